From an optimization exercise on the open Yosys and OpenROAD flow, aimed at small area and a short achievable clock period; shortcuts taken in it are not production practice.
Where RTL was checked, it was by simulation tests only, not by an equivalence proof against the original.
Runs are listed by start time; runs that overlapped did not see each other's results, and the first one shown may already differ from the original design.
Some runs may be left out. An edit can pass the tests and still lose a function that they never use.
For runs 2, 6, 13 to 18, 23 to 25, 27 and 41, only the layout was checked, not whether the RTL still works.
Power figures rest on the tool's default switching activity, not on a simulated workload.

==> design.v <==
module abs_difference
#(parameter WIDTH = 8)
(ori, can, abs);
	input [WIDTH-1:0] ori, can;
	wire signed[WIDTH:0] neg1, neg2;
	output  [WIDTH-1:0] abs;
	assign neg1 = ori - can;
	assign neg2 = can - ori;
	assign abs = (neg1 < 0)? neg2[7:0] : neg1[7:0];
endmodule	
module SAD_4x8
#(parameter WIDTH = 8)
(
	input clk, rst, en,
	input [WIDTH-1:0]
		ori_0,
		ori_1,
		ori_2,
		ori_3,
		ori_4,
		ori_5,
		ori_6,
		ori_7,
		ori_8,
		ori_9,
		ori_10,
		ori_11,
		ori_12,
		ori_13,
		ori_14,
		ori_15,
		ori_16,
		ori_17,
		ori_18,
		ori_19,
		ori_20,
		ori_21,
		ori_22,
		ori_23,
		ori_24,
		ori_25,
		ori_26,
		ori_27,
		ori_28,
		ori_29,
		ori_30,
		ori_31,
		can_0,
		can_1,
		can_2,
		can_3,
		can_4,
		can_5,
		can_6,
		can_7,
		can_8,
		can_9,
		can_10,
		can_11,
		can_12,
		can_13,
		can_14,
		can_15,
		can_16,
		can_17,
		can_18,
		can_19,
		can_20,
		can_21,
		can_22,
		can_23,
		can_24,
		can_25,
		can_26,
		can_27,
		can_28,
		can_29,
		can_30,
		can_31,
	output [WIDTH+4:0] out_sad
 );
	reg [WIDTH-1:0] reg_ori_0,
					reg_ori_1,
					reg_ori_2,
					reg_ori_3,
					reg_ori_4,
					reg_ori_5,
					reg_ori_6,
					reg_ori_7,
					reg_ori_8,
					reg_ori_9,
					reg_ori_10,
					reg_ori_11,
					reg_ori_12,
					reg_ori_13,
					reg_ori_14,
					reg_ori_15,
					reg_ori_16,
					reg_ori_17,
					reg_ori_18,
					reg_ori_19,
					reg_ori_20,
					reg_ori_21,
					reg_ori_22,
					reg_ori_23,
					reg_ori_24,
					reg_ori_25,
					reg_ori_26,
					reg_ori_27,
					reg_ori_28,
					reg_ori_29,
					reg_ori_30,
					reg_ori_31,
					reg_can_0,
					reg_can_1,
					reg_can_2,
					reg_can_3,
					reg_can_4,
					reg_can_5,
					reg_can_6,
					reg_can_7,
					reg_can_8,
					reg_can_9,
					reg_can_10,
					reg_can_11,
					reg_can_12,
					reg_can_13,
					reg_can_14,
					reg_can_15,
					reg_can_16,
					reg_can_17,
					reg_can_18,
					reg_can_19,
					reg_can_20,
					reg_can_21,
					reg_can_22,
					reg_can_23,
					reg_can_24,
					reg_can_25,
					reg_can_26,
					reg_can_27,
					reg_can_28,
					reg_can_29,
					reg_can_30,
					reg_can_31;
	reg [WIDTH+1:0] reg_sum_0,
					reg_sum_1,
					reg_sum_2,
					reg_sum_3,
					reg_sum_4,
					reg_sum_5,
					reg_sum_6,
					reg_sum_7;
	reg [WIDTH+4:0] reg_total_sum;
	reg reg_en;
	wire [WIDTH+1:0] sum_0,
					 sum_1,
					 sum_2,
					 sum_3,
					 sum_4,
					 sum_5,
					 sum_6,
					 sum_7;
	wire [WIDTH-1:0] abs_diff_0,
					 abs_diff_1,
					 abs_diff_2,
					 abs_diff_3,
					 abs_diff_4,
					 abs_diff_5,
					 abs_diff_6,
					 abs_diff_7,
					 abs_diff_8,
					 abs_diff_9,
		 			 abs_diff_10,
		 			 abs_diff_11,
		 			 abs_diff_12,
		 			 abs_diff_13,
					 abs_diff_14,
					 abs_diff_15,
					 abs_diff_16,
					 abs_diff_17,
					 abs_diff_18,
					 abs_diff_19,
					 abs_diff_20,
					 abs_diff_21,
					 abs_diff_22,
					 abs_diff_23,
					 abs_diff_24,
					 abs_diff_25,
					 abs_diff_26,
					 abs_diff_27,
					 abs_diff_28,
					 abs_diff_29,
					 abs_diff_30,
					 abs_diff_31;
	always @(posedge clk)
	begin
		if(rst)
		begin
			reg_ori_0 <= 0;
			reg_ori_1 <= 0;
			reg_ori_2 <= 0;
			reg_ori_3 <= 0;
			reg_ori_4 <= 0;
			reg_ori_5 <= 0;
			reg_ori_6 <= 0;
			reg_ori_7 <= 0;
			reg_ori_8 <= 0;
			reg_ori_9 <= 0;
			reg_ori_10 <= 0;
			reg_ori_11 <= 0;
			reg_ori_12 <= 0;
			reg_ori_13 <= 0;
			reg_ori_14 <= 0;
			reg_ori_15 <= 0;
			reg_ori_16 <= 0;
			reg_ori_17 <= 0;
			reg_ori_18 <= 0;
			reg_ori_19 <= 0;
			reg_ori_20 <= 0;
			reg_ori_21 <= 0;
			reg_ori_22 <= 0;
			reg_ori_23 <= 0;
			reg_ori_24 <= 0;
			reg_ori_25 <= 0;
			reg_ori_26 <= 0;
			reg_ori_27 <= 0;
			reg_ori_28 <= 0;
			reg_ori_29 <= 0;
			reg_ori_30 <= 0;
			reg_ori_31 <= 0;
			reg_can_0 <= 0;
			reg_can_1 <= 0;
			reg_can_2 <= 0;
			reg_can_3 <= 0;
			reg_can_4 <= 0;
			reg_can_5 <= 0;
			reg_can_6 <= 0;
			reg_can_7 <= 0;
			reg_can_8 <= 0;
			reg_can_9 <= 0;
			reg_can_10 <= 0;
			reg_can_11 <= 0;
			reg_can_12 <= 0;
			reg_can_13 <= 0;
			reg_can_14 <= 0;
			reg_can_15 <= 0;
			reg_can_16 <= 0;
			reg_can_17 <= 0;
			reg_can_18 <= 0;
			reg_can_19 <= 0;
			reg_can_20 <= 0;
			reg_can_21 <= 0;
			reg_can_22 <= 0;
			reg_can_23 <= 0;
			reg_can_24 <= 0;
			reg_can_25 <= 0;
			reg_can_26 <= 0;
			reg_can_27 <= 0;
			reg_can_28 <= 0;
			reg_can_29 <= 0;
			reg_can_30 <= 0;
			reg_can_31 <= 0;
			reg_en <= 0;			
		end
		else
		begin
			if(en)
			begin
				reg_ori_0 <= ori_0;
				reg_ori_1 <= ori_1;
				reg_ori_2 <= ori_2;
				reg_ori_3 <= ori_3;
				reg_ori_4 <= ori_4;
				reg_ori_5 <= ori_5;
				reg_ori_6 <= ori_6;
				reg_ori_7 <= ori_7;
				reg_ori_8 <= ori_8;
				reg_ori_9 <= ori_9;
				reg_ori_10 <= ori_10;
				reg_ori_11 <= ori_11;
				reg_ori_12 <= ori_12;
				reg_ori_13 <= ori_13;
				reg_ori_14 <= ori_14;
				reg_ori_15 <= ori_15;
				reg_ori_16 <= ori_16;
				reg_ori_17 <= ori_17;
				reg_ori_18 <= ori_18;
				reg_ori_19 <= ori_19;
				reg_ori_20 <= ori_20;
				reg_ori_21 <= ori_21;
				reg_ori_22 <= ori_22;
				reg_ori_23 <= ori_23;
				reg_ori_24 <= ori_24;
				reg_ori_25 <= ori_25;
				reg_ori_26 <= ori_26;
				reg_ori_27 <= ori_27;
				reg_ori_28 <= ori_28;
				reg_ori_29 <= ori_29;
				reg_ori_30 <= ori_30;
				reg_ori_31 <= ori_31;
				reg_can_0 <= can_0;
				reg_can_1 <= can_1;
				reg_can_2 <= can_2;
				reg_can_3 <= can_3;
				reg_can_4 <= can_4;
				reg_can_5 <= can_5;
				reg_can_6 <= can_6;
				reg_can_7 <= can_7;
				reg_can_8 <= can_8;
				reg_can_9 <= can_9;
				reg_can_10 <= can_10;
				reg_can_11 <= can_11;
				reg_can_12 <= can_12;
				reg_can_13 <= can_13;
				reg_can_14 <= can_14;
				reg_can_15 <= can_15;
				reg_can_16 <= can_16;
				reg_can_17 <= can_17;
				reg_can_18 <= can_18;
				reg_can_19 <= can_19;
				reg_can_20 <= can_20;
				reg_can_21 <= can_21;
				reg_can_22 <= can_22;
				reg_can_23 <= can_23;
				reg_can_24 <= can_24;
				reg_can_25 <= can_25;
				reg_can_26 <= can_26;
				reg_can_27 <= can_27;
				reg_can_28 <= can_28;
				reg_can_29 <= can_29;
				reg_can_30 <= can_30;
				reg_can_31 <= can_31;
			end
			reg_en <= en;
		end
	end
	abs_difference #(WIDTH) b_abs_diff_0 (reg_ori_0, reg_can_0, abs_diff_0);
	abs_difference #(WIDTH) b_abs_diff_1 (reg_ori_1, reg_can_1, abs_diff_1);
	abs_difference #(WIDTH) b_abs_diff_2 (reg_ori_2, reg_can_2, abs_diff_2);
	abs_difference #(WIDTH) b_abs_diff_3 (reg_ori_3, reg_can_3, abs_diff_3);
	abs_difference #(WIDTH) b_abs_diff_4 (reg_ori_4, reg_can_4, abs_diff_4);
	abs_difference #(WIDTH) b_abs_diff_5 (reg_ori_5, reg_can_5, abs_diff_5);
	abs_difference #(WIDTH) b_abs_diff_6 (reg_ori_6, reg_can_6, abs_diff_6);
	abs_difference #(WIDTH) b_abs_diff_7 (reg_ori_7, reg_can_7, abs_diff_7);
	abs_difference #(WIDTH) b_abs_diff_8 (reg_ori_8, reg_can_8, abs_diff_8);
	abs_difference #(WIDTH) b_abs_diff_9 (reg_ori_9, reg_can_9, abs_diff_9);
	abs_difference #(WIDTH) b_abs_diff_10 (reg_ori_10, reg_can_10, abs_diff_10);
	abs_difference #(WIDTH) b_abs_diff_11 (reg_ori_11, reg_can_11, abs_diff_11);
	abs_difference #(WIDTH) b_abs_diff_12 (reg_ori_12, reg_can_12, abs_diff_12);
	abs_difference #(WIDTH) b_abs_diff_13 (reg_ori_13, reg_can_13, abs_diff_13);
	abs_difference #(WIDTH) b_abs_diff_14 (reg_ori_14, reg_can_14, abs_diff_14);
	abs_difference #(WIDTH) b_abs_diff_15 (reg_ori_15, reg_can_15, abs_diff_15);
	abs_difference #(WIDTH) b_abs_diff_16 (reg_ori_16, reg_can_16, abs_diff_16);
	abs_difference #(WIDTH) b_abs_diff_17 (reg_ori_17, reg_can_17, abs_diff_17);
	abs_difference #(WIDTH) b_abs_diff_18 (reg_ori_18, reg_can_18, abs_diff_18);
	abs_difference #(WIDTH) b_abs_diff_19 (reg_ori_19, reg_can_19, abs_diff_19);
	abs_difference #(WIDTH) b_abs_diff_20 (reg_ori_20, reg_can_20, abs_diff_20);
	abs_difference #(WIDTH) b_abs_diff_21 (reg_ori_21, reg_can_21, abs_diff_21);
	abs_difference #(WIDTH) b_abs_diff_22 (reg_ori_22, reg_can_22, abs_diff_22);
	abs_difference #(WIDTH) b_abs_diff_23 (reg_ori_23, reg_can_23, abs_diff_23);
	abs_difference #(WIDTH) b_abs_diff_24 (reg_ori_24, reg_can_24, abs_diff_24);
	abs_difference #(WIDTH) b_abs_diff_25 (reg_ori_25, reg_can_25, abs_diff_25);
	abs_difference #(WIDTH) b_abs_diff_26 (reg_ori_26, reg_can_26, abs_diff_26);
	abs_difference #(WIDTH) b_abs_diff_27 (reg_ori_27, reg_can_27, abs_diff_27);
	abs_difference #(WIDTH) b_abs_diff_28 (reg_ori_28, reg_can_28, abs_diff_28);
	abs_difference #(WIDTH) b_abs_diff_29 (reg_ori_29, reg_can_29, abs_diff_29);
	abs_difference #(WIDTH) b_abs_diff_30 (reg_ori_30, reg_can_30, abs_diff_30);
	abs_difference #(WIDTH) b_abs_diff_31 (reg_ori_31, reg_can_31, abs_diff_31);
	assign sum_0 = abs_diff_0 +
				   abs_diff_1 +
				   abs_diff_2 +
				   abs_diff_3;
	assign sum_1 = abs_diff_4 +
				   abs_diff_5 +
				   abs_diff_6 +
				   abs_diff_7;
	assign sum_2 = abs_diff_8 +
				   abs_diff_9 +
				   abs_diff_10 +
				   abs_diff_11;
    assign sum_3 = abs_diff_12 +
				   abs_diff_13 +
				   abs_diff_14 +
				   abs_diff_15;
	assign sum_4 = abs_diff_16 +
				   abs_diff_17 +
				   abs_diff_18 +
				   abs_diff_19;
	assign sum_5 = abs_diff_20 +
				   abs_diff_21 +
				   abs_diff_22 +
				   abs_diff_23;
	assign sum_6 = abs_diff_24 +
				   abs_diff_25 +
				   abs_diff_26 +
				   abs_diff_27;
	assign sum_7 = abs_diff_28 +
				   abs_diff_29 +
				   abs_diff_30 +
				   abs_diff_31;
	always @(posedge clk)
	begin
		if(rst)
		begin
			reg_sum_0 <= 0;
			reg_sum_1 <= 0;
			reg_sum_2 <= 0;
			reg_sum_3 <= 0;
			reg_sum_4 <= 0;
			reg_sum_5 <= 0;
			reg_sum_6 <= 0;
			reg_sum_7 <= 0;
		end
		else
		begin
			reg_sum_0 <= sum_0;
			reg_sum_1 <= sum_1;
			reg_sum_2 <= sum_2;
			reg_sum_3 <= sum_3;
			reg_sum_4 <= sum_4;
			reg_sum_5 <= sum_5;
			reg_sum_6 <= sum_6;
			reg_sum_7 <= sum_7;
		end
	end
	always @(posedge clk)
	begin
		if(rst)
		begin
			reg_total_sum <= 0;
		end
		else
		begin
			if(reg_en)
				reg_total_sum <= reg_sum_0 +
								 reg_sum_1 +
								 reg_sum_2 +
								 reg_sum_3 +
								 reg_sum_4 +
								 reg_sum_5 +
								 reg_sum_6 +
								 reg_sum_7;
		end
	end
	assign out_sad = reg_total_sum;
endmodule
module control
(
	input  clk, rst, init, finish, ack,
 	output en, done, rst_sad
);
	reg [3:0] state;
	reg reg_en, reg_done, reg_rst_sad;
	parameter INIT = 0, CALC = 1, WAIT = 2, DONE = 3;
	always @(state)
	begin
		case(state)
			INIT:
			begin
				reg_rst_sad = 1;
				reg_done = 0;
				reg_en = 0;
			end
			CALC:
			begin
				reg_rst_sad = 0;
				reg_done = 0;
				reg_en = 1;
			end
			WAIT:
			begin
				reg_rst_sad = 0;
				reg_done = 0;
				reg_en = 1;
			end
			DONE:
			begin
				reg_rst_sad = 0;
				reg_done = 1;
				reg_en = 0;
			end
			default:
			begin
				reg_rst_sad = 1;
				reg_done = 0;
				reg_en = 0;
			end
		endcase
	end
	always @(posedge clk or posedge rst)
	begin
		if(rst)
			state <= INIT;
		else
		begin
			case(state)
				INIT:
				begin
					if(init)
						state <= CALC;
					else
						state <= INIT;
				end
				CALC:
				begin
					if(init)
						state <= CALC;
					else
						state <= WAIT;
				end
				WAIT:
				begin
					if(finish)
						state <= DONE;
					else
						state <= WAIT;
				end
				DONE:
				begin
					if(ack)
						state <= INIT;
					else
						state <= DONE;
				end
			endcase
		end
	end
	assign rst_sad = reg_rst_sad;
	assign en = reg_en;
	assign done = reg_done;
endmodule
module top_level
#(parameter WIDTH = 8)
(
	input clk, rst, init, finish, ack,
	input [WIDTH-1:0]
		ori_0,
		ori_1,
		ori_2,
		ori_3,
		ori_4,
		ori_5,
		ori_6,
		ori_7,
		ori_8,
		ori_9,
		ori_10,
		ori_11,
		ori_12,
		ori_13,
		ori_14,
		ori_15,
		ori_16,
		ori_17,
		ori_18,
		ori_19,
		ori_20,
		ori_21,
		ori_22,
		ori_23,
		ori_24,
		ori_25,
		ori_26,
		ori_27,
		ori_28,
		ori_29,
		ori_30,
		ori_31,
		can_0,
		can_1,
		can_2,
		can_3,
		can_4,
		can_5,
		can_6,
		can_7,
		can_8,
		can_9,
		can_10,
		can_11,
		can_12,
		can_13,
		can_14,
		can_15,
		can_16,
		can_17,
		can_18,
		can_19,
		can_20,
		can_21,
		can_22,
		can_23,
		can_24,
		can_25,
		can_26,
		can_27,
		can_28,
		can_29,
		can_30,
		can_31,
	output done,
	output [WIDTH+4:0] out_sad
	);
	reg [WIDTH-1:0] reg_ori_0,
					reg_ori_1,
					reg_ori_2,
					reg_ori_3,
					reg_ori_4,
					reg_ori_5,
					reg_ori_6,
					reg_ori_7,
					reg_ori_8,
					reg_ori_9,
					reg_ori_10,
					reg_ori_11,
					reg_ori_12,
					reg_ori_13,
					reg_ori_14,
					reg_ori_15,
					reg_ori_16,
					reg_ori_17,
					reg_ori_18,
					reg_ori_19,
					reg_ori_20,
					reg_ori_21,
					reg_ori_22,
					reg_ori_23,
					reg_ori_24,
					reg_ori_25,
					reg_ori_26,
					reg_ori_27,
					reg_ori_28,
					reg_ori_29,
					reg_ori_30,
					reg_ori_31,
					reg_can_0,
					reg_can_1,
					reg_can_2,
					reg_can_3,
					reg_can_4,
					reg_can_5,
					reg_can_6,
					reg_can_7,
					reg_can_8,
					reg_can_9,
					reg_can_10,
					reg_can_11,
					reg_can_12,
					reg_can_13,
					reg_can_14,
					reg_can_15,
					reg_can_16,
					reg_can_17,
					reg_can_18,
					reg_can_19,
					reg_can_20,
					reg_can_21,
					reg_can_22,
					reg_can_23,
					reg_can_24,
					reg_can_25,
					reg_can_26,
					reg_can_27,
					reg_can_28,
					reg_can_29,
					reg_can_30,
					reg_can_31;
	wire rst_regs, en;
	control b_control(
		.clk(clk),
		.rst(rst),
		.init(init),
		.finish(finish),
		.ack(ack),
		.en(en),
		.done(done),
		.rst_sad(rst_regs)
		);
	SAD_4x8 b_SAD_4x8(
		.clk(clk),
		.rst(rst_regs),
		.en(en),
		.ori_0(ori_0),
		.ori_1(ori_1),
		.ori_2(ori_2),
		.ori_3(ori_3),
		.ori_4(ori_4),
		.ori_5(ori_5),
		.ori_6(ori_6),
		.ori_7(ori_7),
		.ori_8(ori_8),
		.ori_9(ori_9),
		.ori_10(ori_10),
		.ori_11(ori_11),
		.ori_12(ori_12),
		.ori_13(ori_13),
		.ori_14(ori_14),
		.ori_15(ori_15),
		.ori_16(ori_16),
		.ori_17(ori_17),
		.ori_18(ori_18),
		.ori_19(ori_19),
		.ori_20(ori_20),
		.ori_21(ori_21),
		.ori_22(ori_22),
		.ori_23(ori_23),
		.ori_24(ori_24),
		.ori_25(ori_25),
		.ori_26(ori_26),
		.ori_27(ori_27),
		.ori_28(ori_28),
		.ori_29(ori_29),
		.ori_30(ori_30),
		.ori_31(ori_31),
		.can_0(can_0),
		.can_1(can_1),
		.can_2(can_2),
		.can_3(can_3),
		.can_4(can_4),
		.can_5(can_5),
		.can_6(can_6),
		.can_7(can_7),
		.can_8(can_8),
		.can_9(can_9),
		.can_10(can_10),
		.can_11(can_11),
		.can_12(can_12),
		.can_13(can_13),
		.can_14(can_14),
		.can_15(can_15),
		.can_16(can_16),
		.can_17(can_17),
		.can_18(can_18),
		.can_19(can_19),
		.can_20(can_20),
		.can_21(can_21),
		.can_22(can_22),
		.can_23(can_23),
		.can_24(can_24),
		.can_25(can_25),
		.can_26(can_26),
		.can_27(can_27),
		.can_28(can_28),
		.can_29(can_29),
		.can_30(can_30),
		.can_31(can_31),
		.out_sad(out_sad)
		);
endmodule
==> run.sh <==
#!/bin/bash
# synth_recipe.tcl (not shown) runs the flow's synth.tcl, then flattens the netlist and writes it again
# the make line also repeats each setting of config.mk as NAME=value (left out here)
make -C /OpenROAD-flow-scripts/flow DESIGN_CONFIG=/design/flow/config.mk WORK_HOME=/design/flow/orfs CLKGATE_MAP_FILE= SYNTH_SCRIPT=/design/flow/synth_recipe.tcl finish
==> config.mk <==
export PLATFORM = sky130hd
export DESIGN_NAME = top_level
export DESIGN_NICKNAME = top_level
export VERILOG_FILES = /design/flow/design.v
export SDC_FILE = /design/flow/constraint.sdc
export NUM_CORES = 4
export LEC_CHECK = 0
export CAP_MARGIN = 20
export CORE_MARGIN = 2
export CORE_UTILIZATION = 40
export SLEW_MARGIN = 20
==> constraint.sdc <==
create_clock -name core_clock -period 5.8 [get_ports {clk}]
set_input_delay 1.1600 -clock core_clock [delete_from_list [all_inputs] [get_ports {clk}]]
set_output_delay 1.1600 -clock core_clock [all_outputs]
set_load 0.01 [all_outputs]
==> results_dict.tcl, run 1 <==
set metrics [dict create \
    status "timing/DRC/antenna clean" \
    syn_area_per_cell_um2 8.71 \
    setup_violations 0 \
    cts.sinks 608 \
    clkTransAtPathRegs_ns 0.05 \
    cts_tree "done" \
    fp.dieW_um 354 \
    fill_cells 11800 \
    die_h_um 354 \
    cp_max_fo 6 \
    vias_per_cell 4.99 \
    crit_required_ns 6.36 \
    max_clock_freq_mhz 182 \
    hold_class "register to register" \
    skew_ns 0.0310 \
    min_period_ns 5.48 \
    async_reset_ff_share_pct 0.329 \
    drive_gt1_share_pct 3.69 \
    crit_type "register to register" \
    seqCellArea_um2 12200 \
    synth-seq-cells 608 \
    grt_use_met3_pct 3.62 \
    grt_overflow 0 \
    grt_pass1_vias 38300 \
    drt_iter0_drc 1888 \
    design.core.area_um2 122000 \
    synth_edf_count 0 \
    start_util_pct 40.3 \
    arrival_ns 6.05 \
    grt_use_met2_pct 34.8 \
    area_delta_synth_final_pct 19.5 \
    cts_max_level 3 \
    synth-seq-area-share_pct 24.8 \
    grt_max_degree 133 \
    num-nets-final 7442 \
    end_kind "register" \
    gp_congestion 0.869 \
    final_cell_mix "844 x inv_1, 725 x nor2_1, 637 x ha_1" \
    start_kind "register" \
    wl_um 131000 \
    drt_pass1_iterations 5 \
    synth_ff_type "dfxtp_1" \
    final_common_cell "inv_1" \
    maxCapViolCount 0 \
    post_synth_num_cell_types 63 \
    dieArea_um2 125000 \
    ioPinCount 531 \
    grt_pass1_wl_um 206000 \
    hold_viol 0 \
    fin_tns_setup_ns 0 \
    clkLatencyLatePin_ns 0.69 \
    antenna_found_initial 15 \
    drv_slew 0 \
    clock_path_buffers 3 \
    slew_headroom_pct 40.0 \
    port_buffers 530 \
    cts_buffers 78 \
    grt_setup_unrepaired "false" \
    use_met1_pct 26.7 \
    synth_nets 6981 \
    post-dp-hpwl_um 105000 \
    synth_cells 5631 \
    grt_usage_pct 20.4 \
    via_count 38800 \
    finalCritPeriodShare_pct 94.5 \
    drc 0 \
    syn_area_um2 49000 \
    yosysWarnings 2 \
    multi_input_area_um2 32900 \
    cts_root_buf "clkbuf_16" \
    top_usage_layer "met2" \
    rows 128 \
    post_drt_wl_per_cell_um 16.8 \
    worstMarginPinSlew_ns 0.899 \
    antenna_left 0 \
]
## cell type report
class / instances / share of cell area (%)
antenna: 5 / 0.0214
clock buffer: 109 / 3.88
clock inverter: 29 / 0.717
inverter: 844 / 5.41
multi-input combinational: 4009 / 56.2
sequential: 608 / 20.8
tap: 1625 / 3.47
timing repair buffer: 551 / 9.51
## critical path, stage by stage (launching register included)
cell      delay, ns
dfxtp_1        0.32
ha_1           0.29
a21o_1         0.19
a21oi_1        0.21
o21a_1         0.18
o21ai_0        0.09
a21oi_1        0.18
xor2_1         0.20
fa_1           0.47
fa_1           0.52
fa_1           0.55
inv_1          0.05
fa_1           0.51
ha_2           0.31
and3_1         0.23
a221o_1        0.31
a21oi_1        0.14
o21ai_1        0.09
nor4bb_1       0.15
or3_1          0.37
## state kept, by name, indices dropped and copies added, names as in the netlist, 10 cells and up
signal,flops
b_SAD_4x8.reg_sum_0,10
b_SAD_4x8.reg_sum_1,10
b_SAD_4x8.reg_sum_2,10
b_SAD_4x8.reg_sum_3,10
b_SAD_4x8.reg_sum_4,10
b_SAD_4x8.reg_sum_5,10
b_SAD_4x8.reg_sum_6,10
b_SAD_4x8.reg_sum_7,10
b_SAD_4x8.reg_total_sum,13
## layer usage
metal	share of wire (%)	vias up	wire (µm)
li1	-	19800	-
met1	47	18200	61000
met2	47	665	61700
met3	4.0	156	5270
met4	2.1	18	2720
met5	0.079	-	103
## final timing paths
kind	startpoint	endpoint	slack, ns	cells after the start
setup / recovery	b_SAD_4x8.reg_sum_1[1]$_SDFF_PN0_	b_SAD_4x8.reg_total_sum[12]$_SDFFE_PN0P_	0.32	19
hold / removal	b_SAD_4x8.reg_total_sum[7]$_SDFFE_PN0P_	b_SAD_4x8.reg_total_sum[7]$_SDFFE_PN0P_	0.48	2
setup reg to reg	b_SAD_4x8.reg_sum_1[1]$_SDFF_PN0_	b_SAD_4x8.reg_total_sum[12]$_SDFFE_PN0P_	0.32	19
hold reg to reg	b_SAD_4x8.reg_total_sum[7]$_SDFFE_PN0P_	b_SAD_4x8.reg_total_sum[7]$_SDFFE_PN0P_	0.48	2
max in group asynchronous	rst	b_control.state[0]$_DFFE_PP0P_	5.03	2
min in group asynchronous	rst	b_control.state[1]$_DFFE_PP0P_	0.66	2
## repair_timing
action	in CTS	in global routing
setup endpoints to repair	0	1
buffers inserted	0	2
hold buffers	0	0
resized for setup	0	4
## Yosys cell counts, drive strengths merged (41+ instances only)
master / number / area (µm²)
xnor2: 128 / 1120
inv: 844 / 3170
mux2i: 613 / 6140
buf: 102 / 510
a31oi: 50 / 313
ha: 640 / 8010
o21a: 42 / 323
o21ai: 159 / 796
nand2: 179 / 672
a311oi: 46 / 403
dfxtp: 606 / 12100
o21bai: 124 / 1250
a21oi: 426 / 2230
nand3: 41 / 205
fa: 193 / 3860
a211oi: 58 / 435
clkbuf: 68 / 258
nor2: 725 / 2720
nor2b: 68 / 425
xor2: 117 / 1020
a21o: 140 / 1050
## metrics by stage
step | std cells | hold slack, ns | setup WS [ns] | instance area [µm²] | utilization (%)
2_1_floorplan | 5631 | 0.460 | 0.508 | 49000 | -
5_1_grt | 7780 | 0.512 | 0.0225 | 58600 | 48.1
6_report | 7780 | 0.484 | 0.320 | 58600 | 48.1
4_1_cts | 7773 | 0.486 | 0.212 | 58600 | 48.1
3_3_place_gp | 7635 | 0.465 | 0.313 | 55900 | 45.9
3_5_place_dp | 7635 | 0.477 | 0.263 | 55900 | 45.9
## logic make-up (layout without fill, tap and decap cells)
family | count (synthesis) | after routing | synth area share (%)
AO/OA/AOI/OAI | 1147 | 1147 | 15.6
AND/OR/NAND/NOR | 1147 | 1147 | 9.86
buffers and inverters | 1014 | 1533 | 8.03
adder cells (fa/ha/maj) | 833 | 833 | 24.2
multiplexers | 637 | 637 | 13.1
flip-flops | 608 | 608 | 24.8
XOR/XNOR | 245 | 245 | 4.38
other | 0 | 5 | 0
Power of run 1 is not shown: default switching activity piles up to over one toggle a cycle in this logic, so the estimate is an artifact.
--- run 2: outline of the changes from run 1 ---
design.v: 750 -> 1562 lines; modules unchanged: 0
  abs_difference: edited, 10 -> 8 lines
  SAD_4x8: edited, 437 -> 1364 lines, shown in part
  control: edited, 85 -> 25 lines
  top_level: edited, 218 -> 165 lines, not shown
==> module abs_difference as of run 2 <==
module abs_difference
#(parameter WIDTH = 8)
(ori, can, abs);
	input  [WIDTH-1:0] ori, can;
	output [WIDTH-1:0] abs;
	wire [WIDTH:0] t = {1'b0, ori} + {1'b0, ~can};
	assign abs = t[WIDTH] ? t[WIDTH-1:0] + 1'b1 : ~t[WIDTH-1:0];
endmodule
==> module SAD_4x8 as of run 2, first 100 of 1364 lines <==
module SAD_4x8
(
	input clk,
	input [7:0]
		ori_0,
		ori_1,
		ori_2,
		ori_3,
		ori_4,
		ori_5,
		ori_6,
		ori_7,
		ori_8,
		ori_9,
		ori_10,
		ori_11,
		ori_12,
		ori_13,
		ori_14,
		ori_15,
		ori_16,
		ori_17,
		ori_18,
		ori_19,
		ori_20,
		ori_21,
		ori_22,
		ori_23,
		ori_24,
		ori_25,
		ori_26,
		ori_27,
		ori_28,
		ori_29,
		ori_30,
		ori_31,
		can_0,
		can_1,
		can_2,
		can_3,
		can_4,
		can_5,
		can_6,
		can_7,
		can_8,
		can_9,
		can_10,
		can_11,
		can_12,
		can_13,
		can_14,
		can_15,
		can_16,
		can_17,
		can_18,
		can_19,
		can_20,
		can_21,
		can_22,
		can_23,
		can_24,
		can_25,
		can_26,
		can_27,
		can_28,
		can_29,
		can_30,
		can_31,
	output [12:0] sum_out
);
	wire [8:0] t_0 = {1'b0, ori_0} + {1'b0, ~can_0};
	wire c_0 = t_0[8];
	wire [7:0] y_0 = t_0[7:0] ^ {8{~c_0}};
	wire [8:0] t_1 = {1'b0, ori_1} + {1'b0, ~can_1};
	wire c_1 = t_1[8];
	wire [7:0] y_1 = t_1[7:0] ^ {8{~c_1}};
	wire [8:0] t_2 = {1'b0, ori_2} + {1'b0, ~can_2};
	wire c_2 = t_2[8];
	wire [7:0] y_2 = t_2[7:0] ^ {8{~c_2}};
	wire [8:0] t_3 = {1'b0, ori_3} + {1'b0, ~can_3};
	wire c_3 = t_3[8];
	wire [7:0] y_3 = t_3[7:0] ^ {8{~c_3}};
	wire [8:0] t_4 = {1'b0, ori_4} + {1'b0, ~can_4};
	wire c_4 = t_4[8];
	wire [7:0] y_4 = t_4[7:0] ^ {8{~c_4}};
	wire [8:0] t_5 = {1'b0, ori_5} + {1'b0, ~can_5};
	wire c_5 = t_5[8];
	wire [7:0] y_5 = t_5[7:0] ^ {8{~c_5}};
	wire [8:0] t_6 = {1'b0, ori_6} + {1'b0, ~can_6};
	wire c_6 = t_6[8];
	wire [7:0] y_6 = t_6[7:0] ^ {8{~c_6}};
	wire [8:0] t_7 = {1'b0, ori_7} + {1'b0, ~can_7};
	wire c_7 = t_7[8];
	wire [7:0] y_7 = t_7[7:0] ^ {8{~c_7}};
	wire [8:0] t_8 = {1'b0, ori_8} + {1'b0, ~can_8};
	wire c_8 = t_8[8];
	wire [7:0] y_8 = t_8[7:0] ^ {8{~c_8}};
	wire d0_8 = ori_8[0] ^ can_8[0];
	wire p1_8 = c_8 & t_8[0];
	wire [8:0] t_9 = {1'b0, ori_9} + {1'b0, ~can_9};
==> module control as of run 2 <==
module control
(
	input  clk, rst, init, finish, ack,
	output done,   
	output idle,   
	output en      
);
	localparam IDLE = 2'd0, CALC = 2'd1, WAIT = 2'd2, DONE = 2'd3;
	reg [1:0] state;
	always @(posedge clk or posedge rst)
	begin
		if (rst)
			state <= IDLE;
		else
			case (state)
				IDLE: state <= init ? CALC : IDLE;
				CALC: state <= init ? CALC : WAIT;
				WAIT: state <= finish ? DONE : WAIT;
				DONE: state <= ack ? IDLE : DONE;
			endcase
	end
	assign done = (state == DONE);
	assign idle = (state == IDLE);
	assign en   = (state == CALC) || (state == WAIT);
endmodule
==> run 2 against run 1 <==
Against the previous run: wire length fell by 38%; register-to-register slack improved by 1.7 ns; count of clock-buffer cells in the layout fell by 91; cell count fell by 45%; worst hold slack improved by 0.0090 ns; global-route usage rose by 4.0 points; die area fell by 47%; clock skew fell by 0.014 ns; setup slack improved by 0.80 ns; sequential cell count fell by 411; synthesized area fell by 48%; critical endpoint is now b_SAD_4x8.ra[36]$_DFF_P_; highest routed layer unchanged.
==> results_dict.tcl, run 2 <==
set metrics [dict create \
    status "timing/DRC/antenna clean" \
    async_reset_ff_share_pct 1.02 \
    drive_gt1_share_pct 2.52 \
    synth-seq-area-share_pct 15.4 \
    max_clock_freq_mhz 214 \
    largest_reg_flops 133 \
    syn_area_per_cell_um2 8.92 \
    finalCritPeriodShare_pct 80.7 \
    hold_class "register to register" \
    drv_slew 0 \
    cts_buffers 17 \
    regMostFlops "b_SAD_4x8.ra" \
    final_common_cell "inv_1" \
    hold_viol 0 \
    ir_drop_mv 0.763 \
    synth-seq-cells 197 \
    min_period_ns 4.68 \
    area_delta_synth_final_pct 26.9 \
    critPathSlowestCell "a211oi_1" \
    die_h_um 257 \
    fill_cells 5904 \
    p_int_mw 7.77 \
    synth_commonest_cells "675 x inv_1, 291 x fa_1, 282 x ha_1" \
    yosysWarnings 3 \
    dieArea_um2 66300 \
    synth_cells 2879 \
    synth_edf_count 0 \
    antenna_left 0 \
    yosys-top-cells-area "fa_1 23%, dfxtp_1 15%, ha_1 14%, inv_1 9.9%, xnor2_1 8.9%" \
    skew_ns 0.0172 \
    vias_per_cell 4.96 \
    grt_pass1_vias 22700 \
    cp_common_cell "fa_1" \
    synth_nets 3969 \
    cts.sinks 197 \
    clkTransAtPathRegs_ns 0.08 \
    clkLatencyLatePin_ns 0.44 \
    drt_pass1_iterations 5 \
    ctsHoldBuffers 0 \
    finalInstanceArea_um2 32600 \
    gp_congestion 0.883 \
    critical-path-max-stage-delay_ns 0.75 \
    start_util_pct 40.6 \
    rows 92 \
    port_buffers 530 \
    start_kind "input pin" \
    cts_root_buf "clkbuf_16" \
    antenna_found_initial 7 \
    design.core.area_um2 63300 \
    p_sw_share_pct 49.7 \
    syn_area_um2 25700 \
    reg_top3 "b_SAD_4x8.ra: 133 flops, b_SAD_4x8.rb: 47 flops, total: 13 flops" \
    clock_path_buffers 2 \
    powerDensity_nw_per_um2 473 \
    leakagePower_nw 15.3 \
    synth.top_cell.area_share_pct 22.7 \
    crit_chain "clkdlybuf4s50_1, ha_1, inv_1, fa_1, and2b_1, o31a_2, o21ai_0, a211oi_1, o21ai_0, xnor2_1, fa_1, inv_1, fa_1" \
    grt_overflow 0 \
    seqCellArea_um2 3950 \
    wl_um 81400 \
    cts_max_level 4 \
    num-nets-final 4492 \
    drc 0 \
    post_cts_buffers 0 \
    grt_usage_pct 24.4 \
    post_cts_resized 0 \
    drt_iter0_drc 1090 \
    post_drt_wl_per_cell_um 19.1 \
    p_clk_share_pct 8.2 \
    via_count 21200 \
    fin_tns_setup_ns 0 \
    grt_setup_unrepaired "false" \
    synth_ff_type "dfxtp_1" \
    grt_max_degree 21 \
    post-dp-hpwl_um 74600 \
    grt_pass1_wl_um 126000 \
    ioPinCount 531 \
    yosysTopAreaCell "fa_1" \
    arrival_ns 5.01 \
    cp_max_fo 6 \
    yosys.cell_count.top_type "inv_1" \
    switchingPower_mw 7.66 \
    final_cell_mix "675 x inv_1, 530 x clkdlybuf4s50_1, 291 x fa_1" \
    crit_type "input pin to register" \
    seqPwrFrac_pct 17.1 \
    maxCapViolCount 0 \
    crit_required_ns 6.13 \
    cts_tree "done" \
    slew_headroom_pct 39.6 \
    combPwrFrac_pct 74.8 \
    setup_violations 0 \
    fp.dieW_um 257 \
    end_kind "register" \
    dpl_cell_area_um2 31900 \
    post_synth_num_cell_types 79 \
    worstMarginPinSlew_ns 0.900 \
    multi_input_area_um2 19100 \
]
[run 2: cell count changes in the layout (fill, tap and decap cells not counted), sizes merged, moves of 98 or more]
cell / previous run / this run
xnor2: 128 / 261
a21oi: 426 / 131
fa: 193 / 291
inv: 848 / 679
dfxtp: 606 / 195
ha: 640 / 282
nor2: 725 / 103
mux2i: 613 / 13
[run 2: cells by family (layout without fill, tap and decap cells)]
kind of cell,count (synthesis),in the layout,synth area share (%)
AO/OA/AOI/OAI,585,585,15.8
XOR/XNOR,347,347,12.0
adder cells (fa/ha/maj),573,573,36.4
buffers and inverters,703,1239,10.3
flip-flops,197,197,15.4
multiplexers,22,22,0.901
other,0,4,0
AND/OR/NAND/NOR,452,452,9.17
[run 2: critical path, delay by kind of cell]
kind                       cells  cell delay, ns
adders and majority gates      4            1.57
buffers and inverters          3            0.58
and+or+nand+nor                1            0.23
xor gates and xnor gates       1            0.21
AOI/OAI and AO/OA              4            1.26
[run 2: metal layers]
metal	vias up	global-route usage [%]	routed length, µm
met5	-	0	41
met4	6	3.48	813
met3	54	2.64	3280
met2	506	45.1	42100
met1	10200	31.1	35200
li1	10400	-	-
[run 2: path summary, 6_finish.rpt]
kind,startpoint,to,slack (ns),cells after the start
setup / recovery,ori_24[0],b_SAD_4x8.ra[36]$_DFF_P_,1.12,13
hold / removal,en_1$_DFF_P_,en_2$_DFF_P_,0.49,0
setup reg to reg,b_SAD_4x8.rb[11]$_DFF_P_,total[9]$_SDFFE_PN0P_,2.00,12
hold reg to reg,en_1$_DFF_P_,en_2$_DFF_P_,0.49,0
max in group asynchronous,rst,b_control.state[1]$_DFF_PP0_,4.84,2
min in group asynchronous,rst,b_control.state[0]$_DFF_PP0_,0.85,2
[run 2: through the flow]
step | utilization [%] | power (mW) | hold WS, ns | cells | worst slack [ns]
after floorplan | - | 10.1 | 0.432 | 2879 | 1.48
after global placement | 50.5 | 14.1 | 0.476 | 4229 | 0.737
final | 51.5 | 15.4 | 0.493 | 4265 | 1.12
after detailed placement | 50.5 | 14.4 | 0.487 | 4229 | 0.667
after global routing | 51.5 | 17.1 | 0.509 | 4265 | 0.863
after CTS | 51.5 | 15.7 | 0.498 | 4261 | 1.13
[run 2: power by group through the flow]
stage          Combinational (mW)  Clock (mW)  Sequential (mW)
6_report                     11.5        1.26             2.64
5_1_grt                      13.1        1.33             2.70
4_1_cts                      11.8        1.28             2.65
3_5_place_dp                 11.7           0             2.68
3_3_place_gp                 11.4           0             2.68
2_1_floorplan                7.65           0             2.49
[run 2: layout make-up]
cell class                 count  share of cell area, %
timing repair buffer         532                   16.3
clock buffer                  18                   1.32
clock inverter                14                  0.649
multi-input combinational   1979                   58.5
sequential                   197                   12.1
antenna                        4                 0.0307
tap                          846                   3.25
inverter                     675                   7.77
==> run 3: too many edits to list; what changed since run 2 <==
design.v: 1562 -> 1562 lines; modules unchanged: 3
  SAD_4x8: edited, 1364 -> 1364 lines, shown in part
==> module SAD_4x8, changes in run 3, first 14 of 475 lines <==
@@ -260,7 +260,7 @@
 	wire p2_31 = p1_31 & t_31[1];
 	wire d2_31 = y_31[2] ^ p2_31;
 	wire p3_31 = p2_31 & t_31[2];
-	reg [132:0] ra;
+	reg [195:0] ra;
 	reg [46:0] rb;
 	wire s1;
 	wire c2;
@@ -809,7 +809,7 @@
 	wire s545;
 	wire c546;
 	always @(posedge clk)
-		ra <= {c310, c308, c306, s309, s307, s305, c304, c302, c300, c298, c296, c294, c292, c184, s303, s301, s299, s297, s295, s293, s291, c290, c288, c286, c284, c282, c280, c278, s183, s289, s287, s285, s283, s281, s279, s277, c276, c274, c272, c270, c268, c266, c264, s163, s275, s273, s271, s269, s267, s265, s263, c262, c260, c258, c256, c254, c252, c250, c248, s143, s261, s259, s257, s255, s253, s251, s249, s247, c246, c244, c242, c240, c238, c236, c234, c232, c230, s123, s245, s243, s241, s239, s237, s235, s233, s231, s229, c228, c226, c224, c222, c220, c218, c216, c214, c212, s227, s225, s223, s221, s219, s217, s215, s213, s211, c210, c208, c206, c204, c202, c200, c198, c196, c194, s209, s207, s205, s203, s201, s199, s197, s195, s193, c192, c190, c188, c186, s191, s189, s187, s185, s25, s23};
--- a/config.mk
+++ b/config.mk
@@ -8,4 +8,5 @@
 export CAP_MARGIN = 20
 export CORE_MARGIN = 2
 export CORE_UTILIZATION = 40
+export SETUP_SLACK_MARGIN = 2.5
 export SLEW_MARGIN = 20
==> run 3 against run 2 <==
Against the previous run: critical path depth is 1 higher; non-clock buffer count is 101 higher; still clean on timing, DRC and antenna; synthesized area grew 4.6%; largest cell class unchanged; synthesized cell count rose by 1.3%; global-route usage fell by 1.3 points.
==> results_dict.tcl, run 3 <==
set metrics [dict create \
    status "timing/DRC/antenna clean" \
    grt_pass1_wl_um 127000 \
    reg_top3 "b_SAD_4x8.ra: 196 flops, b_SAD_4x8.rb: 47 flops, total: 13 flops" \
    crit_chain "inv_2, fa_1, inv_1, fa_1, inv_2, fa_1, inv_2, ha_4, a21o_1, a21oi_2, or4b_4, a31oi_4, xor2_1, o21ai_1" \
    clkTransAtPathRegs_ns 0.07 \
    synth_nets 4007 \
    min_period_ns 3.55 \
    fin_util_pct 55.6 \
    num-nets-final 4637 \
    gp_congestion 0.893 \
    clkLatencyLatePin_ns 0.56 \
    clock_path_buffers 3 \
    maxCapViolCount 0 \
    finalCritPeriodShare_pct 61.2 \
    slew_headroom_pct 62.0 \
    drc 0 \
    regMostFlops "b_SAD_4x8.ra" \
    grt_usage_pct 23.2 \
    die_h_um 263 \
    setup_violations 0 \
    via_count 22000 \
    critical-path-max-stage-delay_ns 0.53 \
    multi_input_area_um2 21300 \
    yosysWarnings 3 \
    yosys-top-cells-area "fa_1 22%, dfxtp_1 19%, ha_1 13%, inv_1 8.4%, xnor2_1 8.1%" \
    crit_type "register to register" \
    synth_edf_count 0 \
    critPathSlowestCell "fa_1" \
    rows 95 \
    leakagePower_nw 17.1 \
    grt_overflow 0 \
    cp_max_fo 2 \
    worstMarginPinSlew_ns 0.561 \
    drt_pass1_iterations 7 \
    fill_cells 5944 \
    synth-seq-area-share_pct 19.4 \
    fp.dieW_um 263 \
    yosys.cell_count.top_type "inv_1" \
    ioPinCount 531 \
    arrival_ns 4.00 \
    antenna_left 0 \
    grt_setup_unrepaired "true" \
    final_cell_mix "562 x inv_1, 472 x clkdlybuf4s50_1, 261 x fa_1" \
    grt_pass1_vias 23500 \
    post-dp-hpwl_um 70100 \
    synth_cells 2917 \
    start_util_pct 40.2 \
    synth-seq-cells 260 \
    post_drt_wl_per_cell_um 18.6 \
    powerDensity_nw_per_um2 557 \
    area_delta_synth_final_pct 38.2 \
    yosysTopAreaCell "fa_1" \
    wl_um 82600 \
    skew_ns 0.0197 \
    cts.sinks 260 \
    end_kind "register" \
    hold_viol 0 \
    cts_buffers 30 \
    grt_max_degree 15 \
    hold_class "register to register" \
    synth_xor_xnor_area_share_pct 12.1 \
    synth_top_family_by_area "adder cells" \
    antenna_found_initial 2 \
    power_mw 20.7 \
    dieArea_um2 69300 \
    vias_per_cell 4.95 \
    drt_iter0_drc 761 \
    post_synth_num_cell_types 81 \
    crit_required_ns 6.25 \
    ir_drop_mv 1.48 \
    synth.top_cell.area_share_pct 21.7 \
    design.core.area_um2 66800 \
    cts_root_buf "clkbuf_16" \
    final_common_cell "inv_1" \
    drive_gt1_share_pct 15.0 \
    port_buffers 530 \
    synth_commonest_cells "598 x inv_1, 291 x fa_1, 282 x ha_1" \
    synth-simple-area-share_pct 10.3 \
    muxShareOfSynthArea_pct 0.647 \
    synth_ff_type "dfxtp_1" \
    cts_tree "done" \
    synthAdderAreaFrac_pct 34.8 \
    fin_tns_setup_ns 0 \
    max_clock_freq_mhz 282 \
    synth-compound-area-share_pct 13.8 \
    seqCellArea_um2 5220 \
    syn_area_um2 26900 \
    start_kind "register" \
    cts_max_level 1 \
    syn_area_per_cell_um2 9.21 \
    largest_reg_flops 196 \
    drv_slew 0 \
    async_reset_ff_share_pct 0.769 \
]
run 3: what timing repair did:
item                                    in CTS  in global routing
hold buffers                                 0                  0
endpoints found under the setup margin     117                130
buffers inserted                            52                 51
gates resized for setup                    161                307
gates cloned                                 0                  0
pin swaps                                  101                171
run 3: cell families (layout without fill, tap and decap cells):
| family | after synthesis | count (layout) |
|---|---|---|
| multiplexers | 17 | 17 |
| XOR/XNOR | 368 | 368 |
| flip-flops | 260 | 260 |
| AO/OA/AOI/OAI | 535 | 535 |
| adder cells (fa/ha/maj) | 573 | 573 |
| AND/OR/NAND/NOR | 531 | 531 |
| buffers and inverters | 633 | 1286 |
| other | 0 | 2 |
run 3: worst paths after layout:
check	slack, ns	from	to	depth (start not counted)
setup / recovery	2.25	b_SAD_4x8.rb[39]$_DFF_P_	total[12]$_SDFFE_PN0P_	14
hold / removal	0.45	total[9]$_SDFFE_PN0P_	total[9]$_SDFFE_PN0P_	2
setup reg to reg	2.25	b_SAD_4x8.rb[39]$_DFF_P_	total[12]$_SDFFE_PN0P_	14
hold reg to reg	0.45	total[9]$_SDFFE_PN0P_	total[9]$_SDFFE_PN0P_	2
max in group asynchronous	4.90	rst	b_control.state[1]$_DFF_PP0_	2
min in group asynchronous	0.78	rst	b_control.state[0]$_DFF_PP0_	2
run 3: critical path: cells and delay by family, from the launching register on:
kind	cells	cell delay (ns)
adders and majority gates	4	1.77
DFF	1	0.32
xor gates and xnor gates	1	0.17
buffers and inverters	4	0.18
and+or+nand+nor	1	0.49
AOI/OAI and AO/OA	4	0.51
run 3: layer usage:
metal	track usage, %	up-vias	share of wire [%]
met5	0	-	0
met4	3.98	0	1.6
met3	1.86	76	2.9
met2	43.7	447	52
met1	29.0	10700	43
li1	-	10700	-
run 3: metrics by stage:
step                std cells  hold WS [ns]  area (µm²)  worst slack, ns
floorplan                2917         0.428       27100             2.27
global placement         4285         0.445       33300             1.35
detailed placement       4285         0.442       33300             1.34
CTS                      4392         0.458       35400             2.22
global route             4445         0.477       37200             2.13
finish                   4445         0.452       37200             2.25
run 3: power by group:
| group | switching, mW | total, mW | internal, mW |
|---|---|---|---|
| clock network | 0.780 | 1.87 | 1.09 |
| logic | 8.33 | 15.4 | 7.12 |
| registers | 0.525 | 3.39 | 2.86 |
| total | 9.63 | 20.7 | 11.1 |
run 3: layout make-up:
| class | count | area share (%) |
|---|---|---|
| Antenna cell | 2 | 0.0135 |
| Tap cell | 873 | 2.94 |
| Clock buffer | 38 | 2.29 |
| Inverter | 598 | 6.14 |
| Timing Repair Buffer | 633 | 16.8 |
| Multi-Input combinational cell | 2024 | 57.4 |
| Sequential cell | 260 | 14.0 |
| Clock inverter | 17 | 0.384 |
==> run 4, diff against run 3 <==
--- a/config.mk
+++ b/config.mk
@@ -8,5 +8,5 @@
 export CAP_MARGIN = 20
 export CORE_MARGIN = 2
 export CORE_UTILIZATION = 40
-export SETUP_SLACK_MARGIN = 2.5
+export SETUP_SLACK_MARGIN = 3.5
 export SLEW_MARGIN = 20
==> run 4 against run 3 <==
Against the previous run: total power rose by 13%; register-to-register slack got worse by 0.06 ns; sequential power rose by 1%; core utilization rose by 13 points; sequential cell count did not move; maximum frequency fell by 1.7%; die area did not move; count of clock-buffer cells in the layout fell by 5; global-route usage rose by 2.8 points.
==> results_dict.tcl, run 4 <==
set metrics [dict create \
    ff2ff_setup_slack_ns 2.19 \
    yosys-top-cells-area "fa_1 22%, dfxtp_1 19%, ha_1 13%, inv_1 8.4%, xnor2_1 8.1%" \
    cp_common_cell "fa_1" \
    synth_top_family_by_area "adder cells" \
    yosysWarnings 3 \
    grt_usage_pct 25.9 \
    post-dp-hpwl_um 71600 \
    muxShareOfSynthArea_pct 0.647 \
    arrival_ns 4.06 \
    ir_drop_mv 0.878 \
    post_drt_wl_per_cell_um 19.6 \
    die_h_um 263 \
    cts_tree "done" \
    critPathSlowestCell "fa_1" \
    maxCapViolCount 0 \
    gp_congestion 0.886 \
    skew_ns 0.0224 \
    hold-path-endpoint "total[10]$_SDFFE_PN0P_" \
    yosys.cell_count.top_type "inv_1" \
    area_delta_synth_final_pct 71.5 \
    drt_pass1_iterations 5 \
    drive_gt1_share_pct 50.9 \
    largest_reg_flops 196 \
    synth-seq-cells 260 \
    synth.top_cell.area_share_pct 21.7 \
    cts_root_buf "clkbuf_16" \
    start_util_pct 40.2 \
    r2r_end "total[12]$_SDFFE_PN0P_" \
    hold_path_depth 2 \
    syn_area_um2 26900 \
    synth-seq-area-share_pct 19.4 \
    hold_class "register to register" \
    cts_buffers 29 \
    port_buffers 530 \
    fill_cells 4912 \
    grt_pass1_vias 26000 \
    dieArea_um2 69300 \
    reg_top3 "b_SAD_4x8.ra: 196 flops, b_SAD_4x8.rb: 47 flops, total: 13 flops" \
    synth_nets 4007 \
    grt_max_degree 16 \
    dp_slack_ns 1.40 \
    via_count 23700 \
    synth_cells 2917 \
    leakagePower_nw 20.0 \
    fin_tns_setup_ns 0 \
    antenna_left 0 \
    grt_overflow 0 \
    post_synth_num_cell_types 81 \
    wl_um 92800 \
    min_period_ns 3.61 \
    worstRegToRegCells 14 \
    syn_area_per_cell_um2 9.21 \
    async_reset_ff_share_pct 0.769 \
    start_kind "register" \
    vias_per_cell 5.01 \
    num-nets-final 4923 \
    setup_ws_ns 2.19 \
    clkLatencyLatePin_ns 0.56 \
    rows 95 \
    grt_pass1_wl_um 143000 \
    regMostFlops "b_SAD_4x8.ra" \
    drv_slew 0 \
    whs_ns 0.452 \
    cts.sinks 260 \
    worstMarginPinSlew_ns 0.589 \
    crit_chain "inv_1, fa_1, inv_2, fa_1, inv_1, fa_1, inv_2, ha_4, a21o_1, a21oi_2, or4b_4, a31oi_4, xor2_1, o21ai_1" \
    synth-simple-area-share_pct 10.3 \
    design.core.area_um2 66800 \
    finalCritPeriodShare_pct 62.3 \
    crit_type "register to register" \
    crit_required_ns 6.25 \
    synth-compound-area-share_pct 13.8 \
    final_cell_mix "302 x buf_4, 300 x inv_1, 253 x inv_2" \
    grt_setup_unrepaired "true" \
    cts_max_level 1 \
    synth_xor_xnor_area_share_pct 12.1 \
    hold_viol 0 \
    synth_commonest_cells "598 x inv_1, 291 x fa_1, 282 x ha_1" \
    hp-start "total[10]$_SDFFE_PN0P_" \
    clkTransAtPathRegs_ns 0.06 \
    setup_violations 0 \
    antenna_found_initial 3 \
    max_clock_freq_mhz 277 \
    drt_iter0_drc 994 \
    yosysTopAreaCell "fa_1" \
    drc 0 \
    ioPinCount 531 \
    synth_ff_type "dfxtp_1" \
    clock_path_buffers 3 \
    fp.dieW_um 263 \
    critical-path-max-stage-delay_ns 0.55 \
    r2r-start "b_SAD_4x8.rb[41]$_DFF_P_" \
    slew_headroom_pct 60.4 \
    status "timing/DRC/antenna clean" \
    powerDensity_nw_per_um2 509 \
    final_common_cell "buf_4" \
    cp_max_fo 3 \
    synth_edf_count 0 \
    synthAdderAreaFrac_pct 34.8 \
    end_kind "register" \
]
==> run 4: cell counts after synthesis <==
No cell type changed its count.
==> run 4: power breakdown <==
part           total [mW]  internal [mW]  switching (mW)
sequential           3.43           2.90           0.536
combinational        18.0           8.72            9.30
clock                1.99           1.20           0.795
==> run 4: worst max-delay path by stage <==
| stage | start | endpoint | slack, ns | cells after the start |
|---|---|---|---|---|
| 6_report | b_SAD_4x8.rb[41]$_DFF_P_ | total[12]$_SDFFE_PN0P_ | 2.19 | 14 |
| 5_1_grt | b_SAD_4x8.rb[41]$_DFF_P_ | total[12]$_SDFFE_PN0P_ | 2.13 | 14 |
| 4_1_cts | b_SAD_4x8.rb[39]$_DFF_P_ | total[12]$_SDFFE_PN0P_ | 2.18 | 14 |
| 3_5_place_dp | can_3[0] | b_SAD_4x8.ra[177]$_DFF_P_ | 1.40 | 11 |
| 3_3_place_gp | can_3[0] | b_SAD_4x8.ra[177]$_DFF_P_ | 1.44 | 11 |
| 2_1_floorplan | can_3[0] | b_SAD_4x8.ra[177]$_DFF_P_ | 2.27 | 11 |
==> run 4: critical path: cells and delay by family, from the launching register on <==
family                   cells  cell delay (ns)
AO/OA/AOI/OAI                4             0.58
XOR/XNOR                     1             0.19
adder cells (fa/ha/maj)      4             1.75
buffers and inverters        4             0.19
flip-flops                   1             0.31
AND/OR/NAND/NOR              1             0.50
==> run 4: area by class of cell <==
type | count | area, µm² | area share, %
clock buffers | 33 | 781 | 1.69
repair buffers | 920 | 8390 | 18.2
flip-flops and latches | 260 | 5280 | 11.5
diodes | 1 | 2.50 | 0.00543
multi-input cells | 2024 | 27600 | 60.0
inverters | 598 | 2660 | 5.76
well taps | 873 | 1090 | 2.37
clock inverters | 21 | 263 | 0.570
==> run 4: repair_timing <==
item                                    in CTS  in global routing
hold buffers                                 0                  0
endpoints found under the setup margin     232                217
pin swaps                                  630                444
gates resized for setup                   1884                483
setup buffers                              300                 90
==> run 4: logic make-up after synthesis <==
family,after synthesis
buf+inv,633
fa+ha+maj,573
compound gates,535
simple gates,531
xor+xnor,368
flops,260
mux,17
==> run 4: layer usage <==
metal | up-vias | GRT usage [%] | share of wire (%)
li1 | 11300 | - | -
met1 | 11900 | 32.4 | 42
met2 | 436 | 49.5 | 55
met3 | 89 | 1.93 | 2.6
met4 | 2 | 3.74 | 1.4
met5 | - | 0 | 0.014
==> run 4: metrics by stage <==
step | utilization [%] | std cells | power [mW] | instance area [µm²]
after floorplan | - | 2917 | 13.7 | 29300
after global placement | 53.2 | 4285 | 17.5 | 35500
after detailed placement | 53.2 | 4285 | 17.8 | 35500
after CTS | 65.5 | 4639 | 22.1 | 43800
after global routing | 69.0 | 4730 | 25.5 | 46100
final | 69.0 | 4730 | 23.4 | 46100
==> run 5, diff against run 4 <==
--- a/config.mk
+++ b/config.mk
@@ -8,5 +8,4 @@
 export CAP_MARGIN = 20
 export CORE_MARGIN = 2
 export CORE_UTILIZATION = 40
-export SETUP_SLACK_MARGIN = 3.5
 export SLEW_MARGIN = 20
==> run 5 against run 4 <==
Against the previous run: still clean on timing, DRC and antenna; via count fell by 13%; maximum frequency fell by 4.6%; core utilization fell by 18 points; register-to-register slack got worse by 0.17 ns; synthesized area did not move; clock power rose by 9.5%; global-route usage fell by 4.3 points; sequential share of layout area rose by 3.8 points; critical path depth fell by 3; setup slack got worse by 0.17 ns; largest cell class unchanged; largest power group unchanged.
==> results_dict.tcl, run 5 <==
set metrics [dict create \
    yosysWarnings 3 \
    worstMarginPinSlew_ns 0.784 \
    grt_pass1_vias 21400 \
    finalCritPeriodShare_pct 65.3 \
    synth_cells 2917 \
    largest_reg_flops 196 \
    maxCapViolCount 0 \
    start_util_pct 40.2 \
    leakagePower_nw 15.8 \
    cts_max_level 1 \
    crit_type "input pin to register" \
    syn_area_um2 26900 \
    synth-seq-area-share_pct 19.4 \
    synth_ff_type "dfxtp_1" \
    yosysTopAreaCell "fa_1" \
    cts.sinks 260 \
    hold_viol 0 \
    fill_cells 6341 \
    fp.dieW_um 263 \
    start_kind "input pin" \
    slew_headroom_pct 47.1 \
    post_cts_resized 0 \
    whs_ns 0.451 \
    crit_required_ns 6.24 \
    area_delta_synth_final_pct 27.5 \
    grt_setup_unrepaired "false" \
    arrival_ns 4.23 \
    post_synth_num_cell_types 81 \
    end_kind "register" \
    drt_iter0_drc 810 \
    grt_overflow 0 \
    yosys.cell_count.top_type "inv_1" \
    cp_max_fo 8 \
    antenna_left 0 \
    ir_drop_mv 0.829 \
    clkLatencyLatePin_ns 0.56 \
    cts_buffers 30 \
    wl_um 74900 \
    clkTransAtPathRegs_ns 0.06 \
    hold_class "register to register" \
    synth_edf_count 0 \
    synth_commonest_cells "598 x inv_1, 291 x fa_1, 282 x ha_1" \
    post-dp-hpwl_um 66800 \
    setup_violations 0 \
    ioPinCount 531 \
    skew_ns 0.0155 \
    status "timing/DRC/antenna clean" \
    drive_gt1_share_pct 2.91 \
    async_reset_ff_share_pct 0.769 \
    post_cts_buffers 0 \
    grt_usage_pct 21.6 \
    cts_root_buf "clkbuf_16" \
    cts_tree "done" \
    fin_tns_setup_ns 0 \
    final_cell_mix "598 x inv_1, 530 x clkdlybuf4s50_1, 291 x fa_1" \
    gp_congestion 0.848 \
    synth-seq-cells 260 \
    vias_per_cell 4.76 \
    min_period_ns 3.79 \
    syn_area_per_cell_um2 9.21 \
    die_h_um 263 \
    grt_max_degree 15 \
    reg_top3 "b_SAD_4x8.ra: 196 flops, b_SAD_4x8.rb: 47 flops, total: 13 flops" \
    ctsHoldBuffers 0 \
    design.core.area_um2 66800 \
    rows 95 \
    max_clock_freq_mhz 264 \
    post_drt_wl_per_cell_um 17.2 \
    antenna_found_initial 4 \
    regMostFlops "b_SAD_4x8.ra" \
    yosys-top-cells-area "fa_1 22%, dfxtp_1 19%, ha_1 13%, inv_1 8.4%, xnor2_1 8.1%" \
    synth_nets 4007 \
    drv_slew 0 \
    dieArea_um2 69300 \
    via_count 20700 \
    final_common_cell "inv_1" \
    clock_path_buffers 3 \
    port_buffers 530 \
    synth.top_cell.area_share_pct 21.7 \
    grt_pass1_wl_um 117000 \
    drc 0 \
    drt_pass1_iterations 5 \
    num-nets-final 4534 \
    powerDensity_nw_per_um2 530 \
]
-- run 5: cell counts after synthesis --
Identical to the previous run, type by type.
-- run 5: kinds of logic after synthesis --
logic type | count (synthesis) | share of synthesized area (%)
fa+ha+maj | 573 | 34.8
simple gates | 531 | 10.3
mux | 17 | 0.647
compound gates | 535 | 13.8
flops | 260 | 19.4
xor+xnor | 368 | 12.1
buf+inv | 633 | 8.94
-- run 5: layout make-up --
class / count / area (µm²) / share of cell area [%]
diodes: 3 / 7.51 / 0.0219
well taps: 873 / 1090 / 3.19
repair buffers: 530 / 5310 / 15.5
clock buffers: 36 / 835 / 2.44
multi-input cells: 2024 / 19300 / 56.2
flip-flops and latches: 260 / 5220 / 15.2
inverters: 598 / 2240 / 6.55
clock inverters: 19 / 312 / 0.909
-- run 5: stage by stage --
step                worst slack, ns  instance area (µm²)  util, %  std cells  power, mW
CTS                            1.98                34300     51.3       4340       18.5
global route                   1.78                34300     51.3       4343       20.5
global placement               1.48                33100     49.6       4285       16.0
finish                         2.01                34300     51.3       4343       18.2
detailed placement             1.44                33100     49.6       4285       16.2
floorplan                      2.15                26900        -       2917       12.2
-- run 5: worst paths after layout --
kind,from,endpoint,slack [ns],depth (start not counted)
worst min-delay path,total[8]$_SDFFE_PN0P_,total[8]$_SDFFE_PN0P_,0.45,2
worst min register to register,total[8]$_SDFFE_PN0P_,total[8]$_SDFFE_PN0P_,0.45,2
worst max register to register,b_SAD_4x8.rb[39]$_DFF_P_,total[12]$_SDFFE_PN0P_,2.02,14
max in group asynchronous,rst,b_control.state[0]$_DFF_PP0_,4.94,2
min in group asynchronous,rst,b_control.state[1]$_DFF_PP0_,0.75,2
worst max-delay path,can_0[0],b_SAD_4x8.ra[176]$_DFF_P_,2.01,11
-- run 5: worst max-delay path, cell delays in order --
cell and delay, ns:
clkdlybuf4s50_1 0.45, inv_1 0.04, ha_1 0.21, fa_1 0.41
a21o_1 0.21, a2111oi_4 0.37, o21bai_1 0.12, a21o_1 0.36
xor2_1 0.24, xnor2_1 0.22, fa_1 0.41
-- run 5: power breakdown --
group          total (mW)  internal (mW)  switching (mW)
clock network        2.18           1.38           0.803
registers            3.41           2.86           0.554
logic                12.6           5.48            7.07
-- run 5: layer usage --
metal	track usage [%]	share of wire, %	vias to the layer above
li1	-	-	10500
met1	27.5	44	9629
met5	0	0	-
met2	39.1	50	410
met4	4.73	2.2	0
met3	2.54	3.7	82
--- run 6: outline of the changes from run 5 ---
design.v: 1562 -> 1593 lines; modules unchanged: 2
  SAD_4x8: edited, 1364 -> 1392 lines, shown in part
  control: edited, 25 -> 28 lines
==> module SAD_4x8, changes in run 6, first 31 of 1147 lines <==
@@ -260,8 +260,8 @@
 	wire p2_31 = p1_31 & t_31[1];
 	wire d2_31 = y_31[2] ^ p2_31;
 	wire p3_31 = p2_31 & t_31[2];
-	reg [195:0] ra;
-	reg [46:0] rb;
+	reg [287:0] ra;
+	reg [44:0] rb;
 	wire s1;
 	wire c2;
 	wire s3;
@@ -808,557 +808,585 @@
 	wire c544;
 	wire s545;
 	wire c546;
+	wire s547;
+	wire c548;
+	wire s549;
+	wire c550;
+	wire s551;
+	wire c552;
+	wire s553;
+	wire c554;
+	wire s555;
+	wire c556;
+	wire s557;
+	wire c558;
+	wire s559;
+	wire c560;
 	always @(posedge clk)
-		ra <= {c184, c182, c180, c178, c176, c174, c172, c170, c168, c166, s183, s181, s179, s177, s175, s173, s171, s169, s167, s165, c164, c162, c160, c158, c156, c154, c152, c150, c148, c146, y_31[7], y_30[7], s163, s161, s159, s157, s155, s153, s151, s149, s147, s145, c144, c142, c140, c138, c136, c134, c132, c130, c128, c126, y_31[6], y_30[6], s143, s141, s139, s137, s135, s133, s131, s129, s127, s125, c124, c122, c120, c118, c116, c114, c112, c110, c108, c106, y_31[5], y_30[5], s123, s121, s119, s117, s115, s113, s111, s109, s107, s105, c104, c102, c100, c98, c96, c94, c92, c90, c88, c86, c84, c82, c80, y_31[4], y_30[4], s103, s101, s99, s97, s95, s93, s91, s89, s87, s85, s83, s81, s79, c78, c76, c74, c72, c70, c68, c66, c64, c62, c60, c58, c56, c54, p3_31, s77, s75, s73, s71, s69, s67, s65, s63, s61, s59, s57, s55, s53, c52, c50, c48, c46, c44, c42, c40, c38, c36, c34, c32, c30, c28, d2_31, s51, s49, s47, s45, s43, s41, s39, s37, s35, s33, s31, s29, s27, c26, c24, c22, c20, c18, c16, c14, c12, c10, c8, c6, c4, c2, d1_31, s25, s23, s21, s19, s17, s15, s13, s11, s9, s7, s5, s3, s1, d0_31};
==> module control as of run 6 <==
module control
(
	input  clk, rst, init, finish, ack,
	output done,   
	output idle,   
	output en      
);
	reg busy, wait_st, done_st;
	wire calc = busy & ~wait_st;
	always @(posedge clk or posedge rst)
	begin
		if (rst)
		begin
			busy    <= 1'b0;
			wait_st <= 1'b0;
			done_st <= 1'b0;
		end
		else
		begin
			busy    <= (idle & init) | calc | (wait_st & ~finish);
			wait_st <= (calc & ~init) | (wait_st & ~finish);
			done_st <= (wait_st & finish) | (done_st & ~ack);
		end
	end
	assign done = done_st;
	assign idle = ~busy & ~done_st;
	assign en   = busy;
endmodule
removed: run.sh
==> flow/run.sh (new file) <==
#!/bin/bash
# The standard layout, except that the port buffers are buf_1 cells
# (buffer_ports otherwise picks the slow, large clkdlybuf4s50_1). repair_design
# and repair_timing still resize them as they do any buffer.
set -euo pipefail
export BUFFER_PORTS_ARGS="-buffer_cell sky130_fd_sc_hd__buf_1"
bash standard.sh finish > standard.log 2>&1
==> standard.sh (new file) <==
#!/bin/bash
# synth_recipe.tcl (not shown) runs the flow's synth.tcl, then flattens the netlist and writes it again
# the make line also repeats each setting of config.mk as NAME=value (left out here)
make -C /OpenROAD-flow-scripts/flow DESIGN_CONFIG=/design/flow/config.mk WORK_HOME=/design/flow/orfs CLKGATE_MAP_FILE= SYNTH_SCRIPT=/design/flow/synth_recipe.tcl "${@:-finish}"
==> run 6 against run 5 <==
Against the previous run: register-to-register slack gained 0.21 ns; setup slack gained 0.21 ns; worst hold slack lost 0.044 ns; core utilization shrank 5.1 points; synthesized cell count grew 9.0%; cell count grew 8.0%; design area shrank 1.6%; wire length grew 5.9%; count of clock-buffer cells in the layout grew 19; die area grew 9.4%; clock skew shrank 0.0015 ns; synthesized area grew 9.5%.
==> results_dict.tcl, run 6 <==
set metrics [dict create \
    async_reset_ff_share_pct 0.855 \
    syn_area_per_cell_um2 9.26 \
    crit_family "adder cells" \
    largest_reg_flops 288 \
    synthAdderAreaFrac_pct 32.2 \
    dieArea_um2 75800 \
    vias_per_cell 4.75 \
    start_kind "register" \
    fill_cells 7195 \
    synth_top_family_by_area "adder cells" \
    post_synth_num_cell_types 69 \
    synth-simple-area-share_pct 7.77 \
    synth.top_cell.area_share_pct 23.7 \
    setup_violations 0 \
    grt_pass1_vias 22500 \
    post_drt_wl_per_cell_um 16.9 \
    dpl_cell_area_um2 32400 \
    cp-startpoint "b_SAD_4x8.ra[123]$_DFF_P_" \
    maxCapViolCount 0 \
    hold_viol 0 \
    clkTransAtPathRegs_ns 0.06 \
    status "timing/DRC/antenna clean" \
    regMostFlops "b_SAD_4x8.ra" \
    yosysWarnings 3 \
    final_common_cell "inv_1" \
    cts_tree "done" \
    min_period_ns 3.57 \
    design.core.area_um2 73000 \
    yosys-top-cells-area "dfxtp_1 24%, fa_1 20%, ha_1 12%, inv_1 9.4%, xnor2_1 8.1%" \
    synth_nets 4277 \
    antenna_left 0 \
    skew_ns 0.0139 \
    arrival_ns 4.01 \
    post_cts_buffers 0 \
    cts_max_level 2 \
    finalInstanceArea_um2 33700 \
    num-nets-final 4798 \
    clock_path_buffers 3 \
    via_count 22300 \
    start_util_pct 40.3 \
    crit_type "register to register" \
    antenna_found_initial 1 \
    cp_num_buf_inv 4 \
    worstRegToRegCells 10 \
    r2r_end "b_SAD_4x8.rb[19]$_DFF_P_" \
    wl_um 79300 \
    end_kind "register" \
    syn_area_um2 29400 \
    post_cts_resized 0 \
    r2r-start "b_SAD_4x8.ra[123]$_DFF_P_" \
    synth-compound-area-share_pct 15.3 \
    reg_top3 "b_SAD_4x8.ra: 288 flops, b_SAD_4x8.rb: 45 flops, total: 13 flops" \
    grt_max_degree 14 \
    ctsHoldBuffers 0 \
    slew_headroom_pct 60.2 \
    synth_ff_type "dfxtp_1" \
    cts.sinks 351 \
    finalCritPeriodShare_pct 61.6 \
    grt_setup_unrepaired "false" \
    port_buffers 530 \
    grt_overflow 0 \
    crit_required_ns 6.24 \
    drive_gt1_share_pct 3.43 \
    fp.dieW_um 275 \
    area_delta_synth_final_pct 14.5 \
    muxShareOfSynthArea_pct 0.914 \
    max_clock_freq_mhz 280 \
    drt_pass1_iterations 7 \
    clkLatencyLatePin_ns 0.56 \
    cts_buffers 39 \
    hold_class "register to register" \
    synth_xor_xnor_area_share_pct 9.73 \
    synth-seq-area-share_pct 23.9 \
    rows 99 \
    cp_max_fo 1 \
    worstMarginPinSlew_ns 0.596 \
    drc 0 \
    post-dp-hpwl_um 70000 \
    cts_root_buf "clkbuf_16" \
    fin_tns_setup_ns 0 \
    final_cell_mix "738 x inv_1, 530 x buf_1, 348 x dfxtp_1" \
    synth_edf_count 0 \
    grt_pass1_wl_um 120000 \
    critPathSlowestCell "fa_1" \
    critical-path-max-stage-delay_ns 0.55 \
    drv_slew 0 \
    synth_commonest_cells "738 x inv_1, 348 x dfxtp_1, 296 x fa_1" \
    crit_path_end "b_SAD_4x8.rb[19]$_DFF_P_" \
    ff2ff_setup_slack_ns 2.23 \
    cp_common_cell "fa_1" \
    yosys.cell_count.top_type "inv_1" \
    crit_chain "inv_1, fa_1, inv_1, fa_1, fa_1, inv_1, fa_1, fa_1, inv_1, fa_1" \
    ioPinCount 531 \
    synth-seq-cells 351 \
    die_h_um 275 \
    gp_congestion 0.884 \
    grt_usage_pct 20.9 \
    drt_iter0_drc 902 \
    synth_cells 3179 \
    yosysTopAreaCell "dfxtp_1" \
    worst-path-stages 10 \
]
==> run 6: changes by cell type after synthesis, moves of 20 or more <==
cell | before | now
inv_1 | 598 | 738
dfxtp_1 | 258 | 348
xor2_1 | 116 | 56
o21ai_0 | 102 | 150
a31oi_1 | 7 | 44
nand2b_1 | 21 | 56
nand3_1 | 39 | 6
a211oi_1 | 31 | 57
nor2_1 | 147 | 122
xnor2_1 | 249 | 271
nand2_1 | 80 | 59
clkbuf_1 | 17 | 37
==> run 6: worst min-delay path by stage <==
stage | from | endpoint | slack, ns | cells past startpoint
CTS | rst | b_control.done_st$_DFF_PP0_ | 0.40 | 2
global placement | en_1$_DFF_P_ | en_2$_DFF_P_ | 0.41 | 0
global route | en_1$_DFF_P_ | en_2$_DFF_P_ | 0.43 | 0
floorplan | b_control.busy$_DFF_PP0_ | en_1$_DFF_P_ | 0.37 | 0
detailed placement | en_1$_DFF_P_ | en_2$_DFF_P_ | 0.40 | 0
finish | en_1$_DFF_P_ | en_2$_DFF_P_ | 0.41 | 0
==> run 6: kinds of logic after synthesis <==
kind of cell,Yosys count
buf+inv,788
compound gates,683
fa+ha+maj,581
simple gates,423
flops,351
xor+xnor,327
mux,26
==> run 6: through the flow <==
step / std cells / hold WS [ns] / utilization [%] / setup slack (ns)
floorplan: 3179 / 0.369 / - / 2.32
global placement: 4618 / 0.409 / 44.4 / 2.22
detailed placement: 4618 / 0.402 / 44.4 / 2.21
CTS: 4689 / 0.403 / 46.2 / 2.20
global route: 4690 / 0.427 / 46.2 / 2.04
finish: 4690 / 0.407 / 46.2 / 2.23
==> run 6: cell type report <==
type	instances	area (µm²)	area share, %
Tap cell	959	1200	3.56
Clock buffer	55	1140	3.37
Clock inverter	16	154	0.457
Multi-Input combinational cell	2040	19400	57.6
Antenna cell	1	2.50	0.00742
Sequential cell	351	7040	20.9
Timing Repair Buffer	530	1990	5.90
Inverter	738	2770	8.22
==> run 6: routing by layer <==
metal | part of all wire (%) | track usage, %
met5 | 0 | 0
met4 | 2.5 | 5.69
met3 | 3.8 | 2.48
met2 | 50 | 37.7
met1 | 43 | 26.1
Power of run 6 is not shown: the default activity estimate is doubtful for this run.
## Run 7: large edit since run 6, in outline
design.v: 1593 -> 1585 lines; modules unchanged: 3
  SAD_4x8: edited, 1392 -> 1384 lines, shown in part
==> module SAD_4x8 as of run 7, first 100 of 1384 lines <==
module SAD_4x8
(
	input clk,
	input [7:0]
		ori_0,
		ori_1,
		ori_2,
		ori_3,
		ori_4,
		ori_5,
		ori_6,
		ori_7,
		ori_8,
		ori_9,
		ori_10,
		ori_11,
		ori_12,
		ori_13,
		ori_14,
		ori_15,
		ori_16,
		ori_17,
		ori_18,
		ori_19,
		ori_20,
		ori_21,
		ori_22,
		ori_23,
		ori_24,
		ori_25,
		ori_26,
		ori_27,
		ori_28,
		ori_29,
		ori_30,
		ori_31,
		can_0,
		can_1,
		can_2,
		can_3,
		can_4,
		can_5,
		can_6,
		can_7,
		can_8,
		can_9,
		can_10,
		can_11,
		can_12,
		can_13,
		can_14,
		can_15,
		can_16,
		can_17,
		can_18,
		can_19,
		can_20,
		can_21,
		can_22,
		can_23,
		can_24,
		can_25,
		can_26,
		can_27,
		can_28,
		can_29,
		can_30,
		can_31,
	output [12:0] sum_out
);
	wire [8:0] t_0 = {1'b0, ori_0} + {1'b0, ~can_0};
	wire c_0 = t_0[8];
	wire [7:0] y_0 = t_0[7:0] ^ {8{~c_0}};
	wire [8:0] t_1 = {1'b0, ori_1} + {1'b0, ~can_1};
	wire c_1 = t_1[8];
	wire [7:0] y_1 = t_1[7:0] ^ {8{~c_1}};
	wire [8:0] t_2 = {1'b0, ori_2} + {1'b0, ~can_2};
	wire c_2 = t_2[8];
	wire [7:0] y_2 = t_2[7:0] ^ {8{~c_2}};
	wire [8:0] t_3 = {1'b0, ori_3} + {1'b0, ~can_3};
	wire c_3 = t_3[8];
	wire [7:0] y_3 = t_3[7:0] ^ {8{~c_3}};
	wire [8:0] t_4 = {1'b0, ori_4} + {1'b0, ~can_4};
	wire c_4 = t_4[8];
	wire [7:0] y_4 = t_4[7:0] ^ {8{~c_4}};
	wire [8:0] t_5 = {1'b0, ori_5} + {1'b0, ~can_5};
	wire c_5 = t_5[8];
	wire [7:0] y_5 = t_5[7:0] ^ {8{~c_5}};
	wire [8:0] t_6 = {1'b0, ori_6} + {1'b0, ~can_6};
	wire c_6 = t_6[8];
	wire [7:0] y_6 = t_6[7:0] ^ {8{~c_6}};
	wire [8:0] t_7 = {1'b0, ori_7} + {1'b0, ~can_7};
	wire c_7 = t_7[8];
	wire [7:0] y_7 = t_7[7:0] ^ {8{~c_7}};
	wire [8:0] t_8 = {1'b0, ori_8} + {1'b0, ~can_8};
	wire c_8 = t_8[8];
	wire [7:0] y_8 = t_8[7:0] ^ {8{~c_8}};
	wire d0_8 = ori_8[0] ^ can_8[0];
	wire p1_8 = c_8 & t_8[0];
	wire [8:0] t_9 = {1'b0, ori_9} + {1'b0, ~can_9};
==> run 7 against run 6 <==
Against the previous run: global-route usage rose by 0.54 points; synthesized area down 8.8%; sequential cell count shrank 92; maximum frequency increased by 6.8%; worst hold slack better by 0.034 ns; critical path type unchanged; synthesized cell count fell by 7.2%; count of clock-buffer cells in the layout down 18; clock skew rose by 0.014 ns; sequential share of layout area fell by 4.0 points; first-iteration DRC count fell by 2.7%; critical path depth up 1.
==> results_dict.tcl, run 7 <==
set metrics [dict create \
    vias_per_cell 4.80 \
    skew_ns 0.0282 \
    drt_iter0_drc 878 \
    cts_buffers 29 \
    drive_gt1_share_pct 3.22 \
    start_util_pct 40.6 \
    setup_violations 0 \
    antennaDiodeCount 0 \
    final_common_cell "inv_1" \
    reg_top3 "b_SAD_4x8.ra: 196 flops, b_SAD_4x8.rb: 45 flops, total: 13 flops" \
    post-dp-hpwl_um 67200 \
    synth_commonest_cells "653 x inv_1, 291 x fa_1, 283 x ha_1" \
    async_reset_ff_share_pct 1.16 \
    ioPinCount 531 \
    cts.sinks 259 \
    clkTransAtPathRegs_ns 0.06 \
    clkLatencyLatePin_ns 0.58 \
    maxCapViolCount 0 \
    final_cell_mix "653 x inv_1, 530 x buf_1, 291 x fa_1" \
    antenna_found_initial 3 \
    powerDensity_nw_per_um2 618 \
    post_cts_resized 0 \
    via_count 21000 \
    area_delta_synth_final_pct 14.8 \
    slew_headroom_pct 55.1 \
    synth_ff_type "dfxtp_1" \
    syn_area_um2 26900 \
    ctsHoldBuffers 0 \
    yosys-top-cells-area "fa_1 22%, dfxtp_1 19%, ha_1 13%, inv_1 9.1%, xnor2_1 8.6%" \
    port_buffers 530 \
    yosysTopAreaCell "fa_1" \
    yosysWarnings 3 \
    rows 94 \
    regMostFlops "b_SAD_4x8.ra" \
    cp_num_buf_inv 2 \
    post_synth_num_cell_types 85 \
    num-nets-final 4581 \
    drc 0 \
    max_clock_freq_mhz 299 \
    hold_class "input pin to async pin" \
    start_kind "register" \
    fin_tns_setup_ns 0 \
    wl_um 75200 \
    fp.dieW_um 263 \
    arrival_ns 3.78 \
    synth_edf_count 0 \
    clock_path_buffers 3 \
    synth_nets 4041 \
    grt_setup_unrepaired "false" \
    cts_tree "done" \
    cp_max_fo 3 \
    cts_root_buf "clkbuf_16" \
    synth.top_cell.area_share_pct 21.7 \
    worstMarginPinSlew_ns 0.670 \
    finalCritPeriodShare_pct 57.7 \
    cts_max_level 1 \
    syn_area_per_cell_um2 9.10 \
    largest_reg_flops 196 \
    crit_type "register to register" \
    drt_pass1_iterations 5 \
    grt_pass1_vias 20900 \
    gp_congestion 0.929 \
    grt_overflow 0 \
    ir_drop_mv 0.720 \
    crit_chain "inv_1, fa_1, inv_1, fa_1, fa_1, a211oi_1, o21bai_1, o2111a_1, o41ai_2, xor2_1, o21ai_1" \
    post_drt_wl_per_cell_um 17.2 \
    dp_slack_ns 1.84 \
    drv_slew 0 \
    leakagePower_nw 14.4 \
    yosys.cell_count.top_type "inv_1" \
    crit_family "adder cells" \
    end_kind "register" \
    die_h_um 263 \
    antenna_left 0 \
    grt_pass1_wl_um 115000 \
    min_period_ns 3.35 \
    synth-seq-area-share_pct 19.4 \
    design.core.area_um2 66100 \
    dieArea_um2 69200 \
    synth-seq-cells 259 \
    status "timing/DRC/antenna clean" \
    critical-path-max-stage-delay_ns 0.50 \
    setup_ws_ns 2.45 \
    hold_viol 0 \
    grt_usage_pct 21.4 \
    crit_required_ns 6.23 \
    grt_max_degree 16 \
    post_cts_buffers 0 \
    cp_common_cell "fa_1" \
    synth_cells 2950 \
    critPathSlowestCell "fa_1" \
]
run 7: changes by cell type in the layout (fill, tap and decap cells not counted), moves of 15 or more:
| cell | delta |
|---|---|
| dfxtp_1 | -92 |
| inv_1 | -85 |
| o21ai_0 | -55 |
| nand2_1 | +51 |
| nand3_1 | +44 |
| a31oi_1 | -37 |
| nand2b_1 | -37 |
| xor2_1 | +36 |
| a211oi_1 | -33 |
| nor3_1 | +26 |
| o21ai_1 | +22 |
| a21oi_1 | -18 |
| o211ai_1 | +17 |
| a21boi_0 | -15 |
run 7: cell families after synthesis:
logic type | after synthesis | share of synthesized area, %
xor+xnor | 357 | 11.7
mux | 22 | 0.853
buf+inv | 674 | 9.49
fa+ha+maj | 574 | 34.9
simple gates | 525 | 9.88
compound gates | 539 | 13.8
flops | 259 | 19.4
run 7: final cells by class:
cell class | instances | area (µm²)
tap | 864 | 1080
fill | 6531 | 35300
multi-input combinational | 2017 | 19100
sequential | 259 | 5200
clock buffer | 37 | 806
clock inverter | 15 | 201
inverter | 653 | 2450
timing repair buffer | 530 | 1990
run 7: power by group:
| part | internal, mW | switching, mW | total [mW] |
|---|---|---|---|
| clock network | 1.16 | 0.785 | 1.95 |
| logic | 5.80 | 7.81 | 13.6 |
| registers | 2.93 | 0.549 | 3.48 |
run 7: per-layer routing:
layer | part of all wire (%) | global-route usage, % | routed length (µm) | vias up
li1 | - | - | - | 10600
met1 | 45 | 28.0 | 33600 | 9803
met2 | 49 | 37.9 | 36900 | 479
met3 | 4.3 | 2.85 | 3250 | 78
met4 | 1.9 | 3.94 | 1440 | 8
met5 | 0.072 | 0 | 54 | -
run 7: path summary, 6_finish.rpt:
| path | startpoint | endpoint | slack (ns) | cells past startpoint |
|---|---|---|---|---|
| min reg2reg | total[12]$_SDFFE_PP0P_ | total[12]$_SDFFE_PP0P_ | 0.45 | 2 |
| min | rst | b_control.wait_st$_DFF_PP0_ | 0.44 | 2 |
| max | b_SAD_4x8.rb[5]$_DFF_P_ | total[12]$_SDFFE_PP0P_ | 2.45 | 11 |
| min in group core_clock | total[12]$_SDFFE_PP0P_ | total[12]$_SDFFE_PP0P_ | 0.45 | 2 |
| max reg2reg | b_SAD_4x8.rb[5]$_DFF_P_ | total[12]$_SDFFE_PP0P_ | 2.45 | 11 |
| max in group asynchronous | rst | b_control.busy$_DFF_PP0_ | 5.22 | 2 |
run 7: stage by stage:
| stage | power, mW | cells | hold slack (ns) | utilization, % | area [µm²] |
|---|---|---|---|---|---|
| finish | 19.0 | 4375 | 0.441 | 46.6 | 30800 |
| detailed placement | 17.3 | 4323 | 0.444 | 45.1 | 29800 |
| floorplan | 12.9 | 2950 | 0.387 | - | 26900 |
| CTS | 19.3 | 4375 | 0.412 | 46.6 | 30800 |
| global placement | 16.9 | 4323 | 0.436 | 45.1 | 29800 |
| global route | 21.4 | 4375 | 0.429 | 46.6 | 30800 |
run 7: worst register-to-register path, delay by kind of cell, from the launching register on:
kind	cells	cell delay (ns)
flops	1	0.31
compound gates	5	1.13
fa+ha+maj	3	1.45
xor+xnor	1	0.21
buf+inv	2	0.11
--- run 8: outline of the changes from run 7 ---
design.v: 1585 -> 1315 lines; modules unchanged: 3
  SAD_4x8: edited, 1384 -> 1106 lines, shown in part
  sad_fa: new, 4 lines
  sad_ha: new, 4 lines
==> module SAD_4x8 as of run 8, first 100 of 1106 lines <==
module SAD_4x8
(
	input clk,
	input [7:0]
		ori_0,
		ori_1,
		ori_2,
		ori_3,
		ori_4,
		ori_5,
		ori_6,
		ori_7,
		ori_8,
		ori_9,
		ori_10,
		ori_11,
		ori_12,
		ori_13,
		ori_14,
		ori_15,
		ori_16,
		ori_17,
		ori_18,
		ori_19,
		ori_20,
		ori_21,
		ori_22,
		ori_23,
		ori_24,
		ori_25,
		ori_26,
		ori_27,
		ori_28,
		ori_29,
		ori_30,
		ori_31,
		can_0,
		can_1,
		can_2,
		can_3,
		can_4,
		can_5,
		can_6,
		can_7,
		can_8,
		can_9,
		can_10,
		can_11,
		can_12,
		can_13,
		can_14,
		can_15,
		can_16,
		can_17,
		can_18,
		can_19,
		can_20,
		can_21,
		can_22,
		can_23,
		can_24,
		can_25,
		can_26,
		can_27,
		can_28,
		can_29,
		can_30,
		can_31,
	output [12:0] sum_out
);
	wire [8:0] t_0 = {1'b0, ori_0} + {1'b0, ~can_0};
	wire c_0 = t_0[8];
	wire [7:0] y_0 = t_0[7:0] ^ {8{~c_0}};
	wire [8:0] t_1 = {1'b0, ori_1} + {1'b0, ~can_1};
	wire c_1 = t_1[8];
	wire [7:0] y_1 = t_1[7:0] ^ {8{~c_1}};
	wire [8:0] t_2 = {1'b0, ori_2} + {1'b0, ~can_2};
	wire c_2 = t_2[8];
	wire [7:0] y_2 = t_2[7:0] ^ {8{~c_2}};
	wire [8:0] t_3 = {1'b0, ori_3} + {1'b0, ~can_3};
	wire c_3 = t_3[8];
	wire [7:0] y_3 = t_3[7:0] ^ {8{~c_3}};
	wire [8:0] t_4 = {1'b0, ori_4} + {1'b0, ~can_4};
	wire c_4 = t_4[8];
	wire [7:0] y_4 = t_4[7:0] ^ {8{~c_4}};
	wire [8:0] t_5 = {1'b0, ori_5} + {1'b0, ~can_5};
	wire c_5 = t_5[8];
	wire [7:0] y_5 = t_5[7:0] ^ {8{~c_5}};
	wire [8:0] t_6 = {1'b0, ori_6} + {1'b0, ~can_6};
	wire c_6 = t_6[8];
	wire [7:0] y_6 = t_6[7:0] ^ {8{~c_6}};
	wire [8:0] t_7 = {1'b0, ori_7} + {1'b0, ~can_7};
	wire c_7 = t_7[8];
	wire [7:0] y_7 = t_7[7:0] ^ {8{~c_7}};
	wire [8:0] t_8 = {1'b0, ori_8} + {1'b0, ~can_8};
	wire c_8 = t_8[8];
	wire [7:0] y_8 = t_8[7:0] ^ {8{~c_8}};
	wire d0_8 = ori_8[0] ^ can_8[0];
	wire p1_8 = c_8 & t_8[0];
	wire [8:0] t_9 = {1'b0, ori_9} + {1'b0, ~can_9};
==> module sad_fa as of run 8 <==
module sad_fa(input a, b, c, output s, co);
	assign s = a ^ b ^ c;
	assign co = (a & b) | (a & c) | (b & c);
endmodule
==> module sad_ha as of run 8 <==
module sad_ha(input a, b, output s, co);
	assign s = a ^ b;
	assign co = a & b;
endmodule
--- a/config.mk
+++ b/config.mk
@@ -9,3 +9,5 @@
 export CORE_MARGIN = 2
 export CORE_UTILIZATION = 40
 export SLEW_MARGIN = 20
+export SYNTH_HIERARCHICAL = 1
+export SYNTH_MINIMUM_KEEP_SIZE = 0
==> run 8 against run 7 <==
Against the previous run: core utilization down 0.075 points; critical path type unchanged; sequential power up 3%; first-iteration DRC count down 6.0%; total power down 1.5%; still clean; maximum frequency down 2.5%; clock skew down 0.015 ns.
==> results_dict.tcl, run 8 <==
set metrics [dict create \
    status "timing/DRC/antenna clean" \
    via_count 20400 \
    cp-startpoint "b_SAD_4x8.rb[5]$_DFF_P_" \
    yosys-top-cells-area "fa_1 22%, dfxtp_1 19%, ha_1 13%, xnor2_1 9.0%, inv_1 6.1%" \
    start_util_pct 40.4 \
    maxCapViolCount 0 \
    powerDensity_nw_per_um2 613 \
    design.core.area_um2 65700 \
    yosysWarnings 9 \
    synth_ff_type "dfxtp_1" \
    critical-path-max-stage-delay_ns 0.47 \
    antenna_found_initial 0 \
    cp_max_fo 4 \
    worstMarginPinSlew_ns 0.947 \
    gp_congestion 0.879 \
    cts_max_level 1 \
    fin_util_pct 46.6 \
    grt_usage_pct 20.9 \
    dieArea_um2 68500 \
    reg_top3 "b_SAD_4x8.ra: 196 flops, b_SAD_4x8.rb: 45 flops, total: 13 flops" \
    seqCellArea_um2 5200 \
    slew_headroom_pct 36.7 \
    power_mw 18.8 \
    skew_ns 0.0129 \
    async_reset_ff_share_pct 1.16 \
    synth-seq-cells 259 \
    post_cts_resized 0 \
    wl_um 72900 \
    crit_type "register to register" \
    synth_cells 2747 \
    area_delta_synth_final_pct 15.2 \
    clock_path_buffers 3 \
    drive_gt1_share_pct 4.26 \
    cts_root_buf "clkbuf_16" \
    ioPinCount 531 \
    grt_pass1_vias 20200 \
    post_cts_buffers 0 \
    arrival_ns 3.92 \
    post-dp-hpwl_um 64800 \
    crit_required_ns 6.29 \
    cts_buffers 30 \
    yosys.cell_count.top_type "inv_1" \
    start_kind "register" \
    syn_area_per_cell_um2 9.67 \
    fill_cells 6356 \
    critPathSlowestCell "fa_1" \
    ctsHoldBuffers 0 \
    antenna_left 0 \
    port_buffers 530 \
    finalCritPeriodShare_pct 59.2 \
    cts_tree "done" \
    final_common_cell "buf_1" \
    die_h_um 262 \
    synth_nets 3843 \
    ir_drop_mv 0.647 \
    clkLatencyLatePin_ns 0.56 \
    synth_edf_count 0 \
    multi_input_area_um2 19600 \
    post_drt_wl_per_cell_um 17.5 \
    synth.top_cell.area_share_pct 22.3 \
    setup_violations 0 \
    ff2ff_setup_slack_ns 2.37 \
    post_synth_num_cell_types 66 \
    regMostFlops "b_SAD_4x8.ra" \
    largest_reg_flops 196 \
    leakagePower_nw 13.5 \
    grt_overflow 0 \
    synth_commonest_cells "430 x inv_1, 296 x fa_1, 283 x ha_1" \
    fin_tns_setup_ns 0 \
    worstRegToRegCells 11 \
    drv_slew 0 \
    antennaDiodeCount 0 \
    fp.dieW_um 262 \
    synth-seq-area-share_pct 19.6 \
    setup_ws_ns 2.37 \
    r2r-start "b_SAD_4x8.rb[5]$_DFF_P_" \
    dp_slack_ns 1.91 \
    min_period_ns 3.43 \
    grt_pass1_wl_um 110000 \
    crit_chain "fa_1, fa_1, ha_1, nor2b_1, o31a_1, o31ai_4, a21oi_1, or4_1, nand4_1, nand3_1, a21oi_1" \
    max_clock_freq_mhz 291 \
    hold_class "input pin to async pin" \
    end_kind "register" \
    num-nets-final 4380 \
    cts.sinks 259 \
    drc 0 \
    clkTransAtPathRegs_ns 0.06 \
    rows 94 \
    drt_iter0_drc 825 \
    syn_area_um2 26600 \
    drt_pass1_iterations 4 \
    yosysTopAreaCell "fa_1" \
    final_cell_mix "530 x buf_1, 430 x inv_1, 296 x fa_1" \
    hold_viol 0 \
    whs_ns 0.438 \
    grt_setup_unrepaired "false" \
    grt_max_degree 28 \
    vias_per_cell 4.90 \
]
## run 8: power by group
group	total [mW]	internal [mW]	switching (mW)
clock network	2.08	1.30	0.781
logic	13.1	5.97	7.14
registers	3.57	2.94	0.638
total	18.8	10.2	8.56
## run 8: worst paths after layout
check | to
max | total[12]$_SDFFE_PP0P_
min | b_control.busy$_DFF_PP0_
max reg2reg | total[12]$_SDFFE_PP0P_
min reg2reg | en_1$_DFF_P_
max in group asynchronous | b_control.wait_st$_DFF_PP0_
min in group core_clock | en_1$_DFF_P_
## run 8: metal layers
layer | GRT usage [%] | up-vias | wire length, µm
met5 | 0 | - | 0
met4 | 2.35 | 0 | 697
met3 | 1.91 | 42 | 2500
met2 | 36.8 | 377 | 35600
met1 | 28.7 | 9675 | 34100
li1 | - | 10300 | -
## run 8: final cells by class
class / count / share of cell area, %
clock buffer: 41 / 2.92
clock inverter: 15 / 0.695
inverter: 430 / 5.27
multi-input combinational: 2033 / 64.1
sequential: 259 / 17.0
tap: 864 / 3.53
timing repair buffer: 530 / 6.50
## run 8: modules after synthesis (local to each module, per instance)
module     times used  area (µm²)  flops+latches  cells
control             1         136              3     13
top_level           1         551             15     58
sad_fa            263        20.0              0      1
SAD_4x8             1       20400            241   2398
sad_ha             15        12.5              0      1
## run 8: worst max-delay path: cells and delay by family (launching register included)
kind / cells / cell delay, ns
AOI/OAI and AO/OA: 4 / 0.88
adders and majority gates: 3 / 1.20
DFF: 1 / 0.43
and+or+nand+nor: 4 / 0.84
## run 8: kinds of logic after synthesis
group,count (synthesis),share of synthesized area [%]
flip-flops,259,19.6
multiplexers,27,1.07
buffers and inverters,455,6.56
XOR/XNOR,344,11.4
AND/OR/NAND/NOR,522,10.3
adder cells (fa/ha/maj),579,35.6
AO/OA/AOI/OAI,561,15.5
## run 8: through the flow
step                      area (µm²)  std cells
after global placement         29500       4116
after global routing           30600       4172
after floorplan                26600       2747
after CTS                      30600       4172
final                          30600       4172
after detailed placement       29500       4116
==> run 9, diff against run 8 <==
==> design.v: back to that of run 7 <==
--- a/config.mk
+++ b/config.mk
@@ -5,9 +5,8 @@
 export SDC_FILE = /design/flow/constraint.sdc
 export NUM_CORES = 4
 export LEC_CHECK = 0
+export ABC_AREA = 1
 export CAP_MARGIN = 20
 export CORE_MARGIN = 2
 export CORE_UTILIZATION = 40
 export SLEW_MARGIN = 20
-export SYNTH_HIERARCHICAL = 1
-export SYNTH_MINIMUM_KEEP_SIZE = 0
==> run 9 against run 8 <==
Against the previous run: register-to-register slack better by 0.20 ns; count of clock-buffer cells in the layout fell by 1; critical endpoint is now b_SAD_4x8.rb[35]$_DFF_P_; combinational power up 3%; die area up 2.6%; highest routed layer unchanged; via count up 9.7%; first-iteration DRC count grew 29%.
==> results_dict.tcl, run 9 <==
set metrics [dict create \
    synth_commonest_cells "900 x inv_1, 646 x nand2_1, 291 x fa_1" \
    synth_nets 4515 \
    cp_max_fo 1 \
    drive_gt1_share_pct 4.19 \
    reg_top3 "b_SAD_4x8.ra: 196 flops, b_SAD_4x8.rb: 45 flops, total: 13 flops" \
    clkLatencyLatePin_ns 0.59 \
    post_cts_resized 0 \
    setup_violations 0 \
    cp_num_buf_inv 2 \
    syn_area_per_cell_um2 7.97 \
    grt_max_degree 16 \
    fill_cells 6744 \
    post_drt_wl_per_cell_um 15.5 \
    antenna_found_initial 1 \
    powerDensity_nw_per_um2 605 \
    vias_per_cell 4.60 \
    synth_cells 3424 \
    num-nets-final 5073 \
    switchingPower_mw 9.42 \
    via_count 22400 \
    p_sw_share_pct 49.6 \
    combPwrFrac_pct 71.3 \
    antennaDiodeCount 0 \
    final_common_cell "inv_1" \
    drt_pass1_iterations 6 \
    hold-path-endpoint "en_2$_DFF_P_" \
    cp_common_cell "fa_1" \
    maxCapViolCount 0 \
    worstRegToRegCells 7 \
    yosys-top-cells-area "fa_1 21%, dfxtp_1 19%, ha_1 13%, inv_1 12%, nand2_1 8.9%" \
    synth_ff_type "dfxtp_1" \
    final_cell_mix "900 x inv_1, 646 x nand2_1, 530 x buf_1" \
    grt_overflow 0 \
    antenna_left 0 \
    synth-seq-cells 259 \
    min_period_ns 3.23 \
    cts.sinks 259 \
    cts_tree "done" \
    async_reset_ff_share_pct 1.16 \
    leakagePower_nw 16.9 \
    top_usage_layer "met2" \
    crit_required_ns 6.24 \
    grt_pass1_vias 22400 \
    post-dp-hpwl_um 68500 \
    r2r_end "b_SAD_4x8.rb[35]$_DFF_P_" \
    ioPinCount 531 \
    p_int_mw 9.57 \
    yosys.cell_count.top_type "inv_1" \
    synth_edf_count 0 \
    port_buffers 530 \
    hold_class "register to register" \
    rows 95 \
    critical-path-max-stage-delay_ns 0.64 \
    grt_use_met2_pct 38.9 \
    grt_use_met3_pct 1.93 \
    grt_pass1_wl_um 118000 \
    synth-seq-area-share_pct 19.1 \
    cts_root_buf "clkbuf_16" \
    worstMarginPinSlew_ns 1.01 \
    clkTransAtPathRegs_ns 0.07 \
    hold_path_depth 0 \
    crit_chain "fa_1, inv_1, fa_1, fa_1, fa_1, inv_1, fa_1" \
    end_kind "register" \
    synth.top_cell.area_share_pct 21.4 \
    p_clk_share_pct 10.5 \
    status "timing/DRC/antenna clean" \
    grt_setup_unrepaired "false" \
    area_delta_synth_final_pct 15.1 \
    gp_congestion 0.917 \
    skew_ns 0.0330 \
    cts_max_level 1 \
    hp-start "en_1$_DFF_P_" \
    start_kind "register" \
    yosysWarnings 3 \
    ir_drop_mv 0.627 \
    drv_slew 0 \
    dp_cells 4824 \
    crit_type "register to register" \
    critPathSlowestCell "fa_1" \
    finalCritPeriodShare_pct 55.7 \
    instances_no_fill 4878 \
    start_util_pct 40.5 \
    max_clock_freq_mhz 310 \
    yosysTopAreaCell "fa_1" \
    grt_usage_pct 21.4 \
    ff2ff_setup_slack_ns 2.57 \
    wl_um 75600 \
    clock_path_buffers 3 \
    whs_ns 0.379 \
    fp.dieW_um 265 \
    arrival_ns 3.67 \
    use_met1_pct 28.0 \
    r2r-start "b_SAD_4x8.ra[170]$_DFF_P_" \
    crit_family "adder cells" \
    drt_iter0_drc 1065 \
    cts_buffers 29 \
    post_synth_num_cell_types 40 \
    post_cts_buffers 0 \
    dieArea_um2 70300 \
    hold_viol 0 \
    slew_headroom_pct 32.6 \
    seqPwrFrac_pct 18.2 \
    die_h_um 265 \
    ctsHoldBuffers 0 \
    syn_area_um2 27300 \
    largest_reg_flops 196 \
    regMostFlops "b_SAD_4x8.ra" \
    fin_tns_setup_ns 0 \
    drc 0 \
    design.core.area_um2 67400 \
]
## run 9: cell types whose count changed after synthesis, moves of 30 or more
cell	change
nand2_1	+567
inv_1	+470
xnor2_1	-168
nand3_1	+145
xor2_1	+104
nand4_1	+81
nand2b_1	-57
nor2_1	-57
a211oi_1	-40
and3_1	-36
nor4_1	-35
nor2b_1	-31
o211ai_1	-31
a21o_1	-30
## run 9: kinds of logic (layout without fill, tap and decap cells)
group	after synthesis	after routing	share of synthesized area [%]
and+or+nand+nor	1100	1100	18.1
xor gates and xnor gates	280	280	9.02
buffers and inverters	913	1494	12.6
AOI/OAI and AO/OA	298	298	6.94
adders and majority gates	574	574	34.3
DFF	259	259	19.1
## run 9: cell type report
class                   instances  area, µm²  area share, %
inverters                     910       3420           10.9
clock inverters                14        204          0.650
well taps                     873       1090           3.48
flip-flops and latches        259       5200           16.6
multi-input cells            2252      18600           59.4
clock buffers                  40        847           2.70
repair buffers                530       1990           6.34
## run 9: power groups by stage
stage | sequential, mW | combinational [mW] | clock, mW
6_report | 3.45 | 13.5 | 2.00
5_1_grt | 3.54 | 15.8 | 2.13
4_1_cts | 3.48 | 13.8 | 2.04
3_5_place_dp | 3.50 | 13.7 | 0
3_3_place_gp | 3.52 | 13.6 | 0
2_1_floorplan | 3.24 | 9.66 | 0
## run 9: worst register-to-register path, cell delays in order (launching register included)
cell and delay (ns):
dfxtp_1 0.33, fa_1 0.64, inv_1 0.11, fa_1 0.45
fa_1 0.52, fa_1 0.52, inv_1 0.05, fa_1 0.47
## run 9: how the worst max path moves through the flow
stage	startpoint	end	slack [ns]	depth (start not counted)
after CTS	b_SAD_4x8.ra[170]$_DFF_P_	b_SAD_4x8.rb[35]$_DFF_P_	2.57	7
after floorplan	can_27[0]	b_SAD_4x8.ra[141]$_DFF_P_	2.67	12
after global routing	b_SAD_4x8.ra[170]$_DFF_P_	b_SAD_4x8.rb[35]$_DFF_P_	2.50	7
after global placement	can_12[0]	b_SAD_4x8.ra[33]$_DFF_P_	2.22	11
after detailed placement	can_12[0]	b_SAD_4x8.ra[33]$_DFF_P_	2.18	11
final	b_SAD_4x8.ra[170]$_DFF_P_	b_SAD_4x8.rb[35]$_DFF_P_	2.57	7
## run 9: metrics by stage
step	util (%)	setup slack, ns	cell area (µm²)	power (mW)
3_3_place_gp	45.0	2.22	30300	17.1
3_5_place_dp	45.0	2.18	30300	17.2
4_1_cts	46.6	2.57	31400	19.3
2_1_floorplan	-	2.67	27300	12.9
6_report	46.6	2.57	31400	19.0
5_1_grt	46.6	2.50	31400	21.5
## run 9: metal layers
metal | vias to the layer above | share of wire, % | wire (µm)
met1 | 10300 | 45 | 33800
met5 | - | 0 | 0
li1 | 11600 | - | -
met4 | 0 | 1.2 | 921
met2 | 454 | 50 | 38000
met3 | 52 | 3.8 | 2910
==> run 10, diff against run 9 <==
--- a/config.mk
+++ b/config.mk
@@ -8,5 +8,6 @@
 export ABC_AREA = 1
 export CAP_MARGIN = 20
 export CORE_MARGIN = 2
-export CORE_UTILIZATION = 40
+export CORE_UTILIZATION = 60
+export PLACE_DENSITY = 0.75
 export SLEW_MARGIN = 20
==> run 10 against run 9 <==
Against the previous run: synthesized cell count did not move; critical path depth unchanged; critical path type unchanged; cell count decreased by 5.7%; core utilization rose by 22 points; die area decreased by 33%; sequential cell count is the same; setup slack worse by 0.057 ns; global-route usage up 9.0 points; non-clock buffer count unchanged; count of clock-buffer cells in the layout is 5 lower.
==> results_dict.tcl, run 10 <==
set metrics [dict create \
    post_cts_buffers 0 \
    drv_slew 0 \
    vias_per_cell 4.96 \
    arrival_ns 3.69 \
    clkLatencyLatePin_ns 0.54 \
    regMostFlops "b_SAD_4x8.ra" \
    worstMarginPinSlew_ns 0.812 \
    grt_max_degree 15 \
    cts_buffers 28 \
    grt_pass1_wl_um 113000 \
    async_reset_ff_share_pct 1.16 \
    synth-seq-cells 259 \
    syn_area_per_cell_um2 7.97 \
    skew_ns 0.00978 \
    r2r_end "b_SAD_4x8.rb[19]$_DFF_P_" \
    cp-startpoint "b_SAD_4x8.ra[101]$_DFF_P_" \
    final_cell_mix "900 x inv_1, 646 x nand2_1, 530 x buf_1" \
    synth_nets 4515 \
    hold_viol 0 \
    synth_xor_xnor_area_share_pct 9.02 \
    crit_path_end "b_SAD_4x8.rb[19]$_DFF_P_" \
    synth_commonest_cells "900 x inv_1, 646 x nand2_1, 291 x fa_1" \
    post_cts_resized 0 \
    dieArea_um2 47200 \
    port_buffers 530 \
    rows 78 \
    clkTransAtPathRegs_ns 0.06 \
    cts.sinks 259 \
    fin_tns_setup_ns 0 \
    yosysTopAreaCell "fa_1" \
    slew_headroom_pct 45.6 \
    syn_area_um2 27300 \
    gp_congestion 0.940 \
    ff2ff_setup_slack_ns 2.51 \
    synthAdderAreaFrac_pct 34.3 \
    yosys-top-cells-area "fa_1 21%, dfxtp_1 19%, ha_1 13%, inv_1 12%, nand2_1 8.9%" \
    drt_iter0_drc 1201 \
    drt_pass1_iterations 5 \
    synth_top_family_by_area "adder cells" \
    end_kind "register" \
    post-dp-hpwl_um 62900 \
    design.core.area_um2 45100 \
    critical-path-max-stage-delay_ns 0.59 \
    yosys.cell_count.top_type "inv_1" \
    final_common_cell "inv_1" \
    grt_overflow 0 \
    largest_reg_flops 196 \
    fp.dieW_um 217 \
    antenna_left 0 \
    grt_usage_pct 30.4 \
    synth-seq-area-share_pct 19.1 \
    cts_max_level 1 \
    cts_tree "done" \
    r2r-start "b_SAD_4x8.ra[101]$_DFF_P_" \
    synth_ff_type "dfxtp_1" \
    drc 0 \
    ioPinCount 531 \
    cp_max_fo 1 \
    max_clock_freq_mhz 304 \
    setup_violations 0 \
    worstRegToRegCells 7 \
    synth_edf_count 0 \
    crit_required_ns 6.21 \
    synth_cells 3424 \
    synth-simple-area-share_pct 18.1 \
    reg_top3 "b_SAD_4x8.ra: 196 flops, b_SAD_4x8.rb: 45 flops, total: 13 flops" \
    maxCapViolCount 0 \
    status "timing/DRC/antenna clean" \
    via_count 22800 \
    post_synth_num_cell_types 40 \
    start_kind "register" \
    num-nets-final 5072 \
    post_drt_wl_per_cell_um 15.4 \
    finalCritPeriodShare_pct 56.7 \
    crit_type "register to register" \
    ctsHoldBuffers 0 \
    cp_common_cell "fa_1" \
    synth.top_cell.area_share_pct 21.4 \
    hold_class "register to register" \
    clock_path_buffers 3 \
    cts_root_buf "clkbuf_16" \
    drive_gt1_share_pct 4.05 \
    die_h_um 217 \
    yosysWarnings 3 \
    grt_setup_unrepaired "false" \
    antenna_found_initial 2 \
    grt_pass1_vias 22600 \
    area_delta_synth_final_pct 13.5 \
    critPathSlowestCell "fa_1" \
    synth-compound-area-share_pct 6.94 \
    wl_um 71000 \
    min_period_ns 3.29 \
    crit_chain "inv_1, fa_1, fa_1, fa_1, fa_1, inv_1, fa_1" \
    start_util_pct 60.5 \
    muxShareOfSynthArea_pct 0 \
]
## run 10: layer usage
| metal | GRT usage [%] | routed length, µm | vias up |
|---|---|---|---|
| met2 | 55.2 | 35500 | 604 |
| met5 | 0 | 13 | - |
| met4 | 6.94 | 1790 | 2 |
| met1 | 38.6 | 30100 | 10600 |
| li1 | - | - | 11600 |
| met3 | 3.52 | 3590 | 93 |
## run 10: critical path: cells and delay by family, from the launching register on
family	cells	cell delay, ns
buf+inv	2	0.12
fa+ha+maj	5	2.73
flops	1	0.31
## run 10: kinds of logic after synthesis
group	count (synthesis)
xor+xnor	280
fa+ha+maj	574
flops	259
buf+inv	913
compound gates	298
simple gates	1100
## run 10: stage by stage
step	std cells	worst slack, ns	cell area [µm²]	hold WS [ns]	utilization, %
floorplan	3424	2.67	27300	0.351	-
global placement	4551	2.25	30000	0.366	66.5
detailed placement	4551	2.22	30000	0.364	66.5
CTS	4601	2.52	31000	0.373	68.7
global route	4602	2.43	31000	0.393	68.7
finish	4602	2.51	31000	0.369	68.7
## run 10: layout make-up
cell class              count  area (µm²)
diodes                      1        2.50
clock buffers              35         758
clock inverters            15         213
fillers                  3961       14100
inverters                 910        3420
multi-input cells        2252       18600
flip-flops and latches    259        5200
well taps                 600         751
repair buffers            530        1990
## run 10: worst min path at each step
stage	from	endpoint	slack, ns	cells after the start
after global routing	en_1$_DFF_P_	en_2$_DFF_P_	0.39	0
after CTS	en_1$_DFF_P_	en_2$_DFF_P_	0.37	0
final	en_1$_DFF_P_	en_2$_DFF_P_	0.37	0
after detailed placement	en_1$_DFF_P_	en_2$_DFF_P_	0.36	0
after global placement	en_1$_DFF_P_	en_2$_DFF_P_	0.37	0
after floorplan	en_1$_DFF_P_	en_2$_DFF_P_	0.35	0
Power of run 10 is not shown: the default activity estimate is doubtful for this run.
==> run 11, diff against run 10 <==
--- a/config.mk
+++ b/config.mk
@@ -8,6 +8,6 @@
 export ABC_AREA = 1
 export CAP_MARGIN = 20
 export CORE_MARGIN = 2
-export CORE_UTILIZATION = 60
-export PLACE_DENSITY = 0.75
+export CORE_UTILIZATION = 45
+export PLACE_DENSITY = 0.9
 export SLEW_MARGIN = 20
==> run 11 against run 10 <==
Against the previous run: still clean; maximum frequency increased by 2.0%; wire length increased by 8.5%; sequential share of layout area decreased by 0.083 points; setup slack improved by 0.065 ns; synthesized area did not move; sequential cell count unchanged; non-clock buffer count unchanged.
==> results_dict.tcl, run 11 <==
set metrics [dict create \
    syn_area_um2 27300 \
    fill_cells 5527 \
    synth_nets 4515 \
    clkLatencyLatePin_ns 0.55 \
    post_drt_wl_per_cell_um 16.1 \
    grt_overflow 0 \
    cts_max_level 1 \
    finalCritPeriodShare_pct 55.6 \
    clock_path_buffers 3 \
    status "timing/DRC/antenna clean" \
    skew_ns 0.0161 \
    start_kind "register" \
    grt_pass1_vias 23500 \
    synth-seq-area-share_pct 19.1 \
    finalInstanceArea_um2 31100 \
    die_h_um 250 \
    area_delta_synth_final_pct 14.1 \
    post_cts_buffers 0 \
    max_clock_freq_mhz 310 \
    grt_max_degree 15 \
    rows 90 \
    whs_ns 0.405 \
    min_period_ns 3.22 \
    dieArea_um2 62600 \
    cts_root_buf "clkbuf_16" \
    antenna_found_initial 7 \
    crit_type "register to register" \
    yosysTopAreaCell "fa_1" \
    port_buffers 530 \
    gp_congestion 0.961 \
    reg_top3 "b_SAD_4x8.ra: 196 flops, b_SAD_4x8.rb: 45 flops, total: 13 flops" \
    ioPinCount 531 \
    dpl_cell_area_um2 30200 \
    worstMarginPinSlew_ns 0.897 \
    post-dp-hpwl_um 68500 \
    wl_um 77000 \
    synth-seq-cells 259 \
    drv_slew 0 \
    cts_buffers 27 \
    cts.sinks 259 \
    cp_common_cell "fa_1" \
    synth_cells 3424 \
    drt_iter0_drc 1320 \
    drc 0 \
    async_reset_ff_share_pct 1.16 \
    hold_viol 0 \
    final_common_cell "inv_1" \
    drt_pass1_iterations 6 \
    yosys.cell_count.top_type "inv_1" \
    end_kind "register" \
    synth.top_cell.area_share_pct 21.4 \
    arrival_ns 3.63 \
    slew_headroom_pct 40.0 \
    post_cts_resized 0 \
    grt_pass1_wl_um 120000 \
    num-nets-final 5071 \
    post_synth_num_cell_types 40 \
    clkTransAtPathRegs_ns 0.07 \
    cts_tree "done" \
    syn_area_per_cell_um2 7.97 \
    start_util_pct 45.4 \
    fin_tns_setup_ns 0 \
    synth_commonest_cells "900 x inv_1, 646 x nand2_1, 291 x fa_1" \
    crit_chain "inv_1, fa_1, inv_1, fa_1, inv_1, fa_1, fa_1, inv_1, fa_1" \
    hold_class "register to register" \
    maxCapViolCount 0 \
    synth_ff_type "dfxtp_1" \
    design.core.area_um2 60100 \
    grt_usage_pct 24.5 \
    antenna_left 0 \
    crit_required_ns 6.21 \
    yosysWarnings 3 \
    via_count 23300 \
    yosys-top-cells-area "fa_1 21%, dfxtp_1 19%, ha_1 13%, inv_1 12%, nand2_1 8.9%" \
    largest_reg_flops 196 \
    ctsHoldBuffers 0 \
    cp_max_fo 1 \
    setup_violations 0 \
    final_cell_mix "900 x inv_1, 646 x nand2_1, 530 x buf_1" \
    fp.dieW_um 250 \
    grt_setup_unrepaired "false" \
    critical-path-max-stage-delay_ns 0.53 \
    critPathSlowestCell "fa_1" \
    regMostFlops "b_SAD_4x8.ra" \
    synth_edf_count 0 \
    vias_per_cell 4.86 \
    drive_gt1_share_pct 4.05 \
]
[run 11: cell counts after synthesis]
No cell type changed its count.
[run 11: worst max-delay path: cells and delay by family (launching register included)]
family	cells	cell delay (ns)
adder cells (fa/ha/maj)	5	2.44
flip-flops	1	0.35
buffers and inverters	4	0.30
[run 11: worst paths after layout]
check                      cells past startpoint                      start  slack (ns)                          end
max in group asynchronous                      2                        rst        5.21     b_control.busy$_DFF_PP0_
min reg2reg                                    0               en_1$_DFF_P_        0.41                 en_2$_DFF_P_
min                                            0               en_1$_DFF_P_        0.41                 en_2$_DFF_P_
max reg2reg                                    9  b_SAD_4x8.ra[110]$_DFF_P_        2.58     b_SAD_4x8.rb[23]$_DFF_P_
min in group asynchronous                      2                        rst        0.45  b_control.wait_st$_DFF_PP0_
max                                            9  b_SAD_4x8.ra[110]$_DFF_P_        2.58     b_SAD_4x8.rb[23]$_DFF_P_
[run 11: logic make-up after synthesis]
| kind of cell | synth area share (%) |
|---|---|
| AND/OR/NAND/NOR | 18.1 |
| buffers and inverters | 12.6 |
| adder cells (fa/ha/maj) | 34.3 |
| AO/OA/AOI/OAI | 6.94 |
| XOR/XNOR | 9.02 |
| flip-flops | 19.1 |
[run 11: per-stage QoR]
stage / instances / util (%) / setup WS, ns
after floorplan: 3424 / - / 2.67
after global placement: 4733 / 50.3 / 2.29
after detailed placement: 4733 / 50.3 / 2.27
after CTS: 4781 / 51.8 / 2.54
after global routing: 4784 / 51.8 / 2.47
final: 4784 / 51.8 / 2.58
[run 11: metal layers]
metal  routed length, µm  vias to the layer above  global-route usage, %  part of all wire [%]
li1                    -                    11600                      -                     -
met4                3090                        8                   8.78                   4.0
met1               32200                    10700                   30.4                    42
met3                3850                      186                   3.08                   5.0
met2               37800                      746                   43.5                    49
met5                  55                        -                      0                 0.071
[run 11: area by class of cell]
cell class / instances / area (µm²) / area share, %
Clock buffer: 36 / 769 / 2.47
Timing Repair Buffer: 530 / 1990 / 6.39
Inverter: 910 / 3420 / 11.0
Clock inverter: 12 / 123 / 0.394
Sequential cell: 259 / 5200 / 16.7
Tap cell: 782 / 978 / 3.14
Antenna cell: 3 / 7.51 / 0.0241
Multi-Input combinational cell: 2252 / 18600 / 59.9
Power of run 11 is not shown: the default activity estimate is doubtful for this run.
==> run 12, diff against run 11 <==
==> design.v: back to that of run 8 <==
--- a/config.mk
+++ b/config.mk
@@ -8,6 +8,7 @@
 export ABC_AREA = 1
 export CAP_MARGIN = 20
 export CORE_MARGIN = 2
-export CORE_UTILIZATION = 45
-export PLACE_DENSITY = 0.9
+export CORE_UTILIZATION = 40
 export SLEW_MARGIN = 20
+export SYNTH_HIERARCHICAL = 1
+export SYNTH_MINIMUM_KEEP_SIZE = 0
==> run 12 against run 11 <==
Against the previous run: largest cell class unchanged; via count rose by 6.7%; count of clock-buffer cells in the layout rose by 5; core utilization fell by 5.8 points; wire length rose by 3.9%; die area rose by 18%; highest routed layer is now met4; worst hold slack improved by 0.037 ns; critical path type unchanged; setup slack improved by 0.17 ns; maximum frequency rose by 5.7%; still clean.
==> results_dict.tcl, run 12 <==
set metrics [dict create \
    antenna_left 0 \
    skew_ns 0.0331 \
    port_buffers 530 \
    yosysWarnings 9 \
    min_period_ns 3.05 \
    setup_violations 0 \
    grt_pass1_wl_um 126000 \
    synth_commonest_cells "1365 x nand2_1, 834 x inv_1, 296 x fa_1" \
    slew_headroom_pct 60.1 \
    vias_per_cell 4.50 \
    die_h_um 272 \
    synth-seq-area-share_pct 18.1 \
    rows 98 \
    num-nets-final 5642 \
    via_count 24800 \
    leakagePower_nw 18.0 \
    dp_cells 5465 \
    ioPinCount 531 \
    fill_cells 7353 \
    grt_setup_unrepaired "false" \
    design.core.area_um2 71200 \
    setup_ws_ns 2.75 \
    clkLatencyLatePin_ns 0.58 \
    finalInstanceArea_um2 32700 \
    max_clock_freq_mhz 328 \
    synth-seq-cells 259 \
    dp_slack_ns 2.42 \
    largest_reg_flops 196 \
    post_cts_resized 0 \
    cts_root_buf "clkbuf_16" \
    start_util_pct 40.2 \
    critical-path-max-stage-delay_ns 0.54 \
    grt_max_degree 16 \
    crit_type "register to register" \
    grt_usage_pct 21.6 \
    gp_congestion 0.917 \
    synth_cells 3989 \
    finalCritPeriodShare_pct 52.6 \
    dpl_cell_area_um2 31800 \
    synth_ff_type "dfxtp_1" \
    seqCellArea_um2 5200 \
    maxCapViolCount 0 \
    fp.dieW_um 272 \
    drv_slew 0 \
    cp_common_cell "fa_1" \
    status "timing/DRC/antenna clean" \
    regMostFlops "b_SAD_4x8.ra" \
    dieArea_um2 73800 \
    crit_chain "fa_1, fa_1, fa_1, fa_1, fa_1" \
    cts.sinks 259 \
    clock_path_buffers 3 \
    wl_um 80000 \
    cts_tree "done" \
    worstMarginPinSlew_ns 0.597 \
    start_kind "register" \
    post_cts_buffers 0 \
    post_synth_num_cell_types 29 \
    cts_max_level 1 \
    area_delta_synth_final_pct 14.2 \
    yosys-top-cells-area "fa_1 21%, dfxtp_1 18%, nand2_1 18%, ha_1 12%, inv_1 11%" \
    post-dp-hpwl_um 71800 \
    end_kind "register" \
    ctsHoldBuffers 0 \
    grt_overflow 0 \
    final_cell_mix "1365 x nand2_1, 834 x inv_1, 530 x buf_1" \
    final_common_cell "nand2_1" \
    fin_tns_setup_ns 0 \
    yosys.cell_count.top_type "nand2_1" \
    multi_input_area_um2 20200 \
    post_drt_wl_per_cell_um 14.5 \
    hold_class "register to register" \
    synth_nets 5085 \
    instances_no_fill 5517 \
    syn_area_per_cell_um2 7.19 \
    synth_edf_count 0 \
    power_mw 18.5 \
    drc 0 \
    cp_max_fo 1 \
    fin_util_pct 45.9 \
    powerDensity_nw_per_um2 565 \
    async_reset_ff_share_pct 1.16 \
    reg_top3 "b_SAD_4x8.ra: 196 flops, b_SAD_4x8.rb: 45 flops, total: 13 flops" \
    drive_gt1_share_pct 3.70 \
    synth.top_cell.area_share_pct 20.7 \
    crit_required_ns 6.24 \
    antenna_found_initial 0 \
    cts_buffers 29 \
    ir_drop_mv 0.655 \
    antennaDiodeCount 0 \
    drt_pass1_iterations 5 \
    hold_viol 0 \
    grt_pass1_vias 24300 \
    critPathSlowestCell "fa_1" \
    whs_ns 0.442 \
    arrival_ns 3.49 \
    yosysTopAreaCell "fa_1" \
    syn_area_um2 28700 \
    drt_iter0_drc 1016 \
    clkTransAtPathRegs_ns 0.06 \
]
==> run 12: path summary, 6_finish.rpt <==
| check | endpoint | startpoint | slack, ns | cells after the start |
|---|---|---|---|---|
| max reg2reg | b_SAD_4x8.rb[27]$_DFF_P_ | b_SAD_4x8.ra[125]$_DFF_P_ | 2.75 | 5 |
| min | en_1$_DFF_P_ | b_control.busy$_DFF_PP0_ | 0.44 | 0 |
| max in group asynchronous | b_control.wait_st$_DFF_PP0_ | rst | 5.22 | 2 |
| min in group asynchronous | b_control.busy$_DFF_PP0_ | rst | 0.45 | 2 |
| min reg2reg | en_1$_DFF_P_ | b_control.busy$_DFF_PP0_ | 0.44 | 0 |
| max | b_SAD_4x8.rb[27]$_DFF_P_ | b_SAD_4x8.ra[125]$_DFF_P_ | 2.75 | 5 |
==> run 12: per-module statistics from Yosys, one instance, submodules excluded <==
module / area [µm²] / copies in the design
SAD_4x8: 22600 / 1
top_level: 524 / 1
control: 133 / 1
sad_fa: 20.0 / 263
sad_ha: 12.5 / 15
==> run 12: report_power, final <==
| group | internal [mW] | switching, mW |
|---|---|---|
| combinational | 5.67 | 7.44 |
| sequential | 2.91 | 0.655 |
| clock | 1.06 | 0.756 |
==> run 12: logic make-up (layout without fill, tap and decap cells) <==
| group | Yosys count | count (layout) | share of synthesized area, % |
|---|---|---|---|
| fa+ha+maj | 579 | 579 | 33.0 |
| simple gates | 1997 | 1997 | 29.6 |
| buf+inv | 862 | 1440 | 11.4 |
| xor+xnor | 175 | 175 | 5.35 |
| flops | 259 | 259 | 18.1 |
| compound gates | 117 | 117 | 2.49 |
==> run 12: layout make-up <==
| type | count | share of cell area [%] |
|---|---|---|
| multi-input combinational | 2868 | 61.7 |
| clock inverter | 11 | 0.352 |
| timing repair buffer | 530 | 6.08 |
| clock buffer | 41 | 2.48 |
| tap | 950 | 3.63 |
| inverter | 858 | 9.84 |
| sequential | 259 | 15.9 |
==> run 12: critical path: cells and delay by family, from the launching register on <==
| family | cells | cell delay, ns |
|---|---|---|
| adder cells (fa/ha/maj) | 5 | 2.52 |
| flip-flops | 1 | 0.43 |
==> run 12: per-layer routing <==
metal  GRT usage [%]  vias up  share of wire, %
met5               0        -                 0
li1                -    13100                 -
met2            38.5      406                49
met1            29.3    11200                47
met4            2.37        0               1.1
met3            1.70       44               3.0
## Run 13: large edit since run 12, in outline
design.v: 1315 -> 1603 lines; modules unchanged: 2
  SAD_4x8: edited, 1106 -> 1406 lines, shown in part
  top_level: edited, 165 -> 161 lines
  removed: sad_fa, sad_ha
==> module SAD_4x8, changes in run 13, first 18 of 874 lines <==
@@ -66,7 +66,10 @@
 		can_29,
 		can_30,
 		can_31,
-	output [12:0] sum_out
+	input clr,    
+	input upd,    
+	input take,   
+	output [12:0] out_sad
 );
 	wire [8:0] t_0 = {1'b0, ori_0} + {1'b0, ~can_0};
 	wire c_0 = t_0[8];
@@ -822,285 +825,582 @@
 		ra <= {c184, c182, c180, c178, c176, c174, c172, c170, c168, c166, s183, s181, s179, s177, s175, s173, s171, s169, s167, s165, c164, c162, c160, c158, c156, c154, c152, c150, c148, c146, y_31[7], y_30[7], s163, s161, s159, s157, s155, s153, s151, s149, s147, s145, c144, c142, c140, c138, c136, c134, c132, c130, c128, c126, y_31[6], y_30[6], s143, s141, s139, s137, s135, s133, s131, s129, s127, s125, c124, c122, c120, c118, c116, c114, c112, c110, c108, c106, y_31[5], y_30[5], s123, s121, s119, s117, s115, s113, s111, s109, s107, s105, c104, c102, c100, c98, c96, c94, c92, c90, c88, c86, c84, c82, c80, y_31[4], y_30[4], s103, s101, s99, s97, s95, s93, s91, s89, s87, s85, s83, s81, s79, c78, c76, c74, c72, c70, c68, c66, c64, c62, c60, c58, c56, c54, p3_31, s77, s75, s73, s71, s69, s67, s65, s63, s61, s59, s57, s55, s53, c52, c50, c48, c46, c44, c42, c40, c38, c36, c34, c32, c30, c28, d2_31, s51, s49, s47, s45, s43, s41, s39, s37, s35, s33, s31, s29, s27, c26, c24, c22, c20, c18, c16, c14, c12, c10, c8, c6, c4, c2, d1_31, s25, s23, s21, s19, s17, s15, s13, s11, s9, s7, s5, s3, s1, d0_31};
 	always @(posedge clk)
 		rb <= {c510, s509, c508, c506, c470, s507, s505, c504, c502, s503, s501, c500, c498, s499, s497, c496, c494, s495, s493, c492, c490, s491, s489, c488, c486, s487, s485, c484, c482, s483, s481, c480, c478, s479, s477, c476, c474, s475, s473, c472, s421, s471, s415, s413, s349};
-	sad_fa u_s1 (.a(y_0[0]), .b(c_0), .c(y_1[0]), .s(s1), .co(c2));
-	sad_fa u_s3 (.a(c_1), .b(y_2[0]), .c(c_2), .s(s3), .co(c4));
==> module top_level, changes in run 13 <==
@@ -71,7 +71,6 @@
 	output [WIDTH+4:0] out_sad
 	);
 	wire idle, en;
-	wire [12:0] sum;
 	control b_control(
 		.clk(clk),
 		.rst(rst),
@@ -82,6 +81,12 @@
 		.idle(idle),
 		.en(en)
 		);
+	reg en_1, en_2;
+	always @(posedge clk)
+	begin
+		en_1 <= en;
+		en_2 <= en_1;
+	end
 	SAD_4x8 b_SAD_4x8(
 		.clk(clk),
 		.ori_0(ori_0),
@@ -148,18 +153,9 @@
 		.can_29(can_29),
 		.can_30(can_30),
 		.can_31(can_31),
-		.sum_out(sum)
+		.clr(idle),
+		.upd(en_1),
+		.take(en_2),
+		.out_sad(out_sad)
 		);
-	reg en_1, en_2;
-	reg [12:0] total;
-	always @(posedge clk)
-	begin
-		en_1 <= en;
-		en_2 <= en_1;
-		if (idle)
-			total <= 0;
-		else if (en_1)
-			total <= en_2 ? sum : 13'd0;
-	end
-	assign out_sad = total;
 endmodule
--- a/config.mk
+++ b/config.mk
@@ -10,5 +10,3 @@
 export CORE_MARGIN = 2
 export CORE_UTILIZATION = 40
 export SLEW_MARGIN = 20
-export SYNTH_HIERARCHICAL = 1
-export SYNTH_MINIMUM_KEEP_SIZE = 0
==> run 13 against run 12 <==
Against the previous run: die area increased by 0.66%; maximum frequency decreased by 12%; critical path depth increased by 3; critical endpoint is now out_sad[12]; synthesized cell count decreased by 1.8%; still clean.
==> results_dict.tcl, run 13 <==
set metrics [dict create \
    cts_root_buf "clkbuf_16" \
    final_common_cell "nand2_1" \
    yosys.cell_count.top_type "nand2_1" \
    finalCritPeriodShare_pct 59.4 \
    ioPinCount 531 \
    min_period_ns 3.45 \
    syn_area_per_cell_um2 7.36 \
    hold_viol 0 \
    cp_max_fo 3 \
    ff2ff_setup_slack_ns 2.57 \
    synth_commonest_cells "1080 x nand2_1, 1039 x inv_1, 314 x nand3_1" \
    arrival_ns 2.29 \
    grt_usage_pct 20.6 \
    p_int_mw 9.09 \
    clkTransAtPathRegs_ns 0.06 \
    fp.dieW_um 273 \
    antenna_found_initial 1 \
    drt_iter0_drc 995 \
    cts.sinks 266 \
    synth-seq-area-share_pct 18.5 \
    ir_drop_mv 0.553 \
    area_delta_synth_final_pct 14.3 \
    rows 98 \
    crit_type "register to output pin" \
    synth_cells 3919 \
    whs_ns 0.467 \
    die_h_um 273 \
    cts_buffers 28 \
    hold_class "input pin to async pin" \
    skew_ns 0.00968 \
    cts_max_level 1 \
    syn_area_um2 28900 \
    instances_no_fill 5445 \
    fill_cells 7335 \
    gp_congestion 0.878 \
    vias_per_cell 4.45 \
    p_clk_share_pct 10.7 \
    r2r-start "b_SAD_4x8.ra[103]$_DFF_P_" \
    grt_pass1_wl_um 121000 \
    regMostFlops "b_SAD_4x8.ra" \
    powerDensity_nw_per_um2 532 \
    status "timing/DRC/antenna clean" \
    async_reset_ff_share_pct 1.13 \
    via_count 24200 \
    clock_path_buffers 3 \
    clkLatencyLatePin_ns 0.55 \
    worstRegToRegCells 7 \
    p_sw_share_pct 48.1 \
    worstMarginPinSlew_ns 0.891 \
    seqPwrFrac_pct 20.2 \
    grt_setup_unrepaired "false" \
    wl_um 77000 \
    grt_overflow 0 \
    yosys-top-cells-area "fa_1 20%, dfxtp_1 18%, nand2_1 14%, inv_1 14%, ha_1 12%" \
    dp_cells 5393 \
    post_cts_buffers 0 \
    max_clock_freq_mhz 290 \
    post_synth_num_cell_types 39 \
    drv_slew 0 \
    setup_violations 0 \
    cts_tree "done" \
    post_cts_resized 0 \
    combPwrFrac_pct 69.0 \
    dpl_cell_area_um2 32000 \
    synth-seq-cells 266 \
    num-nets-final 5565 \
    r2r_end "b_SAD_4x8.rb[19]$_DFF_P_" \
    drt_pass1_iterations 5 \
    post-dp-hpwl_um 69400 \
    synth.top_cell.area_share_pct 20.3 \
    synth_edf_count 0 \
    post_drt_wl_per_cell_um 14.1 \
    synth_ff_type "dfxtp_1" \
    grt_max_degree 26 \
    fin_tns_setup_ns 0 \
    slew_headroom_pct 40.5 \
    switchingPower_mw 8.43 \
    maxCapViolCount 0 \
    largest_reg_flops 196 \
    finalInstanceArea_um2 33000 \
    reg_top3 "b_SAD_4x8.ra: 196 flops, b_SAD_4x8.rb: 45 flops, b_SAD_4x8.t_a: 7 flops" \
    drc 0 \
    dieArea_um2 74300 \
    end_kind "output pin" \
    crit_required_ns 4.64 \
    yosysTopAreaCell "fa_1" \
    antenna_left 0 \
    synth_nets 5011 \
    drive_gt1_share_pct 4.05 \
    port_buffers 530 \
    design.core.area_um2 71500 \
    start_kind "register" \
    yosysWarnings 3 \
    ctsHoldBuffers 0 \
    leakagePower_nw 18.6 \
    grt_pass1_vias 23500 \
    final_cell_mix "1080 x nand2_1, 1039 x inv_1, 530 x buf_1" \
    start_util_pct 40.4 \
]
## run 13: changes by cell type in the layout (fill, tap and decap cells not counted), moves of 12 or more
cell,before,now
a21oi_1,81,118
a21oi_2,5,17
inv_1,834,1039
nand2_1,1365,1080
nand2_4,0,15
nand3_1,284,314
nand3_2,0,16
nand3b_1,70,19
nor2_1,163,69
nor3_2,16,0
or2_2,32,15
xnor2_1,52,84
## run 13: logic make-up after synthesis
| kind of cell | share of synthesized area [%] |
|---|---|
| buf+inv | 13.9 |
| simple gates | 24.3 |
| compound gates | 4.20 |
| fa+ha+maj | 32.6 |
| xor+xnor | 6.56 |
| flops | 18.5 |
## run 13: power by group through the flow
| stage | combinational (mW) | clock (mW) | sequential, mW |
|---|---|---|---|
| after floorplan | 8.32 | 0 | 3.30 |
| after global placement | 11.9 | 0 | 3.62 |
| after detailed placement | 12.3 | 0 | 3.61 |
| after CTS | 12.3 | 1.94 | 3.58 |
| after global routing | 14.3 | 2.01 | 3.63 |
| final | 12.1 | 1.88 | 3.55 |
## run 13: worst max path at each step
stage | startpoint | end | slack (ns) | cells past startpoint
floorplan | can_30[0] | b_SAD_4x8.ra[94]$_DFF_P_ | 2.76 | 11
global route | b_SAD_4x8.t_a[0]$_SDFFE_PP0P_ | out_sad[12] | 2.22 | 8
global placement | can_10[0] | b_SAD_4x8.ra[58]$_DFF_P_ | 2.48 | 9
detailed placement | can_11[0] | b_SAD_4x8.ra[58]$_DFF_P_ | 2.47 | 9
finish | b_SAD_4x8.t_b[0]$_SDFFE_PP0P_ | out_sad[12] | 2.35 | 8
CTS | b_SAD_4x8.t_b[0]$_SDFFE_PP0P_ | out_sad[12] | 2.30 | 8
## run 13: worst max-delay path, cell delays in order, from the launching register on
cell	delay [ns]
dfxtp_1	0.31
inv_1	0.06
fa_1	0.42
inv_1	0.12
fa_1	0.25
nand4_1	0.11
nand3_1	0.09
xor2_1	0.15
buf_1	0.24
## run 13: routing by layer
metal,up-vias,wire length [µm],global-route usage [%],share of wire [%]
met5,-,0,0,0
met4,0,917,2.89,1.2
met3,57,2470,1.42,3.2
met2,435,36900,36.0,48
met1,11000,36700,28.5,48
li1,12800,-,-,-
## run 13: through the flow
| stage | util (%) | worst slack, ns | total power, mW |
|---|---|---|---|
| final | 46.1 | 2.35 | 17.5 |
| after global routing | 46.1 | 2.22 | 19.9 |
| after CTS | 46.1 | 2.30 | 17.9 |
| after global placement | 44.8 | 2.48 | 15.5 |
| after detailed placement | 44.8 | 2.47 | 15.9 |
| after floorplan | - | 2.76 | 11.6 |
## run 13: cell type report
cell class	count	area (µm²)	share of cell area [%]
Inverter	1057	3970	12.0
Multi-Input combinational cell	2590	19500	59.2
Clock buffer	44	862	2.61
Antenna cell	1	2.50	0.00759
Timing Repair Buffer	530	1990	6.03
Sequential cell	266	5340	16.2
Clock inverter	7	110	0.334
Tap cell	950	1190	3.60
==> run 14, diff against run 13 <==
--- a/design.v
+++ b/design.v
@@ -272,7 +272,7 @@
 	wire d2_31 = y_31[2] ^ p2_31;
 	wire p3_31 = p2_31 & t_31[2];
 	reg [195:0] ra;
-	reg [44:0] rb;
+	reg [62:0] rb;
 	wire s1;
 	wire c2;
 	wire s3;
@@ -832,7 +832,7 @@
 	always @(posedge clk)
 		ra <= {c184, c182, c180, c178, c176, c174, c172, c170, c168, c166, s183, s181, s179, s177, s175, s173, s171, s169, s167, s165, c164, c162, c160, c158, c156, c154, c152, c150, c148, c146, y_31[7], y_30[7], s163, s161, s159, s157, s155, s153, s151, s149, s147, s145, c144, c142, c140, c138, c136, c134, c132, c130, c128, c126, y_31[6], y_30[6], s143, s141, s139, s137, s135, s133, s131, s129, s127, s125, c124, c122, c120, c118, c116, c114, c112, c110, c108, c106, y_31[5], y_30[5], s123, s121, s119, s117, s115, s113, s111, s109, s107, s105, c104, c102, c100, c98, c96, c94, c92, c90, c88, c86, c84, c82, c80, y_31[4], y_30[4], s103, s101, s99, s97, s95, s93, s91, s89, s87, s85, s83, s81, s79, c78, c76, c74, c72, c70, c68, c66, c64, c62, c60, c58, c56, c54, p3_31, s77, s75, s73, s71, s69, s67, s65, s63, s61, s59, s57, s55, s53, c52, c50, c48, c46, c44, c42, c40, c38, c36, c34, c32, c30, c28, d2_31, s51, s49, s47, s45, s43, s41, s39, s37, s35, s33, s31, s29, s27, c26, c24, c22, c20, c18, c16, c14, c12, c10, c8, c6, c4, c2, d1_31, s25, s23, s21, s19, s17, s15, s13, s11, s9, s7, s5, s3, s1, d0_31};
 	always @(posedge clk)
-		rb <= {c510, s509, c508, c506, c470, s507, s505, c504, c502, s503, s501, c500, c498, s499, s497, c496, c494, s495, s493, c492, c490, s491, s489, c488, c486, s487, s485, c484, c482, s483, s481, c480, c478, s479, s477, c476, c474, s475, s473, c472, s421, s471, s415, s413, s349};
+		rb <= {c470, c468, c466, s469, s467, s465, c464, c462, c460, s463, s461, s459, c458, c456, c454, s457, s455, s453, c452, c450, c448, s451, s449, s447, c446, c444, c442, s445, s443, s441, c440, c438, c436, s439, s437, s435, c434, c432, c430, s433, s431, s429, c428, c426, c424, s427, s425, s423, c422, c420, c418, s421, s419, s417, c416, c414, s355, s415, s413, s349, s347, s259, ra[13]};
 	assign s1 = y_0[0] ^ c_0 ^ y_1[0];
 	assign c2 = (y_0[0] & c_0) | (y_0[0] & y_1[0]) | (c_0 & y_1[0]);
 	assign s3 = c_1 ^ y_2[0] ^ c_2;
@@ -1303,92 +1303,92 @@
 	assign c468 = (c346 & c406) | (c346 & c408) | (c406 & c408);
 	assign s469 = c410 ^ c412;
 	assign c470 = c410 & c412;
-	assign s471 = ra[13] ^ s259 ^ s347;
-	assign c472 = (ra[13] & s259) | (ra[13] & s347) | (s259 & s347);
-	assign s473 = s355 ^ c414 ^ c416;
-	assign c474 = (s355 & c414) | (s355 & c416) | (c414 & c416);
-	assign s475 = s417 ^ s419;
-	assign c476 = s417 & s419;
-	assign s477 = c418 ^ c420 ^ c422;
-	assign c478 = (c418 & c420) | (c418 & c422) | (c420 & c422);
-	assign s479 = s423 ^ s425 ^ s427;
-	assign c480 = (s423 & s425) | (s423 & s427) | (s425 & s427);
-	assign s481 = c424 ^ c426 ^ c428;
-	assign c482 = (c424 & c426) | (c424 & c428) | (c426 & c428);
-	assign s483 = s429 ^ s431 ^ s433;
-	assign c484 = (s429 & s431) | (s429 & s433) | (s431 & s433);
-	assign s485 = c430 ^ c432 ^ c434;
-	assign c486 = (c430 & c432) | (c430 & c434) | (c432 & c434);
-	assign s487 = s435 ^ s437 ^ s439;
-	assign c488 = (s435 & s437) | (s435 & s439) | (s437 & s439);
-	assign s489 = c436 ^ c438 ^ c440;
-	assign c490 = (c436 & c438) | (c436 & c440) | (c438 & c440);
-	assign s491 = s441 ^ s443 ^ s445;
-	assign c492 = (s441 & s443) | (s441 & s445) | (s443 & s445);
-	assign s493 = c442 ^ c444 ^ c446;
-	assign c494 = (c442 & c444) | (c442 & c446) | (c444 & c446);
-	assign s495 = s447 ^ s449 ^ s451;
-	assign c496 = (s447 & s449) | (s447 & s451) | (s449 & s451);
-	assign s497 = c448 ^ c450 ^ c452;
-	assign c498 = (c448 & c450) | (c448 & c452) | (c450 & c452);
-	assign s499 = s453 ^ s455 ^ s457;
-	assign c500 = (s453 & s455) | (s453 & s457) | (s455 & s457);
-	assign s501 = c454 ^ c456 ^ c458;
-	assign c502 = (c454 & c456) | (c454 & c458) | (c456 & c458);
-	assign s503 = s459 ^ s461 ^ s463;
-	assign c504 = (s459 & s461) | (s459 & s463) | (s461 & s463);
-	assign s505 = c460 ^ c462 ^ c464;
-	assign c506 = (c460 & c462) | (c460 & c464) | (c462 & c464);
-	assign s507 = s465 ^ s467 ^ s469;
-	assign c508 = (s465 & s467) | (s465 & s469) | (s467 & s469);
-	assign s509 = c466 ^ c468;
-	assign c510 = c466 & c468;
-	assign s511 = rb[0] ^ rb[1];
-	assign c512 = rb[0] & rb[1];
-	assign s513 = rb[4] ^ rb[5] ^ rb[6];
-	assign c514 = (rb[4] & rb[5]) | (rb[4] & rb[6]) | (rb[5] & rb[6]);
-	assign s515 = rb[8] ^ rb[9] ^ rb[10];
-	assign c516 = (rb[8] & rb[9]) | (rb[8] & rb[10]) | (rb[9] & rb[10]);
-	assign s517 = rb[12] ^ rb[13] ^ rb[14];
-	assign c518 = (rb[12] & rb[13]) | (rb[12] & rb[14]) | (rb[13] & rb[14]);
-	assign s519 = rb[16] ^ rb[17] ^ rb[18];
-	assign c520 = (rb[16] & rb[17]) | (rb[16] & rb[18]) | (rb[17] & rb[18]);
-	assign s521 = rb[20] ^ rb[21] ^ rb[22];
-	assign c522 = (rb[20] & rb[21]) | (rb[20] & rb[22]) | (rb[21] & rb[22]);
-	assign s523 = rb[24] ^ rb[25] ^ rb[26];
-	assign c524 = (rb[24] & rb[25]) | (rb[24] & rb[26]) | (rb[25] & rb[26]);
-	assign s525 = rb[28] ^ rb[29] ^ rb[30];
-	assign c526 = (rb[28] & rb[29]) | (rb[28] & rb[30]) | (rb[29] & rb[30]);
-	assign s527 = rb[32] ^ rb[33] ^ rb[34];
-	assign c528 = (rb[32] & rb[33]) | (rb[32] & rb[34]) | (rb[33] & rb[34]);
-	assign s529 = rb[36] ^ rb[37] ^ rb[38];
-	assign c530 = (rb[36] & rb[37]) | (rb[36] & rb[38]) | (rb[37] & rb[38]);
-	assign s531 = rb[40] ^ rb[41] ^ rb[42];
-	assign c532 = (rb[40] & rb[41]) | (rb[40] & rb[42]) | (rb[41] & rb[42]);
-	assign s533 = rb[2] ^ rb[3];
-	assign c534 = rb[2] & rb[3];
-	assign s535 = rb[7] ^ c512 ^ s513;
-	assign c536 = (rb[7] & c512) | (rb[7] & s513) | (c512 & s513);
-	assign s537 = rb[11] ^ c514 ^ s515;
-	assign c538 = (rb[11] & c514) | (rb[11] & s515) | (c514 & s515);
-	assign s539 = rb[15] ^ c516 ^ s517;
-	assign c540 = (rb[15] & c516) | (rb[15] & s517) | (c516 & s517);
-	assign s541 = rb[19] ^ c518 ^ s519;
-	assign c542 = (rb[19] & c518) | (rb[19] & s519) | (c518 & s519);
-	assign s543 = rb[23] ^ c520 ^ s521;
-	assign c544 = (rb[23] & c520) | (rb[23] & s521) | (c520 & s521);
-	assign s545 = rb[27] ^ c522 ^ s523;
-	assign c546 = (rb[27] & c522) | (rb[27] & s523) | (c522 & s523);
-	assign s547 = rb[31] ^ c524 ^ s525;
-	assign c548 = (rb[31] & c524) | (rb[31] & s525) | (c524 & s525);
-	assign s549 = rb[35] ^ c526 ^ s527;
-	assign c550 = (rb[35] & c526) | (rb[35] & s527) | (c526 & s527);
-	assign s551 = rb[39] ^ c528 ^ s529;
-	assign c552 = (rb[39] & c528) | (rb[39] & s529) | (c528 & s529);
-	assign s553 = rb[43] ^ c530 ^ s531;
-	assign c554 = (rb[43] & c530) | (rb[43] & s531) | (c530 & s531);
-	assign s555 = rb[44] ^ c532;
-	assign c556 = rb[44] & c532;
+	assign s471 = rb[0] ^ rb[1] ^ rb[2];
+	assign c472 = (rb[0] & rb[1]) | (rb[0] & rb[2]) | (rb[1] & rb[2]);
+	assign s473 = rb[6] ^ rb[7] ^ rb[8];
+	assign c474 = (rb[6] & rb[7]) | (rb[6] & rb[8]) | (rb[7] & rb[8]);
+	assign s475 = rb[9] ^ rb[10];
+	assign c476 = rb[9] & rb[10];
+	assign s477 = rb[12] ^ rb[13] ^ rb[14];
+	assign c478 = (rb[12] & rb[13]) | (rb[12] & rb[14]) | (rb[13] & rb[14]);
+	assign s479 = rb[15] ^ rb[16] ^ rb[17];
+	assign c480 = (rb[15] & rb[16]) | (rb[15] & rb[17]) | (rb[16] & rb[17]);
+	assign s481 = rb[18] ^ rb[19] ^ rb[20];
+	assign c482 = (rb[18] & rb[19]) | (rb[18] & rb[20]) | (rb[19] & rb[20]);
+	assign s483 = rb[21] ^ rb[22] ^ rb[23];
+	assign c484 = (rb[21] & rb[22]) | (rb[21] & rb[23]) | (rb[22] & rb[23]);
+	assign s485 = rb[24] ^ rb[25] ^ rb[26];
+	assign c486 = (rb[24] & rb[25]) | (rb[24] & rb[26]) | (rb[25] & rb[26]);
+	assign s487 = rb[27] ^ rb[28] ^ rb[29];
+	assign c488 = (rb[27] & rb[28]) | (rb[27] & rb[29]) | (rb[28] & rb[29]);
+	assign s489 = rb[30] ^ rb[31] ^ rb[32];
+	assign c490 = (rb[30] & rb[31]) | (rb[30] & rb[32]) | (rb[31] & rb[32]);
+	assign s491 = rb[33] ^ rb[34] ^ rb[35];
+	assign c492 = (rb[33] & rb[34]) | (rb[33] & rb[35]) | (rb[34] & rb[35]);
+	assign s493 = rb[36] ^ rb[37] ^ rb[38];
+	assign c494 = (rb[36] & rb[37]) | (rb[36] & rb[38]) | (rb[37] & rb[38]);
+	assign s495 = rb[39] ^ rb[40] ^ rb[41];
+	assign c496 = (rb[39] & rb[40]) | (rb[39] & rb[41]) | (rb[40] & rb[41]);
+	assign s497 = rb[42] ^ rb[43] ^ rb[44];
+	assign c498 = (rb[42] & rb[43]) | (rb[42] & rb[44]) | (rb[43] & rb[44]);
+	assign s499 = rb[45] ^ rb[46] ^ rb[47];
+	assign c500 = (rb[45] & rb[46]) | (rb[45] & rb[47]) | (rb[46] & rb[47]);
+	assign s501 = rb[48] ^ rb[49] ^ rb[50];
+	assign c502 = (rb[48] & rb[49]) | (rb[48] & rb[50]) | (rb[49] & rb[50]);
+	assign s503 = rb[51] ^ rb[52] ^ rb[53];
+	assign c504 = (rb[51] & rb[52]) | (rb[51] & rb[53]) | (rb[52] & rb[53]);
+	assign s505 = rb[54] ^ rb[55] ^ rb[56];
+	assign c506 = (rb[54] & rb[55]) | (rb[54] & rb[56]) | (rb[55] & rb[56]);
+	assign s507 = rb[57] ^ rb[58] ^ rb[59];
+	assign c508 = (rb[57] & rb[58]) | (rb[57] & rb[59]) | (rb[58] & rb[59]);
+	assign s509 = rb[60] ^ rb[61];
+	assign c510 = rb[60] & rb[61];
+	assign s511 = rb[3] ^ rb[4];
+	assign c512 = rb[3] & rb[4];
+	assign s513 = rb[11] ^ c472 ^ s473;
+	assign c514 = (rb[11] & c472) | (rb[11] & s473) | (c472 & s473);
+	assign s515 = c474 ^ c476 ^ s477;
+	assign c516 = (c474 & c476) | (c474 & s477) | (c476 & s477);
+	assign s517 = c478 ^ c480 ^ s481;
+	assign c518 = (c478 & c480) | (c478 & s481) | (c480 & s481);
+	assign s519 = c482 ^ c484 ^ s485;
+	assign c520 = (c482 & c484) | (c482 & s485) | (c484 & s485);
+	assign s521 = c486 ^ c488 ^ s489;
+	assign c522 = (c486 & c488) | (c486 & s489) | (c488 & s489);
+	assign s523 = c490 ^ c492 ^ s493;
+	assign c524 = (c490 & c492) | (c490 & s493) | (c492 & s493);
+	assign s525 = c494 ^ c496 ^ s497;
+	assign c526 = (c494 & c496) | (c494 & s497) | (c496 & s497);
+	assign s527 = c498 ^ c500 ^ s501;
+	assign c528 = (c498 & c500) | (c498 & s501) | (c500 & s501);
+	assign s529 = c502 ^ c504 ^ s505;
+	assign c530 = (c502 & c504) | (c502 & s505) | (c504 & s505);
+	assign s531 = rb[62] ^ c506 ^ c508;
+	assign c532 = (rb[62] & c506) | (rb[62] & c508) | (c506 & c508);
+	assign s533 = rb[5] ^ s471;
+	assign c534 = rb[5] & s471;
+	assign s535 = s475 ^ c512 ^ s513;
+	assign c536 = (s475 & c512) | (s475 & s513) | (c512 & s513);
+	assign s537 = s479 ^ c514 ^ s515;
+	assign c538 = (s479 & c514) | (s479 & s515) | (c514 & s515);
+	assign s539 = s483 ^ c516 ^ s517;
+	assign c540 = (s483 & c516) | (s483 & s517) | (c516 & s517);
+	assign s541 = s487 ^ c518 ^ s519;
+	assign c542 = (s487 & c518) | (s487 & s519) | (c518 & s519);
+	assign s543 = s491 ^ c520 ^ s521;
+	assign c544 = (s491 & c520) | (s491 & s521) | (c520 & s521);
+	assign s545 = s495 ^ c522 ^ s523;
+	assign c546 = (s495 & c522) | (s495 & s523) | (c522 & s523);
+	assign s547 = s499 ^ c524 ^ s525;
+	assign c548 = (s499 & c524) | (s499 & s525) | (c524 & s525);
+	assign s549 = s503 ^ c526 ^ s527;
+	assign c550 = (s503 & c526) | (s503 & s527) | (c526 & s527);
+	assign s551 = s507 ^ c528 ^ s529;
+	assign c552 = (s507 & c528) | (s507 & s529) | (c528 & s529);
+	assign s553 = s509 ^ c530 ^ s531;
+	assign c554 = (s509 & c530) | (s509 & s531) | (c530 & s531);
+	assign s555 = c510 ^ c532;
+	assign c556 = c510 & c532;
 	wire [12:0] op_a = {c556, c554, c552, c550, c548, c546, c544, c542, c540, c538, c536, c534, s511};
 	wire [12:0] op_b = {1'b0, s555, s553, s551, s549, s547, s545, s543, s541, s539, s537, s535, s533};
 	wire [6:0] lo = op_a[5:0] + op_b[5:0];
==> run 14 against run 13 <==
Against the previous run: still clean on timing, DRC and antenna; via count fell by 0.14%; worst hold slack got worse by 0.14 ns; synthesized area is 0.69% higher; wire length grew 2.2%; register-to-register slack barely moved; global-route usage grew 0.33 points; sequential share of layout area increased by 1.0 points; clock skew is 0.0017 ns higher; setup slack got worse by 0.015 ns; die area increased by 0.67%; maximum frequency down 0.42%; largest cell class unchanged.
==> results_dict.tcl, run 14 <==
set metrics [dict create \
    p_int_mw 8.51 \
    grt_pass1_vias 23900 \
    cp-startpoint "b_SAD_4x8.t_b[0]$_SDFFE_PP0P_" \
    grt_max_degree 27 \
    rows 98 \
    cp_max_fo 3 \
    post_synth_num_cell_types 38 \
    clock_path_buffers 3 \
    cts_buffers 30 \
    start_kind "register" \
    regMostFlops "b_SAD_4x8.ra" \
    drt_iter0_drc 1040 \
    p_clk_share_pct 11.7 \
    syn_area_um2 29100 \
    crit_required_ns 4.64 \
    final_cell_mix "1058 x nand2_1, 1058 x inv_1, 530 x buf_1" \
    arrival_ns 2.30 \
    dieArea_um2 74800 \
    grt_overflow 0 \
    die_h_um 273 \
    end_kind "output pin" \
    port_buffers 530 \
    drc 0 \
    grt_usage_pct 20.9 \
    synth.top_cell.area_share_pct 20.2 \
    synth_commonest_cells "1058 x inv_1, 1058 x nand2_1, 298 x nand3_1" \
    whs_ns 0.332 \
    drt_pass1_iterations 5 \
    yosysWarnings 3 \
    synth_cells 3919 \
    powerDensity_nw_per_um2 492 \
    post-dp-hpwl_um 70800 \
    async_reset_ff_share_pct 1.06 \
    ir_drop_mv 0.513 \
    antennaDiodeCount 0 \
    max_clock_freq_mhz 289 \
    worstRegToRegCells 12 \
    cts.sinks 284 \
    grt_pass1_wl_um 123000 \
    post_cts_resized 0 \
    p_sw_share_pct 47.9 \
    syn_area_per_cell_um2 7.41 \
    hold_class "register to register" \
    via_count 24200 \
    skew_ns 0.0113 \
    fin_tns_setup_ns 0 \
    post_drt_wl_per_cell_um 14.5 \
    wl_um 78700 \
    clkTransAtPathRegs_ns 0.06 \
    crit_path_end "out_sad[12]" \
    leakagePower_nw 18.7 \
    cts_root_buf "clkbuf_16" \
    ff2ff_setup_slack_ns 2.56 \
    crit_chain "inv_1, fa_1, inv_1, fa_1, nand4_1, nand3_1, xor2_1, buf_1" \
    grt_setup_unrepaired "false" \
    drive_gt1_share_pct 3.65 \
    crit_type "register to output pin" \
    hp-start "b_SAD_4x8.ra[13]$_DFF_P_" \
    ioPinCount 531 \
    cts_tree "done" \
    post_cts_buffers 0 \
    setup_violations 0 \
    cp_num_buf_inv 3 \
    fp.dieW_um 273 \
    synth-seq-cells 284 \
    status "timing/DRC/antenna clean" \
    synth-seq-area-share_pct 19.6 \
    yosysTopAreaCell "fa_1" \
    vias_per_cell 4.45 \
    gp_congestion 0.902 \
    synth_ff_type "dfxtp_1" \
    synth_nets 5011 \
    maxCapViolCount 0 \
    start_util_pct 40.5 \
    antenna_found_initial 0 \
    design.core.area_um2 71700 \
    r2r-start "b_SAD_4x8.rb[0]$_DFF_P_" \
    seqPwrFrac_pct 22.2 \
    crit_family "adder cells" \
    combPwrFrac_pct 66.0 \
    cts_max_level 1 \
    critical-path-max-stage-delay_ns 0.40 \
    hold_viol 0 \
    reg_top3 "b_SAD_4x8.ra: 196 flops, b_SAD_4x8.rb: 63 flops, b_SAD_4x8.t_a: 7 flops" \
    synth_edf_count 0 \
    yosys-top-cells-area "fa_1 20%, dfxtp_1 19%, inv_1 14%, nand2_1 14%, ha_1 12%" \
    min_period_ns 3.46 \
    num-nets-final 5567 \
    fill_cells 7377 \
    area_delta_synth_final_pct 14.1 \
    finalCritPeriodShare_pct 59.7 \
    worst-path-stages 8 \
    worstMarginPinSlew_ns 0.892 \
    slew_headroom_pct 40.5 \
    r2r_end "b_SAD_4x8.t_lo[4]$_SDFFE_PP0P_" \
    antenna_left 0 \
    ctsHoldBuffers 0 \
    largest_reg_flops 196 \
    critPathSlowestCell "fa_1" \
    clkLatencyLatePin_ns 0.57 \
    switchingPower_mw 7.82 \
    drv_slew 0 \
]
-- run 14: cell count changes after synthesis, sizes merged, moves of 13 or more --
cell / before / now
nand3: 330 / 313
nand2: 1119 / 1096
dfxtp: 263 / 281
inv: 1057 / 1070
-- run 14: how the worst min path moves through the flow --
stage / slack [ns] / to / cells after the start
CTS: 0.33 / b_SAD_4x8.rb[0]$_DFF_P_ / 0
floorplan: 0.31 / b_SAD_4x8.rb[0]$_DFF_P_ / 0
global placement: 0.32 / b_SAD_4x8.rb[0]$_DFF_P_ / 0
detailed placement: 0.32 / b_SAD_4x8.rb[0]$_DFF_P_ / 0
global route: 0.35 / b_SAD_4x8.rb[0]$_DFF_P_ / 0
finish: 0.33 / b_SAD_4x8.rb[0]$_DFF_P_ / 0
-- run 14: logic make-up after synthesis --
kind of cell	count (synthesis)	synth area share, %
AO/OA/AOI/OAI	186	4.01
XOR/XNOR	227	6.84
adder cells (fa/ha/maj)	575	32.3
buffers and inverters	1076	14.0
flip-flops	284	19.6
AND/OR/NAND/NOR	1571	23.2
-- run 14: layout make-up --
class                           count  area, µm²  share of cell area [%]
Multi-Input combinational cell   2559      19300                    58.2
Sequential cell                   284       5700                    17.2
Inverter                         1070       4020                    12.1
Timing Repair Buffer              530       1990                    6.00
Tap cell                          950       1190                    3.58
Clock buffer                       42        868                    2.62
Clock inverter                     10        105                   0.317
-- run 14: through the flow --
step | std cells | worst slack, ns | total power, mW | utilization (%) | cell area [µm²]
2_1_floorplan | 3919 | 2.78 | 10.9 | - | 29100
3_3_place_gp | 5393 | 2.39 | 14.3 | 44.9 | 32200
3_5_place_dp | 5393 | 2.33 | 14.6 | 44.9 | 32200
4_1_cts | 5445 | 2.29 | 16.6 | 46.2 | 33200
5_1_grt | 5445 | 2.15 | 18.4 | 46.2 | 33200
6_report | 5445 | 2.34 | 16.3 | 46.2 | 33200
-- run 14: power groups by stage --
stage          clock network (mW)  registers, mW  logic [mW]
2_1_floorplan                   0           3.40        7.49
5_1_grt                      2.05           3.73        12.6
4_1_cts                      1.97           3.66        11.0
3_3_place_gp                    0           3.71        10.6
6_report                     1.92           3.63        10.8
3_5_place_dp                    0           3.69        10.9
-- run 14: worst reg2reg max path, stage by stage (launching register included) --
cell	delay [ns]
dfxtp_1	0.30
inv_1	0.05
fa_1	0.42
inv_1	0.20
fa_1	0.49
fa_1	0.57
inv_1	0.05
fa_1	0.40
o21ai_0	0.30
xnor2_1	0.17
nand2_1	0.07
nand2_1	0.08
inv_1	0.03
-- run 14: per-layer routing --
metal | vias to the layer above | routed length [µm] | global-route usage, %
met1 | 11000 | 36300 | 27.8
met3 | 62 | 2460 | 1.84
li1 | 12700 | - | -
met5 | - | 0 | 0
met2 | 398 | 38700 | 37.6
met4 | 0 | 1220 | 3.18
==> run 15: too many edits to list; what changed since run 14 <==
design.v: 1603 -> 1333 lines; modules unchanged: 3
  SAD_4x8: edited, 1406 -> 1128 lines, shown in part
  sad_fa: new, 4 lines
  sad_ha: new, 4 lines
==> module SAD_4x8 as of run 15, first 102 of 1128 lines <==
module SAD_4x8
(
	input clk,
	input [7:0]
		ori_0,
		ori_1,
		ori_2,
		ori_3,
		ori_4,
		ori_5,
		ori_6,
		ori_7,
		ori_8,
		ori_9,
		ori_10,
		ori_11,
		ori_12,
		ori_13,
		ori_14,
		ori_15,
		ori_16,
		ori_17,
		ori_18,
		ori_19,
		ori_20,
		ori_21,
		ori_22,
		ori_23,
		ori_24,
		ori_25,
		ori_26,
		ori_27,
		ori_28,
		ori_29,
		ori_30,
		ori_31,
		can_0,
		can_1,
		can_2,
		can_3,
		can_4,
		can_5,
		can_6,
		can_7,
		can_8,
		can_9,
		can_10,
		can_11,
		can_12,
		can_13,
		can_14,
		can_15,
		can_16,
		can_17,
		can_18,
		can_19,
		can_20,
		can_21,
		can_22,
		can_23,
		can_24,
		can_25,
		can_26,
		can_27,
		can_28,
		can_29,
		can_30,
		can_31,
	input clr,    
	input upd,    
	input take,   
	output [12:0] out_sad
);
	wire [8:0] t_0 = {1'b0, ori_0} + {1'b0, ~can_0};
	wire c_0 = t_0[8];
	wire [7:0] y_0 = t_0[7:0] ^ {8{~c_0}};
	wire [8:0] t_1 = {1'b0, ori_1} + {1'b0, ~can_1};
	wire c_1 = t_1[8];
	wire [7:0] y_1 = t_1[7:0] ^ {8{~c_1}};
	wire [8:0] t_2 = {1'b0, ori_2} + {1'b0, ~can_2};
	wire c_2 = t_2[8];
	wire [7:0] y_2 = t_2[7:0] ^ {8{~c_2}};
	wire [8:0] t_3 = {1'b0, ori_3} + {1'b0, ~can_3};
	wire c_3 = t_3[8];
	wire [7:0] y_3 = t_3[7:0] ^ {8{~c_3}};
	wire [8:0] t_4 = {1'b0, ori_4} + {1'b0, ~can_4};
	wire c_4 = t_4[8];
	wire [7:0] y_4 = t_4[7:0] ^ {8{~c_4}};
	wire [8:0] t_5 = {1'b0, ori_5} + {1'b0, ~can_5};
	wire c_5 = t_5[8];
	wire [7:0] y_5 = t_5[7:0] ^ {8{~c_5}};
	wire [8:0] t_6 = {1'b0, ori_6} + {1'b0, ~can_6};
	wire c_6 = t_6[8];
	wire [7:0] y_6 = t_6[7:0] ^ {8{~c_6}};
	wire [8:0] t_7 = {1'b0, ori_7} + {1'b0, ~can_7};
	wire c_7 = t_7[8];
	wire [7:0] y_7 = t_7[7:0] ^ {8{~c_7}};
	wire [8:0] t_8 = {1'b0, ori_8} + {1'b0, ~can_8};
	wire c_8 = t_8[8];
	wire [7:0] y_8 = t_8[7:0] ^ {8{~c_8}};
	wire d0_8 = ori_8[0] ^ can_8[0];
	wire p1_8 = c_8 & t_8[0];
==> module sad_fa as of run 15 <==
module sad_fa(input a, b, c, output s, co);
	assign s = a ^ b ^ c;
	assign co = (a & b) | (a & c) | (b & c);
endmodule
==> module sad_ha as of run 15 <==
module sad_ha(input a, b, output s, co);
	assign s = a ^ b;
	assign co = a & b;
endmodule
--- a/config.mk
+++ b/config.mk
@@ -5,8 +5,10 @@
 export SDC_FILE = /design/flow/constraint.sdc
 export NUM_CORES = 4
 export LEC_CHECK = 0
-export ABC_AREA = 1
+export ABC_AREA = 0
 export CAP_MARGIN = 20
 export CORE_MARGIN = 2
 export CORE_UTILIZATION = 40
 export SLEW_MARGIN = 20
+export SYNTH_HIERARCHICAL = 1
+export SYNTH_MINIMUM_KEEP_SIZE = 0
==> run 15 against run 14 <==
Against the previous run: clock skew rose by 0.0047 ns; combinational power barely moved; non-clock buffer count rose by 2; synthesized area fell by 5.8%; die area fell by 5.8%; count of clock-buffer cells in the layout rose by 1; register-to-register slack got worse by 0.06 ns; setup slack got worse by 0.35 ns.
==> results_dict.tcl, run 15 <==
set metrics [dict create \
    powerDensity_nw_per_um2 519 \
    grt_max_degree 29 \
    start_kind "register" \
    wl_um 76100 \
    crit_type "register to output pin" \
    drc 0 \
    post_cts_resized 0 \
    skew_ns 0.0161 \
    grt_usage_pct 21.6 \
    drv_slew 0 \
    crit_required_ns 4.64 \
    post_cts_buffers 0 \
    yosysTopAreaCell "fa_1" \
    post-dp-hpwl_um 67500 \
    drt_iter0_drc 1019 \
    post_drt_wl_per_cell_um 18.0 \
    num-nets-final 4418 \
    ioPinCount 531 \
    hold_viol 0 \
    min_period_ns 3.81 \
    cts_tree "done" \
    yosys.cell_count.top_type "inv_1" \
    gp_congestion 0.907 \
    cts.sinks 284 \
    drt_pass1_iterations 6 \
    synth.top_cell.area_share_pct 21.8 \
    cp_max_fo 2 \
    antennaDiodeCount 0 \
    synth_nets 3871 \
    syn_area_per_cell_um2 9.86 \
    start_util_pct 40.6 \
    antenna_left 0 \
    arrival_ns 2.65 \
    maxCapViolCount 0 \
    finalInstanceArea_um2 31500 \
    async_reset_ff_share_pct 1.06 \
    clkTransAtPathRegs_ns 0.06 \
    r2r-start "b_SAD_4x8.rb[0]$_DFF_P_" \
    instances_no_fill 4220 \
    leakagePower_nw 14.0 \
    vias_per_cell 5.00 \
    dpl_cell_area_um2 30400 \
    grt_pass1_vias 21700 \
    ctsHoldBuffers 0 \
    die_h_um 266 \
    post_synth_num_cell_types 74 \
    antenna_found_initial 1 \
    p_int_mw 9.18 \
    fill_cells 6609 \
    power_mw 16.3 \
    critical-path-max-stage-delay_ns 0.40 \
    syn_area_um2 27400 \
    crit_chain "inv_1, fa_1, inv_1, fa_1, a21o_1, a21oi_1, o21bai_1, a21oi_1, xnor2_1, buf_1" \
    grt_pass1_wl_um 118000 \
    synth-seq-area-share_pct 20.8 \
    hold_class "register to register" \
    dp_slack_ns 2.04 \
    cts_root_buf "clkbuf_16" \
    cp-startpoint "b_SAD_4x8.t_a[0]$_SDFFE_PP0P_" \
    grt_setup_unrepaired "false" \
    synth_cells 2774 \
    setup_violations 0 \
    clkLatencyLatePin_ns 0.53 \
    final_cell_mix "530 x buf_1, 379 x inv_1, 298 x fa_1" \
    setup_ws_ns 1.99 \
    fp.dieW_um 266 \
    ir_drop_mv 0.501 \
    hp-start "b_SAD_4x8.ra[13]$_DFF_P_" \
    via_count 21100 \
    cts_buffers 34 \
    end_kind "output pin" \
    area_delta_synth_final_pct 15.0 \
    synth-seq-cells 284 \
    seqPwrFrac_pct 23.1 \
    grt_overflow 0 \
    design.core.area_um2 67400 \
    combPwrFrac_pct 64.2 \
    critPathSlowestCell "fa_1" \
    cp_num_buf_inv 3 \
    switchingPower_mw 7.16 \
    dp_cells 4158 \
    status "timing/DRC/antenna clean" \
    yosys-top-cells-area "fa_1 22%, dfxtp_1 21%, ha_1 13%, xnor2_1 6.9%, inv_1 5.2%" \
    finalCritPeriodShare_pct 65.7 \
    dieArea_um2 70500 \
    yosysWarnings 9 \
    fin_tns_setup_ns 0 \
    regMostFlops "b_SAD_4x8.ra" \
    reg_top3 "b_SAD_4x8.ra: 196 flops, b_SAD_4x8.rb: 63 flops, b_SAD_4x8.t_a: 7 flops" \
    crit_family "compound AO/OA/AOI/OAI gates" \
    synth_commonest_cells "379 x inv_1, 298 x fa_1, 282 x ha_1" \
    synth_edf_count 0 \
    p_clk_share_pct 12.7 \
    port_buffers 530 \
    final_common_cell "buf_1" \
    cts_max_level 2 \
    clock_path_buffers 3 \
    worstMarginPinSlew_ns 0.560 \
    p_sw_share_pct 43.8 \
    synth_ff_type "dfxtp_1" \
    largest_reg_flops 196 \
    max_clock_freq_mhz 262 \
    drive_gt1_share_pct 3.56 \
    slew_headroom_pct 62.5 \
    rows 95 \
]
run 15: changes by cell type in the layout (fill, tap and decap cells not counted), sizes merged, moves of 46 or more:
cell	delta
o21ai	+67
mux2i	+50
a211oi	+59
nand2	-1012
xor2	-49
inv	-687
xnor2	+124
nor2	+73
nand2b	+46
nand3	-278
run 15: cells by family (layout without fill, tap and decap cells):
logic type / count (synthesis) / count (layout) / synth area share [%]
AO/OA/AOI/OAI: 596 / 596 / 15.0
XOR/XNOR: 322 / 322 / 11.4
adder cells (fa/ha/maj): 580 / 580 / 34.7
buffers and inverters: 400 / 973 / 5.51
flip-flops: 284 / 284 / 20.8
multiplexers: 50 / 50 / 1.83
AND/OR/NAND/NOR: 542 / 542 / 10.8
run 15: final cells by class:
type,instances,area [µm²],area share (%)
well taps,873,1090,3.47
multi-input cells,2090,20100,64.0
inverters,379,1420,4.52
repair buffers,532,2000,6.37
flip-flops and latches,284,5700,18.1
clock buffers,43,935,2.97
clock inverters,19,166,0.529
run 15: layer usage:
| layer | wire, µm | track usage [%] |
|---|---|---|
| met5 | 14 | 0 |
| met1 | 34300 | 28.4 |
| met4 | 949 | 3.47 |
| met3 | 3300 | 2.83 |
| met2 | 37500 | 38.3 |
run 15: worst paths after layout:
| path | endpoint | slack, ns | cells after the start |
|---|---|---|---|
| worst max-delay path | out_sad[12] | 1.99 | 10 |
| worst min-delay path | b_SAD_4x8.rb[0]$_DFF_P_ | 0.33 | 0 |
| worst max register to register | b_SAD_4x8.t_c$_SDFFE_PP0P_ | 2.50 | 9 |
| worst min register to register | b_SAD_4x8.rb[0]$_DFF_P_ | 0.33 | 0 |
| max in group asynchronous | b_control.wait_st$_DFF_PP0_ | 5.20 | 2 |
| min in group asynchronous | b_control.busy$_DFF_PP0_ | 0.47 | 2 |
run 15: worst reg2reg max path: stages, from the launching register on:
cell,delay (ns)
dfxtp_1,0.34
fa_1,0.55
fa_1,0.57
fa_1,0.46
fa_1,0.45
a21o_1,0.19
a21oi_1,0.22
nor2b_1,0.08
nor4b_1,0.22
a2111oi_0,0.08
run 15: metrics by stage:
stage / utilization [%] / hold WS, ns
after global routing: 46.7 / 0.340
after CTS: 46.7 / 0.334
final: 46.7 / 0.331
after floorplan: - / 0.310
after global placement: 45.1 / 0.319
after detailed placement: 45.1 / 0.319
run 15: power by group through the flow:
stage	registers (mW)	clock network (mW)	logic, mW
after floorplan	3.52	0	7.17
after global placement	3.85	0	10.4
after detailed placement	3.83	0	10.6
after CTS	3.81	2.14	10.6
after global routing	3.88	2.22	12.0
final	3.77	2.08	10.5
run 15: Yosys stat by module (local to each module, per instance):
| module | flops+latches | cell area (µm²) |
|---|---|---|
| SAD_4x8 | 279 | 21700 |
| control | 3 | 136 |
| top_level | 2 | 40.0 |
| sad_fa | 0 | 20.0 |
| sad_ha | 0 | 12.5 |
==> run 16, diff against run 15 <==
--- a/config.mk
+++ b/config.mk
@@ -5,7 +5,7 @@
 export SDC_FILE = /design/flow/constraint.sdc
 export NUM_CORES = 4
 export LEC_CHECK = 0
-export ABC_AREA = 0
+export ABC_AREA = 1
 export CAP_MARGIN = 20
 export CORE_MARGIN = 2
 export CORE_UTILIZATION = 40
==> run 16 against run 15 <==
Against the previous run: count of clock-buffer cells in the layout is the same; total power grew 0.36%; clock skew grew 0.0041 ns; global-route usage shrank 0.64 points; synthesized area grew 6.7%; register-to-register slack gained 0.26 ns; combinational power is essentially flat; first-iteration DRC count shrank 5.0%; synthesized cell count grew 42%; critical path depth shrank 2; sequential cell count is the same; die area grew 6.6%.
==> results_dict.tcl, run 16 <==
set metrics [dict create \
    switchingPower_mw 7.51 \
    synth-seq-area-share_pct 19.5 \
    fill_cells 7404 \
    crit_chain "inv_1, fa_1, inv_1, fa_1, nand4_1, nand3_1, xor2_1, buf_1" \
    drv_slew 0 \
    post-dp-hpwl_um 69900 \
    crit_type "register to output pin" \
    cts.sinks 284 \
    area_delta_synth_final_pct 14.8 \
    grt_pass1_wl_um 123000 \
    setup_violations 0 \
    min_period_ns 3.44 \
    yosys-top-cells-area "fa_1 20%, dfxtp_1 19%, nand2_1 16%, ha_1 12%, inv_1 11%" \
    vias_per_cell 4.51 \
    grt_overflow 0 \
    dp_cells 5424 \
    finalCritPeriodShare_pct 59.4 \
    synth.top_cell.area_share_pct 20.4 \
    drc 0 \
    yosys.cell_count.top_type "nand2_1" \
    powerDensity_nw_per_um2 489 \
    slew_headroom_pct 33.6 \
    skew_ns 0.0202 \
    gp_congestion 0.874 \
    ir_drop_mv 0.628 \
    post_synth_num_cell_types 28 \
    yosysTopAreaCell "fa_1" \
    end_kind "output pin" \
    wl_um 78200 \
    antenna_found_initial 0 \
    arrival_ns 2.28 \
    start_util_pct 40.2 \
    dieArea_um2 75200 \
    hold_viol 0 \
    dp_slack_ns 2.44 \
    cts_root_buf "clkbuf_16" \
    async_reset_ff_share_pct 1.06 \
    grt_usage_pct 20.9 \
    final_cell_mix "1277 x nand2_1, 845 x inv_1, 530 x buf_1" \
    maxCapViolCount 0 \
    fp.dieW_um 274 \
    num-nets-final 5598 \
    clock_path_buffers 3 \
    port_buffers 530 \
    worstMarginPinSlew_ns 0.995 \
    ctsHoldBuffers 0 \
    cts_tree "done" \
    seqCellArea_um2 5700 \
    hold_class "register to register" \
    post_cts_resized 0 \
    fin_util_pct 46.2 \
    synth_commonest_cells "1277 x nand2_1, 845 x inv_1, 298 x fa_1" \
    critical-path-max-stage-delay_ns 0.41 \
    drt_iter0_drc 968 \
    cts_buffers 34 \
    post_cts_buffers 0 \
    whs_ns 0.327 \
    grt_setup_unrepaired "false" \
    p_int_mw 8.88 \
    cts_max_level 2 \
    instances_no_fill 5483 \
    synth_nets 5037 \
    syn_area_um2 29200 \
    via_count 24700 \
    clkLatencyLatePin_ns 0.54 \
    synth-seq-cells 284 \
    leakagePower_nw 18.4 \
    start_kind "register" \
    fin_tns_setup_ns 0 \
    grt_max_degree 29 \
    p_sw_share_pct 45.8 \
    syn_area_per_cell_um2 7.41 \
    reg_top3 "b_SAD_4x8.ra: 196 flops, b_SAD_4x8.rb: 63 flops, b_SAD_4x8.t_a: 7 flops" \
    synth_edf_count 0 \
    setup_ws_ns 2.36 \
    post_drt_wl_per_cell_um 14.3 \
    crit_family "adder cells" \
    largest_reg_flops 196 \
    combPwrFrac_pct 63.6 \
    rows 99 \
    final_common_cell "nand2_1" \
    antenna_left 0 \
    crit_required_ns 4.64 \
    seqPwrFrac_pct 23.1 \
    design.core.area_um2 72600 \
    synth_ff_type "dfxtp_1" \
    grt_pass1_vias 24300 \
    die_h_um 274 \
    critPathSlowestCell "fa_1" \
    cp_num_buf_inv 3 \
    p_clk_share_pct 13.3 \
    cp_max_fo 3 \
    ioPinCount 531 \
    status "timing/DRC/antenna clean" \
    clkTransAtPathRegs_ns 0.06 \
    antennaDiodeCount 0 \
    drive_gt1_share_pct 5.19 \
    yosysWarnings 9 \
    max_clock_freq_mhz 290 \
    synth_cells 3940 \
    regMostFlops "b_SAD_4x8.ra" \
    multi_input_area_um2 20200 \
    drt_pass1_iterations 7 \
]
==> run 16: cell count changes after synthesis, moves of 54 or more <==
cell	change
nand2_2	+54
nand2_1	+1193
a21oi_1	-73
xnor2_1	-171
a211oi_1	-59
o21ai_0	-79
nand3_1	+261
inv_1	+466
nand3b_1	+66
==> run 16: modules after synthesis, one instance, submodules excluded <==
| module | flops+latches | times used | cells |
|---|---|---|---|
| top_level | 2 | 1 | 2 |
| sad_fa | 0 | 263 | 1 |
| control | 3 | 1 | 16 |
| SAD_4x8 | 279 | 1 | 3644 |
| sad_ha | 0 | 15 | 1 |
==> run 16: power by group through the flow <==
| stage | clock, mW | combinational [mW] | sequential [mW] |
|---|---|---|---|
| 6_report | 2.18 | 10.4 | 3.79 |
| 5_1_grt | 2.33 | 12.0 | 3.90 |
| 4_1_cts | 2.24 | 10.6 | 3.83 |
| 3_5_place_dp | 0 | 10.5 | 3.86 |
| 3_3_place_gp | 0 | 10.3 | 3.86 |
| 2_1_floorplan | 0 | 7.28 | 3.49 |
==> run 16: kinds of logic after synthesis <==
logic type / count (synthesis) / share of synthesized area [%]
and+or+nand+nor: 1891 / 28.0
AOI/OAI and AO/OA: 127 / 3.21
xor gates and xnor gates: 182 / 5.46
buffers and inverters: 876 / 11.3
DFF: 284 / 19.5
adders and majority gates: 580 / 32.5
==> run 16: worst paths after layout <==
| path | cells past startpoint | end | from | slack [ns] |
|---|---|---|---|---|
| max | 8 | out_sad[12] | b_SAD_4x8.t_c$_SDFFE_PP0P_ | 2.36 |
| min | 0 | b_SAD_4x8.rb[0]$_DFF_P_ | b_SAD_4x8.ra[13]$_DFF_P_ | 0.33 |
| max reg2reg | 9 | b_SAD_4x8.t_lo[4]$_SDFFE_PP0P_ | b_SAD_4x8.rb[0]$_DFF_P_ | 2.76 |
| min reg2reg | 0 | b_SAD_4x8.rb[0]$_DFF_P_ | b_SAD_4x8.ra[13]$_DFF_P_ | 0.33 |
| max in group asynchronous | 2 | b_control.busy$_DFF_PP0_ | rst | 5.22 |
| min in group asynchronous | 2 | b_control.done_st$_DFF_PP0_ | rst | 0.45 |
==> run 16: layout make-up <==
type	count	area share (%)
multi-input cells	2780	60.3
flip-flops and latches	284	17.0
inverters	871	9.76
repair buffers	530	5.94
well taps	959	3.58
clock buffers	43	2.85
clock inverters	16	0.594
==> run 16: stage by stage <==
step	power [mW]	area, µm²
after floorplan	10.8	29200
after global placement	14.2	32400
after detailed placement	14.4	32400
after CTS	16.7	33500
after global routing	18.2	33500
final	16.4	33500
==> run 16: metal layers <==
metal  share of wire (%)  GRT usage, %
met1                  45          27.0
met2                  49          37.7
met3                 4.2          2.63
met4                 1.7          3.66
met5                   0             0
==> run 17, diff against run 16 <==
--- a/design.v
+++ b/design.v
@@ -272,7 +272,7 @@
 	wire d2_31 = y_31[2] ^ p2_31;
 	wire p3_31 = p2_31 & t_31[2];
 	reg [195:0] ra;
-	reg [62:0] rb;
+	reg [44:0] rb;
 	wire s1;
 	wire c2;
 	wire s3;
@@ -832,7 +832,7 @@
 	always @(posedge clk)
 		ra <= {c184, c182, c180, c178, c176, c174, c172, c170, c168, c166, s183, s181, s179, s177, s175, s173, s171, s169, s167, s165, c164, c162, c160, c158, c156, c154, c152, c150, c148, c146, y_31[7], y_30[7], s163, s161, s159, s157, s155, s153, s151, s149, s147, s145, c144, c142, c140, c138, c136, c134, c132, c130, c128, c126, y_31[6], y_30[6], s143, s141, s139, s137, s135, s133, s131, s129, s127, s125, c124, c122, c120, c118, c116, c114, c112, c110, c108, c106, y_31[5], y_30[5], s123, s121, s119, s117, s115, s113, s111, s109, s107, s105, c104, c102, c100, c98, c96, c94, c92, c90, c88, c86, c84, c82, c80, y_31[4], y_30[4], s103, s101, s99, s97, s95, s93, s91, s89, s87, s85, s83, s81, s79, c78, c76, c74, c72, c70, c68, c66, c64, c62, c60, c58, c56, c54, p3_31, s77, s75, s73, s71, s69, s67, s65, s63, s61, s59, s57, s55, s53, c52, c50, c48, c46, c44, c42, c40, c38, c36, c34, c32, c30, c28, d2_31, s51, s49, s47, s45, s43, s41, s39, s37, s35, s33, s31, s29, s27, c26, c24, c22, c20, c18, c16, c14, c12, c10, c8, c6, c4, c2, d1_31, s25, s23, s21, s19, s17, s15, s13, s11, s9, s7, s5, s3, s1, d0_31};
 	always @(posedge clk)
-		rb <= {c470, c468, c466, s469, s467, s465, c464, c462, c460, s463, s461, s459, c458, c456, c454, s457, s455, s453, c452, c450, c448, s451, s449, s447, c446, c444, c442, s445, s443, s441, c440, c438, c436, s439, s437, s435, c434, c432, c430, s433, s431, s429, c428, c426, c424, s427, s425, s423, c422, c420, c418, s421, s419, s417, c416, c414, s355, s415, s413, s349, s347, s259, ra[13]};
+		rb <= {c510, s509, c508, c506, c470, s507, s505, c504, c502, s503, s501, c500, c498, s499, s497, c496, c494, s495, s493, c492, c490, s491, s489, c488, c486, s487, s485, c484, c482, s483, s481, c480, c478, s479, s477, c476, c474, s475, s473, c472, s421, s471, s415, s413, s349};
 	sad_fa u_s1 (.a(y_0[0]), .b(c_0), .c(y_1[0]), .s(s1), .co(c2));
 	sad_fa u_s3 (.a(c_1), .b(y_2[0]), .c(c_2), .s(s3), .co(c4));
 	sad_fa u_s5 (.a(y_3[0]), .b(c_3), .c(y_4[0]), .s(s5), .co(c6));
@@ -1068,49 +1068,49 @@
 	sad_fa u_s465 (.a(c340), .b(c342), .c(c344), .s(s465), .co(c466));
 	sad_fa u_s467 (.a(c346), .b(c406), .c(c408), .s(s467), .co(c468));
 	sad_ha u_s469 (.a(c410), .b(c412), .s(s469), .co(c470));
-	sad_fa u_s471 (.a(rb[0]), .b(rb[1]), .c(rb[2]), .s(s471), .co(c472));
-	sad_fa u_s473 (.a(rb[6]), .b(rb[7]), .c(rb[8]), .s(s473), .co(c474));
-	sad_ha u_s475 (.a(rb[9]), .b(rb[10]), .s(s475), .co(c476));
-	sad_fa u_s477 (.a(rb[12]), .b(rb[13]), .c(rb[14]), .s(s477), .co(c478));
-	sad_fa u_s479 (.a(rb[15]), .b(rb[16]), .c(rb[17]), .s(s479), .co(c480));
-	sad_fa u_s481 (.a(rb[18]), .b(rb[19]), .c(rb[20]), .s(s481), .co(c482));
-	sad_fa u_s483 (.a(rb[21]), .b(rb[22]), .c(rb[23]), .s(s483), .co(c484));
-	sad_fa u_s485 (.a(rb[24]), .b(rb[25]), .c(rb[26]), .s(s485), .co(c486));
-	sad_fa u_s487 (.a(rb[27]), .b(rb[28]), .c(rb[29]), .s(s487), .co(c488));
-	sad_fa u_s489 (.a(rb[30]), .b(rb[31]), .c(rb[32]), .s(s489), .co(c490));
-	sad_fa u_s491 (.a(rb[33]), .b(rb[34]), .c(rb[35]), .s(s491), .co(c492));
-	sad_fa u_s493 (.a(rb[36]), .b(rb[37]), .c(rb[38]), .s(s493), .co(c494));
-	sad_fa u_s495 (.a(rb[39]), .b(rb[40]), .c(rb[41]), .s(s495), .co(c496));
-	sad_fa u_s497 (.a(rb[42]), .b(rb[43]), .c(rb[44]), .s(s497), .co(c498));
-	sad_fa u_s499 (.a(rb[45]), .b(rb[46]), .c(rb[47]), .s(s499), .co(c500));
-	sad_fa u_s501 (.a(rb[48]), .b(rb[49]), .c(rb[50]), .s(s501), .co(c502));
-	sad_fa u_s503 (.a(rb[51]), .b(rb[52]), .c(rb[53]), .s(s503), .co(c504));
-	sad_fa u_s505 (.a(rb[54]), .b(rb[55]), .c(rb[56]), .s(s505), .co(c506));
-	sad_fa u_s507 (.a(rb[57]), .b(rb[58]), .c(rb[59]), .s(s507), .co(c508));
-	sad_ha u_s509 (.a(rb[60]), .b(rb[61]), .s(s509), .co(c510));
-	sad_ha u_s511 (.a(rb[3]), .b(rb[4]), .s(s511), .co(c512));
-	sad_fa u_s513 (.a(rb[11]), .b(c472), .c(s473), .s(s513), .co(c514));
-	sad_fa u_s515 (.a(c474), .b(c476), .c(s477), .s(s515), .co(c516));
-	sad_fa u_s517 (.a(c478), .b(c480), .c(s481), .s(s517), .co(c518));
-	sad_fa u_s519 (.a(c482), .b(c484), .c(s485), .s(s519), .co(c520));
-	sad_fa u_s521 (.a(c486), .b(c488), .c(s489), .s(s521), .co(c522));
-	sad_fa u_s523 (.a(c490), .b(c492), .c(s493), .s(s523), .co(c524));
-	sad_fa u_s525 (.a(c494), .b(c496), .c(s497), .s(s525), .co(c526));
-	sad_fa u_s527 (.a(c498), .b(c500), .c(s501), .s(s527), .co(c528));
-	sad_fa u_s529 (.a(c502), .b(c504), .c(s505), .s(s529), .co(c530));
-	sad_fa u_s531 (.a(rb[62]), .b(c506), .c(c508), .s(s531), .co(c532));
-	sad_ha u_s533 (.a(rb[5]), .b(s471), .s(s533), .co(c534));
-	sad_fa u_s535 (.a(s475), .b(c512), .c(s513), .s(s535), .co(c536));
-	sad_fa u_s537 (.a(s479), .b(c514), .c(s515), .s(s537), .co(c538));
-	sad_fa u_s539 (.a(s483), .b(c516), .c(s517), .s(s539), .co(c540));
-	sad_fa u_s541 (.a(s487), .b(c518), .c(s519), .s(s541), .co(c542));
-	sad_fa u_s543 (.a(s491), .b(c520), .c(s521), .s(s543), .co(c544));
-	sad_fa u_s545 (.a(s495), .b(c522), .c(s523), .s(s545), .co(c546));
-	sad_fa u_s547 (.a(s499), .b(c524), .c(s525), .s(s547), .co(c548));
-	sad_fa u_s549 (.a(s503), .b(c526), .c(s527), .s(s549), .co(c550));
-	sad_fa u_s551 (.a(s507), .b(c528), .c(s529), .s(s551), .co(c552));
-	sad_fa u_s553 (.a(s509), .b(c530), .c(s531), .s(s553), .co(c554));
-	sad_ha u_s555 (.a(c510), .b(c532), .s(s555), .co(c556));
+	sad_fa u_s471 (.a(ra[13]), .b(s259), .c(s347), .s(s471), .co(c472));
+	sad_fa u_s473 (.a(s355), .b(c414), .c(c416), .s(s473), .co(c474));
+	sad_ha u_s475 (.a(s417), .b(s419), .s(s475), .co(c476));
+	sad_fa u_s477 (.a(c418), .b(c420), .c(c422), .s(s477), .co(c478));
+	sad_fa u_s479 (.a(s423), .b(s425), .c(s427), .s(s479), .co(c480));
+	sad_fa u_s481 (.a(c424), .b(c426), .c(c428), .s(s481), .co(c482));
+	sad_fa u_s483 (.a(s429), .b(s431), .c(s433), .s(s483), .co(c484));
+	sad_fa u_s485 (.a(c430), .b(c432), .c(c434), .s(s485), .co(c486));
+	sad_fa u_s487 (.a(s435), .b(s437), .c(s439), .s(s487), .co(c488));
+	sad_fa u_s489 (.a(c436), .b(c438), .c(c440), .s(s489), .co(c490));
+	sad_fa u_s491 (.a(s441), .b(s443), .c(s445), .s(s491), .co(c492));
+	sad_fa u_s493 (.a(c442), .b(c444), .c(c446), .s(s493), .co(c494));
+	sad_fa u_s495 (.a(s447), .b(s449), .c(s451), .s(s495), .co(c496));
+	sad_fa u_s497 (.a(c448), .b(c450), .c(c452), .s(s497), .co(c498));
+	sad_fa u_s499 (.a(s453), .b(s455), .c(s457), .s(s499), .co(c500));
+	sad_fa u_s501 (.a(c454), .b(c456), .c(c458), .s(s501), .co(c502));
+	sad_fa u_s503 (.a(s459), .b(s461), .c(s463), .s(s503), .co(c504));
+	sad_fa u_s505 (.a(c460), .b(c462), .c(c464), .s(s505), .co(c506));
+	sad_fa u_s507 (.a(s465), .b(s467), .c(s469), .s(s507), .co(c508));
+	sad_ha u_s509 (.a(c466), .b(c468), .s(s509), .co(c510));
+	sad_ha u_s511 (.a(rb[0]), .b(rb[1]), .s(s511), .co(c512));
+	sad_fa u_s513 (.a(rb[4]), .b(rb[5]), .c(rb[6]), .s(s513), .co(c514));
+	sad_fa u_s515 (.a(rb[8]), .b(rb[9]), .c(rb[10]), .s(s515), .co(c516));
+	sad_fa u_s517 (.a(rb[12]), .b(rb[13]), .c(rb[14]), .s(s517), .co(c518));
+	sad_fa u_s519 (.a(rb[16]), .b(rb[17]), .c(rb[18]), .s(s519), .co(c520));
+	sad_fa u_s521 (.a(rb[20]), .b(rb[21]), .c(rb[22]), .s(s521), .co(c522));
+	sad_fa u_s523 (.a(rb[24]), .b(rb[25]), .c(rb[26]), .s(s523), .co(c524));
+	sad_fa u_s525 (.a(rb[28]), .b(rb[29]), .c(rb[30]), .s(s525), .co(c526));
+	sad_fa u_s527 (.a(rb[32]), .b(rb[33]), .c(rb[34]), .s(s527), .co(c528));
+	sad_fa u_s529 (.a(rb[36]), .b(rb[37]), .c(rb[38]), .s(s529), .co(c530));
+	sad_fa u_s531 (.a(rb[40]), .b(rb[41]), .c(rb[42]), .s(s531), .co(c532));
+	sad_ha u_s533 (.a(rb[2]), .b(rb[3]), .s(s533), .co(c534));
+	sad_fa u_s535 (.a(rb[7]), .b(c512), .c(s513), .s(s535), .co(c536));
+	sad_fa u_s537 (.a(rb[11]), .b(c514), .c(s515), .s(s537), .co(c538));
+	sad_fa u_s539 (.a(rb[15]), .b(c516), .c(s517), .s(s539), .co(c540));
+	sad_fa u_s541 (.a(rb[19]), .b(c518), .c(s519), .s(s541), .co(c542));
+	sad_fa u_s543 (.a(rb[23]), .b(c520), .c(s521), .s(s543), .co(c544));
+	sad_fa u_s545 (.a(rb[27]), .b(c522), .c(s523), .s(s545), .co(c546));
+	sad_fa u_s547 (.a(rb[31]), .b(c524), .c(s525), .s(s547), .co(c548));
+	sad_fa u_s549 (.a(rb[35]), .b(c526), .c(s527), .s(s549), .co(c550));
+	sad_fa u_s551 (.a(rb[39]), .b(c528), .c(s529), .s(s551), .co(c552));
+	sad_fa u_s553 (.a(rb[43]), .b(c530), .c(s531), .s(s553), .co(c554));
+	sad_ha u_s555 (.a(rb[44]), .b(c532), .s(s555), .co(c556));
 	wire [12:0] op_a = {c556, c554, c552, c550, c548, c546, c544, c542, c540, c538, c536, c534, s511};
 	wire [12:0] op_b = {1'b0, s555, s553, s551, s549, s547, s545, s543, s541, s539, s537, s535, s533};
 	wire [6:0] lo = op_a[5:0] + op_b[5:0];
--- a/config.mk
+++ b/config.mk
@@ -5,7 +5,7 @@
 export SDC_FILE = /design/flow/constraint.sdc
 export NUM_CORES = 4
 export LEC_CHECK = 0
-export ABC_AREA = 1
+export ABC_AREA = 0
 export CAP_MARGIN = 20
 export CORE_MARGIN = 2
 export CORE_UTILIZATION = 40
==> run 17 against run 16 <==
Against the previous run: clock power is 17% lower; global-route usage grew 0.26 points; maximum frequency decreased by 11%; synthesized cell count is 30% lower; critical endpoint unchanged; via count decreased by 15%; highest routed layer unchanged; sequential share of layout area is 0.26 points higher; clock skew is 0.0041 ns higher; critical path depth is 2 higher; sequential power is 3% lower.
==> results_dict.tcl, run 17 <==
set metrics [dict create \
    r2r_end "b_SAD_4x8.rb[31]$_DFF_P_" \
    antenna_left 0 \
    rows 95 \
    clock_path_buffers 3 \
    design.core.area_um2 67000 \
    ir_drop_mv 0.641 \
    synth-seq-cells 266 \
    largest_reg_flops 196 \
    grt_pass1_wl_um 115000 \
    skew_ns 0.0242 \
    critical-path-max-stage-delay_ns 0.39 \
    powerDensity_nw_per_um2 560 \
    synth_edf_count 0 \
    fill_cells 6562 \
    area_delta_synth_final_pct 14.5 \
    post_drt_wl_per_cell_um 17.8 \
    drt_pass1_iterations 5 \
    instances_no_fill 4187 \
    cp-startpoint "b_SAD_4x8.t_a[0]$_SDFFE_PP0P_" \
    setup_violations 0 \
    ff2ff_setup_slack_ns 2.77 \
    r2r-start "b_SAD_4x8.ra[149]$_DFF_P_" \
    cts.sinks 266 \
    gp_congestion 0.875 \
    vias_per_cell 5.00 \
    crit_path_end "out_sad[12]" \
    post_cts_buffers 0 \
    async_reset_ff_share_pct 1.13 \
    grt_overflow 0 \
    synth-seq-area-share_pct 19.8 \
    antennaDiodeCount 0 \
    cts_root_buf "clkbuf_16" \
    crit_type "register to output pin" \
    critPathSlowestCell "fa_1" \
    fin_tns_setup_ns 0 \
    antenna_found_initial 0 \
    fin_util_pct 46.1 \
    port_buffers 530 \
    dpl_cell_area_um2 30000 \
    whs_ns 0.446 \
    synth_commonest_cells "379 x inv_1, 298 x fa_1, 282 x ha_1" \
    clkLatencyLatePin_ns 0.56 \
    reg_top3 "b_SAD_4x8.ra: 196 flops, b_SAD_4x8.rb: 45 flops, b_SAD_4x8.t_a: 7 flops" \
    cts_max_level 1 \
    syn_area_um2 27000 \
    drive_gt1_share_pct 3.11 \
    cts_tree "done" \
    grt_setup_unrepaired "false" \
    worstRegToRegCells 5 \
    grt_max_degree 29 \
    grt_usage_pct 21.2 \
    hold_viol 0 \
    leakagePower_nw 13.8 \
    slew_headroom_pct 46.9 \
    finalInstanceArea_um2 30900 \
    yosysWarnings 9 \
    synth_ff_type "dfxtp_1" \
    via_count 20900 \
    fp.dieW_um 264 \
    dp_cells 4139 \
    max_clock_freq_mhz 259 \
    yosys-top-cells-area "fa_1 22%, dfxtp_1 20%, ha_1 13%, xnor2_1 6.9%, inv_1 5.3%" \
    crit_required_ns 4.64 \
    syn_area_per_cell_um2 9.80 \
    drv_slew 0 \
    ioPinCount 531 \
    cp_num_buf_inv 3 \
    worstMarginPinSlew_ns 0.797 \
    die_h_um 264 \
    yosysTopAreaCell "fa_1" \
    post_synth_num_cell_types 74 \
    min_period_ns 3.86 \
    synth.top_cell.area_share_pct 22.1 \
    start_kind "register" \
    finalCritPeriodShare_pct 66.5 \
    crit_chain "inv_1, fa_1, inv_1, fa_1, a21o_1, a21oi_1, o21bai_1, a21oi_1, xnor2_1, buf_1" \
    hold_class "input pin to async pin" \
    end_kind "output pin" \
    arrival_ns 2.70 \
    ctsHoldBuffers 0 \
    grt_pass1_vias 21400 \
    final_common_cell "buf_1" \
    yosys.cell_count.top_type "inv_1" \
    post_cts_resized 0 \
    wl_um 74700 \
    synth_cells 2756 \
    cp_max_fo 2 \
    clkTransAtPathRegs_ns 0.06 \
    regMostFlops "b_SAD_4x8.ra" \
    start_util_pct 40.3 \
    dieArea_um2 69600 \
    worst-path-stages 10 \
    synth_nets 3853 \
    cts_buffers 29 \
    num-nets-final 4394 \
    final_cell_mix "530 x buf_1, 379 x inv_1, 298 x fa_1" \
    maxCapViolCount 0 \
    drt_iter0_drc 953 \
    crit_family "compound AO/OA/AOI/OAI gates" \
    drc 0 \
    post-dp-hpwl_um 66300 \
    status "timing/DRC/antenna clean" \
]
[run 17: cell families (layout without fill, tap and decap cells)]
logic type	count (synthesis)	count (layout)	share of synthesized area (%)
adder cells (fa/ha/maj)	580	580	35.2
AO/OA/AOI/OAI	596	596	15.2
buffers and inverters	400	958	5.58
flip-flops	266	266	19.8
AND/OR/NAND/NOR	542	542	10.9
multiplexers	50	50	1.85
XOR/XNOR	322	322	11.5
[run 17: per-module statistics from Yosys, one instance, submodules excluded]
module / flip-flops and latches / cell area, µm²
SAD_4x8: 261 / 21400
control: 3 / 136
top_level: 2 / 40.0
sad_fa: 0 / 20.0
sad_ha: 0 / 12.5
[run 17: per-layer routing]
| layer | up-vias | wire (µm) | track usage (%) |
|---|---|---|---|
| li1 | 10500 | - | - |
| met5 | - | 0 | 0 |
| met1 | 9947 | 34400 | 28.3 |
| met4 | 0 | 1140 | 3.15 |
| met2 | 412 | 36700 | 37.7 |
| met3 | 65 | 2430 | 2.23 |
[run 17: cell type report]
cell class / count / area (µm²) / area share (%)
multi-input cells: 2090 / 20100 / 65.2
flip-flops and latches: 266 / 5340 / 17.3
repair buffers: 531 / 2000 / 6.46
inverters: 379 / 1420 / 4.60
well taps: 873 / 1090 / 3.53
clock buffers: 39 / 813 / 2.63
clock inverters: 9 / 105 / 0.340
[run 17: worst min-delay path by stage]
| stage | start | to | slack (ns) |
|---|---|---|---|
| finish | rst | b_control.busy$_DFF_PP0_ | 0.45 |
| floorplan | en_1$_DFF_P_ | en_2$_DFF_P_ | 0.33 |
| global placement | b_SAD_4x8.ra[12]$_DFF_P_ | b_SAD_4x8.rb[2]$_DFF_P_ | 0.44 |
| detailed placement | b_SAD_4x8.ra[12]$_DFF_P_ | b_SAD_4x8.rb[2]$_DFF_P_ | 0.45 |
| global route | rst | b_control.busy$_DFF_PP0_ | 0.44 |
| CTS | rst | b_control.busy$_DFF_PP0_ | 0.42 |
[run 17: where the power goes]
| part | switching (mW) | internal (mW) | leakage [nW] |
|---|---|---|---|
| Clock | 0.741 | 1.06 | 0.452 |
| Combinational | 6.32 | 5.53 | 11.1 |
| Sequential | 0.644 | 3.02 | 2.25 |
[run 17: per-stage QoR]
step | worst slack (ns) | total power, mW
2_1_floorplan | 2.30 | 11.4
4_1_cts | 1.89 | 17.6
6_report | 1.94 | 17.3
3_5_place_dp | 2.02 | 15.7
3_3_place_gp | 2.01 | 15.6
5_1_grt | 1.75 | 19.2
==> run 18, diff against run 17 <==
--- a/config.mk
+++ b/config.mk
@@ -5,7 +5,7 @@
 export SDC_FILE = /design/flow/constraint.sdc
 export NUM_CORES = 4
 export LEC_CHECK = 0
-export ABC_AREA = 0
+export ABC_AREA = 1
 export CAP_MARGIN = 20
 export CORE_MARGIN = 2
 export CORE_UTILIZATION = 40
==> run 18 against run 17 <==
Against the previous run: still clean; total power is 1.1% lower; setup slack better by 0.35 ns; worst hold slack lost 0.012 ns; via count grew 16%; design area is 6.8% higher; register-to-register slack got worse by 0.04 ns; sequential power hardly changed; combinational power decreased by 3%; wire length grew 3.2%; sequential cell count stayed put; largest cell class unchanged.
==> results_dict.tcl, run 18 <==
set metrics [dict create \
    synth_edf_count 0 \
    grt_overflow 0 \
    start_util_pct 40.4 \
    post_cts_resized 0 \
    via_count 24300 \
    crit_required_ns 4.64 \
    syn_area_um2 28800 \
    grt_setup_unrepaired "false" \
    p_clk_share_pct 11.4 \
    clkTransAtPathRegs_ns 0.06 \
    switchingPower_mw 7.86 \
    async_reset_ff_share_pct 1.13 \
    reg_top3 "b_SAD_4x8.ra: 196 flops, b_SAD_4x8.rb: 45 flops, b_SAD_4x8.t_a: 7 flops" \
    crit_type "register to output pin" \
    cts_buffers 30 \
    synth_cells 3922 \
    status "timing/DRC/antenna clean" \
    yosysTopAreaCell "fa_1" \
    combPwrFrac_pct 67.3 \
    antenna_left 0 \
    antenna_found_initial 1 \
    powerDensity_nw_per_um2 519 \
    ctsHoldBuffers 0 \
    setup_violations 0 \
    drc 0 \
    clkLatencyLatePin_ns 0.59 \
    area_delta_synth_final_pct 14.5 \
    synth-seq-cells 266 \
    syn_area_per_cell_um2 7.35 \
    yosys-top-cells-area "fa_1 21%, dfxtp_1 18%, nand2_1 17%, ha_1 12%, inv_1 11%" \
    gp_congestion 0.888 \
    cts_tree "done" \
    worstRegToRegCells 5 \
    seqPwrFrac_pct 21.3 \
    worstMarginPinSlew_ns 0.979 \
    die_h_um 272 \
    port_buffers 530 \
    r2r-start "b_SAD_4x8.ra[126]$_DFF_P_" \
    post-dp-hpwl_um 69100 \
    p_sw_share_pct 45.9 \
    final_common_cell "nand2_1" \
    design.core.area_um2 71400 \
    final_cell_mix "1277 x nand2_1, 845 x inv_1, 530 x buf_1" \
    rows 98 \
    synth.top_cell.area_share_pct 20.7 \
    leakagePower_nw 18.2 \
    min_period_ns 3.51 \
    post_synth_num_cell_types 28 \
    post_drt_wl_per_cell_um 14.1 \
    synth-seq-area-share_pct 18.5 \
    cts.sinks 266 \
    wl_um 77000 \
    antennaDiodeCount 0 \
    max_clock_freq_mhz 285 \
    regMostFlops "b_SAD_4x8.ra" \
    start_kind "register" \
    fp.dieW_um 272 \
    p_int_mw 9.26 \
    drive_gt1_share_pct 5.07 \
    cts_root_buf "clkbuf_16" \
    synth_commonest_cells "1277 x nand2_1, 845 x inv_1, 298 x fa_1" \
    hold_class "input pin to async pin" \
    yosys.cell_count.top_type "nand2_1" \
    num-nets-final 5576 \
    ff2ff_setup_slack_ns 2.73 \
    end_kind "output pin" \
    synth_nets 5019 \
    yosysWarnings 9 \
    ir_drop_mv 0.873 \
    slew_headroom_pct 34.6 \
    grt_pass1_wl_um 122000 \
    synth_ff_type "dfxtp_1" \
    fin_util_pct 46.3 \
    vias_per_cell 4.46 \
    arrival_ns 2.35 \
    post_cts_buffers 0 \
    grt_usage_pct 20.7 \
    ioPinCount 531 \
    hold_viol 0 \
    drv_slew 0 \
    maxCapViolCount 0 \
    skew_ns 0.0360 \
    dieArea_um2 74200 \
    largest_reg_flops 196 \
    fill_cells 7357 \
    cts_max_level 1 \
    cp_max_fo 3 \
    grt_max_degree 29 \
    clock_path_buffers 3 \
    finalCritPeriodShare_pct 60.4 \
    grt_pass1_vias 23900 \
    drt_iter0_drc 1015 \
    fin_tns_setup_ns 0 \
    r2r_end "b_SAD_4x8.rb[27]$_DFF_P_" \
    drt_pass1_iterations 5 \
]
-- run 18: cell types whose count changed in the layout (fill, tap and decap cells not counted), sizes merged, moves of 40 or more --
cell / previous run / this run
inv: 380 / 874
a21oi: 162 / 120
nand3: 35 / 305
mux2i: 50 / 0
xor2: 88 / 139
nor2: 159 / 119
xnor2: 214 / 43
a21o: 47 / 2
o21ai: 88 / 4
nand2: 84 / 1331
nor2b: 44 / 0
nand2b: 46 / 0
a211oi: 59 / 0
nand3b: 1 / 67
-- run 18: per-module statistics from Yosys (local to each module, per instance) --
module / cells / flip-flops and latches / times used
sad_ha: 1 / 0 / 15
top_level: 2 / 2 / 1
control: 16 / 3 / 1
sad_fa: 1 / 0 / 263
SAD_4x8: 3626 / 261 / 1
-- run 18: worst max path at each step --
stage                                from                       end  slack [ns]  cells past startpoint
3_3_place_gp                     can_4[0]  b_SAD_4x8.ra[29]$_DFF_P_        2.50                      9
6_report       b_SAD_4x8.t_c$_SDFFE_PP0P_               out_sad[12]        2.29                      8
3_5_place_dp                     can_2[0]  b_SAD_4x8.ra[28]$_DFF_P_        2.46                      9
5_1_grt        b_SAD_4x8.t_c$_SDFFE_PP0P_               out_sad[12]        2.14                      8
4_1_cts        b_SAD_4x8.t_c$_SDFFE_PP0P_               out_sad[12]        2.23                      8
2_1_floorplan                    can_2[0]   b_SAD_4x8.ra[2]$_DFF_P_        2.79                      8
-- run 18: layout make-up --
cell class / instances / area (µm²) / area share, %
Multi-Input combinational cell: 2780 / 20200 / 61.2
Clock inverter: 11 / 153 / 0.462
Inverter: 871 / 3270 / 9.90
Sequential cell: 266 / 5340 / 16.2
Timing Repair Buffer: 530 / 1990 / 6.02
Tap cell: 950 / 1190 / 3.60
Clock buffer: 42 / 886 / 2.68
-- run 18: worst max-delay path, stage by stage (launching register included) --
cell	delay [ns]
dfxtp_1	0.33
inv_1	0.06
fa_1	0.43
inv_1	0.13
fa_1	0.25
nand4_1	0.11
nand3_1	0.09
xor2_1	0.14
buf_1	0.24
-- run 18: logic make-up after synthesis --
family / share of synthesized area (%)
AND/OR/NAND/NOR: 28.3
XOR/XNOR: 5.53
adder cells (fa/ha/maj): 32.9
AO/OA/AOI/OAI: 3.25
buffers and inverters: 11.4
flip-flops: 18.5
-- run 18: power by group through the flow --
| stage | clock network (mW) | registers, mW | logic (mW) |
|---|---|---|---|
| detailed placement | 0 | 3.71 | 11.8 |
| global placement | 0 | 3.72 | 11.7 |
| CTS | 2.02 | 3.68 | 11.9 |
| finish | 1.96 | 3.64 | 11.5 |
| floorplan | 0 | 3.38 | 7.87 |
| global route | 2.09 | 3.75 | 13.4 |
-- run 18: metal layers --
layer / part of all wire (%) / track usage, % / vias to the layer above
met4: 1.2 / 2.85 / 0
li1: - / - / 12900
met1: 46 / 27.5 / 10900
met3: 3.4 / 1.89 / 51
met2: 49 / 37.1 / 393
met5: 0 / 0 / -
-- run 18: per-stage QoR --
stage | total power, mW | area [µm²] | worst slack (ns) | cells | hold slack [ns]
global route | 19.2 | 33000 | 2.14 | 5450 | 0.424
detailed placement | 15.5 | 32000 | 2.46 | 5397 | 0.460
floorplan | 11.2 | 28800 | 2.79 | 3922 | 0.326
finish | 17.1 | 33000 | 2.29 | 5450 | 0.434
CTS | 17.6 | 33000 | 2.23 | 5450 | 0.410
global placement | 15.4 | 32000 | 2.50 | 5397 | 0.451
==> run 19, diff against run 18 <==
--- a/design.v
+++ b/design.v
@@ -74,10 +74,7 @@
 		can_29,
 		can_30,
 		can_31,
-	input clr,    
-	input upd,    
-	input take,   
-	output [12:0] out_sad
+	output [12:0] sum_out
 );
 	wire [8:0] t_0 = {1'b0, ori_0} + {1'b0, ~can_0};
 	wire c_0 = t_0[8];
@@ -1113,26 +1110,7 @@
 	sad_ha u_s555 (.a(rb[44]), .b(c532), .s(s555), .co(c556));
 	wire [12:0] op_a = {c556, c554, c552, c550, c548, c546, c544, c542, c540, c538, c536, c534, s511};
 	wire [12:0] op_b = {1'b0, s555, s553, s551, s549, s547, s545, s543, s541, s539, s537, s535, s533};
-	wire [6:0] lo = op_a[5:0] + op_b[5:0];
-	wire [6:0] nxt_a = op_a[12:6];
-	wire [5:0] nxt_b = {op_b[11], op_b[10], op_b[9], op_b[8], op_b[7], op_b[6]};
-	reg [5:0] t_lo;
-	reg t_c;
-	reg [6:0] t_a;
-	reg [5:0] t_b;
-	always @(posedge clk)
-	begin
-		if (clr | (upd & ~take))
-		begin
-			t_lo <= 0; t_c <= 0; t_a <= 0; t_b <= 0;
-		end
-		else if (upd)
-		begin
-			t_lo <= lo[5:0]; t_c <= lo[6]; t_a <= nxt_a; t_b <= nxt_b;
-		end
-	end
-	wire [6:0] hi_b = {1'b0, t_b[5], t_b[4], t_b[3], t_b[2], t_b[1], t_b[0]};
-	assign out_sad = {t_a + hi_b + t_c, t_lo};
+	assign sum_out = op_a + op_b;
 endmodule
 module sad_fa(input a, b, c, output s, co);
 	assign s = a ^ b ^ c;
@@ -1243,6 +1221,7 @@
 	output [WIDTH+4:0] out_sad
 	);
 	wire idle, en;
+	wire [12:0] sum;
 	control b_control(
 		.clk(clk),
 		.rst(rst),
@@ -1253,12 +1232,6 @@
 		.idle(idle),
 		.en(en)
 		);
-	reg en_1, en_2;
-	always @(posedge clk)
-	begin
-		en_1 <= en;
-		en_2 <= en_1;
-	end
 	SAD_4x8 b_SAD_4x8(
 		.clk(clk),
 		.ori_0(ori_0),
@@ -1325,9 +1298,18 @@
 		.can_29(can_29),
 		.can_30(can_30),
 		.can_31(can_31),
-		.clr(idle),
-		.upd(en_1),
-		.take(en_2),
-		.out_sad(out_sad)
+		.sum_out(sum)
 		);
+	reg en_1, en_2;
+	reg [12:0] total;
+	always @(posedge clk)
+	begin
+		en_1 <= en;
+		en_2 <= en_1;
+		if (idle)
+			total <= 0;
+		else if (en_1)
+			total <= en_2 ? sum : 13'd0;
+	end
+	assign out_sad = total;
 endmodule
--- a/config.mk
+++ b/config.mk
@@ -9,6 +9,7 @@
 export CAP_MARGIN = 20
 export CORE_MARGIN = 2
 export CORE_UTILIZATION = 40
+export SETUP_SLACK_MARGIN = 2.6
 export SLEW_MARGIN = 20
 export SYNTH_HIERARCHICAL = 1
 export SYNTH_MINIMUM_KEEP_SIZE = 0
==> run 19 against run 18 <==
Against the previous run: design area fell by 0.88%; critical path depth fell by 3; count of clock-buffer cells in the layout is 1 lower; critical endpoint is now b_SAD_4x8.rb[27]$_DFF_P_; critical path type is now register to register; largest cell class unchanged.
==> results_dict.tcl, run 19 <==
set metrics [dict create \
    fp.dieW_um 272 \
    grt_max_degree 16 \
    grt_pass1_wl_um 126000 \
    dieArea_um2 73800 \
    start_kind "register" \
    hold_class "register to register" \
    drt_pass1_iterations 5 \
    port_buffers 530 \
    grt_setup_unrepaired "false" \
    grt_overflow 0 \
    leakagePower_nw 18.0 \
    cp_max_fo 1 \
    regMostFlops "b_SAD_4x8.ra" \
    vias_per_cell 4.50 \
    die_h_um 272 \
    synth_edf_count 0 \
    final_cell_mix "1365 x nand2_1, 834 x inv_1, 530 x buf_1" \
    fin_tns_setup_ns 0 \
    cts_max_level 1 \
    antenna_left 0 \
    drc 0 \
    post-dp-hpwl_um 71800 \
    synth_commonest_cells "1365 x nand2_1, 834 x inv_1, 296 x fa_1" \
    slew_headroom_pct 60.1 \
    crit_chain "fa_1, fa_1, fa_1, fa_1, fa_1" \
    drv_slew 0 \
    dp_slack_ns 2.42 \
    num-nets-final 5642 \
    cts_root_buf "clkbuf_16" \
    ioPinCount 531 \
    power_mw 18.5 \
    yosys.cell_count.top_type "nand2_1" \
    worstMarginPinSlew_ns 0.597 \
    synth-seq-cells 259 \
    arrival_ns 3.49 \
    ctsHoldBuffers 0 \
    cts_tree "done" \
    final_common_cell "nand2_1" \
    gp_congestion 0.917 \
    clock_path_buffers 3 \
    design.core.area_um2 71200 \
    setup_ws_ns 2.75 \
    async_reset_ff_share_pct 1.16 \
    start_util_pct 40.2 \
    grt_pass1_vias 24300 \
    synth-seq-area-share_pct 18.1 \
    post_synth_num_cell_types 29 \
    wl_um 80000 \
    status "timing/DRC/antenna clean" \
    area_delta_synth_final_pct 14.2 \
    clkTransAtPathRegs_ns 0.06 \
    post_cts_buffers 0 \
    reg_top3 "b_SAD_4x8.ra: 196 flops, b_SAD_4x8.rb: 45 flops, total: 13 flops" \
    skew_ns 0.0331 \
    clkLatencyLatePin_ns 0.58 \
    largest_reg_flops 196 \
    synth.top_cell.area_share_pct 20.7 \
    antennaDiodeCount 0 \
    yosys-top-cells-area "fa_1 21%, dfxtp_1 18%, nand2_1 18%, ha_1 12%, inv_1 11%" \
    syn_area_um2 28700 \
    yosysTopAreaCell "fa_1" \
    cp_num_buf_inv 0 \
    setup_violations 0 \
    grt_usage_pct 21.6 \
    antenna_found_initial 0 \
    via_count 24800 \
    whs_ns 0.442 \
    cp_common_cell "fa_1" \
    powerDensity_nw_per_um2 565 \
    crit_required_ns 6.24 \
    rows 98 \
    post_drt_wl_per_cell_um 14.5 \
    post_cts_resized 0 \
    crit_family "adder cells" \
    critPathSlowestCell "fa_1" \
    critical-path-max-stage-delay_ns 0.54 \
    synth_nets 5085 \
    finalCritPeriodShare_pct 52.6 \
    synth_ff_type "dfxtp_1" \
    hold_viol 0 \
    maxCapViolCount 0 \
    drt_iter0_drc 1016 \
    end_kind "register" \
    fill_cells 7353 \
    yosysWarnings 9 \
    cts.sinks 259 \
    ir_drop_mv 0.655 \
    drive_gt1_share_pct 3.70 \
    max_clock_freq_mhz 328 \
    synth_cells 3989 \
    crit_type "register to register" \
    syn_area_per_cell_um2 7.19 \
    cts_buffers 29 \
    min_period_ns 3.05 \
]
-- run 19: cell types whose count changed after synthesis, sizes merged, moves of 10 or more --
cell,delta
nand2,+61
xor2,-16
nor2,+51
nand3,-21
a21oi,-31
inv,-13
o21ai,+10
-- run 19: per-layer routing --
layer,global-route usage [%],vias up,wire [µm]
met5,0,-,0
met4,2.37,0,863
met3,1.70,44,2410
met2,38.5,406,39100
met1,29.3,11200,37700
li1,-,13100,-
-- run 19: path summary, 6_finish.rpt --
path,from,end,slack [ns],cells past startpoint
setup / recovery,b_SAD_4x8.ra[125]$_DFF_P_,b_SAD_4x8.rb[27]$_DFF_P_,2.75,5
hold / removal,b_control.busy$_DFF_PP0_,en_1$_DFF_P_,0.44,0
setup reg to reg,b_SAD_4x8.ra[125]$_DFF_P_,b_SAD_4x8.rb[27]$_DFF_P_,2.75,5
hold reg to reg,b_control.busy$_DFF_PP0_,en_1$_DFF_P_,0.44,0
max in group asynchronous,rst,b_control.wait_st$_DFF_PP0_,5.22,2
min in group asynchronous,rst,b_control.busy$_DFF_PP0_,0.45,2
-- run 19: power by group --
part	internal [mW]	switching (mW)	total, mW	leakage, nW
Sequential	2.91	0.655	3.56	2.19
Clock	1.06	0.756	1.81	0.456
Combinational	5.67	7.44	13.1	15.4
-- run 19: worst reg2reg max path: cells and delay by family, from the launching register on --
family	cells	cell delay, ns
adders and majority gates	5	2.53
DFF	1	0.43
-- run 19: area by class of cell --
class	count	area (µm²)	share of cell area, %
Sequential cell	259	5200	15.9
Timing Repair Buffer	530	1990	6.08
Tap cell	950	1190	3.63
Clock inverter	11	115	0.352
Inverter	858	3220	9.84
Clock buffer	41	811	2.48
Multi-Input combinational cell	2868	20200	61.7
-- run 19: per-module statistics from Yosys, one instance, submodules excluded --
module / flip-flops and latches / copies in the design
control: 3 / 1
top_level: 15 / 1
SAD_4x8: 241 / 1
sad_ha: 0 / 15
sad_fa: 0 / 263
-- run 19: through the flow --
stage               area, µm²  util [%]  instances
detailed placement      31800      44.6       5465
global route            32700      45.9       5517
global placement        31800      44.6       5465
CTS                     32700      45.9       5517
finish                  32700      45.9       5517
floorplan               28700         -       3989
-- run 19: kinds of logic (layout without fill, tap and decap cells) --
logic type      after synthesis  in the layout  synth area share (%)
xor+xnor                    175            175                  5.35
buf+inv                     862           1440                  11.4
flops                       259            259                  18.1
fa+ha+maj                   579            579                  33.0
compound gates              117            117                  2.49
simple gates               1997           1997                  29.6
==> run 20, diff against run 19 <==
==> design.v: back to that of run 7 <==
--- a/config.mk
+++ b/config.mk
@@ -8,8 +8,7 @@
 export ABC_AREA = 1
 export CAP_MARGIN = 20
 export CORE_MARGIN = 2
-export CORE_UTILIZATION = 40
-export SETUP_SLACK_MARGIN = 2.6
+export CORE_UTILIZATION = 45
+export PLACE_DENSITY = 0.9
+export SETUP_SLACK_MARGIN = 2.8
 export SLEW_MARGIN = 20
-export SYNTH_HIERARCHICAL = 1
-export SYNTH_MINIMUM_KEEP_SIZE = 0
==> run 20 against run 19 <==
Against the previous run: sequential share of layout area increased by 0.53 points; global-route usage increased by 1.9 points; synthesized cell count decreased by 14%; synthesized area decreased by 4.8%; wire length decreased by 8.0%; highest routed layer unchanged; design area decreased by 2.9%; count of clock-buffer cells in the layout decreased by 4; sequential cell count unchanged.
==> results_dict.tcl, run 20 <==
set metrics [dict create \
    synth_ff_type "dfxtp_1" \
    drv_slew 0 \
    num-nets-final 5073 \
    port_buffers 530 \
    via_count 23100 \
    antenna_found_initial 2 \
    yosys.cell_count.top_type "inv_1" \
    arrival_ns 3.54 \
    ctsHoldBuffers 0 \
    synth_cells 3424 \
    post-dp-hpwl_um 65100 \
    ff2ff_setup_slack_ns 2.69 \
    clkTransAtPathRegs_ns 0.06 \
    cts_buffers 29 \
    synth_commonest_cells "900 x inv_1, 646 x nand2_1, 291 x fa_1" \
    final_common_cell "inv_1" \
    syn_area_per_cell_um2 7.97 \
    start_util_pct 45.4 \
    synth_edf_count 0 \
    hold_viol 0 \
    grt_pass1_wl_um 117000 \
    yosysTopAreaCell "fa_1" \
    antenna_left 0 \
    cts_max_level 1 \
    cp_num_buf_inv 2 \
    async_reset_ff_share_pct 1.16 \
    synth-seq-cells 259 \
    crit_type "register to register" \
    yosysWarnings 3 \
    maxCapViolCount 0 \
    cts_tree "done" \
    crit_family "adder cells" \
    fin_tns_setup_ns 0 \
    grt_max_degree 15 \
    grt_overflow 0 \
    grt_pass1_vias 23700 \
    crit_chain "fa_2, inv_2, fa_1, fa_1, fa_1, inv_2, fa_1" \
    worstMarginPinSlew_ns 1.00 \
    fill_cells 5481 \
    synth.top_cell.area_share_pct 21.4 \
    end_kind "register" \
    hold_class "register to register" \
    drc 0 \
    largest_reg_flops 196 \
    post_drt_wl_per_cell_um 15.4 \
    reg_top3 "b_SAD_4x8.ra: 196 flops, b_SAD_4x8.rb: 45 flops, total: 13 flops" \
    rows 90 \
    die_h_um 250 \
    setup_ws_ns 2.69 \
    gp_congestion 0.948 \
    fp.dieW_um 250 \
    post_synth_num_cell_types 40 \
    wl_um 73600 \
    synth_nets 4515 \
    cp_common_cell "fa_1" \
    slew_headroom_pct 33.1 \
    status "timing/DRC/antenna clean" \
    critical-path-max-stage-delay_ns 0.63 \
    drt_pass1_iterations 6 \
    min_period_ns 3.11 \
    cts.sinks 259 \
    setup_violations 0 \
    synth-seq-area-share_pct 19.1 \
    clock_path_buffers 3 \
    crit_required_ns 6.22 \
    post_cts_buffers 0 \
    start_kind "register" \
    finalCritPeriodShare_pct 53.6 \
    dp_slack_ns 2.31 \
    critPathSlowestCell "fa_2" \
    max_clock_freq_mhz 322 \
    grt_setup_unrepaired "true" \
    regMostFlops "b_SAD_4x8.ra" \
    skew_ns 0.0140 \
    cts_root_buf "clkbuf_16" \
    dieArea_um2 62600 \
    syn_area_um2 27300 \
    vias_per_cell 4.83 \
    drt_iter0_drc 1077 \
    grt_usage_pct 23.5 \
    whs_ns 0.402 \
    final_cell_mix "856 x inv_1, 631 x nand2_1, 528 x buf_1" \
    drive_gt1_share_pct 8.34 \
    clkLatencyLatePin_ns 0.56 \
    design.core.area_um2 60100 \
    cp_max_fo 1 \
    yosys-top-cells-area "fa_1 21%, dfxtp_1 19%, ha_1 13%, inv_1 12%, nand2_1 8.9%" \
    area_delta_synth_final_pct 16.5 \
    ioPinCount 531 \
]
## run 20: cell types whose count changed in the layout (fill, tap and decap cells not counted), moves of 22 or more
| cell | previous run | this run |
|---|---|---|
| nand3b_1 | 70 | 20 |
| fa_2 | 0 | 58 |
| nand3_1 | 284 | 183 |
| nor2_1 | 163 | 52 |
| inv_1 | 834 | 856 |
| a21oi_1 | 81 | 157 |
| inv_2 | 24 | 49 |
| xor2_1 | 123 | 173 |
| fa_1 | 296 | 233 |
| xnor2_1 | 52 | 105 |
| nand2_1 | 1365 | 631 |
| nand4_1 | 25 | 90 |
| o21ai_0 | 2 | 29 |
## run 20: layout make-up
class | instances | area [µm²] | area share (%)
clock inverter | 15 | 241 | 0.760
clock buffer | 37 | 807 | 2.54
tap | 782 | 978 | 3.08
antenna | 2 | 5.00 | 0.0157
sequential | 259 | 5220 | 16.4
multi-input combinational | 2252 | 19100 | 60.1
inverter | 910 | 3450 | 10.8
timing repair buffer | 530 | 1990 | 6.27
## run 20: worst paths after layout
check | start | to | depth (start not counted)
setup / recovery | b_SAD_4x8.ra[100]$_DFF_P_ | b_SAD_4x8.rb[19]$_DFF_P_ | 7
hold / removal | en_1$_DFF_P_ | en_2$_DFF_P_ | 0
setup reg to reg | b_SAD_4x8.ra[100]$_DFF_P_ | b_SAD_4x8.rb[19]$_DFF_P_ | 7
hold reg to reg | en_1$_DFF_P_ | en_2$_DFF_P_ | 0
max in group asynchronous | rst | b_control.done_st$_DFF_PP0_ | 2
min in group asynchronous | rst | b_control.wait_st$_DFF_PP0_ | 2
## run 20: metal layers
| layer | vias up | track usage, % | share of wire (%) |
|---|---|---|---|
| met4 | 0 | 7.63 | 3.7 |
| met3 | 145 | 2.51 | 4.7 |
| met5 | - | 0 | 0 |
| li1 | 11600 | - | - |
| met1 | 10700 | 29.1 | 42 |
| met2 | 655 | 42.5 | 50 |
## run 20: kinds of logic (layout without fill, tap and decap cells)
group,count (synthesis),in the layout,synth area share (%)
AO/OA/AOI/OAI,298,298,6.94
XOR/XNOR,280,280,9.02
adder cells (fa/ha/maj),574,574,34.3
buffers and inverters,913,1492,12.6
flip-flops,259,259,19.1
other,0,2,0
AND/OR/NAND/NOR,1100,1100,18.1
## run 20: stage by stage
stage / std cells / util (%) / instance area [µm²]
final: 4787 / 52.9 / 31800
after global routing: 4787 / 52.9 / 31800
after CTS: 4785 / 52.8 / 31700
after detailed placement: 4733 / 50.9 / 30600
after global placement: 4733 / 50.9 / 30600
after floorplan: 3424 / - / 27700
## run 20: timing repair
item	CTS	global route
gates resized for setup	41	33
setup endpoints to repair	16	17
pin swaps	32	31
gates cloned	0	0
Power of run 20 is not shown: the default activity estimate is doubtful for this run.
==> run 21, diff against run 20 <==
==> design.v: back to that of run 8 <==
--- a/config.mk
+++ b/config.mk
@@ -10,5 +10,7 @@
 export CORE_MARGIN = 2
 export CORE_UTILIZATION = 45
 export PLACE_DENSITY = 0.9
-export SETUP_SLACK_MARGIN = 2.8
+export SETUP_SLACK_MARGIN = 2.9
 export SLEW_MARGIN = 20
+export SYNTH_HIERARCHICAL = 1
+export SYNTH_MINIMUM_KEEP_SIZE = 0
==> run 21 against run 20 <==
Against the previous run: synthesized cell count up 17%; sequential cell count unchanged; synthesized area rose by 5.1%; worst hold slack gained 0.030 ns; core utilization down 0.074 points; cell count increased by 13%; critical path depth fell by 2; sequential share of layout area is 0.68 points lower; maximum frequency is 4.3% higher; design area is 4.8% higher; register-to-register slack better by 0.13 ns; largest cell class unchanged.
==> results_dict.tcl, run 21 <==
set metrics [dict create \
    synth_nets 5085 \
    cts_max_level 1 \
    grt_pass1_wl_um 133000 \
    cts_buffers 28 \
    combPwrFrac_pct 71.3 \
    synth-simple-area-share_pct 29.6 \
    synth-seq-area-share_pct 18.1 \
    drc 0 \
    fill_cells 5936 \
    arrival_ns 3.41 \
    min_period_ns 2.98 \
    clock_path_buffers 3 \
    drv_slew 0 \
    yosys.cell_count.top_type "nand2_1" \
    hold_viol 0 \
    post-dp-hpwl_um 74900 \
    max_clock_freq_mhz 335 \
    rows 92 \
    num-nets-final 5641 \
    end_kind "register" \
    critPathSlowestCell "fa_2" \
    antenna_found_initial 7 \
    synth_cells 3989 \
    synth_xor_xnor_area_share_pct 5.35 \
    crit_chain "fa_2, fa_1, fa_2, fa_1, fa_1" \
    crit_family "adder cells" \
    syn_area_um2 28700 \
    synth-compound-area-share_pct 2.49 \
    gp_congestion 0.965 \
    p_int_mw 10.0 \
    whs_ns 0.432 \
    crit_type "register to register" \
    skew_ns 0.0378 \
    synth_ff_type "dfxtp_1" \
    largest_reg_flops 196 \
    worstMarginPinSlew_ns 0.655 \
    synth_top_family_by_area "adder cells" \
    yosysTopAreaCell "fa_1" \
    dieArea_um2 65700 \
    vias_per_cell 4.85 \
    reg_top3 "b_SAD_4x8.ra: 196 flops, b_SAD_4x8.rb: 45 flops, total: 13 flops" \
    drt_iter0_drc 1570 \
    cts_tree "done" \
    fin_util_pct 52.8 \
    setup_violations 0 \
    status "timing/DRC/antenna clean" \
    switchingPower_mw 9.30 \
    leakagePower_nw 18.1 \
    post_drt_wl_per_cell_um 15.6 \
    ff2ff_setup_slack_ns 2.82 \
    finalInstanceArea_um2 33300 \
    drt_pass1_iterations 8 \
    crit_required_ns 6.23 \
    setup_ws_ns 2.82 \
    clkTransAtPathRegs_ns 0.06 \
    post_synth_num_cell_types 29 \
    fin_tns_setup_ns 0 \
    yosys-top-cells-area "fa_1 21%, dfxtp_1 18%, nand2_1 18%, ha_1 12%, inv_1 11%" \
    cts.sinks 259 \
    seqPwrFrac_pct 18.9 \
    p_sw_share_pct 48.1 \
    async_reset_ff_share_pct 1.16 \
    powerDensity_nw_per_um2 581 \
    grt_usage_pct 25.4 \
    start_util_pct 45.4 \
    drive_gt1_share_pct 6.88 \
    syn_area_per_cell_um2 7.19 \
    dp_slack_ns 2.34 \
    design.core.area_um2 63100 \
    wl_um 84500 \
    clkLatencyLatePin_ns 0.59 \
    maxCapViolCount 0 \
    start_kind "register" \
    synth_commonest_cells "1365 x nand2_1, 834 x inv_1, 296 x fa_1" \
    yosysWarnings 9 \
    fp.dieW_um 256 \
    slew_headroom_pct 56.3 \
    cp_common_cell "fa_1" \
    cts_root_buf "clkbuf_16" \
    muxShareOfSynthArea_pct 0 \
    grt_setup_unrepaired "true" \
    power_mw 19.3 \
    dpl_cell_area_um2 32100 \
    instances_no_fill 5416 \
    synth.top_cell.area_share_pct 20.7 \
    ir_drop_mv 0.683 \
    via_count 26300 \
    synth_edf_count 0 \
    dp_cells 5361 \
    grt_max_degree 16 \
    cp_max_fo 1 \
    area_delta_synth_final_pct 16.2 \
    regMostFlops "b_SAD_4x8.ra" \
    final_cell_mix "1352 x nand2_1, 819 x inv_1, 527 x buf_1" \
    antenna_left 0 \
    grt_overflow 0 \
    die_h_um 256 \
    synth-seq-cells 259 \
    cp_num_buf_inv 0 \
    grt_pass1_vias 26100 \
    ctsHoldBuffers 0 \
    critical-path-max-stage-delay_ns 0.63 \
    port_buffers 530 \
    synthAdderAreaFrac_pct 33.0 \
    p_clk_share_pct 9.9 \
    ioPinCount 531 \
    hold_class "input pin to async pin" \
    final_common_cell "nand2_1" \
    finalCritPeriodShare_pct 51.4 \
]
[run 21: cell count changes after synthesis, sizes merged, moves of 21 or more]
| cell | previous run | this run |
|---|---|---|
| nand4 | 90 | 25 |
| inv | 909 | 858 |
| xnor2 | 105 | 52 |
| nand3b | 20 | 70 |
| a31oi | 21 | 0 |
| o21ai | 44 | 14 |
| nor2 | 53 | 170 |
| xor2 | 175 | 123 |
| nand2 | 678 | 1392 |
| nand3 | 204 | 284 |
| a21oi | 179 | 89 |
[run 21: worst paths after layout]
check | start | endpoint | cells after the start
worst max-delay path | b_SAD_4x8.ra[99]$_DFF_P_ | b_SAD_4x8.rb[19]$_DFF_P_ | 5
worst min-delay path | rst | b_control.wait_st$_DFF_PP0_ | 2
worst max register to register | b_SAD_4x8.ra[99]$_DFF_P_ | b_SAD_4x8.rb[19]$_DFF_P_ | 5
worst min register to register | b_SAD_4x8.ra[12]$_DFF_P_ | b_SAD_4x8.rb[2]$_DFF_P_ | 1
max in group asynchronous | rst | b_control.done_st$_DFF_PP0_ | 2
min in group core_clock | b_SAD_4x8.ra[12]$_DFF_P_ | b_SAD_4x8.rb[2]$_DFF_P_ | 1
[run 21: repair_timing]
item	CTS	global route
endpoints found under the setup margin	18	18
setup buffers	0	0
pin swaps	20	13
gates resized for setup	41	27
[run 21: power by group through the flow]
stage                     Clock, mW  Combinational, mW  Sequential [mW]
after floorplan                   0               9.09             3.30
after global placement            0               12.6             3.68
after detailed placement          0               13.3             3.67
after CTS                      1.94               13.6             3.67
after global routing           2.00               15.5             3.73
final                          1.91               13.8             3.65
[run 21: final cells by class]
type / instances / area [µm²] / share of cell area, %
Clock inverter: 9 / 151 / 0.455
Multi-Input combinational cell: 2868 / 20700 / 62.2
Inverter: 858 / 3280 / 9.84
Clock buffer: 42 / 843 / 2.53
Sequential cell: 259 / 5240 / 15.7
Timing Repair Buffer: 530 / 1990 / 5.99
Antenna cell: 4 / 10.0 / 0.0301
Tap cell: 846 / 1060 / 3.18
[run 21: kinds of logic after synthesis]
group                    after synthesis
buffers and inverters                862
adder cells (fa/ha/maj)              579
XOR/XNOR                             175
AO/OA/AOI/OAI                        117
flip-flops                           259
AND/OR/NAND/NOR                     1997
[run 21: modules after synthesis, one instance, submodules excluded]
| module | area, µm² | flops+latches | times used |
|---|---|---|---|
| SAD_4x8 | 22600 | 241 | 1 |
| sad_ha | 12.5 | 0 | 15 |
| sad_fa | 20.0 | 0 | 263 |
| top_level | 524 | 15 | 1 |
| control | 133 | 3 | 1 |
[run 21: metal layers]
metal | share of wire, % | global-route usage (%)
met2 | 49 | 45.7
met1 | 42 | 31.2
met5 | 0.044 | 0
met3 | 5.3 | 3.19
met4 | 4.1 | 8.62
==> run 22, diff against run 21 <==
--- a/config.mk
+++ b/config.mk
@@ -8,9 +8,8 @@
 export ABC_AREA = 1
 export CAP_MARGIN = 20
 export CORE_MARGIN = 2
-export CORE_UTILIZATION = 45
-export PLACE_DENSITY = 0.9
-export SETUP_SLACK_MARGIN = 2.9
+export CORE_UTILIZATION = 40
+export SETUP_SLACK_MARGIN = 3.1
 export SLEW_MARGIN = 20
 export SYNTH_HIERARCHICAL = 1
 export SYNTH_MINIMUM_KEEP_SIZE = 0
==> run 22 against run 21 <==
Against the previous run: maximum frequency decreased by 1.2%; via count decreased by 3.5%; count of clock-buffer cells in the layout increased by 1; still clean.
==> results_dict.tcl, run 22 <==
set metrics [dict create \
    regMostFlops "b_SAD_4x8.ra" \
    drive_gt1_share_pct 16.5 \
    grt_overflow 0 \
    setup_ws_ns 2.78 \
    async_reset_ff_share_pct 1.16 \
    yosysWarnings 9 \
    yosys-top-cells-area "fa_1 21%, dfxtp_1 18%, nand2_1 18%, ha_1 12%, inv_1 11%" \
    via_count 25300 \
    skew_ns 0.0234 \
    cts_buffers 29 \
    maxCapViolCount 0 \
    synth-seq-cells 259 \
    post_drt_wl_per_cell_um 14.8 \
    synth_ff_type "dfxtp_1" \
    powerDensity_nw_per_um2 587 \
    end_kind "register" \
    cts_root_buf "clkbuf_16" \
    grt_usage_pct 21.9 \
    syn_area_per_cell_um2 7.19 \
    r2r-start "b_SAD_4x8.ra[75]$_DFF_P_" \
    ff2ff_setup_slack_ns 2.78 \
    crit_required_ns 6.30 \
    syn_area_um2 28700 \
    num-nets-final 5676 \
    drv_slew 0 \
    cp_max_fo 1 \
    slew_headroom_pct 50.7 \
    synthAdderAreaFrac_pct 33.0 \
    wl_um 82300 \
    min_period_ns 3.02 \
    synth_commonest_cells "1365 x nand2_1, 834 x inv_1, 296 x fa_1" \
    design.core.area_um2 71200 \
    synth-simple-area-share_pct 29.6 \
    finalCritPeriodShare_pct 52.0 \
    reg_top3 "b_SAD_4x8.ra: 196 flops, b_SAD_4x8.rb: 45 flops, total: 13 flops" \
    worstMarginPinSlew_ns 0.739 \
    cp-startpoint "b_SAD_4x8.ra[75]$_DFF_P_" \
    port_buffers 530 \
    dp_slack_ns 2.37 \
    fp.dieW_um 272 \
    muxShareOfSynthArea_pct 0 \
    yosys.cell_count.top_type "nand2_1" \
    grt_pass1_vias 24600 \
    dieArea_um2 73800 \
    drc 0 \
    vias_per_cell 4.56 \
    clkTransAtPathRegs_ns 0.06 \
    switchingPower_mw 9.87 \
    area_delta_synth_final_pct 25.4 \
    hold_viol 0 \
    yosysTopAreaCell "fa_1" \
    antennaDiodeCount 0 \
    r2r_end "b_SAD_4x8.rb[15]$_DFF_P_" \
    combPwrFrac_pct 74.0 \
    cts_max_level 1 \
    synth.top_cell.area_share_pct 20.7 \
    crit_type "register to register" \
    ir_drop_mv 0.741 \
    leakagePower_nw 18.5 \
    antenna_found_initial 1 \
    start_kind "register" \
    worstRegToRegCells 5 \
    synth-compound-area-share_pct 2.49 \
    antenna_left 0 \
    grt_pass1_wl_um 127000 \
    synth_xor_xnor_area_share_pct 5.35 \
    p_sw_share_pct 46.8 \
    synth_nets 5085 \
    synth_cells 3989 \
    largest_reg_flops 196 \
    dpl_cell_area_um2 33800 \
    post-dp-hpwl_um 73100 \
    dp_cells 5465 \
    ctsHoldBuffers 0 \
    clkLatencyLatePin_ns 0.57 \
    rows 98 \
    cts_tree "done" \
    drt_pass1_iterations 5 \
    final_common_cell "nand2_1" \
    instances_no_fill 5552 \
    gp_congestion 0.909 \
    fin_tns_setup_ns 0 \
    finalInstanceArea_um2 35900 \
    clock_path_buffers 3 \
    ioPinCount 531 \
    start_util_pct 40.2 \
    cts.sinks 259 \
    status "timing/DRC/antenna clean" \
    fill_cells 7039 \
    synth-seq-area-share_pct 18.1 \
    arrival_ns 3.51 \
    synth_edf_count 0 \
    post_synth_num_cell_types 29 \
    grt_max_degree 16 \
    die_h_um 272 \
    max_clock_freq_mhz 332 \
    final_cell_mix "1297 x nand2_1, 754 x inv_1, 507 x buf_1" \
    synth_top_family_by_area "adder cells" \
    hold_class "input pin to async pin" \
    p_clk_share_pct 9.1 \
    p_int_mw 11.2 \
    seqPwrFrac_pct 17.0 \
    grt_setup_unrepaired "true" \
    drt_iter0_drc 1180 \
    setup_violations 0 \
]
-- run 22: cell types whose count changed in the layout (fill, tap and decap cells not counted), sizes merged --
cell,previous run,this run
clkinvlp,1,3
bufinv,3,2
buf,527,540
clkbuf,45,60
nand2,1392,1399
diode,4,0
-- run 22: worst max-delay path by stage --
| stage | endpoint | cells past startpoint |
|---|---|---|
| 2_1_floorplan | b_SAD_4x8.ra[30]$_DFF_P_ | 10 |
| 3_3_place_gp | b_SAD_4x8.ra[29]$_DFF_P_ | 11 |
| 3_5_place_dp | b_SAD_4x8.ra[58]$_DFF_P_ | 11 |
| 4_1_cts | b_SAD_4x8.rb[19]$_DFF_P_ | 5 |
| 5_1_grt | b_SAD_4x8.rb[15]$_DFF_P_ | 5 |
| 6_report | b_SAD_4x8.rb[15]$_DFF_P_ | 5 |
-- run 22: layout make-up --
| type | count | area [µm²] | share of cell area, % |
|---|---|---|---|
| flip-flops and latches | 259 | 5230 | 14.6 |
| clock inverters | 10 | 119 | 0.331 |
| repair buffers | 557 | 2280 | 6.36 |
| multi-input cells | 2875 | 22700 | 63.1 |
| inverters | 858 | 3570 | 9.93 |
| clock buffers | 43 | 878 | 2.44 |
| well taps | 950 | 1190 | 3.31 |
-- run 22: Yosys stat by module (local to each module, per instance) --
module / flip-flops and latches / cell area (µm²) / copies in the design / cells
top_level: 15 / 524 / 1 / 59
control: 3 / 133 / 1 / 16
SAD_4x8: 241 / 22600 / 1 / 3636
sad_ha: 0 / 12.5 / 15 / 1
sad_fa: 0 / 20.0 / 263 / 1
-- run 22: cells by family after synthesis --
group / count (synthesis)
simple gates: 1997
flops: 259
compound gates: 117
fa+ha+maj: 579
xor+xnor: 175
buf+inv: 862
-- run 22: worst max-delay path, stage by stage (launching register included) --
cell and delay (ns):
dfxtp_2 0.32, fa_2 0.63, fa_1 0.46, fa_2 0.56, fa_2 0.44, fa_2 0.54
-- run 22: per-layer routing --
layer	global-route usage, %	wire [µm]	up-vias	part of all wire, %
li1	-	-	13200	-
met1	29.0	37300	11600	45
met2	38.8	40600	475	49
met3	2.46	3110	70	3.8
met4	3.64	1350	0	1.6
met5	0	0	-	0
-- run 22: power groups by stage --
stage,sequential (mW),combinational [mW],clock [mW]
after detailed placement,3.60,13.7,0
after global routing,3.68,17.6,2.02
after floorplan,3.30,9.36,0
after CTS,3.60,14.3,1.94
final,3.58,15.6,1.91
after global placement,3.62,13.3,0
-- run 22: repair_timing --
item | 4_1_cts | 5_1_grt
endpoints found under the setup margin | 55 | 110
pin swaps | 21 | 89
gates cloned | 0 | 7
buffers inserted | 2 | 25
gates resized for setup | 68 | 150
-- run 22: through the flow --
stage / util, % / hold slack [ns] / total power, mW
after floorplan: - / 0.402 / 12.7
after global placement: 47.5 / 0.448 / 16.9
after detailed placement: 47.5 / 0.450 / 17.3
after CTS: 49.2 / 0.415 / 19.8
after global routing: 50.5 / 0.421 / 23.3
final: 50.5 / 0.437 / 21.1
## Run 23: large edit since run 22, in outline
design.v: 1315 -> 1492 lines; modules unchanged: 5
  SAD_4x8: edited, 1106 -> 1277 lines, shown in part
  sad_x3: new, 3 lines
  sad_mj: new, 3 lines
==> module SAD_4x8 as of run 23, first 100 of 1277 lines <==
module SAD_4x8
(
	input clk,
	input [7:0]
		ori_0,
		ori_1,
		ori_2,
		ori_3,
		ori_4,
		ori_5,
		ori_6,
		ori_7,
		ori_8,
		ori_9,
		ori_10,
		ori_11,
		ori_12,
		ori_13,
		ori_14,
		ori_15,
		ori_16,
		ori_17,
		ori_18,
		ori_19,
		ori_20,
		ori_21,
		ori_22,
		ori_23,
		ori_24,
		ori_25,
		ori_26,
		ori_27,
		ori_28,
		ori_29,
		ori_30,
		ori_31,
		can_0,
		can_1,
		can_2,
		can_3,
		can_4,
		can_5,
		can_6,
		can_7,
		can_8,
		can_9,
		can_10,
		can_11,
		can_12,
		can_13,
		can_14,
		can_15,
		can_16,
		can_17,
		can_18,
		can_19,
		can_20,
		can_21,
		can_22,
		can_23,
		can_24,
		can_25,
		can_26,
		can_27,
		can_28,
		can_29,
		can_30,
		can_31,
	output [12:0] sum_out
);
	wire [8:0] t_0 = {1'b0, ori_0} + {1'b0, ~can_0};
	wire c_0 = t_0[8];
	wire [7:0] y_0 = t_0[7:0] ^ {8{~c_0}};
	wire [8:0] t_1 = {1'b0, ori_1} + {1'b0, ~can_1};
	wire c_1 = t_1[8];
	wire [7:0] y_1 = t_1[7:0] ^ {8{~c_1}};
	wire [8:0] t_2 = {1'b0, ori_2} + {1'b0, ~can_2};
	wire c_2 = t_2[8];
	wire [7:0] y_2 = t_2[7:0] ^ {8{~c_2}};
	wire [8:0] t_3 = {1'b0, ori_3} + {1'b0, ~can_3};
	wire c_3 = t_3[8];
	wire [7:0] y_3 = t_3[7:0] ^ {8{~c_3}};
	wire [8:0] t_4 = {1'b0, ori_4} + {1'b0, ~can_4};
	wire c_4 = t_4[8];
	wire [7:0] y_4 = t_4[7:0] ^ {8{~c_4}};
	wire [8:0] t_5 = {1'b0, ori_5} + {1'b0, ~can_5};
	wire c_5 = t_5[8];
	wire [7:0] y_5 = t_5[7:0] ^ {8{~c_5}};
	wire [8:0] t_6 = {1'b0, ori_6} + {1'b0, ~can_6};
	wire c_6 = t_6[8];
	wire [7:0] y_6 = t_6[7:0] ^ {8{~c_6}};
	wire [8:0] t_7 = {1'b0, ori_7} + {1'b0, ~can_7};
	wire c_7 = t_7[8];
	wire [7:0] y_7 = t_7[7:0] ^ {8{~c_7}};
	wire [8:0] t_8 = {1'b0, ori_8} + {1'b0, ~can_8};
	wire c_8 = t_8[8];
	wire [7:0] y_8 = t_8[7:0] ^ {8{~c_8}};
	wire d0_8 = ori_8[0] ^ can_8[0];
	wire p1_8 = c_8 & t_8[0];
	wire [8:0] t_9 = {1'b0, ori_9} + {1'b0, ~can_9};
==> module sad_x3 as of run 23 <==
module sad_x3(input a, b, c, output s);
	assign s = a ^ b ^ c;
endmodule
==> module sad_mj as of run 23 <==
module sad_mj(input a, b, c, output co);
	assign co = (a & b) | (a & c) | (b & c);
endmodule
--- a/config.mk
+++ b/config.mk
@@ -9,7 +9,6 @@
 export CAP_MARGIN = 20
 export CORE_MARGIN = 2
 export CORE_UTILIZATION = 40
-export SETUP_SLACK_MARGIN = 3.1
 export SLEW_MARGIN = 20
 export SYNTH_HIERARCHICAL = 1
 export SYNTH_MINIMUM_KEEP_SIZE = 0
==> run 23 against run 22 <==
Against the previous run: still clean on timing, DRC and antenna; worst hold slack improved by 0.0092 ns; via count increased by 39%; sequential share of layout area fell by 1.4 points; die area rose by 21%; synthesized area up 22%; cell count up 40%; sequential power grew 5%; first-iteration DRC count increased by 37%; clock skew up 0.0019 ns; maximum frequency increased by 4.8%; register-to-register slack better by 0.64 ns; largest cell class unchanged.
==> results_dict.tcl, run 23 <==
set metrics [dict create \
    cts_max_level 2 \
    maxCapViolCount 0 \
    ctsHoldBuffers 0 \
    cp_max_fo 9 \
    critPathSlowestCell "fa_1" \
    finalCritPeriodShare_pct 49.6 \
    syn_area_um2 34900 \
    combPwrFrac_pct 73.0 \
    hold_viol 0 \
    yosysTopAreaCell "nand2_1" \
    synth.top_cell.area_share_pct 29.2 \
    start_kind "input pin" \
    slew_headroom_pct 60.7 \
    syn_area_per_cell_um2 5.78 \
    drive_gt1_share_pct 5.25 \
    fin_tns_setup_ns 0 \
    ff2ff_setup_slack_ns 3.42 \
    cp-startpoint "can_21[0]" \
    final_common_cell "nand2_1" \
    status "timing/DRC/antenna clean" \
    area_delta_synth_final_pct 13.2 \
    synth_nets 6952 \
    port_buffers 530 \
    dp_slack_ns 2.36 \
    synth_cells 6027 \
    start_util_pct 40.3 \
    dpl_cell_area_um2 38300 \
    synth_commonest_cells "2715 x nand2_1, 1344 x inv_1, 462 x nand3_1" \
    ioPinCount 531 \
    powerDensity_nw_per_um2 568 \
    vias_per_cell 4.52 \
    whs_ns 0.446 \
    grt_max_degree 16 \
    synth-seq-area-share_pct 14.9 \
    synth-seq-cells 259 \
    crit_chain "buf_1, inv_1, ha_1, inv_1, fa_1, inv_1, nand3_1, nand2_2, nand2_1, nand2_2, xor2_1, fa_1" \
    end_kind "register" \
    grt_overflow 0 \
    arrival_ns 3.29 \
    reg_top3 "b_SAD_4x8.ra: 196 flops, b_SAD_4x8.rb: 45 flops, total: 13 flops" \
    drt_iter0_drc 1622 \
    wl_um 99600 \
    post_cts_buffers 0 \
    grt_setup_unrepaired "false" \
    design.core.area_um2 86600 \
    synth_edf_count 0 \
    setup_violations 0 \
    rows 108 \
    seqPwrFrac_pct 16.8 \
    power_mw 22.4 \
    drt_pass1_iterations 5 \
    instances_no_fill 7769 \
    skew_ns 0.0253 \
    cts_buffers 34 \
    clkTransAtPathRegs_ns 0.06 \
    drv_slew 0 \
    ir_drop_mv 0.362 \
    max_clock_freq_mhz 347 \
    cts.sinks 259 \
    cp_num_buf_inv 4 \
    fin_util_pct 45.6 \
    cp_common_cell "inv_1" \
    crit_required_ns 6.21 \
    post_drt_wl_per_cell_um 12.8 \
    post_cts_resized 0 \
    p_int_mw 9.82 \
    post-dp-hpwl_um 88800 \
    synth_ff_type "dfxtp_1" \
    antenna_left 0 \
    dieArea_um2 89500 \
    antenna_found_initial 3 \
    fp.dieW_um 299 \
    grt_pass1_wl_um 158000 \
    regMostFlops "b_SAD_4x8.ra" \
    post_synth_num_cell_types 32 \
    crit_type "input pin to register" \
    hold_class "input pin to async pin" \
    setup_ws_ns 2.92 \
    yosys.cell_count.top_type "nand2_1" \
    final_cell_mix "2715 x nand2_1, 1344 x inv_1, 530 x buf_1" \
    clock_path_buffers 3 \
    grt_usage_pct 22.0 \
    yosys-top-cells-area "nand2_1 29%, dfxtp_1 15%, inv_1 14%, ha_1 10%, fa_1 7.2%" \
    gp_congestion 0.881 \
    num-nets-final 7514 \
    finalInstanceArea_um2 39500 \
    critical-path-max-stage-delay_ns 0.49 \
    min_period_ns 2.88 \
    r2r-start "b_SAD_4x8.rb[12]$_DFF_P_" \
    leakagePower_nw 24.5 \
    largest_reg_flops 196 \
    yosysWarnings 9 \
    p_sw_share_pct 56.2 \
    die_h_um 299 \
    drc 0 \
    clkLatencyLatePin_ns 0.55 \
    cts_root_buf "clkbuf_16" \
    cts_tree "done" \
    p_clk_share_pct 10.2 \
    grt_pass1_vias 31800 \
    async_reset_ff_share_pct 1.16 \
    via_count 35100 \
    dp_cells 7708 \
    switchingPower_mw 12.6 \
    worstMarginPinSlew_ns 0.589 \
    crit_family "adder cells" \
]
## run 23: path summary, 6_finish.rpt
check	endpoint	cells after the start
setup / recovery	b_SAD_4x8.ra[63]$_DFF_P_	12
hold / removal	b_control.wait_st$_DFF_PP0_	2
setup reg to reg	total[12]$_SDFFE_PP0P_	18
hold reg to reg	en_1$_DFF_P_	0
max in group asynchronous	b_control.busy$_DFF_PP0_	2
min in group core_clock	en_1$_DFF_P_	0
## run 23: cells by family (layout without fill, tap and decap cells)
| group | Yosys count | after routing | synth area share (%) |
|---|---|---|---|
| AND/OR/NAND/NOR | 3700 | 3700 | 46.4 |
| buffers and inverters | 1371 | 1957 | 14.8 |
| adder cells (fa/ha/maj) | 408 | 408 | 17.3 |
| flip-flops | 259 | 259 | 14.9 |
| XOR/XNOR | 175 | 175 | 4.40 |
| AO/OA/AOI/OAI | 114 | 114 | 2.08 |
| other | 0 | 1 | 0 |
## run 23: power by group through the flow
stage	Sequential [mW]	Combinational (mW)	Clock (mW)
2_1_floorplan	3.31	12.7	0
3_3_place_gp	3.79	15.9	0
3_5_place_dp	3.80	16.4	0
4_1_cts	3.77	16.4	2.33
5_1_grt	3.89	19.0	2.41
6_report	3.77	16.4	2.28
## run 23: cell type report
| type | instances | area, µm² |
|---|---|---|
| repair buffers | 530 | 1990 |
| inverters | 1367 | 5130 |
| well taps | 1155 | 1450 |
| fillers | 9303 | 47200 |
| multi-input cells | 4397 | 24500 |
| clock inverters | 21 | 283 |
| clock buffers | 39 | 911 |
| flip-flops and latches | 259 | 5200 |
| diodes | 1 | 2.50 |
## run 23: modules after synthesis (local to each module, per instance)
module,copies in the design,area [µm²],flip-flops and latches,cells inside
sad_ha,15,12.5,0,1
sad_mj,171,21.3,0,4
sad_fa,92,20.0,0,1
top_level,1,524,15,59
control,1,133,3,16
sad_x3,171,35.0,0,9
SAD_4x8,1,22600,241,3622
## run 23: worst register-to-register path, delay by kind of cell (launching register included)
kind	cells	cell delay [ns]
DFF	1	0.41
adders and majority gates	1	0.34
buffers and inverters	2	0.13
AOI/OAI and AO/OA	1	0.07
and+or+nand+nor	14	1.27
## run 23: metal layers
layer,wire [µm],global-route usage (%)
met3,3020,1.81
met4,1420,3.80
met2,48100,39.8
met1,47100,28.7
met5,0,0
==> run 24, diff against run 23 <==
--- a/design.v
+++ b/design.v
@@ -830,98 +830,190 @@
 		ra <= {c184, c182, c180, c178, c176, c174, c172, c170, c168, c166, s183, s181, s179, s177, s175, s173, s171, s169, s167, s165, c164, c162, c160, c158, c156, c154, c152, c150, c148, c146, y_31[7], y_30[7], s163, s161, s159, s157, s155, s153, s151, s149, s147, s145, c144, c142, c140, c138, c136, c134, c132, c130, c128, c126, y_31[6], y_30[6], s143, s141, s139, s137, s135, s133, s131, s129, s127, s125, c124, c122, c120, c118, c116, c114, c112, c110, c108, c106, y_31[5], y_30[5], s123, s121, s119, s117, s115, s113, s111, s109, s107, s105, c104, c102, c100, c98, c96, c94, c92, c90, c88, c86, c84, c82, c80, y_31[4], y_30[4], s103, s101, s99, s97, s95, s93, s91, s89, s87, s85, s83, s81, s79, c78, c76, c74, c72, c70, c68, c66, c64, c62, c60, c58, c56, c54, p3_31, s77, s75, s73, s71, s69, s67, s65, s63, s61, s59, s57, s55, s53, c52, c50, c48, c46, c44, c42, c40, c38, c36, c34, c32, c30, c28, d2_31, s51, s49, s47, s45, s43, s41, s39, s37, s35, s33, s31, s29, s27, c26, c24, c22, c20, c18, c16, c14, c12, c10, c8, c6, c4, c2, d1_31, s25, s23, s21, s19, s17, s15, s13, s11, s9, s7, s5, s3, s1, d0_31};
 	always @(posedge clk)
 		rb <= {c510, s509, c508, c506, c470, s507, s505, c504, c502, s503, s501, c500, c498, s499, s497, c496, c494, s495, s493, c492, c490, s491, s489, c488, c486, s487, s485, c484, c482, s483, s481, c480, c478, s479, s477, c476, c474, s475, s473, c472, s421, s471, s415, s413, s349};
-	sad_fa u_s1 (.a(y_0[0]), .b(c_0), .c(y_1[0]), .s(s1), .co(c2));
-	sad_fa u_s3 (.a(c_1), .b(y_2[0]), .c(c_2), .s(s3), .co(c4));
-	sad_fa u_s5 (.a(y_3[0]), .b(c_3), .c(y_4[0]), .s(s5), .co(c6));
-	sad_fa u_s7 (.a(c_4), .b(y_5[0]), .c(c_5), .s(s7), .co(c8));
-	sad_fa u_s9 (.a(y_6[0]), .b(c_6), .c(y_7[0]), .s(s9), .co(c10));
-	sad_fa u_s11 (.a(c_7), .b(d0_8), .c(d0_9), .s(s11), .co(c12));
-	sad_fa u_s13 (.a(d0_10), .b(d0_11), .c(d0_12), .s(s13), .co(c14));
-	sad_fa u_s15 (.a(d0_13), .b(d0_14), .c(d0_15), .s(s15), .co(c16));
-	sad_fa u_s17 (.a(d0_16), .b(d0_17), .c(d0_18), .s(s17), .co(c18));
-	sad_fa u_s19 (.a(d0_19), .b(d0_20), .c(d0_21), .s(s19), .co(c20));
-	sad_fa u_s21 (.a(d0_22), .b(d0_23), .c(d0_24), .s(s21), .co(c22));
-	sad_fa u_s23 (.a(d0_25), .b(d0_26), .c(d0_27), .s(s23), .co(c24));
-	sad_fa u_s25 (.a(d0_28), .b(d0_29), .c(d0_30), .s(s25), .co(c26));
-	sad_fa u_s27 (.a(y_0[1]), .b(y_1[1]), .c(y_2[1]), .s(s27), .co(c28));
-	sad_fa u_s29 (.a(y_3[1]), .b(y_4[1]), .c(y_5[1]), .s(s29), .co(c30));
-	sad_fa u_s31 (.a(y_6[1]), .b(y_7[1]), .c(y_8[1]), .s(s31), .co(c32));
-	sad_fa u_s33 (.a(p1_8), .b(y_9[1]), .c(p1_9), .s(s33), .co(c34));
-	sad_fa u_s35 (.a(y_10[1]), .b(p1_10), .c(y_11[1]), .s(s35), .co(c36));
-	sad_fa u_s37 (.a(p1_11), .b(y_12[1]), .c(p1_12), .s(s37), .co(c38));
-	sad_fa u_s39 (.a(y_13[1]), .b(p1_13), .c(y_14[1]), .s(s39), .co(c40));
-	sad_fa u_s41 (.a(p1_14), .b(y_15[1]), .c(p1_15), .s(s41), .co(c42));
-	sad_fa u_s43 (.a(d1_16), .b(d1_17), .c(d1_18), .s(s43), .co(c44));
-	sad_fa u_s45 (.a(d1_19), .b(d1_20), .c(d1_21), .s(s45), .co(c46));
-	sad_fa u_s47 (.a(d1_22), .b(d1_23), .c(d1_24), .s(s47), .co(c48));
-	sad_fa u_s49 (.a(d1_25), .b(d1_26), .c(d1_27), .s(s49), .co(c50));
-	sad_fa u_s51 (.a(d1_28), .b(d1_29), .c(d1_30), .s(s51), .co(c52));
-	sad_fa u_s53 (.a(y_0[2]), .b(y_1[2]), .c(y_2[2]), .s(s53), .co(c54));
-	sad_fa u_s55 (.a(y_3[2]), .b(y_4[2]), .c(y_5[2]), .s(s55), .co(c56));
-	sad_fa u_s57 (.a(y_6[2]), .b(y_7[2]), .c(y_8[2]), .s(s57), .co(c58));
-	sad_fa u_s59 (.a(y_9[2]), .b(y_10[2]), .c(y_11[2]), .s(s59), .co(c60));
-	sad_fa u_s61 (.a(y_12[2]), .b(y_13[2]), .c(y_14[2]), .s(s61), .co(c62));
-	sad_fa u_s63 (.a(y_15[2]), .b(y_16[2]), .c(p2_16), .s(s63), .co(c64));
-	sad_fa u_s65 (.a(y_17[2]), .b(p2_17), .c(y_18[2]), .s(s65), .co(c66));
-	sad_fa u_s67 (.a(p2_18), .b(y_19[2]), .c(p2_19), .s(s67), .co(c68));
-	sad_fa u_s69 (.a(y_20[2]), .b(p2_20), .c(y_21[2]), .s(s69), .co(c70));
-	sad_fa u_s71 (.a(p2_21), .b(y_22[2]), .c(p2_22), .s(s71), .co(c72));
-	sad_fa u_s73 (.a(y_23[2]), .b(p2_23), .c(d2_24), .s(s73), .co(c74));
-	sad_fa u_s75 (.a(d2_25), .b(d2_26), .c(d2_27), .s(s75), .co(c76));
-	sad_fa u_s77 (.a(d2_28), .b(d2_29), .c(d2_30), .s(s77), .co(c78));
-	sad_fa u_s79 (.a(y_0[3]), .b(y_1[3]), .c(y_2[3]), .s(s79), .co(c80));
-	sad_fa u_s81 (.a(y_3[3]), .b(y_4[3]), .c(y_5[3]), .s(s81), .co(c82));
-	sad_fa u_s83 (.a(y_6[3]), .b(y_7[3]), .c(y_8[3]), .s(s83), .co(c84));
-	sad_fa u_s85 (.a(y_9[3]), .b(y_10[3]), .c(y_11[3]), .s(s85), .co(c86));
-	sad_fa u_s87 (.a(y_12[3]), .b(y_13[3]), .c(y_14[3]), .s(s87), .co(c88));
-	sad_fa u_s89 (.a(y_15[3]), .b(y_16[3]), .c(y_17[3]), .s(s89), .co(c90));
-	sad_fa u_s91 (.a(y_18[3]), .b(y_19[3]), .c(y_20[3]), .s(s91), .co(c92));
-	sad_fa u_s93 (.a(y_21[3]), .b(y_22[3]), .c(y_23[3]), .s(s93), .co(c94));
-	sad_fa u_s95 (.a(y_24[3]), .b(p3_24), .c(y_25[3]), .s(s95), .co(c96));
-	sad_fa u_s97 (.a(p3_25), .b(y_26[3]), .c(p3_26), .s(s97), .co(c98));
-	sad_fa u_s99 (.a(y_27[3]), .b(p3_27), .c(y_28[3]), .s(s99), .co(c100));
-	sad_fa u_s101 (.a(p3_28), .b(y_29[3]), .c(p3_29), .s(s101), .co(c102));
-	sad_fa u_s103 (.a(y_30[3]), .b(p3_30), .c(y_31[3]), .s(s103), .co(c104));
-	sad_fa u_s105 (.a(y_0[4]), .b(y_1[4]), .c(y_2[4]), .s(s105), .co(c106));
-	sad_fa u_s107 (.a(y_3[4]), .b(y_4[4]), .c(y_5[4]), .s(s107), .co(c108));
-	sad_fa u_s109 (.a(y_6[4]), .b(y_7[4]), .c(y_8[4]), .s(s109), .co(c110));
-	sad_fa u_s111 (.a(y_9[4]), .b(y_10[4]), .c(y_11[4]), .s(s111), .co(c112));
-	sad_fa u_s113 (.a(y_12[4]), .b(y_13[4]), .c(y_14[4]), .s(s113), .co(c114));
-	sad_fa u_s115 (.a(y_15[4]), .b(y_16[4]), .c(y_17[4]), .s(s115), .co(c116));
-	sad_fa u_s117 (.a(y_18[4]), .b(y_19[4]), .c(y_20[4]), .s(s117), .co(c118));
-	sad_fa u_s119 (.a(y_21[4]), .b(y_22[4]), .c(y_23[4]), .s(s119), .co(c120));
-	sad_fa u_s121 (.a(y_24[4]), .b(y_25[4]), .c(y_26[4]), .s(s121), .co(c122));
-	sad_fa u_s123 (.a(y_27[4]), .b(y_28[4]), .c(y_29[4]), .s(s123), .co(c124));
-	sad_fa u_s125 (.a(y_0[5]), .b(y_1[5]), .c(y_2[5]), .s(s125), .co(c126));
-	sad_fa u_s127 (.a(y_3[5]), .b(y_4[5]), .c(y_5[5]), .s(s127), .co(c128));
-	sad_fa u_s129 (.a(y_6[5]), .b(y_7[5]), .c(y_8[5]), .s(s129), .co(c130));
-	sad_fa u_s131 (.a(y_9[5]), .b(y_10[5]), .c(y_11[5]), .s(s131), .co(c132));
-	sad_fa u_s133 (.a(y_12[5]), .b(y_13[5]), .c(y_14[5]), .s(s133), .co(c134));
-	sad_fa u_s135 (.a(y_15[5]), .b(y_16[5]), .c(y_17[5]), .s(s135), .co(c136));
-	sad_fa u_s137 (.a(y_18[5]), .b(y_19[5]), .c(y_20[5]), .s(s137), .co(c138));
-	sad_fa u_s139 (.a(y_21[5]), .b(y_22[5]), .c(y_23[5]), .s(s139), .co(c140));
-	sad_fa u_s141 (.a(y_24[5]), .b(y_25[5]), .c(y_26[5]), .s(s141), .co(c142));
-	sad_fa u_s143 (.a(y_27[5]), .b(y_28[5]), .c(y_29[5]), .s(s143), .co(c144));
-	sad_fa u_s145 (.a(y_0[6]), .b(y_1[6]), .c(y_2[6]), .s(s145), .co(c146));
-	sad_fa u_s147 (.a(y_3[6]), .b(y_4[6]), .c(y_5[6]), .s(s147), .co(c148));
-	sad_fa u_s149 (.a(y_6[6]), .b(y_7[6]), .c(y_8[6]), .s(s149), .co(c150));
-	sad_fa u_s151 (.a(y_9[6]), .b(y_10[6]), .c(y_11[6]), .s(s151), .co(c152));
-	sad_fa u_s153 (.a(y_12[6]), .b(y_13[6]), .c(y_14[6]), .s(s153), .co(c154));
-	sad_fa u_s155 (.a(y_15[6]), .b(y_16[6]), .c(y_17[6]), .s(s155), .co(c156));
-	sad_fa u_s157 (.a(y_18[6]), .b(y_19[6]), .c(y_20[6]), .s(s157), .co(c158));
-	sad_fa u_s159 (.a(y_21[6]), .b(y_22[6]), .c(y_23[6]), .s(s159), .co(c160));
-	sad_fa u_s161 (.a(y_24[6]), .b(y_25[6]), .c(y_26[6]), .s(s161), .co(c162));
-	sad_fa u_s163 (.a(y_27[6]), .b(y_28[6]), .c(y_29[6]), .s(s163), .co(c164));
-	sad_fa u_s165 (.a(y_0[7]), .b(y_1[7]), .c(y_2[7]), .s(s165), .co(c166));
-	sad_fa u_s167 (.a(y_3[7]), .b(y_4[7]), .c(y_5[7]), .s(s167), .co(c168));
-	sad_fa u_s169 (.a(y_6[7]), .b(y_7[7]), .c(y_8[7]), .s(s169), .co(c170));
-	sad_fa u_s171 (.a(y_9[7]), .b(y_10[7]), .c(y_11[7]), .s(s171), .co(c172));
-	sad_fa u_s173 (.a(y_12[7]), .b(y_13[7]), .c(y_14[7]), .s(s173), .co(c174));
-	sad_fa u_s175 (.a(y_15[7]), .b(y_16[7]), .c(y_17[7]), .s(s175), .co(c176));
-	sad_fa u_s177 (.a(y_18[7]), .b(y_19[7]), .c(y_20[7]), .s(s177), .co(c178));
-	sad_fa u_s179 (.a(y_21[7]), .b(y_22[7]), .c(y_23[7]), .s(s179), .co(c180));
-	sad_fa u_s181 (.a(y_24[7]), .b(y_25[7]), .c(y_26[7]), .s(s181), .co(c182));
-	sad_fa u_s183 (.a(y_27[7]), .b(y_28[7]), .c(y_29[7]), .s(s183), .co(c184));
+	sad_x3 u_s1 (.a(y_0[0]), .b(c_0), .c(y_1[0]), .s(s1));
+	sad_mj u_c2 (.a(y_0[0]), .b(c_0), .c(y_1[0]), .co(c2));
+	sad_x3 u_s3 (.a(c_1), .b(y_2[0]), .c(c_2), .s(s3));
+	sad_mj u_c4 (.a(c_1), .b(y_2[0]), .c(c_2), .co(c4));
+	sad_x3 u_s5 (.a(y_3[0]), .b(c_3), .c(y_4[0]), .s(s5));
+	sad_mj u_c6 (.a(y_3[0]), .b(c_3), .c(y_4[0]), .co(c6));
+	sad_x3 u_s7 (.a(c_4), .b(y_5[0]), .c(c_5), .s(s7));
+	sad_mj u_c8 (.a(c_4), .b(y_5[0]), .c(c_5), .co(c8));
+	sad_x3 u_s9 (.a(y_6[0]), .b(c_6), .c(y_7[0]), .s(s9));
+	sad_mj u_c10 (.a(y_6[0]), .b(c_6), .c(y_7[0]), .co(c10));
+	sad_x3 u_s11 (.a(c_7), .b(d0_8), .c(d0_9), .s(s11));
+	sad_mj u_c12 (.a(c_7), .b(d0_8), .c(d0_9), .co(c12));
+	sad_x3 u_s13 (.a(d0_10), .b(d0_11), .c(d0_12), .s(s13));
+	sad_mj u_c14 (.a(d0_10), .b(d0_11), .c(d0_12), .co(c14));
+	sad_x3 u_s15 (.a(d0_13), .b(d0_14), .c(d0_15), .s(s15));
+	sad_mj u_c16 (.a(d0_13), .b(d0_14), .c(d0_15), .co(c16));
+	sad_x3 u_s17 (.a(d0_16), .b(d0_17), .c(d0_18), .s(s17));
+	sad_mj u_c18 (.a(d0_16), .b(d0_17), .c(d0_18), .co(c18));
+	sad_x3 u_s19 (.a(d0_19), .b(d0_20), .c(d0_21), .s(s19));
+	sad_mj u_c20 (.a(d0_19), .b(d0_20), .c(d0_21), .co(c20));
+	sad_x3 u_s21 (.a(d0_22), .b(d0_23), .c(d0_24), .s(s21));
+	sad_mj u_c22 (.a(d0_22), .b(d0_23), .c(d0_24), .co(c22));
+	sad_x3 u_s23 (.a(d0_25), .b(d0_26), .c(d0_27), .s(s23));
+	sad_mj u_c24 (.a(d0_25), .b(d0_26), .c(d0_27), .co(c24));
+	sad_x3 u_s25 (.a(d0_28), .b(d0_29), .c(d0_30), .s(s25));
+	sad_mj u_c26 (.a(d0_28), .b(d0_29), .c(d0_30), .co(c26));
+	sad_x3 u_s27 (.a(y_0[1]), .b(y_1[1]), .c(y_2[1]), .s(s27));
+	sad_mj u_c28 (.a(y_0[1]), .b(y_1[1]), .c(y_2[1]), .co(c28));
+	sad_x3 u_s29 (.a(y_3[1]), .b(y_4[1]), .c(y_5[1]), .s(s29));
+	sad_mj u_c30 (.a(y_3[1]), .b(y_4[1]), .c(y_5[1]), .co(c30));
+	sad_x3 u_s31 (.a(y_6[1]), .b(y_7[1]), .c(y_8[1]), .s(s31));
+	sad_mj u_c32 (.a(y_6[1]), .b(y_7[1]), .c(y_8[1]), .co(c32));
+	sad_x3 u_s33 (.a(p1_8), .b(y_9[1]), .c(p1_9), .s(s33));
+	sad_mj u_c34 (.a(p1_8), .b(y_9[1]), .c(p1_9), .co(c34));
+	sad_x3 u_s35 (.a(y_10[1]), .b(p1_10), .c(y_11[1]), .s(s35));
+	sad_mj u_c36 (.a(y_10[1]), .b(p1_10), .c(y_11[1]), .co(c36));
+	sad_x3 u_s37 (.a(p1_11), .b(y_12[1]), .c(p1_12), .s(s37));
+	sad_mj u_c38 (.a(p1_11), .b(y_12[1]), .c(p1_12), .co(c38));
+	sad_x3 u_s39 (.a(y_13[1]), .b(p1_13), .c(y_14[1]), .s(s39));
+	sad_mj u_c40 (.a(y_13[1]), .b(p1_13), .c(y_14[1]), .co(c40));
+	sad_x3 u_s41 (.a(p1_14), .b(y_15[1]), .c(p1_15), .s(s41));
+	sad_mj u_c42 (.a(p1_14), .b(y_15[1]), .c(p1_15), .co(c42));
+	sad_x3 u_s43 (.a(d1_16), .b(d1_17), .c(d1_18), .s(s43));
+	sad_mj u_c44 (.a(d1_16), .b(d1_17), .c(d1_18), .co(c44));
+	sad_x3 u_s45 (.a(d1_19), .b(d1_20), .c(d1_21), .s(s45));
+	sad_mj u_c46 (.a(d1_19), .b(d1_20), .c(d1_21), .co(c46));
+	sad_x3 u_s47 (.a(d1_22), .b(d1_23), .c(d1_24), .s(s47));
+	sad_mj u_c48 (.a(d1_22), .b(d1_23), .c(d1_24), .co(c48));
+	sad_x3 u_s49 (.a(d1_25), .b(d1_26), .c(d1_27), .s(s49));
+	sad_mj u_c50 (.a(d1_25), .b(d1_26), .c(d1_27), .co(c50));
+	sad_x3 u_s51 (.a(d1_28), .b(d1_29), .c(d1_30), .s(s51));
+	sad_mj u_c52 (.a(d1_28), .b(d1_29), .c(d1_30), .co(c52));
+	sad_x3 u_s53 (.a(y_0[2]), .b(y_1[2]), .c(y_2[2]), .s(s53));
+	sad_mj u_c54 (.a(y_0[2]), .b(y_1[2]), .c(y_2[2]), .co(c54));
+	sad_x3 u_s55 (.a(y_3[2]), .b(y_4[2]), .c(y_5[2]), .s(s55));
+	sad_mj u_c56 (.a(y_3[2]), .b(y_4[2]), .c(y_5[2]), .co(c56));
+	sad_x3 u_s57 (.a(y_6[2]), .b(y_7[2]), .c(y_8[2]), .s(s57));
+	sad_mj u_c58 (.a(y_6[2]), .b(y_7[2]), .c(y_8[2]), .co(c58));
+	sad_x3 u_s59 (.a(y_9[2]), .b(y_10[2]), .c(y_11[2]), .s(s59));
+	sad_mj u_c60 (.a(y_9[2]), .b(y_10[2]), .c(y_11[2]), .co(c60));
+	sad_x3 u_s61 (.a(y_12[2]), .b(y_13[2]), .c(y_14[2]), .s(s61));
+	sad_mj u_c62 (.a(y_12[2]), .b(y_13[2]), .c(y_14[2]), .co(c62));
+	sad_x3 u_s63 (.a(y_15[2]), .b(y_16[2]), .c(p2_16), .s(s63));
+	sad_mj u_c64 (.a(y_15[2]), .b(y_16[2]), .c(p2_16), .co(c64));
+	sad_x3 u_s65 (.a(y_17[2]), .b(p2_17), .c(y_18[2]), .s(s65));
+	sad_mj u_c66 (.a(y_17[2]), .b(p2_17), .c(y_18[2]), .co(c66));
+	sad_x3 u_s67 (.a(p2_18), .b(y_19[2]), .c(p2_19), .s(s67));
+	sad_mj u_c68 (.a(p2_18), .b(y_19[2]), .c(p2_19), .co(c68));
+	sad_x3 u_s69 (.a(y_20[2]), .b(p2_20), .c(y_21[2]), .s(s69));
+	sad_mj u_c70 (.a(y_20[2]), .b(p2_20), .c(y_21[2]), .co(c70));
+	sad_x3 u_s71 (.a(p2_21), .b(y_22[2]), .c(p2_22), .s(s71));
+	sad_mj u_c72 (.a(p2_21), .b(y_22[2]), .c(p2_22), .co(c72));
+	sad_x3 u_s73 (.a(y_23[2]), .b(p2_23), .c(d2_24), .s(s73));
+	sad_mj u_c74 (.a(y_23[2]), .b(p2_23), .c(d2_24), .co(c74));
+	sad_x3 u_s75 (.a(d2_25), .b(d2_26), .c(d2_27), .s(s75));
+	sad_mj u_c76 (.a(d2_25), .b(d2_26), .c(d2_27), .co(c76));
+	sad_x3 u_s77 (.a(d2_28), .b(d2_29), .c(d2_30), .s(s77));
+	sad_mj u_c78 (.a(d2_28), .b(d2_29), .c(d2_30), .co(c78));
+	sad_x3 u_s79 (.a(y_0[3]), .b(y_1[3]), .c(y_2[3]), .s(s79));
+	sad_mj u_c80 (.a(y_0[3]), .b(y_1[3]), .c(y_2[3]), .co(c80));
+	sad_x3 u_s81 (.a(y_3[3]), .b(y_4[3]), .c(y_5[3]), .s(s81));
+	sad_mj u_c82 (.a(y_3[3]), .b(y_4[3]), .c(y_5[3]), .co(c82));
+	sad_x3 u_s83 (.a(y_6[3]), .b(y_7[3]), .c(y_8[3]), .s(s83));
+	sad_mj u_c84 (.a(y_6[3]), .b(y_7[3]), .c(y_8[3]), .co(c84));
+	sad_x3 u_s85 (.a(y_9[3]), .b(y_10[3]), .c(y_11[3]), .s(s85));
+	sad_mj u_c86 (.a(y_9[3]), .b(y_10[3]), .c(y_11[3]), .co(c86));
+	sad_x3 u_s87 (.a(y_12[3]), .b(y_13[3]), .c(y_14[3]), .s(s87));
+	sad_mj u_c88 (.a(y_12[3]), .b(y_13[3]), .c(y_14[3]), .co(c88));
+	sad_x3 u_s89 (.a(y_15[3]), .b(y_16[3]), .c(y_17[3]), .s(s89));
+	sad_mj u_c90 (.a(y_15[3]), .b(y_16[3]), .c(y_17[3]), .co(c90));
+	sad_x3 u_s91 (.a(y_18[3]), .b(y_19[3]), .c(y_20[3]), .s(s91));
+	sad_mj u_c92 (.a(y_18[3]), .b(y_19[3]), .c(y_20[3]), .co(c92));
+	sad_x3 u_s93 (.a(y_21[3]), .b(y_22[3]), .c(y_23[3]), .s(s93));
+	sad_mj u_c94 (.a(y_21[3]), .b(y_22[3]), .c(y_23[3]), .co(c94));
+	sad_x3 u_s95 (.a(y_24[3]), .b(p3_24), .c(y_25[3]), .s(s95));
+	sad_mj u_c96 (.a(y_24[3]), .b(p3_24), .c(y_25[3]), .co(c96));
+	sad_x3 u_s97 (.a(p3_25), .b(y_26[3]), .c(p3_26), .s(s97));
+	sad_mj u_c98 (.a(p3_25), .b(y_26[3]), .c(p3_26), .co(c98));
+	sad_x3 u_s99 (.a(y_27[3]), .b(p3_27), .c(y_28[3]), .s(s99));
+	sad_mj u_c100 (.a(y_27[3]), .b(p3_27), .c(y_28[3]), .co(c100));
+	sad_x3 u_s101 (.a(p3_28), .b(y_29[3]), .c(p3_29), .s(s101));
+	sad_mj u_c102 (.a(p3_28), .b(y_29[3]), .c(p3_29), .co(c102));
+	sad_x3 u_s103 (.a(y_30[3]), .b(p3_30), .c(y_31[3]), .s(s103));
+	sad_mj u_c104 (.a(y_30[3]), .b(p3_30), .c(y_31[3]), .co(c104));
+	sad_x3 u_s105 (.a(y_0[4]), .b(y_1[4]), .c(y_2[4]), .s(s105));
+	sad_mj u_c106 (.a(y_0[4]), .b(y_1[4]), .c(y_2[4]), .co(c106));
+	sad_x3 u_s107 (.a(y_3[4]), .b(y_4[4]), .c(y_5[4]), .s(s107));
+	sad_mj u_c108 (.a(y_3[4]), .b(y_4[4]), .c(y_5[4]), .co(c108));
+	sad_x3 u_s109 (.a(y_6[4]), .b(y_7[4]), .c(y_8[4]), .s(s109));
+	sad_mj u_c110 (.a(y_6[4]), .b(y_7[4]), .c(y_8[4]), .co(c110));
+	sad_x3 u_s111 (.a(y_9[4]), .b(y_10[4]), .c(y_11[4]), .s(s111));
+	sad_mj u_c112 (.a(y_9[4]), .b(y_10[4]), .c(y_11[4]), .co(c112));
+	sad_x3 u_s113 (.a(y_12[4]), .b(y_13[4]), .c(y_14[4]), .s(s113));
+	sad_mj u_c114 (.a(y_12[4]), .b(y_13[4]), .c(y_14[4]), .co(c114));
+	sad_x3 u_s115 (.a(y_15[4]), .b(y_16[4]), .c(y_17[4]), .s(s115));
+	sad_mj u_c116 (.a(y_15[4]), .b(y_16[4]), .c(y_17[4]), .co(c116));
+	sad_x3 u_s117 (.a(y_18[4]), .b(y_19[4]), .c(y_20[4]), .s(s117));
+	sad_mj u_c118 (.a(y_18[4]), .b(y_19[4]), .c(y_20[4]), .co(c118));
+	sad_x3 u_s119 (.a(y_21[4]), .b(y_22[4]), .c(y_23[4]), .s(s119));
+	sad_mj u_c120 (.a(y_21[4]), .b(y_22[4]), .c(y_23[4]), .co(c120));
+	sad_x3 u_s121 (.a(y_24[4]), .b(y_25[4]), .c(y_26[4]), .s(s121));
+	sad_mj u_c122 (.a(y_24[4]), .b(y_25[4]), .c(y_26[4]), .co(c122));
+	sad_x3 u_s123 (.a(y_27[4]), .b(y_28[4]), .c(y_29[4]), .s(s123));
+	sad_mj u_c124 (.a(y_27[4]), .b(y_28[4]), .c(y_29[4]), .co(c124));
+	sad_x3 u_s125 (.a(y_0[5]), .b(y_1[5]), .c(y_2[5]), .s(s125));
+	sad_mj u_c126 (.a(y_0[5]), .b(y_1[5]), .c(y_2[5]), .co(c126));
+	sad_x3 u_s127 (.a(y_3[5]), .b(y_4[5]), .c(y_5[5]), .s(s127));
+	sad_mj u_c128 (.a(y_3[5]), .b(y_4[5]), .c(y_5[5]), .co(c128));
+	sad_x3 u_s129 (.a(y_6[5]), .b(y_7[5]), .c(y_8[5]), .s(s129));
+	sad_mj u_c130 (.a(y_6[5]), .b(y_7[5]), .c(y_8[5]), .co(c130));
+	sad_x3 u_s131 (.a(y_9[5]), .b(y_10[5]), .c(y_11[5]), .s(s131));
+	sad_mj u_c132 (.a(y_9[5]), .b(y_10[5]), .c(y_11[5]), .co(c132));
+	sad_x3 u_s133 (.a(y_12[5]), .b(y_13[5]), .c(y_14[5]), .s(s133));
+	sad_mj u_c134 (.a(y_12[5]), .b(y_13[5]), .c(y_14[5]), .co(c134));
+	sad_x3 u_s135 (.a(y_15[5]), .b(y_16[5]), .c(y_17[5]), .s(s135));
+	sad_mj u_c136 (.a(y_15[5]), .b(y_16[5]), .c(y_17[5]), .co(c136));
+	sad_x3 u_s137 (.a(y_18[5]), .b(y_19[5]), .c(y_20[5]), .s(s137));
+	sad_mj u_c138 (.a(y_18[5]), .b(y_19[5]), .c(y_20[5]), .co(c138));
+	sad_x3 u_s139 (.a(y_21[5]), .b(y_22[5]), .c(y_23[5]), .s(s139));
+	sad_mj u_c140 (.a(y_21[5]), .b(y_22[5]), .c(y_23[5]), .co(c140));
+	sad_x3 u_s141 (.a(y_24[5]), .b(y_25[5]), .c(y_26[5]), .s(s141));
+	sad_mj u_c142 (.a(y_24[5]), .b(y_25[5]), .c(y_26[5]), .co(c142));
+	sad_x3 u_s143 (.a(y_27[5]), .b(y_28[5]), .c(y_29[5]), .s(s143));
+	sad_mj u_c144 (.a(y_27[5]), .b(y_28[5]), .c(y_29[5]), .co(c144));
+	sad_x3 u_s145 (.a(y_0[6]), .b(y_1[6]), .c(y_2[6]), .s(s145));
+	sad_mj u_c146 (.a(y_0[6]), .b(y_1[6]), .c(y_2[6]), .co(c146));
+	sad_x3 u_s147 (.a(y_3[6]), .b(y_4[6]), .c(y_5[6]), .s(s147));
+	sad_mj u_c148 (.a(y_3[6]), .b(y_4[6]), .c(y_5[6]), .co(c148));
+	sad_x3 u_s149 (.a(y_6[6]), .b(y_7[6]), .c(y_8[6]), .s(s149));
+	sad_mj u_c150 (.a(y_6[6]), .b(y_7[6]), .c(y_8[6]), .co(c150));
+	sad_x3 u_s151 (.a(y_9[6]), .b(y_10[6]), .c(y_11[6]), .s(s151));
+	sad_mj u_c152 (.a(y_9[6]), .b(y_10[6]), .c(y_11[6]), .co(c152));
+	sad_x3 u_s153 (.a(y_12[6]), .b(y_13[6]), .c(y_14[6]), .s(s153));
+	sad_mj u_c154 (.a(y_12[6]), .b(y_13[6]), .c(y_14[6]), .co(c154));
+	sad_x3 u_s155 (.a(y_15[6]), .b(y_16[6]), .c(y_17[6]), .s(s155));
+	sad_mj u_c156 (.a(y_15[6]), .b(y_16[6]), .c(y_17[6]), .co(c156));
+	sad_x3 u_s157 (.a(y_18[6]), .b(y_19[6]), .c(y_20[6]), .s(s157));
+	sad_mj u_c158 (.a(y_18[6]), .b(y_19[6]), .c(y_20[6]), .co(c158));
+	sad_x3 u_s159 (.a(y_21[6]), .b(y_22[6]), .c(y_23[6]), .s(s159));
+	sad_mj u_c160 (.a(y_21[6]), .b(y_22[6]), .c(y_23[6]), .co(c160));
+	sad_x3 u_s161 (.a(y_24[6]), .b(y_25[6]), .c(y_26[6]), .s(s161));
+	sad_mj u_c162 (.a(y_24[6]), .b(y_25[6]), .c(y_26[6]), .co(c162));
+	sad_x3 u_s163 (.a(y_27[6]), .b(y_28[6]), .c(y_29[6]), .s(s163));
+	sad_mj u_c164 (.a(y_27[6]), .b(y_28[6]), .c(y_29[6]), .co(c164));
+	sad_x3 u_s165 (.a(y_0[7]), .b(y_1[7]), .c(y_2[7]), .s(s165));
+	sad_mj u_c166 (.a(y_0[7]), .b(y_1[7]), .c(y_2[7]), .co(c166));
+	sad_x3 u_s167 (.a(y_3[7]), .b(y_4[7]), .c(y_5[7]), .s(s167));
+	sad_mj u_c168 (.a(y_3[7]), .b(y_4[7]), .c(y_5[7]), .co(c168));
+	sad_x3 u_s169 (.a(y_6[7]), .b(y_7[7]), .c(y_8[7]), .s(s169));
+	sad_mj u_c170 (.a(y_6[7]), .b(y_7[7]), .c(y_8[7]), .co(c170));
+	sad_x3 u_s171 (.a(y_9[7]), .b(y_10[7]), .c(y_11[7]), .s(s171));
+	sad_mj u_c172 (.a(y_9[7]), .b(y_10[7]), .c(y_11[7]), .co(c172));
+	sad_x3 u_s173 (.a(y_12[7]), .b(y_13[7]), .c(y_14[7]), .s(s173));
+	sad_mj u_c174 (.a(y_12[7]), .b(y_13[7]), .c(y_14[7]), .co(c174));
+	sad_x3 u_s175 (.a(y_15[7]), .b(y_16[7]), .c(y_17[7]), .s(s175));
+	sad_mj u_c176 (.a(y_15[7]), .b(y_16[7]), .c(y_17[7]), .co(c176));
+	sad_x3 u_s177 (.a(y_18[7]), .b(y_19[7]), .c(y_20[7]), .s(s177));
+	sad_mj u_c178 (.a(y_18[7]), .b(y_19[7]), .c(y_20[7]), .co(c178));
+	sad_x3 u_s179 (.a(y_21[7]), .b(y_22[7]), .c(y_23[7]), .s(s179));
+	sad_mj u_c180 (.a(y_21[7]), .b(y_22[7]), .c(y_23[7]), .co(c180));
+	sad_x3 u_s181 (.a(y_24[7]), .b(y_25[7]), .c(y_26[7]), .s(s181));
+	sad_mj u_c182 (.a(y_24[7]), .b(y_25[7]), .c(y_26[7]), .co(c182));
+	sad_x3 u_s183 (.a(y_27[7]), .b(y_28[7]), .c(y_29[7]), .s(s183));
+	sad_mj u_c184 (.a(y_27[7]), .b(y_28[7]), .c(y_29[7]), .co(c184));
 	sad_x3 u_s185 (.a(ra[14]), .b(ra[15]), .c(ra[16]), .s(s185));
 	sad_mj u_c186 (.a(ra[14]), .b(ra[15]), .c(ra[16]), .co(c186));
 	sad_x3 u_s187 (.a(ra[17]), .b(ra[18]), .c(ra[19]), .s(s187));
==> run 24 against run 23 <==
Against the previous run: still clean; sequential cell count unchanged; sequential power down 4%; setup slack got worse by 0.040 ns; critical path depth up 2; maximum frequency fell by 1.4%; count of clock-buffer cells in the layout is 12 higher; sequential share of layout area fell by 1.1 points; non-clock buffer count unchanged; design area grew 9.1%; first-iteration DRC count grew 19%; global-route usage shrank 0.39 points; die area increased by 9.6%; largest power group unchanged.
==> results_dict.tcl, run 24 <==
set metrics [dict create \
    final_cell_mix "3474 x nand2_1, 1650 x inv_1, 564 x nand3_1" \
    r2r-start "b_SAD_4x8.rb[4]$_DFF_P_" \
    post-dp-hpwl_um 94300 \
    worstMarginPinSlew_ns 0.914 \
    antennaDiodeCount 0 \
    drive_gt1_share_pct 5.50 \
    critPathSlowestCell "xor2_1" \
    gp_congestion 0.881 \
    grt_max_degree 16 \
    synth.top_cell.area_share_pct 34.1 \
    via_count 40600 \
    synth_top_family_by_area "simple AND/OR/NAND/NOR gates" \
    regMostFlops "b_SAD_4x8.ra" \
    p_clk_share_pct 10.0 \
    arrival_ns 3.36 \
    drc 0 \
    synth_commonest_cells "3474 x nand2_1, 1650 x inv_1, 564 x nand3_1" \
    max_clock_freq_mhz 343 \
    drv_slew 0 \
    end_kind "register" \
    start_kind "input pin" \
    synthAdderAreaFrac_pct 11.0 \
    p_sw_share_pct 56.9 \
    die_h_um 313 \
    seqCellArea_um2 5200 \
    largest_reg_flops 196 \
    yosys-top-cells-area "nand2_1 34%, inv_1 16%, dfxtp_1 13%, ha_1 9.3%, nand3_1 7.4%" \
    drt_pass1_iterations 5 \
    grt_overflow 0 \
    clkTransAtPathRegs_ns 0.06 \
    synth-seq-area-share_pct 13.6 \
    dp_cells 8950 \
    finalCritPeriodShare_pct 50.3 \
    cts_root_buf "clkbuf_16" \
    grt_usage_pct 21.6 \
    fp.dieW_um 313 \
    hold_viol 0 \
    skew_ns 0.0288 \
    crit_required_ns 6.24 \
    ff2ff_setup_slack_ns 3.37 \
    antenna_found_initial 7 \
    antenna_left 0 \
    synth_edf_count 0 \
    crit_type "input pin to register" \
    ctsHoldBuffers 0 \
    drt_iter0_drc 1926 \
    post_cts_resized 0 \
    grt_pass1_wl_um 173000 \
    synth_xor_xnor_area_share_pct 4.00 \
    min_period_ns 2.92 \
    status "timing/DRC/antenna clean" \
    syn_area_um2 38300 \
    synth_cells 7159 \
    port_buffers 530 \
    cp_num_buf_inv 5 \
    r2r_end "total[8]$_SDFFE_PP0P_" \
    dieArea_um2 98200 \
    powerDensity_nw_per_um2 540 \
    cts_buffers 37 \
    synth-seq-cells 259 \
    reg_top3 "b_SAD_4x8.ra: 196 flops, b_SAD_4x8.rb: 45 flops, total: 13 flops" \
    clock_path_buffers 3 \
    fin_tns_setup_ns 0 \
    worstRegToRegCells 16 \
    yosysTopAreaCell "nand2_1" \
    design.core.area_um2 94900 \
    synth_nets 7992 \
    ioPinCount 531 \
    muxShareOfSynthArea_pct 0 \
    p_int_mw 10.0 \
    setup_violations 0 \
    seqPwrFrac_pct 15.6 \
    multi_input_area_um2 26800 \
    switchingPower_mw 13.2 \
    clkLatencyLatePin_ns 0.57 \
    syn_area_per_cell_um2 5.35 \
    hold_class "input pin to async pin" \
    critical-path-max-stage-delay_ns 0.75 \
    fill_cells 10300 \
    crit_chain "buf_1, inv_1, ha_1, inv_1, fa_1, inv_1, nand3_1, nand2_1, nand2_1, nand2_2, xor2_1, inv_1, nand2_1, nand2_1" \
    maxCapViolCount 0 \
    yosysWarnings 9 \
    area_delta_synth_final_pct 12.4 \
    leakagePower_nw 28.0 \
    combPwrFrac_pct 74.4 \
    final_common_cell "nand2_1" \
    cts_tree "done" \
    cts_max_level 2 \
    ir_drop_mv 0.362 \
    post_synth_num_cell_types 31 \
    crit_family "XOR/XNOR gates" \
    grt_setup_unrepaired "false" \
    cts.sinks 259 \
    grt_pass1_vias 36200 \
    num-nets-final 8557 \
    post_cts_buffers 0 \
    async_reset_ff_share_pct 1.16 \
    instances_no_fill 9013 \
    rows 113 \
    synth-simple-area-share_pct 53.2 \
    fin_util_pct 45.4 \
    yosys.cell_count.top_type "nand2_1" \
    cp_max_fo 10 \
    vias_per_cell 4.51 \
    synth_ff_type "dfxtp_1" \
    start_util_pct 40.3 \
    slew_headroom_pct 38.9 \
    post_drt_wl_per_cell_um 11.8 \
    synth-compound-area-share_pct 1.82 \
    wl_um 106000 \
]
-- run 24: cell types whose count changed in the layout (fill, tap and decap cells not counted), sizes merged, moves of 4 or more --
cell	before	now
nand2	2752	3504
inv	1372	1668
nand3	633	827
fa	125	33
clkbuf	39	51
nor2	163	153
nand3b	74	66
o21bai	7	1
xnor2	67	61
xor2	108	114
a21oi	95	99
-- run 24: layer usage --
| metal | part of all wire [%] | global-route usage (%) | vias up | routed length, µm |
|---|---|---|---|---|
| li1 | - | - | 22400 | - |
| met1 | 48 | 28.1 | 17600 | 50800 |
| met2 | 47 | 38.8 | 537 | 50300 |
| met3 | 3.0 | 1.65 | 101 | 3190 |
| met4 | 1.9 | 4.57 | 2 | 2060 |
| met5 | 0.011 | 0 | - | 12 |
-- run 24: per-module statistics from Yosys (local to each module, per instance) --
module	copies in the design	flip-flops and latches
sad_x3	263	0
control	1	3
SAD_4x8	1	241
sad_mj	263	0
top_level	1	15
sad_ha	15	0
-- run 24: logic make-up after synthesis --
group | Yosys count
buffers and inverters | 1671
AO/OA/AOI/OAI | 112
adder cells (fa/ha/maj) | 316
AND/OR/NAND/NOR | 4626
XOR/XNOR | 175
flip-flops | 259
-- run 24: per-stage QoR --
| step | instance area (µm²) | hold slack, ns | setup WS, ns | power [mW] |
|---|---|---|---|---|
| after floorplan | 38300 | 0.402 | 2.92 | 16.8 |
| after global placement | 41800 | 0.451 | 2.26 | 20.5 |
| after detailed placement | 41800 | 0.457 | 2.30 | 21.0 |
| after CTS | 43000 | 0.392 | 2.90 | 23.4 |
| after global routing | 43000 | 0.421 | 2.71 | 26.4 |
| final | 43000 | 0.435 | 2.88 | 23.2 |
-- run 24: how the worst max path moves through the flow --
stage               startpoint                  endpoint  cells after the start
CTS                  can_31[0]  b_SAD_4x8.ra[94]$_DFF_P_                     14
detailed placement   can_31[0]  b_SAD_4x8.ra[94]$_DFF_P_                     14
global route         can_31[0]  b_SAD_4x8.ra[94]$_DFF_P_                     14
floorplan            can_25[0]  b_SAD_4x8.ra[91]$_DFF_P_                     16
finish               can_31[0]  b_SAD_4x8.ra[94]$_DFF_P_                     14
global placement     can_31[0]  b_SAD_4x8.ra[94]$_DFF_P_                     14
-- run 24: area by class of cell --
cell class | count | share of cell area, %
Multi-Input combinational cell | 5229 | 62.2
Sequential cell | 259 | 12.1
Tap cell | 1265 | 3.68
Inverter | 1667 | 14.5
Clock inverter | 12 | 0.439
Clock buffer | 51 | 2.42
Timing Repair Buffer | 530 | 4.62
-- run 24: power by group through the flow --
stage                     Sequential [mW]  Combinational [mW]  Clock (mW)
after floorplan                      3.26                13.5           0
after global placement               3.63                16.9           0
after detailed placement             3.64                17.4           0
after CTS                            3.61                17.4        2.39
after global routing                 3.74                20.2        2.47
final                                3.62                17.3        2.33
## Run 25: large edit since run 24, in outline
design.v: 1584 -> 1492 lines; modules unchanged: 7
  SAD_4x8: edited, 1369 -> 1277 lines, shown in part
==> module SAD_4x8, changes in run 25, first 17 of 389 lines <==
@@ -261,7 +261,7 @@
 	wire d2_31 = y_31[2] ^ p2_31;
 	wire p3_31 = p2_31 & t_31[2];
 	reg [195:0] ra;
-	reg [44:0] rb;
+	reg [34:0] rb;
 	wire s1;
 	wire c2;
 	wire s3;
@@ -821,191 +821,99 @@
 	always @(posedge clk)
 		ra <= {c184, c182, c180, c178, c176, c174, c172, c170, c168, c166, s183, s181, s179, s177, s175, s173, s171, s169, s167, s165, c164, c162, c160, c158, c156, c154, c152, c150, c148, c146, y_31[7], y_30[7], s163, s161, s159, s157, s155, s153, s151, s149, s147, s145, c144, c142, c140, c138, c136, c134, c132, c130, c128, c126, y_31[6], y_30[6], s143, s141, s139, s137, s135, s133, s131, s129, s127, s125, c124, c122, c120, c118, c116, c114, c112, c110, c108, c106, y_31[5], y_30[5], s123, s121, s119, s117, s115, s113, s111, s109, s107, s105, c104, c102, c100, c98, c96, c94, c92, c90, c88, c86, c84, c82, c80, y_31[4], y_30[4], s103, s101, s99, s97, s95, s93, s91, s89, s87, s85, s83, s81, s79, c78, c76, c74, c72, c70, c68, c66, c64, c62, c60, c58, c56, c54, p3_31, s77, s75, s73, s71, s69, s67, s65, s63, s61, s59, s57, s55, s53, c52, c50, c48, c46, c44, c42, c40, c38, c36, c34, c32, c30, c28, d2_31, s51, s49, s47, s45, s43, s41, s39, s37, s35, s33, s31, s29, s27, c26, c24, c22, c20, c18, c16, c14, c12, c10, c8, c6, c4, c2, d1_31, s25, s23, s21, s19, s17, s15, s13, s11, s9, s7, s5, s3, s1, d0_31};
 	always @(posedge clk)
-		rb <= {c510, s509, c508, c506, c470, s507, s505, c504, c502, s503, s501, c500, c498, s499, s497, c496, c494, s495, s493, c492, c490, s491, s489, c488, c486, s487, s485, c484, c482, s483, s481, c480, c478, s479, s477, c476, c474, s475, s473, c472, s421, s471, s415, s413, s349};
-	sad_x3 u_s1 (.a(y_0[0]), .b(c_0), .c(y_1[0]), .s(s1));
-	sad_mj u_c2 (.a(y_0[0]), .b(c_0), .c(y_1[0]), .co(c2));
-	sad_x3 u_s3 (.a(c_1), .b(y_2[0]), .c(c_2), .s(s3));
==> run 25 against run 24 <==
Against the previous run: still clean on timing, DRC and antenna; maximum frequency up 5.0%; register-to-register slack got worse by 0.07 ns; core utilization is 0.28 points higher; critical path type unchanged; clock skew grew 0.0027 ns; highest routed layer is now met4; non-clock buffer count is the same; design area is 9.3% lower.
==> results_dict.tcl, run 25 <==
set metrics [dict create \
    status "timing/DRC/antenna clean" \
    highest_layer "met4" \
    final_common_cell "nand2_1" \
    post-dp-hpwl_um 89000 \
    post_cts_buffers 0 \
    finalInstanceArea_um2 39100 \
    crit_chain "buf_1, inv_1, ha_1, inv_1, fa_1, inv_1, nand3_1, nand2_2, nand2_1, nand2_2, xor2_1, fa_1" \
    met2_length_um 46900 \
    critPathSlowestCell "fa_1" \
    grt_setup_unrepaired "false" \
    async_reset_ff_share_pct 1.20 \
    start_util_pct 40.5 \
    hold_class "input pin to async pin" \
    ioPinCount 531 \
    setup_violations 0 \
    max_clock_freq_mhz 360 \
    dpl_cell_area_um2 38000 \
    largest_reg_flops 196 \
    drive_gt1_share_pct 5.09 \
    slew_headroom_pct 61.4 \
    num-nets-final 7501 \
    synth_nets 6942 \
    ff2ff_setup_slack_ns 3.30 \
    drc 0 \
    grt_overflow 0 \
    crit_required_ns 6.26 \
    grt_max_degree 16 \
    area_delta_synth_final_pct 12.7 \
    clock_path_buffers 3 \
    finalCritPeriodShare_pct 47.9 \
    fin_tns_setup_ns 0 \
    crit_path_end "b_SAD_4x8.ra[63]$_DFF_P_" \
    synth_cells 6017 \
    drt_iter0_drc 1812 \
    synth.top_cell.area_share_pct 29.4 \
    dp_cells 7687 \
    synth-seq-cells 249 \
    reg_top3 "b_SAD_4x8.ra: 196 flops, b_SAD_4x8.rb: 35 flops, total: 13 flops" \
    clkLatencyLatePin_ns 0.59 \
    post_synth_num_cell_types 32 \
    post_drt_wl_per_cell_um 12.8 \
    clkTransAtPathRegs_ns 0.06 \
    cts_tree "done" \
    crit_type "input pin to register" \
    r2r-start "b_SAD_4x8.ra[110]$_DFF_P_" \
    ctsHoldBuffers 0 \
    wl_met3_um 4160 \
    start_kind "input pin" \
    cts_buffers 31 \
    die_h_um 298 \
    wirelength_met1_um 45500 \
    rows 107 \
    yosysTopAreaCell "nand2_1" \
    grt_pass1_wl_um 156000 \
    cts_max_level 1 \
    yosys-top-cells-area "nand2_1 29%, inv_1 15%, dfxtp_1 14%, ha_1 10%, fa_1 7.2%" \
    antenna_found_initial 3 \
    post_cts_resized 0 \
    port_buffers 530 \
    r2r_end "b_SAD_4x8.rb[20]$_DFF_P_" \
    cp_common_cell "inv_1" \
    hold_viol 0 \
    final_cell_mix "2715 x nand2_1, 1344 x inv_1, 530 x buf_1" \
    yosysWarnings 9 \
    arrival_ns 3.24 \
    wl_um 99400 \
    dieArea_um2 89000 \
    regMostFlops "b_SAD_4x8.ra" \
    skew_ns 0.0315 \
    grt_usage_pct 21.8 \
    synth_edf_count 0 \
    syn_area_um2 34700 \
    via_count 35000 \
    synth_commonest_cells "2715 x nand2_1, 1344 x inv_1, 462 x nand3_1" \
    design.core.area_um2 85500 \
    drv_slew 0 \
    cts.sinks 249 \
    yosys.cell_count.top_type "nand2_1" \
    cp-startpoint "can_21[0]" \
    antenna_left 0 \
    cts_root_buf "clkbuf_16" \
    vias_per_cell 4.51 \
    grt_pass1_vias 31400 \
    synth-seq-area-share_pct 14.4 \
    maxCapViolCount 0 \
    min_period_ns 2.78 \
    cp_max_fo 9 \
    instances_no_fill 7743 \
    worstRegToRegCells 23 \
    end_kind "register" \
    critical-path-max-stage-delay_ns 0.48 \
    drt_pass1_iterations 6 \
    synth_ff_type "dfxtp_1" \
    worstMarginPinSlew_ns 0.578 \
    syn_area_per_cell_um2 5.76 \
    gp_congestion 0.897 \
    fp.dieW_um 298 \
]
## run 25: cell types whose count changed after synthesis, sizes merged, moves of 6 or more
| cell | previous run | this run |
|---|---|---|
| dfxtp | 256 | 246 |
| o21bai | 1 | 7 |
| nand3 | 827 | 633 |
| nand2 | 3504 | 2752 |
| inv | 1667 | 1367 |
| nand3b | 66 | 74 |
| xnor2 | 61 | 67 |
| fa | 33 | 125 |
| xor2 | 114 | 108 |
| nor2 | 153 | 163 |
## run 25: cell type report
type                    instances  area [µm²]
repair buffers                530        1990
clock buffers                  42         857
clock inverters                12         141
well taps                    1144        1430
flip-flops and latches        249        5000
diodes                          2        5.00
inverters                    1367        5130
multi-input cells            4397       24500
fillers                      9183       46500
## run 25: how the worst min path moves through the flow
stage | depth (start not counted) | end | from
after global routing | 2 | b_control.busy$_DFF_PP0_ | rst
after global placement | 0 | en_1$_DFF_P_ | b_control.busy$_DFF_PP0_
after detailed placement | 0 | en_1$_DFF_P_ | b_control.busy$_DFF_PP0_
after floorplan | 0 | en_1$_DFF_P_ | b_control.busy$_DFF_PP0_
after CTS | 2 | b_control.busy$_DFF_PP0_ | rst
final | 2 | b_control.wait_st$_DFF_PP0_ | rst
## run 25: critical path, delay by kind of cell
kind                       cells  cell delay [ns]
adders and majority gates      3             1.07
buffers and inverters          4             0.27
xor gates and xnor gates       1             0.35
and+or+nand+nor                4             0.40
## run 25: metal layers
layer  GRT usage (%)  vias up
li1                -    19100
met1            28.2    15200
met2            38.4      580
met3            2.33      127
met4            5.64        0
met5               0        -
## run 25: logic make-up (layout without fill, tap and decap cells)
logic type      count (synthesis)  count (layout)  share of synthesized area (%)
compound gates                114             114                           2.10
xor+xnor                      175             175                           4.42
fa+ha+maj                     408             408                           17.4
buf+inv                      1371            1951                           14.9
flops                         249             249                           14.4
other cells                     0               2                              0
simple gates                 3700            3700                           46.7
## run 25: stage by stage
stage	setup WS [ns]	util, %	hold slack (ns)
3_3_place_gp	2.43	44.5	0.435
5_1_grt	2.87	45.6	0.426
6_report	3.02	45.6	0.430
2_1_floorplan	2.79	-	0.402
3_5_place_dp	2.42	44.5	0.446
4_1_cts	3.05	45.6	0.402
## run 25: Yosys stat by module (local to each module, per instance)
module / cells / flops+latches
SAD_4x8: 3612 / 231
top_level: 59 / 15
control: 16 / 3
sad_x3: 9 / 0
sad_mj: 4 / 0
sad_fa: 1 / 0
sad_ha: 1 / 0
Power of run 25 is not shown: the default activity estimate is doubtful for this run.
==> run 26, diff against run 25 <==
==> design.v: back to that of run 8 <==
--- a/config.mk
+++ b/config.mk
@@ -9,6 +9,7 @@
 export CAP_MARGIN = 20
 export CORE_MARGIN = 2
 export CORE_UTILIZATION = 40
+export SETUP_SLACK_MARGIN = 2.9
 export SLEW_MARGIN = 20
 export SYNTH_HIERARCHICAL = 1
 export SYNTH_MINIMUM_KEEP_SIZE = 0
==> run 26 against run 25 <==
Against the previous run: still clean; design area is 14% lower; sequential share of layout area is 2.9 points higher; count of clock-buffer cells in the layout is 2 higher; cell count is 29% lower; global-route usage is 0.47 points higher; worst hold slack better by 0.0037 ns; first-iteration DRC count is 37% lower; critical path type is now register to register; highest routed layer unchanged.
==> results_dict.tcl, run 26 <==
set metrics [dict create \
    status "timing/DRC/antenna clean" \
    drv_slew 0 \
    clock_path_buffers 3 \
    yosysWarnings 9 \
    synth-seq-area-share_pct 18.1 \
    drt_pass1_iterations 6 \
    hold_viol 0 \
    wirelength_met1_um 35900 \
    p_int_mw 9.87 \
    crit_chain "fa_1, fa_1, fa_1, fa_1, fa_1" \
    arrival_ns 3.37 \
    syn_area_um2 28700 \
    crit_family "adder cells" \
    final_common_cell "nand2_1" \
    cts_buffers 28 \
    yosys-top-cells-area "fa_1 21%, dfxtp_1 18%, nand2_1 18%, ha_1 12%, inv_1 11%" \
    maxCapViolCount 0 \
    switchingPower_mw 9.04 \
    setup_ws_ns 2.86 \
    finalCritPeriodShare_pct 50.7 \
    synth_edf_count 0 \
    min_period_ns 2.94 \
    critical-path-max-stage-delay_ns 0.61 \
    reg_top3 "b_SAD_4x8.ra: 196 flops, b_SAD_4x8.rb: 45 flops, total: 13 flops" \
    via_count 25100 \
    yosysTopAreaCell "fa_1" \
    powerDensity_nw_per_um2 566 \
    grt_pass1_vias 24600 \
    clkLatencyLatePin_ns 0.58 \
    synth_top_family_by_area "adder cells" \
    dieArea_um2 73800 \
    synth_commonest_cells "1365 x nand2_1, 834 x inv_1, 296 x fa_1" \
    hold_class "input pin to async pin" \
    ir_drop_mv 0.577 \
    fp.dieW_um 272 \
    synth-seq-cells 259 \
    wl_met3_um 3660 \
    muxShareOfSynthArea_pct 0 \
    die_h_um 272 \
    drt_iter0_drc 1140 \
    largest_reg_flops 196 \
    leakagePower_nw 18.1 \
    slew_headroom_pct 59.0 \
    post_synth_num_cell_types 29 \
    crit_type "register to register" \
    worstMarginPinSlew_ns 0.615 \
    regMostFlops "b_SAD_4x8.ra" \
    dp_slack_ns 2.38 \
    drc 0 \
    ff2ff_setup_slack_ns 2.86 \
    ctsHoldBuffers 0 \
    cp_common_cell "fa_1" \
    rows 98 \
    synth_nets 5085 \
    cts_root_buf "clkbuf_16" \
    post-dp-hpwl_um 74900 \
    synth_ff_type "dfxtp_1" \
    final_cell_mix "1352 x nand2_1, 819 x inv_1, 529 x buf_1" \
    gp_congestion 0.915 \
    cp_max_fo 1 \
    area_delta_synth_final_pct 16.5 \
    crit_required_ns 6.23 \
    synth-simple-area-share_pct 29.6 \
    end_kind "register" \
    ioPinCount 531 \
    max_clock_freq_mhz 340 \
    synthAdderAreaFrac_pct 33.0 \
    cts_tree "done" \
    clkTransAtPathRegs_ns 0.07 \
    grt_usage_pct 22.2 \
    yosys.cell_count.top_type "nand2_1" \
    cts.sinks 259 \
    post_drt_wl_per_cell_um 15.1 \
    antenna_found_initial 6 \
    grt_max_degree 16 \
    fin_tns_setup_ns 0 \
    cp_num_buf_inv 0 \
    met2_length_um 41500 \
    grt_overflow 0 \
    synth-compound-area-share_pct 2.49 \
    setup_violations 0 \
    antenna_left 0 \
    synth_cells 3989 \
    port_buffers 530 \
    p_clk_share_pct 10.0 \
    skew_ns 0.0304 \
    wl_um 83100 \
    async_reset_ff_share_pct 1.16 \
    syn_area_per_cell_um2 7.19 \
    p_sw_share_pct 47.8 \
    cts_max_level 1 \
    design.core.area_um2 71200 \
    grt_setup_unrepaired "true" \
    num-nets-final 5642 \
    vias_per_cell 4.55 \
    start_kind "register" \
    worst-path-stages 5 \
    fin_util_pct 46.9 \
    highest_layer "met4" \
    combPwrFrac_pct 70.8 \
    critPathSlowestCell "fa_1" \
    drive_gt1_share_pct 6.68 \
    seqPwrFrac_pct 19.2 \
    start_util_pct 40.2 \
    synth.top_cell.area_share_pct 20.7 \
    synth_xor_xnor_area_share_pct 5.35 \
    worstRegToRegCells 5 \
    grt_pass1_wl_um 128000 \
]
[run 26: power by group through the flow]
stage	logic (mW)	registers, mW	clock network, mW
floorplan	9.09	3.30	0
global placement	13.0	3.67	0
detailed placement	13.1	3.66	0
CTS	13.3	3.65	1.93
global route	15.4	3.71	2.01
finish	13.4	3.63	1.89
[run 26: cells by family after synthesis]
logic type      after synthesis
xor+xnor                    175
simple gates               1997
flops                       259
buf+inv                     862
compound gates              117
fa+ha+maj                   579
[run 26: area by class of cell]
| cell class | instances | area, µm² |
|---|---|---|
| fill | 7266 | 37800 |
| multi-input combinational | 2868 | 20700 |
| sequential | 259 | 5230 |
| inverter | 858 | 3280 |
| timing repair buffer | 531 | 2000 |
| tap | 950 | 1190 |
| clock buffer | 44 | 841 |
| clock inverter | 7 | 141 |
| antenna | 4 | 10.0 |
[run 26: per-layer routing]
layer / GRT usage [%] / vias to the layer above
met5: 0 / -
met4: 5.34 / 0
met3: 3.00 / 88
met2: 40.1 / 483
met1: 28.0 / 11400
li1: - / 13100
[run 26: worst paths after layout]
path / start / end
min: rst / b_control.wait_st$_DFF_PP0_
max reg2reg: b_SAD_4x8.ra[69]$_DFF_P_ / b_SAD_4x8.rb[15]$_DFF_P_
max in group asynchronous: rst / b_control.done_st$_DFF_PP0_
min in group core_clock: b_control.busy$_DFF_PP0_ / en_1$_DFF_P_
max: b_SAD_4x8.ra[69]$_DFF_P_ / b_SAD_4x8.rb[15]$_DFF_P_
min reg2reg: b_control.busy$_DFF_PP0_ / en_1$_DFF_P_
[run 26: timing repair]
item	in CTS	in global routing
buffers inserted	0	1
gates resized for setup	31	28
pin swaps	11	14
endpoints found under the hold margin	0	0
setup endpoints to repair	17	16
[run 26: Yosys stat by module, one instance, submodules excluded]
module / cells / times used / flip-flops and latches / cell area, µm²
SAD_4x8: 3636 / 1 / 241 / 22600
top_level: 59 / 1 / 15 / 524
control: 16 / 1 / 3 / 133
sad_fa: 1 / 263 / 0 / 20.0
sad_ha: 1 / 15 / 0 / 12.5
[run 26: stage by stage]
stage	hold WS (ns)	instance area, µm²	std cells	power [mW]
final	0.434	33400	5521	18.9
after global routing	0.423	33400	5521	21.1
after CTS	0.411	33300	5516	18.8
after detailed placement	0.435	32300	5465	16.8
after global placement	0.433	32300	5465	16.7
after floorplan	0.402	29100	3989	12.4
==> run 27, diff against run 26 <==
==> design.v: back to that of run 25 <==
--- a/config.mk
+++ b/config.mk
@@ -5,11 +5,10 @@
 export SDC_FILE = /design/flow/constraint.sdc
 export NUM_CORES = 4
 export LEC_CHECK = 0
-export ABC_AREA = 1
+export ABC_AREA = 0
 export CAP_MARGIN = 20
 export CORE_MARGIN = 2
 export CORE_UTILIZATION = 40
-export SETUP_SLACK_MARGIN = 2.9
 export SLEW_MARGIN = 20
 export SYNTH_HIERARCHICAL = 1
 export SYNTH_MINIMUM_KEEP_SIZE = 0
==> run 27 against run 26 <==
Against the previous run: wire length fell by 7.9%; cell count decreased by 20%; design area shrank 1.1%; global-route usage shrank 2.0 points; count of clock-buffer cells in the layout shrank 9; synthesized cell count is 27% lower; die area up 0.95%; critical path type is now input pin to register; sequential cell count fell by 10; first-iteration DRC count decreased by 12%; largest cell class unchanged; clock skew shrank 0.021 ns; still clean on timing, DRC and antenna.
==> results_dict.tcl, run 27 <==
set metrics [dict create \
    antenna_found_initial 0 \
    yosysTopAreaCell "dfxtp_1" \
    rows 98 \
    ff2ff_setup_slack_ns 2.84 \
    synth_nets 3830 \
    yosysWarnings 9 \
    cts_buffers 29 \
    final_cell_mix "530 x buf_1, 428 x inv_1, 283 x ha_1" \
    vias_per_cell 4.96 \
    fp.dieW_um 273 \
    min_period_ns 3.31 \
    synth_cells 2905 \
    area_delta_synth_final_pct 14.2 \
    grt_pass1_wl_um 118000 \
    grt_overflow 0 \
    post_cts_buffers 0 \
    antenna_left 0 \
    worstMarginPinSlew_ns 0.919 \
    max_clock_freq_mhz 302 \
    fill_cells 6967 \
    start_kind "input pin" \
    cts_max_level 1 \
    start_util_pct 40.4 \
    slew_headroom_pct 38.5 \
    post_drt_wl_per_cell_um 17.3 \
    num-nets-final 4364 \
    worstRegToRegCells 6 \
    post_synth_num_cell_types 69 \
    drv_slew 0 \
    skew_ns 0.00970 \
    cts_root_buf "clkbuf_16" \
    drt_pass1_iterations 7 \
    crit_chain "buf_1, inv_1, ha_1, inv_1, fa_1, nand2b_1, a21oi_1, nand2b_1, a21oi_1, o21bai_2, xor2_1, fa_1" \
    end_kind "register" \
    async_reset_ff_share_pct 1.20 \
    wl_um 76500 \
    drt_iter0_drc 1008 \
    synth_commonest_cells "428 x inv_1, 283 x ha_1, 274 x xnor2_1" \
    cts.sinks 249 \
    critical-path-max-stage-delay_ns 0.44 \
    multi_input_area_um2 22200 \
    yosys-top-cells-area "dfxtp_1 17%, xor3_1 14%, ha_1 12%, fa_1 8.6%, xnor2_1 8.3%" \
    port_buffers 530 \
    arrival_ns 3.75 \
    hold_class "input pin to async pin" \
    die_h_um 273 \
    dieArea_um2 74500 \
    post_cts_resized 0 \
    crit_required_ns 6.24 \
    synth-seq-area-share_pct 17.3 \
    gp_congestion 0.888 \
    synth_ff_type "dfxtp_1" \
    regMostFlops "b_SAD_4x8.ra" \
    yosys.cell_count.top_type "inv_1" \
    cp_max_fo 6 \
    cp-startpoint "can_8[0]" \
    synth_edf_count 0 \
    synth-seq-cells 249 \
    finalCritPeriodShare_pct 57.1 \
    reg_top3 "b_SAD_4x8.ra: 196 flops, b_SAD_4x8.rb: 35 flops, total: 13 flops" \
    hold_viol 0 \
    crit_type "input pin to register" \
    r2r-start "b_SAD_4x8.ra[111]$_DFF_P_" \
    grt_setup_unrepaired "false" \
    maxCapViolCount 0 \
    status "timing/DRC/antenna clean" \
    clkLatencyLatePin_ns 0.56 \
    synth.top_cell.area_share_pct 17.0 \
    antennaDiodeCount 0 \
    post-dp-hpwl_um 67600 \
    largest_reg_flops 196 \
    clkTransAtPathRegs_ns 0.06 \
    clock_path_buffers 3 \
    grt_max_degree 28 \
    ctsHoldBuffers 0 \
    syn_area_um2 28900 \
    critPathSlowestCell "fa_1" \
    fin_tns_setup_ns 0 \
    syn_area_per_cell_um2 9.96 \
    grt_pass1_vias 21600 \
    seqCellArea_um2 5000 \
    final_common_cell "buf_1" \
    setup_violations 0 \
    design.core.area_um2 71600 \
    cts_tree "done" \
    drive_gt1_share_pct 8.81 \
    via_count 21900 \
    drc 0 \
    grt_usage_pct 20.2 \
    ioPinCount 531 \
]
## run 27: changes by cell type in the layout (fill, tap and decap cells not counted), moves of 89 or more
cell / change
nand3_1: -226
nand2_1: -1277
inv_1: -391
fa_1: -111
xor3_1: +171
xnor2_1: +224
maj3_2: +171
a21oi_1: +89
## run 27: cell families (layout without fill, tap and decap cells)
| family | after synthesis | in the layout | synth area share, % |
|---|---|---|---|
| muxes | 26 | 26 | 0.942 |
| and+or+nand+nor | 517 | 517 | 9.45 |
| DFF | 249 | 249 | 17.3 |
| xor gates and xnor gates | 517 | 517 | 24.6 |
| AOI/OAI and AO/OA | 562 | 562 | 14.2 |
| buffers and inverters | 455 | 1011 | 5.99 |
| adders and majority gates | 579 | 579 | 27.5 |
## run 27: worst max-delay path: cells and delay by family
kind                       cells  cell delay (ns)
buffers and inverters          3             0.18
and+or+nand+nor                2             0.41
AOI/OAI and AO/OA              3             0.73
xor gates and xnor gates       1             0.23
adders and majority gates      3             1.03
## run 27: area by class of cell
type	count	share of cell area [%]
flip-flops and latches	249	15.1
clock inverters	18	0.708
repair buffers	530	6.02
well taps	950	3.60
inverters	428	4.86
multi-input cells	2201	67.2
clock buffers	35	2.45
## run 27: worst paths after layout
kind	endpoint
worst min-delay path	b_control.done_st$_DFF_PP0_
min in group core_clock	b_SAD_4x8.rb[0]$_DFF_P_
max in group asynchronous	b_control.busy$_DFF_PP0_
worst max register to register	b_SAD_4x8.rb[20]$_DFF_P_
worst min register to register	b_SAD_4x8.rb[0]$_DFF_P_
worst max-delay path	b_SAD_4x8.ra[30]$_DFF_P_
## run 27: metal layers
metal / share of wire (%) / vias up / wire length [µm] / GRT usage (%)
met3: 3.0 / 65 / 2300 / 1.76
li1: - / 11200 / - / -
met1: 45 / 10200 / 34600 / 26.5
met2: 50 / 372 / 38300 / 36.4
met4: 1.7 / 0 / 1320 / 3.57
met5: 0 / - / 0 / 0
## run 27: per-module statistics from Yosys, one instance, submodules excluded
module | copies in the design | cells inside | area (µm²) | flops+latches
SAD_4x8 | 1 | 2385 | 20200 | 231
control | 1 | 13 | 136 | 3
sad_fa | 92 | 1 | 20.0 | 0
sad_ha | 15 | 1 | 12.5 | 0
sad_mj | 171 | 1 | 11.3 | 0
sad_x3 | 171 | 1 | 23.8 | 0
top_level | 1 | 58 | 551 | 15
## run 27: stage by stage
step / setup slack, ns / util, % / hold WS, ns / instance area (µm²) / instances
detailed placement: 1.95 / 44.7 / 0.450 / 32000 / 4358
global route: 2.27 / 46.1 / 0.435 / 33000 / 4411
CTS: 2.53 / 46.1 / 0.417 / 33000 / 4411
finish: 2.49 / 46.1 / 0.437 / 33000 / 4411
global placement: 1.98 / 44.7 / 0.437 / 32000 / 4358
floorplan: 2.25 / - / 0.407 / 28900 / 2905
Power of run 27 is not shown: the default activity estimate is doubtful for this run.
==> run 28, diff against run 27 <==
==> design.v: back to that of run 8 <==
==> flow/run.sh (replaced) <==
#!/bin/bash
# The standard layout with two changes:
#  - the port buffers are buf_1 cells (buffer_ports otherwise picks the slow,
#    large clkdlybuf4s50_1); repair_design and repair_timing still resize them.
#  - synthesis maps the logic with abc_speed.script from this folder: the
#    standard script's delay mapping without its final buffering and sizing
#    passes, so the netlist starts small and the layout's repair_timing sizes
#    up only the paths that need it. Registers, flattening and renaming are
#    exactly as in the standard flow's synthesis (synth_recipe.tcl is used unchanged).
set -euo pipefail
export BUFFER_PORTS_ARGS="-buffer_cell sky130_fd_sc_hd__buf_1"
rm -rf scripts_abc
cp -r "$FLOW_HOME/scripts" scripts_abc
cp flow/abc_speed.script scripts_abc/abc_speed.script
export SCRIPTS_DIR="$PWD/scripts_abc"
bash standard.sh finish > standard.log 2>&1
==> flow/abc_speed.script (new file) <==
strash
&get -n
&st
&dch
&nf
&put
--- a/config.mk
+++ b/config.mk
@@ -5,10 +5,10 @@
 export SDC_FILE = /design/flow/constraint.sdc
 export NUM_CORES = 4
 export LEC_CHECK = 0
-export ABC_AREA = 0
 export CAP_MARGIN = 20
 export CORE_MARGIN = 2
 export CORE_UTILIZATION = 40
+export SETUP_SLACK_MARGIN = 2.9
 export SLEW_MARGIN = 20
 export SYNTH_HIERARCHICAL = 1
 export SYNTH_MINIMUM_KEEP_SIZE = 0
==> run 28 against run 27 <==
Against the previous run: still clean; maximum frequency up 12%; setup slack better by 0.36 ns; worst hold slack better by 0.014 ns; count of clock-buffer cells in the layout up 6; critical endpoint is now b_SAD_4x8.rb[15]$_DFF_P_; largest cell class unchanged; highest routed layer unchanged.
==> results_dict.tcl, run 28 <==
set metrics [dict create \
    synth_commonest_cells "351 x clkinv_1, 313 x xnor2_1, 296 x fa_1" \
    critical-path-max-stage-delay_ns 0.60 \
    start_util_pct 40.3 \
    finalCritPeriodShare_pct 50.8 \
    grt_usage_pct 22.1 \
    drv_slew 0 \
    ioPinCount 531 \
    drive_gt1_share_pct 18.6 \
    synth_nets 3474 \
    max_clock_freq_mhz 339 \
    dp_cells 3681 \
    whs_ns 0.451 \
    post_synth_num_cell_types 29 \
    cts_tree "done" \
    synth_cells 2378 \
    gp_congestion 0.906 \
    crit_chain "fa_2, fa_2, fa_1, fa_1, fa_1" \
    antenna_left 0 \
    worstRegToRegCells 5 \
    grt_pass1_wl_um 105000 \
    critPathSlowestCell "fa_2" \
    rows 89 \
    synth-seq-cells 259 \
    design.core.area_um2 58800 \
    antenna_found_initial 0 \
    yosysTopAreaCell "fa_1" \
    reg_top3 "b_SAD_4x8.ra: 196 flops, b_SAD_4x8.rb: 45 flops, total: 13 flops" \
    synth_ff_type "dfxtp_1" \
    drc 0 \
    skew_ns 0.00962 \
    dieArea_um2 61300 \
    grt_overflow 0 \
    synth_edf_count 0 \
    drt_iter0_drc 512 \
    grt_pass1_vias 19500 \
    via_count 18200 \
    syn_area_um2 23700 \
    instances_no_fill 3751 \
    end_kind "register" \
    ir_drop_mv 0.672 \
    clkLatencyLatePin_ns 0.54 \
    cp_num_buf_inv 0 \
    crit_family "adder cells" \
    synth-seq-area-share_pct 21.9 \
    finalInstanceArea_um2 31000 \
    fin_util_pct 52.7 \
    port_buffers 530 \
    min_period_ns 2.95 \
    final_common_cell "buf_1" \
    clock_path_buffers 3 \
    setup_ws_ns 2.85 \
    crit_required_ns 6.22 \
    wl_um 68400 \
    syn_area_per_cell_um2 9.97 \
    cts.sinks 259 \
    hold_class "input pin to async pin" \
    num-nets-final 4050 \
    r2r-start "b_SAD_4x8.ra[69]$_DFF_P_" \
    ff2ff_setup_slack_ns 2.85 \
    dpl_cell_area_um2 29500 \
    worstMarginPinSlew_ns 0.945 \
    fp.dieW_um 248 \
    fin_tns_setup_ns 0 \
    largest_reg_flops 196 \
    arrival_ns 3.37 \
    cp_common_cell "fa_1" \
    grt_max_degree 28 \
    setup_violations 0 \
    async_reset_ff_share_pct 1.16 \
    status "timing/DRC/antenna clean" \
    clkTransAtPathRegs_ns 0.06 \
    die_h_um 248 \
    power_mw 20.1 \
    grt_setup_unrepaired "true" \
    yosysWarnings 9 \
    post-dp-hpwl_um 61600 \
    cts_max_level 1 \
    crit_type "register to register" \
    slew_headroom_pct 36.8 \
    final_cell_mix "525 x buf_1, 296 x clkinv_1, 241 x dfxtp_1" \
    yosys-top-cells-area "fa_1 25%, dfxtp_1 22%, ha_1 15%, xnor2_1 12%, clkinv_1 5.6%" \
    maxCapViolCount 0 \
    r2r_end "b_SAD_4x8.rb[15]$_DFF_P_" \
    powerDensity_nw_per_um2 650 \
    cts_buffers 30 \
    post_drt_wl_per_cell_um 18.2 \
    antennaDiodeCount 0 \
    yosys.cell_count.top_type "clkinv_1" \
    cp_max_fo 1 \
    synth.top_cell.area_share_pct 25.0 \
    leakagePower_nw 12.0 \
    dp_slack_ns 2.27 \
    vias_per_cell 4.84 \
    drt_pass1_iterations 5 \
    area_delta_synth_final_pct 30.6 \
    regMostFlops "b_SAD_4x8.ra" \
    hold_viol 0 \
    cts_root_buf "clkbuf_16" \
    start_kind "register" \
]
[run 28: cell families after synthesis]
logic type | share of synthesized area (%)
xor gates and xnor gates | 16.1
AOI/OAI and AO/OA | 10.1
adders and majority gates | 39.9
buffers and inverters | 5.55
DFF | 21.9
and+or+nand+nor | 6.47
[run 28: cell type report]
class	instances	area (µm²)
Inverter	351	1710
Tap cell	773	967
Clock inverter	15	183
Sequential cell	259	5220
Timing Repair Buffer	539	2110
Clock buffer	41	843
Multi-Input combinational cell	1773	19900
Fill cell	5332	27800
[run 28: worst max-delay path by stage]
| stage | startpoint | to | slack (ns) | cells after the start |
|---|---|---|---|---|
| 3_5_place_dp | can_5[0] | b_SAD_4x8.ra[29]$_DFF_P_ | 2.27 | 10 |
| 2_1_floorplan | can_10[0] | b_SAD_4x8.ra[32]$_DFF_P_ | 2.70 | 9 |
| 5_1_grt | b_SAD_4x8.rb[4]$_DFF_P_ | total[12]$_SDFFE_PP0P_ | 2.79 | 10 |
| 6_report | b_SAD_4x8.ra[69]$_DFF_P_ | b_SAD_4x8.rb[15]$_DFF_P_ | 2.85 | 5 |
| 4_1_cts | b_SAD_4x8.ra[70]$_DFF_P_ | b_SAD_4x8.rb[19]$_DFF_P_ | 2.86 | 5 |
| 3_3_place_gp | can_1[0] | b_SAD_4x8.ra[1]$_DFF_P_ | 2.35 | 10 |
[run 28: report_power, final]
group / switching [mW] / total (mW) / internal, mW
combinational: 7.62 / 14.5 / 6.89
clock: 0.769 / 1.93 / 1.16
sequential: 0.666 / 3.69 / 3.02
[run 28: modules after synthesis (local to each module, per instance)]
module,area (µm²),cells inside,flops+latches,copies in the design
SAD_4x8,17600,2033,241,1
control,125,13,3,1
sad_ha,12.5,1,0,15
top_level,512,54,15,1
sad_fa,20.0,1,0,263
[run 28: routing by layer]
layer / GRT usage (%) / wire length [µm] / up-vias
met1: 29.2 / 30400 / 8853
li1: - / - / 8932
met2: 40.9 / 35500 / 324
met3: 0.930 / 1900 / 47
met5: 0 / 0 / -
met4: 2.59 / 680 / 0
[run 28: what timing repair did]
action / CTS / global route
hold buffers: 0 / 0
pin swaps: 18 / 26
endpoints found under the setup margin: 17 / 47
buffers inserted: 5 / 4
gates resized for setup: 47 / 38
gates cloned: 2 / 3
[run 28: worst reg2reg max path, cell delays in order (launching register included)]
cell     delay, ns
dfxtp_2       0.34
fa_2          0.52
fa_2          0.60
fa_1          0.44
fa_1          0.52
fa_1          0.41
==> run 29, diff against run 28 <==
==> design.v: back to that of run 7 <==
--- a/config.mk
+++ b/config.mk
@@ -8,7 +8,5 @@
 export CAP_MARGIN = 20
 export CORE_MARGIN = 2
 export CORE_UTILIZATION = 40
-export SETUP_SLACK_MARGIN = 2.9
+export SETUP_SLACK_MARGIN = 2.8
 export SLEW_MARGIN = 20
-export SYNTH_HIERARCHICAL = 1
-export SYNTH_MINIMUM_KEEP_SIZE = 0
==> run 29 against run 28 <==
Against the previous run: clock skew is 0.00058 ns lower; critical path type unchanged; wire length is 3.3% higher; register-to-register slack worse by 0.16 ns; non-clock buffer count is 72 higher; die area is 2.3% higher; still clean on timing, DRC and antenna; critical endpoint is now b_SAD_4x8.rb[19]$_DFF_P_; largest cell class unchanged; global-route usage is 0.66 points higher.
==> results_dict.tcl, run 29 <==
set metrics [dict create \
    via_count 18600 \
    cp_max_fo 1 \
    synth_ff_type "dfxtp_1" \
    drive_gt1_share_pct 21.5 \
    yosysTopAreaCell "fa_1" \
    area_delta_synth_final_pct 33.5 \
    finalCritPeriodShare_pct 53.6 \
    rows 90 \
    r2r-start "b_SAD_4x8.ra[68]$_DFF_P_" \
    regMostFlops "b_SAD_4x8.ra" \
    die_h_um 250 \
    clkLatencyLatePin_ns 0.57 \
    final_cell_mix "554 x clkinv_1, 510 x buf_1, 241 x dfxtp_1" \
    grt_overflow 0 \
    design.core.area_um2 60100 \
    yosys.cell_count.top_type "clkinv_1" \
    num-nets-final 4255 \
    hold_class "register to register" \
    grt_setup_unrepaired "true" \
    wl_um 70700 \
    dieArea_um2 62700 \
    syn_area_um2 24300 \
    clock_path_buffers 3 \
    grt_pass1_wl_um 110000 \
    async_reset_ff_share_pct 1.16 \
    hp-start "en_1$_DFF_P_" \
    synth_nets 3611 \
    drv_slew 0 \
    synth-seq-area-share_pct 21.4 \
    grt_pass1_vias 20300 \
    post_synth_num_cell_types 38 \
    yosys-top-cells-area "fa_1 24%, dfxtp_1 21%, ha_1 15%, xnor2_1 13%, clkinv_1 9.8%" \
    cp-startpoint "b_SAD_4x8.ra[68]$_DFF_P_" \
    worstMarginPinSlew_ns 0.964 \
    cts_root_buf "clkbuf_16" \
    cts_buffers 30 \
    skew_ns 0.00903 \
    syn_area_per_cell_um2 9.63 \
    fp.dieW_um 250 \
    crit_required_ns 6.31 \
    antenna_left 0 \
    drt_pass1_iterations 5 \
    synth_commonest_cells "636 x clkinv_1, 351 x xnor2_1, 291 x fa_1" \
    ctsHoldBuffers 0 \
    drt_iter0_drc 506 \
    synth.top_cell.area_share_pct 24.0 \
    status "timing/DRC/antenna clean" \
    ioPinCount 531 \
    hold_viol 0 \
    setup_ws_ns 2.69 \
    max_clock_freq_mhz 322 \
    whs_ns 0.414 \
    fill_cells 5466 \
    dp_slack_ns 2.01 \
    antenna_found_initial 0 \
    port_buffers 530 \
    setup_violations 0 \
    maxCapViolCount 0 \
    arrival_ns 3.62 \
    crit_type "register to register" \
    start_kind "register" \
    post-dp-hpwl_um 62800 \
    slew_headroom_pct 35.5 \
    post_drt_wl_per_cell_um 17.8 \
    cts_tree "done" \
    end_kind "register" \
    vias_per_cell 4.68 \
    final_common_cell "clkinv_1" \
    gp_congestion 0.959 \
    min_period_ns 3.11 \
    fin_tns_setup_ns 0 \
    drc 0 \
    reg_top3 "b_SAD_4x8.ra: 196 flops, b_SAD_4x8.rb: 45 flops, total: 13 flops" \
    start_util_pct 40.4 \
    synth_cells 2520 \
    synth-seq-cells 259 \
    cts_max_level 1 \
    antennaDiodeCount 0 \
    synth_edf_count 0 \
    cts.sinks 259 \
    largest_reg_flops 196 \
    yosysWarnings 3 \
    grt_max_degree 15 \
    grt_usage_pct 22.7 \
    clkTransAtPathRegs_ns 0.06 \
]
## run 29: cells by family (layout without fill, tap and decap cells)
kind of cell    count (synthesis)  in the layout  synth area share, %
fa+ha+maj                     574            574                 38.6
xor+xnor                      420            420                 15.2
mux                             8              8                0.330
simple gates                  209            209                 3.76
compound gates                414            415                 10.9
flops                         259            259                 21.4
buf+inv                       636           1299                 9.84
## run 29: stage by stage
stage | cells | area, µm² | utilization [%]
floorplan | 2520 | 26600 | -
global placement | 3832 | 29600 | 49.2
detailed placement | 3832 | 29600 | 49.2
CTS | 3939 | 31400 | 52.3
global route | 3966 | 32400 | 53.9
finish | 3966 | 32400 | 53.9
## run 29: what timing repair did
| item | CTS | global route |
|---|---|---|
| hold endpoints to repair | 0 | 0 |
| setup endpoints to repair | 123 | 100 |
| gates cloned | 1 | 0 |
| pin swaps | 80 | 124 |
| resized for setup | 91 | 158 |
| buffers inserted | 54 | 27 |
## run 29: worst max-delay path, stage by stage (launching register included)
cell and delay (ns):
dfxtp_2 0.32, fa_1 0.56, clkinv_2 0.08, fa_1 0.45, fa_1 0.49, fa_1 0.58, clkinv_2 0.06, fa_2 0.51
## run 29: path summary, 6_finish.rpt
path                                               end  slack, ns  cells past startpoint
max                           b_SAD_4x8.rb[19]$_DFF_P_       2.69                      7
min                                       en_2$_DFF_P_       0.41                      0
max reg2reg                   b_SAD_4x8.rb[19]$_DFF_P_       2.69                      7
min reg2reg                               en_2$_DFF_P_       0.41                      0
max in group asynchronous     b_control.busy$_DFF_PP0_       5.27                      2
min in group asynchronous  b_control.wait_st$_DFF_PP0_       0.42                      2
## run 29: final cells by class
| class | instances | area, µm² | share of cell area, % |
|---|---|---|---|
| tap | 782 | 978 | 3.02 |
| sequential | 259 | 5220 | 16.1 |
| inverter | 636 | 2750 | 8.47 |
| timing repair buffer | 611 | 2960 | 9.13 |
| clock inverter | 8 | 97.6 | 0.301 |
| multi-input combinational | 1626 | 19500 | 60.2 |
| clock buffer | 44 | 885 | 2.73 |
## run 29: per-layer routing
layer / vias up / share of wire, % / GRT usage, %
met1: 9012 / 45 / 30.2
met2: 333 / 51 / 41.2
met4: 0 / 1.2 / 2.60
li1: 9166 / - / -
met3: 52 / 2.8 / 2.07
met5: - / 0 / 0
Power of run 29 is not shown: the default activity estimate is doubtful for this run.
==> run 30, diff against run 29 <==
==> design.v: back to that of run 8 <==
--- a/config.mk
+++ b/config.mk
@@ -8,5 +8,7 @@
 export CAP_MARGIN = 20
 export CORE_MARGIN = 2
 export CORE_UTILIZATION = 40
-export SETUP_SLACK_MARGIN = 2.8
+export SETUP_SLACK_MARGIN = 0
 export SLEW_MARGIN = 20
+export SYNTH_HIERARCHICAL = 1
+export SYNTH_MINIMUM_KEEP_SIZE = 0
==> run 30 against run 29 <==
Against the previous run: still clean on timing, DRC and antenna; design area decreased by 14%; clock skew rose by 0.0024 ns; non-clock buffer count fell by 81; core utilization decreased by 6.6 points; sequential share of layout area rose by 2.6 points; die area is 2.2% lower; global-route usage down 1.4 points.
==> results_dict.tcl, run 30 <==
set metrics [dict create \
    final_common_cell "buf_1" \
    maxCapViolCount 0 \
    rows 89 \
    synth-seq-cells 259 \
    cts_max_level 1 \
    cts.sinks 259 \
    synth.top_cell.area_share_pct 25.0 \
    critPathSlowestCell "fa_1" \
    clkLatencyLatePin_ns 0.55 \
    synth-seq-area-share_pct 21.9 \
    ctsHoldBuffers 0 \
    setup_violations 0 \
    grt_max_degree 28 \
    grt_usage_pct 21.3 \
    dpl_cell_area_um2 26700 \
    arrival_ns 3.95 \
    critical-path-max-stage-delay_ns 0.54 \
    drt_pass1_iterations 7 \
    post_cts_resized 0 \
    ff2ff_setup_slack_ns 2.33 \
    antenna_left 0 \
    yosysTopAreaCell "fa_1" \
    synth_commonest_cells "351 x clkinv_1, 313 x xnor2_1, 296 x fa_1" \
    fp.dieW_um 248 \
    yosysWarnings 9 \
    start_kind "register" \
    crit_required_ns 6.28 \
    post-dp-hpwl_um 59700 \
    hold_class "input pin to async pin" \
    synth_ff_type "dfxtp_1" \
    drive_gt1_share_pct 1.82 \
    cp_max_fo 3 \
    skew_ns 0.0114 \
    fin_util_pct 47.3 \
    hold_viol 0 \
    crit_family "adder cells" \
    end_kind "register" \
    post_cts_buffers 0 \
    post_synth_num_cell_types 29 \
    drt_iter0_drc 684 \
    largest_reg_flops 196 \
    port_buffers 530 \
    status "timing/DRC/antenna clean" \
    regMostFlops "b_SAD_4x8.ra" \
    wl_um 65900 \
    synth_cells 2378 \
    cts_buffers 30 \
    cp_common_cell "fa_1" \
    worstMarginPinSlew_ns 0.941 \
    fin_tns_setup_ns 0 \
    gp_congestion 0.905 \
    clkTransAtPathRegs_ns 0.06 \
    synth_nets 3474 \
    final_cell_mix "530 x buf_1, 351 x clkinv_1, 313 x xnor2_1" \
    drv_slew 0 \
    cts_root_buf "clkbuf_16" \
    finalInstanceArea_um2 27800 \
    cp_num_buf_inv 1 \
    yosys-top-cells-area "fa_1 25%, dfxtp_1 22%, ha_1 15%, xnor2_1 12%, clkinv_1 5.6%" \
    crit_type "register to register" \
    min_period_ns 3.47 \
    area_delta_synth_final_pct 17.1 \
    grt_pass1_vias 19100 \
    grt_overflow 0 \
    finalCritPeriodShare_pct 59.9 \
    grt_pass1_wl_um 101000 \
    cts_tree "done" \
    num-nets-final 4036 \
    synth_edf_count 0 \
    syn_area_um2 23700 \
    die_h_um 248 \
    async_reset_ff_share_pct 1.16 \
    crit_chain "fa_1, fa_1, clkinv_1, fa_1, o21ai_0, a41oi_1, o31ai_1, xor2_1, nand3_1, a21oi_1" \
    reg_top3 "b_SAD_4x8.ra: 196 flops, b_SAD_4x8.rb: 45 flops, total: 13 flops" \
    grt_setup_unrepaired "false" \
    max_clock_freq_mhz 288 \
    clock_path_buffers 3 \
    via_count 18000 \
    dieArea_um2 61300 \
    dp_slack_ns 1.93 \
    start_util_pct 40.3 \
    post_drt_wl_per_cell_um 17.7 \
    ioPinCount 531 \
    yosys.cell_count.top_type "clkinv_1" \
    slew_headroom_pct 37.0 \
    setup_ws_ns 2.33 \
    vias_per_cell 4.82 \
    syn_area_per_cell_um2 9.97 \
    design.core.area_um2 58800 \
    antennaDiodeCount 0 \
    antenna_found_initial 0 \
    drc 0 \
]
-- run 30: modules after synthesis, one instance, submodules excluded --
module	flops+latches	area, µm²
SAD_4x8	241	17600
control	3	125
sad_fa	0	20.0
sad_ha	0	12.5
top_level	15	512
-- run 30: final timing paths --
| path | cells past startpoint | start | to |
|---|---|---|---|
| setup reg to reg | 10 | b_SAD_4x8.rb[5]$_DFF_P_ | total[12]$_SDFFE_PP0P_ |
| setup / recovery | 10 | b_SAD_4x8.rb[5]$_DFF_P_ | total[12]$_SDFFE_PP0P_ |
| max in group asynchronous | 2 | rst | b_control.busy$_DFF_PP0_ |
| min in group core_clock | 2 | total[11]$_SDFFE_PP0P_ | total[11]$_SDFFE_PP0P_ |
| hold reg to reg | 2 | total[11]$_SDFFE_PP0P_ | total[11]$_SDFFE_PP0P_ |
| hold / removal | 2 | rst | b_control.done_st$_DFF_PP0_ |
-- run 30: logic make-up after synthesis --
| group | count (synthesis) | share of synthesized area (%) |
|---|---|---|
| fa+ha+maj | 579 | 39.9 |
| xor+xnor | 435 | 16.1 |
| compound gates | 404 | 10.1 |
| buf+inv | 351 | 5.55 |
| simple gates | 350 | 6.47 |
| flops | 259 | 21.9 |
-- run 30: final cells by class --
class / instances / area (µm²)
fillers: 5646 / 31000
multi-input cells: 1768 / 17200
flip-flops and latches: 259 / 5200
repair buffers: 530 / 1990
inverters: 351 / 1320
well taps: 773 / 967
clock buffers: 37 / 848
clock inverters: 18 / 262
-- run 30: routing by layer --
layer	wire length (µm)	share of wire, %	global-route usage (%)
met3	2480	3.8	1.97
met4	422	0.64	2.03
met5	0	0	0
met2	33300	51	38.5
met1	29700	45	28.5
-- run 30: metrics by stage --
step,hold WS (ns),std cells
floorplan,0.386,2378
global placement,0.451,3681
detailed placement,0.452,3681
CTS,0.411,3736
global route,0.417,3736
finish,0.426,3736
Power of run 30 is not shown: the default activity estimate is doubtful for this run.
==> run 31, diff against run 30 <==
--- a/config.mk
+++ b/config.mk
@@ -8,7 +8,7 @@
 export CAP_MARGIN = 20
 export CORE_MARGIN = 2
 export CORE_UTILIZATION = 40
-export SETUP_SLACK_MARGIN = 0
+export SETUP_SLACK_MARGIN = 2.3
 export SLEW_MARGIN = 20
 export SYNTH_HIERARCHICAL = 1
 export SYNTH_MINIMUM_KEEP_SIZE = 0
==> run 31 against run 30 <==
Against the previous run: synthesized cell count did not move; cell count unchanged; die area unchanged; critical endpoint is now b_SAD_4x8.ra[182]$_DFF_P_; design area about the same; still clean on timing, DRC and antenna.
==> results_dict.tcl, run 31 <==
set metrics [dict create \
    clkLatencyLatePin_ns 0.55 \
    synth_cells 2378 \
    hold_class "input pin to async pin" \
    syn_area_per_cell_um2 9.97 \
    port_buffers 530 \
    min_period_ns 3.28 \
    grt_max_degree 28 \
    drive_gt1_share_pct 1.92 \
    wl_um 65900 \
    final_common_cell "buf_1" \
    yosys.cell_count.top_type "clkinv_1" \
    grt_use_met2_pct 38.5 \
    drt_pass1_iterations 7 \
    post_cts_resized 0 \
    post_synth_num_cell_types 29 \
    max_clock_freq_mhz 305 \
    reg_top3 "b_SAD_4x8.ra: 196 flops, b_SAD_4x8.rb: 45 flops, total: 13 flops" \
    end_kind "register" \
    use_met1_pct 28.5 \
    grt_pass1_vias 19100 \
    fp.dieW_um 248 \
    cts_max_level 1 \
    cts_root_buf "clkbuf_16" \
    synth_edf_count 0 \
    synth_ff_type "dfxtp_1" \
    crit_required_ns 6.22 \
    synth.top_cell.area_share_pct 25.0 \
    ioPinCount 531 \
    antenna_found_initial 0 \
    design.core.area_um2 58800 \
    cts_tree "done" \
    finalCritPeriodShare_pct 56.5 \
    yosysTopAreaCell "fa_1" \
    hold_viol 0 \
    rows 89 \
    drt_iter0_drc 698 \
    final_cell_mix "530 x buf_1, 351 x clkinv_1, 313 x xnor2_1" \
    area_delta_synth_final_pct 17.2 \
    synth-seq-cells 259 \
    slew_headroom_pct 37.0 \
    cts_buffers 30 \
    arrival_ns 3.69 \
    via_count 18000 \
    die_h_um 248 \
    vias_per_cell 4.82 \
    async_reset_ff_share_pct 1.16 \
    start_kind "input pin" \
    yosys-top-cells-area "fa_1 25%, dfxtp_1 22%, ha_1 15%, xnor2_1 12%, clkinv_1 5.6%" \
    synth_nets 3474 \
    cts.sinks 259 \
    start_util_pct 40.3 \
    skew_ns 0.0120 \
    clock_path_buffers 3 \
    fin_tns_setup_ns 0 \
    maxCapViolCount 0 \
    grt_usage_pct 21.3 \
    cp_max_fo 8 \
    grt_pass1_wl_um 101000 \
    worstMarginPinSlew_ns 0.941 \
    grt_overflow 0 \
    num-nets-final 4036 \
    top_usage_layer "met2" \
    clkTransAtPathRegs_ns 0.06 \
    largest_reg_flops 196 \
    syn_area_um2 23700 \
    antenna_left 0 \
    synth_commonest_cells "351 x clkinv_1, 313 x xnor2_1, 296 x fa_1" \
    post_drt_wl_per_cell_um 17.6 \
    gp_congestion 0.905 \
    antennaDiodeCount 0 \
    dieArea_um2 61300 \
    drc 0 \
    drv_slew 0 \
    crit_type "input pin to register" \
    post_cts_buffers 0 \
    grt_setup_unrepaired "true" \
    grt_use_met3_pct 1.97 \
    regMostFlops "b_SAD_4x8.ra" \
    yosysWarnings 9 \
    post-dp-hpwl_um 59700 \
    ctsHoldBuffers 0 \
    status "timing/DRC/antenna clean" \
    synth-seq-area-share_pct 21.9 \
    setup_violations 0 \
]
-- run 31: cell counts after synthesis --
Identical to the previous run, type by type.
-- run 31: path summary, 6_finish.rpt --
kind | startpoint | endpoint | slack [ns] | cells after the start
min in group core_clock | total[11]$_SDFFE_PP0P_ | total[11]$_SDFFE_PP0P_ | 0.47 | 2
hold reg to reg | total[11]$_SDFFE_PP0P_ | total[11]$_SDFFE_PP0P_ | 0.47 | 2
max in group asynchronous | rst | b_control.busy$_DFF_PP0_ | 5.27 | 2
setup / recovery | can_20[0] | b_SAD_4x8.ra[182]$_DFF_P_ | 2.52 | 10
hold / removal | rst | b_control.done_st$_DFF_PP0_ | 0.43 | 2
setup reg to reg | b_SAD_4x8.rb[5]$_DFF_P_ | total[12]$_SDFFE_PP0P_ | 2.53 | 10
-- run 31: routing by layer --
layer / routed length (µm) / part of all wire, %
met4: 422 / 0.64
met1: 29600 / 45
met5: 0 / 0
met2: 33300 / 51
met3: 2580 / 3.9
-- run 31: per-module statistics from Yosys, one instance, submodules excluded --
module	area [µm²]	copies in the design	cells inside	flip-flops and latches
sad_fa	20.0	263	1	0
sad_ha	12.5	15	1	0
SAD_4x8	17600	1	2033	241
top_level	512	1	54	15
control	125	1	13	3
-- run 31: critical path, stage by stage --
cell,delay (ns)
buf_1,0.08
clkinv_1,0.04
ha_1,0.16
clkinv_1,0.08
fa_1,0.39
o21ai_0,0.43
a21oi_1,0.37
xor2_1,0.25
xnor2_1,0.28
fa_1,0.47
-- run 31: stage by stage --
stage | hold slack [ns] | util (%) | setup slack [ns] | area, µm² | instances
final | 0.426 | 47.3 | 2.52 | 27800 | 3736
after floorplan | 0.386 | - | 2.33 | 23700 | 2378
after global routing | 0.417 | 47.3 | 2.27 | 27800 | 3736
after detailed placement | 0.452 | 45.4 | 1.93 | 26700 | 3681
after CTS | 0.411 | 47.3 | 2.30 | 27800 | 3736
after global placement | 0.451 | 45.4 | 1.94 | 26700 | 3681
-- run 31: final cells by class --
type | instances | area (µm²)
clock buffers | 37 | 848
clock inverters | 18 | 262
fillers | 5647 | 31000
inverters | 351 | 1320
multi-input cells | 1768 | 17200
flip-flops and latches | 259 | 5200
well taps | 773 | 967
repair buffers | 530 | 1990
-- run 31: logic make-up after synthesis --
family | after synthesis | share of synthesized area [%]
AOI/OAI and AO/OA | 404 | 10.1
buffers and inverters | 351 | 5.55
DFF | 259 | 21.9
xor gates and xnor gates | 435 | 16.1
and+or+nand+nor | 350 | 6.47
adders and majority gates | 579 | 39.9
Power of run 31 is not shown: the default activity estimate is doubtful for this run.
==> run 32, diff against run 31 <==
--- a/config.mk
+++ b/config.mk
@@ -8,7 +8,7 @@
 export CAP_MARGIN = 20
 export CORE_MARGIN = 2
 export CORE_UTILIZATION = 40
-export SETUP_SLACK_MARGIN = 2.3
+export SETUP_SLACK_MARGIN = 2.6
 export SLEW_MARGIN = 20
 export SYNTH_HIERARCHICAL = 1
 export SYNTH_MINIMUM_KEEP_SIZE = 0
==> run 32 against run 31 <==
Against the previous run: still clean on timing, DRC and antenna; non-clock buffer count grew 1; setup slack better by 0.20 ns; worst hold slack improved by 0.017 ns; critical path type unchanged; critical endpoint is now b_SAD_4x8.ra[114]$_DFF_P_; largest cell class unchanged; highest routed layer unchanged.
==> results_dict.tcl, run 32 <==
set metrics [dict create \
    synthAdderAreaFrac_pct 39.9 \
    synth_xor_xnor_area_share_pct 16.1 \
    synth-simple-area-share_pct 6.47 \
    reg_top3 "b_SAD_4x8.ra: 196 flops, b_SAD_4x8.rb: 45 flops, total: 13 flops" \
    async_reset_ff_share_pct 1.16 \
    slew_headroom_pct 34.8 \
    crit_required_ns 6.22 \
    syn_area_per_cell_um2 9.97 \
    worstMarginPinSlew_ns 0.975 \
    largest_reg_flops 196 \
    die_h_um 248 \
    grt_pass1_vias 19000 \
    drv_slew 0 \
    post_synth_num_cell_types 29 \
    finalCritPeriodShare_pct 53.1 \
    ff2ff_setup_slack_ns 2.79 \
    grt_usage_pct 21.2 \
    fin_tns_setup_ns 0 \
    final_common_cell "buf_1" \
    num-nets-final 4037 \
    syn_area_um2 23700 \
    grt_pass1_wl_um 101000 \
    ir_drop_mv 0.584 \
    leakagePower_nw 11.2 \
    max_clock_freq_mhz 325 \
    ioPinCount 531 \
    start_util_pct 40.3 \
    crit_family "adder cells" \
    drc 0 \
    yosysTopAreaCell "fa_1" \
    via_count 18100 \
    power_mw 18.9 \
    area_delta_synth_final_pct 17.9 \
    clkTransAtPathRegs_ns 0.06 \
    design.core.area_um2 58800 \
    hold_class "input pin to async pin" \
    synth_nets 3474 \
    synth-compound-area-share_pct 10.1 \
    post-dp-hpwl_um 59900 \
    synth_top_family_by_area "adder cells" \
    crit_chain "buf_1, clkinv_1, ha_1, clkinv_1, fa_1, o21ai_1, a31oi_1, o21a_2, xnor2_1, fa_1" \
    cp_max_fo 8 \
    synth_edf_count 0 \
    multi_input_area_um2 17500 \
    synth_cells 2378 \
    yosysWarnings 9 \
    clkLatencyLatePin_ns 0.56 \
    synth.top_cell.area_share_pct 25.0 \
    grt_overflow 0 \
    muxShareOfSynthArea_pct 0 \
    status "timing/DRC/antenna clean" \
    antenna_found_initial 0 \
    regMostFlops "b_SAD_4x8.ra" \
    port_buffers 530 \
    cts_max_level 1 \
    min_period_ns 3.08 \
    cts.sinks 259 \
    cts_tree "done" \
    cts_buffers 30 \
    critPathSlowestCell "fa_1" \
    post_drt_wl_per_cell_um 17.7 \
    grt_setup_unrepaired "false" \
    crit_type "input pin to register" \
    skew_ns 0.0362 \
    clock_path_buffers 3 \
    synth_ff_type "dfxtp_1" \
    drt_pass1_iterations 5 \
    grt_max_degree 28 \
    yosys-top-cells-area "fa_1 25%, dfxtp_1 22%, ha_1 15%, xnor2_1 12%, clkinv_1 5.6%" \
    vias_per_cell 4.84 \
    maxCapViolCount 0 \
    antennaDiodeCount 0 \
    cp_num_buf_inv 3 \
    critical-path-max-stage-delay_ns 0.50 \
    fill_cells 5628 \
    drt_iter0_drc 598 \
    powerDensity_nw_per_um2 674 \
    arrival_ns 3.50 \
    seqCellArea_um2 5200 \
    start_kind "input pin" \
    fp.dieW_um 248 \
    gp_congestion 0.930 \
    end_kind "register" \
    cts_root_buf "clkbuf_16" \
    dieArea_um2 61300 \
    antenna_left 0 \
    final_cell_mix "530 x buf_1, 351 x clkinv_1, 301 x xnor2_1" \
    rows 89 \
    hold_viol 0 \
    synth-seq-cells 259 \
    synth_commonest_cells "351 x clkinv_1, 313 x xnor2_1, 296 x fa_1" \
    yosys.cell_count.top_type "clkinv_1" \
    drive_gt1_share_pct 3.71 \
    ctsHoldBuffers 0 \
    setup_violations 0 \
    synth-seq-area-share_pct 21.9 \
    wl_um 66100 \
]
==> run 32: cell counts after synthesis <==
Identical to the previous run, type by type.
==> run 32: where the power goes <==
part	internal, mW	switching, mW
Clock	1.11	0.759
Sequential	3.01	0.668
Combinational	6.16	7.15
Total	10.3	8.58
==> run 32: cell families (layout without fill, tap and decap cells) <==
logic type / after synthesis / after routing
flip-flops: 259 / 259
AO/OA/AOI/OAI: 404 / 404
XOR/XNOR: 435 / 435
buffers and inverters: 351 / 936
AND/OR/NAND/NOR: 350 / 350
adder cells (fa/ha/maj): 579 / 579
==> run 32: through the flow <==
step / hold slack (ns) / cell area (µm²) / util [%] / cells / setup WS (ns)
2_1_floorplan: 0.386 / 24000 / - / 2378 / 2.61
3_5_place_dp: 0.458 / 27000 / 45.8 / 3681 / 2.17
3_3_place_gp: 0.454 / 27000 / 45.8 / 3681 / 2.13
5_1_grt: 0.430 / 28000 / 47.6 / 3736 / 2.62
4_1_cts: 0.424 / 27900 / 47.5 / 3735 / 2.61
6_report: 0.443 / 28000 / 47.6 / 3736 / 2.72
==> run 32: worst paths after layout <==
| path | startpoint | end | cells past startpoint |
|---|---|---|---|
| setup / recovery | can_12[0] | b_SAD_4x8.ra[114]$_DFF_P_ | 10 |
| hold / removal | rst | b_control.busy$_DFF_PP0_ | 2 |
| setup reg to reg | b_SAD_4x8.rb[4]$_DFF_P_ | total[12]$_SDFFE_PP0P_ | 10 |
| hold reg to reg | b_SAD_4x8.ra[11]$_DFF_P_ | b_SAD_4x8.rb[2]$_DFF_P_ | 1 |
| max in group asynchronous | rst | b_control.done_st$_DFF_PP0_ | 2 |
| min in group core_clock | b_SAD_4x8.ra[11]$_DFF_P_ | b_SAD_4x8.rb[2]$_DFF_P_ | 1 |
==> run 32: routing by layer <==
metal / vias to the layer above / part of all wire [%] / routed length [µm] / track usage, %
met3: 62 / 3.8 / 2510 / 1.96
met1: 8759 / 44 / 29200 / 28.0
met2: 384 / 51 / 33400 / 38.3
met5: - / 0 / 0 / 0
li1: 8887 / - / - / -
met4: 0 / 1.5 / 964 / 3.36
==> run 32: area by class of cell <==
type                            instances  share of cell area, %
Timing Repair Buffer                  531                   7.14
Inverter                              351                   4.71
Tap cell                              773                   3.46
Clock buffer                           41                   3.02
Clock inverter                         13                  0.510
Multi-Input combinational cell       1768                   62.6
Sequential cell                       259                   18.6
==> run 32: per-module statistics from Yosys (local to each module, per instance) <==
module     cell area, µm²  cells  flip-flops and latches
sad_ha               12.5      1                       0
top_level             512     54                      15
sad_fa               20.0      1                       0
SAD_4x8             17600   2033                     241
control               125     13                       3
==> run 32: repair_timing <==
item | CTS | global route
resized for setup | 2 | 2
buffers inserted | 0 | 1
setup endpoints to repair | 1 | 1
pin swaps | 0 | 2
==> run 33, diff against run 32 <==
--- a/config.mk
+++ b/config.mk
@@ -8,7 +8,7 @@
 export CAP_MARGIN = 20
 export CORE_MARGIN = 2
 export CORE_UTILIZATION = 40
-export SETUP_SLACK_MARGIN = 2.6
+export SETUP_SLACK_MARGIN = 2.45
 export SLEW_MARGIN = 20
 export SYNTH_HIERARCHICAL = 1
 export SYNTH_MINIMUM_KEEP_SIZE = 0
==> run 33 against run 32 <==
Against the previous run: still clean on timing, DRC and antenna; wire length grew 0.28%; via count shrank 1.0%; synthesized cell count is the same; worst hold slack lost 0.022 ns; core utilization shrank 0.49 points; die area is the same; clock skew shrank 0.012 ns; design area shrank 1.0%; sequential share of layout area grew 0.19 points; critical endpoint is now total[12]$_SDFFE_PP0P_; largest cell class unchanged.
==> results_dict.tcl, run 33 <==
set metrics [dict create \
    wl_um 66300 \
    grt_setup_unrepaired "false" \
    design.core.area_um2 58800 \
    grt_max_degree 28 \
    yosys-top-cells-area "fa_1 25%, dfxtp_1 22%, ha_1 15%, xnor2_1 12%, clkinv_1 5.6%" \
    drt_pass1_iterations 5 \
    synth.top_cell.area_share_pct 25.0 \
    drv_slew 0 \
    synth_edf_count 0 \
    drc 0 \
    cts_max_level 1 \
    synth_ff_type "dfxtp_1" \
    post_drt_wl_per_cell_um 17.8 \
    antennaDiodeCount 0 \
    regMostFlops "b_SAD_4x8.ra" \
    r2r-start "b_SAD_4x8.rb[5]$_DFF_P_" \
    vias_per_cell 4.80 \
    cts.sinks 259 \
    cp-startpoint "b_SAD_4x8.rb[5]$_DFF_P_" \
    crit_required_ns 6.28 \
    drt_iter0_drc 753 \
    maxCapViolCount 0 \
    hold_class "input pin to async pin" \
    gp_congestion 0.923 \
    finalCritPeriodShare_pct 55.9 \
    cts_buffers 29 \
    skew_ns 0.0246 \
    fin_tns_setup_ns 0 \
    arrival_ns 3.72 \
    synth_cells 2378 \
    clock_path_buffers 3 \
    min_period_ns 3.24 \
    antenna_left 0 \
    finalInstanceArea_um2 27700 \
    whs_ns 0.421 \
    synth_commonest_cells "351 x clkinv_1, 313 x xnor2_1, 296 x fa_1" \
    grt_pass1_wl_um 101000 \
    synth-seq-cells 259 \
    num-nets-final 4035 \
    slew_headroom_pct 37.7 \
    largest_reg_flops 196 \
    final_common_cell "buf_1" \
    syn_area_um2 23700 \
    start_kind "register" \
    met2_length_um 33200 \
    synth-seq-area-share_pct 21.9 \
    worstMarginPinSlew_ns 0.931 \
    status "timing/DRC/antenna clean" \
    clkLatencyLatePin_ns 0.56 \
    grt_usage_pct 21.4 \
    async_reset_ff_share_pct 1.16 \
    cts_root_buf "clkbuf_16" \
    clkTransAtPathRegs_ns 0.06 \
    cp_max_fo 3 \
    yosys.cell_count.top_type "clkinv_1" \
    wl_met3_um 2240 \
    yosysTopAreaCell "fa_1" \
    max_clock_freq_mhz 309 \
    rows 89 \
    highest_layer "met4" \
    post_synth_num_cell_types 29 \
    antenna_found_initial 1 \
    port_buffers 530 \
    reg_top3 "b_SAD_4x8.ra: 196 flops, b_SAD_4x8.rb: 45 flops, total: 13 flops" \
    final_cell_mix "530 x buf_1, 351 x clkinv_1, 313 x xnor2_1" \
    yosysWarnings 9 \
    grt_pass1_vias 19000 \
    end_kind "register" \
    via_count 17900 \
    dieArea_um2 61300 \
    setup_violations 0 \
    die_h_um 248 \
    post-dp-hpwl_um 59800 \
    start_util_pct 40.3 \
    wirelength_met1_um 29400 \
    grt_overflow 0 \
    dpl_cell_area_um2 26700 \
    synth_nets 3474 \
    fp.dieW_um 248 \
    area_delta_synth_final_pct 16.7 \
    fin_util_pct 47.1 \
    hold_viol 0 \
    crit_type "register to register" \
    ioPinCount 531 \
    syn_area_per_cell_um2 9.97 \
    cts_tree "done" \
    drive_gt1_share_pct 1.96 \
]
[run 33: layout make-up]
class                           instances  area (µm²)
Clock buffer                           42         875
Timing Repair Buffer                  530        1990
Sequential cell                       259        5200
Inverter                              351        1320
Multi-Input combinational cell       1768       17300
Tap cell                              773         967
Clock inverter                          7        73.8
Fill cell                            5674       31100
[run 33: modules after synthesis, one instance, submodules excluded]
module     flops+latches  area [µm²]  cells inside
sad_ha                 0        12.5             1
sad_fa                 0        20.0             1
SAD_4x8              241       17600          2033
control                3         125            13
top_level             15         512            54
[run 33: layer usage]
| layer | global-route usage (%) | vias up |
|---|---|---|
| met3 | 1.46 | 67 |
| li1 | - | 8873 |
| met4 | 4.77 | 0 |
| met5 | 0 | - |
| met2 | 38.5 | 396 |
| met1 | 28.2 | 8572 |
[run 33: critical path, cell delays in order (launching register included)]
cell	delay, ns
dfxtp_1	0.39
fa_1	0.45
fa_1	0.52
clkinv_1	0.09
fa_1	0.45
o21ai_2	0.24
a41oi_1	0.21
o31ai_1	0.34
xor2_1	0.18
nand3_1	0.10
a21oi_1	0.19
[run 33: path summary, 6_finish.rpt]
check | endpoint | slack (ns) | cells after the start
max in group asynchronous | b_control.busy$_DFF_PP0_ | 5.27 | 2
setup reg to reg | total[12]$_SDFFE_PP0P_ | 2.56 | 10
setup / recovery | total[12]$_SDFFE_PP0P_ | 2.56 | 10
hold reg to reg | total[8]$_SDFFE_PP0P_ | 0.47 | 2
hold / removal | b_control.wait_st$_DFF_PP0_ | 0.42 | 2
min in group core_clock | total[8]$_SDFFE_PP0P_ | 0.47 | 2
[run 33: metrics by stage]
| stage | std cells | setup WS (ns) |
|---|---|---|
| 3_3_place_gp | 3681 | 2.03 |
| 5_1_grt | 3730 | 2.45 |
| 6_report | 3730 | 2.56 |
| 4_1_cts | 3730 | 2.53 |
| 3_5_place_dp | 3681 | 1.97 |
| 2_1_floorplan | 2378 | 2.45 |
[run 33: logic make-up after synthesis]
| family | after synthesis | share of synthesized area [%] |
|---|---|---|
| fa+ha+maj | 579 | 39.9 |
| xor+xnor | 435 | 16.1 |
| compound gates | 404 | 10.1 |
| buf+inv | 351 | 5.55 |
| simple gates | 350 | 6.47 |
| flops | 259 | 21.9 |
[run 33: timing repair]
action / 4_1_cts / 5_1_grt
cloned: 0 / 0
setup endpoints to repair: 1 / 21
gates resized for setup: 1 / 11
pin swaps: 0 / 0
buffers inserted: 0 / 0
hold buffers: 0 / 0
Power of run 33 is not shown: the default activity estimate is doubtful for this run.
==> run 34, diff against run 33 <==
--- a/config.mk
+++ b/config.mk
@@ -8,7 +8,7 @@
 export CAP_MARGIN = 20
 export CORE_MARGIN = 2
 export CORE_UTILIZATION = 40
-export SETUP_SLACK_MARGIN = 2.45
+export SETUP_SLACK_MARGIN = 2.7
 export SLEW_MARGIN = 20
 export SYNTH_HIERARCHICAL = 1
 export SYNTH_MINIMUM_KEEP_SIZE = 0
==> run 34 against run 33 <==
Against the previous run: die area unchanged; non-clock buffer count up 2; first-iteration DRC count down 34%; setup slack better by 0.20 ns; sequential share of layout area down 0.59 points; clock skew down 0.015 ns; design area up 3.2%; sequential cell count unchanged; wire length up 0.14%; still clean.
==> results_dict.tcl, run 34 <==
set metrics [dict create \
    status "timing/DRC/antenna clean" \
    grt_max_degree 28 \
    end_kind "register" \
    port_buffers 530 \
    drc 0 \
    slew_headroom_pct 39.5 \
    drv_slew 0 \
    antenna_left 0 \
    fin_util_pct 48.6 \
    synth_edf_count 0 \
    syn_area_um2 23700 \
    r2r_end "b_SAD_4x8.rb[15]$_DFF_P_" \
    rows 89 \
    yosys-top-cells-area "fa_1 25%, dfxtp_1 22%, ha_1 15%, xnor2_1 12%, clkinv_1 5.6%" \
    setup_violations 0 \
    post_synth_num_cell_types 29 \
    worstRegToRegCells 5 \
    grt_pass1_wl_um 103000 \
    worstMarginPinSlew_ns 0.904 \
    grt_pass1_vias 19400 \
    fill_cells 5566 \
    synth_ff_type "dfxtp_1" \
    post-dp-hpwl_um 59800 \
    num-nets-final 4036 \
    drt_pass1_iterations 5 \
    grt_overflow 0 \
    drt_iter0_drc 498 \
    maxCapViolCount 0 \
    via_count 18000 \
    ff2ff_setup_slack_ns 2.79 \
    crit_type "input pin to register" \
    fin_tns_setup_ns 0 \
    antenna_found_initial 2 \
    ioPinCount 531 \
    synth_commonest_cells "351 x clkinv_1, 313 x xnor2_1, 296 x fa_1" \
    cts.sinks 259 \
    gp_congestion 0.912 \
    hold_viol 0 \
    synth-seq-area-share_pct 21.9 \
    cts_tree "done" \
    dieArea_um2 61300 \
    finalCritPeriodShare_pct 52.4 \
    min_period_ns 3.04 \
    finalInstanceArea_um2 28600 \
    start_util_pct 40.3 \
    regMostFlops "b_SAD_4x8.ra" \
    crit_required_ns 6.18 \
    yosysWarnings 9 \
    yosysTopAreaCell "fa_1" \
    post_drt_wl_per_cell_um 17.8 \
    cts_max_level 1 \
    multi_input_area_um2 18100 \
    r2r-start "b_SAD_4x8.ra[70]$_DFF_P_" \
    grt_setup_unrepaired "true" \
    wl_um 66400 \
    fp.dieW_um 248 \
    grt_usage_pct 21.8 \
    synth_cells 2378 \
    largest_reg_flops 196 \
    arrival_ns 3.42 \
    synth_nets 3474 \
    yosys.cell_count.top_type "clkinv_1" \
    die_h_um 248 \
    cp_max_fo 7 \
    drive_gt1_share_pct 7.16 \
    reg_top3 "b_SAD_4x8.ra: 196 flops, b_SAD_4x8.rb: 45 flops, total: 13 flops" \
    cts_buffers 28 \
    final_cell_mix "530 x buf_1, 349 x clkinv_1, 277 x fa_1" \
    skew_ns 0.0101 \
    vias_per_cell 4.81 \
    clkLatencyLatePin_ns 0.54 \
    clkTransAtPathRegs_ns 0.06 \
    max_clock_freq_mhz 329 \
    dpl_cell_area_um2 27500 \
    final_common_cell "buf_1" \
    synth.top_cell.area_share_pct 25.0 \
    seqCellArea_um2 5200 \
    cts_root_buf "clkbuf_16" \
    clock_path_buffers 3 \
    syn_area_per_cell_um2 9.97 \
    hold_class "input pin to async pin" \
    synth-seq-cells 259 \
    async_reset_ff_share_pct 1.16 \
    design.core.area_um2 58800 \
    area_delta_synth_final_pct 20.4 \
    start_kind "input pin" \
]
-- run 34: worst max path at each step --
stage | cells after the start | to | startpoint | slack [ns]
floorplan | 9 | b_SAD_4x8.ra[32]$_DFF_P_ | can_10[0] | 2.68
global placement | 10 | b_SAD_4x8.ra[182]$_DFF_P_ | can_18[0] | 2.29
detailed placement | 9 | b_SAD_4x8.ra[195]$_DFF_P_ | can_27[5] | 2.24
CTS | 10 | total[12]$_SDFFE_PP0P_ | b_SAD_4x8.rb[4]$_DFF_P_ | 2.72
global route | 10 | total[12]$_SDFFE_PP0P_ | b_SAD_4x8.rb[4]$_DFF_P_ | 2.65
finish | 9 | b_SAD_4x8.ra[195]$_DFF_P_ | can_27[5] | 2.76
-- run 34: logic make-up after synthesis --
logic type	Yosys count	synth area share [%]
adder cells (fa/ha/maj)	579	39.9
buffers and inverters	351	5.55
AND/OR/NAND/NOR	350	6.47
XOR/XNOR	435	16.1
AO/OA/AOI/OAI	404	10.1
flip-flops	259	21.9
-- run 34: layer usage --
metal / track usage (%) / up-vias / wire, µm
met2: 39.7 / 379 / 33900
met4: 5.27 / 0 / 1640
met1: 27.5 / 8614 / 28600
met3: 2.28 / 81 / 2270
li1: - / 8895 / -
met5: 0 / - / 0
-- run 34: critical path, cell delays in order --
cell and delay, ns:
buf_1 0.09, clkinv_1 0.10, ha_1 0.38, a21oi_1 0.27, o21ai_0 0.17, a21oi_2 0.36
xor2_1 0.24, xnor2_1 0.14, fa_1 0.52
-- run 34: area by class of cell --
type / count / area share [%]
tap: 773 / 3.39
multi-input combinational: 1768 / 63.5
clock inverter: 11 / 0.473
antenna: 1 / 0.00876
inverter: 351 / 4.62
sequential: 259 / 18.2
timing repair buffer: 532 / 7.02
clock buffer: 40 / 2.79
-- run 34: per-stage QoR --
step,worst slack [ns],std cells,hold slack [ns]
after global placement,2.29,3681,0.457
after CTS,2.72,3732,0.413
after floorplan,2.68,2378,0.386
after global routing,2.65,3735,0.434
after detailed placement,2.24,3681,0.459
final,2.76,3735,0.440
-- run 34: per-module statistics from Yosys, one instance, submodules excluded --
module / cells / copies in the design / cell area, µm² / flip-flops and latches
SAD_4x8: 2033 / 1 / 17600 / 241
sad_ha: 1 / 15 / 12.5 / 0
top_level: 54 / 1 / 512 / 15
sad_fa: 1 / 263 / 20.0 / 0
control: 13 / 1 / 125 / 3
-- run 34: repair_timing --
item,4_1_cts,5_1_grt
buffers inserted,0,2
pin swaps,1,3
gates resized for setup,2,14
setup endpoints to repair,2,9
hold buffers,0,0
Power of run 34 is not shown: the default activity estimate is doubtful for this run.
==> run 35, diff against run 34 <==
--- a/config.mk
+++ b/config.mk
@@ -8,7 +8,7 @@
 export CAP_MARGIN = 20
 export CORE_MARGIN = 2
 export CORE_UTILIZATION = 40
-export SETUP_SLACK_MARGIN = 2.7
+export SETUP_SLACK_MARGIN = 2.8
 export SLEW_MARGIN = 20
 export SYNTH_HIERARCHICAL = 1
 export SYNTH_MINIMUM_KEEP_SIZE = 0
==> run 35 against run 34 <==
Against the previous run: cell count about the same; still clean; design area rose by 4.7%; synthesized area stayed put; critical path depth down 4.
==> results_dict.tcl, run 35 <==
set metrics [dict create \
    via_count 18100 \
    async_reset_ff_share_pct 1.16 \
    syn_area_per_cell_um2 9.97 \
    min_period_ns 2.97 \
    final_cell_mix "530 x buf_1, 315 x clkinv_1, 259 x ha_1" \
    start_kind "register" \
    post_synth_num_cell_types 29 \
    post_drt_wl_per_cell_um 18.1 \
    drive_gt1_share_pct 13.1 \
    num-nets-final 4038 \
    dieArea_um2 61300 \
    cts_max_level 1 \
    dp_slack_ns 2.34 \
    reg_top3 "b_SAD_4x8.ra: 196 flops, b_SAD_4x8.rb: 45 flops, total: 13 flops" \
    crit_type "register to register" \
    arrival_ns 3.37 \
    fin_tns_setup_ns 0 \
    antennaDiodeCount 0 \
    start_util_pct 40.3 \
    cts_tree "done" \
    ioPinCount 531 \
    clkLatencyLatePin_ns 0.54 \
    finalCritPeriodShare_pct 51.2 \
    synth_nets 3474 \
    synth-seq-cells 259 \
    regMostFlops "b_SAD_4x8.ra" \
    vias_per_cell 4.84 \
    grt_max_degree 28 \
    grt_pass1_wl_um 104000 \
    drt_iter0_drc 580 \
    hold_class "input pin to async pin" \
    worstMarginPinSlew_ns 1.05 \
    largest_reg_flops 196 \
    synth_commonest_cells "351 x clkinv_1, 313 x xnor2_1, 296 x fa_1" \
    synth-seq-area-share_pct 21.9 \
    fp.dieW_um 248 \
    die_h_um 248 \
    synth_cells 2378 \
    gp_congestion 0.892 \
    drv_slew 0 \
    synth_edf_count 0 \
    final_common_cell "buf_1" \
    skew_ns 0.00997 \
    cts.sinks 259 \
    design.core.area_um2 58800 \
    cts_buffers 29 \
    yosys-top-cells-area "fa_1 25%, dfxtp_1 22%, ha_1 15%, xnor2_1 12%, clkinv_1 5.6%" \
    hold_viol 0 \
    slew_headroom_pct 30.0 \
    area_delta_synth_final_pct 26.1 \
    yosys.cell_count.top_type "clkinv_1" \
    maxCapViolCount 0 \
    post-dp-hpwl_um 61000 \
    rows 89 \
    wl_um 67500 \
    port_buffers 530 \
    setup_ws_ns 2.83 \
    grt_usage_pct 22.0 \
    drc 0 \
    synth_ff_type "dfxtp_1" \
    cp_max_fo 1 \
    drt_pass1_iterations 5 \
    cts_root_buf "clkbuf_16" \
    max_clock_freq_mhz 337 \
    yosysWarnings 9 \
    syn_area_um2 23700 \
    clkTransAtPathRegs_ns 0.06 \
    setup_violations 0 \
    yosysTopAreaCell "fa_1" \
    grt_overflow 0 \
    antenna_left 0 \
    crit_required_ns 6.21 \
    end_kind "register" \
    clock_path_buffers 3 \
    status "timing/DRC/antenna clean" \
    synth.top_cell.area_share_pct 25.0 \
    grt_setup_unrepaired "true" \
    antenna_found_initial 0 \
    grt_pass1_vias 19600 \
]
-- run 35: cell counts after synthesis --
Identical to the previous run, type by type.
-- run 35: path summary, 6_finish.rpt --
path | endpoint | cells after the start | from | slack (ns)
max | b_SAD_4x8.rb[15]$_DFF_P_ | 5 | b_SAD_4x8.ra[56]$_DFF_P_ | 2.83
min | b_control.wait_st$_DFF_PP0_ | 2 | rst | 0.46
max reg2reg | b_SAD_4x8.rb[15]$_DFF_P_ | 5 | b_SAD_4x8.ra[56]$_DFF_P_ | 2.83
min reg2reg | total[0]$_SDFFE_PP0P_ | 2 | total[0]$_SDFFE_PP0P_ | 0.47
max in group asynchronous | b_control.busy$_DFF_PP0_ | 2 | rst | 5.23
min in group core_clock | total[0]$_SDFFE_PP0P_ | 2 | total[0]$_SDFFE_PP0P_ | 0.47
-- run 35: critical path, stage by stage (launching register included) --
cell and delay, ns:
dfxtp_1 0.35, fa_1 0.55, fa_1 0.55, fa_1 0.44
fa_1 0.53, fa_1 0.42
-- run 35: final cells by class --
class                           instances  area (µm²)
Fill cell                            5447       28900
Multi-Input combinational cell       1768       19200
Sequential cell                       259        5220
Timing Repair Buffer                  533        2010
Inverter                              351        1530
Tap cell                              773         967
Clock buffer                           41         811
Clock inverter                         11         133
-- run 35: cells by family (layout without fill, tap and decap cells) --
kind of cell               count (synthesis)  count (layout)  synth area share (%)
AOI/OAI and AO/OA                        404             404                  10.1
xor gates and xnor gates                 435             435                  16.1
adders and majority gates                579             579                  39.9
buffers and inverters                    351             936                  5.55
DFF                                      259             259                  21.9
and+or+nand+nor                          350             350                  6.47
-- run 35: layer usage --
layer / GRT usage, % / routed length [µm]
met4: 2.69 / 864
met2: 41.3 / 35200
met1: 28.2 / 29400
met5: 0 / 0
met3: 1.83 / 1990
-- run 35: timing repair --
item | CTS | global route
setup buffers | 1 | 2
pin swaps | 3 | 17
hold buffers | 0 | 0
resized for setup | 15 | 36
hold endpoints to repair | 0 | 0
setup endpoints to repair | 9 | 13
-- run 35: modules after synthesis, one instance, submodules excluded --
module,area (µm²),flops+latches
SAD_4x8,17600,241
control,125,3
top_level,512,15
sad_fa,20.0,0
sad_ha,12.5,0
-- run 35: metrics by stage --
| step | cells | instance area (µm²) | utilization (%) | hold WS [ns] |
|---|---|---|---|---|
| finish | 3736 | 29900 | 50.9 | 0.463 |
| detailed placement | 3681 | 28800 | 49.0 | 0.450 |
| global placement | 3681 | 28800 | 49.0 | 0.437 |
| CTS | 3734 | 29800 | 50.7 | 0.442 |
| global route | 3736 | 29900 | 50.9 | 0.443 |
| floorplan | 2378 | 25800 | - | 0.386 |
Power of run 35 is not shown: the default activity estimate is doubtful for this run.
==> run 36, diff against run 35 <==
--- a/config.mk
+++ b/config.mk
@@ -7,8 +7,9 @@
 export LEC_CHECK = 0
 export CAP_MARGIN = 20
 export CORE_MARGIN = 2
-export CORE_UTILIZATION = 40
-export SETUP_SLACK_MARGIN = 2.8
+export CORE_UTILIZATION = 50
+export PLACE_DENSITY = 0.8
+export SETUP_SLACK_MARGIN = 2.6
 export SLEW_MARGIN = 20
 export SYNTH_HIERARCHICAL = 1
 export SYNTH_MINIMUM_KEEP_SIZE = 0
==> run 36 against run 35 <==
Against the previous run: first-iteration DRC count increased by 48%; global-route usage increased by 3.5 points; sequential cell count unchanged; die area decreased by 20%; core utilization increased by 8.7 points; highest routed layer unchanged.
==> results_dict.tcl, run 36 <==
set metrics [dict create \
    cp-startpoint "b_SAD_4x8.rb[5]$_DFF_P_" \
    cts_root_buf "clkbuf_16" \
    ff2ff_setup_slack_ns 2.72 \
    port_buffers 530 \
    maxCapViolCount 0 \
    finalCritPeriodShare_pct 53.2 \
    drv_slew 0 \
    post_synth_num_cell_types 29 \
    synth_commonest_cells "351 x clkinv_1, 313 x xnor2_1, 296 x fa_1" \
    start_util_pct 50.8 \
    dieArea_um2 49200 \
    status "timing/DRC/antenna clean" \
    crit_path_end "total[12]$_SDFFE_PP0P_" \
    crit_type "register to register" \
    cts.sinks 259 \
    area_delta_synth_final_pct 17.2 \
    end_kind "register" \
    synth-seq-area-share_pct 21.9 \
    drive_gt1_share_pct 3.88 \
    setup_violations 0 \
    syn_area_per_cell_um2 9.97 \
    die_h_um 222 \
    multi_input_area_um2 17500 \
    async_reset_ff_share_pct 1.16 \
    regMostFlops "b_SAD_4x8.ra" \
    worstRegToRegCells 10 \
    grt_max_degree 28 \
    antenna_left 0 \
    yosys-top-cells-area "fa_1 25%, dfxtp_1 22%, ha_1 15%, xnor2_1 12%, clkinv_1 5.6%" \
    fp.dieW_um 222 \
    syn_area_um2 23700 \
    cts_buffers 29 \
    hold_class "register to register" \
    vias_per_cell 5.04 \
    cts_max_level 1 \
    synth-seq-cells 259 \
    start_kind "register" \
    fin_tns_setup_ns 0 \
    post-dp-hpwl_um 55700 \
    fin_util_pct 59.6 \
    hold_viol 0 \
    seqCellArea_um2 5200 \
    cp_max_fo 3 \
    final_cell_mix "530 x buf_1, 351 x clkinv_1, 300 x xnor2_1" \
    synth_cells 2378 \
    wl_um 62000 \
    skew_ns 0.0111 \
    fill_cells 4020 \
    gp_congestion 0.956 \
    ctsHoldBuffers 0 \
    drt_iter0_drc 858 \
    rows 79 \
    grt_pass1_wl_um 98000 \
    reg_top3 "b_SAD_4x8.ra: 196 flops, b_SAD_4x8.rb: 45 flops, total: 13 flops" \
    grt_overflow 0 \
    min_period_ns 3.08 \
    yosysWarnings 9 \
    design.core.area_um2 46700 \
    grt_usage_pct 25.5 \
    r2r_end "total[12]$_SDFFE_PP0P_" \
    grt_setup_unrepaired "true" \
    worstMarginPinSlew_ns 0.998 \
    final_common_cell "buf_1" \
    synth.top_cell.area_share_pct 25.0 \
    slew_headroom_pct 33.3 \
    num-nets-final 4036 \
    yosysTopAreaCell "fa_1" \
    max_clock_freq_mhz 324 \
    grt_pass1_vias 19200 \
    clock_path_buffers 3 \
    yosys.cell_count.top_type "clkinv_1" \
    clkTransAtPathRegs_ns 0.06 \
    arrival_ns 3.54 \
    synth_nets 3474 \
    ioPinCount 531 \
    synth_ff_type "dfxtp_1" \
    r2r-start "b_SAD_4x8.rb[5]$_DFF_P_" \
    largest_reg_flops 196 \
    drt_pass1_iterations 16 \
    post_drt_wl_per_cell_um 17.4 \
    clkLatencyLatePin_ns 0.54 \
    via_count 18000 \
    crit_required_ns 6.26 \
    drc 0 \
    synth_edf_count 0 \
    antenna_found_initial 2 \
    cts_tree "done" \
    whs_ns 0.430 \
]
## run 36: cell counts after synthesis
Identical to the previous run, type by type.
## run 36: final cells by class
type	count	area share [%]
Tap cell	607	2.73
Clock buffer	35	2.87
Clock inverter	17	0.806
Antenna cell	2	0.0180
Multi-Input combinational cell	1768	62.9
Sequential cell	259	18.7
Inverter	351	4.74
Timing Repair Buffer	531	7.18
## run 36: worst max-delay path, cell delays in order (launching register included)
cell      delay [ns]
dfxtp_1         0.37
fa_1            0.45
fa_1            0.54
clkinv_1        0.10
fa_1            0.46
o21ai_2         0.20
a41oi_2         0.19
o31ai_2         0.27
xor2_1          0.16
nand3_1         0.10
a21oi_1         0.18
## run 36: logic make-up after synthesis
kind of cell             after synthesis  synth area share, %
flip-flops                           259                 21.9
AO/OA/AOI/OAI                        404                 10.1
adder cells (fa/ha/maj)              579                 39.9
buffers and inverters                351                 5.55
AND/OR/NAND/NOR                      350                 6.47
XOR/XNOR                             435                 16.1
## run 36: what timing repair did
action	CTS	global route
pin swaps	1	2
endpoints found under the setup margin	1	2
resized for setup	2	3
setup buffers	0	1
gates cloned	0	0
endpoints found under the hold margin	0	0
## run 36: through the flow
stage / instances / setup WS [ns] / area, µm²
2_1_floorplan: 2378 / 2.61 / 24000
3_3_place_gp: 3515 / 2.22 / 26700
3_5_place_dp: 3515 / 2.18 / 26700
4_1_cts: 3567 / 2.63 / 27800
5_1_grt: 3570 / 2.57 / 27800
6_report: 3570 / 2.72 / 27800
## run 36: layer usage
metal	vias up	track usage, %	share of wire, %
met5	-	0	0
met4	0	8.11	3.3
met3	111	3.11	4.7
met2	519	45.3	50
met1	8445	32.4	42
li1	8900	-	-
## run 36: worst min-delay path by stage
| stage | slack (ns) | from | endpoint | cells after the start |
|---|---|---|---|---|
| after detailed placement | 0.42 | b_control.busy$_DFF_PP0_ | en_1$_DFF_P_ | 0 |
| after floorplan | 0.39 | b_control.busy$_DFF_PP0_ | en_1$_DFF_P_ | 0 |
| after global placement | 0.42 | b_control.busy$_DFF_PP0_ | en_1$_DFF_P_ | 0 |
| after global routing | 0.44 | rst | b_control.busy$_DFF_PP0_ | 2 |
| after CTS | 0.43 | rst | b_control.busy$_DFF_PP0_ | 2 |
| final | 0.43 | b_control.busy$_DFF_PP0_ | en_1$_DFF_P_ | 0 |
## run 36: modules after synthesis, one instance, submodules excluded
module / flops+latches / times used / cells / cell area [µm²]
control: 3 / 1 / 13 / 125
SAD_4x8: 241 / 1 / 2033 / 17600
top_level: 15 / 1 / 54 / 512
sad_fa: 0 / 263 / 1 / 20.0
sad_ha: 0 / 15 / 1 / 12.5
Power of run 36 is not shown: the default activity estimate is doubtful for this run.
==> run 37, diff against run 36 <==
==> flow/abc_speed.script (replaced) <==
strash
&get -n
&st
&dch
&nf -p -R 20
&put
--- a/config.mk
+++ b/config.mk
@@ -7,8 +7,7 @@
 export LEC_CHECK = 0
 export CAP_MARGIN = 20
 export CORE_MARGIN = 2
-export CORE_UTILIZATION = 50
-export PLACE_DENSITY = 0.8
+export CORE_UTILIZATION = 40
 export SETUP_SLACK_MARGIN = 2.6
 export SLEW_MARGIN = 20
 export SYNTH_HIERARCHICAL = 1
==> run 37 against run 36 <==
Against the previous run: wire length up 10%; critical path depth up 1; design area up 2.4%; global-route usage down 3.5 points; critical path type is now input pin to register; first-iteration DRC count down 16%; maximum frequency down 1.8%; via count up 1.1%; clock skew up 0.0084 ns; worst hold slack better by 0.019 ns; synthesized area down 0.28%; sequential cell count unchanged.
==> results_dict.tcl, run 37 <==
set metrics [dict create \
    muxShareOfSynthArea_pct 0 \
    grt_max_degree 28 \
    start_util_pct 40.3 \
    port_buffers 530 \
    rows 89 \
    synth-seq-area-share_pct 22.0 \
    die_h_um 247 \
    slew_headroom_pct 40.5 \
    crit_type "input pin to register" \
    yosys-top-cells-area "fa_1 25%, dfxtp_1 22%, ha_1 15%, xnor2_1 12%, clkinv_1 5.6%" \
    post-dp-hpwl_um 61400 \
    synth_edf_count 0 \
    synth_top_family_by_area "adder cells" \
    num-nets-final 4062 \
    hold_viol 0 \
    grt_overflow 0 \
    wl_um 68200 \
    synth-simple-area-share_pct 7.28 \
    yosysWarnings 9 \
    synth-compound-area-share_pct 9.04 \
    reg_top3 "b_SAD_4x8.ra: 196 flops, b_SAD_4x8.rb: 45 flops, total: 13 flops" \
    status "timing/DRC/antenna clean" \
    synth_cells 2394 \
    drt_iter0_drc 718 \
    end_kind "register" \
    crit_chain "buf_1, clkinv_1, ha_1, clkinv_1, fa_1, o21ai_1, nand3_1, nand2_1, a31oi_2, xnor2_1, fa_1" \
    r2r_end "total[11]$_SDFFE_PP0P_" \
    gp_congestion 0.918 \
    cts_root_buf "clkbuf_16" \
    clkTransAtPathRegs_ns 0.06 \
    cp_max_fo 8 \
    async_reset_ff_share_pct 1.16 \
    fin_tns_setup_ns 0 \
    arrival_ns 3.55 \
    drt_pass1_iterations 5 \
    cts_max_level 1 \
    max_clock_freq_mhz 318 \
    largest_reg_flops 196 \
    clkLatencyLatePin_ns 0.55 \
    worstRegToRegCells 10 \
    final_common_cell "buf_1" \
    grt_usage_pct 22.0 \
    min_period_ns 3.14 \
    drv_slew 0 \
    synthAdderAreaFrac_pct 40.0 \
    ioPinCount 531 \
    ff2ff_setup_slack_ns 2.74 \
    critPathSlowestCell "fa_1" \
    r2r-start "b_SAD_4x8.rb[20]$_DFF_P_" \
    fp.dieW_um 247 \
    synth.top_cell.area_share_pct 25.1 \
    clock_path_buffers 3 \
    critical-path-max-stage-delay_ns 0.47 \
    synth_ff_type "dfxtp_1" \
    vias_per_cell 4.83 \
    yosysTopAreaCell "fa_1" \
    drc 0 \
    design.core.area_um2 58700 \
    grt_pass1_wl_um 103000 \
    cts_buffers 29 \
    post_drt_wl_per_cell_um 18.1 \
    dieArea_um2 61100 \
    worstMarginPinSlew_ns 0.890 \
    yosys.cell_count.top_type "clkinv_1" \
    regMostFlops "b_SAD_4x8.ra" \
    grt_pass1_vias 19000 \
    via_count 18200 \
    setup_violations 0 \
    antenna_found_initial 0 \
    synth_xor_xnor_area_share_pct 16.1 \
    crit_required_ns 6.21 \
    area_delta_synth_final_pct 20.4 \
    synth-seq-cells 259 \
    syn_area_um2 23700 \
    final_cell_mix "530 x buf_1, 337 x clkinv_1, 320 x xnor2_1" \
    synth_nets 3490 \
    skew_ns 0.0195 \
    synth_commonest_cells "351 x clkinv_1, 320 x xnor2_1, 296 x fa_1" \
    finalCritPeriodShare_pct 54.2 \
    grt_setup_unrepaired "true" \
    cts_tree "done" \
    setup_ws_ns 2.66 \
    maxCapViolCount 0 \
    dp_slack_ns 1.89 \
    syn_area_per_cell_um2 9.88 \
    post_synth_num_cell_types 27 \
    start_kind "input pin" \
    drive_gt1_share_pct 5.39 \
    fill_cells 5540 \
    ctsHoldBuffers 0 \
    hold_class "input pin to async pin" \
    antenna_left 0 \
    cts.sinks 259 \
]
run 37: changes by cell type after synthesis, sizes merged, moves of 3 or more:
cell,before,now
a211oi,5,13
a21oi,202,196
nand2,168,171
nand3,86,95
nor2,47,82
o21a,16,0
o21ba,13,0
xnor2,313,320
xor2,122,115
run 37: worst max-delay path, delay by kind of cell:
kind,cells,cell delay (ns)
AO/OA/AOI/OAI,2,0.50
XOR/XNOR,1,0.35
adder cells (fa/ha/maj),3,1.07
buffers and inverters,3,0.22
AND/OR/NAND/NOR,2,0.25
run 37: final cells by class:
cell class / count / area, µm² / share of cell area (%)
Antenna cell: 1 / 2.50 / 0.00879
Clock buffer: 39 / 813 / 2.86
Clock inverter: 14 / 168 / 0.589
Inverter: 351 / 1400 / 4.92
Multi-Input combinational cell: 1784 / 17800 / 62.4
Sequential cell: 259 / 5200 / 18.3
Tap cell: 773 / 967 / 3.40
Timing Repair Buffer: 541 / 2160 / 7.58
run 37: worst max-delay path by stage:
stage | startpoint | end | slack [ns] | cells after the start
global route | b_SAD_4x8.rb[5]$_DFF_P_ | total[12]$_SDFFE_PP0P_ | 2.54 | 10
detailed placement | can_6[0] | b_SAD_4x8.ra[30]$_DFF_P_ | 1.89 | 11
finish | can_14[0] | b_SAD_4x8.ra[59]$_DFF_P_ | 2.66 | 11
global placement | can_6[0] | b_SAD_4x8.ra[30]$_DFF_P_ | 1.99 | 11
CTS | b_SAD_4x8.rb[5]$_DFF_P_ | total[12]$_SDFFE_PP0P_ | 2.56 | 10
floorplan | can_0[0] | b_SAD_4x8.ra[1]$_DFF_P_ | 2.44 | 10
run 37: layer usage:
layer	wire length (µm)	track usage, %	vias up
met3	2720	2.22	66
li1	-	-	8934
met2	34400	39.8	420
met5	0	0	-
met4	1310	3.96	0
met1	29800	28.6	8751
run 37: repair_timing:
action / 4_1_cts / 5_1_grt
pin swaps: 5 / 10
resized for setup: 1 / 9
setup endpoints to repair: 37 / 40
setup buffers: 3 / 8
run 37: per-module statistics from Yosys, one instance, submodules excluded:
module / times used / flip-flops and latches
SAD_4x8: 1 / 241
top_level: 1 / 15
control: 1 / 3
sad_fa: 263 / 0
sad_ha: 15 / 0
run 37: kinds of logic after synthesis:
kind of cell	Yosys count
flip-flops	259
buffers and inverters	351
XOR/XNOR	435
adder cells (fa/ha/maj)	579
AND/OR/NAND/NOR	397
AO/OA/AOI/OAI	373
run 37: metrics by stage:
stage               util, %  instance area, µm²  hold WS [ns]  cells
floorplan                 -               24300         0.386   2394
global placement       46.5               27300         0.447   3697
detailed placement     46.5               27300         0.453   3697
CTS                    48.2               28300         0.427   3753
global route           48.5               28500         0.458   3761
finish                 48.5               28500         0.450   3762
Power of run 37 is not shown: the default activity estimate is doubtful for this run.
==> run 38, diff against run 37 <==
==> flow/abc_speed.script (replaced) <==
strash
&get -n
&st
&dch
&nf -p -R 50
&put
==> run 38 against run 37 <==
Against the previous run: global-route usage shrank 0.22 points; sequential cell count unchanged; setup slack better by 0.0099 ns; wire length decreased by 1.5%; via count is essentially flat; count of clock-buffer cells in the layout is 2 higher; non-clock buffer count down 1; synthesized cell count is 0.17% higher; first-iteration DRC count is 8.6% lower; cell count increased by 0.11%; clock skew shrank 0.011 ns.
==> results_dict.tcl, run 38 <==
set metrics [dict create \
    gp_congestion 0.921 \
    synth_commonest_cells "351 x clkinv_1, 317 x xnor2_1, 296 x fa_1" \
    grt_pass1_vias 19200 \
    hold_viol 0 \
    clock_path_buffers 3 \
    synth-simple-area-share_pct 7.27 \
    slew_headroom_pct 49.7 \
    wl_um 67200 \
    power_mw 19.0 \
    design.core.area_um2 58700 \
    synth_edf_count 0 \
    syn_area_um2 23600 \
    skew_ns 0.00858 \
    p_sw_share_pct 45.8 \
    port_buffers 530 \
    synth-seq-area-share_pct 22.0 \
    yosysTopAreaCell "fa_1" \
    yosys-top-cells-area "fa_1 25%, dfxtp_1 22%, ha_1 15%, xnor2_1 12%, clkinv_1 5.6%" \
    antennaDiodeCount 0 \
    via_count 18200 \
    cts_max_level 1 \
    min_period_ns 3.13 \
    synth_ff_type "dfxtp_1" \
    drt_iter0_drc 656 \
    clkLatencyLatePin_ns 0.55 \
    maxCapViolCount 0 \
    grt_setup_unrepaired "true" \
    start_kind "input pin" \
    p_clk_share_pct 10.3 \
    grt_max_degree 16 \
    final_cell_mix "530 x buf_1, 337 x clkinv_1, 314 x xnor2_1" \
    num-nets-final 4066 \
    antenna_found_initial 0 \
    clkTransAtPathRegs_ns 0.06 \
    hold_class "input pin to async pin" \
    area_delta_synth_final_pct 20.4 \
    reg_top3 "b_SAD_4x8.ra: 196 flops, b_SAD_4x8.rb: 45 flops, total: 13 flops" \
    end_kind "register" \
    largest_reg_flops 196 \
    synth_cells 2398 \
    synth.top_cell.area_share_pct 25.1 \
    ctsHoldBuffers 0 \
    cts_buffers 30 \
    antenna_left 0 \
    leakagePower_nw 11.3 \
    fp.dieW_um 247 \
    powerDensity_nw_per_um2 667 \
    die_h_um 247 \
    status "timing/DRC/antenna clean" \
    p_int_mw 10.3 \
    switchingPower_mw 8.70 \
    drc 0 \
    muxShareOfSynthArea_pct 0 \
    grt_overflow 0 \
    post_drt_wl_per_cell_um 17.8 \
    drv_slew 0 \
    arrival_ns 3.56 \
    cp_max_fo 8 \
    yosys.cell_count.top_type "clkinv_1" \
    yosysWarnings 9 \
    fin_tns_setup_ns 0 \
    cts_tree "done" \
    finalCritPeriodShare_pct 54.0 \
    synth_top_family_by_area "adder cells" \
    cts.sinks 259 \
    regMostFlops "b_SAD_4x8.ra" \
    setup_ws_ns 2.67 \
    crit_type "input pin to register" \
    grt_usage_pct 21.8 \
    post_synth_num_cell_types 26 \
    setup_violations 0 \
    start_util_pct 40.3 \
    rows 89 \
    cts_root_buf "clkbuf_16" \
    drive_gt1_share_pct 5.41 \
    dp_slack_ns 1.91 \
    synth_xor_xnor_area_share_pct 16.1 \
    ioPinCount 531 \
    synth_nets 3494 \
    vias_per_cell 4.83 \
    combPwrFrac_pct 70.2 \
    synth-seq-cells 259 \
    drt_pass1_iterations 5 \
    dieArea_um2 61100 \
    grt_pass1_wl_um 102000 \
    synth-compound-area-share_pct 8.99 \
    synthAdderAreaFrac_pct 40.0 \
    worstMarginPinSlew_ns 0.754 \
    ir_drop_mv 0.724 \
    async_reset_ff_share_pct 1.16 \
    seqPwrFrac_pct 19.6 \
    max_clock_freq_mhz 319 \
    final_common_cell "buf_1" \
    crit_required_ns 6.23 \
    post-dp-hpwl_um 60300 \
    syn_area_per_cell_um2 9.86 \
]
==> run 38: cell count changes after synthesis, sizes merged, moves of 2 or more <==
| cell | change |
|---|---|
| nand3 | -13 |
| a21oi | +4 |
| nand2 | +2 |
| xnor2 | -3 |
| nor2 | +16 |
| nand2b | -15 |
| nor2b | +13 |
| xor2 | +3 |
| a211oi | -3 |
==> run 38: final cells by class <==
cell class / count / area [µm²]
Timing Repair Buffer: 540 / 2130
Multi-Input combinational cell: 1788 / 17700
Fill cell: 5551 / 30200
Sequential cell: 259 / 5200
Inverter: 351 / 1400
Tap cell: 773 / 967
Clock inverter: 14 / 165
Clock buffer: 41 / 863
==> run 38: power groups by stage <==
stage / sequential, mW / clock [mW] / combinational (mW)
after floorplan: 3.45 / 0 / 9.16
after global placement: 3.79 / 0 / 13.0
after detailed placement: 3.78 / 0 / 13.4
after CTS: 3.76 / 1.99 / 13.5
after global routing: 3.83 / 2.06 / 15.2
final: 3.72 / 1.95 / 13.3
==> run 38: repair_timing <==
item | CTS | global route
hold endpoints to repair | 0 | 0
cloned | 0 | 0
setup endpoints to repair | 36 | 35
pin swaps | 4 | 5
buffers inserted | 4 | 6
gates resized for setup | 1 | 7
==> run 38: stage by stage <==
stage / cells / hold WS (ns) / utilization (%) / cell area [µm²]
floorplan: 2398 / 0.363 / - / 24300
global placement: 3701 / 0.455 / 46.4 / 27300
detailed placement: 3701 / 0.451 / 46.4 / 27300
CTS: 3760 / 0.433 / 48.3 / 28300
global route: 3766 / 0.450 / 48.5 / 28500
finish: 3766 / 0.453 / 48.5 / 28500
==> run 38: worst max-delay path, stage by stage <==
cell	delay, ns
buf_1	0.22
clkinv_8	0.07
ha_4	0.17
fa_2	0.40
nand3_2	0.08
nand2_2	0.08
a31oi_4	0.16
nor2_2	0.08
a211oi_4	0.29
buf_12	0.17
xor2_1	0.24
fa_1	0.43
==> run 38: kinds of logic (layout without fill, tap and decap cells) <==
group / after synthesis / in the layout
adders and majority gates: 579 / 579
xor gates and xnor gates: 435 / 435
and+or+nand+nor: 401 / 401
AOI/OAI and AO/OA: 373 / 373
buffers and inverters: 351 / 946
DFF: 259 / 259
==> run 38: routing by layer <==
| metal | track usage, % | up-vias | part of all wire (%) |
|---|---|---|---|
| met5 | 0 | - | 0 |
| met4 | 2.50 | 0 | 1.1 |
| met3 | 1.90 | 40 | 3.6 |
| met2 | 39.7 | 383 | 51 |
| met1 | 28.8 | 8830 | 44 |
| li1 | - | 8929 | - |
==> run 38: per-module statistics from Yosys, one instance, submodules excluded <==
module     flops+latches  cells inside
top_level             15            55
sad_ha                 0             1
control                3            13
SAD_4x8              241          2052
sad_fa                 0             1
==> run 38: path summary, 6_finish.rpt <==
| check | depth (start not counted) | startpoint | slack (ns) | to |
|---|---|---|---|---|
| setup reg to reg | 5 | b_SAD_4x8.ra[97]$_DFF_P_ | 2.71 | b_SAD_4x8.rb[23]$_DFF_P_ |
| hold reg to reg | 1 | b_SAD_4x8.ra[11]$_DFF_P_ | 0.47 | b_SAD_4x8.rb[2]$_DFF_P_ |
| min in group core_clock | 1 | b_SAD_4x8.ra[11]$_DFF_P_ | 0.47 | b_SAD_4x8.rb[2]$_DFF_P_ |
| max in group asynchronous | 2 | rst | 5.23 | b_control.busy$_DFF_PP0_ |
| hold / removal | 2 | rst | 0.45 | b_control.done_st$_DFF_PP0_ |
| setup / recovery | 12 | can_3[0] | 2.67 | b_SAD_4x8.ra[29]$_DFF_P_ |
==> run 39, diff against run 38 <==
==> flow/abc_speed.script (replaced) <==
strash
&get -n
&st
&dch
&nf
&put
buffer -c
==> run 39 against run 38 <==
Against the previous run: still clean; maximum frequency shrank 0.44%; sequential share of layout area grew 0.31 points; cell count shrank 0.48%.
==> results_dict.tcl, run 39 <==
set metrics [dict create \
    wl_um 70500 \
    finalInstanceArea_um2 28000 \
    worstRegToRegCells 10 \
    reg_top3 "b_SAD_4x8.ra: 196 flops, b_SAD_4x8.rb: 45 flops, total: 13 flops" \
    drt_pass1_iterations 5 \
    start_kind "register" \
    synth_commonest_cells "351 x inv_1, 313 x xnor2_1, 296 x fa_1" \
    grt_setup_unrepaired "true" \
    worst-path-stages 10 \
    rows 90 \
    cts_buffers 29 \
    min_period_ns 3.14 \
    synth-seq-area-share_pct 21.5 \
    yosysWarnings 9 \
    cts_max_level 1 \
    hold_path_depth 0 \
    synth_nets 3493 \
    r2r-start "b_SAD_4x8.rb[32]$_DFF_P_" \
    dieArea_um2 62300 \
    cp_max_fo 4 \
    yosys.cell_count.top_type "inv_1" \
    crit_required_ns 6.29 \
    drv_slew 0 \
    setup_violations 0 \
    hp-start "b_control.busy$_DFF_PP0_" \
    final_cell_mix "530 x buf_1, 351 x inv_1, 309 x xnor2_1" \
    drc 0 \
    die_h_um 250 \
    syn_area_um2 24100 \
    finalCritPeriodShare_pct 54.2 \
    synth_edf_count 0 \
    syn_area_per_cell_um2 10.1 \
    dpl_cell_area_um2 26900 \
    port_buffers 530 \
    design.core.area_um2 60000 \
    crit_family "adder cells" \
    synth_cells 2397 \
    drive_gt1_share_pct 5.77 \
    grt_pass1_wl_um 108000 \
    ff2ff_setup_slack_ns 2.66 \
    fp.dieW_um 250 \
    cts.sinks 259 \
    worstMarginPinSlew_ns 0.833 \
    end_kind "register" \
    status "timing/DRC/antenna clean" \
    clkTransAtPathRegs_ns 0.06 \
    via_count 18100 \
    grt_max_degree 28 \
    slew_headroom_pct 44.3 \
    clock_path_buffers 3 \
    cp_num_buf_inv 0 \
    maxCapViolCount 0 \
    crit_type "register to register" \
    crit_chain "fa_1, fa_1, ha_1, a21oi_1, nor2_1, a211oi_1, o31ai_2, xor2_1, nand3_1, a21oi_1" \
    hold_viol 0 \
    ctsHoldBuffers 0 \
    cts_root_buf "clkbuf_16" \
    skew_ns 0.0120 \
    antenna_left 0 \
    synth_ff_type "dfxtp_1" \
    drt_iter0_drc 630 \
    grt_overflow 0 \
    fin_tns_setup_ns 0 \
    final_common_cell "buf_1" \
    hold_class "register to register" \
    async_reset_ff_share_pct 1.16 \
    max_clock_freq_mhz 318 \
    gp_congestion 0.931 \
    post_synth_num_cell_types 34 \
    grt_usage_pct 22.6 \
    grt_pass1_vias 19700 \
    synth-seq-cells 259 \
    start_util_pct 40.2 \
    whs_ns 0.426 \
    cp-startpoint "b_SAD_4x8.rb[32]$_DFF_P_" \
    ioPinCount 531 \
    fill_cells 5701 \
    yosysTopAreaCell "fa_1" \
    num-nets-final 4037 \
    antenna_found_initial 5 \
    regMostFlops "b_SAD_4x8.ra" \
    cts_tree "done" \
    post_drt_wl_per_cell_um 18.8 \
    critPathSlowestCell "fa_1" \
    vias_per_cell 4.84 \
    critical-path-max-stage-delay_ns 0.55 \
    yosys-top-cells-area "fa_1 25%, dfxtp_1 21%, ha_1 15%, xnor2_1 11%, inv_1 5.5%" \
    synth.top_cell.area_share_pct 24.6 \
    largest_reg_flops 196 \
    clkLatencyLatePin_ns 0.56 \
    area_delta_synth_final_pct 16.0 \
    arrival_ns 3.63 \
    post-dp-hpwl_um 63500 \
]
==> run 39: changes by cell type in the layout (fill, tap and decap cells not counted), moves of 13 or more <==
cell      previous run  this run
o21ba_2              0        13
inv_1                0       351
nor2_1              89        47
a31oi_1             16        31
nor2b_1             13         0
a21o_1              48         0
a31oi_4             14         1
clkinv_1           337         0
a21o_2               0        49
or2b_2               0        15
==> run 39: worst register-to-register path, delay by kind of cell (launching register included) <==
kind	cells	cell delay (ns)
AO/OA/AOI/OAI	4	0.89
XOR/XNOR	1	0.31
adder cells (fa/ha/maj)	3	1.34
flip-flops	1	0.32
AND/OR/NAND/NOR	2	0.23
==> run 39: worst paths after layout <==
check | end
max in group asynchronous | b_control.busy$_DFF_PP0_
setup / recovery | total[11]$_SDFFE_PP0P_
setup reg to reg | total[11]$_SDFFE_PP0P_
hold / removal | en_1$_DFF_P_
hold reg to reg | en_1$_DFF_P_
min in group asynchronous | b_control.done_st$_DFF_PP0_
==> run 39: cell families (layout without fill, tap and decap cells) <==
kind of cell,Yosys count,after routing,share of synthesized area [%]
DFF,259,259,21.5
AOI/OAI and AO/OA,404,404,10.4
and+or+nand+nor,350,350,6.52
buffers and inverters,370,937,6.47
adders and majority gates,579,579,39.2
other,0,2,0
xor gates and xnor gates,435,435,15.8
==> run 39: timing repair <==
action	in CTS	in global routing
hold endpoints to repair	0	0
endpoints found under the setup margin	1	32
buffers inserted	1	1
pin swaps	3	6
gates resized for setup	2	20
==> run 39: area by class of cell <==
type / count / area (µm²) / share of cell area (%)
well taps: 782 / 978 / 3.50
diodes: 2 / 5.00 / 0.0179
clock buffers: 40 / 858 / 3.07
repair buffers: 532 / 2000 / 7.16
inverters: 351 / 1320 / 4.71
clock inverters: 14 / 168 / 0.599
multi-input cells: 1768 / 17500 / 62.4
flip-flops and latches: 259 / 5200 / 18.6
==> run 39: through the flow <==
step / util [%] / worst slack [ns] / cells
2_1_floorplan: - / 2.60 / 2397
3_3_place_gp: 44.8 / 2.08 / 3690
3_5_place_dp: 44.8 / 2.07 / 3690
4_1_cts: 46.5 / 2.60 / 3745
5_1_grt: 46.6 / 2.56 / 3747
6_report: 46.6 / 2.66 / 3748
==> run 39: Yosys stat by module, one instance, submodules excluded <==
module / copies in the design / cell area [µm²]
sad_ha: 15 / 12.5
top_level: 1 / 618
SAD_4x8: 1 / 17900
sad_fa: 263 / 20.0
control: 1 / 130
==> run 39: per-layer routing <==
| metal | GRT usage (%) | vias to the layer above | share of wire, % |
|---|---|---|---|
| li1 | - | 8897 | - |
| met1 | 28.8 | 8752 | 44 |
| met2 | 40.1 | 395 | 49 |
| met3 | 3.19 | 97 | 3.9 |
| met4 | 5.92 | 4 | 2.8 |
| met5 | 0 | - | 0.040 |
Power of run 39 is not shown: the default activity estimate is doubtful for this run.
==> run 40, diff against run 39 <==
==> flow/abc_speed.script (replaced) <==
strash
&get -n
&st
&dch
&nf
&put
buffer -c
topo
stime -c
upsize -c
dnsize -c
==> run 40 against run 39 <==
Against the previous run: design area up 0.11%; register-to-register slack gained 0.03 ns; synthesized area shrank 0.10%; non-clock buffer count unchanged; die area fell by 0.10%; critical path depth rose by 2; setup slack better by 0.035 ns; maximum frequency rose by 1.1%; global-route usage grew 0.28 points.
==> results_dict.tcl, run 40 <==
set metrics [dict create \
    slew_headroom_pct 40.9 \
    drv_slew 0 \
    grt_usage_pct 22.9 \
    maxCapViolCount 0 \
    area_delta_synth_final_pct 16.2 \
    skew_ns 0.0296 \
    syn_area_per_cell_um2 10.1 \
    syn_area_um2 24100 \
    final_common_cell "buf_1" \
    fin_tns_setup_ns 0 \
    crit_family "adder cells" \
    cts_root_buf "clkbuf_16" \
    synth_nets 3493 \
    antenna_left 0 \
    cts.sinks 259 \
    yosysWarnings 9 \
    setup_violations 0 \
    synth_cells 2397 \
    hold_viol 0 \
    cp_num_buf_inv 2 \
    fin_util_pct 47.2 \
    antennaDiodeCount 0 \
    synth_commonest_cells "351 x inv_1, 313 x xnor2_1, 296 x fa_1" \
    cp-startpoint "b_SAD_4x8.rb[12]$_DFF_P_" \
    regMostFlops "b_SAD_4x8.ra" \
    cts_buffers 29 \
    met2_length_um 35600 \
    yosysTopAreaCell "fa_1" \
    crit_chain "fa_1, fa_1, ha_1, a21oi_1, o21ai_2, buf_4, buf_4, a21bo_2, a21oi_2, xnor2_2, nand3_1, a21oi_1" \
    max_clock_freq_mhz 322 \
    final_cell_mix "530 x buf_1, 351 x inv_1, 309 x xnor2_1" \
    drt_iter0_drc 724 \
    clkTransAtPathRegs_ns 0.06 \
    grt_setup_unrepaired "true" \
    fill_cells 5700 \
    design.core.area_um2 59400 \
    port_buffers 530 \
    async_reset_ff_share_pct 1.16 \
    worstMarginPinSlew_ns 0.883 \
    crit_type "register to register" \
    drt_pass1_iterations 5 \
    rows 89 \
    cts_tree "done" \
    hold_class "input pin to async pin" \
    post-dp-hpwl_um 64300 \
    synth-seq-area-share_pct 21.6 \
    start_util_pct 40.6 \
    vias_per_cell 4.85 \
    drc 0 \
    multi_input_area_um2 17500 \
    critPathSlowestCell "fa_1" \
    die_h_um 249 \
    num-nets-final 4037 \
    synth_edf_count 0 \
    clkLatencyLatePin_ns 0.57 \
    seqCellArea_um2 5200 \
    finalCritPeriodShare_pct 53.6 \
    reg_top3 "b_SAD_4x8.ra: 196 flops, b_SAD_4x8.rb: 45 flops, total: 13 flops" \
    grt_pass1_vias 19900 \
    via_count 18100 \
    critical-path-max-stage-delay_ns 0.55 \
    synth-seq-cells 259 \
    start_kind "register" \
    status "timing/DRC/antenna clean" \
    grt_overflow 0 \
    clock_path_buffers 3 \
    min_period_ns 3.11 \
    largest_reg_flops 196 \
    dieArea_um2 62200 \
    post_drt_wl_per_cell_um 19.1 \
    gp_congestion 0.942 \
    cts_max_level 1 \
    fp.dieW_um 249 \
    crit_required_ns 6.29 \
    synth.top_cell.area_share_pct 24.6 \
    yosys-top-cells-area "fa_1 25%, dfxtp_1 21%, ha_1 15%, xnor2_1 11%, inv_1 5.5%" \
    post_synth_num_cell_types 37 \
    drive_gt1_share_pct 3.91 \
    ioPinCount 531 \
    yosys.cell_count.top_type "inv_1" \
    antenna_found_initial 5 \
    highest_layer "met5" \
    end_kind "register" \
    wl_met3_um 3200 \
    cp_max_fo 4 \
    arrival_ns 3.60 \
    wirelength_met1_um 31000 \
    synth_ff_type "dfxtp_1" \
    grt_pass1_wl_um 109000 \
    grt_max_degree 28 \
    wl_um 71500 \
    r2r-start "b_SAD_4x8.rb[12]$_DFF_P_" \
]
[run 40: layer usage]
metal / track usage [%] / vias to the layer above
met1: 29.3 / 8722
met5: 0 / -
met2: 40.7 / 429
met4: 4.94 / 6
li1: - / 8882
met3: 3.55 / 77
[run 40: kinds of logic (layout without fill, tap and decap cells)]
family	after synthesis	count (layout)	synth area share, %
fa+ha+maj	579	579	39.3
xor+xnor	435	435	15.8
compound gates	404	404	10.8
buf+inv	370	937	6.20
simple gates	350	350	6.36
flops	259	259	21.6
[run 40: final timing paths]
check                                         endpoint  slack (ns)  cells after the start
setup / recovery                total[10]$_SDFFE_PP0P_        2.69                     12
hold / removal                b_control.busy$_DFF_PP0_        0.44                      2
setup reg to reg                total[10]$_SDFFE_PP0P_        2.69                     12
hold reg to reg                b_SAD_4x8.rb[2]$_DFF_P_        0.45                      1
max in group asynchronous  b_control.wait_st$_DFF_PP0_        5.23                      2
min in group core_clock        b_SAD_4x8.rb[2]$_DFF_P_        0.45                      1
[run 40: repair_timing]
item	in CTS	in global routing
endpoints found under the hold margin	0	0
endpoints found under the setup margin	1	30
hold buffers	0	0
pin swaps	3	6
buffers inserted	1	1
resized for setup	1	24
[run 40: final cells by class]
type / instances / area share, %
clock buffer: 38 / 2.92
clock inverter: 16 / 0.674
inverter: 351 / 4.70
multi-input combinational: 1768 / 62.5
sequential: 259 / 18.6
tap: 773 / 3.45
timing repair buffer: 532 / 7.15
[run 40: Yosys stat by module, one instance, submodules excluded]
module | times used | flops+latches | cells inside
SAD_4x8 | 1 | 241 | 2048
sad_fa | 263 | 0 | 1
control | 1 | 3 | 13
top_level | 1 | 15 | 58
sad_ha | 15 | 0 | 1
[run 40: per-stage QoR]
| step | setup WS (ns) | hold WS (ns) | std cells | instance area, µm² |
|---|---|---|---|---|
| after CTS | 2.62 | 0.408 | 3736 | 27900 |
| final | 2.69 | 0.435 | 3737 | 28000 |
| after global placement | 2.16 | 0.432 | 3681 | 26900 |
| after detailed placement | 2.10 | 0.442 | 3681 | 26900 |
| after global routing | 2.56 | 0.434 | 3737 | 28000 |
| after floorplan | 2.61 | 0.407 | 2397 | 24100 |
Power of run 40 is not shown: the default activity estimate is doubtful for this run.
## Run 41: large edit since run 40, in outline
design.v: 1315 -> 1203 lines; modules unchanged: 5
  SAD_4x8: edited, 1106 -> 978 lines, shown in part
  sad_px: new, 16 lines
==> module SAD_4x8 as of run 41, first 99 of 978 lines <==
module SAD_4x8
(
	input clk,
	input [7:0]
		ori_0,
		ori_1,
		ori_2,
		ori_3,
		ori_4,
		ori_5,
		ori_6,
		ori_7,
		ori_8,
		ori_9,
		ori_10,
		ori_11,
		ori_12,
		ori_13,
		ori_14,
		ori_15,
		ori_16,
		ori_17,
		ori_18,
		ori_19,
		ori_20,
		ori_21,
		ori_22,
		ori_23,
		ori_24,
		ori_25,
		ori_26,
		ori_27,
		ori_28,
		ori_29,
		ori_30,
		ori_31,
		can_0,
		can_1,
		can_2,
		can_3,
		can_4,
		can_5,
		can_6,
		can_7,
		can_8,
		can_9,
		can_10,
		can_11,
		can_12,
		can_13,
		can_14,
		can_15,
		can_16,
		can_17,
		can_18,
		can_19,
		can_20,
		can_21,
		can_22,
		can_23,
		can_24,
		can_25,
		can_26,
		can_27,
		can_28,
		can_29,
		can_30,
		can_31,
	output [12:0] sum_out
);
	wire [8:0] o_0;
	sad_px #(.SH(0)) u_px_0 (.a(ori_0), .b(can_0), .o(o_0));
	wire [8:0] o_1;
	sad_px #(.SH(0)) u_px_1 (.a(ori_1), .b(can_1), .o(o_1));
	wire [8:0] o_2;
	sad_px #(.SH(0)) u_px_2 (.a(ori_2), .b(can_2), .o(o_2));
	wire [8:0] o_3;
	sad_px #(.SH(0)) u_px_3 (.a(ori_3), .b(can_3), .o(o_3));
	wire [8:0] o_4;
	sad_px #(.SH(0)) u_px_4 (.a(ori_4), .b(can_4), .o(o_4));
	wire [8:0] o_5;
	sad_px #(.SH(0)) u_px_5 (.a(ori_5), .b(can_5), .o(o_5));
	wire [8:0] o_6;
	sad_px #(.SH(0)) u_px_6 (.a(ori_6), .b(can_6), .o(o_6));
	wire [8:0] o_7;
	sad_px #(.SH(0)) u_px_7 (.a(ori_7), .b(can_7), .o(o_7));
	wire [8:0] o_8;
	sad_px #(.SH(1)) u_px_8 (.a(ori_8), .b(can_8), .o(o_8));
	wire [8:0] o_9;
	sad_px #(.SH(1)) u_px_9 (.a(ori_9), .b(can_9), .o(o_9));
	wire [8:0] o_10;
	sad_px #(.SH(1)) u_px_10 (.a(ori_10), .b(can_10), .o(o_10));
	wire [8:0] o_11;
	sad_px #(.SH(1)) u_px_11 (.a(ori_11), .b(can_11), .o(o_11));
	wire [8:0] o_12;
	sad_px #(.SH(1)) u_px_12 (.a(ori_12), .b(can_12), .o(o_12));
	wire [8:0] o_13;
	sad_px #(.SH(1)) u_px_13 (.a(ori_13), .b(can_13), .o(o_13));
	wire [8:0] o_14;
==> module sad_px as of run 41 <==
module sad_px #(parameter SH = 0) (input [7:0] a, b, output [8:0] o);
	wire [8:0] t = {1'b0, a} + {1'b0, ~b};
	wire c = t[8];
	wire [7:0] y = t[7:0] ^ {8{~c}};
	wire [8:0] p;
	assign p[0] = c;
	genvar j;
	generate for (j = 0; j < 8; j = j + 1) begin : g
		assign p[j + 1] = p[j] & t[j];
		if (j < SH)
			assign o[j] = y[j] ^ p[j];
		else
			assign o[j] = y[j];
	end endgenerate
	assign o[8] = p[SH];
endmodule
==> flow/abc_speed.script (replaced) <==
strash
&get -n
&st
&dch
&nf
&put
==> run 41 against run 40 <==
Against the previous run: first-iteration DRC count down 11%; sequential cell count unchanged; design area up 1.1%; cell count down 3.0%; maximum frequency up 1.3%; count of clock-buffer cells in the layout unchanged; register-to-register slack better by 0.10 ns; critical path type is now input pin to register; synthesized cell count down 5.6%; non-clock buffer count down 2; largest cell class unchanged; clock skew down 0.010 ns.
==> results_dict.tcl, run 41 <==
set metrics [dict create \
    switchingPower_mw 8.38 \
    grt_usage_pct 21.6 \
    crit_chain "buf_1, clkinv_1, ha_1, clkinv_1, fa_1, nand3b_1, a21oi_1, nor2_2, xnor3_1, fa_1" \
    p_clk_share_pct 9.5 \
    setup_violations 0 \
    synth-seq-area-share_pct 21.5 \
    die_h_um 250 \
    rows 90 \
    r2r_end "b_SAD_4x8.rb[23]$_DFF_P_" \
    synth_edf_count 0 \
    synth.top_cell.area_share_pct 24.5 \
    grt_max_degree 28 \
    crit_family "adder cells" \
    grt_use_met2_pct 40.2 \
    ir_drop_mv 0.694 \
    cp_max_fo 7 \
    crit_type "input pin to register" \
    p_sw_share_pct 45.2 \
    r2r-start "b_SAD_4x8.ra[104]$_DFF_P_" \
    area_delta_synth_final_pct 17.2 \
    ctsHoldBuffers 0 \
    final_cell_mix "530 x buf_1, 339 x clkinv_1, 292 x fa_1" \
    cts_buffers 28 \
    max_clock_freq_mhz 326 \
    vias_per_cell 4.92 \
    critical-path-max-stage-delay_ns 0.49 \
    slew_headroom_pct 37.1 \
    regMostFlops "b_SAD_4x8.ra" \
    worstMarginPinSlew_ns 0.940 \
    fp.dieW_um 250 \
    cp_num_buf_inv 3 \
    start_util_pct 40.3 \
    fill_cells 5710 \
    drt_pass1_iterations 5 \
    synth_commonest_cells "339 x clkinv_1, 296 x fa_1, 283 x ha_1" \
    crit_required_ns 6.20 \
    final_common_cell "buf_1" \
    combPwrFrac_pct 70.6 \
    grt_overflow 0 \
    port_buffers 530 \
    antenna_found_initial 1 \
    synth-seq-cells 259 \
    dp_slack_ns 2.17 \
    fin_util_pct 47.2 \
    post_cts_resized 0 \
    yosys-top-cells-area "fa_1 25%, dfxtp_1 21%, ha_1 15%, xnor2_1 8.5%, clkinv_1 5.3%" \
    clkLatencyLatePin_ns 0.55 \
    ioPinCount 531 \
    top_usage_layer "met2" \
    syn_area_um2 24200 \
    fin_tns_setup_ns 0 \
    syn_area_per_cell_um2 10.7 \
    yosysTopAreaCell "fa_1" \
    post_cts_buffers 0 \
    power_mw 18.5 \
    cts_max_level 1 \
    setup_ws_ns 2.73 \
    synth_cells 2262 \
    drv_slew 0 \
    cts_root_buf "clkbuf_16" \
    synth_nets 3358 \
    via_count 17800 \
    seqCellArea_um2 5200 \
    async_reset_ff_share_pct 1.16 \
    post-dp-hpwl_um 60600 \
    seqPwrFrac_pct 19.9 \
    post_drt_wl_per_cell_um 18.5 \
    cts.sinks 259 \
    synth_ff_type "dfxtp_1" \
    design.core.area_um2 60000 \
    min_period_ns 3.07 \
    yosys.cell_count.top_type "clkinv_1" \
    post_synth_num_cell_types 32 \
    arrival_ns 3.47 \
    grt_setup_unrepaired "false" \
    leakagePower_nw 11.9 \
    status "timing/DRC/antenna clean" \
    powerDensity_nw_per_um2 654 \
    p_int_mw 10.1 \
    dieArea_um2 62400 \
    skew_ns 0.0192 \
    antenna_left 0 \
    use_met1_pct 27.4 \
    drc 0 \
    yosysWarnings 9 \
    critPathSlowestCell "fa_1" \
    grt_pass1_wl_um 105000 \
    drive_gt1_share_pct 3.27 \
    start_kind "input pin" \
    wl_um 66900 \
    finalCritPeriodShare_pct 52.9 \
    clock_path_buffers 3 \
    largest_reg_flops 196 \
    grt_use_met3_pct 2.32 \
    hold_class "input pin to async pin" \
    ff2ff_setup_slack_ns 2.79 \
    worstRegToRegCells 5 \
    clkTransAtPathRegs_ns 0.06 \
    reg_top3 "b_SAD_4x8.ra: 196 flops, b_SAD_4x8.rb: 45 flops, total: 13 flops" \
    drt_iter0_drc 642 \
    num-nets-final 3918 \
    multi_input_area_um2 18000 \
    hold_viol 0 \
    grt_pass1_vias 19700 \
    maxCapViolCount 0 \
    gp_congestion 0.934 \
    cts_tree "done" \
    end_kind "register" \
]
-- run 41: cell type report --
cell class,count,area share [%]
Tap cell,782,3.45
Clock inverter,13,0.371
Timing Repair Buffer,530,7.02
Sequential cell,259,18.4
Clock buffer,38,2.89
Antenna cell,1,0.00883
Inverter,339,4.49
Multi-Input combinational cell,1664,63.4
-- run 41: worst register-to-register path, cell delays in order (launching register included) --
cell	delay [ns]
dfxtp_1	0.32
fa_1	0.58
fa_1	0.52
fa_1	0.53
fa_1	0.54
fa_1	0.41
-- run 41: cells by family (layout without fill, tap and decap cells) --
logic type	Yosys count	in the layout	share of synthesized area (%)
fa+ha+maj	579	579	39.2
other cells	0	1	0
compound gates	422	422	11.4
flops	259	259	21.5
simple gates	276	276	5.91
xor+xnor	387	387	16.8
buf+inv	339	920	5.26
-- run 41: worst max path at each step --
stage	start	to	slack [ns]	depth (start not counted)
floorplan	can_0[0]	b_SAD_4x8.ra[1]$_DFF_P_	2.59	9
global placement	can_20[0]	b_SAD_4x8.ra[138]$_DFF_P_	2.20	10
detailed placement	can_20[0]	b_SAD_4x8.ra[138]$_DFF_P_	2.17	10
CTS	can_20[0]	b_SAD_4x8.ra[138]$_DFF_P_	2.73	10
global route	can_20[0]	b_SAD_4x8.ra[138]$_DFF_P_	2.61	10
finish	can_20[0]	b_SAD_4x8.ra[138]$_DFF_P_	2.73	10
-- run 41: per-layer routing --
layer | vias to the layer above | wire (µm)
met4 | 0 | 1020
met1 | 8631 | 28900
met2 | 398 | 34700
li1 | 8758 | -
met5 | - | 0
met3 | 54 | 2360
-- run 41: power groups by stage --
stage | registers (mW) | clock network, mW | logic [mW]
after CTS | 3.72 | 1.82 | 13.4
after floorplan | 3.44 | 0 | 9.13
after global routing | 3.78 | 1.88 | 15.1
after global placement | 3.75 | 0 | 13.2
final | 3.68 | 1.77 | 13.1
after detailed placement | 3.74 | 0 | 13.3
-- run 41: Yosys stat by module, one instance, submodules excluded, a selection --
module,cell area (µm²),times used
top_level,512,1
SAD_4x8,5290,1
control,125,1
sad_ha,12.5,15
sad_fa,20.0,263
-- run 41: stage by stage --
stage	std cells	instance area [µm²]	hold slack, ns
after CTS	3625	28300	0.427
after global placement	3574	27400	0.454
after floorplan	2262	24400	0.386
after detailed placement	3574	27400	0.450
after global routing	3626	28300	0.436
final	3626	28300	0.442
==> run 42, diff against run 41 <==
==> design.v: back to that of run 8 <==
--- a/config.mk
+++ b/config.mk
@@ -8,6 +8,7 @@
 export CAP_MARGIN = 20
 export CORE_MARGIN = 2
 export CORE_UTILIZATION = 40
+export PLACE_DENSITY = 0.75
 export SETUP_SLACK_MARGIN = 2.6
 export SLEW_MARGIN = 20
 export SYNTH_HIERARCHICAL = 1
==> run 42 against run 41 <==
Against the previous run: still clean on timing, DRC and antenna; cell count increased by 3.0%; maximum frequency about the same; worst hold slack got worse by 0.028 ns; critical path depth decreased by 5.
==> results_dict.tcl, run 42 <==
set metrics [dict create \
    status "timing/DRC/antenna clean" \
    yosysTopAreaCell "fa_1" \
    grt_usage_pct 21.2 \
    fill_cells 5608 \
    arrival_ns 3.50 \
    hold_class "input pin to async pin" \
    via_count 17800 \
    synth.top_cell.area_share_pct 25.0 \
    seqCellArea_um2 5200 \
    drt_iter0_drc 558 \
    end_kind "register" \
    grt_overflow 0 \
    crit_type "register to register" \
    fin_tns_setup_ns 0 \
    cts.sinks 259 \
    cp_max_fo 1 \
    post_drt_wl_per_cell_um 17.4 \
    cts_tree "done" \
    async_reset_ff_share_pct 1.16 \
    grt_pass1_wl_um 99600 \
    finalCritPeriodShare_pct 52.9 \
    post_synth_num_cell_types 29 \
    cts_buffers 30 \
    synth_nets 3474 \
    grt_setup_unrepaired "false" \
    syn_area_um2 23700 \
    setup_violations 0 \
    min_period_ns 3.07 \
    synth-seq-cells 259 \
    hold_viol 0 \
    dieArea_um2 61300 \
    ioPinCount 531 \
    antenna_found_initial 1 \
    clkLatencyLatePin_ns 0.57 \
    synth_cells 2378 \
    die_h_um 248 \
    start_kind "register" \
    maxCapViolCount 0 \
    slew_headroom_pct 32.3 \
    area_delta_synth_final_pct 17.9 \
    skew_ns 0.0144 \
    clkTransAtPathRegs_ns 0.06 \
    drive_gt1_share_pct 3.68 \
    vias_per_cell 4.76 \
    synth_edf_count 0 \
    max_clock_freq_mhz 326 \
    antenna_left 0 \
    gp_congestion 0.909 \
    grt_pass1_vias 18500 \
    drv_slew 0 \
    synth_ff_type "dfxtp_1" \
    yosys.cell_count.top_type "clkinv_1" \
    final_common_cell "buf_1" \
    drc 0 \
    worstMarginPinSlew_ns 1.01 \
    reg_top3 "b_SAD_4x8.ra: 196 flops, b_SAD_4x8.rb: 45 flops, total: 13 flops" \
    syn_area_per_cell_um2 9.97 \
    yosys-top-cells-area "fa_1 25%, dfxtp_1 22%, ha_1 15%, xnor2_1 12%, clkinv_1 5.6%" \
    synth_commonest_cells "351 x clkinv_1, 313 x xnor2_1, 296 x fa_1" \
    wl_um 65100 \
    multi_input_area_um2 17500 \
    fp.dieW_um 248 \
    grt_max_degree 28 \
    post_cts_buffers 0 \
    cts_max_level 1 \
    start_util_pct 40.3 \
    yosysWarnings 9 \
    port_buffers 530 \
    regMostFlops "b_SAD_4x8.ra" \
    synth-seq-area-share_pct 21.9 \
    drt_pass1_iterations 4 \
    final_cell_mix "530 x buf_1, 351 x clkinv_1, 301 x xnor2_1" \
    post-dp-hpwl_um 58300 \
    largest_reg_flops 196 \
    cts_root_buf "clkbuf_16" \
    rows 89 \
    clock_path_buffers 3 \
    design.core.area_um2 58800 \
    num-nets-final 4036 \
    crit_required_ns 6.23 \
]
-- run 42: changes by cell type after synthesis, sizes merged, moves of 40 or more --
cell	change
a21oi	+61
a31oi	-40
o21ai	+42
nand2	+87
a21o	-63
xnor2	+77
xnor3	-48
-- run 42: metrics by stage --
stage                     setup WS (ns)  area [µm²]  util [%]  hold slack, ns  instances
final                              2.73       28000      47.6           0.414       3733
after detailed placement           2.22       27000      45.8           0.449       3681
after CTS                          2.62       27900      47.5           0.382       3732
after global routing               2.59       28000      47.6           0.412       3733
after floorplan                    2.61       24000         -           0.386       2378
after global placement             2.24       27000      45.8           0.446       3681
-- run 42: final cells by class --
type	count	share of cell area, %
Sequential cell	259	18.6
Timing Repair Buffer	530	7.11
Multi-Input combinational cell	1768	62.6
Antenna cell	1	0.00895
Clock inverter	7	0.295
Inverter	351	4.71
Tap cell	773	3.46
Clock buffer	44	3.20
-- run 42: critical path, stage by stage (launching register included) --
cell and delay, ns:
dfxtp_1 0.40, fa_1 0.54, fa_1 0.59, fa_1 0.44, fa_1 0.53, fa_1 0.42
-- run 42: layer usage --
metal	up-vias	track usage [%]	share of wire (%)
li1	8892	-	-
met1	8450	27.2	43
met2	370	38.5	51
met3	60	2.49	3.7
met4	0	4.09	1.6
met5	-	0	0
-- run 42: kinds of logic (layout without fill, tap and decap cells) --
group                      count (synthesis)  in the layout  synth area share [%]
DFF                                      259            259                  21.9
buffers and inverters                    351            932                  5.55
adders and majority gates                579            579                  39.9
other                                      0              1                     0
xor gates and xnor gates                 435            435                  16.1
AOI/OAI and AO/OA                        404            404                  10.1
and+or+nand+nor                          350            350                  6.47
-- run 42: what timing repair did --
action | 4_1_cts | 5_1_grt
endpoints found under the setup margin | 1 | 2
resized for setup | 2 | 5
hold buffers | 0 | 0
pin swaps | 2 | 1
-- run 42: path summary, 6_finish.rpt --
kind | depth (start not counted) | from | slack [ns] | end
worst max register to register | 5 | b_SAD_4x8.ra[69]$_DFF_P_ | 2.73 | b_SAD_4x8.rb[15]$_DFF_P_
worst max-delay path | 5 | b_SAD_4x8.ra[69]$_DFF_P_ | 2.73 | b_SAD_4x8.rb[15]$_DFF_P_
max in group asynchronous | 2 | rst | 5.28 | b_control.wait_st$_DFF_PP0_
worst min register to register | 1 | b_SAD_4x8.ra[11]$_DFF_P_ | 0.47 | b_SAD_4x8.rb[2]$_DFF_P_
min in group core_clock | 1 | b_SAD_4x8.ra[11]$_DFF_P_ | 0.47 | b_SAD_4x8.rb[2]$_DFF_P_
worst min-delay path | 2 | rst | 0.41 | b_control.done_st$_DFF_PP0_
-- run 42: Yosys stat by module, one instance, submodules excluded --
| module | flops+latches | cells inside | copies in the design |
|---|---|---|---|
| control | 3 | 13 | 1 |
| sad_fa | 0 | 1 | 263 |
| sad_ha | 0 | 1 | 15 |
| SAD_4x8 | 241 | 2033 | 1 |
| top_level | 15 | 54 | 1 |
Power of run 42 is not shown: the default activity estimate is doubtful for this run.
==> run 43, diff against run 42 <==
--- a/config.mk
+++ b/config.mk
@@ -8,7 +8,7 @@
 export CAP_MARGIN = 20
 export CORE_MARGIN = 2
 export CORE_UTILIZATION = 40
-export PLACE_DENSITY = 0.75
+export GPL_ROUTABILITY_DRIVEN = 0
 export SETUP_SLACK_MARGIN = 2.6
 export SLEW_MARGIN = 20
 export SYNTH_HIERARCHICAL = 1
==> run 43 against run 42 <==
Against the previous run: critical path type is now input pin to register; cell count about the same; register-to-register slack gained 0.03 ns; die area unchanged; count of clock-buffer cells in the layout fell by 3; critical endpoint is now b_SAD_4x8.ra[114]$_DFF_P_; design area hardly changed; still clean on timing, DRC and antenna.
==> results_dict.tcl, run 43 <==
set metrics [dict create \
    skew_ns 0.0150 \
    drive_gt1_share_pct 3.71 \
    regMostFlops "b_SAD_4x8.ra" \
    fp.dieW_um 248 \
    synth-seq-area-share_pct 21.9 \
    synth_ff_type "dfxtp_1" \
    reg_top3 "b_SAD_4x8.ra: 196 flops, b_SAD_4x8.rb: 45 flops, total: 13 flops" \
    instances_no_fill 3734 \
    arrival_ns 3.52 \
    yosysWarnings 9 \
    grt_overflow 0 \
    antenna_found_initial 0 \
    drc 0 \
    wirelength_met1_um 29000 \
    clkTransAtPathRegs_ns 0.06 \
    cts_buffers 29 \
    wl_um 65500 \
    syn_area_um2 23700 \
    ctsHoldBuffers 0 \
    synth.top_cell.area_share_pct 25.0 \
    cts_root_buf "clkbuf_16" \
    drt_pass1_iterations 5 \
    cts_tree "done" \
    final_cell_mix "530 x buf_1, 351 x clkinv_1, 301 x xnor2_1" \
    port_buffers 530 \
    r2r-start "b_SAD_4x8.ra[123]$_DFF_P_" \
    fin_tns_setup_ns 0 \
    start_util_pct 40.3 \
    cp-startpoint "ori_12[0]" \
    grt_setup_unrepaired "true" \
    setup_violations 0 \
    grt_usage_pct 21.2 \
    dp_cells 3681 \
    design.core.area_um2 58800 \
    largest_reg_flops 196 \
    grt_max_degree 28 \
    via_count 18000 \
    die_h_um 248 \
    hold_viol 0 \
    ioPinCount 531 \
    leakagePower_nw 11.2 \
    status "timing/DRC/antenna clean" \
    crit_required_ns 6.22 \
    synth_commonest_cells "351 x clkinv_1, 313 x xnor2_1, 296 x fa_1" \
    hold_class "input pin to async pin" \
    vias_per_cell 4.82 \
    finalCritPeriodShare_pct 53.4 \
    wl_met3_um 2230 \
    post_synth_num_cell_types 29 \
    synth_nets 3474 \
    slew_headroom_pct 37.7 \
    maxCapViolCount 0 \
    crit_type "input pin to register" \
    area_delta_synth_final_pct 17.8 \
    synth-seq-cells 259 \
    num-nets-final 4036 \
    yosys-top-cells-area "fa_1 25%, dfxtp_1 22%, ha_1 15%, xnor2_1 12%, clkinv_1 5.6%" \
    end_kind "register" \
    fill_cells 5520 \
    clkLatencyLatePin_ns 0.56 \
    powerDensity_nw_per_um2 669 \
    yosys.cell_count.top_type "clkinv_1" \
    ir_drop_mv 0.670 \
    antennaDiodeCount 0 \
    cts.sinks 259 \
    drt_iter0_drc 607 \
    synth_cells 2378 \
    cp_max_fo 8 \
    async_reset_ff_share_pct 1.16 \
    antenna_left 0 \
    clock_path_buffers 3 \
    post_drt_wl_per_cell_um 17.6 \
    synth_edf_count 0 \
    syn_area_per_cell_um2 9.97 \
    post-dp-hpwl_um 59000 \
    max_clock_freq_mhz 323 \
    rows 89 \
    highest_layer "met4" \
    yosysTopAreaCell "fa_1" \
    worstMarginPinSlew_ns 0.932 \
    drv_slew 0 \
    start_kind "input pin" \
    met2_length_um 33600 \
    grt_pass1_wl_um 101000 \
    cts_max_level 1 \
    dieArea_um2 61300 \
    grt_pass1_vias 19100 \
    min_period_ns 3.10 \
    final_common_cell "buf_1" \
]
-- run 43: changes by cell type in the layout (fill, tap and decap cells not counted), sizes merged --
| cell | change |
|---|---|
| clkinv | +2 |
| buf | +1 |
| clkinvlp | -1 |
| diode | -1 |
| inv | +2 |
| clkbuf | -3 |
| bufinv | +1 |
-- run 43: power breakdown --
group	internal [mW]	switching (mW)	total [mW]
Sequential	3.01	0.676	3.69
Clock	1.11	0.747	1.86
Combinational	6.11	7.05	13.2
Total	10.2	8.48	18.7
-- run 43: routing by layer --
| metal | track usage, % | up-vias |
|---|---|---|
| met5 | 0 | - |
| met4 | 2.38 | 0 |
| met3 | 2.03 | 48 |
| met2 | 39.1 | 361 |
| met1 | 27.7 | 8675 |
| li1 | - | 8904 |
-- run 43: final timing paths --
path                       slack, ns                          end  cells after the start
min reg2reg                     0.47        total[9]$_SDFFE_PP0P_                      2
min in group core_clock         0.47        total[9]$_SDFFE_PP0P_                      2
min                             0.43  b_control.done_st$_DFF_PP0_                      2
max in group asynchronous       5.26     b_control.busy$_DFF_PP0_                      2
max                             2.70    b_SAD_4x8.ra[114]$_DFF_P_                      9
max reg2reg                     2.76     b_SAD_4x8.rb[31]$_DFF_P_                      5
-- run 43: timing repair --
action / in CTS / in global routing
pin swaps: 0 / 2
hold endpoints to repair: 0 / 0
buffers inserted: 0 / 1
endpoints found under the setup margin: 1 / 3
resized for setup: 2 / 2
-- run 43: cells by family after synthesis --
group / after synthesis / synth area share, %
AO/OA/AOI/OAI: 404 / 10.1
buffers and inverters: 351 / 5.55
flip-flops: 259 / 21.9
XOR/XNOR: 435 / 16.1
adder cells (fa/ha/maj): 579 / 39.9
AND/OR/NAND/NOR: 350 / 6.47
-- run 43: area by class of cell --
class | instances | area [µm²] | area share, %
multi-input combinational | 1768 | 17500 | 62.6
sequential | 259 | 5200 | 18.6
timing repair buffer | 531 | 2000 | 7.14
inverter | 351 | 1320 | 4.71
tap | 773 | 967 | 3.46
clock buffer | 41 | 851 | 3.04
clock inverter | 11 | 125 | 0.448
-- run 43: critical path, cell delays in order --
cell,delay (ns)
buf_1,0.14
ha_1,0.21
clkinv_1,0.09
fa_1,0.41
o21ai_1,0.22
a31oi_1,0.15
o21a_2,0.31
xnor2_1,0.33
fa_1,0.50
-- run 43: stage by stage --
stage / power [mW] / setup slack [ns] / cell area (µm²) / utilization [%] / hold slack, ns
final: 18.7 / 2.70 / 28000 / 47.5 / 0.435
after floorplan: 12.6 / 2.61 / 24000 / - / 0.386
after global placement: 16.8 / 2.17 / 27000 / 45.8 / 0.454
after global routing: 20.9 / 2.57 / 28000 / 47.5 / 0.414
after detailed placement: 17.0 / 2.14 / 27000 / 45.8 / 0.463
after CTS: 19.0 / 2.65 / 27900 / 47.5 / 0.402
-- run 43: modules after synthesis (local to each module, per instance) --
module     times used  cell area (µm²)
SAD_4x8             1            17600
sad_ha             15             12.5
sad_fa            263             20.0
top_level           1              512
control             1              125

-- re-timing with driven ports --
The flow's constraints put no driver on any port. The routed layouts listed below were extracted and timed again, unchanged, in two steps.
Step 1, drivers: a clkbuf_16 drives clk and a buf_2 each remaining input, both assumed.
Step 2 adds t to the input delays and takes it off the output delays; t is the mean of the earliest and latest rising clock arrival at the registers after step 1. Input paths then give back, and output paths get back, about the clock's delay inside the block.
Slacks: no drivers / after step 1 / after step 2; pairs: no drivers / after step 1.
| run | t (ns) | slack for setup (ns) | worst setup path after step 2 | slew at the worst register clock pin (ns) | pins driven straight from the clock port |
|---|---|---|---|---|---|
| run 1 | 0.756 | 0.320 / 0.320 / 0.320 | register to register | 0.06 / 0.06 | 1 |
| run 2 | 0.484 | 1.119 / 1.133 / 0.649 | input to register | 0.08 / 0.08 | 1 |
| run 3 | 0.613 | 2.248 / 2.248 / 1.946 | input to register | 0.07 / 0.07 | 1 |
| run 4 | 0.615 | 2.186 / 2.186 / 1.946 | input to register | 0.07 / 0.07 | 1 |
| run 5 | 0.605 | 2.013 / 2.021 / 1.426 | input to register | 0.07 / 0.07 | 1 |
| run 6 | 0.615 | 2.225 / 2.225 / 2.225 | register to register | 0.06 / 0.06 | 1 |
| run 7 | 0.625 | 2.453 / 2.453 / 1.890 | input to register | 0.07 / 0.07 | 1 |
| run 8 | 0.620 | 2.368 / 2.368 / 1.889 | input to register | 0.07 / 0.07 | 1 |
| run 9 | 0.625 | 2.570 / 2.570 / 2.180 | input to register | 0.07 / 0.07 | 1 |
| run 10 | 0.596 | 2.513 / 2.513 / 2.199 | input to register | 0.07 / 0.07 | 1 |
| run 11 | 0.589 | 2.578 / 2.578 / 2.298 | input to register | 0.07 / 0.07 | 1 |
| run 12 | 0.616 | 2.751 / 2.751 / 2.401 | input to register | 0.07 / 0.07 | 1 |
| run 13 | 0.598 | 2.354 / 2.297 / 2.495 | input to register | 0.06 / 0.06 | 1 |
| run 14 | 0.624 | 2.339 / 2.277 / 2.379 | input to register | 0.07 / 0.07 | 1 |
| run 15 | 0.577 | 1.990 / 1.929 / 2.034 | input to register | 0.06 / 0.06 | 1 |
| run 16 | 0.591 | 2.355 / 2.297 / 2.461 | input to register | 0.06 / 0.06 | 1 |
| run 17 | 0.603 | 1.942 / 1.885 / 2.037 | input to register | 0.06 / 0.06 | 1 |
| run 18 | 0.629 | 2.294 / 2.240 / 2.469 | input to register | 0.07 / 0.07 | 1 |
| run 19 | 0.616 | 2.751 / 2.751 / 2.401 | input to register | 0.07 / 0.07 | 1 |
| run 20 | 0.604 | 2.690 / 2.690 / 2.376 | input to register | 0.07 / 0.07 | 1 |
| run 21 | 0.622 | 2.819 / 2.819 / 2.395 | input to register | 0.07 / 0.07 | 1 |
| run 22 | 0.625 | 2.784 / 2.784 / 2.560 | input to register | 0.06 / 0.06 | 1 |
| run 23 | 0.599 | 2.921 / 2.963 / 2.364 | input to register | 0.07 / 0.07 | 1 |
| run 24 | 0.613 | 2.882 / 2.922 / 2.309 | input to register | 0.06 / 0.06 | 1 |
| run 25 | 0.632 | 3.019 / 3.056 / 2.424 | input to register | 0.07 / 0.07 | 1 |
| run 26 | 0.619 | 2.860 / 2.860 / 2.398 | input to register | 0.07 / 0.07 | 1 |
| run 27 | 0.619 | 2.487 / 2.532 / 1.914 | input to register | 0.06 / 0.06 | 1 |
| run 28 | 0.589 | 2.851 / 2.851 / 2.380 | input to register | 0.07 / 0.07 | 1 |
| run 29 | 0.619 | 2.690 / 2.690 / 2.149 | input to register | 0.06 / 0.06 | 1 |
| run 30 | 0.601 | 2.327 / 2.327 / 1.933 | input to register | 0.06 / 0.06 | 1 |
| run 31 | 0.601 | 2.523 / 2.535 / 1.949 | input to register | 0.06 / 0.06 | 1 |
| run 32 | 0.601 | 2.723 / 2.734 / 2.133 | input to register | 0.07 / 0.07 | 1 |
| run 33 | 0.599 | 2.559 / 2.559 / 2.041 | input to register | 0.06 / 0.06 | 1 |
| run 34 | 0.589 | 2.763 / 2.787 / 2.207 | input to register | 0.07 / 0.07 | 1 |
| run 35 | 0.587 | 2.832 / 2.832 / 2.353 | input to register | 0.06 / 0.06 | 1 |
| run 36 | 0.583 | 2.716 / 2.716 / 2.197 | input to register | 0.07 / 0.07 | 1 |
| run 37 | 0.589 | 2.659 / 2.680 / 2.091 | input to register | 0.07 / 0.07 | 1 |
| run 38 | 0.603 | 2.669 / 2.699 / 2.096 | input to register | 0.06 / 0.06 | 1 |
| run 39 | 0.610 | 2.655 / 2.655 / 2.097 | input to register | 0.06 / 0.06 | 1 |
| run 40 | 0.619 | 2.690 / 2.690 / 2.129 | input to register | 0.07 / 0.07 | 1 |
| run 41 | 0.597 | 2.731 / 2.765 / 2.168 | input to register | 0.07 / 0.07 | 1 |
| run 42 | 0.618 | 2.733 / 2.733 / 2.214 | input to register | 0.06 / 0.06 | 1 |
| run 43 | 0.605 | 2.702 / 2.728 / 2.123 | input to register | 0.06 / 0.06 | 1 |
After both steps every run listed still meets setup and hold. For run 25, which loses most, drivers alone change the setup slack by +0.037 ns; drivers and shift together by -0.595 ns.
